Context: an optimization exercise on an open-source flow, tuned for small area and a short achievable clock period. The choices shown serve that exercise and are no tape-out recipe. At most, simulation tests tie the RTL to the original design; equivalence was not proved. Order is by start time. A run may have started before the one above it ended, and the first run may already hold edits. Some runs may be left out. An edit can pass the tests and still lose a function that they never use. Function not checked in runs 1 to 4, 9, 16, 17, 20, 21, 23 to 25, 30 to 33, 35, 36, 39, 41, 42 and 46: the RTL went through the layout flow alone.

==> design.v <==
module calc(out, decimal, CLK, RST, CE, plus, sub, multi, equal);
output [14:0] out;
input  [9:0]  decimal;
input  CLK, RST, CE, plus, sub, multi, equal;
reg [14:0] B, R;
reg [2:0]  cnt;
reg [1:0]  ope;    
reg        P;      
reg [3:0]  D;      
wire [3:0] d = decimal[9] ? 4'd9 : decimal[8] ? 4'd8 : decimal[7] ? 4'd7 :
               decimal[6] ? 4'd6 : decimal[5] ? 4'd5 : decimal[4] ? 4'd4 :
               decimal[3] ? 4'd3 : decimal[2] ? 4'd2 : decimal[1] ? 4'd1 : 4'd0;
wire digit = (decimal != 10'd0) && (cnt != 3'd7);
wire oper  = plus | sub | multi;
wire o_add = P & (ope == 2'd1), o_sub = P & (ope == 2'd2), o_mul = P & (ope == 2'd3);
wire o_non = P & (ope == 2'd0);
wire o_as  = o_add | o_sub;
wire x4  = (D == 4'd3) | (D == 4'd4) | (D == 4'd5);
wire x8  = (D >= 4'd6);
wire y1  = (D == 4'd1) | (D == 4'd3) | (D == 4'd5) | (D == 4'd7) | (D == 4'd9);
wire y2  = (D == 4'd2) | (D == 4'd6);
wire yn  = (D == 4'd3) | (D == 4'd6) | (D == 4'd7);
wire [14:0] B2 = {B[13:0], 1'b0};
wire [14:0] B4 = {B[12:0], 2'b0};
wire [14:0] B8 = {B[11:0], 3'b0};
wire [14:0] X = o_as  ? ~B8 :
                o_mul ? ((x8 ? B8 : 15'd0) | (x4 ? B4 : 15'd0)) : 15'd0;
wire [14:0] Yp = (y1 ? B : 15'd0) | (y2 ? B2 : 15'd0);
wire [14:0] Y = o_as  ? ~B :
                o_mul ? (yn ? ~Yp : Yp) : 15'd0;
wire [14:0] Z = o_sub ? {11'h7ff, ~D} : (o_add | o_non) ? {11'd0, D} : 15'd0;
wire [2:0]  c = o_add ? 3'd2 : o_sub ? 3'd3 : (o_mul & yn) ? 3'd1 : 3'd0;
wire [14:0] W = P ? {R[11:0], c} : R;
wire [14:0] V = P ? {R[13:0], 1'b0} : 15'd0;
wire [14:0] Reff = W + V + X + Y + Z;
always @(posedge CLK)
    D <= d;
always @(posedge CLK or negedge RST)
    if (!RST) begin
        B <= 0; R <= 0; cnt <= 0; ope <= 0; P <= 0;
    end else begin
        P <= digit;
        if (digit) begin
            R <= Reff;
            cnt <= cnt + 3'd1;
        end else if (oper) begin
            B <= Reff;
            ope <= plus ? 2'd1 : sub ? 2'd2 : 2'd3;
            R <= (plus | sub) ? Reff : 15'd0;
            cnt <= 0;
        end else if (equal) begin
            if (ope != 2'd0) B <= Reff;
            ope <= 0;
            R <= 0;
            cnt <= 0;
        end else if (CE) begin
            R <= (ope == 2'd1 || ope == 2'd2) ? B : 15'd0;
            cnt <= 0;
        end else
            R <= Reff;
    end
assign out = B;
endmodule
==> run.sh <==
#!/bin/bash
# synth_recipe.tcl (not shown) runs the flow's synth.tcl, then flattens the netlist and writes it again
# the make line also repeats each setting of config.mk as NAME=value (left out here)
make -C /OpenROAD-flow-scripts/flow DESIGN_CONFIG=/design/flow/config.mk WORK_HOME=/design/flow/orfs CLKGATE_MAP_FILE= SYNTH_SCRIPT=/design/flow/synth_recipe.tcl finish
==> config.mk <==
export PLATFORM = sky130hd
export DESIGN_NAME = calc
export DESIGN_NICKNAME = calc
export VERILOG_FILES = /design/flow/design.v
export SDC_FILE = /design/flow/constraint.sdc
export NUM_CORES = 4
export LEC_CHECK = 0
export CAP_MARGIN = 20
export CORE_MARGIN = 2
export CORE_UTILIZATION = 40
export SETUP_SLACK_MARGIN = 4
export SLEW_MARGIN = 20
==> constraint.sdc <==
create_clock -name core_clock -period 7.5 [get_ports {CLK}]
set_input_delay 1.5000 -clock core_clock [delete_from_list [all_inputs] [get_ports {CLK}]]
set_output_delay 1.5000 -clock core_clock [all_outputs]
set_load 0.01 [all_outputs]
==> results of run 1 <==
## timing repair
action,in CTS,in global routing
gates cloned,4,0
pin swaps,17,14
setup endpoints to repair,30,30
buffers inserted,23,18
hold buffers,0,0
resized for setup,53,18
## per-layer routing
metal  global-route usage  vias up  wire length [um]
met5                    0        -                 0
met2                0.354      124              5820
met1                0.300     1896              5530
met4               0.0403        0               114
met3               0.0418       13               694
li1                     -     1778                 -
## metrics by stage
stage	worst slack, ns	area, sq um	utilization	cells	hold WS (ns)
after detailed placement	1.96	4770	0.442	616	0.493
after global placement	1.97	4770	0.442	616	0.475
after floorplan	2.90	4480	-	484	0.455
after CTS	2.77	5280	0.489	651	0.505
final	2.76	5550	0.514	669	0.497
after global routing	2.59	5550	0.514	669	0.528
## synth_stat cells, types with 2 or more instances
master | number | share of area
fa_1 | 40 | 0.18
nor2_1 | 40 | 0.034
dfrtp_1 | 36 | 0.20
inv_1 | 35 | 0.030
a22oi_1 | 28 | 0.048
clkbuf_1 | 27 | 0.023
xor2_1 | 27 | 0.054
o22ai_1 | 26 | 0.037
a21oi_1 | 25 | 0.028
nand2_1 | 25 | 0.021
o21ai_0 | 24 | 0.027
ha_1 | 20 | 0.057
and2_1 | 17 | 0.024
mux2_2 | 16 | 0.041
a21o_1 | 14 | 0.024
a22o_1 | 10 | 0.020
xnor2_1 | 9 | 0.018
buf_2 | 6 | 0.0068
nor3_1 | 6 | 0.0068
dfxtp_1 | 4 | 0.018
mux2i_1 | 4 | 0.0091
nor2b_1 | 4 | 0.0057
buf_1 | 3 | 0.0026
buf_4 | 3 | 0.0051
nand2b_1 | 3 | 0.0043
nor4_1 | 3 | 0.0043
a2111oi_0 | 2 | 0.0040
a32o_1 | 2 | 0.0046
o22a_1 | 2 | 0.0040
o31ai_1 | 2 | 0.0034
or2_2 | 2 | 0.0028
or4_1 | 2 | 0.0034
## cells by family after synthesis
kind of cell / count (synthesis) / share of synthesized area
muxes: 20 / 0.0501
DFF: 40 / 0.223
adders and majority gates: 60 / 0.239
AOI/OAI and AO/OA: 143 / 0.217
and+or+nand+nor: 108 / 0.122
buffers and inverters: 75 / 0.0683
xor gates and xnor gates: 38 / 0.0805
## sequential cells by signal, indices dropped and copies added (netlist names)
signal / count
B: 15
D: 4
P: 1
R: 15
cnt: 3
ope: 2
## worst max-delay path, delay by kind of cell, from the launching register on
family / cells / cell delay [ns]
flops: 1 / 0.41
buf+inv: 5 / 0.35
simple gates: 3 / 0.63
fa+ha+maj: 6 / 1.98
xor+xnor: 1 / 0.08
compound gates: 5 / 0.90
mux: 1 / 0.27
## layout by cell type, fill, tap and decap left out, types with 4 or more instances in the layout
cell and n:
a21o_1 14, a21oi_1 18, a21oi_2 7, a22o_1 10, a22oi_1 27, and2_1 16, buf_4 36, clkbuf_8 7
clkdlybuf4s50_1 30, dfrtp_1 30, dfrtp_2 5, dfxtp_4 4, fa_1 37, ha_1 15, inv_1 32, mux2_2 16
mux2i_1 4, nand2_1 25, nor2_1 36, nor3_1 6, o21ai_0 17, o21ai_2 4, o22ai_1 18, o22ai_2 7
xnor2_1 9, xor2_1 25
## cell type report
class | instances | area, sq um | share of cell area
Tap cell | 140 | 175 | 0.0316
Clock inverter | 1 | 30.0 | 0.00542
Timing Repair Buffer | 72 | 646 | 0.116
Sequential cell | 40 | 1010 | 0.181
Multi-Input combinational cell | 373 | 3450 | 0.623
Clock buffer | 7 | 96.3 | 0.0174
Inverter | 36 | 139 | 0.0250
## worst paths after layout
check                                        start            endpoint  slack [ns]  cells after the start
worst max-delay path            ope[1]$_DFFE_PN0P_   B[14]$_DFFE_PN0P_        2.76                     21
worst min-delay path            cnt[0]$_DFFE_PN0P_  cnt[0]$_DFFE_PN0P_        0.50                      1
worst max register to register  ope[1]$_DFFE_PN0P_   B[14]$_DFFE_PN0P_        2.76                     21
worst min register to register  cnt[0]$_DFFE_PN0P_  cnt[0]$_DFFE_PN0P_        0.50                      1
max in group asynchronous                      RST         P$_DFF_PN0_        5.56                      1
min in group asynchronous                      RST      R[1]$_DFF_PN0_        1.30                      1
==> flow_summary.json, run 1 <==
{
  "core_sq_um": 10800,
  "ys_async_sr_fraction": 0.900,
  "worst_slew_pin_slew_ns": 1.11,
  "n_antenna_cell": 0,
  "synth-edff-count": 0,
  "root_buffer": "clkbuf_8",
  "track_usage": 0.216,
  "syn_area_sq_um": 4400,
  "gp_congestion": 0.881,
  "start_kind": "register",
  "rsz0062_at_grt": "true",
  "fill_cells": 940,
  "drc": 0,
  "clock-sinks": 40,
  "max_clock_freq_mhz": 211,
  "dieArea_sq_um": 11800,
  "clk_latency_ns": 0.30,
  "grt_overflow": 0,
  "nets": 605,
  "htree_levels": 2,
  "grt_max_degree": 37,
  "cp_data_required_time_ns": 7.69,
  "drv_slew": 0,
  "synth_flop_cell": "dfrtp_1",
  "ys_warn_count": 1,
  "antenna_found_initial": 0,
  "tns_ns": 0,
  "dpl.hpwl_mm": 8.02,
  "setup_viol": 0,
  "crit_top_cell": "fa_1",
  "syn_nets": 561,
  "io_pins": 32,
  "worstSetupPathType": "register to register",
  "relSlewSlack": 0.253,
  "clkTransAtPathRegs_ns": 0.08,
  "antenna_left": 0,
  "synthCells": 484,
  "routed_via_density": 5.70,
  "max-cap-violations": 0,
  "end_kind": "register",
  "drive_gt1_frac": 0.255,
  "cp.arrival_ns": 4.92,
  "max-clock-path-buffers": 2,
  "critPathMaxStageDelay_ns": 0.50,
  "synth_seq_cells": 40,
  "holdCritPathClass": "register to register",
  "initial_core_util": 0.407,
  "finalCriticalPeriod_ns": 4.74,
  "die_x_um": 109,
  "wire_per_inst_um": 18.2,
  "status": "no timing/DRC/antenna violations",
  "fin_crit_sh": 0.631,
  "syn_to_final_growth_pct": 26.1,
  "firstDrtPassIters": 5,
  "crit_fanout": 4,
  "worstPathCellList": "buf_6, ha_4, o21ai_4, inv_2, a41o_1, fa_1, inv_1, fa_1, fa_1, inv_1, ha_2, inv_2, fa_2, nor2b_1, o21ai_2, a21boi_4, or4_4, a21o_1, nand2_1, xor2_1, mux2_2",
  "num_vias": 3811,
  "num_rows": 38,
  "grt_pass1_wl_mm": 19.7,
  "ys_seq_area_frac": 0.223,
  "clock_skew_ns": 0.0118,
  "first_iter_violations": 289,
  "finalHoldViolCount": 0,
  "crit_slowest_cell": "fa_1",
  "drt-total-wl_mm": 12.2,
  "cts_tree": "done",
  "io_buffer_count": 31,
  "avgSynthCellArea_sq_um": 9.09,
  "cts_made_buffers": 5,
  "die_y_um": 109,
  "grt_pass1_vias": 3734,
  "ys_types": 49
}
Power of run 1 is left out: the tool's default activity adds up to more than one toggle a clock period on the data nets, which glitch-free logic cannot reach.
==> inputs of run 2 (changes only) <==
--- a/config.mk
+++ b/config.mk
@@ -9,4 +9,3 @@
 export CORE_MARGIN = 2
 export CORE_UTILIZATION = 40
-export SETUP_SLACK_MARGIN = 4
 export SLEW_MARGIN = 20
==> run 2 against run 1 <==
Net effect: still clean; area after synthesis stayed put; count of clock-buffer cells in the layout shrank 1; fmax shrank 17%; first-iteration DRC count shrank 23%; critical path type unchanged.
==> flow_summary.json, run 2 <==
{
  "worstPathCellList": "nor2_1, a32o_1, a41o_1, fa_1, inv_1, fa_1, fa_1, inv_1, ha_1, inv_1, fa_1, nor2b_1, o21ai_0, a21boi_1, o21ai_0, a21oi_1, xor2_1, a22oi_1, nor2_1",
  "initial_core_util": 0.407,
  "ys_seq_area_frac": 0.223,
  "io_buffer_count": 31,
  "cp_data_required_time_ns": 7.74,
  "max-clock-path-buffers": 2,
  "rrSetupSlack_ns": 1.82,
  "holdCritPathClass": "register to register",
  "reg_top3": "B (15), R (15), D (4)",
  "holdBufCountCts": 0,
  "dpl.hpwl_mm": 8.04,
  "synthTopCellsByCount": "fa_1, nor2_1, dfrtp_1",
  "worstSetupEndpoint": "R[10]$_DFF_PN0_",
  "syn_to_final_growth_pct": 10.0,
  "synth-edff-count": 0,
  "ys_async_sr_fraction": 0.900,
  "grt_overflow": 0,
  "grt_pass1_vias": 3616,
  "routed_via_density": 5.66,
  "cp-startpoint": "D[2]$_SDFF_PP0_",
  "synth_flop_cell": "dfrtp_1",
  "clock_skew_ns": 0.00890,
  "gp_congestion": 0.839,
  "die_x_um": 109,
  "first_iter_violations": 223,
  "timing.rr.end": "R[10]$_DFF_PN0_",
  "post_cts_buffers": 0,
  "cts_tree": "done",
  "crit_top_cell": "fa_1",
  "htree_levels": 2,
  "synthCells": 484,
  "max_clock_freq_mhz": 176,
  "ys_warn_count": 1,
  "worst_slew_pin_slew_ns": 1.05,
  "nets": 562,
  "firstDrtPassIters": 6,
  "synth_area_leaders": "dfrtp_1, fa_1, ha_1",
  "final_cell_mix": "nor2_1, fa_1, dfrtp_1",
  "reg2regPathDepth": 19,
  "yosys.area.top_type_share": 0.205,
  "num_rows": 38,
  "relSlewSlack": 0.299,
  "antenna_found_initial": 0,
  "drive_gt1_frac": 0.0679,
  "wire_per_inst_um": 17.3,
  "worstSetupPathType": "register to register",
  "worstReg2RegStart": "D[2]$_SDFF_PP0_",
  "cts_made_buffers": 5,
  "core_sq_um": 10800,
  "dieArea_sq_um": 11800,
  "finalHoldViolCount": 0,
  "critPathMaxStageDelay_ns": 1.02,
  "fin_crit_sh": 0.757,
  "ys_types": 49,
  "crit_slowest_cell": "dfxtp_1",
  "syn_area_sq_um": 4400,
  "io_pins": 32,
  "fill_cells": 1072,
  "drc": 0,
  "end_kind": "register",
  "synth_area_leader_cell": "dfrtp_1",
  "syn_nets": 561,
  "root_buffer": "clkbuf_8",
  "grt_pass1_wl_mm": 18.5,
  "min_path_cells": 1,
  "grt_max_degree": 37,
  "cts.repair.resized": 0,
  "track_usage": 0.201,
  "drv_slew": 0,
  "setup_viol": 0,
  "cp.arrival_ns": 5.92,
  "avgSynthCellArea_sq_um": 9.09,
  "clkTransAtPathRegs_ns": 0.09,
  "status": "no timing/DRC/antenna violations",
  "clk_latency_ns": 0.30,
  "antenna_left": 0,
  "clock-sinks": 40,
  "finalCriticalPeriod_ns": 5.68,
  "tns_ns": 0,
  "drt-total-wl_mm": 10.9,
  "synth_seq_cells": 40,
  "max-cap-violations": 0,
  "rsz0062_at_grt": "false",
  "start_kind": "register",
  "die_y_um": 109,
  "crit_fanout": 22,
  "num_vias": 3541,
  "n_antenna_cell": 0
}
run 2: worst max-delay path, delay by kind of cell, from the launching register on:
| kind | cells | cell delay [ns] |
|---|---|---|
| AO/OA/AOI/OAI | 7 | 1.74 |
| adder cells (fa/ha/maj) | 5 | 2.00 |
| XOR/XNOR | 1 | 0.32 |
| buffers and inverters | 3 | 0.17 |
| flip-flops | 1 | 1.02 |
| AND/OR/NAND/NOR | 3 | 0.34 |
run 2: per-layer routing:
metal	share of wire	vias up	global-route usage
met5	0	-	0
met4	0.012	0	0.0440
met3	0.036	14	0.0323
met2	0.48	67	0.333
met1	0.47	1774	0.278
li1	-	1686	-
run 2: logic make-up (layout without fill, tap and decap cells):
kind of cell | count (synthesis) | after routing | synth area share
compound gates | 143 | 143 | 0.217
simple gates | 108 | 108 | 0.122
buf+inv | 75 | 77 | 0.0683
fa+ha+maj | 60 | 60 | 0.239
flops | 40 | 40 | 0.223
xor+xnor | 38 | 38 | 0.0805
mux | 20 | 20 | 0.0501
run 2: stage by stage:
| stage | util | hold slack (ns) | instance area [sq um] | worst slack [ns] | instances |
|---|---|---|---|---|---|
| global route | 0.448 | 0.532 | 4840 | 1.49 | 626 |
| detailed placement | 0.438 | 0.486 | 4730 | 1.92 | 618 |
| CTS | 0.448 | 0.497 | 4840 | 1.90 | 626 |
| global placement | 0.438 | 0.472 | 4730 | 1.99 | 618 |
| floorplan | - | 0.455 | 4400 | 2.42 | 484 |
| finish | 0.448 | 0.507 | 4840 | 1.82 | 626 |
run 2: worst min-delay path by stage:
stage,endpoint,startpoint
6_report,cnt[0]$_DFFE_PN0P_,cnt[0]$_DFFE_PN0P_
2_1_floorplan,cnt[0]$_DFFE_PN0P_,cnt[0]$_DFFE_PN0P_
3_3_place_gp,cnt[0]$_DFFE_PN0P_,cnt[0]$_DFFE_PN0P_
3_5_place_dp,cnt[0]$_DFFE_PN0P_,cnt[0]$_DFFE_PN0P_
5_1_grt,cnt[0]$_DFFE_PN0P_,cnt[0]$_DFFE_PN0P_
4_1_cts,cnt[0]$_DFFE_PN0P_,cnt[0]$_DFFE_PN0P_
run 2: cell type report:
class | count | area [sq um] | share of cell area
multi-input cells | 369 | 3120 | 0.645
repair buffers | 33 | 320 | 0.0662
clock inverters | 2 | 35.0 | 0.00724
well taps | 140 | 175 | 0.0362
clock buffers | 6 | 72.6 | 0.0150
inverters | 36 | 135 | 0.0279
flip-flops and latches | 40 | 981 | 0.203
Power of run 2 is left out for the same reason.
==> inputs of run 3 (changes only) <==
==> design.v (replaced) <==
module calc(out, decimal, CLK, RST, CE, plus, sub, multi, equal);
output [14:0] out;
input  [9:0]  decimal;
input  CLK, RST, CE, plus, sub, multi, equal;
reg [14:0] B, R;
reg [2:0]  cnt;
reg [1:0]  ope;    
reg        P;      
reg [4:0]  E;      
wire [3:0] d = decimal[9] ? 4'd9 : decimal[8] ? 4'd8 : decimal[7] ? 4'd7 :
               decimal[6] ? 4'd6 : decimal[5] ? 4'd5 : decimal[4] ? 4'd4 :
               decimal[3] ? 4'd3 : decimal[2] ? 4'd2 : decimal[1] ? 4'd1 : 4'd0;
wire digit = (decimal != 10'd0) && (cnt != 3'd7);
wire oper  = plus | sub | multi;
wire o_as = (ope == 2'd1) | (ope == 2'd2);
wire o_mul = (ope == 2'd3);
wire x4 = (d == 4'd3) | (d == 4'd4) | (d == 4'd5);
wire x8 = (d >= 4'd6);
wire y1 = (d == 4'd1) | (d == 4'd3) | (d == 4'd5) | (d == 4'd7) | (d == 4'd9);
wire y2 = (d == 4'd2) | (d == 4'd6);
wire yn = (d == 4'd3) | (d == 4'd6) | (d == 4'd7);
wire [4:0] K = (ope == 2'd1) ? 5'd9 + {1'b0, d} :
               (ope == 2'd2) ? 5'd9 - {1'b0, d} : {1'b0, d};
wire [4:0] Enext = o_mul ? {x8, x4, y2, y1, yn} : K;
wire m   = P & o_mul;
wire as  = P & o_as;
wire [14:0] B2 = {B[13:0], 1'b0};
wire [14:0] B4 = {B[12:0], 2'b0};
wire [14:0] B8 = {B[11:0], 3'b0};
wire [14:0] X = as ? {~B[11:0], 3'b000} :
                ((m & E[4]) ? B8 : 15'd0) | ((m & E[3]) ? B4 : 15'd0);
wire [14:0] Yp = ((m & E[1]) ? B : 15'd0) | ((m & E[2]) ? B2 : 15'd0);
wire [14:0] Y = as ? ~B : ((m & E[0]) ? ~Yp : Yp);
wire [4:0]  Z = !P ? 5'd0 : o_mul ? {4'd0, E[0]} : E;
wire [14:0] W = P ? {R[11:0], 3'b000} : R;
wire [14:0] V = P ? {R[13:0], 1'b0} : 15'd0;
wire [14:0] Reff = W + V + X + Y + {10'd0, Z};
always @(posedge CLK)
    E <= Enext;
always @(posedge CLK or negedge RST)
    if (!RST) begin
        B <= 0; R <= 0; cnt <= 0; ope <= 0; P <= 0;
    end else begin
        P <= digit;
        if (digit) begin
            R <= Reff;
            cnt <= cnt + 3'd1;
        end else if (oper) begin
            B <= Reff;
            ope <= plus ? 2'd1 : sub ? 2'd2 : 2'd3;
            R <= (plus | sub) ? Reff : 15'd0;
            cnt <= 0;
        end else if (equal) begin
            if (ope != 2'd0) B <= Reff;
            ope <= 0;
            R <= 0;
            cnt <= 0;
        end else if (CE) begin
            R <= o_as ? B : 15'd0;
            cnt <= 0;
        end else
            R <= Reff;
    end
assign out = B;
endmodule
--- a/config.mk
+++ b/config.mk
@@ -9,3 +9,4 @@
 export CORE_MARGIN = 2
 export CORE_UTILIZATION = 40
+export SETUP_SLACK_MARGIN = 4
 export SLEW_MARGIN = 20
==> run 3 against run 2 <==
Net effect: die area shrank 4.3%; global-route usage grew 1.3 points; via count grew 8.5%.
==> flow_summary.json, run 3 <==
{
  "start_kind": "register",
  "status": "no timing/DRC/antenna violations",
  "synthTopCellsByCount": "nand2_1, o21ai_0, a21oi_1",
  "drv_slew": 0,
  "ys_warn_count": 1,
  "ys_types": 50,
  "synth_flop_cell": "dfrtp_1",
  "clock_skew_ns": 0.0156,
  "final_common_cell": "nand2_1",
  "fill_cells": 1008,
  "worstPathCellList": "ha_4, buf_4, nand3_1, a21oi_2, buf_4, o21ai_0, o21a_1, fa_1, fa_1, inv_2, fa_2, inv_2, ha_4, inv_2, fa_2, nor2b_2, o21ai_2, a21oi_2, o21ai_1, a21boi_1, or3_1, a32o_1",
  "holdCritPathClass": "register to register",
  "synth-edff-count": 0,
  "worst_slew_pin_slew_ns": 0.846,
  "crit_fanout": 5,
  "syn_to_final_growth_pct": 25.2,
  "cts_tree": "done",
  "root_buffer": "clkbuf_8",
  "fin_crit_sh": 0.638,
  "synth_area_leaders": "dfrtp_1, fa_1, ha_1",
  "dpl.hpwl_mm": 7.89,
  "antenna_left": 0,
  "synthCells": 490,
  "avgSynthCellArea_sq_um": 8.57,
  "synth_area_leader_cell": "dfrtp_1",
  "track_usage": 0.214,
  "max-clock-path-buffers": 2,
  "setup_viol": 0,
  "stdcell_area_sq_um": 5260,
  "yosys.cell_count.top_type": "nand2_1",
  "rsz0062_at_grt": "true",
  "reg_top3": "B (15), R (15), E (5)",
  "die_y_um": 106,
  "first_iter_violations": 178,
  "relSlewSlack": 0.436,
  "critPathMaxStageDelay_ns": 0.57,
  "clock-sinks": 41,
  "cts_made_buffers": 5,
  "grt_pass1_vias": 3705,
  "num_rows": 37,
  "worstSetupPathType": "register to register",
  "wire_per_inst_um": 17.6,
  "drive_gt1_frac": 0.221,
  "gp_congestion": 0.858,
  "crit_slowest_cell": "fa_2",
  "finalCriticalPeriod_ns": 4.78,
  "routed_via_density": 5.77,
  "dieArea_sq_um": 11300,
  "grt_max_degree": 37,
  "end_kind": "register",
  "yosys.area.top_type_share": 0.214,
  "clkTransAtPathRegs_ns": 0.09,
  "syn_area_sq_um": 4200,
  "io_buffer_count": 31,
  "holdBufCountCts": 0,
  "num_vias": 3841,
  "htree_levels": 2,
  "finalHoldViolCount": 0,
  "tns_ns": 0,
  "synth_seq_cells": 41,
  "syn_nets": 570,
  "max_clock_freq_mhz": 209,
  "drc": 0,
  "place_area_sq_um": 4600,
  "initial_core_util": 0.409,
  "final_cell_mix": "nand2_1, o21ai_0, dfrtp_1",
  "cp.arrival_ns": 4.99,
  "ys_async_sr_fraction": 0.878,
  "die_x_um": 106,
  "firstDrtPassIters": 6,
  "antenna_found_initial": 0,
  "nets": 609,
  "grt_pass1_wl_mm": 19.1,
  "io_pins": 32,
  "crit_top_cell": "inv_2",
  "drt-total-wl_mm": 11.7,
  "core_sq_um": 10300,
  "grt_overflow": 0,
  "ys_seq_area_frac": 0.238,
  "clk_latency_ns": 0.30,
  "cp_data_required_time_ns": 7.70,
  "rrSetupSlack_ns": 2.72,
  "n_antenna_cell": 0,
  "max-cap-violations": 0
}
run 3: cell families (layout without fill, tap and decap cells):
logic type,count (synthesis),after routing,share of synthesized area
flops,41,41,0.238
xor+xnor,16,16,0.0366
compound gates,178,178,0.273
fa+ha+maj,63,63,0.243
simple gates,115,117,0.126
mux,7,7,0.0182
buf+inv,70,108,0.0655
run 3: metal layers:
| layer | routed length (um) | up-vias | global-route usage |
|---|---|---|---|
| met4 | 326 | 0 | 0.0612 |
| li1 | - | 1813 | - |
| met3 | 523 | 25 | 0.0264 |
| met5 | 0 | - | 0 |
| met2 | 5630 | 111 | 0.352 |
| met1 | 5260 | 1892 | 0.296 |
run 3: what timing repair did:
action                     4_1_cts  5_1_grt
setup buffers                   27        3
setup endpoints to repair       30       27
resized for setup               67       17
pin swaps                       38       24
gates cloned                     2        0
run 3: critical path, delay by kind of cell (launching register included):
family	cells	cell delay [ns]
AO/OA/AOI/OAI	8	1.15
adder cells (fa/ha/maj)	6	2.08
buffers and inverters	5	0.44
flip-flops	1	0.46
AND/OR/NAND/NOR	3	0.54
run 3: path summary, 6_finish.rpt:
path,cells after the start,end,startpoint
min,1,cnt[0]$_DFFE_PN0P_,cnt[0]$_DFFE_PN0P_
max in group asynchronous,1,ope[0]$_DFFE_PN0P_,RST
max reg2reg,22,R[13]$_DFF_PN0_,ope[0]$_DFFE_PN0P_
min reg2reg,1,cnt[0]$_DFFE_PN0P_,cnt[0]$_DFFE_PN0P_
min in group asynchronous,1,R[6]$_DFF_PN0_,RST
max,22,R[13]$_DFF_PN0_,ope[0]$_DFFE_PN0P_
run 3: stage by stage:
stage / util / instances / setup slack, ns / hold slack (ns)
final: 0.512 / 666 / 2.72 / 0.490
after CTS: 0.503 / 663 / 2.73 / 0.498
after detailed placement: 0.447 / 626 / 1.72 / 0.486
after global placement: 0.447 / 626 / 1.81 / 0.479
after global routing: 0.512 / 666 / 2.52 / 0.517
after floorplan: - / 490 / 2.73 / 0.455
run 3: area by class of cell:
class	count	area, sq um	area share
Tap cell	136	170	0.0323
Clock inverter	1	30.0	0.00571
Timing Repair Buffer	67	611	0.116
Sequential cell	41	1000	0.190
Multi-Input combinational cell	381	3220	0.613
Clock buffer	7	86.3	0.0164
Inverter	33	138	0.0262
Power of run 3 is left out for the same reason.
==> inputs of run 4 (changes only) <==
--- a/config.mk
+++ b/config.mk
@@ -9,4 +9,3 @@
 export CORE_MARGIN = 2
 export CORE_UTILIZATION = 40
-export SETUP_SLACK_MARGIN = 4
 export SLEW_MARGIN = 20
==> run 4 against run 3 <==
Net effect: flip-flop and latch count stayed put; via count decreased by 5.1%; die area is the same; largest cell class unchanged; sequential share of layout area up 2.3 points; wire length is 7.0% lower; count of clock-buffer cells in the layout did not move; non-clock buffer count down 27; final cell count is 4.4% lower; fmax decreased by 17%; clock skew fell by 0.0070 ns; synthesized cell count unchanged; critical path type unchanged.
==> flow_summary.json, run 4 <==
{
  "finalHoldViolCount": 0,
  "grt_pass1_wl_mm": 17.9,
  "io_buffer_count": 31,
  "grt_max_degree": 40,
  "avgSynthCellArea_sq_um": 8.57,
  "routed_via_density": 5.72,
  "die_x_um": 106,
  "status": "no timing/DRC/antenna violations",
  "ys_seq_area_frac": 0.238,
  "fin_crit_sh": 0.768,
  "antenna_left": 0,
  "track_usage": 0.202,
  "clkTransAtPathRegs_ns": 0.08,
  "ys_types": 50,
  "dieArea_sq_um": 11300,
  "worst_slew_pin_slew_ns": 0.835,
  "holdBufCountCts": 0,
  "n_antenna_cell": 0,
  "cts.repair.resized": 0,
  "yosys.cell_count.top_type": "nand2_1",
  "rrSetupSlack_ns": 1.74,
  "final_cell_mix": "nand2_1, o21ai_0, a21oi_1",
  "max-cap-violations": 0,
  "drive_gt1_frac": 0.0599,
  "cp.arrival_ns": 5.95,
  "synth_seq_cells": 41,
  "num_vias": 3645,
  "clk_latency_ns": 0.31,
  "max_clock_freq_mhz": 174,
  "rsz0062_at_grt": "false",
  "synthTopCellsByCount": "nand2_1, o21ai_0, a21oi_1",
  "synth-edff-count": 0,
  "die_y_um": 106,
  "dpl.hpwl_mm": 8.06,
  "htree_levels": 2,
  "gp_congestion": 0.868,
  "setup_viol": 0,
  "reg_top3": "B (15), R (15), E (5)",
  "syn_nets": 570,
  "first_iter_violations": 158,
  "firstDrtPassIters": 4,
  "ys_async_sr_fraction": 0.878,
  "start_kind": "register",
  "cts_made_buffers": 5,
  "nets": 580,
  "finalCriticalPeriod_ns": 5.76,
  "grt_pass1_vias": 3558,
  "antenna_found_initial": 0,
  "tns_ns": 0,
  "synth_area_leader_cell": "dfrtp_1",
  "worstSetupPathType": "register to register",
  "clock_skew_ns": 0.00860,
  "synthCells": 490,
  "synth_flop_cell": "dfrtp_1",
  "end_kind": "register",
  "io_pins": 32,
  "max-clock-path-buffers": 2,
  "grt_overflow": 0,
  "yosys.area.top_type_share": 0.214,
  "num_rows": 37,
  "syn_to_final_growth_pct": 11.6,
  "drt-total-wl_mm": 10.9,
  "cp_data_required_time_ns": 7.69,
  "drc": 0,
  "cts_tree": "done",
  "final_common_cell": "nand2_1",
  "holdCritPathClass": "register to register",
  "crit_fanout": 15,
  "relSlewSlack": 0.444,
  "core_sq_um": 10300,
  "initial_core_util": 0.409,
  "syn_area_sq_um": 4200,
  "post_cts_buffers": 0,
  "ys_warn_count": 1,
  "drv_slew": 0,
  "root_buffer": "clkbuf_8",
  "synth_area_leaders": "dfrtp_1, fa_1, ha_1",
  "wire_per_inst_um": 17.1,
  "clock-sinks": 41
}
[run 4: cell counts after synthesis]
Identical to the previous run, type by type.
[run 4: metrics by stage]
step	cell area, sq um	cells	hold WS, ns	worst slack [ns]	utilization
3_5_place_dp	4600	629	0.496	1.74	0.447
4_1_cts	4690	637	0.507	1.73	0.456
2_1_floorplan	4200	490	0.455	2.11	-
3_3_place_gp	4600	629	0.475	1.84	0.447
6_report	4690	637	0.497	1.74	0.456
5_1_grt	4690	637	0.536	1.29	0.456
[run 4: final cells by class]
type / instances / area, sq um
clock buffers: 7 / 86.3
well taps: 136 / 170
fillers: 1012 / 5590
repair buffers: 40 / 373
multi-input cells: 379 / 2930
clock inverters: 1 / 7.51
flip-flops and latches: 41 / 1000
inverters: 33 / 124
[run 4: layer usage]
layer | wire, um | vias up | part of all wire | track usage
met1 | 4840 | 1743 | 0.44 | 0.262
li1 | - | 1747 | - | -
met5 | 0 | - | 0 | 0
met2 | 5110 | 129 | 0.47 | 0.332
met3 | 674 | 26 | 0.062 | 0.0448
met4 | 301 | 0 | 0.028 | 0.0696
[run 4: worst paths after layout]
path / depth (start not counted) / from / to
setup reg to reg: 20 / ope[1]$_DFFE_PN0P_ / B[14]$_DFFE_PN0P_
hold reg to reg: 1 / cnt[0]$_DFFE_PN0P_ / cnt[0]$_DFFE_PN0P_
max in group asynchronous: 1 / RST / P$_DFF_PN0_
min in group asynchronous: 1 / RST / B[9]$_DFFE_PN0P_
setup / recovery: 20 / ope[1]$_DFFE_PN0P_ / B[14]$_DFFE_PN0P_
hold / removal: 1 / cnt[0]$_DFFE_PN0P_ / cnt[0]$_DFFE_PN0P_
[run 4: cells by family (layout without fill, tap and decap cells)]
family / after synthesis / count (layout) / share of synthesized area
buffers and inverters: 70 / 81 / 0.0655
XOR/XNOR: 16 / 16 / 0.0366
adder cells (fa/ha/maj): 63 / 63 / 0.243
AND/OR/NAND/NOR: 115 / 115 / 0.126
multiplexers: 7 / 7 / 0.0182
flip-flops: 41 / 41 / 0.238
AO/OA/AOI/OAI: 178 / 178 / 0.273
[run 4: critical path, cell delays in order, from the launching register on]
cell,delay (ns)
dfrtp_1,0.40
ha_1,0.44
clkinv_1,0.35
nor3_1,0.24
buf_4,0.23
a21oi_1,0.05
o21ai_0,0.15
o21a_1,0.15
fa_1,0.44
fa_1,0.55
inv_1,0.05
fa_1,0.59
inv_1,0.06
ha_1,0.31
a211o_1,0.31
o211ai_2,0.09
a21oi_1,0.15
o21a_1,0.21
o221ai_1,0.17
xnor3_1,0.43
mux2_2,0.27
Power of run 4 is left out for the same reason.
==> inputs of run 5 (changes only) <==
==> design.v (replaced) <==
module calc(out, decimal, CLK, RST, CE, plus, sub, multi, equal);
output [14:0] out;
input  [9:0]  decimal;
input  CLK, RST, CE, plus, sub, multi, equal;
reg [14:0] B, R;
reg [2:0]  cnt;
reg [1:0]  ope;    
reg        P;      
reg fx8, fx4, fxn, fy1, fy2, fyn;   
reg fk;                             
reg fci;                            
reg [3:0] ff;                       
wire [3:0] d = decimal[9] ? 4'd9 : decimal[8] ? 4'd8 : decimal[7] ? 4'd7 :
               decimal[6] ? 4'd6 : decimal[5] ? 4'd5 : decimal[4] ? 4'd4 :
               decimal[3] ? 4'd3 : decimal[2] ? 4'd2 : decimal[1] ? 4'd1 : 4'd0;
wire digit = (decimal != 10'd0) && (cnt != 3'd7);
wire o_non = (ope == 2'd0), o_add = (ope == 2'd1), o_sub = (ope == 2'd2), o_mul = (ope == 2'd3);
wire o_as  = o_add | o_sub;
wire bx4 = (d == 4'd3) | (d == 4'd4) | (d == 4'd5);
wire bx8 = (d >= 4'd6);
wire by1 = (d == 4'd1) | (d == 4'd3) | (d == 4'd5) | (d == 4'd7) | (d == 4'd9);
wire by2 = (d == 4'd2) | (d == 4'd6);
wire byn = (d == 4'd3) | (d == 4'd6) | (d == 4'd7);
wire [3:0] f = o_mul ? 4'd0 : o_sub ? 4'd9 - d : d;
always @(posedge CLK) begin
    fx8 <= o_as | (o_mul & bx8);
    fx4 <= o_mul & bx4;
    fxn <= o_as;
    fy1 <= o_as | (o_mul & by1);
    fy2 <= o_mul & by2;
    fyn <= o_as | (o_mul & byn);
    fk  <= o_add;
    fci <= o_add | (o_mul & byn);
    ff  <= {f[3], f[2] | f[3], f[1] | f[3], f[0]};
end
wire [14:0] W = {R[11:0], fk, fk, fk};
wire [14:0] V = {R[13:0], fk};
wire [11:0] Xh = ((fx8 ? B[11:0] : 12'd0) | (fx4 ? B[12:1] : 12'd0)) ^ {12{fxn}};
wire [14:0] X = {Xh, (fx4 & B[0]) | ff[2], ff[1], ff[0]};
wire [14:0] Y = ((fy1 ? B : 15'd0) | (fy2 ? {B[13:0], 1'b0} : 15'd0)) ^ {15{fyn}};
wire [14:0] s1 = W ^ V ^ X;
wire [14:0] c1 = {(W[13:0] & V[13:0]) | (W[13:0] & X[13:0]) | (V[13:0] & X[13:0]), ff[3]};
wire [14:0] s2 = s1 ^ c1 ^ Y;
wire [14:0] c2 = {(s1[13:0] & c1[13:0]) | (s1[13:0] & Y[13:0]) | (c1[13:0] & Y[13:0]), ff[3]};
wire [14:0] S = s2 + c2 + {14'd0, fci};
wire [14:0] Reff = P ? S : R;
always @(posedge CLK or negedge RST)
    if (!RST) begin
        B <= 0; R <= 0; cnt <= 0; ope <= 0; P <= 0;
    end else begin
        P <= digit;
        if (digit) begin
            R <= Reff;
            cnt <= cnt + 3'd1;
        end else if (plus | sub | multi) begin
            B <= Reff;
            ope <= plus ? 2'd1 : sub ? 2'd2 : 2'd3;
            R <= (plus | sub) ? Reff : 15'd0;
            cnt <= 0;
        end else if (equal) begin
            if (!o_non) B <= Reff;
            ope <= 0;
            R <= 0;
            cnt <= 0;
        end else if (CE) begin
            R <= o_as ? B : 15'd0;
            cnt <= 0;
        end else
            R <= Reff;
    end
assign out = B;
endmodule
==> run 5 against run 4 <==
Net effect: still clean; non-clock buffer count decreased by 8; count of clock-buffer cells in the layout decreased by 1; global-route usage decreased by 0.55 points; area after synthesis decreased by 7.1%; flip-flop and latch count increased by 7; final area decreased by 6.5%; die area decreased by 6.8%; first-iteration DRC count decreased by 2.5%; critical endpoint is now R[10]$_DFF_PN0_; largest cell class unchanged.
==> flow_summary.json, run 5 <==
{
  "synth_area_leaders": "dfrtp_1, fa_1, xnor2_1",
  "gp_congestion": 0.848,
  "drt-total-wl_mm": 9.66,
  "post_cts_buffers": 0,
  "clock_skew_ns": 0.0147,
  "holdBufCountCts": 0,
  "grt_pass1_vias": 3031,
  "start_kind": "register",
  "grt_max_degree": 37,
  "num_vias": 3070,
  "syn_nets": 474,
  "cp.arrival_ns": 4.54,
  "cts_made_buffers": 5,
  "grt_pass1_wl_mm": 16.0,
  "max_clock_freq_mhz": 233,
  "synth_seq_cells": 48,
  "max-clock-path-buffers": 2,
  "htree_levels": 2,
  "dieArea_sq_um": 10600,
  "reg2regPathDepth": 11,
  "worst-path-buf-inv": 0,
  "grt_overflow": 0,
  "grt_use_met3": 0.0258,
  "finalCriticalPeriod_ns": 4.30,
  "clock-sinks": 48,
  "critical-path-top-delay-family": "adder cells",
  "drive_gt1_frac": 0.0442,
  "syn_to_final_growth_pct": 12.3,
  "antenna_found_initial": 0,
  "synth_area_leader_cell": "dfrtp_1",
  "io_buffer_count": 31,
  "drc": 0,
  "rsz0062_at_grt": "false",
  "avgSynthCellArea_sq_um": 9.57,
  "drv_slew": 0,
  "nets": 495,
  "holdCritPathClass": "register to register",
  "synthCells": 408,
  "timing.rr.end": "R[10]$_DFF_PN0_",
  "die_y_um": 103,
  "max-cap-violations": 0,
  "n_antenna_cell": 0,
  "ys_async_sr_fraction": 0.750,
  "tns_ns": 0,
  "ys_types": 54,
  "crit_top_cell": "fa_1",
  "end_kind": "register",
  "core_sq_um": 9640,
  "yosys.area.top_type_share": 0.231,
  "fin_crit_sh": 0.573,
  "rrSetupSlack_ns": 3.20,
  "worstPathCellList": "xor2_1, fa_1, fa_1, fa_1, nand2b_1, a21o_1, a211oi_1, nor3_1, o31ai_1, a221oi_1, nor2_1",
  "track_usage": 0.196,
  "ys_seq_area_frac": 0.292,
  "antenna_left": 0,
  "reg_top3": "B (15), R (15), ff (4)",
  "finalHoldViolCount": 0,
  "cp_data_required_time_ns": 7.74,
  "first_iter_violations": 154,
  "min_from": "cnt[0]$_DFFE_PN0P_",
  "ys_warn_count": 1,
  "root_buffer": "clkbuf_8",
  "met2_usage": 0.322,
  "worstReg2RegStart": "fyn$_DFF_P_",
  "cts.repair.resized": 0,
  "routed_via_density": 5.45,
  "num_rows": 36,
  "relSlewSlack": 0.330,
  "post-route-util": 0.455,
  "grt-busiest-layer": "met2",
  "status": "no timing/DRC/antenna violations",
  "setup_viol": 0,
  "worst_slew_pin_slew_ns": 1.00,
  "hold_end": "cnt[0]$_DFFE_PN0P_",
  "met1_usage": 0.285,
  "clkTransAtPathRegs_ns": 0.10,
  "final_cell_mix": "dfrtp_1, nand2_1, xnor2_1, clkdlybuf4s50_1, fa_1",
  "min_path_cells": 1,
  "crit_fanout": 15,
  "dpl.hpwl_mm": 7.46,
  "io_pins": 32,
  "crit_slowest_cell": "dfxtp_1",
  "worstSetupPathType": "register to register",
  "firstDrtPassIters": 5,
  "wire_per_inst_um": 17.2,
  "synth_flop_cell": "dfrtp_1",
  "clk_latency_ns": 0.31,
  "cts_tree": "done",
  "syn_area_sq_um": 3900,
  "initial_core_util": 0.405,
  "critPathMaxStageDelay_ns": 0.99,
  "die_x_um": 103,
  "synthTopCellsByCount": "dfrtp_1, nand2_1, xnor2_1",
  "synth-edff-count": 0
}
[run 5: metrics by stage]
step / area (sq um) / worst slack [ns] / hold WS (ns) / std cells
after floorplan: 3910 / 3.80 / 0.464 / 408
after global placement: 4300 / 3.28 / 0.490 / 555
after detailed placement: 4300 / 3.28 / 0.499 / 555
after CTS: 4390 / 3.26 / 0.521 / 563
after global routing: 4390 / 2.92 / 0.550 / 563
final: 4390 / 3.20 / 0.516 / 563
[run 5: area by class of cell]
class                      count  area, sq um
multi-input combinational    320         2600
sequential                    48         1140
clock inverter                 2         11.3
inverter                      22         85.1
fill                         963         5250
tap                          133          166
clock buffer                   6         72.6
timing repair buffer          32          313
[run 5: per-layer routing]
| metal | vias to the layer above | part of all wire | wire (um) |
|---|---|---|---|
| met4 | 0 | 0.0070 | 68 |
| li1 | 1479 | - | - |
| met5 | - | 0 | 0 |
| met3 | 7 | 0.052 | 502 |
| met2 | 81 | 0.47 | 4570 |
| met1 | 1503 | 0.47 | 4520 |
[run 5: how the worst max path moves through the flow]
stage          cells after the start                 to   startpoint
6_report                          11    R[10]$_DFF_PN0_  fyn$_DFF_P_
5_1_grt                           11    R[10]$_DFF_PN0_  fyn$_DFF_P_
4_1_cts                           11    R[10]$_DFF_PN0_  fyn$_DFF_P_
3_5_place_dp                      11    R[10]$_DFF_PN0_  fyn$_DFF_P_
3_3_place_gp                      11  B[14]$_DFFE_PN0P_  fyn$_DFF_P_
2_1_floorplan                     11    R[13]$_DFF_PN0_  fxn$_DFF_P_
[run 5: cells by family after synthesis]
family                     after synthesis  synth area share
AOI/OAI and AO/OA                      118             0.207
and+or+nand+nor                         99             0.120
adders and majority gates               49             0.213
DFF                                     48             0.292
xor gates and xnor gates                44            0.0987
buffers and inverters                   40            0.0429
muxes                                   10            0.0269
Power of run 5 is left out for the same reason.
==> inputs of run 6 (changes only) <==
--- a/config.mk
+++ b/config.mk
@@ -9,3 +9,4 @@
 export CORE_MARGIN = 2
 export CORE_UTILIZATION = 40
+export SETUP_SLACK_MARGIN = 5
 export SLEW_MARGIN = 20
==> run 6 against run 5 <==
Net effect: via count rose by 14%; critical path depth did not move; final area rose by 28%; fmax rose by 19%; critical path type unchanged; largest cell class unchanged; highest routed layer unchanged.
==> flow_summary.json, run 6 <==
{
  "die_x_um": 103,
  "holdCritPathClass": "register to register",
  "syn_to_final_growth_pct": 44.1,
  "post-route-util": 0.584,
  "grt_overflow": 0,
  "initial_core_util": 0.405,
  "synth_seq_cells": 48,
  "fill_cells": 852,
  "place_ws_ns": 3.37,
  "grt_pass1_wl_mm": 18.6,
  "clock-sinks": 48,
  "synthMuxAreaShare": 0.0269,
  "end_kind": "register",
  "stdcell_count": 640,
  "max-clock-path-buffers": 2,
  "finalCriticalPeriod_ns": 3.60,
  "first_iter_violations": 160,
  "fin_crit_sh": 0.479,
  "dieArea_sq_um": 10600,
  "synth_flop_cell": "dfrtp_1",
  "routed_via_density": 5.46,
  "nets": 572,
  "track_usage": 0.227,
  "ys_types": 54,
  "core_sq_um": 9640,
  "syn_nets": 474,
  "wire_per_inst_um": 18.2,
  "tns_ns": 0,
  "holdBufCountCts": 0,
  "finalHoldViolCount": 0,
  "htree_levels": 2,
  "ys_warn_count": 1,
  "synth-edff-count": 0,
  "clkTransAtPathRegs_ns": 0.10,
  "start_kind": "register",
  "placedCellCount": 554,
  "cp.arrival_ns": 3.74,
  "clock_skew_ns": 0.00846,
  "drive_gt1_frac": 0.430,
  "drv_slew": 0,
  "max-cap-violations": 0,
  "reg_top3": "B (15), R (15), ff (4)",
  "antenna_found_initial": 0,
  "grt_max_degree": 37,
  "num_rows": 36,
  "final_cell_mix": "buf_4, nand2_1, buf_6",
  "grt_pass1_vias": 3503,
  "synth-xor-area-share": 0.0987,
  "num_vias": 3495,
  "setup_slack_ns": 3.90,
  "synthTopCellsByCount": "dfrtp_1, nand2_1, xnor2_1",
  "dpl.hpwl_mm": 7.81,
  "firstDrtPassIters": 5,
  "synth_top_family_by_area": "adder cells",
  "rsz0062_at_grt": "true",
  "synthCells": 408,
  "drt-total-wl_mm": 11.6,
  "synth_compound_area_frac": 0.207,
  "yosys.area.top_type_share": 0.231,
  "drc": 0,
  "crit_fanout": 4,
  "cp_data_required_time_ns": 7.64,
  "die_y_um": 103,
  "max_clock_freq_mhz": 278,
  "status": "no timing/DRC/antenna violations",
  "worstSetupPathType": "register to register",
  "synthAdderAreaFrac": 0.213,
  "setup_viol": 0,
  "ys_async_sr_fraction": 0.750,
  "ys_seq_area_frac": 0.292,
  "synth_area_leader_cell": "dfrtp_1",
  "clk_latency_ns": 0.30,
  "final_common_cell": "buf_4",
  "relSlewSlack": 0.425,
  "io_buffer_count": 31,
  "cts_made_buffers": 5,
  "worst_slew_pin_slew_ns": 0.863,
  "root_buffer": "clkbuf_8",
  "synth-simple-area-share": 0.120,
  "antenna_left": 0,
  "avgSynthCellArea_sq_um": 9.57,
  "n_antenna_cell": 0,
  "io_pins": 32,
  "synth_area_leaders": "dfrtp_1, fa_1, xnor2_1",
  "cts_tree": "done",
  "syn_area_sq_um": 3900,
  "gp_congestion": 0.852
}
==> run 6: per-stage QoR <==
| step | instance area [sq um] | hold slack, ns |
|---|---|---|
| floorplan | 4210 | 0.465 |
| global placement | 4550 | 0.487 |
| finish | 5630 | 0.510 |
| CTS | 5430 | 0.509 |
| global route | 5630 | 0.532 |
| detailed placement | 4550 | 0.495 |
==> run 6: metal layers <==
metal	track usage	wire, um	up-vias
li1	-	-	1638
met1	0.332	5470	1763
met2	0.373	5650	84
met3	0.0183	422	10
met4	0.0466	103	0
met5	0	0	-
==> run 6: kinds of logic (layout without fill, tap and decap cells) <==
kind of cell    after synthesis  after routing
compound gates              118            119
xor+xnor                     44             44
fa+ha+maj                    49             49
buf+inv                      40            138
flops                        48             48
mux                          10             10
simple gates                 99             99
==> run 6: worst max-delay path, stage by stage (launching register included) <==
cell	delay (ns)
dfrtp_2	0.46
a22oi_2	0.24
xnor2_2	0.15
fa_1	0.45
fa_1	0.51
ha_4	0.20
a2111o_1	0.44
o22ai_4	0.22
o21ai_2	0.11
a311oi_2	0.29
xor2_1	0.23
a32oi_1	0.13
==> run 6: cell type report <==
type,count,area [sq um],share of cell area
multi-input combinational,321,3130,0.557
sequential,48,1180,0.210
timing repair buffer,108,918,0.163
tap,133,166,0.0296
inverter,22,90.1,0.0160
clock buffer,5,68.8,0.0122
clock inverter,3,68.8,0.0122
==> run 6: final timing paths <==
check                      cells past startpoint                 end  slack, ns                from
max                                           11     R[13]$_DFF_PN0_       3.90    B[3]$_DFFE_PN0P_
min                                            1  cnt[0]$_DFFE_PN0P_       0.51  cnt[0]$_DFFE_PN0P_
max reg2reg                                   11     R[13]$_DFF_PN0_       3.90    B[3]$_DFFE_PN0P_
min reg2reg                                    1  cnt[0]$_DFFE_PN0P_       0.51  cnt[0]$_DFFE_PN0P_
max in group asynchronous                      1    B[0]$_DFFE_PN0P_       5.60                 RST
min in group asynchronous                      1  cnt[0]$_DFFE_PN0P_       1.30                 RST
==> run 6: what timing repair did <==
item / CTS / global route
endpoints found under the setup margin: 60 / 50
resized for setup: 198 / 28
gates cloned: 1 / 0
buffers inserted: 64 / 13
pin swaps: 51 / 30
Power of run 6 is left out for the same reason.
==> inputs of run 7 (changes only) <==
--- a/config.mk
+++ b/config.mk
@@ -6,7 +6,8 @@
 export NUM_CORES = 4
 export LEC_CHECK = 0
+export ABC_CLOCK_PERIOD_IN_PS = 2500
 export CAP_MARGIN = 20
 export CORE_MARGIN = 2
 export CORE_UTILIZATION = 40
-export SETUP_SLACK_MARGIN = 5
+export SETUP_SLACK_MARGIN = 4
 export SLEW_MARGIN = 20
==> run 7 against run 6 <==
Net effect: non-clock buffer count decreased by 57; flip-flop and latch count unchanged; register-to-register slack improved by 0.06 ns; first-iteration DRC count up 14%.
==> flow_summary.json, run 7 <==
{
  "status": "no timing/DRC/antenna violations",
  "io_pins": 32,
  "grt_pass1_wl_mm": 16.5,
  "finalCriticalPeriod_ns": 3.53,
  "clock_skew_ns": 0.00908,
  "relSlewSlack": 0.370,
  "cp.arrival_ns": 3.67,
  "end_kind": "register",
  "crit_fanout": 12,
  "yosys.area.top_type_share": 0.231,
  "ys_warn_count": 1,
  "cts_made_buffers": 5,
  "max_clock_freq_mhz": 283,
  "drt-total-wl_mm": 10.2,
  "tns_ns": 0,
  "num_vias": 3249,
  "synth_compound_area_frac": 0.207,
  "synth-xor-area-share": 0.0987,
  "holdCritPathClass": "register to register",
  "synthAdderAreaFrac": 0.213,
  "die_x_um": 103,
  "synthMuxAreaShare": 0.0269,
  "synth_area_leaders": "dfrtp_1, fa_1, xnor2_1",
  "worst_slew_pin_slew_ns": 0.945,
  "synth_top_family_by_area": "adder cells",
  "num_rows": 36,
  "first_iter_violations": 182,
  "n_antenna_cell": 0,
  "routed_via_density": 5.58,
  "synth_area_leader_cell": "dfrtp_1",
  "multi_input_area_sq_um": 2910,
  "ys_seq_area_frac": 0.292,
  "root_buffer": "clkbuf_8",
  "syn_nets": 474,
  "synth-edff-count": 0,
  "max-cap-violations": 0,
  "io_buffer_count": 31,
  "final_cell_mix": "nand2_1, dfrtp_1, clkdlybuf4s50_1",
  "whs_ns": 0.508,
  "reg_top3": "B (15), R (15), ff (4)",
  "ys_types": 54,
  "avgSynthCellArea_sq_um": 9.57,
  "track_usage": 0.204,
  "drive_gt1_frac": 0.212,
  "setup_slack_ns": 3.97,
  "syn_area_sq_um": 3900,
  "wire_per_inst_um": 17.6,
  "regArea_sq_um": 1170,
  "htree_levels": 2,
  "worstSetupPathType": "register to register",
  "synth-simple-area-share": 0.120,
  "clock-sinks": 48,
  "synth_flop_cell": "dfrtp_1",
  "nets": 514,
  "gp_congestion": 0.975,
  "ys_async_sr_fraction": 0.750,
  "final_common_cell": "nand2_1",
  "cp_data_required_time_ns": 7.64,
  "clk_latency_ns": 0.31,
  "rsz0062_at_grt": "true",
  "synthCells": 408,
  "fin_crit_sh": 0.471,
  "place_ws_ns": 3.26,
  "initial_core_util": 0.405,
  "syn_to_final_growth_pct": 25.9,
  "dieArea_sq_um": 10600,
  "drv_slew": 0,
  "finalHoldViolCount": 0,
  "dpl.hpwl_mm": 7.53,
  "fill_cells": 917,
  "grt_max_degree": 37,
  "cts_tree": "done",
  "synthTopCellsByCount": "dfrtp_1, nand2_1, xnor2_1",
  "antenna_found_initial": 0,
  "holdBufCountCts": 0,
  "die_y_um": 103,
  "setup_viol": 0,
  "start_kind": "register",
  "clkTransAtPathRegs_ns": 0.09,
  "grt_pass1_vias": 3291,
  "synth_seq_cells": 48,
  "grt_overflow": 0,
  "firstDrtPassIters": 5,
  "drc": 0,
  "core_sq_um": 9640,
  "max-clock-path-buffers": 2,
  "antenna_left": 0
}
[run 7: cells by family after synthesis]
family                   Yosys count
AO/OA/AOI/OAI                    118
AND/OR/NAND/NOR                   99
adder cells (fa/ha/maj)           49
flip-flops                        48
XOR/XNOR                          44
buffers and inverters             40
multiplexers                      10
[run 7: stage by stage]
step / instance area, sq um / instances / utilization
after floorplan: 3920 / 408 / -
after global placement: 4310 / 555 / 0.447
after detailed placement: 4310 / 555 / 0.447
after CTS: 4770 / 578 / 0.495
after global routing: 4920 / 582 / 0.510
final: 4920 / 582 / 0.510
[run 7: final timing paths]
| check | from | endpoint | slack [ns] | depth (start not counted) |
|---|---|---|---|---|
| max reg2reg | fx8$_DFF_P_ | R[13]$_DFF_PN0_ | 3.97 | 11 |
| min | cnt[0]$_DFFE_PN0P_ | cnt[0]$_DFFE_PN0P_ | 0.51 | 1 |
| min in group asynchronous | RST | B[14]$_DFFE_PN0P_ | 1.27 | 1 |
| max | fx8$_DFF_P_ | R[13]$_DFF_PN0_ | 3.97 | 11 |
| min reg2reg | cnt[0]$_DFFE_PN0P_ | cnt[0]$_DFFE_PN0P_ | 0.51 | 1 |
| max in group asynchronous | RST | B[1]$_DFFE_PN0P_ | 5.65 | 1 |
[run 7: critical path, cell delays in order (launching register included)]
cell and delay (ns):
dfxtp_4 0.41, a22oi_2 0.20, xnor2_2 0.09, fa_1 0.57
fa_1 0.47, ha_4 0.29, a2111o_1 0.39, o22ai_4 0.19
o21ai_2 0.10, a311oi_2 0.30, xor2_1 0.21, a32oi_1 0.12
[run 7: area by class of cell]
| cell class | instances | area share |
|---|---|---|
| Multi-Input combinational cell | 320 | 0.593 |
| Sequential cell | 48 | 0.237 |
| Timing Repair Buffer | 51 | 0.0926 |
| Tap cell | 133 | 0.0339 |
| Clock buffer | 7 | 0.0242 |
| Inverter | 22 | 0.0173 |
| Clock inverter | 1 | 0.00178 |
[run 7: timing repair]
action / in CTS / in global routing
gates resized for setup: 53 / 21
pin swaps: 23 / 17
endpoints found under the setup margin: 29 / 23
setup buffers: 15 / 4
[run 7: metal layers]
layer / share of wire / track usage
met1: 0.43 / 0.271
met2: 0.50 / 0.354
met3: 0.062 / 0.0325
met4: 0.0068 / 0.0466
met5: 0 / 0
Power of run 7 is left out for the same reason.
==> inputs of run 8 (changes only) <==
--- a/config.mk
+++ b/config.mk
@@ -6,5 +6,4 @@
 export NUM_CORES = 4
 export LEC_CHECK = 0
-export ABC_CLOCK_PERIOD_IN_PS = 2500
 export CAP_MARGIN = 20
 export CORE_MARGIN = 2
==> run 8 against run 7 <==
Net effect: sequential share of layout area unchanged; global-route usage unchanged; wire length unchanged; hold slack unchanged; flip-flop and latch count unchanged; core utilization unchanged; non-clock buffer count unchanged; final area unchanged; first-iteration DRC count unchanged; via count unchanged.
==> flow_summary.json, run 8 <==
{
  "num_vias": 3249,
  "yosys.area.top_type_share": 0.231,
  "status": "no timing/DRC/antenna violations",
  "syn_to_final_growth_pct": 25.9,
  "grt_pass1_wl_mm": 16.5,
  "worst_slew_pin_slew_ns": 0.945,
  "finalHoldViolCount": 0,
  "gp_congestion": 0.975,
  "tns_ns": 0,
  "cp.arrival_ns": 3.67,
  "relSlewSlack": 0.370,
  "worst-path-buf-inv": 0,
  "worstSetupPathType": "register to register",
  "grt_overflow": 0,
  "dieArea_sq_um": 10600,
  "cts_tree": "done",
  "max-cap-violations": 0,
  "routed_via_density": 5.58,
  "reg_top3": "B (15), R (15), ff (4)",
  "firstDrtPassIters": 5,
  "ys_warn_count": 1,
  "cp_data_required_time_ns": 7.64,
  "avgSynthCellArea_sq_um": 9.57,
  "wire_per_inst_um": 17.6,
  "rsz0062_at_grt": "true",
  "final_cell_mix": "nand2_1, dfrtp_1, clkdlybuf4s50_1",
  "final_common_cell": "nand2_1",
  "first_iter_violations": 182,
  "synthTopCellsByCount": "dfrtp_1, nand2_1, xnor2_1",
  "worstPathCellList": "a22oi_2, xnor2_2, fa_1, fa_1, ha_4, a2111o_1, o22ai_4, o21ai_2, a311oi_2, xor2_1, a32oi_1",
  "ys_seq_area_frac": 0.292,
  "clk_latency_ns": 0.31,
  "initial_core_util": 0.405,
  "critical-path-top-delay-family": "adder cells",
  "ys_async_sr_fraction": 0.750,
  "io_pins": 32,
  "n_antenna_cell": 0,
  "die_x_um": 103,
  "cp_num_cells": 11,
  "antenna_found_initial": 0,
  "num_rows": 36,
  "finalCriticalPeriod_ns": 3.53,
  "clkTransAtPathRegs_ns": 0.09,
  "synth_flop_cell": "dfrtp_1",
  "clock-sinks": 48,
  "fill_cells": 917,
  "drc": 0,
  "holdBufCountCts": 0,
  "max-clock-path-buffers": 2,
  "ys_types": 54,
  "crit_fanout": 12,
  "drive_gt1_frac": 0.212,
  "nets": 514,
  "crit_top_cell": "fa_1",
  "antenna_left": 0,
  "drv_slew": 0,
  "drt-total-wl_mm": 10.2,
  "fin_crit_sh": 0.471,
  "track_usage": 0.204,
  "multi_input_area_sq_um": 2910,
  "syn_area_sq_um": 3900,
  "cts_made_buffers": 5,
  "start_kind": "register",
  "reg2regPathDepth": 11,
  "grt_pass1_vias": 3291,
  "critPathMaxStageDelay_ns": 0.57,
  "synth_area_leaders": "dfrtp_1, fa_1, xnor2_1",
  "holdCritPathClass": "register to register",
  "syn_nets": 474,
  "die_y_um": 103,
  "grt_max_degree": 37,
  "regArea_sq_um": 1170,
  "clock_skew_ns": 0.00908,
  "crit_slowest_cell": "fa_1",
  "synthCells": 408,
  "synth_seq_cells": 48,
  "max_clock_freq_mhz": 283,
  "io_buffer_count": 31,
  "dpl.hpwl_mm": 7.53,
  "htree_levels": 2,
  "core_sq_um": 9640,
  "root_buffer": "clkbuf_8",
  "synth-edff-count": 0,
  "min_path_cells": 1,
  "synth_area_leader_cell": "dfrtp_1",
  "end_kind": "register",
  "setup_viol": 0
}
==> run 8: layer usage <==
metal  vias to the layer above  share of wire  wire length, um  global-route usage
li1                       1520              -                -                   -
met1                      1618           0.43             4430               0.271
met2                       104           0.50             5110               0.354
met3                         7          0.062              631              0.0325
met4                         0         0.0068               70              0.0466
met5                         -              0                0                   0
==> run 8: per-stage QoR <==
step / instances / setup slack [ns] / hold slack (ns) / instance area (sq um) / util
2_1_floorplan: 408 / 4.04 / 0.464 / 3920 / -
3_3_place_gp: 555 / 3.28 / 0.486 / 4310 / 0.447
3_5_place_dp: 555 / 3.26 / 0.494 / 4310 / 0.447
4_1_cts: 578 / 4.00 / 0.513 / 4770 / 0.495
5_1_grt: 582 / 3.87 / 0.529 / 4920 / 0.510
6_report: 582 / 3.97 / 0.508 / 4920 / 0.510
==> run 8: kinds of logic after synthesis <==
logic type | count (synthesis) | share of synthesized area
fa+ha+maj | 49 | 0.213
flops | 48 | 0.292
buf+inv | 40 | 0.0429
xor+xnor | 44 | 0.0987
compound gates | 118 | 0.207
simple gates | 99 | 0.120
mux | 10 | 0.0269
==> run 8: layout make-up <==
type | instances | area share
Clock inverter | 1 | 0.00178
Inverter | 22 | 0.0173
Tap cell | 133 | 0.0339
Clock buffer | 7 | 0.0242
Sequential cell | 48 | 0.237
Multi-Input combinational cell | 320 | 0.593
Timing Repair Buffer | 51 | 0.0926
==> run 8: path summary, 6_finish.rpt <==
check,from,end,slack [ns]
max in group asynchronous,RST,B[1]$_DFFE_PN0P_,5.65
min in group asynchronous,RST,B[14]$_DFFE_PN0P_,1.27
worst min register to register,cnt[0]$_DFFE_PN0P_,cnt[0]$_DFFE_PN0P_,0.51
worst max register to register,fx8$_DFF_P_,R[13]$_DFF_PN0_,3.97
worst min-delay path,cnt[0]$_DFFE_PN0P_,cnt[0]$_DFFE_PN0P_,0.51
worst max-delay path,fx8$_DFF_P_,R[13]$_DFF_PN0_,3.97
==> run 8: timing repair <==
item	4_1_cts	5_1_grt
setup buffers	15	4
endpoints found under the setup margin	29	23
resized for setup	53	21
pin swaps	23	17
Power of run 8 is left out for the same reason.
==> inputs of run 9 (changes only) <==
--- a/design.v
+++ b/design.v
@@ -7,5 +7,6 @@
 reg [1:0]  ope;    
 reg        P;      
-reg fx8, fx4, fxn, fy1, fy2, fyn;   
+reg [14:2] Xr;                      
+reg fy1, fy2, fyn;                  
 reg fk;                             
 reg fci;                            
@@ -24,7 +25,7 @@
 wire [3:0] f = o_mul ? 4'd0 : o_sub ? 4'd9 - d : d;
 always @(posedge CLK) begin
-    fx8 <= o_as | (o_mul & bx8);
-    fx4 <= o_mul & bx4;
-    fxn <= o_as;
+    Xr  <= {((o_as | (o_mul & bx8)) ? B[11:0] : 12'd0) ^ {12{o_as}} |
+            ((o_mul & bx4) ? B[12:1] : 12'd0),
+            (o_mul & bx4 & B[0]) | f[2] | f[3]};
     fy1 <= o_as | (o_mul & by1);
     fy2 <= o_mul & by2;
@@ -32,10 +33,9 @@
     fk  <= o_add;
     fci <= o_add | (o_mul & byn);
-    ff  <= {f[3], f[2] | f[3], f[1] | f[3], f[0]};
+    ff  <= {f[3], 1'b0, f[1] | f[3], f[0]};
 end
 wire [14:0] W = {R[11:0], fk, fk, fk};
 wire [14:0] V = {R[13:0], fk};
-wire [11:0] Xh = ((fx8 ? B[11:0] : 12'd0) | (fx4 ? B[12:1] : 12'd0)) ^ {12{fxn}};
-wire [14:0] X = {Xh, (fx4 & B[0]) | ff[2], ff[1], ff[0]};
+wire [14:0] X = {Xr, ff[1], ff[0]};
 wire [14:0] Y = ((fy1 ? B : 15'd0) | (fy2 ? {B[13:0], 1'b0} : 15'd0)) ^ {15{fyn}};
 wire [14:0] s1 = W ^ V ^ X;
==> run 9 against run 8 <==
Net effect: die area grew 8.1%; via count is 6.2% higher; clock skew is 0.0038 ns higher; final area rose by 6.7%; synthesized cell count grew 13%; critical path depth up 1; wire length rose by 3.1%; first-iteration DRC count up 26%; count of clock-buffer cells in the layout is 4 higher.
==> flow_summary.json, run 9 <==
{
  "initial_core_util": 0.410,
  "finalCriticalPeriod_ns": 3.43,
  "start_kind": "register",
  "antenna_left": 0,
  "synth_area_leaders": "dfrtp_1, fa_1, dfxtp_1",
  "dpl.hpwl_mm": 7.44,
  "synth_area_leader_cell": "dfrtp_1",
  "max-clock-path-buffers": 2,
  "yosys.cell_count.top_type": "inv_1",
  "io_pins": 32,
  "final_common_cell": "inv_1",
  "worstPathCellList": "fa_1, inv_2, fa_1, inv_2, ha_4, nor2b_4, o31a_1, o211ai_2, nand2_2, a311oi_4, mux2i_1, o311ai_1",
  "io_buffer_count": 31,
  "worstSetupPathType": "register to register",
  "wire_per_inst_um": 16.2,
  "clock_skew_ns": 0.0129,
  "holdCritPathClass": "register to register",
  "worstSetupEndpoint": "B[13]$_DFFE_PN0P_",
  "gp_congestion": 0.845,
  "fill_cells": 945,
  "grt_pass1_vias": 3567,
  "htree_levels": 3,
  "cp_data_required_time_ns": 7.68,
  "track_usage": 0.199,
  "routed_via_density": 5.30,
  "worst_slew_pin_slew_ns": 0.961,
  "antenna_found_initial": 0,
  "die_y_um": 107,
  "fin_crit_sh": 0.457,
  "syn_to_final_growth_pct": 23.9,
  "status": "no timing/DRC/antenna violations",
  "dieArea_sq_um": 11400,
  "timing.rr.end": "B[13]$_DFFE_PN0P_",
  "root_buffer": "clkbuf_8",
  "drv_slew": 0,
  "n_antenna_cell": 0,
  "worstReg2RegStart": "R[0]$_DFF_PN0_",
  "clk_latency_ns": 0.35,
  "max-cap-violations": 0,
  "holdBufCountCts": 0,
  "rrSetupSlack_ns": 4.07,
  "synthTopCellsByCount": "inv_1, nand2_1, dfrtp_1",
  "drt-total-wl_mm": 10.6,
  "crit_slowest_cell": "fa_1",
  "grt_pass1_wl_mm": 17.7,
  "syn_nets": 528,
  "clock-sinks": 57,
  "end_kind": "register",
  "synth-edff-count": 0,
  "yosys.area.top_type_share": 0.213,
  "synth_flop_cell": "dfrtp_1",
  "multi_input_area_sq_um": 2740,
  "synthCells": 462,
  "cp-startpoint": "R[0]$_DFF_PN0_",
  "finalHoldViolCount": 0,
  "critPathMaxStageDelay_ns": 0.54,
  "rsz0062_at_grt": "true",
  "final_cell_mix": "inv_1, nand2_1, dfrtp_1",
  "drive_gt1_frac": 0.157,
  "cts_made_buffers": 9,
  "cts_tree": "done",
  "first_iter_violations": 229,
  "num_rows": 37,
  "ys_warn_count": 1,
  "reg2regPathDepth": 12,
  "synth_seq_cells": 57,
  "num_vias": 3451,
  "regArea_sq_um": 1330,
  "firstDrtPassIters": 5,
  "ys_seq_area_frac": 0.312,
  "cp.arrival_ns": 3.61,
  "min_from": "cnt[1]$_DFFE_PN0P_",
  "tns_ns": 0,
  "setup_viol": 0,
  "ys_types": 57,
  "core_sq_um": 10300,
  "max_clock_freq_mhz": 292,
  "drc": 0,
  "relSlewSlack": 0.359,
  "grt_max_degree": 37,
  "die_x_um": 107,
  "avgSynthCellArea_sq_um": 9.17,
  "grt_overflow": 0,
  "reg_top3": "B (15), R (15), Xr (13)",
  "ys_async_sr_fraction": 0.632,
  "syn_area_sq_um": 4240,
  "nets": 576,
  "clkTransAtPathRegs_ns": 0.07,
  "crit_fanout": 3
}
run 9: metrics by stage:
step	hold slack [ns]	util	area, sq um	setup slack [ns]	std cells
floorplan	0.464	-	4240	4.08	462
global placement	0.496	0.450	4650	3.42	614
detailed placement	0.496	0.453	4670	3.31	616
CTS	0.514	0.488	5030	4.00	636
global route	0.551	0.508	5250	3.88	651
finish	0.510	0.508	5250	4.07	651
run 9: final cells by class:
cell class / instances / share of cell area
multi-input combinational: 325 / 0.523
inverter: 64 / 0.0463
clock inverter: 5 / 0.0238
clock buffer: 11 / 0.0289
timing repair buffer: 53 / 0.0918
sequential: 57 / 0.254
tap: 136 / 0.0324
run 9: kinds of logic (layout without fill, tap and decap cells):
group,count (synthesis),in the layout,share of synthesized area
multiplexers,11,11,0.0263
AND/OR/NAND/NOR,125,125,0.142
AO/OA/AOI/OAI,111,111,0.187
flip-flops,57,57,0.312
adder cells (fa/ha/maj),49,49,0.196
buffers and inverters,80,133,0.0762
XOR/XNOR,29,29,0.0600
run 9: metal layers:
metal / up-vias / track usage / share of wire / wire length, um
li1: 1662 / - / - / -
met2: 106 / 0.328 / 0.48 / 5050
met3: 19 / 0.0304 / 0.051 / 533
met1: 1664 / 0.264 / 0.45 / 4750
met5: - / 0 / 0 / 0
met4: 0 / 0.0770 / 0.021 / 225
run 9: how the worst min path moves through the flow:
stage | end | slack, ns | cells after the start
finish | cnt[1]$_DFFE_PN0P_ | 0.51 | 2
CTS | cnt[1]$_DFFE_PN0P_ | 0.51 | 2
global route | cnt[0]$_DFFE_PN0P_ | 0.55 | 1
detailed placement | cnt[1]$_DFFE_PN0P_ | 0.50 | 2
floorplan | cnt[0]$_DFFE_PN0P_ | 0.46 | 1
global placement | cnt[1]$_DFFE_PN0P_ | 0.50 | 2
run 9: worst max-delay path: cells and delay by family, from the launching register on:
| family | cells | cell delay, ns |
|---|---|---|
| and+or+nand+nor | 2 | 0.22 |
| adders and majority gates | 3 | 1.27 |
| AOI/OAI and AO/OA | 4 | 1.01 |
| muxes | 1 | 0.26 |
| DFF | 1 | 0.40 |
| buffers and inverters | 2 | 0.10 |
run 9: timing repair:
| action | CTS | global route |
|---|---|---|
| pin swaps | 3 | 21 |
| endpoints found under the hold margin | 0 | 0 |
| resized for setup | 13 | 26 |
| endpoints found under the setup margin | 25 | 15 |
| setup buffers | 4 | 15 |
Power of run 9 is left out for the same reason.
==> inputs of run 10 (changes only) <==
--- a/design.v
+++ b/design.v
@@ -7,6 +7,5 @@
 reg [1:0]  ope;    
 reg        P;      
-reg [14:2] Xr;                      
-reg fy1, fy2, fyn;                  
+reg fx8, fx4, fxn, fy1, fy2, fyn;   
 reg fk;                             
 reg fci;                            
@@ -25,7 +24,7 @@
 wire [3:0] f = o_mul ? 4'd0 : o_sub ? 4'd9 - d : d;
 always @(posedge CLK) begin
-    Xr  <= {((o_as | (o_mul & bx8)) ? B[11:0] : 12'd0) ^ {12{o_as}} |
-            ((o_mul & bx4) ? B[12:1] : 12'd0),
-            (o_mul & bx4 & B[0]) | f[2] | f[3]};
+    fx8 <= o_as | (o_mul & bx8);
+    fx4 <= o_mul & bx4;
+    fxn <= o_as;
     fy1 <= o_as | (o_mul & by1);
     fy2 <= o_mul & by2;
@@ -33,9 +32,10 @@
     fk  <= o_add;
     fci <= o_add | (o_mul & byn);
-    ff  <= {f[3], 1'b0, f[1] | f[3], f[0]};
+    ff  <= {f[3], f[2] | f[3], f[1] | f[3], f[0]};
 end
 wire [14:0] W = {R[11:0], fk, fk, fk};
 wire [14:0] V = {R[13:0], fk};
-wire [14:0] X = {Xr, ff[1], ff[0]};
+wire [11:0] Xh = ((fx8 ? B[11:0] : 12'd0) | (fx4 ? B[12:1] : 12'd0)) ^ {12{fxn}};
+wire [14:0] X = {Xh, (fx4 & B[0]) | ff[2], ff[1], ff[0]};
 wire [14:0] Y = ((fy1 ? B : 15'd0) | (fy2 ? {B[13:0], 1'b0} : 15'd0)) ^ {15{fyn}};
 wire [14:0] s1 = W ^ V ^ X;
==> flow/run.sh (new file) <==
#!/bin/bash
# Standard layout, but with plain buf_2 cells as the port buffers.
set -euo pipefail
bash standard.sh "BUFFER_PORTS_ARGS=-buffer_cell sky130_fd_sc_hd__buf_2" finish > orfs_flow.log 2>&1
==> standard.sh (new file) <==
#!/bin/bash
# synth_recipe.tcl (not shown) runs the flow's synth.tcl, then flattens the netlist and writes it again
# the make line also repeats each setting of config.mk as NAME=value (left out here)
make -C /OpenROAD-flow-scripts/flow DESIGN_CONFIG=/design/flow/config.mk WORK_HOME=/design/flow/orfs CLKGATE_MAP_FILE= SYNTH_SCRIPT=/design/flow/synth_recipe.tcl "${@:-finish}"
removed: run.sh
==> run 10 against run 9 <==
Net effect: sequential share of layout area fell by 0.77 points; fmax down 5.5%; clock skew fell by 0.0063 ns; final cell count down 11%; critical path depth shrank 1; still clean; final area is 9.3% lower; largest cell class unchanged; die area is 7.5% lower.
==> flow_summary.json, run 10 <==
{
  "synth_flop_cell": "dfrtp_1",
  "final_common_cell": "nand2_1",
  "first_iter_violations": 176,
  "crit_fanout": 3,
  "worstSetupPathType": "register to register",
  "gp_congestion": 0.982,
  "dpl.hpwl_mm": 7.52,
  "max-cap-violations": 0,
  "synthCells": 408,
  "io_buffer_count": 31,
  "ys_warn_count": 1,
  "tns_ns": 0,
  "firstDrtPassIters": 5,
  "place_area_sq_um": 4160,
  "holdCritPathClass": "register to register",
  "syn_to_final_growth_pct": 21.8,
  "setup_slack_ns": 3.87,
  "rsz0062_at_grt": "true",
  "start_kind": "register",
  "crit_top_cell": "fa_1",
  "antenna_left": 0,
  "grt_pass1_wl_mm": 16.3,
  "synth-edff-count": 0,
  "clk_latency_ns": 0.30,
  "cts_made_buffers": 5,
  "cp.arrival_ns": 3.76,
  "antenna_found_initial": 0,
  "avgSynthCellArea_sq_um": 9.57,
  "syn_nets": 474,
  "ys_async_sr_fraction": 0.750,
  "cp-startpoint": "B[3]$_DFFE_PN0P_",
  "synth_seq_cells": 48,
  "htree_levels": 2,
  "min_from": "cnt[0]$_DFFE_PN0P_",
  "nets": 513,
  "finalCriticalPeriod_ns": 3.63,
  "synthTopCellsByCount": "dfrtp_1, nand2_1, xnor2_1",
  "track_usage": 0.200,
  "max_clock_freq_mhz": 276,
  "root_buffer": "clkbuf_8",
  "setup_viol": 0,
  "drc": 0,
  "clock-sinks": 48,
  "drv_slew": 0,
  "final_cell_mix": "nand2_1, buf_2, dfrtp_1, fa_1, nor2_1",
  "critPathMaxStageDelay_ns": 0.56,
  "num_vias": 3290,
  "drive_gt1_frac": 0.281,
  "clkTransAtPathRegs_ns": 0.09,
  "routed_via_density": 5.66,
  "reg_top3": "B (15), R (15), ff (4)",
  "stdcell_area_sq_um": 4760,
  "drt-total-wl_mm": 10.3,
  "worstPathCellList": "a22oi_2, xnor2_2, fa_1, fa_1, ha_4, a2111o_1, o22ai_4, o21ai_4, a311oi_2, xor2_1, a32oi_1",
  "fin_crit_sh": 0.484,
  "status": "no timing/DRC/antenna violations",
  "wire_per_inst_um": 17.8,
  "synth_area_leader_cell": "dfrtp_1",
  "dieArea_sq_um": 10600,
  "grt_max_degree": 37,
  "place_ws_ns": 3.28,
  "yosys.area.top_type_share": 0.231,
  "relSlewSlack": 0.422,
  "cp_data_required_time_ns": 7.63,
  "grt_overflow": 0,
  "end_kind": "register",
  "ys_seq_area_frac": 0.292,
  "worstReg2RegStart": "B[3]$_DFFE_PN0P_",
  "core_sq_um": 9640,
  "syn_area_sq_um": 3900,
  "n_antenna_cell": 0,
  "io_pins": 32,
  "cts_tree": "done",
  "ys_types": 54,
  "grt_pass1_vias": 3088,
  "max-clock-path-buffers": 2,
  "finalHoldViolCount": 0,
  "initial_core_util": 0.405,
  "crit_slowest_cell": "fa_1",
  "reg2regPathDepth": 11,
  "worst_slew_pin_slew_ns": 0.867,
  "clock_skew_ns": 0.00661,
  "die_y_um": 103,
  "num_rows": 36,
  "synth_area_leaders": "dfrtp_1, fa_1, xnor2_1",
  "min_path_cells": 1,
  "die_x_um": 103
}
run 10: changes by cell type after synthesis, sizes merged, moves of 5 or more:
| cell | previous run | this run |
|---|---|---|
| inv | 64 | 22 |
| xnor2 | 11 | 30 |
| nand2 | 53 | 36 |
| nor2b | 18 | 3 |
| a221o | 12 | 0 |
| o21ai | 32 | 20 |
| a22oi | 15 | 26 |
| dfxtp | 21 | 12 |
| nand2b | 0 | 9 |
| a21oi | 16 | 22 |
| o31ai | 1 | 6 |
run 10: critical path: cells and delay by family, from the launching register on:
| family | cells | cell delay (ns) |
|---|---|---|
| compound gates | 6 | 1.45 |
| xor+xnor | 2 | 0.34 |
| flops | 1 | 0.44 |
| fa+ha+maj | 3 | 1.23 |
run 10: worst paths after layout:
path	to	slack [ns]
worst min-delay path	cnt[0]$_DFFE_PN0P_	0.51
worst max-delay path	R[13]$_DFF_PN0_	3.87
worst max register to register	R[13]$_DFF_PN0_	3.87
worst min register to register	cnt[0]$_DFFE_PN0P_	0.51
min in group asynchronous	B[12]$_DFFE_PN0P_	1.30
max in group asynchronous	B[0]$_DFFE_PN0P_	5.61
run 10: cell families after synthesis:
logic type,share of synthesized area
xor gates and xnor gates,0.0987
DFF,0.292
buffers and inverters,0.0429
and+or+nand+nor,0.120
adders and majority gates,0.213
AOI/OAI and AO/OA,0.207
muxes,0.0269
run 10: timing repair:
| action | 4_1_cts | 5_1_grt |
|---|---|---|
| hold buffers | 0 | 0 |
| gates resized for setup | 36 | 39 |
| pin swaps | 7 | 25 |
| endpoints found under the setup margin | 17 | 18 |
| endpoints found under the hold margin | 0 | 0 |
| setup buffers | 7 | 11 |
run 10: routing by layer:
metal  track usage  wire length, um  up-vias
met1         0.284             4520     1610
met2         0.328             4870      136
met4        0.0486              303        0
met5             0                0        -
met3        0.0237              630       31
li1              -                -     1513
run 10: area by class of cell:
type	instances	area [sq um]
fill	891	4880
sequential	48	1170
multi-input combinational	320	2930
tap	133	166
clock inverter	1	6.26
clock buffer	7	86.3
timing repair buffer	50	310
inverter	22	85.1
run 10: metrics by stage:
step / std cells / hold WS (ns) / util
4_1_cts: 570 / 0.513 / 0.460
6_report: 581 / 0.508 / 0.494
3_5_place_dp: 555 / 0.501 / 0.431
3_3_place_gp: 555 / 0.489 / 0.431
2_1_floorplan: 408 / 0.464 / -
5_1_grt: 581 / 0.535 / 0.494
Power of run 10 is left out for the same reason.
==> inputs of run 11 (changes only) <==
==> flow/run.sh (replaced) <==
#!/bin/bash
# Standard layout, but with plain buf_2 cells as the port buffers and
# without mapping adders to full-adder cells before ABC.
set -euo pipefail
bash standard.sh "BUFFER_PORTS_ARGS=-buffer_cell sky130_fd_sc_hd__buf_2" ADDER_MAP_FILE= finish > orfs_flow.log 2>&1
==> run 11 against run 10 <==
Net effect: register-to-register slack got worse by 0.08 ns; flip-flop and latch count did not move; fmax fell by 2.2%; critical path type unchanged; critical endpoint unchanged.
==> flow_summary.json, run 11 <==
{
  "synth_area_leader_cell": "dfrtp_1",
  "dieArea_sq_um": 12200,
  "drc": 0,
  "avgSynthCellArea_sq_um": 8.49,
  "grt_pass1_vias": 3961,
  "critPathMaxStageDelay_ns": 0.48,
  "setup_viol": 0,
  "n_antenna_cell": 0,
  "syn_nets": 550,
  "drt-total-wl_mm": 11.7,
  "worstPathCellList": "a22oi_2, xnor3_1, xor2_2, xnor2_4, mux2i_1, a32oi_2, o211ai_4, a21oi_4, o311ai_4, a211o_1, o311ai_4, or2_1, a211oi_2, a22oi_1",
  "firstDrtPassIters": 4,
  "rsz0062_at_grt": "true",
  "status": "no timing/DRC/antenna violations",
  "final_cell_mix": "xnor2_1, nor2_1, nand2_1",
  "whs_ns": 0.557,
  "reg_top3": "B (15), R (15), ff (4)",
  "yosys.cell_count.top_type": "xnor2_1",
  "initial_core_util": 0.414,
  "max-clock-path-buffers": 2,
  "rrSetupSlack_ns": 3.79,
  "max_clock_freq_mhz": 270,
  "yosys.area.top_type_share": 0.199,
  "die_y_um": 110,
  "grt_use_met3": 0.0194,
  "first_iter_violations": 245,
  "fill_cells": 1055,
  "grt_overflow": 0,
  "critical-path-top-delay-family": "compound AO/OA/AOI/OAI gates",
  "tns_ns": 0,
  "max-cap-violations": 0,
  "placedCellCount": 677,
  "worst-path-buf-inv": 0,
  "syn_to_final_growth_pct": 18.6,
  "timing.rr.end": "R[13]$_DFF_PN0_",
  "met1_usage": 0.271,
  "clock-sinks": 48,
  "regArea_sq_um": 1170,
  "synth-edff-count": 0,
  "crit_top_cell": "o311ai_4",
  "ys_warn_count": 1,
  "cts_made_buffers": 5,
  "ys_async_sr_fraction": 0.750,
  "hold_end": "cnt[2]$_DFFE_PN0P_",
  "gp_congestion": 0.895,
  "ys_types": 71,
  "root_buffer": "clkbuf_16",
  "min_path_cells": 1,
  "synth_flop_cell": "dfrtp_1",
  "setup_slack_ns": 3.79,
  "drive_gt1_frac": 0.269,
  "met2_usage": 0.354,
  "ys_seq_area_frac": 0.252,
  "end_kind": "register",
  "synth_area_leaders": "dfrtp_1, xnor2_1, a22oi_1",
  "crit_slowest_cell": "dfrtp_1",
  "core_sq_um": 10900,
  "nets": 589,
  "worst_slew_pin_slew_ns": 1.10,
  "io_buffer_count": 31,
  "synthCells": 533,
  "grt_pass1_wl_mm": 19.3,
  "multi_input_area_sq_um": 3430,
  "worstSetupPathType": "register to register",
  "worstReg2RegStart": "B[4]$_DFFE_PN0P_",
  "holdBufCountCts": 0,
  "final_common_cell": "xnor2_1",
  "num_rows": 38,
  "start_kind": "register",
  "grt-busiest-layer": "met2",
  "io_pins": 32,
  "grt_max_degree": 37,
  "synth_seq_cells": 48,
  "holdCritPathClass": "register to register",
  "reg2regPathDepth": 14,
  "antenna_found_initial": 0,
  "dpl.hpwl_mm": 8.44,
  "syn_area_sq_um": 4530,
  "track_usage": 0.202,
  "crit_fanout": 7,
  "cts_tree": "done",
  "place_ws_ns": 3.19,
  "cp_data_required_time_ns": 7.66,
  "min_from": "cnt[2]$_DFFE_PN0P_",
  "synthTopCellsByCount": "xnor2_1, nor2_1, nand2_1",
  "clock_skew_ns": 0.00908,
  "cp.arrival_ns": 3.87,
  "routed_via_density": 5.60,
  "antenna_left": 0,
  "die_x_um": 110,
  "finalCriticalPeriod_ns": 3.71,
  "fin_crit_sh": 0.495,
  "clk_latency_ns": 0.28,
  "num_vias": 3993,
  "relSlewSlack": 0.268,
  "drv_slew": 0,
  "finalHoldViolCount": 0,
  "stdcell_count": 713,
  "clkTransAtPathRegs_ns": 0.07,
  "wire_per_inst_um": 16.4,
  "htree_levels": 2
}
-- run 11: per-stage QoR --
| step | util | instance area, sq um |
|---|---|---|
| 6_report | 0.491 | 5370 |
| 5_1_grt | 0.491 | 5370 |
| 4_1_cts | 0.480 | 5250 |
| 3_5_place_dp | 0.438 | 4790 |
| 3_3_place_gp | 0.438 | 4790 |
| 2_1_floorplan | - | 4600 |
-- run 11: per-layer routing --
metal,vias up,share of wire
met1,1920,0.46
met4,0,0.013
met3,10,0.033
met5,-,0
li1,1983,-
met2,80,0.49
-- run 11: cells by family (layout without fill, tap and decap cells) --
family | Yosys count | in the layout | share of synthesized area
adder cells (fa/ha/maj) | 15 | 15 | 0.0340
buffers and inverters | 36 | 76 | 0.0376
multiplexers | 19 | 19 | 0.0451
AND/OR/NAND/NOR | 160 | 160 | 0.163
AO/OA/AOI/OAI | 154 | 154 | 0.247
flip-flops | 48 | 48 | 0.252
XOR/XNOR | 101 | 101 | 0.222
-- run 11: worst max-delay path by stage --
stage | endpoint | slack, ns | cells past startpoint | from
floorplan | R[13]$_DFF_PN0_ | 3.95 | 10 | decimal[7]
global placement | R[13]$_DFF_PN0_ | 3.33 | 14 | fyn$_DFF_P_
detailed placement | R[13]$_DFF_PN0_ | 3.19 | 14 | fyn$_DFF_P_
CTS | R[13]$_DFF_PN0_ | 3.81 | 14 | B[2]$_DFFE_PN0P_
global route | B[13]$_DFFE_PN0P_ | 3.62 | 14 | B[2]$_DFFE_PN0P_
finish | R[13]$_DFF_PN0_ | 3.79 | 14 | B[4]$_DFFE_PN0P_
-- run 11: area by class of cell --
type	instances	share of cell area
multi-input cells	449	0.639
flip-flops and latches	48	0.219
repair buffers	60	0.0718
well taps	140	0.0326
clock buffers	6	0.0259
clock inverters	2	0.00629
inverters	8	0.00559
-- run 11: worst reg2reg max path, cell delays in order, from the launching register on --
cell and delay [ns]:
dfrtp_1 0.48, a22oi_2 0.26, xnor3_1 0.30, xor2_2 0.25, xnor2_4 0.17, mux2i_1 0.24
a32oi_2 0.17, o211ai_4 0.35, a21oi_4 0.15, o311ai_4 0.33, a211o_1 0.18, o311ai_4 0.11
or2_1 0.26, a211oi_2 0.22, a22oi_1 0.12
-- run 11: what timing repair did --
item / 4_1_cts / 5_1_grt
pin swaps: 22 / 7
setup endpoints to repair: 21 / 30
cloned: 0 / 0
gates resized for setup: 34 / 14
setup buffers: 21 / 7
Power of run 11 is left out for the same reason.
==> inputs of run 12 (changes only) <==
==> flow/run.sh (replaced) <==
#!/bin/bash
# Standard layout, but with plain buf_2 cells as the port buffers.
set -euo pipefail
bash standard.sh "BUFFER_PORTS_ARGS=-buffer_cell sky130_fd_sc_hd__buf_2" finish > orfs_flow.log 2>&1
--- a/config.mk
+++ b/config.mk
@@ -9,4 +9,4 @@
 export CORE_MARGIN = 2
 export CORE_UTILIZATION = 40
-export SETUP_SLACK_MARGIN = 4
+export SETUP_SLACK_MARGIN = 3
 export SLEW_MARGIN = 20
==> run 12 against run 11 <==
Net effect: highest routed layer unchanged; area after synthesis is 14% lower; hold slack worse by 0.043 ns; largest cell class unchanged; sequential share of layout area is 4.8 points higher; critical endpoint is now R[10]$_DFF_PN0_; wire length is 15% lower.
==> flow_summary.json, run 12 <==
{
  "status": "no timing/DRC/antenna violations",
  "num_rows": 36,
  "max-clock-path-buffers": 2,
  "tns_ns": 0,
  "synthCells": 408,
  "synth_area_leaders": "dfrtp_1, fa_1, xnor2_1",
  "clock_skew_ns": 0.0199,
  "worstSetupPathType": "register to register",
  "grt_overflow": 0,
  "die_y_um": 103,
  "setup_viol": 0,
  "firstDrtPassIters": 4,
  "holdBufCountCts": 0,
  "cts_tree": "done",
  "holdCritPathClass": "register to register",
  "clock-sinks": 48,
  "finalHoldViolCount": 0,
  "synth_area_leader_cell": "dfrtp_1",
  "root_buffer": "clkbuf_8",
  "post_cts_buffers": 0,
  "cp.arrival_ns": 4.42,
  "end_kind": "register",
  "yosys.area.top_type_share": 0.231,
  "synth-xor-area-share": 0.0987,
  "crit_slowest_cell": "dfxtp_1",
  "critPathMaxStageDelay_ns": 0.89,
  "track_usage": 0.201,
  "dieArea_sq_um": 10600,
  "wire_per_inst_um": 17.6,
  "io_buffer_count": 31,
  "cts_made_buffers": 5,
  "ys_async_sr_fraction": 0.750,
  "min_path_cells": 2,
  "reg_top3": "B (15), R (15), ff (4)",
  "grt_pass1_vias": 3091,
  "reg2regPathDepth": 11,
  "crit_fanout": 15,
  "nets": 495,
  "htree_levels": 2,
  "synthMuxAreaShare": 0.0269,
  "avgSynthCellArea_sq_um": 9.57,
  "synth_seq_cells": 48,
  "relSlewSlack": 0.384,
  "routed_via_density": 5.55,
  "worst_slew_pin_slew_ns": 0.922,
  "synth_flop_cell": "dfrtp_1",
  "ys_types": 54,
  "hold_end": "cnt[1]$_DFFE_PN0P_",
  "final_cell_mix": "dfrtp_1, nand2_1, buf_2",
  "antenna_left": 0,
  "fin_crit_sh": 0.555,
  "synthTopCellsByCount": "dfrtp_1, nand2_1, xnor2_1",
  "drc": 0,
  "crit_top_cell": "fa_1",
  "worst-path-buf-inv": 0,
  "max_clock_freq_mhz": 240,
  "initial_core_util": 0.405,
  "clkTransAtPathRegs_ns": 0.09,
  "finalCriticalPeriod_ns": 4.16,
  "antenna_found_initial": 0,
  "syn_area_sq_um": 3900,
  "setup_slack_ns": 3.34,
  "synth-edff-count": 0,
  "syn_to_final_growth_pct": 9.45,
  "core_sq_um": 9640,
  "grt_pass1_wl_mm": 16.0,
  "placedCellCount": 555,
  "drive_gt1_frac": 0.114,
  "drv_slew": 0,
  "synth-simple-area-share": 0.120,
  "max-cap-violations": 0,
  "stdcell_count": 563,
  "rrSetupSlack_ns": 3.34,
  "cp_data_required_time_ns": 7.76,
  "fill_cells": 960,
  "dpl.hpwl_mm": 7.54,
  "num_vias": 3123,
  "grt_max_degree": 37,
  "place_ws_ns": 3.37,
  "worstPathCellList": "xor2_1, fa_1, fa_1, fa_1, nand2b_1, a21o_1, a211oi_1, nor3_1, o31ai_1, a221oi_1, nor2_1",
  "synthAdderAreaFrac": 0.213,
  "timing.rr.end": "R[10]$_DFF_PN0_",
  "min_from": "cnt[1]$_DFFE_PN0P_",
  "cts.repair.resized": 0,
  "die_x_um": 103,
  "rsz0062_at_grt": "false",
  "synth_top_family_by_area": "adder cells",
  "syn_nets": 474,
  "io_pins": 32,
  "clk_latency_ns": 0.33,
  "ys_warn_count": 1,
  "worstReg2RegStart": "fyn$_DFF_P_",
  "start_kind": "register",
  "drt-total-wl_mm": 9.89,
  "gp_congestion": 0.946,
  "first_iter_violations": 198,
  "critical-path-top-delay-family": "adder cells",
  "ys_seq_area_frac": 0.292,
  "n_antenna_cell": 0,
  "synth_compound_area_frac": 0.207
}
-- run 12: final cells by class --
type,instances,area (sq um),share of cell area
clock buffers,8,123,0.0287
flip-flops and latches,48,1140,0.267
multi-input cells,320,2600,0.607
well taps,133,166,0.0389
inverters,22,85.1,0.0199
repair buffers,32,163,0.0381
-- run 12: worst reg2reg max path: cells and delay by family (launching register included) --
kind,cells,cell delay [ns]
adder cells (fa/ha/maj),3,1.37
flip-flops,1,0.89
AND/OR/NAND/NOR,3,0.40
XOR/XNOR,1,0.23
AO/OA/AOI/OAI,4,1.22
-- run 12: cell families after synthesis --
group                      after synthesis
adders and majority gates               49
AOI/OAI and AO/OA                      118
muxes                                   10
DFF                                     48
and+or+nand+nor                         99
buffers and inverters                   40
xor gates and xnor gates                44
-- run 12: how the worst max path moves through the flow --
stage | startpoint | end | cells after the start
4_1_cts | fyn$_DFF_P_ | R[10]$_DFF_PN0_ | 11
5_1_grt | fyn$_DFF_P_ | R[10]$_DFF_PN0_ | 11
3_3_place_gp | fyn$_DFF_P_ | R[10]$_DFF_PN0_ | 11
2_1_floorplan | fxn$_DFF_P_ | R[13]$_DFF_PN0_ | 11
6_report | fyn$_DFF_P_ | R[10]$_DFF_PN0_ | 11
3_5_place_dp | fyn$_DFF_P_ | R[10]$_DFF_PN0_ | 11
-- run 12: per-stage QoR --
step	hold slack [ns]	util	cell area [sq um]
6_report	0.514	0.443	4270
5_1_grt	0.554	0.443	4270
4_1_cts	0.520	0.443	4270
3_5_place_dp	0.495	0.431	4150
3_3_place_gp	0.486	0.431	4150
2_1_floorplan	0.464	-	3910
-- run 12: layer usage --
layer | routed length, um | vias up | track usage
li1 | - | 1484 | -
met1 | 4630 | 1525 | 0.275
met2 | 4560 | 98 | 0.326
met3 | 499 | 16 | 0.0366
met4 | 196 | 0 | 0.0607
met5 | 0 | - | 0
Power of run 12 is left out for the same reason.
==> inputs of run 13 (changes only) <==
--- a/config.mk
+++ b/config.mk
@@ -9,4 +9,4 @@
 export CORE_MARGIN = 2
 export CORE_UTILIZATION = 40
-export SETUP_SLACK_MARGIN = 3
+export SETUP_SLACK_MARGIN = 3.5
 export SLEW_MARGIN = 20
==> run 13 against run 12 <==
Net effect: first-iteration DRC count is 4.0% lower; fmax is 8.8% higher; final cell count stayed put; core utilization is 0.35 points higher; wire length is 0.63% lower; non-clock buffer count stayed put; via count is 1.1% lower; clock skew is 0.0028 ns lower; worst setup slack better by 0.34 ns; area after synthesis stayed put; count of clock-buffer cells in the layout stayed put; sequential share of layout area is 0.064 points lower.
==> flow_summary.json, run 13 <==
{
  "ys_async_sr_fraction": 0.750,
  "setup_viol": 0,
  "synth_area_leaders": "dfrtp_1, fa_1, xnor2_1",
  "nets": 495,
  "fin_crit_sh": 0.510,
  "finalCriticalPeriod_ns": 3.82,
  "synth_seq_cells": 48,
  "end_kind": "register",
  "avgSynthCellArea_sq_um": 9.57,
  "grt-busiest-layer": "met2",
  "worstPathCellList": "a22oi_1, xnor2_1, fa_1, fa_1, ha_1, a2111o_1, o22ai_2, o21ai_1, a311oi_2, xor2_1, a32oi_1",
  "track_usage": 0.201,
  "tns_ns": 0,
  "status": "no timing/DRC/antenna violations",
  "syn_nets": 474,
  "syn_area_sq_um": 3900,
  "drc": 0,
  "clk_latency_ns": 0.32,
  "ys_seq_area_frac": 0.292,
  "final_cell_mix": "dfrtp_1, nand2_1, buf_2",
  "die_y_um": 103,
  "io_buffer_count": 31,
  "grt_use_met3": 0.0366,
  "grt_pass1_vias": 3091,
  "crit_slowest_cell": "dfrtp_1",
  "reg2regPathDepth": 11,
  "crit_top_cell": "fa_1",
  "relSlewSlack": 0.384,
  "root_buffer": "clkbuf_8",
  "worstReg2RegStart": "B[4]$_DFFE_PN0P_",
  "critPathMaxStageDelay_ns": 0.48,
  "worst-path-buf-inv": 0,
  "holdBufCountCts": 0,
  "synth_area_leader_cell": "dfrtp_1",
  "synthTopCellsByCount": "dfrtp_1, nand2_1, xnor2_1",
  "io_pins": 32,
  "drive_gt1_frac": 0.137,
  "cp_data_required_time_ns": 7.67,
  "clkTransAtPathRegs_ns": 0.10,
  "critical-path-top-delay-family": "compound AO/OA/AOI/OAI gates",
  "clock_skew_ns": 0.0171,
  "holdCritPathClass": "register to register",
  "drv_slew": 0,
  "dieArea_sq_um": 10600,
  "die_x_um": 103,
  "finalHoldViolCount": 0,
  "grt_pass1_wl_mm": 16.0,
  "met1_usage": 0.275,
  "first_iter_violations": 190,
  "num_vias": 3089,
  "min_from": "cnt[1]$_DFFE_PN0P_",
  "firstDrtPassIters": 5,
  "synth-edff-count": 0,
  "rsz0062_at_grt": "true",
  "htree_levels": 2,
  "post_cts_buffers": 0,
  "max-cap-violations": 0,
  "crit_fanout": 7,
  "num_rows": 36,
  "worstSetupPathType": "register to register",
  "reg_top3": "B (15), R (15), ff (4)",
  "synth_flop_cell": "dfrtp_1",
  "grt_overflow": 0,
  "n_antenna_cell": 0,
  "hold_end": "cnt[1]$_DFFE_PN0P_",
  "antenna_found_initial": 0,
  "start_kind": "register",
  "timing.rr.end": "R[13]$_DFF_PN0_",
  "cts_tree": "done",
  "cts_made_buffers": 5,
  "initial_core_util": 0.405,
  "ys_warn_count": 1,
  "cp.arrival_ns": 3.99,
  "wire_per_inst_um": 17.5,
  "clock-sinks": 48,
  "syn_to_final_growth_pct": 10.3,
  "max_clock_freq_mhz": 262,
  "max-clock-path-buffers": 2,
  "gp_congestion": 0.946,
  "yosys.area.top_type_share": 0.231,
  "antenna_left": 0,
  "drt-total-wl_mm": 9.83,
  "min_path_cells": 2,
  "rrSetupSlack_ns": 3.68,
  "cp_num_cells": 11,
  "ys_types": 54,
  "met2_usage": 0.326,
  "worst_slew_pin_slew_ns": 0.922,
  "dpl.hpwl_mm": 7.54,
  "synthCells": 408,
  "routed_via_density": 5.49,
  "core_sq_um": 9640,
  "grt_max_degree": 37
}
==> run 13: cell counts after synthesis <==
No cell type changed its count.
==> run 13: per-stage QoR <==
step	hold WS, ns	setup WS, ns	util	instances	cell area [sq um]
after global placement	0.486	3.41	0.431	555	4150
after detailed placement	0.495	3.37	0.431	555	4150
after global routing	0.554	3.49	0.447	563	4310
final	0.514	3.68	0.447	563	4310
after floorplan	0.464	3.80	-	408	3910
after CTS	0.520	3.51	0.444	563	4280
==> run 13: worst register-to-register path, delay by kind of cell (launching register included) <==
kind | cells | cell delay (ns)
xor+xnor | 2 | 0.44
fa+ha+maj | 3 | 1.29
compound gates | 6 | 1.46
flops | 1 | 0.48
==> run 13: cell families (layout without fill, tap and decap cells) <==
| kind of cell | count (synthesis) | after routing | synth area share |
|---|---|---|---|
| multiplexers | 10 | 10 | 0.0269 |
| buffers and inverters | 40 | 62 | 0.0429 |
| AO/OA/AOI/OAI | 118 | 118 | 0.207 |
| XOR/XNOR | 44 | 44 | 0.0987 |
| flip-flops | 48 | 48 | 0.292 |
| AND/OR/NAND/NOR | 99 | 99 | 0.120 |
| adder cells (fa/ha/maj) | 49 | 49 | 0.213 |
==> run 13: area by class of cell <==
| type | instances | area [sq um] |
|---|---|---|
| fill | 953 | 5330 |
| multi-input combinational | 320 | 2620 |
| sequential | 48 | 1150 |
| tap | 133 | 166 |
| timing repair buffer | 32 | 163 |
| clock buffer | 8 | 123 |
| inverter | 22 | 85.1 |
==> run 13: per-layer routing <==
metal  vias up  part of all wire
met3        15             0.058
met4         0             0.020
met1      1503              0.46
met2        90              0.46
met5         -                 0
li1       1481                 -
==> run 13: worst max path at each step <==
stage | from | to | slack, ns
6_report | B[4]$_DFFE_PN0P_ | R[13]$_DFF_PN0_ | 3.68
5_1_grt | B[4]$_DFFE_PN0P_ | R[13]$_DFF_PN0_ | 3.49
4_1_cts | fxn$_DFF_P_ | R[13]$_DFF_PN0_ | 3.51
3_5_place_dp | fyn$_DFF_P_ | R[10]$_DFF_PN0_ | 3.37
3_3_place_gp | fyn$_DFF_P_ | R[10]$_DFF_PN0_ | 3.41
2_1_floorplan | fxn$_DFF_P_ | R[13]$_DFF_PN0_ | 3.80
==> run 13: timing repair <==
action,in CTS,in global routing
resized for setup,2,8
endpoints found under the setup margin,4,10
hold endpoints to repair,0,0
Power of run 13 is left out for the same reason.
==> inputs of run 14 (changes only) <==
--- a/config.mk
+++ b/config.mk
@@ -9,4 +9,4 @@
 export CORE_MARGIN = 2
 export CORE_UTILIZATION = 40
-export SETUP_SLACK_MARGIN = 3.5
+export SETUP_SLACK_MARGIN = 3.75
 export SLEW_MARGIN = 20
==> run 14 against run 13 <==
Net effect: area after synthesis is the same; critical path depth is the same; final cell count grew 1.1%; largest cell class unchanged; critical endpoint unchanged; first-iteration DRC count shrank 15%; critical path type unchanged; flip-flop and latch count is the same; die area is the same.
==> flow_summary.json, run 14 <==
{
  "antenna_left": 0,
  "firstDrtPassIters": 6,
  "cts_tree": "done",
  "nets": 501,
  "syn_area_sq_um": 3900,
  "synth_area_leaders": "dfrtp_1, fa_1, xnor2_1",
  "die_y_um": 103,
  "htree_levels": 2,
  "dieArea_sq_um": 10600,
  "placedCellCount": 555,
  "end_kind": "register",
  "relSlewSlack": 0.389,
  "rrSetupSlack_ns": 3.83,
  "max_clock_freq_mhz": 273,
  "fin_crit_sh": 0.489,
  "routed_via_density": 5.53,
  "setup_viol": 0,
  "track_usage": 0.202,
  "finalHoldViolCount": 0,
  "gp_congestion": 0.946,
  "max-clock-path-buffers": 2,
  "fill_cells": 938,
  "worstReg2RegStart": "B[3]$_DFFE_PN0P_",
  "tns_ns": 0,
  "drc": 0,
  "antenna_found_initial": 0,
  "synth_seq_cells": 48,
  "worst_slew_pin_slew_ns": 0.915,
  "ys_warn_count": 1,
  "start_kind": "register",
  "drt-total-wl_mm": 9.97,
  "ys_async_sr_fraction": 0.750,
  "clock-sinks": 48,
  "die_x_um": 103,
  "synthCells": 408,
  "wire_per_inst_um": 17.5,
  "rsz0062_at_grt": "true",
  "drive_gt1_frac": 0.193,
  "cp-startpoint": "B[3]$_DFFE_PN0P_",
  "n_antenna_cell": 0,
  "num_vias": 3145,
  "holdCritPathClass": "register to register",
  "synthTopCellsByCount": "dfrtp_1, nand2_1, xnor2_1",
  "cp.arrival_ns": 3.83,
  "syn_to_final_growth_pct": 14.3,
  "worstSetupPathType": "register to register",
  "initial_core_util": 0.405,
  "ys_seq_area_frac": 0.292,
  "clkTransAtPathRegs_ns": 0.10,
  "stdcell_count": 569,
  "cp_data_required_time_ns": 7.67,
  "final_common_cell": "nand2_1",
  "cts_made_buffers": 5,
  "synth-edff-count": 0,
  "io_buffer_count": 31,
  "synth_area_leader_cell": "dfrtp_1",
  "ys_types": 54,
  "grt_max_degree": 37,
  "io_pins": 32,
  "holdBufCountCts": 0,
  "reg_top3": "B (15), R (15), ff (4)",
  "syn_nets": 474,
  "yosys.area.top_type_share": 0.231,
  "root_buffer": "clkbuf_8",
  "drv_slew": 0,
  "final_cell_mix": "nand2_1, dfrtp_1, buf_2",
  "grt_overflow": 0,
  "first_iter_violations": 161,
  "dpl.hpwl_mm": 7.54,
  "status": "no timing/DRC/antenna violations",
  "max-cap-violations": 0,
  "min_from": "cnt[1]$_DFFE_PN0P_",
  "crit_fanout": 7,
  "avgSynthCellArea_sq_um": 9.57,
  "num_rows": 36,
  "core_sq_um": 9640,
  "clock_skew_ns": 0.0167,
  "grt_pass1_wl_mm": 16.1,
  "finalCriticalPeriod_ns": 3.67,
  "clk_latency_ns": 0.33,
  "synth_flop_cell": "dfrtp_1",
  "grt_pass1_vias": 3093
}
## run 14: cell counts after synthesis
No cell type changed its count.
## run 14: final timing paths
path	end	cells past startpoint
setup / recovery	R[13]$_DFF_PN0_	11
hold / removal	cnt[1]$_DFFE_PN0P_	2
setup reg to reg	R[13]$_DFF_PN0_	11
hold reg to reg	cnt[1]$_DFFE_PN0P_	2
max in group asynchronous	B[0]$_DFFE_PN0P_	1
min in group asynchronous	cnt[1]$_DFFE_PN0P_	1
## run 14: cell families after synthesis
group,synth area share
buffers and inverters,0.0429
DFF,0.292
muxes,0.0269
xor gates and xnor gates,0.0987
adders and majority gates,0.213
and+or+nand+nor,0.120
AOI/OAI and AO/OA,0.207
## run 14: through the flow
| stage | hold slack, ns | setup WS (ns) | util | instance area (sq um) |
|---|---|---|---|---|
| finish | 0.514 | 3.83 | 0.463 | 4460 |
| CTS | 0.520 | 3.77 | 0.448 | 4320 |
| global route | 0.554 | 3.68 | 0.463 | 4460 |
| detailed placement | 0.495 | 3.37 | 0.431 | 4150 |
| floorplan | 0.464 | 3.80 | - | 3910 |
| global placement | 0.486 | 3.41 | 0.431 | 4150 |
## run 14: critical path, cell delays in order, from the launching register on
cell and delay, ns:
dfrtp_2 0.48, a22oi_1 0.26, xnor2_1 0.18, fa_1 0.46, fa_1 0.49, ha_4 0.19
a2111o_1 0.45, o22ai_4 0.21, o21ai_2 0.10, a311oi_2 0.29, xor2_1 0.25, a32oi_1 0.13
## run 14: layer usage
| layer | GRT usage | share of wire | vias up |
|---|---|---|---|
| li1 | - | - | 1498 |
| met5 | 0 | 0 | - |
| met2 | 0.333 | 0.47 | 104 |
| met1 | 0.275 | 0.45 | 1527 |
| met4 | 0.0547 | 0.017 | 0 |
| met3 | 0.0366 | 0.062 | 16 |
## run 14: layout make-up
| cell class | count | area (sq um) | area share |
|---|---|---|---|
| Timing Repair Buffer | 38 | 208 | 0.0466 |
| Multi-Input combinational cell | 320 | 2720 | 0.609 |
| Inverter | 22 | 85.1 | 0.0191 |
| Sequential cell | 48 | 1160 | 0.261 |
| Clock buffer | 8 | 123 | 0.0275 |
| Tap cell | 133 | 166 | 0.0373 |
## run 14: timing repair
action,4_1_cts,5_1_grt
setup endpoints to repair,11,12
pin swaps,3,10
resized for setup,12,23
setup buffers,0,6
hold endpoints to repair,0,0
Power of run 14 is left out for the same reason.
==> inputs of run 15 (changes only) <==
--- a/config.mk
+++ b/config.mk
@@ -9,4 +9,4 @@
 export CORE_MARGIN = 2
 export CORE_UTILIZATION = 40
-export SETUP_SLACK_MARGIN = 3.75
+export SETUP_SLACK_MARGIN = 3.25
 export SLEW_MARGIN = 20
==> run 15 against run 14 <==
Net effect: highest routed layer unchanged; critical path type unchanged; non-clock buffer count shrank 6; critical endpoint unchanged; hold slack hardly changed; wire length down 0.84%; die area did not move.
==> flow_summary.json, run 15 <==
{
  "status": "no timing/DRC/antenna violations",
  "cts_made_buffers": 5,
  "cts.repair.resized": 0,
  "crit_fanout": 12,
  "num_vias": 3123,
  "firstDrtPassIters": 4,
  "yosys.area.top_type_share": 0.231,
  "worst_slew_pin_slew_ns": 0.922,
  "grt_pass1_vias": 3091,
  "ys_types": 54,
  "max_clock_freq_mhz": 246,
  "clock_skew_ns": 0.0199,
  "nets": 495,
  "clock-sinks": 48,
  "dpl.hpwl_mm": 7.54,
  "synth_area_leader_cell": "dfrtp_1",
  "io_pins": 32,
  "grt_overflow": 0,
  "gp_congestion": 0.946,
  "first_iter_violations": 198,
  "rsz0062_at_grt": "false",
  "synth_flop_cell": "dfrtp_1",
  "cp_data_required_time_ns": 7.67,
  "holdBufCountCts": 0,
  "post_cts_buffers": 0,
  "end_kind": "register",
  "initial_core_util": 0.405,
  "clk_latency_ns": 0.33,
  "wire_per_inst_um": 17.6,
  "antenna_left": 0,
  "max-clock-path-buffers": 2,
  "grt_pass1_wl_mm": 16.0,
  "drv_slew": 0,
  "avgSynthCellArea_sq_um": 9.57,
  "hold_end": "cnt[1]$_DFFE_PN0P_",
  "drive_gt1_frac": 0.121,
  "max-cap-violations": 0,
  "min_from": "cnt[1]$_DFFE_PN0P_",
  "final_cell_mix": "dfrtp_1, nand2_1, buf_2",
  "antenna_found_initial": 0,
  "root_buffer": "clkbuf_8",
  "syn_area_sq_um": 3900,
  "fill_cells": 959,
  "dieArea_sq_um": 10600,
  "start_kind": "register",
  "syn_nets": 474,
  "reg_top3": "B (15), R (15), ff (4)",
  "n_antenna_cell": 0,
  "cts_tree": "done",
  "fin_crit_sh": 0.542,
  "die_x_um": 103,
  "synth-edff-count": 0,
  "synthCells": 408,
  "grt_max_degree": 37,
  "drt-total-wl_mm": 9.89,
  "rrSetupSlack_ns": 3.44,
  "finalHoldViolCount": 0,
  "cp.arrival_ns": 4.23,
  "ys_async_sr_fraction": 0.750,
  "reg2regPathDepth": 10,
  "ys_warn_count": 1,
  "drc": 0,
  "min_path_cells": 2,
  "num_rows": 36,
  "clkTransAtPathRegs_ns": 0.11,
  "ys_seq_area_frac": 0.292,
  "io_buffer_count": 31,
  "htree_levels": 2,
  "worstSetupPathType": "register to register",
  "worstReg2RegStart": "fxn$_DFF_P_",
  "setup_viol": 0,
  "tns_ns": 0,
  "die_y_um": 103,
  "synthTopCellsByCount": "dfrtp_1, nand2_1, xnor2_1",
  "track_usage": 0.201,
  "core_sq_um": 9640,
  "synth_seq_cells": 48,
  "routed_via_density": 5.55,
  "timing.rr.end": "R[13]$_DFF_PN0_",
  "synth_area_leaders": "dfrtp_1, fa_1, xnor2_1",
  "finalCriticalPeriod_ns": 4.06,
  "holdCritPathClass": "register to register",
  "syn_to_final_growth_pct": 9.55,
  "relSlewSlack": 0.384
}
==> run 15: changes by cell type in the layout (fill, tap and decap cells not counted), sizes merged <==
cell / previous run / this run
buf: 38 / 32
==> run 15: through the flow <==
stage                     setup slack, ns  utilization  cell area (sq um)  cells  hold WS, ns
after detailed placement             3.37        0.431               4150    555        0.495
after global placement               3.41        0.431               4150    555        0.486
after floorplan                      3.80            -               3910    408        0.464
after CTS                            3.36        0.443               4270    563        0.520
after global routing                 3.27        0.444               4280    563        0.554
final                                3.44        0.444               4280    563        0.514
==> run 15: how the worst max path moves through the flow <==
stage,startpoint,end,cells after the start
5_1_grt,fx8$_DFF_P_,R[13]$_DFF_PN0_,11
2_1_floorplan,fxn$_DFF_P_,R[13]$_DFF_PN0_,11
3_5_place_dp,fyn$_DFF_P_,R[10]$_DFF_PN0_,11
3_3_place_gp,fyn$_DFF_P_,R[10]$_DFF_PN0_,11
6_report,fxn$_DFF_P_,R[13]$_DFF_PN0_,10
4_1_cts,fyn$_DFF_P_,R[10]$_DFF_PN0_,11
==> run 15: kinds of logic (layout without fill, tap and decap cells) <==
| logic type | Yosys count | in the layout | share of synthesized area |
|---|---|---|---|
| buffers and inverters | 40 | 62 | 0.0429 |
| AO/OA/AOI/OAI | 118 | 118 | 0.207 |
| AND/OR/NAND/NOR | 99 | 99 | 0.120 |
| XOR/XNOR | 44 | 44 | 0.0987 |
| multiplexers | 10 | 10 | 0.0269 |
| flip-flops | 48 | 48 | 0.292 |
| adder cells (fa/ha/maj) | 49 | 49 | 0.213 |
==> run 15: critical path, stage by stage, from the launching register on <==
cell,delay [ns]
dfxtp_1,0.74
xnor2_1,0.21
fa_1,0.54
fa_1,0.42
ha_1,0.37
a2111o_1,0.39
o22ai_1,0.34
o21ai_1,0.15
a311oi_1,0.36
xor2_1,0.26
a32oi_1,0.13
==> run 15: layout make-up <==
type                    instances  area [sq um]  area share
multi-input cells             320          2600       0.607
flip-flops and latches         48          1140       0.268
well taps                     133           166      0.0389
repair buffers                 32           163      0.0380
clock buffers                   8           123      0.0287
inverters                      22          85.1      0.0199
==> run 15: routing by layer <==
metal  share of wire  wire (um)  global-route usage  vias up
met2            0.46       4560               0.326       98
met3           0.050        499              0.0366       16
li1                -          -                   -     1484
met4           0.020        196              0.0607        0
met5               0          0                   0        -
met1            0.47       4630               0.275     1525
Power of run 15 is left out for the same reason.
==> inputs of run 16 (changes only) <==
--- a/design.v
+++ b/design.v
@@ -43,5 +43,38 @@
 wire [14:0] s2 = s1 ^ c1 ^ Y;
 wire [14:0] c2 = {(s1[13:0] & c1[13:0]) | (s1[13:0] & Y[13:0]) | (c1[13:0] & Y[13:0]), ff[3]};
-wire [14:0] S = s2 + c2 + {14'd0, fci};
+wire [15:0] g0 = {s2 & c2, fci};
+wire [15:0] p0 = {s2 ^ c2, 1'b0};
+wire [15:0] g1, p1, g2, p2, g3, p3, g4;
+genvar i;
+generate
+    for (i = 0; i < 16; i = i + 1) begin : pfx
+        if (i % 2 == 1) begin
+            assign g1[i] = g0[i] | (p0[i] & g0[i-1]);
+            assign p1[i] = p0[i] & p0[i-1];
+        end else begin
+            assign g1[i] = g0[i];
+            assign p1[i] = p0[i];
+        end
+        if (i % 4 >= 2) begin
+            assign g2[i] = g1[i] | (p1[i] & g1[(i/4)*4+1]);
+            assign p2[i] = p1[i] & p1[(i/4)*4+1];
+        end else begin
+            assign g2[i] = g1[i];
+            assign p2[i] = p1[i];
+        end
+        if (i % 8 >= 4) begin
+            assign g3[i] = g2[i] | (p2[i] & g2[(i/8)*8+3]);
+            assign p3[i] = p2[i] & p2[(i/8)*8+3];
+        end else begin
+            assign g3[i] = g2[i];
+            assign p3[i] = p2[i];
+        end
+        if (i >= 8)
+            assign g4[i] = g3[i] | (p3[i] & g3[7]);
+        else
+            assign g4[i] = g3[i];
+    end
+endgenerate
+wire [14:0] S = p0[15:1] ^ g4[14:0];
 wire [14:0] Reff = P ? S : R;
 always @(posedge CLK or negedge RST)
--- a/config.mk
+++ b/config.mk
@@ -9,4 +9,4 @@
 export CORE_MARGIN = 2
 export CORE_UTILIZATION = 40
-export SETUP_SLACK_MARGIN = 3.25
+export SETUP_SLACK_MARGIN = 3.5
 export SLEW_MARGIN = 20
==> run 16 against run 15 <==
Net effect: still clean on timing, DRC and antenna; via count down 5.9%; fmax rose by 3.7%; worst setup slack better by 0.15 ns; critical endpoint is now B[14]$_DFFE_PN0P_; core utilization grew 2.8 points; critical path type unchanged; clock skew is 0.015 ns lower; synthesized cell count decreased by 0.98%.
==> flow_summary.json, run 16 <==
{
  "finalHoldViolCount": 0,
  "ys_async_sr_fraction": 0.750,
  "tns_ns": 0,
  "ys_seq_area_frac": 0.301,
  "synth-edff-count": 0,
  "synth_area_leaders": "dfrtp_1, fa_1, ha_1",
  "crit_fanout": 7,
  "gp_congestion": 0.786,
  "yosys.cell_count.top_type": "inv_1",
  "setup_viol": 0,
  "dieArea_sq_um": 10300,
  "track_usage": 0.180,
  "place_ws_ns": 3.51,
  "placedCellCount": 548,
  "grt_overflow": 0,
  "clkTransAtPathRegs_ns": 0.10,
  "grt_pass1_vias": 2963,
  "root_buffer": "clkbuf_8",
  "io_pins": 32,
  "syn_nets": 472,
  "initial_core_util": 0.411,
  "nets": 504,
  "stdcell_count": 566,
  "holdCritPathClass": "register to register",
  "worst_slew_pin_slew_ns": 0.922,
  "ys_warn_count": 1,
  "cp.arrival_ns": 4.12,
  "n_antenna_cell": 0,
  "cp-startpoint": "B[1]$_DFFE_PN0P_",
  "cts_made_buffers": 5,
  "cts_tree": "done",
  "core_sq_um": 9240,
  "htree_levels": 2,
  "synth_flop_cell": "dfrtp_1",
  "io_buffer_count": 31,
  "rsz0062_at_grt": "true",
  "yosys.area.top_type_share": 0.237,
  "drive_gt1_frac": 0.190,
  "reg2regPathDepth": 14,
  "syn_to_final_growth_pct": 14.8,
  "synth_area_leader_cell": "dfrtp_1",
  "clock_skew_ns": 0.00445,
  "routed_via_density": 5.19,
  "clk_latency_ns": 0.32,
  "avgSynthCellArea_sq_um": 9.39,
  "holdBufCountCts": 0,
  "dpl.hpwl_mm": 6.21,
  "status": "no timing/DRC/antenna violations",
  "num_vias": 2938,
  "antenna_left": 0,
  "ys_types": 46,
  "rrSetupSlack_ns": 3.58,
  "grt_max_degree": 37,
  "worstSetupEndpoint": "B[14]$_DFFE_PN0P_",
  "grt_pass1_wl_mm": 14.5,
  "final_common_cell": "inv_1",
  "max_clock_freq_mhz": 255,
  "syn_area_sq_um": 3790,
  "die_y_um": 101,
  "fin_crit_sh": 0.522,
  "firstDrtPassIters": 4,
  "first_iter_violations": 114,
  "drt-total-wl_mm": 8.61,
  "finalCriticalPeriod_ns": 3.92,
  "cp_data_required_time_ns": 7.70,
  "relSlewSlack": 0.385,
  "synthCells": 404,
  "reg_top3": "B (15), R (15), ff (4)",
  "end_kind": "register",
  "drc": 0,
  "drv_slew": 0,
  "max-clock-path-buffers": 2,
  "clock-sinks": 48,
  "wire_per_inst_um": 15.2,
  "final_cell_mix": "inv_1, nand2_1, dfrtp_1, fa_1, buf_2",
  "timing.rr.end": "B[14]$_DFFE_PN0P_",
  "setup_slack_ns": 3.58,
  "die_x_um": 101,
  "synth_seq_cells": 48,
  "antenna_found_initial": 0,
  "worstSetupPathType": "register to register",
  "synthTopCellsByCount": "inv_1, nand2_1, dfrtp_1",
  "worstReg2RegStart": "B[1]$_DFFE_PN0P_",
  "start_kind": "register",
  "num_rows": 35,
  "max-cap-violations": 0
}
-- run 16: cell types whose count changed in the layout (fill, tap and decap cells not counted), moves of 5 or more --
cell	previous run	this run
inv_1	21	49
nor2_1	27	12
a21oi_1	21	7
buf_4	1	11
o21ai_0	16	26
o21ai_1	4	14
nand2_1	36	45
xnor2_1	30	21
a22oi_1	26	21
a22oi_2	0	5
dfrtp_1	36	31
dfrtp_2	0	5
-- run 16: worst min path at each step --
stage | start | end | slack (ns) | depth (start not counted)
6_report | cnt[0]$_DFFE_PN0P_ | cnt[0]$_DFFE_PN0P_ | 0.52 | 1
5_1_grt | cnt[0]$_DFFE_PN0P_ | cnt[0]$_DFFE_PN0P_ | 0.55 | 1
4_1_cts | cnt[0]$_DFFE_PN0P_ | cnt[0]$_DFFE_PN0P_ | 0.52 | 1
3_5_place_dp | cnt[0]$_DFFE_PN0P_ | cnt[0]$_DFFE_PN0P_ | 0.50 | 1
3_3_place_gp | cnt[0]$_DFFE_PN0P_ | cnt[0]$_DFFE_PN0P_ | 0.49 | 1
2_1_floorplan | cnt[0]$_DFFE_PN0P_ | cnt[0]$_DFFE_PN0P_ | 0.46 | 1
-- run 16: cells by family after synthesis --
kind of cell,synth area share
xor gates and xnor gates,0.0969
AOI/OAI and AO/OA,0.172
buffers and inverters,0.0696
muxes,0.0297
adders and majority gates,0.229
and+or+nand+nor,0.102
DFF,0.301
-- run 16: repair_timing --
action	CTS	global route
setup buffers	0	10
pin swaps	0	15
endpoints found under the setup margin	2	10
resized for setup	1	26
gates cloned	0	0
hold endpoints to repair	0	0
-- run 16: layer usage --
layer | part of all wire | vias to the layer above | GRT usage | routed length [um]
li1 | - | 1409 | - | -
met1 | 0.47 | 1448 | 0.255 | 4010
met2 | 0.48 | 71 | 0.296 | 4140
met3 | 0.038 | 10 | 0.0235 | 326
met4 | 0.015 | 0 | 0.0374 | 128
met5 | 0 | - | 0 | 0
-- run 16: per-stage QoR --
step / instance area, sq um / hold WS, ns / utilization
final: 4360 / 0.515 / 0.472
after global placement: 4050 / 0.495 / 0.438
after detailed placement: 4050 / 0.504 / 0.438
after floorplan: 3790 / 0.463 / -
after CTS: 4160 / 0.521 / 0.450
after global routing: 4360 / 0.548 / 0.472
-- run 16: layout make-up --
class / count / area (sq um)
fill: 891 / 4880
clock buffer: 6 / 93.8
multi-input combinational: 289 / 2500
clock inverter: 2 / 16.3
tap: 129 / 161
inverter: 50 / 188
timing repair buffer: 42 / 238
sequential: 48 / 1160
-- run 16: critical path, cell delays in order (launching register included) --
cell	delay [ns]
dfrtp_1	0.48
a22oi_1	0.24
xor2_1	0.23
fa_1	0.45
inv_1	0.08
fa_1	0.45
ha_1	0.29
o211ai_1	0.09
a21o_1	0.20
a31oi_2	0.16
a221o_1	0.41
o31a_1	0.30
xnor2_1	0.12
mux2i_1	0.21
o21ai_1	0.08
Power of run 16 is left out for the same reason.
==> inputs of run 17 (changes only) <==
--- a/config.mk
+++ b/config.mk
@@ -9,4 +9,4 @@
 export CORE_MARGIN = 2
 export CORE_UTILIZATION = 40
-export SETUP_SLACK_MARGIN = 3.5
+export SETUP_SLACK_MARGIN = 3.75
 export SLEW_MARGIN = 20
==> run 17 against run 16 <==
Net effect: die area is the same; final cell count up 0.71%; critical path type unchanged; count of clock-buffer cells in the layout is the same; worst setup slack improved by 0.096 ns; wire length shrank 1.1%; flip-flop and latch count is the same; first-iteration DRC count down 5.3%; sequential share of layout area shrank 0.23 points.
==> flow_summary.json, run 17 <==
{
  "status": "no timing/DRC/antenna violations",
  "routed_via_density": 5.06,
  "setup_viol": 0,
  "cp_data_required_time_ns": 7.70,
  "yosys.cell_count.top_type": "inv_1",
  "initial_core_util": 0.411,
  "num_vias": 2884,
  "holdCritPathClass": "register to register",
  "max_clock_freq_mhz": 262,
  "die_y_um": 101,
  "rrSetupSlack_ns": 3.68,
  "syn_area_sq_um": 3790,
  "root_buffer": "clkbuf_8",
  "dpl.hpwl_mm": 6.10,
  "synth-edff-count": 0,
  "finalCriticalPeriod_ns": 3.82,
  "drc": 0,
  "grt_pass1_vias": 2934,
  "worstSetupEndpoint": "R[14]$_DFF_PN0_",
  "n_antenna_cell": 0,
  "nets": 508,
  "clock-sinks": 48,
  "first_iter_violations": 108,
  "reg_top3": "B (15), R (15), ff (4)",
  "final_cell_mix": "inv_1, nand2_1, buf_2",
  "grt_pass1_wl_mm": 14.1,
  "max-cap-violations": 0,
  "relSlewSlack": 0.391,
  "io_buffer_count": 31,
  "rsz0062_at_grt": "true",
  "die_x_um": 101,
  "synthCells": 404,
  "worstSetupPathType": "register to register",
  "track_usage": 0.174,
  "ys_async_sr_fraction": 0.750,
  "clkTransAtPathRegs_ns": 0.11,
  "cts_tree": "done",
  "grt_max_degree": 37,
  "worst_slew_pin_slew_ns": 0.913,
  "drv_slew": 0,
  "synth_seq_cells": 48,
  "drive_gt1_frac": 0.218,
  "end_kind": "register",
  "num_rows": 35,
  "tns_ns": 0,
  "antenna_left": 0,
  "firstDrtPassIters": 4,
  "dieArea_sq_um": 10300,
  "htree_levels": 2,
  "cp-startpoint": "B[3]$_DFFE_PN0P_",
  "synth_flop_cell": "dfrtp_1",
  "start_kind": "register",
  "synth_area_leader_cell": "dfrtp_1",
  "ys_seq_area_frac": 0.301,
  "fin_crit_sh": 0.510,
  "cp.arrival_ns": 4.02,
  "max-clock-path-buffers": 2,
  "crit_fanout": 5,
  "grt_overflow": 0,
  "clock_skew_ns": 0.0162,
  "avgSynthCellArea_sq_um": 9.39,
  "gp_congestion": 0.802,
  "finalHoldViolCount": 0,
  "drt-total-wl_mm": 8.51,
  "synth_area_leaders": "dfrtp_1, fa_1, ha_1",
  "timing.rr.end": "R[14]$_DFF_PN0_",
  "wire_per_inst_um": 14.9,
  "ys_warn_count": 1,
  "antenna_found_initial": 0,
  "io_pins": 32,
  "core_sq_um": 9240,
  "synthTopCellsByCount": "inv_1, nand2_1, dfrtp_1",
  "reg2regPathDepth": 14,
  "syn_to_final_growth_pct": 16.2,
  "yosys.area.top_type_share": 0.237,
  "syn_nets": 472,
  "worstReg2RegStart": "B[3]$_DFFE_PN0P_",
  "ys_types": 46,
  "cts_made_buffers": 5,
  "clk_latency_ns": 0.32
}
==> run 17: worst min-delay path by stage <==
stage,start,endpoint,cells past startpoint
2_1_floorplan,cnt[0]$_DFFE_PN0P_,cnt[0]$_DFFE_PN0P_,1
3_3_place_gp,cnt[0]$_DFFE_PN0P_,cnt[0]$_DFFE_PN0P_,1
3_5_place_dp,cnt[0]$_DFFE_PN0P_,cnt[0]$_DFFE_PN0P_,1
4_1_cts,cnt[0]$_DFFE_PN0P_,cnt[0]$_DFFE_PN0P_,1
5_1_grt,cnt[0]$_DFFE_PN0P_,cnt[0]$_DFFE_PN0P_,1
6_report,cnt[0]$_DFFE_PN0P_,cnt[0]$_DFFE_PN0P_,1
==> run 17: worst max-delay path, stage by stage, from the launching register on <==
cell      delay (ns)
dfrtp_2         0.46
a22oi_2         0.22
xor2_2          0.21
fa_1            0.43
fa_1            0.51
inv_2           0.05
ha_4            0.22
o21a_1          0.20
o211ai_1        0.26
a31oi_4         0.08
a221o_1         0.37
o31a_1          0.26
xnor2_1         0.12
mux2i_1         0.21
o21ai_1         0.09
==> run 17: final cells by class <==
cell class	count	area, sq um
tap	129	161
sequential	48	1160
multi-input combinational	289	2520
fill	872	4830
inverter	50	188
clock buffer	6	93.8
timing repair buffer	46	272
clock inverter	2	17.5
==> run 17: cell families (layout without fill, tap and decap cells) <==
| family | Yosys count | count (layout) | share of synthesized area |
|---|---|---|---|
| AND/OR/NAND/NOR | 84 | 84 | 0.102 |
| flip-flops | 48 | 48 | 0.301 |
| buffers and inverters | 67 | 104 | 0.0696 |
| adder cells (fa/ha/maj) | 51 | 51 | 0.229 |
| AO/OA/AOI/OAI | 101 | 101 | 0.172 |
| XOR/XNOR | 42 | 42 | 0.0969 |
| multiplexers | 11 | 11 | 0.0297 |
==> run 17: per-stage QoR <==
stage	worst slack (ns)	hold WS (ns)	util	instances	instance area [sq um]
after detailed placement	3.47	0.521	0.438	548	4050
after CTS	3.64	0.538	0.467	563	4320
final	3.68	0.522	0.477	570	4410
after global placement	3.57	0.494	0.438	548	4050
after floorplan	3.75	0.463	-	404	3800
after global routing	3.56	0.553	0.477	570	4410
==> run 17: what timing repair did <==
action,4_1_cts,5_1_grt
setup buffers,7,7
endpoints found under the setup margin,10,13
hold buffers,0,0
pin swaps,9,12
resized for setup,24,14
==> run 17: routing by layer <==
metal,share of wire,track usage
met1,0.47,0.235
met2,0.47,0.286
met3,0.043,0.0373
met5,0,0
met4,0.016,0.0426
Power of run 17 is left out for the same reason.
==> inputs of run 18 (changes only) <==
--- a/design.v
+++ b/design.v
@@ -43,38 +43,5 @@
 wire [14:0] s2 = s1 ^ c1 ^ Y;
 wire [14:0] c2 = {(s1[13:0] & c1[13:0]) | (s1[13:0] & Y[13:0]) | (c1[13:0] & Y[13:0]), ff[3]};
-wire [15:0] g0 = {s2 & c2, fci};
-wire [15:0] p0 = {s2 ^ c2, 1'b0};
-wire [15:0] g1, p1, g2, p2, g3, p3, g4;
-genvar i;
-generate
-    for (i = 0; i < 16; i = i + 1) begin : pfx
-        if (i % 2 == 1) begin
-            assign g1[i] = g0[i] | (p0[i] & g0[i-1]);
-            assign p1[i] = p0[i] & p0[i-1];
-        end else begin
-            assign g1[i] = g0[i];
-            assign p1[i] = p0[i];
-        end
-        if (i % 4 >= 2) begin
-            assign g2[i] = g1[i] | (p1[i] & g1[(i/4)*4+1]);
-            assign p2[i] = p1[i] & p1[(i/4)*4+1];
-        end else begin
-            assign g2[i] = g1[i];
-            assign p2[i] = p1[i];
-        end
-        if (i % 8 >= 4) begin
-            assign g3[i] = g2[i] | (p2[i] & g2[(i/8)*8+3]);
-            assign p3[i] = p2[i] & p2[(i/8)*8+3];
-        end else begin
-            assign g3[i] = g2[i];
-            assign p3[i] = p2[i];
-        end
-        if (i >= 8)
-            assign g4[i] = g3[i] | (p3[i] & g3[7]);
-        else
-            assign g4[i] = g3[i];
-    end
-endgenerate
-wire [14:0] S = p0[15:1] ^ g4[14:0];
+wire [14:0] S = s2 + c2 + {14'd0, fci};
 wire [14:0] Reff = P ? S : R;
 always @(posedge CLK or negedge RST)
--- a/config.mk
+++ b/config.mk
@@ -8,5 +8,5 @@
 export CAP_MARGIN = 20
 export CORE_MARGIN = 2
-export CORE_UTILIZATION = 40
+export CORE_UTILIZATION = 70
 export SETUP_SLACK_MARGIN = 3.75
 export SLEW_MARGIN = 20
==> run 18 against run 17 <==
Net effect: worst setup slack better by 0.11 ns; synthesized cell count up 0.99%; register-to-register slack better by 0.11 ns; flip-flop and latch count unchanged; critical path depth down 3; final cell count down 11%; first-iteration DRC count rose to 3.2 times the previous value; critical path type unchanged; critical endpoint is now R[13]$_DFF_PN0_; largest cell class unchanged.
==> flow_summary.json, run 18 <==
{
  "grt_overflow": 0,
  "final_common_cell": "nand2_1",
  "dieArea_sq_um": 6190,
  "dpl.hpwl_mm": 7.19,
  "root_buffer": "clkbuf_8",
  "stdcell_count": 509,
  "core_sq_um": 5440,
  "placedCellCount": 494,
  "nets": 502,
  "reg_top3": "B (15), R (15), ff (4)",
  "cp_data_required_time_ns": 7.64,
  "cts_made_buffers": 5,
  "synth_flop_cell": "dfrtp_1",
  "synth_area_leader_cell": "dfrtp_1",
  "regArea_sq_um": 1160,
  "max-cap-violations": 0,
  "end_kind": "register",
  "die_y_um": 78.7,
  "status": "no timing/DRC/antenna violations",
  "grt_max_degree": 37,
  "max-clock-path-buffers": 2,
  "clkTransAtPathRegs_ns": 0.09,
  "worst_slew_pin_slew_ns": 0.892,
  "first_iter_violations": 342,
  "grt_pass1_vias": 3161,
  "routed_via_density": 6.50,
  "avgSynthCellArea_sq_um": 9.57,
  "htree_levels": 2,
  "yosys.area.top_type_share": 0.231,
  "fill_cells": 338,
  "drive_gt1_frac": 0.199,
  "drc": 0,
  "cts_tree": "done",
  "num_vias": 3311,
  "ys_seq_area_frac": 0.292,
  "track_usage": 0.338,
  "synth-edff-count": 0,
  "clock_skew_ns": 0.00573,
  "antenna_left": 0,
  "ys_warn_count": 1,
  "gp_congestion": 0.922,
  "die_x_um": 78.7,
  "initial_core_util": 0.718,
  "grt_pass1_wl_mm": 16.1,
  "syn_to_final_growth_pct": 13.6,
  "synth_area_leaders": "dfrtp_1, fa_1, xnor2_1",
  "synthTopCellsByCount": "dfrtp_1, nand2_1, xnor2_1",
  "syn_area_sq_um": 3900,
  "relSlewSlack": 0.405,
  "firstDrtPassIters": 5,
  "ys_async_sr_fraction": 0.750,
  "finalCriticalPeriod_ns": 3.71,
  "holdCritPathClass": "register to register",
  "antenna_found_initial": 0,
  "crit_fanout": 4,
  "max_clock_freq_mhz": 269,
  "io_buffer_count": 31,
  "tns_ns": 0,
  "rsz0062_at_grt": "false",
  "io_pins": 32,
  "fin_crit_sh": 0.495,
  "n_antenna_cell": 0,
  "num_rows": 27,
  "finalHoldViolCount": 0,
  "ys_types": 54,
  "clk_latency_ns": 0.30,
  "drt-total-wl_mm": 10.3,
  "drv_slew": 0,
  "setup_viol": 0,
  "multi_input_area_sq_um": 2760,
  "synthCells": 408,
  "cp.arrival_ns": 3.86,
  "start_kind": "register",
  "synth_seq_cells": 48,
  "syn_nets": 474,
  "holdBufCountCts": 0,
  "wire_per_inst_um": 20.2,
  "clock-sinks": 48,
  "final_cell_mix": "nand2_1, dfrtp_1, buf_2",
  "worstSetupPathType": "register to register"
}
-- run 18: cell count changes after synthesis, moves of 4 or more --
cell / previous run / this run
buf_2: 7 / 3
nand2_1: 45 / 36
o22ai_1: 0 / 4
nor2_1: 12 / 27
xnor2_1: 21 / 30
xor2_1: 21 / 14
o31ai_1: 2 / 6
o21ai_0: 26 / 16
o21ai_1: 14 / 4
inv_1: 49 / 21
a21oi_1: 8 / 21
-- run 18: layout make-up --
class | count | share of cell area
clock buffer | 8 | 0.0277
inverter | 22 | 0.0192
multi-input combinational | 320 | 0.622
sequential | 48 | 0.263
tap | 72 | 0.0203
timing repair buffer | 39 | 0.0485
-- run 18: cell families after synthesis --
logic type	Yosys count	share of synthesized area
adders and majority gates	49	0.213
and+or+nand+nor	99	0.120
xor gates and xnor gates	44	0.0987
DFF	48	0.292
AOI/OAI and AO/OA	118	0.207
buffers and inverters	40	0.0429
muxes	10	0.0269
-- run 18: final timing paths --
check                                    from                 end  slack, ns  cells past startpoint
min reg2reg                cnt[0]$_DFFE_PN0P_  cnt[0]$_DFFE_PN0P_       0.51                      1
min                        cnt[0]$_DFFE_PN0P_  cnt[0]$_DFFE_PN0P_       0.51                      1
min in group asynchronous                 RST      R[4]$_DFF_PN0_       1.29                      1
max reg2reg                  B[2]$_DFFE_PN0P_     R[13]$_DFF_PN0_       3.79                     11
max                          B[2]$_DFFE_PN0P_     R[13]$_DFF_PN0_       3.79                     11
max in group asynchronous                 RST    B[0]$_DFFE_PN0P_       5.64                      1
-- run 18: stage by stage --
stage / worst slack (ns) / cell area (sq um) / utilization / hold slack, ns
after floorplan: 3.80 / 3910 / - / 0.464
after global placement: 3.60 / 4080 / 0.749 / 0.486
after detailed placement: 3.46 / 4080 / 0.749 / 0.497
after CTS: 3.74 / 4220 / 0.776 / 0.520
after global routing: 3.66 / 4430 / 0.815 / 0.553
final: 3.79 / 4430 / 0.815 / 0.515
-- run 18: metal layers --
metal,GRT usage,wire [um],share of wire
met1,0.485,4280,0.42
met2,0.527,4810,0.47
met3,0.0602,911,0.089
met4,0.104,256,0.025
met5,0,0,0
-- run 18: timing repair --
action / in CTS / in global routing
cloned: 0 / 0
resized for setup: 9 / 33
pin swaps: 2 / 11
endpoints found under the setup margin: 11 / 12
buffers inserted: 0 / 7
-- run 18: critical path: stages (launching register included) --
cell and delay (ns):
dfrtp_2 0.45, a22oi_2 0.23, xnor2_2 0.11, fa_1 0.46
fa_1 0.50, ha_1 0.26, a2111o_1 0.47, o22ai_4 0.24
o21ai_4 0.09, a311oi_2 0.33, xor2_1 0.27, a32oi_1 0.13
Power of run 18 is left out for the same reason.
==> inputs of run 19 (changes only) <==
--- a/config.mk
+++ b/config.mk
@@ -6,7 +6,8 @@
 export NUM_CORES = 4
 export LEC_CHECK = 0
+export ABC_AREA = 1
 export CAP_MARGIN = 20
 export CORE_MARGIN = 2
-export CORE_UTILIZATION = 70
+export CORE_UTILIZATION = 40
 export SETUP_SLACK_MARGIN = 3.75
 export SLEW_MARGIN = 20
==> run 19 against run 18 <==
Net effect: area after synthesis rose by 12%; wire length rose by 13%; fmax rose by 5.5%; synthesized cell count rose by 47%; via count rose by 19%; register-to-register slack improved by 0.19 ns; core utilization fell by 37 points.
==> flow_summary.json, run 19 <==
{
  "status": "no timing/DRC/antenna violations",
  "max-cap-violations": 0,
  "finalHoldViolCount": 0,
  "clock-sinks": 48,
  "worstReg2RegStart": "B[6]$_DFFE_PN0P_",
  "synthTopCellsByCount": "nand2_1, inv_1, nand3_1",
  "crit_fanout": 5,
  "ys_warn_count": 1,
  "synth_seq_cells": 48,
  "grt_pass1_wl_mm": 19.3,
  "grt_overflow": 0,
  "avgSynthCellArea_sq_um": 7.30,
  "synth-edff-count": 0,
  "rsz0062_at_grt": "false",
  "critPathMaxStageDelay_ns": 0.45,
  "yosys.cell_count.top_type": "nand2_1",
  "htree_levels": 2,
  "finalCriticalPeriod_ns": 3.52,
  "synth_area_leaders": "dfrtp_1, nand2_1, fa_1",
  "dpl.hpwl_mm": 9.41,
  "holdCritPathClass": "register to register",
  "crit_slowest_cell": "fa_1",
  "final_cell_mix": "nand2_1, inv_1, nand3_1",
  "cts_made_buffers": 5,
  "critical-path-top-delay-family": "adder cells",
  "worstSetupPathType": "register to register",
  "clk_latency_ns": 0.30,
  "synth_flop_cell": "dfrtp_1",
  "yosys.area.top_type_share": 0.206,
  "drive_gt1_frac": 0.113,
  "die_x_um": 109,
  "tns_ns": 0,
  "synthCells": 599,
  "syn_area_sq_um": 4380,
  "grt_pass1_vias": 3858,
  "drt-total-wl_mm": 11.6,
  "rrSetupSlack_ns": 3.98,
  "min_from": "cnt[0]$_DFFE_PN0P_",
  "relSlewSlack": 0.423,
  "max_clock_freq_mhz": 284,
  "clock_skew_ns": 0.00842,
  "clkTransAtPathRegs_ns": 0.09,
  "fin_crit_sh": 0.469,
  "gp_congestion": 0.888,
  "antenna_found_initial": 0,
  "grt_max_degree": 37,
  "cts_tree": "done",
  "synth_area_leader_cell": "dfrtp_1",
  "dieArea_sq_um": 11800,
  "wire_per_inst_um": 15.2,
  "root_buffer": "clkbuf_8",
  "io_buffer_count": 31,
  "worst-path-buf-inv": 2,
  "drc": 0,
  "cp_data_required_time_ns": 7.71,
  "cp.arrival_ns": 3.73,
  "crit_top_cell": "nand2_1",
  "syn_to_final_growth_pct": 9.21,
  "drv_slew": 0,
  "core_sq_um": 10700,
  "worst_slew_pin_slew_ns": 0.866,
  "die_y_um": 109,
  "final_common_cell": "nand2_1",
  "max-clock-path-buffers": 2,
  "track_usage": 0.210,
  "ys_types": 39,
  "antenna_left": 0,
  "setup_viol": 0,
  "start_kind": "register",
  "num_vias": 3952,
  "ys_seq_area_frac": 0.261,
  "initial_core_util": 0.407,
  "reg_top3": "B (15), R (15), ff (4)",
  "n_antenna_cell": 0,
  "syn_nets": 665,
  "firstDrtPassIters": 6,
  "worstPathCellList": "inv_1, o22ai_1, xor2_1, fa_1, fa_1, ha_1, nand2_1, nor2_2, nand3_1, nand4_1, nand3_1, nand2_1, nand2_1, nand2_1, inv_1",
  "ys_async_sr_fraction": 0.750,
  "routed_via_density": 5.15,
  "holdBufCountCts": 0,
  "nets": 692,
  "end_kind": "register",
  "num_rows": 38,
  "io_pins": 32,
  "first_iter_violations": 173,
  "cp-startpoint": "B[6]$_DFFE_PN0P_"
}
## run 19: cell types whose count changed after synthesis, sizes merged, moves of 23 or more
| cell | before | now |
|---|---|---|
| inv | 22 | 106 |
| a22oi | 26 | 0 |
| xnor2 | 30 | 1 |
| o21ai | 20 | 43 |
| nand3 | 5 | 53 |
| nand2 | 36 | 162 |
## run 19: logic make-up after synthesis
kind of cell	Yosys count	synth area share
xor+xnor	28	0.0560
flops	48	0.261
compound gates	97	0.129
buf+inv	120	0.107
mux	1	0.00229
fa+ha+maj	49	0.190
simple gates	256	0.255
## run 19: timing repair
| action | 4_1_cts | 5_1_grt |
|---|---|---|
| setup buffers | 0 | 1 |
| resized for setup | 0 | 13 |
| endpoints found under the setup margin | 0 | 11 |
## run 19: cell type report
class / instances / area (sq um)
Clock buffer: 6 / 82.6
Sequential cell: 48 / 1140
Timing Repair inverter: 1 / 7.51
Fill cell: 1147 / 5970
Inverter: 107 / 408
Multi-Input combinational cell: 431 / 2790
Tap cell: 140 / 175
Timing Repair Buffer: 32 / 163
Clock inverter: 2 / 10.0
## run 19: worst paths after layout
path | to | cells past startpoint
worst max-delay path | R[10]$_DFF_PN0_ | 15
worst min-delay path | cnt[0]$_DFFE_PN0P_ | 1
worst max register to register | R[10]$_DFF_PN0_ | 15
worst min register to register | cnt[0]$_DFFE_PN0P_ | 1
max in group asynchronous | B[5]$_DFFE_PN0P_ | 1
min in group asynchronous | B[8]$_DFFE_PN0P_ | 1
## run 19: metal layers
layer  wire length, um  GRT usage  up-vias
li1                  -          -     1960
met1              5290      0.277     1884
met2              5750      0.362       93
met3               382     0.0229       15
met4               211     0.0678        0
met5                 0          0        -
## run 19: stage by stage
| stage | std cells | util | instance area, sq um | hold WS (ns) | setup slack (ns) |
|---|---|---|---|---|---|
| global placement | 757 | 0.432 | 4640 | 0.475 | 3.95 |
| CTS | 765 | 0.441 | 4740 | 0.501 | 3.93 |
| floorplan | 599 | - | 4380 | 0.450 | 4.30 |
| detailed placement | 757 | 0.432 | 4640 | 0.489 | 3.94 |
| finish | 767 | 0.445 | 4780 | 0.489 | 3.98 |
| global route | 767 | 0.445 | 4780 | 0.513 | 3.76 |
Power of run 19 is left out for the same reason.
==> inputs of run 20 (changes only) <==
--- a/design.v
+++ b/design.v
@@ -23,17 +23,21 @@
 wire byn = (d == 4'd3) | (d == 4'd6) | (d == 4'd7);
 wire [3:0] f = o_mul ? 4'd0 : o_sub ? 4'd9 - d : d;
-always @(posedge CLK) begin
-    fx8 <= o_as | (o_mul & bx8);
-    fx4 <= o_mul & bx4;
-    fxn <= o_as;
-    fy1 <= o_as | (o_mul & by1);
-    fy2 <= o_mul & by2;
-    fyn <= o_as | (o_mul & byn);
-    fk  <= o_add;
-    fci <= o_add | (o_mul & byn);
-    ff  <= {f[3], f[2] | f[3], f[1] | f[3], f[0]};
-end
-wire [14:0] W = {R[11:0], fk, fk, fk};
-wire [14:0] V = {R[13:0], fk};
+always @(posedge CLK or negedge RST)
+    if (!RST) begin
+        fx8 <= 0; fx4 <= 0; fxn <= 0; fy1 <= 0; fy2 <= 0; fyn <= 0;
+        fk <= 0; fci <= 0; ff <= 0;
+    end else begin
+        fx8 <= digit & (o_as | (o_mul & bx8));
+        fx4 <= digit & o_mul & bx4;
+        fxn <= digit & o_as;
+        fy1 <= digit & (o_as | (o_mul & by1));
+        fy2 <= digit & o_mul & by2;
+        fyn <= digit & (o_as | (o_mul & byn));
+        fk  <= digit & o_add;
+        fci <= digit & (o_add | (o_mul & byn));
+        ff  <= digit ? {f[3], f[2] | f[3], f[1] | f[3], f[0]} : 4'd0;
+    end
+wire [14:0] W = P ? {R[11:0], fk, fk, fk} : R;
+wire [14:0] V = P ? {R[13:0], fk} : 15'd0;
 wire [11:0] Xh = ((fx8 ? B[11:0] : 12'd0) | (fx4 ? B[12:1] : 12'd0)) ^ {12{fxn}};
 wire [14:0] X = {Xh, (fx4 & B[0]) | ff[2], ff[1], ff[0]};
@@ -44,5 +48,5 @@
 wire [14:0] c2 = {(s1[13:0] & c1[13:0]) | (s1[13:0] & Y[13:0]) | (c1[13:0] & Y[13:0]), ff[3]};
 wire [14:0] S = s2 + c2 + {14'd0, fci};
-wire [14:0] Reff = P ? S : R;
+wire [14:0] Reff = S;    
 always @(posedge CLK or negedge RST)
     if (!RST) begin
--- a/config.mk
+++ b/config.mk
@@ -6,8 +6,7 @@
 export NUM_CORES = 4
 export LEC_CHECK = 0
-export ABC_AREA = 1
 export CAP_MARGIN = 20
 export CORE_MARGIN = 2
-export CORE_UTILIZATION = 40
+export CORE_UTILIZATION = 55
 export SETUP_SLACK_MARGIN = 3.75
 export SLEW_MARGIN = 20
==> run 20 against run 19 <==
Net effect: register-to-register slack worse by 0.29 ns; core utilization up 20 points; sequential share of layout area rose by 2.0 points; critical path depth fell by 3; final cell count down 29%; area after synthesis shrank 6.0%; flip-flop and latch count unchanged; hold slack better by 0.026 ns; first-iteration DRC count up 1.7%; via count shrank 19%; die area fell by 31%; critical path type unchanged.
==> flow_summary.json, run 20 <==
{
  "synth_area_leader_cell": "dfrtp_1",
  "reg_top3": "B (15), R (15), ff (4)",
  "stdcell_area_sq_um": 4670,
  "routed_via_density": 5.88,
  "grt_pass1_vias": 3048,
  "num_vias": 3200,
  "drt-total-wl_mm": 9.77,
  "clock-sinks": 48,
  "max_clock_freq_mhz": 263,
  "ys_warn_count": 1,
  "rrSetupSlack_ns": 3.69,
  "worstSetupPathType": "register to register",
  "die_y_um": 90.5,
  "grt_overflow": 0,
  "clkTransAtPathRegs_ns": 0.10,
  "synthCells": 414,
  "antenna_left": 0,
  "antenna_found_initial": 0,
  "cp_data_required_time_ns": 7.70,
  "multi_input_area_sq_um": 2900,
  "final_cell_mix": "dfrtp_1, xnor2_1, nand2_1",
  "drive_gt1_frac": 0.243,
  "synthTopCellsByCount": "dfrtp_1, xnor2_1, nand2_1",
  "cp.arrival_ns": 4.01,
  "crit_fanout": 7,
  "firstDrtPassIters": 4,
  "fill_cells": 596,
  "worst_slew_pin_slew_ns": 1.06,
  "status": "no timing/DRC/antenna violations",
  "final_common_cell": "dfrtp_1",
  "nets": 510,
  "ys_async_sr_fraction": 1.00,
  "dpl.hpwl_mm": 7.02,
  "relSlewSlack": 0.290,
  "regArea_sq_um": 1210,
  "cts_tree": "done",
  "drc": 0,
  "io_pins": 32,
  "cts_made_buffers": 5,
  "syn_area_sq_um": 4110,
  "drv_slew": 0,
  "initial_core_util": 0.567,
  "max-clock-path-buffers": 2,
  "die_x_um": 90.5,
  "io_buffer_count": 31,
  "placedCellCount": 527,
  "setup_slack_ns": 3.69,
  "n_antenna_cell": 0,
  "yosys.cell_count.top_type": "dfrtp_1",
  "synth_flop_cell": "dfrtp_1",
  "cp-startpoint": "P$_DFF_PN0_",
  "finalCriticalPeriod_ns": 3.81,
  "max-cap-violations": 0,
  "htree_levels": 2,
  "first_iter_violations": 176,
  "synth_seq_cells": 48,
  "tns_ns": 0,
  "stdcell_count": 544,
  "avgSynthCellArea_sq_um": 9.93,
  "synth-edff-count": 0,
  "setup_viol": 0,
  "worstReg2RegStart": "P$_DFF_PN0_",
  "gp_congestion": 0.850,
  "yosys.area.top_type_share": 0.292,
  "place_ws_ns": 3.33,
  "synth_area_leaders": "dfrtp_1, fa_1, xnor2_1",
  "min_from": "cnt[2]$_DFFE_PN0P_",
  "end_kind": "register",
  "ys_types": 61,
  "root_buffer": "clkbuf_8",
  "place_area_sq_um": 4330,
  "wire_per_inst_um": 18.0,
  "clock_skew_ns": 0.0165,
  "syn_nets": 480,
  "ys_seq_area_frac": 0.292,
  "core_sq_um": 7250,
  "syn_to_final_growth_pct": 13.5,
  "holdCritPathClass": "register to register",
  "grt_max_degree": 49,
  "finalHoldViolCount": 0,
  "dieArea_sq_um": 8180,
  "fin_crit_sh": 0.507,
  "start_kind": "register",
  "track_usage": 0.247,
  "rsz0062_at_grt": "true",
  "num_rows": 31,
  "grt_pass1_wl_mm": 16.0,
  "clk_latency_ns": 0.31
}
==> run 20: layout make-up <==
| type | count | area share |
|---|---|---|
| multi-input cells | 326 | 0.620 |
| clock inverters | 3 | 0.00509 |
| well taps | 99 | 0.0265 |
| clock buffers | 5 | 0.0147 |
| repair buffers | 41 | 0.0557 |
| inverters | 22 | 0.0177 |
| flip-flops and latches | 48 | 0.260 |
==> run 20: worst paths after layout <==
kind	to	cells after the start
min in group asynchronous	R[14]$_DFF_PN0_	2
setup reg to reg	R[13]$_DFF_PN0_	12
setup / recovery	R[13]$_DFF_PN0_	12
max in group asynchronous	P$_DFF_PN0_	2
hold / removal	cnt[2]$_DFFE_PN0P_	2
hold reg to reg	cnt[2]$_DFFE_PN0P_	2
==> run 20: routing by layer <==
| layer | GRT usage | vias to the layer above | routed length (um) |
|---|---|---|---|
| li1 | - | 1537 | - |
| met1 | 0.357 | 1599 | 4640 |
| met2 | 0.407 | 56 | 4640 |
| met5 | 0 | - | 0 |
| met4 | 0.0487 | 0 | 93 |
| met3 | 0.0275 | 8 | 396 |
==> run 20: kinds of logic (layout without fill, tap and decap cells) <==
logic type / count (synthesis) / in the layout / synth area share
compound gates: 111 / 111 / 0.191
simple gates: 110 / 110 / 0.146
fa+ha+maj: 49 / 49 / 0.202
flops: 48 / 48 / 0.292
xor+xnor: 41 / 41 / 0.0873
buf+inv: 40 / 71 / 0.0408
mux: 15 / 15 / 0.0408
==> run 20: timing repair <==
item	CTS	global route
endpoints found under the hold margin	0	0
pin swaps	5	15
resized for setup	8	30
cloned	0	1
hold buffers	0	0
setup endpoints to repair	19	15
setup buffers	3	5
==> run 20: metrics by stage <==
| stage | utilization | hold WS [ns] |
|---|---|---|
| floorplan | - | 0.467 |
| global placement | 0.596 | 0.486 |
| detailed placement | 0.596 | 0.493 |
| CTS | 0.617 | 0.515 |
| global route | 0.644 | 0.533 |
| finish | 0.644 | 0.515 |
==> run 20: worst max-delay path: stages (launching register included) <==
cell     delay (ns)
dfrtp_4        0.50
buf_12         0.15
mux2i_4        0.18
fa_1           0.49
inv_2          0.04
fa_1           0.49
ha_1           0.31
nor2b_4        0.13
o31a_1         0.26
o31a_1         0.37
and3_4         0.22
or3_4          0.33
a32o_1         0.23
Power of run 20 is left out for the same reason.
==> inputs of run 21 (changes only) <==
--- a/design.v
+++ b/design.v
@@ -7,5 +7,6 @@
 reg [1:0]  ope;    
 reg        P;      
-reg fx8, fx4, fxn, fy1, fy2, fyn;   
+reg [14:2] Xr;                      
+reg fy1, fy2, fyn;                  
 reg fk;                             
 reg fci;                            
@@ -23,23 +24,18 @@
 wire byn = (d == 4'd3) | (d == 4'd6) | (d == 4'd7);
 wire [3:0] f = o_mul ? 4'd0 : o_sub ? 4'd9 - d : d;
-always @(posedge CLK or negedge RST)
-    if (!RST) begin
-        fx8 <= 0; fx4 <= 0; fxn <= 0; fy1 <= 0; fy2 <= 0; fyn <= 0;
-        fk <= 0; fci <= 0; ff <= 0;
-    end else begin
-        fx8 <= digit & (o_as | (o_mul & bx8));
-        fx4 <= digit & o_mul & bx4;
-        fxn <= digit & o_as;
-        fy1 <= digit & (o_as | (o_mul & by1));
-        fy2 <= digit & o_mul & by2;
-        fyn <= digit & (o_as | (o_mul & byn));
-        fk  <= digit & o_add;
-        fci <= digit & (o_add | (o_mul & byn));
-        ff  <= digit ? {f[3], f[2] | f[3], f[1] | f[3], f[0]} : 4'd0;
-    end
-wire [14:0] W = P ? {R[11:0], fk, fk, fk} : R;
-wire [14:0] V = P ? {R[13:0], fk} : 15'd0;
-wire [11:0] Xh = ((fx8 ? B[11:0] : 12'd0) | (fx4 ? B[12:1] : 12'd0)) ^ {12{fxn}};
-wire [14:0] X = {Xh, (fx4 & B[0]) | ff[2], ff[1], ff[0]};
+always @(posedge CLK) begin
+    Xr  <= {((o_as | (o_mul & bx8)) ? B[11:0] : 12'd0) ^ {12{o_as}} |
+            ((o_mul & bx4) ? B[12:1] : 12'd0),
+            (o_mul & bx4 & B[0]) | f[2] | f[3]};
+    fy1 <= o_as | (o_mul & by1);
+    fy2 <= o_mul & by2;
+    fyn <= o_as | (o_mul & byn);
+    fk  <= o_add;
+    fci <= o_add | (o_mul & byn);
+    ff  <= {f[3], 1'b0, f[1] | f[3], f[0]};
+end
+wire [14:0] W = {R[11:0], fk, fk, fk};
+wire [14:0] V = {R[13:0], fk};
+wire [14:0] X = {Xr, ff[1], ff[0]};
 wire [14:0] Y = ((fy1 ? B : 15'd0) | (fy2 ? {B[13:0], 1'b0} : 15'd0)) ^ {15{fyn}};
 wire [14:0] s1 = W ^ V ^ X;
@@ -48,5 +44,5 @@
 wire [14:0] c2 = {(s1[13:0] & c1[13:0]) | (s1[13:0] & Y[13:0]) | (c1[13:0] & Y[13:0]), ff[3]};
 wire [14:0] S = s2 + c2 + {14'd0, fci};
-wire [14:0] Reff = S;    
+wire [14:0] Reff = P ? S : R;
 always @(posedge CLK or negedge RST)
     if (!RST) begin
==> run 21 against run 20 <==
Net effect: largest cell class unchanged; critical path type unchanged; die area increased by 2.9%; worst setup slack improved by 0.25 ns; synthesized cell count increased by 12%; flip-flop and latch count increased by 9.
==> flow_summary.json, run 21 <==
{
  "status": "no timing/DRC/antenna violations",
  "syn_nets": 528,
  "num_vias": 3372,
  "first_iter_violations": 157,
  "start_kind": "register",
  "drt-total-wl_mm": 9.96,
  "holdCritPathClass": "register to register",
  "rrSetupSlack_ns": 3.95,
  "syn_area_sq_um": 4240,
  "synth-edff-count": 0,
  "synth_flop_cell": "dfrtp_1",
  "htree_levels": 3,
  "synth_area_leader_cell": "dfrtp_1",
  "clock_skew_ns": 0.0113,
  "worstSetupPathType": "register to register",
  "max-clock-path-buffers": 2,
  "worstSetupEndpoint": "R[13]$_DFF_PN0_",
  "holdBufCountCts": 0,
  "drc": 0,
  "fill_cells": 657,
  "timing.rr.end": "R[13]$_DFF_PN0_",
  "ys_seq_area_frac": 0.312,
  "reg2regPathDepth": 12,
  "worst_slew_pin_slew_ns": 1.02,
  "n_antenna_cell": 0,
  "worstPathCellList": "fa_1, inv_1, fa_1, inv_1, ha_1, nor2b_1, o31a_1, o211ai_2, nand2_1, a311oi_4, mux2i_1, o311ai_1",
  "io_pins": 32,
  "clk_latency_ns": 0.35,
  "wire_per_inst_um": 16.8,
  "regArea_sq_um": 1330,
  "syn_to_final_growth_pct": 9.81,
  "clkTransAtPathRegs_ns": 0.07,
  "drv_slew": 0,
  "cts_made_buffers": 9,
  "crit_fanout": 3,
  "yosys.area.top_type_share": 0.213,
  "worst-path-buf-inv": 2,
  "antenna_found_initial": 0,
  "cp_data_required_time_ns": 7.69,
  "multi_input_area_sq_um": 2620,
  "yosys.cell_count.top_type": "inv_1",
  "io_buffer_count": 31,
  "die_y_um": 91.8,
  "track_usage": 0.258,
  "relSlewSlack": 0.320,
  "synthTopCellsByCount": "inv_1, nand2_1, dfrtp_1",
  "cp_num_cells": 12,
  "finalCriticalPeriod_ns": 3.55,
  "core_sq_um": 7370,
  "nets": 556,
  "grt_pass1_wl_mm": 16.8,
  "reg_top3": "B (15), R (15), Xr (13)",
  "end_kind": "register",
  "initial_core_util": 0.575,
  "placedCellCount": 577,
  "worstReg2RegStart": "R[0]$_DFF_PN0_",
  "root_buffer": "clkbuf_8",
  "ys_types": 57,
  "antenna_left": 0,
  "tns_ns": 0,
  "final_common_cell": "inv_1",
  "dpl.hpwl_mm": 7.22,
  "clock-sinks": 57,
  "rsz0062_at_grt": "false",
  "synthCells": 462,
  "cp-startpoint": "R[0]$_DFF_PN0_",
  "grt_overflow": 0,
  "routed_via_density": 5.68,
  "max-cap-violations": 0,
  "dieArea_sq_um": 8420,
  "critical-path-top-delay-family": "adder cells",
  "gp_congestion": 0.881,
  "avgSynthCellArea_sq_um": 9.17,
  "die_x_um": 91.8,
  "place_area_sq_um": 4450,
  "ys_async_sr_fraction": 0.632,
  "synth_area_leaders": "dfrtp_1, fa_1, dfxtp_1",
  "critPathMaxStageDelay_ns": 0.55,
  "grt_pass1_vias": 3342,
  "max_clock_freq_mhz": 281,
  "cp.arrival_ns": 3.74,
  "setup_viol": 0,
  "num_rows": 31,
  "final_cell_mix": "inv_1, nand2_1, dfrtp_1",
  "drive_gt1_frac": 0.133,
  "crit_slowest_cell": "fa_1",
  "stdcell_count": 594,
  "fin_crit_sh": 0.474,
  "synth_seq_cells": 57,
  "grt_max_degree": 37,
  "ys_warn_count": 1,
  "stdcell_area_sq_um": 4650,
  "finalHoldViolCount": 0,
  "cts_tree": "done",
  "firstDrtPassIters": 5
}
## run 21: cell count changes in the layout (fill, tap and decap cells not counted), sizes merged, moves of 12 or more
cell,change
inv,+42
xnor2,-28
dfxtp,+21
and2,-18
nand2,+18
xor2,+16
mux2,-13
dfrtp,-12
nor2b,+12
## run 21: metrics by stage
step / setup WS [ns] / util / hold slack [ns]
4_1_cts: 3.83 / 0.625 / 0.513
3_3_place_gp: 3.67 / 0.604 / 0.487
6_report: 3.95 / 0.631 / 0.514
3_5_place_dp: 3.56 / 0.604 / 0.495
2_1_floorplan: 4.08 / - / 0.464
5_1_grt: 3.71 / 0.631 / 0.538
## run 21: area by class of cell
type | instances | area share
Tap cell | 99 | 0.0266
Clock inverter | 4 | 0.00430
Inverter | 64 | 0.0522
Timing Repair Buffer | 33 | 0.0374
Clock buffer | 12 | 0.0291
Multi-Input combinational cell | 325 | 0.564
Sequential cell | 57 | 0.286
## run 21: worst min path at each step
stage	cells past startpoint	slack [ns]	end	start
after detailed placement	2	0.50	cnt[1]$_DFFE_PN0P_	cnt[1]$_DFFE_PN0P_
final	2	0.51	cnt[1]$_DFFE_PN0P_	cnt[1]$_DFFE_PN0P_
after floorplan	1	0.46	cnt[0]$_DFFE_PN0P_	cnt[0]$_DFFE_PN0P_
after global placement	2	0.49	cnt[1]$_DFFE_PN0P_	cnt[1]$_DFFE_PN0P_
after CTS	2	0.51	cnt[1]$_DFFE_PN0P_	cnt[1]$_DFFE_PN0P_
after global routing	1	0.54	cnt[0]$_DFFE_PN0P_	cnt[0]$_DFFE_PN0P_
## run 21: metal layers
| layer | global-route usage | share of wire | vias to the layer above |
|---|---|---|---|
| met4 | 0.0572 | 0.011 | 0 |
| met5 | 0 | 0 | - |
| met3 | 0.0534 | 0.045 | 11 |
| li1 | - | - | 1623 |
| met2 | 0.399 | 0.46 | 77 |
| met1 | 0.377 | 0.48 | 1661 |
## run 21: repair_timing
action / CTS / global route
setup buffers: 0 / 0
resized for setup: 2 / 7
pin swaps: 0 / 1
hold endpoints to repair: 0 / 0
endpoints found under the setup margin: 6 / 8
## run 21: tightest hold or removal path, delay by kind of cell, from the launching register on
family           cells  cell delay, ns
flip-flops           1            0.35
AND/OR/NAND/NOR      2            0.13
## run 21: logic make-up after synthesis
logic type                 Yosys count  synth area share
muxes                               11            0.0263
adders and majority gates           49             0.196
AOI/OAI and AO/OA                  111             0.187
and+or+nand+nor                    125             0.142
xor gates and xnor gates            29            0.0600
buffers and inverters               80            0.0762
DFF                                 57             0.312
Power of run 21 is left out for the same reason.
==> inputs of run 22 (changes only) <==
--- a/design.v
+++ b/design.v
@@ -7,6 +7,5 @@
 reg [1:0]  ope;    
 reg        P;      
-reg [14:2] Xr;                      
-reg fy1, fy2, fyn;                  
+reg fx8, fx4, fxn, fy1, fy2, fyn;   
 reg fk;                             
 reg fci;                            
@@ -25,7 +24,7 @@
 wire [3:0] f = o_mul ? 4'd0 : o_sub ? 4'd9 - d : d;
 always @(posedge CLK) begin
-    Xr  <= {((o_as | (o_mul & bx8)) ? B[11:0] : 12'd0) ^ {12{o_as}} |
-            ((o_mul & bx4) ? B[12:1] : 12'd0),
-            (o_mul & bx4 & B[0]) | f[2] | f[3]};
+    fx8 <= o_as | (o_mul & bx8);
+    fx4 <= o_mul & bx4;
+    fxn <= o_as;
     fy1 <= o_as | (o_mul & by1);
     fy2 <= o_mul & by2;
@@ -33,9 +32,10 @@
     fk  <= o_add;
     fci <= o_add | (o_mul & byn);
-    ff  <= {f[3], 1'b0, f[1] | f[3], f[0]};
+    ff  <= {f[3], f[2] | f[3], f[1] | f[3], f[0]};
 end
 wire [14:0] W = {R[11:0], fk, fk, fk};
 wire [14:0] V = {R[13:0], fk};
-wire [14:0] X = {Xr, ff[1], ff[0]};
+wire [11:0] Xh = ((fx8 ? B[11:0] : 12'd0) | (fx4 ? B[12:1] : 12'd0)) ^ {12{fxn}};
+wire [14:0] X = {Xh, (fx4 & B[0]) | ff[2], ff[1], ff[0]};
 wire [14:0] Y = ((fy1 ? B : 15'd0) | (fy2 ? {B[13:0], 1'b0} : 15'd0)) ^ {15{fyn}};
 wire [14:0] s1 = W ^ V ^ X;
==> run 22 against run 21 <==
Net effect: critical path depth is 1 lower; first-iteration DRC count rose by 7.0%; non-clock buffer count is 5 higher; sequential share of layout area is 2.2 points lower; global-route usage up 1.6 points; clock skew down 0.0060 ns; fmax shrank 1.5%; via count down 5.3%; count of clock-buffer cells in the layout down 7; die area shrank 7.5%; synthesized cell count fell by 12%; core utilization increased by 1.4 points; critical path type unchanged.
==> flow_summary.json, run 22 <==
{
  "status": "no timing/DRC/antenna violations",
  "synth_flop_cell": "dfrtp_1",
  "finalCriticalPeriod_ns": 3.61,
  "die_x_um": 88.3,
  "crit_fanout": 15,
  "clkTransAtPathRegs_ns": 0.10,
  "start_kind": "register",
  "fill_cells": 580,
  "drt-total-wl_mm": 10.1,
  "fin_crit_sh": 0.481,
  "rrSetupSlack_ns": 3.89,
  "grt_pass1_wl_mm": 16.2,
  "n_antenna_cell": 0,
  "synth_seq_cells": 48,
  "min_from": "cnt[0]$_DFFE_PN0P_",
  "stdcell_area_sq_um": 4410,
  "max_clock_freq_mhz": 277,
  "io_buffer_count": 31,
  "die_y_um": 88.3,
  "place_ws_ns": 3.29,
  "max-cap-violations": 0,
  "synthMuxAreaShare": 0.0269,
  "cp-startpoint": "fyn$_DFF_P_",
  "cp.arrival_ns": 3.81,
  "num_rows": 30,
  "synth_area_leaders": "dfrtp_1, fa_1, xnor2_1",
  "synthTopCellsByCount": "dfrtp_1, nand2_1, xnor2_1",
  "synth_top_family_by_area": "adder cells",
  "ys_async_sr_fraction": 0.750,
  "track_usage": 0.274,
  "reg2regPathDepth": 11,
  "drive_gt1_frac": 0.200,
  "num_vias": 3194,
  "ys_seq_area_frac": 0.292,
  "syn_to_final_growth_pct": 12.9,
  "holdCritPathClass": "register to register",
  "synth-simple-area-share": 0.120,
  "clk_latency_ns": 0.31,
  "tns_ns": 0,
  "htree_levels": 2,
  "worstReg2RegStart": "fyn$_DFF_P_",
  "synth_compound_area_frac": 0.207,
  "synth-edff-count": 0,
  "io_pins": 32,
  "ys_types": 54,
  "setup_slack_ns": 3.89,
  "syn_area_sq_um": 3900,
  "cts_tree": "done",
  "cp_data_required_time_ns": 7.70,
  "wire_per_inst_um": 19.1,
  "yosys.area.top_type_share": 0.231,
  "first_iter_violations": 168,
  "min_path_cells": 1,
  "dpl.hpwl_mm": 7.30,
  "clock_skew_ns": 0.00526,
  "clock-sinks": 48,
  "root_buffer": "clkbuf_8",
  "grt_overflow": 0,
  "relSlewSlack": 0.426,
  "synthCells": 408,
  "cts_made_buffers": 5,
  "avgSynthCellArea_sq_um": 9.57,
  "grt_max_degree": 37,
  "whs_ns": 0.510,
  "grt_pass1_vias": 3097,
  "antenna_found_initial": 0,
  "setup_viol": 0,
  "place_area_sq_um": 4110,
  "dieArea_sq_um": 7790,
  "final_cell_mix": "nand2_1, dfrtp_1, buf_2",
  "antenna_left": 0,
  "worst_slew_pin_slew_ns": 0.861,
  "holdBufCountCts": 0,
  "firstDrtPassIters": 5,
  "initial_core_util": 0.572,
  "syn_nets": 474,
  "worstSetupPathType": "register to register",
  "finalHoldViolCount": 0,
  "drc": 0,
  "core_sq_um": 6830,
  "ys_warn_count": 1,
  "nets": 501,
  "routed_via_density": 6.00,
  "final_common_cell": "nand2_1",
  "synth_area_leader_cell": "dfrtp_1",
  "end_kind": "register",
  "synth-xor-area-share": 0.0987,
  "gp_congestion": 0.933,
  "synthAdderAreaFrac": 0.213,
  "reg_top3": "B (15), R (15), ff (4)",
  "max-clock-path-buffers": 2,
  "drv_slew": 0,
  "rsz0062_at_grt": "true"
}
## run 22: per-layer routing
| metal | track usage | wire, um |
|---|---|---|
| met2 | 0.420 | 4820 |
| met4 | 0.0840 | 236 |
| met1 | 0.396 | 4460 |
| met5 | 0 | 0 |
| met3 | 0.0532 | 631 |
## run 22: path summary, 6_finish.rpt
path / endpoint
max: R[10]$_DFF_PN0_
min reg2reg: cnt[0]$_DFFE_PN0P_
min: cnt[0]$_DFFE_PN0P_
min in group asynchronous: B[9]$_DFFE_PN0P_
max reg2reg: R[10]$_DFF_PN0_
max in group asynchronous: B[3]$_DFFE_PN0P_
## run 22: final cells by class
| class | count | area, sq um | area share |
|---|---|---|---|
| Timing Repair Buffer | 38 | 208 | 0.0471 |
| Sequential cell | 48 | 1160 | 0.264 |
| Multi-Input combinational cell | 320 | 2740 | 0.621 |
| Clock inverter | 3 | 22.5 | 0.00511 |
| Clock buffer | 5 | 68.8 | 0.0156 |
| Tap cell | 96 | 120 | 0.0272 |
| Inverter | 22 | 85.1 | 0.0193 |
## run 22: cell families after synthesis
kind of cell / Yosys count
adders and majority gates: 49
and+or+nand+nor: 99
buffers and inverters: 40
muxes: 10
AOI/OAI and AO/OA: 118
xor gates and xnor gates: 44
DFF: 48
## run 22: worst max-delay path, cell delays in order (launching register included)
cell and delay [ns]:
dfxtp_4 0.55, xor2_1 0.23, fa_1 0.46, fa_1 0.45, fa_1 0.48, nand2b_1 0.20
a21o_1 0.24, a211oi_4 0.30, o21a_1 0.17, o31ai_2 0.09, a221oi_1 0.25, nor2_1 0.08
## run 22: what timing repair did
item,CTS,global route
endpoints found under the setup margin,12,12
gates resized for setup,10,29
pin swaps,0,10
setup buffers,0,5
cloned,0,0
## run 22: through the flow
step,util,instances
detailed placement,0.602,519
global route,0.645,532
floorplan,-,408
finish,0.645,532
CTS,0.620,527
global placement,0.602,519
Power of run 22 is left out for the same reason.
==> inputs of run 23 (changes only) <==
--- a/design.v
+++ b/design.v
@@ -7,7 +7,5 @@
 reg [1:0]  ope;    
 reg        P;      
-reg fx8, fx4, fxn, fy1, fy2, fyn;   
-reg fk;                             
-reg fci;                            
+reg fx8, fx4, fy1, fy2, fyn;        
 reg [3:0] ff;                       
 wire [3:0] d = decimal[9] ? 4'd9 : decimal[8] ? 4'd8 : decimal[7] ? 4'd7 :
@@ -15,6 +13,6 @@
                decimal[3] ? 4'd3 : decimal[2] ? 4'd2 : decimal[1] ? 4'd1 : 4'd0;
 wire digit = (decimal != 10'd0) && (cnt != 3'd7);
-wire o_non = (ope == 2'd0), o_add = (ope == 2'd1), o_sub = (ope == 2'd2), o_mul = (ope == 2'd3);
-wire o_as  = o_add | o_sub;
+wire o_non = (ope == 2'b00), o_add = (ope == 2'b10), o_sub = (ope == 2'b11), o_mul = (ope == 2'b01);
+wire o_as  = ope[1];
 wire bx4 = (d == 4'd3) | (d == 4'd4) | (d == 4'd5);
 wire bx8 = (d >= 4'd6);
@@ -26,12 +24,12 @@
     fx8 <= o_as | (o_mul & bx8);
     fx4 <= o_mul & bx4;
-    fxn <= o_as;
     fy1 <= o_as | (o_mul & by1);
     fy2 <= o_mul & by2;
     fyn <= o_as | (o_mul & byn);
-    fk  <= o_add;
-    fci <= o_add | (o_mul & byn);
     ff  <= {f[3], f[2] | f[3], f[1] | f[3], f[0]};
 end
+wire fxn = o_as;                    
+wire fk  = o_add;                   
+wire fci = o_add | (o_mul & fyn);   
 wire [14:0] W = {R[11:0], fk, fk, fk};
 wire [14:0] V = {R[13:0], fk};
@@ -55,5 +53,5 @@
         end else if (plus | sub | multi) begin
             B <= Reff;
-            ope <= plus ? 2'd1 : sub ? 2'd2 : 2'd3;
+            ope <= plus ? 2'b10 : sub ? 2'b11 : 2'b01;
             R <= (plus | sub) ? Reff : 15'd0;
             cnt <= 0;
==> run 23 against run 22 <==
Net effect: synthesized cell count fell by 0.49%; core utilization down 0.29 points; still clean on timing, DRC and antenna; critical path depth decreased by 1; non-clock buffer count rose by 3; final cell count grew 0.56%; via count rose by 1.4%; first-iteration DRC count up 47%; final area down 0.99%; global-route usage up 0.48 points; critical endpoint is now B[13]$_DFFE_PN0P_; area after synthesis down 1.6%; register-to-register slack lost 0.05 ns.
==> flow_summary.json, run 23 <==
{
  "io_buffer_count": 31,
  "holdBufCountCts": 0,
  "place_area_sq_um": 4060,
  "drv_slew": 0,
  "setup_viol": 0,
  "synth_seq_cells": 45,
  "avgSynthCellArea_sq_um": 9.47,
  "relSlewSlack": 0.340,
  "reg_top3": "B (15), R (15), ff (4)",
  "synth_area_leader_cell": "dfrtp_1",
  "synth_flop_cell": "dfrtp_1",
  "die_y_um": 87.6,
  "end_kind": "register",
  "crit_fanout": 8,
  "clock-sinks": 45,
  "cts_made_buffers": 5,
  "num_rows": 30,
  "holdCritPathClass": "register to register",
  "n_antenna_cell": 0,
  "drive_gt1_frac": 0.226,
  "gp_congestion": 0.897,
  "firstDrtPassIters": 5,
  "wire_per_inst_um": 18.9,
  "synth_area_leaders": "dfrtp_1, fa_1, xnor2_1",
  "max_clock_freq_mhz": 273,
  "ys_types": 53,
  "routed_via_density": 6.05,
  "stdcell_area_sq_um": 4370,
  "tns_ns": 0,
  "post-route-util": 0.643,
  "max-clock-path-buffers": 2,
  "dieArea_sq_um": 7670,
  "clkTransAtPathRegs_ns": 0.09,
  "synth-edff-count": 0,
  "grt_max_degree": 37,
  "io_pins": 32,
  "status": "no timing/DRC/antenna violations",
  "cp.arrival_ns": 3.86,
  "finalCriticalPeriod_ns": 3.66,
  "worst_slew_pin_slew_ns": 0.990,
  "antenna_found_initial": 0,
  "finalHoldViolCount": 0,
  "clock_skew_ns": 0.00625,
  "root_buffer": "clkbuf_8",
  "drt-total-wl_mm": 10.1,
  "ys_async_sr_fraction": 0.800,
  "max-cap-violations": 0,
  "syn_nets": 468,
  "rsz0062_at_grt": "true",
  "drc": 0,
  "grt_pass1_vias": 3165,
  "initial_core_util": 0.566,
  "syn_area_sq_um": 3840,
  "first_iter_violations": 247,
  "track_usage": 0.279,
  "clk_latency_ns": 0.30,
  "htree_levels": 2,
  "num_vias": 3238,
  "final_common_cell": "xnor2_1",
  "grt_pass1_wl_mm": 16.4,
  "die_x_um": 87.6,
  "synthCells": 406,
  "ys_seq_area_frac": 0.281,
  "dpl.hpwl_mm": 7.27,
  "ys_warn_count": 1,
  "core_sq_um": 6790,
  "antenna_left": 0,
  "nets": 500,
  "cp_data_required_time_ns": 7.70,
  "synthTopCellsByCount": "xnor2_1, dfrtp_1, nand2_1",
  "yosys.area.top_type_share": 0.234,
  "yosys.cell_count.top_type": "xnor2_1",
  "worstSetupPathType": "register to register",
  "syn_to_final_growth_pct": 13.6,
  "fin_crit_sh": 0.488,
  "final_cell_mix": "xnor2_1, nand2_1, dfrtp_1",
  "start_kind": "register",
  "cts_tree": "done",
  "grt_overflow": 0
}
==> run 23: cell types whose count changed in the layout (fill, tap and decap cells not counted), sizes merged, moves of 5 or more <==
cell and delta:
xor2 -9, o21ai +6, a21oi +6, nand2b -5
xnor2 +7
==> run 23: critical path, cell delays in order (launching register included) <==
cell and delay (ns):
dfrtp_4 0.51, buf_4 0.20, xnor2_1 0.21, fa_1 0.46, fa_1 0.50, ha_2 0.31
a21o_1 0.18, a31o_2 0.26, a221oi_1 0.23, or3b_4 0.43, mux2_2 0.26
==> run 23: routing by layer <==
metal / up-vias / part of all wire / global-route usage
met1: 1589 / 0.48 / 0.417
met5: - / 0 / 0
met4: 0 / 0.016 / 0.0727
met3: 14 / 0.053 / 0.0443
li1: 1503 / - / -
met2: 132 / 0.45 / 0.423
==> run 23: kinds of logic (layout without fill, tap and decap cells) <==
group,count (synthesis),in the layout,share of synthesized area
AOI/OAI and AO/OA,124,124,0.216
xor gates and xnor gates,42,42,0.0957
adders and majority gates,45,45,0.203
buffers and inverters,39,72,0.0391
DFF,45,45,0.281
muxes,15,15,0.0417
and+or+nand+nor,96,96,0.123
==> run 23: final timing paths <==
kind                                    start                  to  slack (ns)  cells after the start
setup reg to reg           ope[1]$_DFFE_PN0P_   B[13]$_DFFE_PN0P_        3.84                     10
hold / removal             cnt[2]$_DFFE_PN0P_  cnt[2]$_DFFE_PN0P_        0.52                      1
min in group asynchronous                 RST  cnt[0]$_DFFE_PN0P_        1.30                      1
hold reg to reg            cnt[2]$_DFFE_PN0P_  cnt[2]$_DFFE_PN0P_        0.52                      1
setup / recovery           ope[1]$_DFFE_PN0P_   B[13]$_DFFE_PN0P_        3.84                     10
max in group asynchronous                 RST  ope[1]$_DFFE_PN0P_        5.54                      1
==> run 23: layout make-up <==
type	count	area, sq um
clock buffer	5	68.8
clock inverter	3	17.5
inverter	23	91.3
tap	96	120
fill	582	2430
timing repair buffer	41	230
sequential	45	1100
multi-input combinational	322	2730
==> run 23: repair_timing <==
action                                  4_1_cts  5_1_grt
endpoints found under the setup margin       22       12
pin swaps                                     0        6
buffers inserted                              5        5
resized for setup                             9       35
==> run 23: metrics by stage <==
stage	setup slack (ns)	hold slack, ns	instances
6_report	3.84	0.519	535
3_3_place_gp	3.30	0.494	517
3_5_place_dp	3.22	0.491	517
2_1_floorplan	3.78	0.470	406
5_1_grt	3.70	0.547	535
4_1_cts	3.75	0.521	530
Power of run 23 is left out for the same reason.
==> inputs of run 24 (changes only) <==
--- a/config.mk
+++ b/config.mk
@@ -6,4 +6,5 @@
 export NUM_CORES = 4
 export LEC_CHECK = 0
+export ABC_AREA = 1
 export CAP_MARGIN = 20
 export CORE_MARGIN = 2
==> run 24 against run 23 <==
Net effect: highest routed layer unchanged; largest cell class unchanged; flip-flop and latch count is the same; die area grew 12%; hold slack lost 0.0084 ns; still clean on timing, DRC and antenna; critical path type unchanged.
==> flow_summary.json, run 24 <==
{
  "status": "no timing/DRC/antenna violations",
  "cp_data_required_time_ns": 7.70,
  "ys_seq_area_frac": 0.250,
  "die_y_um": 92.6,
  "relSlewSlack": 0.426,
  "cts_made_buffers": 5,
  "drc": 0,
  "die_x_um": 92.6,
  "clkTransAtPathRegs_ns": 0.09,
  "grt_max_degree": 37,
  "max-cap-violations": 0,
  "root_buffer": "clkbuf_8",
  "rrSetupSlack_ns": 3.86,
  "stdcell_count": 707,
  "final_common_cell": "nand2_1",
  "finalHoldViolCount": 0,
  "start_kind": "register",
  "num_vias": 3734,
  "clock-sinks": 45,
  "place_area_sq_um": 4520,
  "holdCritPathClass": "register to register",
  "synthCells": 577,
  "antenna_left": 0,
  "drt-total-wl_mm": 10.9,
  "max_clock_freq_mhz": 274,
  "first_iter_violations": 277,
  "grt_pass1_wl_mm": 18.7,
  "worstSetupPathType": "register to register",
  "fill_cells": 737,
  "grt_pass1_vias": 3717,
  "yosys.cell_count.top_type": "nand2_1",
  "clock_skew_ns": 0.00855,
  "tns_ns": 0,
  "ys_warn_count": 1,
  "worst_slew_pin_slew_ns": 0.861,
  "avgSynthCellArea_sq_um": 7.48,
  "met2_usage": 0.455,
  "cts_tree": "done",
  "synthTopCellsByCount": "nand2_1, inv_1, nand3_1",
  "whs_ns": 0.511,
  "crit_fanout": 5,
  "clk_latency_ns": 0.31,
  "routed_via_density": 5.28,
  "synth_flop_cell": "dfrtp_1",
  "syn_nets": 639,
  "num_rows": 32,
  "syn_to_final_growth_pct": 8.26,
  "grt_use_met3": 0.0309,
  "synth_seq_cells": 45,
  "synth_area_leader_cell": "dfrtp_1",
  "n_antenna_cell": 0,
  "io_buffer_count": 31,
  "ys_types": 42,
  "initial_core_util": 0.565,
  "holdBufCountCts": 0,
  "dpl.hpwl_mm": 8.62,
  "wire_per_inst_um": 15.4,
  "grt_overflow": 0,
  "nets": 666,
  "finalCriticalPeriod_ns": 3.64,
  "placedCellCount": 697,
  "track_usage": 0.282,
  "synth-edff-count": 0,
  "end_kind": "register",
  "synth_area_leaders": "dfrtp_1, fa_1, nand2_1",
  "firstDrtPassIters": 5,
  "drive_gt1_frac": 0.170,
  "stdcell_area_sq_um": 4670,
  "final_cell_mix": "nand2_1, inv_1, nand3_1",
  "syn_area_sq_um": 4320,
  "met1_usage": 0.415,
  "rsz0062_at_grt": "true",
  "core_sq_um": 7650,
  "antenna_found_initial": 0,
  "io_pins": 32,
  "htree_levels": 2,
  "setup_viol": 0,
  "yosys.area.top_type_share": 0.209,
  "drv_slew": 0,
  "reg_top3": "B (15), R (15), ff (4)",
  "grt-busiest-layer": "met2",
  "cp.arrival_ns": 3.85,
  "gp_congestion": 0.930,
  "max-clock-path-buffers": 2,
  "fin_crit_sh": 0.486,
  "dieArea_sq_um": 8580,
  "ys_async_sr_fraction": 0.800
}
==> run 24: worst paths after layout <==
check                                    from            endpoint  cells past startpoint
setup / recovery                  fx4$_DFF_P_   B[14]$_DFFE_PN0P_                     18
hold / removal             cnt[1]$_DFFE_PN0P_  cnt[1]$_DFFE_PN0P_                      1
setup reg to reg                  fx4$_DFF_P_   B[14]$_DFFE_PN0P_                     18
hold reg to reg            cnt[1]$_DFFE_PN0P_  cnt[1]$_DFFE_PN0P_                      1
max in group asynchronous                 RST  ope[1]$_DFFE_PN0P_                      1
min in group asynchronous                 RST      R[1]$_DFF_PN0_                      1
==> run 24: through the flow <==
stage | setup WS (ns) | utilization
after floorplan | 4.35 | -
after global placement | 3.78 | 0.591
after detailed placement | 3.66 | 0.591
after CTS | 3.91 | 0.606
after global routing | 3.75 | 0.611
final | 3.86 | 0.611
==> run 24: cell families after synthesis <==
group,after synthesis,share of synthesized area
buffers and inverters,115,0.109
adders and majority gates,45,0.181
xor gates and xnor gates,32,0.0649
DFF,45,0.250
and+or+nand+nor,255,0.267
muxes,1,0.00232
AOI/OAI and AO/OA,84,0.126
==> run 24: worst max-delay path, cell delays in order (launching register included) <==
cell and delay (ns):
dfxtp_2 0.40, clkinvlp_2 0.23, buf_4 0.21, o22ai_1 0.17
xor2_1 0.23, fa_1 0.46, fa_1 0.50, inv_1 0.05
ha_1 0.34, a21oi_1 0.22, nand2_1 0.08, a21oi_1 0.12
nand2_1 0.13, inv_1 0.09, nand2_1 0.05, nand2_1 0.05
nand2_1 0.07, nand3_1 0.09, nand2_1 0.06
==> run 24: repair_timing <==
action	4_1_cts	5_1_grt
gates resized for setup	1	8
gates cloned	0	1
endpoints found under the setup margin	14	16
setup buffers	0	1
pin swaps	0	0
==> run 24: layout make-up <==
class / count / area [sq um] / share of cell area
Multi-Input combinational cell: 417 / 2790 / 0.596
Sequential cell: 45 / 1090 / 0.232
Inverter: 101 / 388 / 0.0830
Timing Repair Buffer: 33 / 170 / 0.0364
Tap cell: 102 / 128 / 0.0273
Clock buffer: 5 / 68.8 / 0.0147
Clock inverter: 3 / 43.8 / 0.00937
Timing Repair inverter: 1 / 5.00 / 0.00107
==> run 24: per-layer routing <==
layer,up-vias,part of all wire
met2,82,0.46
met5,-,0
li1,1871,-
met1,1772,0.50
met3,9,0.035
met4,0,0.010
Power of run 24 is left out for the same reason.
==> inputs of run 25 (changes only) <==
--- a/config.mk
+++ b/config.mk
@@ -10,4 +10,4 @@
 export CORE_MARGIN = 2
 export CORE_UTILIZATION = 55
-export SETUP_SLACK_MARGIN = 3.75
+export SETUP_SLACK_MARGIN = 3.5
 export SLEW_MARGIN = 20
==> run 25 against run 24 <==
Net effect: core utilization fell by 0.49 points; fmax rose by 1.1%; final area fell by 0.80%; clock skew barely moved; critical path type unchanged; synthesized cell count did not move; first-iteration DRC count fell by 24%; area after synthesis did not move; highest routed layer unchanged; non-clock buffer count fell by 1; wire length fell by 0.97%.
==> flow_summary.json, run 25 <==
{
  "holdBufCountCts": 0,
  "hold_end": "cnt[1]$_DFFE_PN0P_",
  "final_common_cell": "nand2_1",
  "drv_slew": 0,
  "cp.arrival_ns": 3.81,
  "ys_async_sr_fraction": 0.800,
  "first_iter_violations": 210,
  "io_pins": 32,
  "fin_crit_sh": 0.481,
  "start_kind": "register",
  "drt-total-wl_mm": 10.8,
  "stdcell_area_sq_um": 4640,
  "io_buffer_count": 31,
  "status": "no timing/DRC/antenna violations",
  "worst_slew_pin_slew_ns": 0.868,
  "initial_core_util": 0.565,
  "place_area_sq_um": 4520,
  "clock_skew_ns": 0.00895,
  "num_rows": 32,
  "synth_flop_cell": "dfrtp_1",
  "synthCells": 577,
  "grt_pass1_wl_mm": 18.7,
  "max-cap-violations": 0,
  "die_y_um": 92.6,
  "die_x_um": 92.6,
  "grt_max_degree": 37,
  "worstSetupPathType": "register to register",
  "track_usage": 0.281,
  "max-clock-path-buffers": 2,
  "root_buffer": "clkbuf_8",
  "setup_viol": 0,
  "clk_latency_ns": 0.31,
  "cts_tree": "done",
  "antenna_left": 0,
  "synth_seq_cells": 45,
  "placedCellCount": 697,
  "tns_ns": 0,
  "dpl.hpwl_mm": 8.62,
  "routed_via_density": 5.30,
  "relSlewSlack": 0.422,
  "max_clock_freq_mhz": 277,
  "clock-sinks": 45,
  "cts_made_buffers": 5,
  "worstReg2RegStart": "ope[1]$_DFFE_PN0P_",
  "min_path_cells": 1,
  "synth-edff-count": 0,
  "gp_congestion": 0.930,
  "ys_seq_area_frac": 0.250,
  "timing.rr.end": "R[8]$_DFF_PN0_",
  "reg_top3": "B (15), R (15), ff (4)",
  "nets": 664,
  "finalHoldViolCount": 0,
  "cp_data_required_time_ns": 7.71,
  "min_from": "cnt[1]$_DFFE_PN0P_",
  "crit_fanout": 17,
  "core_sq_um": 7650,
  "ys_warn_count": 1,
  "drc": 0,
  "synth_area_leader_cell": "dfrtp_1",
  "final_cell_mix": "nand2_1, inv_1, nand3_1",
  "syn_to_final_growth_pct": 7.39,
  "n_antenna_cell": 0,
  "wire_per_inst_um": 15.3,
  "grt_overflow": 0,
  "finalCriticalPeriod_ns": 3.61,
  "holdCritPathClass": "register to register",
  "avgSynthCellArea_sq_um": 7.48,
  "syn_area_sq_um": 4320,
  "firstDrtPassIters": 6,
  "drive_gt1_frac": 0.158,
  "end_kind": "register",
  "htree_levels": 2,
  "rrSetupSlack_ns": 3.89,
  "whs_ns": 0.511,
  "num_vias": 3733,
  "dieArea_sq_um": 8580,
  "yosys.cell_count.top_type": "nand2_1",
  "clkTransAtPathRegs_ns": 0.09,
  "stdcell_count": 705,
  "synthTopCellsByCount": "nand2_1, inv_1, nand3_1",
  "syn_nets": 639,
  "synth_area_leaders": "dfrtp_1, fa_1, nand2_1",
  "reg2regPathDepth": 16,
  "antenna_found_initial": 0,
  "ys_types": 42,
  "yosys.area.top_type_share": 0.209,
  "rsz0062_at_grt": "false",
  "grt_pass1_vias": 3716
}
run 25: final cells by class:
| class | count | area (sq um) |
|---|---|---|
| clock buffers | 5 | 68.8 |
| clock inverters | 3 | 43.8 |
| fillers | 744 | 3010 |
| inverters | 101 | 384 |
| multi-input cells | 417 | 2770 |
| flip-flops and latches | 45 | 1080 |
| well taps | 102 | 128 |
| repair buffers | 32 | 163 |
run 25: per-layer routing:
layer / share of wire / global-route usage / vias up
met1: 0.47 / 0.417 / 1753
li1: - / - / 1871
met3: 0.056 / 0.0309 / 7
met2: 0.46 / 0.449 / 102
met4: 0.0085 / 0.0535 / 0
met5: 0 / 0 / -
run 25: timing repair:
| item | 4_1_cts | 5_1_grt |
|---|---|---|
| setup buffers | 0 | 0 |
| gates resized for setup | 0 | 1 |
| endpoints found under the setup margin | 0 | 17 |
| hold endpoints to repair | 0 | 0 |
run 25: worst max-delay path, cell delays in order, from the launching register on:
cell     delay, ns
dfrtp_2       0.65
inv_4         0.13
nor2_1        0.31
fa_1          0.48
inv_1         0.08
fa_1          0.45
fa_1          0.45
inv_1         0.11
nand3_1       0.07
nand3_1       0.15
nand2_1       0.10
nand3_1       0.09
nand3_1       0.11
o21ai_1       0.16
nand2_1       0.07
nand2_1       0.07
inv_1         0.03
run 25: logic make-up after synthesis:
logic type / after synthesis / synth area share
adder cells (fa/ha/maj): 45 / 0.181
XOR/XNOR: 32 / 0.0649
flip-flops: 45 / 0.250
multiplexers: 1 / 0.00232
buffers and inverters: 115 / 0.109
AO/OA/AOI/OAI: 84 / 0.126
AND/OR/NAND/NOR: 255 / 0.267
run 25: worst max-delay path by stage:
stage                     endpoint                from  cells past startpoint  slack [ns]
finish              R[8]$_DFF_PN0_  ope[1]$_DFFE_PN0P_                     16        3.89
global route        R[8]$_DFF_PN0_  ope[1]$_DFFE_PN0P_                     16        3.60
CTS                 R[8]$_DFF_PN0_  ope[1]$_DFFE_PN0P_                     16        3.65
detailed placement  R[8]$_DFF_PN0_  ope[1]$_DFFE_PN0P_                     16        3.66
global placement    R[8]$_DFF_PN0_  ope[1]$_DFFE_PN0P_                     16        3.78
floorplan           R[8]$_DFF_PN0_         fx4$_DFF_P_                     17        4.35
run 25: metrics by stage:
stage	worst slack, ns	util
2_1_floorplan	4.35	-
3_3_place_gp	3.78	0.591
3_5_place_dp	3.66	0.591
4_1_cts	3.65	0.606
5_1_grt	3.60	0.606
6_report	3.89	0.606
Power of run 25 is left out for the same reason.
==> inputs of run 26 (changes only) <==
--- a/design.v
+++ b/design.v
@@ -7,5 +7,6 @@
 reg [1:0]  ope;    
 reg        P;      
-reg fx8, fx4, fy1, fy2, fyn;        
+reg [14:2] Xr;                      
+reg fy1, fy2, fyn;                  
 reg [3:0] ff;                       
 wire [3:0] d = decimal[9] ? 4'd9 : decimal[8] ? 4'd8 : decimal[7] ? 4'd7 :
@@ -22,18 +23,17 @@
 wire [3:0] f = o_mul ? 4'd0 : o_sub ? 4'd9 - d : d;
 always @(posedge CLK) begin
-    fx8 <= o_as | (o_mul & bx8);
-    fx4 <= o_mul & bx4;
+    Xr  <= {((o_as | (o_mul & bx8)) ? B[11:0] : 12'd0) ^ {12{o_as}} |
+            ((o_mul & bx4) ? B[12:1] : 12'd0),
+            (o_mul & bx4 & B[0]) | f[2] | f[3]};
     fy1 <= o_as | (o_mul & by1);
     fy2 <= o_mul & by2;
     fyn <= o_as | (o_mul & byn);
-    ff  <= {f[3], f[2] | f[3], f[1] | f[3], f[0]};
+    ff  <= {f[3], 1'b0, f[1] | f[3], f[0]};
 end
-wire fxn = o_as;                    
 wire fk  = o_add;                   
 wire fci = o_add | (o_mul & fyn);   
 wire [14:0] W = {R[11:0], fk, fk, fk};
 wire [14:0] V = {R[13:0], fk};
-wire [11:0] Xh = ((fx8 ? B[11:0] : 12'd0) | (fx4 ? B[12:1] : 12'd0)) ^ {12{fxn}};
-wire [14:0] X = {Xh, (fx4 & B[0]) | ff[2], ff[1], ff[0]};
+wire [14:0] X = {Xr, ff[1], ff[0]};
 wire [14:0] Y = ((fy1 ? B : 15'd0) | (fy2 ? {B[13:0], 1'b0} : 15'd0)) ^ {15{fyn}};
 wire [14:0] s1 = W ^ V ^ X;
--- a/config.mk
+++ b/config.mk
@@ -6,8 +6,7 @@
 export NUM_CORES = 4
 export LEC_CHECK = 0
-export ABC_AREA = 1
 export CAP_MARGIN = 20
 export CORE_MARGIN = 2
 export CORE_UTILIZATION = 55
-export SETUP_SLACK_MARGIN = 3.5
+export SETUP_SLACK_MARGIN = 4.25
 export SLEW_MARGIN = 20
==> run 26 against run 25 <==
Net effect: sequential share of layout area grew 4.1 points; global-route usage fell by 2.7 points; still clean on timing, DRC and antenna; highest routed layer unchanged; fmax up 8.9%; register-to-register slack better by 0.29 ns; via count decreased by 11%; area after synthesis is 5.7% lower; final cell count down 16%; wire length is 5.4% lower; worst setup slack gained 0.29 ns; count of clock-buffer cells in the layout increased by 2; clock skew down 0.0025 ns.
==> flow_summary.json, run 26 <==
{
  "holdBufCountCts": 0,
  "end_kind": "register",
  "root_buffer": "clkbuf_8",
  "gp_congestion": 0.889,
  "firstDrtPassIters": 5,
  "clock_skew_ns": 0.00645,
  "topRoutingLayerUsed": "met4",
  "max_clock_freq_mhz": 302,
  "clkTransAtPathRegs_ns": 0.10,
  "wire_per_inst_um": 17.3,
  "worstPathCellList": "fa_1, inv_1, fa_1, inv_1, ha_4, a21oi_4, o211ai_1, a31oi_1, o21ai_2, a31oi_4, nor4b_1, or3_1",
  "antenna_left": 0,
  "avgSynthCellArea_sq_um": 9.06,
  "clk_latency_ns": 0.30,
  "synth_area_leaders": "dfrtp_1, fa_1, dfxtp_1",
  "finalHoldViolCount": 0,
  "num_vias": 3317,
  "synth_area_leader_cell": "dfrtp_1",
  "core_sq_um": 7210,
  "synthCells": 449,
  "final_common_cell": "nand2_1",
  "final_cell_mix": "nand2_1, inv_1, buf_2",
  "drt-total-wl_mm": 10.2,
  "yosys.area.top_type_share": 0.221,
  "first_iter_violations": 199,
  "n_antenna_cell": 0,
  "syn_to_final_growth_pct": 17.1,
  "met3WireLength_um": 466,
  "fill_cells": 609,
  "setup_slack_ns": 4.19,
  "place_ws_ns": 3.47,
  "drv_slew": 0,
  "rsz0062_at_grt": "true",
  "cp-startpoint": "R[3]$_DFF_PN0_",
  "drive_gt1_frac": 0.238,
  "worstReg2RegStart": "R[3]$_DFF_PN0_",
  "drt-met1-wl_mm": 4.56,
  "setup_viol": 0,
  "fin_crit_sh": 0.442,
  "drc": 0,
  "io_buffer_count": 31,
  "syn_area_sq_um": 4070,
  "tns_ns": 0,
  "reg_top3": "B (15), R (15), Xr (13)",
  "num_rows": 31,
  "grt_pass1_vias": 3153,
  "ys_types": 53,
  "cts_made_buffers": 5,
  "met2_length_mm": 4.96,
  "critical-path-top-delay-family": "adder cells",
  "stdcell_count": 590,
  "grt_pass1_wl_mm": 16.3,
  "critPathMaxStageDelay_ns": 0.54,
  "synthTopCellsByCount": "nand2_1, inv_1, o21ai_0",
  "synth_flop_cell": "dfrtp_1",
  "max-cap-violations": 0,
  "htree_levels": 2,
  "worst_slew_pin_slew_ns": 1.01,
  "ys_warn_count": 1,
  "cp_data_required_time_ns": 7.69,
  "worst-path-buf-inv": 2,
  "relSlewSlack": 0.324,
  "start_kind": "register",
  "max-clock-path-buffers": 2,
  "nets": 550,
  "cts_tree": "done",
  "initial_core_util": 0.564,
  "crit_fanout": 5,
  "cp_num_cells": 12,
  "placedCellCount": 563,
  "finalCriticalPeriod_ns": 3.31,
  "die_x_um": 90.0,
  "routed_via_density": 5.62,
  "antenna_found_initial": 0,
  "worstSetupPathType": "register to register",
  "timing.rr.end": "B[13]$_DFFE_PN0P_",
  "holdCritPathClass": "register to register",
  "status": "no timing/DRC/antenna violations",
  "die_y_um": 90.0,
  "cp.arrival_ns": 3.50,
  "track_usage": 0.254,
  "rrSetupSlack_ns": 4.19,
  "yosys.cell_count.top_type": "nand2_1",
  "syn_nets": 509,
  "worstSetupEndpoint": "B[13]$_DFFE_PN0P_",
  "dpl.hpwl_mm": 6.58,
  "io_pins": 32,
  "reg2regPathDepth": 12,
  "dieArea_sq_um": 8100,
  "synth-edff-count": 0,
  "synth_seq_cells": 55,
  "clock-sinks": 55,
  "grt_max_degree": 37,
  "ys_async_sr_fraction": 0.655,
  "grt_overflow": 0,
  "crit_slowest_cell": "fa_1",
  "ys_seq_area_frac": 0.315
}
==> run 26: layout make-up <==
type | count | area, sq um | share of cell area
flip-flops and latches | 55 | 1310 | 0.274
well taps | 99 | 124 | 0.0260
inverters | 54 | 205 | 0.0430
multi-input cells | 323 | 2740 | 0.575
clock inverters | 1 | 5.00 | 0.00105
repair buffers | 51 | 309 | 0.0648
clock buffers | 7 | 76.3 | 0.0160
==> run 26: through the flow <==
stage | util | hold WS (ns) | area [sq um]
2_1_floorplan | - | 0.464 | 4080
3_3_place_gp | 0.593 | 0.492 | 4280
3_5_place_dp | 0.593 | 0.496 | 4280
4_1_cts | 0.629 | 0.515 | 4540
5_1_grt | 0.661 | 0.551 | 4770
6_report | 0.661 | 0.515 | 4770
==> run 26: logic make-up after synthesis <==
| family | synth area share |
|---|---|
| AO/OA/AOI/OAI | 0.180 |
| XOR/XNOR | 0.0796 |
| adder cells (fa/ha/maj) | 0.187 |
| buffers and inverters | 0.0701 |
| flip-flops | 0.315 |
| multiplexers | 0.0295 |
| AND/OR/NAND/NOR | 0.140 |
==> run 26: worst register-to-register path, stage by stage, from the launching register on <==
cell and delay (ns):
dfrtp_2 0.46, fa_1 0.54, inv_1 0.06, fa_1 0.48, inv_1 0.06, ha_4 0.25
a21oi_4 0.17, o211ai_1 0.14, a31oi_1 0.25, o21ai_2 0.13, a31oi_4 0.23, nor4b_1 0.09
or3_1 0.35
==> run 26: timing repair <==
item,in CTS,in global routing
endpoints found under the setup margin,30,16
buffers inserted,10,9
pin swaps,7,23
resized for setup,29,50
==> run 26: per-layer routing <==
metal	global-route usage	vias to the layer above
li1	-	1601
met1	0.353	1609
met2	0.422	89
met3	0.0419	18
met4	0.0526	0
met5	0	-
==> run 26: worst min-delay path by stage <==
stage                        from            endpoint  slack, ns  depth (start not counted)
5_1_grt        cnt[0]$_DFFE_PN0P_  cnt[0]$_DFFE_PN0P_       0.55                          1
2_1_floorplan  cnt[0]$_DFFE_PN0P_  cnt[0]$_DFFE_PN0P_       0.46                          1
3_5_place_dp   cnt[0]$_DFFE_PN0P_  cnt[0]$_DFFE_PN0P_       0.50                          1
4_1_cts        cnt[0]$_DFFE_PN0P_  cnt[0]$_DFFE_PN0P_       0.52                          1
3_3_place_gp   cnt[2]$_DFFE_PN0P_  cnt[2]$_DFFE_PN0P_       0.49                          2
6_report       cnt[0]$_DFFE_PN0P_  cnt[0]$_DFFE_PN0P_       0.51                          1
Power of run 26 is left out for the same reason.
==> inputs of run 27 (changes only) <==
--- a/config.mk
+++ b/config.mk
@@ -9,4 +9,4 @@
 export CORE_MARGIN = 2
 export CORE_UTILIZATION = 55
-export SETUP_SLACK_MARGIN = 4.25
+export SETUP_SLACK_MARGIN = 4
 export SLEW_MARGIN = 20
==> run 27 against run 26 <==
Net effect: still clean; worst setup slack got worse by 0.066 ns; clock skew rose by 0.0022 ns; wire length fell by 6.6%; count of clock-buffer cells in the layout rose by 1; critical path depth did not move; synthesized cell count did not move; final area fell by 4.5%; largest cell class unchanged.
==> flow_summary.json, run 27 <==
{
  "status": "no timing/DRC/antenna violations",
  "crit_fanout": 5,
  "cp.arrival_ns": 3.55,
  "synthTopCellsByCount": "nand2_1, inv_1, o21ai_0",
  "synth_area_leaders": "dfrtp_1, fa_1, dfxtp_1",
  "drive_gt1_frac": 0.155,
  "crit_slowest_cell": "fa_1",
  "die_y_um": 90.0,
  "nets": 544,
  "initial_core_util": 0.564,
  "fill_cells": 661,
  "worst_slew_pin_slew_ns": 1.03,
  "gp_congestion": 0.874,
  "cts_tree": "done",
  "grt-busiest-layer": "met2",
  "grt_max_degree": 37,
  "grt_overflow": 0,
  "routed_via_density": 5.58,
  "clkTransAtPathRegs_ns": 0.10,
  "num_vias": 3260,
  "ys_warn_count": 1,
  "reg_top3": "B (15), R (15), Xr (13)",
  "syn_to_final_growth_pct": 11.8,
  "setup_viol": 0,
  "track_usage": 0.245,
  "num_rows": 31,
  "n_antenna_cell": 0,
  "syn_area_sq_um": 4070,
  "synth_area_leader_cell": "dfrtp_1",
  "holdBufCountCts": 0,
  "ys_async_sr_fraction": 0.655,
  "clock_skew_ns": 0.00867,
  "finalCriticalPeriod_ns": 3.38,
  "core_sq_um": 7210,
  "stdcell_count": 584,
  "place_ws_ns": 3.51,
  "dieArea_sq_um": 8100,
  "htree_levels": 2,
  "synth_seq_cells": 55,
  "max-clock-path-buffers": 2,
  "max_clock_freq_mhz": 296,
  "holdCritPathClass": "register to register",
  "clk_latency_ns": 0.31,
  "drv_slew": 0,
  "final_common_cell": "nand2_1",
  "antenna_left": 0,
  "ys_types": 53,
  "die_x_um": 90.0,
  "placedCellCount": 563,
  "io_pins": 32,
  "met2_usage": 0.408,
  "first_iter_violations": 134,
  "met1_usage": 0.344,
  "cp_data_required_time_ns": 7.67,
  "ys_seq_area_frac": 0.315,
  "critPathMaxStageDelay_ns": 0.55,
  "yosys.area.top_type_share": 0.221,
  "synthCells": 449,
  "avgSynthCellArea_sq_um": 9.06,
  "clock-sinks": 55,
  "fin_crit_sh": 0.450,
  "firstDrtPassIters": 4,
  "setup_slack_ns": 4.12,
  "grt_use_met3": 0.0293,
  "drt-total-wl_mm": 9.52,
  "wire_per_inst_um": 16.3,
  "rsz0062_at_grt": "true",
  "io_buffer_count": 31,
  "cts_made_buffers": 5,
  "dpl.hpwl_mm": 6.60,
  "worstPathCellList": "fa_1, inv_1, fa_1, inv_1, ha_1, a21oi_1, o211ai_1, a21boi_0, o21ai_0, xor2_1, mux2i_1, o21ai_0",
  "end_kind": "register",
  "yosys.cell_count.top_type": "nand2_1",
  "antenna_found_initial": 0,
  "relSlewSlack": 0.312,
  "synth-edff-count": 0,
  "final_cell_mix": "nand2_1, inv_1, o21ai_0",
  "tns_ns": 0,
  "synth_flop_cell": "dfrtp_1",
  "worstSetupPathType": "register to register",
  "root_buffer": "clkbuf_8",
  "grt_pass1_vias": 3090,
  "grt_pass1_wl_mm": 15.7,
  "max-cap-violations": 0,
  "start_kind": "register",
  "syn_nets": 509,
  "drc": 0,
  "finalHoldViolCount": 0
}
## run 27: cell counts after synthesis
Identical to the previous run, type by type.
## run 27: logic make-up after synthesis
logic type               Yosys count  share of synthesized area
AO/OA/AOI/OAI                    113                      0.180
XOR/XNOR                          37                     0.0796
adder cells (fa/ha/maj)           45                      0.187
buffers and inverters             71                     0.0701
flip-flops                        55                      0.315
multiplexers                      12                     0.0295
AND/OR/NAND/NOR                  116                      0.140
## run 27: per-stage QoR
| step | utilization | instance area [sq um] | hold slack [ns] |
|---|---|---|---|
| floorplan | - | 4070 | 0.464 |
| global placement | 0.593 | 4280 | 0.490 |
| detailed placement | 0.593 | 4280 | 0.495 |
| CTS | 0.611 | 4410 | 0.519 |
| global route | 0.631 | 4550 | 0.546 |
| finish | 0.631 | 4550 | 0.519 |
## run 27: worst max-delay path: cells and delay by family, from the launching register on
family	cells	cell delay (ns)
buffers and inverters	2	0.09
muxes	1	0.17
AOI/OAI and AO/OA	5	0.99
xor gates and xnor gates	1	0.17
DFF	1	0.46
adders and majority gates	3	1.37
## run 27: final timing paths
check / startpoint / endpoint / slack (ns) / cells past startpoint
min in group asynchronous: RST / B[11]$_DFFE_PN0P_ / 1.29 / 1
min: cnt[1]$_DFFE_PN0P_ / cnt[1]$_DFFE_PN0P_ / 0.52 / 2
min reg2reg: cnt[1]$_DFFE_PN0P_ / cnt[1]$_DFFE_PN0P_ / 0.52 / 2
max reg2reg: R[1]$_DFF_PN0_ / R[9]$_DFF_PN0_ / 4.12 / 12
max in group asynchronous: RST / ope[1]$_DFFE_PN0P_ / 5.59 / 1
max: R[1]$_DFF_PN0_ / R[9]$_DFF_PN0_ / 4.12 / 12
## run 27: cell type report
cell class              instances  area (sq um)  share of cell area
clock buffers                   8           100              0.0220
repair buffers                 45           277              0.0608
well taps                      99           124              0.0272
inverters                      54           205              0.0451
multi-input cells             323          2550               0.560
flip-flops and latches         55          1300               0.285
## run 27: metal layers
layer	routed length (um)	part of all wire	vias to the layer above
met1	4410	0.46	1590
met4	124	0.013	0
li1	-	-	1584
met2	4560	0.48	74
met3	416	0.044	12
met5	0	0	-
## run 27: timing repair
item	in CTS	in global routing
resized for setup	9	15
endpoints found under the setup margin	24	18
pin swaps	0	5
buffers inserted	1	12
hold endpoints to repair	0	0
Power of run 27 is left out for the same reason.
==> inputs of run 28 (changes only) <==
--- a/config.mk
+++ b/config.mk
@@ -9,4 +9,6 @@
 export CORE_MARGIN = 2
 export CORE_UTILIZATION = 55
-export SETUP_SLACK_MARGIN = 4
+export CTS_CLUSTER_DIAMETER = 200
+export CTS_CLUSTER_SIZE = 30
+export SETUP_SLACK_MARGIN = 3.9
 export SLEW_MARGIN = 20
==> run 28 against run 27 <==
Net effect: non-clock buffer count shrank 6; die area unchanged; worst setup slack worse by 0.054 ns; count of clock-buffer cells in the layout unchanged; sequential share of layout area rose by 0.54 points; still clean; global-route usage is 0.85 points higher; critical endpoint is now B[13]$_DFFE_PN0P_; fmax is 1.6% lower; synthesized cell count unchanged; first-iteration DRC count up 49%.
==> flow_summary.json, run 28 <==
{
  "status": "no timing/DRC/antenna violations",
  "holdCritPathClass": "register to register",
  "routed_via_density": 5.57,
  "cp_data_required_time_ns": 7.70,
  "worstPathCellList": "fa_1, inv_1, fa_1, inv_1, ha_2, nand3_1, o211ai_1, a31oi_1, o21ai_2, a31oi_4, and4_1, or3_1",
  "clk_latency_ns": 0.31,
  "clkTransAtPathRegs_ns": 0.10,
  "holdBufCountCts": 0,
  "worstSetupPathType": "register to register",
  "ys_types": 53,
  "gp_congestion": 0.843,
  "timing.rr.end": "B[13]$_DFFE_PN0P_",
  "crit_fanout": 5,
  "rsz0062_at_grt": "true",
  "synthCells": 449,
  "grt_pass1_wl_mm": 16.2,
  "drt-total-wl_mm": 9.61,
  "tns_ns": 0,
  "start_kind": "register",
  "root_buffer": "clkbuf_8",
  "fill_cells": 654,
  "syn_to_final_growth_pct": 9.62,
  "synth_seq_cells": 55,
  "ys_seq_area_frac": 0.315,
  "die_x_um": 90.0,
  "hold_end": "cnt[2]$_DFFE_PN0P_",
  "worst_slew_pin_slew_ns": 1.03,
  "ys_warn_count": 1,
  "synth_area_leaders": "dfrtp_1, fa_1, dfxtp_1",
  "setup_viol": 0,
  "grt_max_degree": 37,
  "finalHoldViolCount": 0,
  "antenna_found_initial": 0,
  "wire_per_inst_um": 16.6,
  "reg_top3": "B (15), R (15), Xr (13)",
  "cts_tree": "done",
  "max_clock_freq_mhz": 291,
  "drive_gt1_frac": 0.134,
  "regArea_sq_um": 1300,
  "grt_pass1_vias": 3188,
  "drv_slew": 0,
  "finalCriticalPeriod_ns": 3.43,
  "first_iter_violations": 199,
  "syn_area_sq_um": 4070,
  "crit_slowest_cell": "fa_1",
  "antenna_left": 0,
  "io_pins": 32,
  "ys_async_sr_fraction": 0.655,
  "end_kind": "register",
  "rrSetupSlack_ns": 4.07,
  "synth_flop_cell": "dfrtp_1",
  "clock-sinks": 55,
  "nets": 538,
  "worstReg2RegStart": "R[1]$_DFF_PN0_",
  "synthTopCellsByCount": "nand2_1, inv_1, o21ai_0",
  "num_vias": 3222,
  "synth_area_leader_cell": "dfrtp_1",
  "max-clock-path-buffers": 2,
  "io_buffer_count": 31,
  "num_rows": 31,
  "drc": 0,
  "whs_ns": 0.515,
  "yosys.area.top_type_share": 0.221,
  "min_from": "cnt[2]$_DFFE_PN0P_",
  "firstDrtPassIters": 4,
  "track_usage": 0.253,
  "clock_skew_ns": 0.0128,
  "fin_crit_sh": 0.457,
  "cts_made_buffers": 5,
  "cp.arrival_ns": 3.63,
  "grt_overflow": 0,
  "relSlewSlack": 0.311,
  "dpl.hpwl_mm": 6.74,
  "final_common_cell": "nand2_1",
  "initial_core_util": 0.564,
  "cp-startpoint": "R[1]$_DFF_PN0_",
  "multi_input_area_sq_um": 2540,
  "reg2regPathDepth": 12,
  "min_path_cells": 2,
  "synth-edff-count": 0,
  "critPathMaxStageDelay_ns": 0.55,
  "core_sq_um": 7210,
  "yosys.cell_count.top_type": "nand2_1",
  "avgSynthCellArea_sq_um": 9.06,
  "final_cell_mix": "nand2_1, inv_1, o21ai_0",
  "dieArea_sq_um": 8100,
  "htree_levels": 2,
  "n_antenna_cell": 0,
  "max-cap-violations": 0,
  "syn_nets": 509,
  "die_y_um": 90.0
}
## run 28: cell count changes in the layout (fill, tap and decap cells not counted), sizes merged
cell  change
buf       -6
## run 28: cell families after synthesis
family                     synth area share
AOI/OAI and AO/OA                     0.180
xor gates and xnor gates             0.0796
adders and majority gates             0.187
buffers and inverters                0.0701
DFF                                   0.315
muxes                                0.0295
and+or+nand+nor                       0.140
## run 28: worst max path at each step
stage | endpoint | cells past startpoint
3_3_place_gp | B[10]$_DFFE_PN0P_ | 11
2_1_floorplan | B[12]$_DFFE_PN0P_ | 13
6_report | B[13]$_DFFE_PN0P_ | 12
3_5_place_dp | B[13]$_DFFE_PN0P_ | 13
5_1_grt | B[13]$_DFFE_PN0P_ | 12
4_1_cts | B[13]$_DFFE_PN0P_ | 13
## run 28: layer usage
| layer | routed length [um] | global-route usage |
|---|---|---|
| met1 | 4420 | 0.349 |
| met2 | 4680 | 0.425 |
| met4 | 97 | 0.0615 |
| met3 | 417 | 0.0344 |
| met5 | 0 | 0 |
## run 28: critical path: cells and delay by family, from the launching register on
kind / cells / cell delay, ns
adder cells (fa/ha/maj): 3 / 1.38
flip-flops: 1 / 0.46
AO/OA/AOI/OAI: 4 / 0.74
AND/OR/NAND/NOR: 3 / 0.62
buffers and inverters: 2 / 0.09
## run 28: stage by stage
stage                util  setup slack (ns)  cell area, sq um  cells
floorplan               -              3.99              4070    449
global placement    0.594              3.60              4280    564
finish              0.618              4.07              4460    578
global route        0.618              3.84              4460    578
detailed placement  0.594              3.50              4280    564
CTS                 0.608              3.87              4380    573
## run 28: area by class of cell
cell class,instances,area share
flip-flops and latches,55,0.291
inverters,54,0.0460
well taps,99,0.0278
clock buffers,8,0.0179
multi-input cells,323,0.569
repair buffers,39,0.0482
## run 28: timing repair
action,in CTS,in global routing
gates resized for setup,6,15
setup buffers,1,5
setup endpoints to repair,18,16
pin swaps,0,5
hold endpoints to repair,0,0
Power of run 28 is left out for the same reason.
==> inputs of run 29 (changes only) <==
--- a/config.mk
+++ b/config.mk
@@ -8,7 +8,5 @@
 export CAP_MARGIN = 20
 export CORE_MARGIN = 2
-export CORE_UTILIZATION = 55
-export CTS_CLUSTER_DIAMETER = 200
-export CTS_CLUSTER_SIZE = 30
+export CORE_UTILIZATION = 45
 export SETUP_SLACK_MARGIN = 3.9
 export SLEW_MARGIN = 20
==> run 29 against run 28 <==
Net effect: first-iteration DRC count is 3.5% lower; register-to-register slack worse by 0.03 ns; global-route usage fell by 5.2 points; clock skew is 0.0048 ns lower; non-clock buffer count rose by 5; final area is 1.6% higher; highest routed layer unchanged.
==> flow_summary.json, run 29 <==
{
  "max-cap-violations": 0,
  "io_buffer_count": 31,
  "synth-edff-count": 0,
  "num_rows": 34,
  "synthTopCellsByCount": "nand2_1, inv_1, o21ai_0",
  "final_cell_mix": "nand2_1, inv_1, o21ai_0",
  "rsz0062_at_grt": "true",
  "routed_via_density": 5.43,
  "ys_seq_area_frac": 0.315,
  "synth_area_leader_cell": "dfrtp_1",
  "n_antenna_cell": 0,
  "relSlewSlack": 0.331,
  "htree_levels": 2,
  "setup_viol": 0,
  "drive_gt1_frac": 0.143,
  "holdBufCountCts": 0,
  "clk_latency_ns": 0.31,
  "whs_ns": 0.505,
  "clkTransAtPathRegs_ns": 0.10,
  "avgSynthCellArea_sq_um": 9.06,
  "holdCritPathClass": "register to register",
  "root_buffer": "clkbuf_8",
  "multi_input_area_sq_um": 2530,
  "num_vias": 3215,
  "finalCriticalPeriod_ns": 3.46,
  "die_x_um": 99.1,
  "die_y_um": 99.1,
  "cp.arrival_ns": 3.66,
  "synthCells": 449,
  "synth_seq_cells": 55,
  "io_pins": 32,
  "tns_ns": 0,
  "gp_congestion": 0.808,
  "stdcell_count": 592,
  "final_common_cell": "nand2_1",
  "yosys.cell_count.top_type": "nand2_1",
  "core_sq_um": 8760,
  "max-clock-path-buffers": 2,
  "drv_slew": 0,
  "worstPathCellList": "fa_1, inv_1, fa_1, inv_1, ha_1, a21oi_1, o211ai_1, a31oi_1, o21ai_2, a31oi_2, nor4b_1, or3_1",
  "drc": 0,
  "cts_tree": "done",
  "synth_flop_cell": "dfrtp_1",
  "syn_area_sq_um": 4070,
  "dpl.hpwl_mm": 6.62,
  "yosys.area.top_type_share": 0.221,
  "ys_types": 53,
  "max_clock_freq_mhz": 289,
  "ys_async_sr_fraction": 0.655,
  "firstDrtPassIters": 4,
  "placedCellCount": 572,
  "grt_pass1_vias": 3062,
  "syn_to_final_growth_pct": 11.4,
  "end_kind": "register",
  "initial_core_util": 0.464,
  "fill_cells": 830,
  "syn_nets": 509,
  "clock-sinks": 55,
  "finalHoldViolCount": 0,
  "ys_warn_count": 1,
  "grt_overflow": 0,
  "cts_made_buffers": 5,
  "wire_per_inst_um": 16.3,
  "first_iter_violations": 192,
  "antenna_left": 0,
  "nets": 543,
  "start_kind": "register",
  "status": "no timing/DRC/antenna violations",
  "regArea_sq_um": 1300,
  "track_usage": 0.202,
  "cp_data_required_time_ns": 7.70,
  "critPathMaxStageDelay_ns": 0.55,
  "crit_fanout": 5,
  "synth_area_leaders": "dfrtp_1, fa_1, dfxtp_1",
  "antenna_found_initial": 0,
  "dieArea_sq_um": 9820,
  "fin_crit_sh": 0.461,
  "grt_pass1_wl_mm": 15.8,
  "drt-total-wl_mm": 9.63,
  "grt_max_degree": 37,
  "clock_skew_ns": 0.00808,
  "reg_top3": "B (15), R (15), Xr (13)",
  "worst_slew_pin_slew_ns": 1.00,
  "crit_slowest_cell": "fa_1",
  "worstSetupPathType": "register to register"
}
==> run 29: cell types whose count changed in the layout (fill, tap and decap cells not counted), moves of 2 or more <==
cell	previous run	this run
clkbuf_1	3	1
buf_4	8	11
clkbuf_8	5	7
o21ai_0	41	43
o21ai_1	3	1
==> run 29: cell type report <==
type,instances,area share
Timing Repair Buffer,44,0.0593
Sequential cell,55,0.286
Clock buffer,8,0.0221
Inverter,54,0.0453
Multi-Input combinational cell,323,0.558
Tap cell,108,0.0298
==> run 29: layer usage <==
layer,share of wire,global-route usage,up-vias
li1,-,-,1585
met1,0.47,0.294,1538
met2,0.46,0.315,80
met3,0.055,0.0253,12
met4,0.016,0.0622,0
met5,0,0,-
==> run 29: cell families after synthesis <==
family                   synth area share
AO/OA/AOI/OAI                       0.180
XOR/XNOR                           0.0796
buffers and inverters              0.0701
multiplexers                       0.0295
flip-flops                          0.315
AND/OR/NAND/NOR                     0.140
adder cells (fa/ha/maj)             0.187
==> run 29: through the flow <==
step / area [sq um] / util / setup slack, ns
3_5_place_dp: 4290 / 0.489 / 3.46
4_1_cts: 4420 / 0.504 / 3.93
6_report: 4530 / 0.517 / 4.04
3_3_place_gp: 4290 / 0.489 / 3.52
5_1_grt: 4530 / 0.517 / 3.84
2_1_floorplan: 4070 / - / 3.99
==> run 29: timing repair <==
item	in CTS	in global routing
setup buffers	1	11
gates resized for setup	9	7
pin swaps	0	2
setup endpoints to repair	18	19
==> run 29: worst paths after layout <==
path,startpoint,endpoint,slack (ns),cells past startpoint
min in group asynchronous,RST,B[4]$_DFFE_PN0P_,1.28,1
max reg2reg,R[1]$_DFF_PN0_,B[13]$_DFFE_PN0P_,4.04,12
min reg2reg,cnt[0]$_DFFE_PN0P_,cnt[0]$_DFFE_PN0P_,0.51,1
max,R[1]$_DFF_PN0_,B[13]$_DFFE_PN0P_,4.04,12
min,cnt[0]$_DFFE_PN0P_,cnt[0]$_DFFE_PN0P_,0.51,1
max in group asynchronous,RST,ope[1]$_DFFE_PN0P_,5.58,1
==> run 29: worst max-delay path, delay by kind of cell, from the launching register on <==
| kind | cells | cell delay, ns |
|---|---|---|
| and+or+nand+nor | 2 | 0.47 |
| DFF | 1 | 0.46 |
| buffers and inverters | 2 | 0.09 |
| adders and majority gates | 3 | 1.37 |
| AOI/OAI and AO/OA | 5 | 0.97 |
Power of run 29 is left out for the same reason.
==> inputs of run 30 (changes only) <==
--- a/design.v
+++ b/design.v
@@ -9,4 +9,6 @@
 reg [14:2] Xr;                      
 reg fy1, fy2, fyn;                  
+reg fk;                             
+reg fci;                            
 reg [3:0] ff;                       
 wire [3:0] d = decimal[9] ? 4'd9 : decimal[8] ? 4'd8 : decimal[7] ? 4'd7 :
@@ -30,7 +32,7 @@
     fyn <= o_as | (o_mul & byn);
     ff  <= {f[3], 1'b0, f[1] | f[3], f[0]};
+    fk  <= o_add;
+    fci <= o_add | (o_mul & byn);
 end
-wire fk  = o_add;                   
-wire fci = o_add | (o_mul & fyn);   
 wire [14:0] W = {R[11:0], fk, fk, fk};
 wire [14:0] V = {R[13:0], fk};
--- a/config.mk
+++ b/config.mk
@@ -8,5 +8,5 @@
 export CAP_MARGIN = 20
 export CORE_MARGIN = 2
-export CORE_UTILIZATION = 45
+export CORE_UTILIZATION = 55
 export SETUP_SLACK_MARGIN = 3.9
 export SLEW_MARGIN = 20
==> run 30 against run 29 <==
Net effect: global-route usage increased by 5.3 points; area after synthesis increased by 2.9%; critical path depth unchanged; wire length increased by 4.9%; worst setup slack got worse by 0.0085 ns; synthesized cell count increased by 4.7%; register-to-register slack about the same; sequential share of layout area decreased by 0.61 points; critical path type unchanged.
==> flow_summary.json, run 30 <==
{
  "status": "no timing/DRC/antenna violations",
  "ys_async_sr_fraction": 0.632,
  "synth_flop_cell": "dfrtp_1",
  "met1_usage": 0.375,
  "clock_skew_ns": 0.00864,
  "ys_warn_count": 1,
  "first_iter_violations": 236,
  "cp_data_required_time_ns": 7.68,
  "n_antenna_cell": 0,
  "end_kind": "register",
  "core_sq_um": 7330,
  "final_common_cell": "inv_1",
  "drive_gt1_frac": 0.165,
  "worstSetupPathType": "register to register",
  "clkTransAtPathRegs_ns": 0.06,
  "routed_via_density": 5.47,
  "die_x_um": 91.3,
  "ys_seq_area_frac": 0.315,
  "firstDrtPassIters": 4,
  "yosys.cell_count.top_type": "inv_1",
  "grt_pass1_vias": 3197,
  "synth_area_leaders": "dfrtp_1, fa_1, dfxtp_1",
  "initial_core_util": 0.571,
  "fill_cells": 628,
  "final_cell_mix": "inv_1, nand2_1, o21ai_0",
  "critPathMaxStageDelay_ns": 0.54,
  "crit_fanout": 6,
  "synth-edff-count": 0,
  "grt_use_met3": 0.0398,
  "met2_usage": 0.379,
  "finalHoldViolCount": 0,
  "start_kind": "register",
  "htree_levels": 3,
  "fin_crit_sh": 0.462,
  "io_pins": 32,
  "min_from": "cnt[0]$_DFFE_PN0P_",
  "cts_made_buffers": 9,
  "reg_top3": "B (15), R (15), Xr (13)",
  "clk_latency_ns": 0.33,
  "relSlewSlack": 0.299,
  "crit_slowest_cell": "fa_1",
  "avgSynthCellArea_sq_um": 8.91,
  "cts_tree": "done",
  "nets": 567,
  "synth_area_leader_cell": "dfrtp_1",
  "die_y_um": 91.3,
  "max_clock_freq_mhz": 288,
  "clock-sinks": 57,
  "antenna_found_initial": 0,
  "synthTopCellsByCount": "inv_1, nand2_1, o21ai_0",
  "yosys.area.top_type_share": 0.215,
  "io_buffer_count": 31,
  "num_vias": 3330,
  "rsz0062_at_grt": "true",
  "setup_viol": 0,
  "drt-total-wl_mm": 10.1,
  "max-cap-violations": 0,
  "synth_seq_cells": 57,
  "tns_ns": 0,
  "worstReg2RegStart": "R[3]$_DFF_PN0_",
  "antenna_left": 0,
  "drc": 0,
  "critical-path-top-delay-family": "adder cells",
  "ys_types": 52,
  "dpl.hpwl_mm": 7.28,
  "worst-path-buf-inv": 2,
  "worstPathCellList": "fa_1, inv_1, fa_1, inv_1, ha_1, a21oi_2, o21ai_0, a21oi_2, a21oi_1, or3_1, a31oi_2, o21ai_0",
  "holdCritPathClass": "register to register",
  "grt_overflow": 0,
  "grt_max_degree": 37,
  "drv_slew": 0,
  "gp_congestion": 0.803,
  "worst_slew_pin_slew_ns": 1.05,
  "track_usage": 0.254,
  "syn_nets": 532,
  "root_buffer": "clkbuf_8",
  "max-clock-path-buffers": 2,
  "cp-startpoint": "R[3]$_DFF_PN0_",
  "finalCriticalPeriod_ns": 3.47,
  "dieArea_sq_um": 8330,
  "syn_area_sq_um": 4190,
  "grt-busiest-layer": "met2",
  "syn_to_final_growth_pct": 13.7,
  "wire_per_inst_um": 16.6,
  "num_rows": 31,
  "synthCells": 470,
  "cp.arrival_ns": 3.65,
  "grt_pass1_wl_mm": 16.3
}
[run 30: changes by cell type after synthesis, moves of 6 or more]
cell	delta
nor2_1	+9
a21oi_1	+7
xnor2_1	-7
inv_1	+6
nand2b_1	+6
o21ai_0	-6
[run 30: what timing repair did]
action	4_1_cts	5_1_grt
hold endpoints to repair	0	0
setup buffers	0	10
pin swaps	0	10
hold buffers	0	0
setup endpoints to repair	19	15
resized for setup	8	13
[run 30: cell families (layout without fill, tap and decap cells)]
group / count (synthesis) / after routing / synth area share
xor+xnor: 28 / 28 / 0.0585
simple gates: 132 / 132 / 0.155
mux: 9 / 9 / 0.0230
flops: 57 / 57 / 0.315
compound gates: 122 / 122 / 0.191
buf+inv: 77 / 117 / 0.0705
fa+ha+maj: 45 / 45 / 0.186
[run 30: worst register-to-register path, cell delays in order (launching register included)]
cell     delay (ns)
dfrtp_1        0.43
fa_1           0.54
inv_1          0.04
fa_1           0.47
inv_1          0.04
ha_1           0.38
a21oi_2        0.21
o21ai_0        0.12
a21oi_2        0.18
a21oi_1        0.10
or3_1          0.33
a31oi_2        0.33
o21ai_0        0.15
[run 30: final cells by class]
cell class	instances	area, sq um	area share
well taps	99	124	0.0260
multi-input cells	336	2640	0.554
flip-flops and latches	57	1330	0.280
inverters	59	221	0.0465
clock buffers	14	173	0.0363
repair buffers	42	238	0.0499
clock inverters	2	35.0	0.00736
[run 30: worst paths after layout]
kind	depth (start not counted)	slack, ns	endpoint
worst max-delay path	12	4.03	B[11]$_DFFE_PN0P_
worst min-delay path	1	0.49	cnt[0]$_DFFE_PN0P_
worst max register to register	12	4.03	B[11]$_DFFE_PN0P_
worst min register to register	1	0.49	cnt[0]$_DFFE_PN0P_
max in group asynchronous	1	5.68	B[0]$_DFFE_PN0P_
min in group asynchronous	1	1.26	cnt[2]$_DFFE_PN0P_
[run 30: per-layer routing]
layer	wire (um)	vias to the layer above
li1	-	1650
met1	4880	1592
met2	4520	78
met3	565	10
met4	142	0
met5	0	-
[run 30: stage by stage]
stage	hold WS (ns)	util	cells	instance area, sq um	worst slack (ns)
finish	0.495	0.649	609	4760	4.03
floorplan	0.455	-	470	4190	4.07
global route	0.527	0.649	609	4760	3.89
CTS	0.500	0.632	599	4630	3.93
detailed placement	0.489	0.600	583	4400	3.43
global placement	0.487	0.600	583	4400	3.51
Power of run 30 is left out for the same reason.
==> inputs of run 31 (changes only) <==
==> flow/run.sh (replaced) <==
#!/bin/bash
# Standard layout, but with plain buf_2 cells as the port buffers, and
# without Yosys's generic ABC pass before full adders are extracted.
set -euo pipefail
bash standard.sh "BUFFER_PORTS_ARGS=-buffer_cell sky130_fd_sc_hd__buf_2" "SYNTH_ARGS=-noabc" finish > orfs_flow.log 2>&1
==> run 31 against run 30 <==
Net effect: count of clock-buffer cells in the layout is 2 lower; largest cell class unchanged; hold slack better by 0.039 ns; critical path type unchanged; still clean; via count is 6.0% lower.
==> flow_summary.json, run 31 <==
{
  "final_common_cell": "nand2_1",
  "firstDrtPassIters": 4,
  "cts_made_buffers": 9,
  "initial_core_util": 0.573,
  "finalCriticalPeriod_ns": 3.47,
  "die_x_um": 88.6,
  "die_y_um": 88.6,
  "setup_viol": 0,
  "fill_cells": 576,
  "synth-edff-count": 0,
  "worstReg2RegStart": "R[0]$_DFF_PN0_",
  "dpl.hpwl_mm": 6.71,
  "synth_area_leader_cell": "dfrtp_1",
  "grt_max_degree": 37,
  "drv_slew": 0,
  "routed_via_density": 5.91,
  "num_rows": 30,
  "io_pins": 32,
  "worstSetupPathType": "register to register",
  "reg2regPathDepth": 11,
  "synth_area_leaders": "dfrtp_1, fa_1, dfxtp_1",
  "core_sq_um": 6870,
  "synth_seq_cells": 57,
  "cp.arrival_ns": 3.73,
  "clock-sinks": 57,
  "hold_end": "cnt[0]$_DFFE_PN0P_",
  "grt_pass1_vias": 2927,
  "num_vias": 3130,
  "yosys.area.top_type_share": 0.229,
  "antenna_left": 0,
  "cp-startpoint": "R[0]$_DFF_PN0_",
  "max-cap-violations": 0,
  "rrSetupSlack_ns": 4.03,
  "cp_data_required_time_ns": 7.76,
  "clkTransAtPathRegs_ns": 0.07,
  "avgSynthCellArea_sq_um": 9.95,
  "ys_seq_area_frac": 0.335,
  "ys_async_sr_fraction": 0.632,
  "min_from": "cnt[0]$_DFFE_PN0P_",
  "synthTopCellsByCount": "nand2_1, dfrtp_1, fa_1",
  "clk_latency_ns": 0.34,
  "drive_gt1_frac": 0.214,
  "ys_types": 55,
  "holdCritPathClass": "register to register",
  "syn_nets": 458,
  "multi_input_area_sq_um": 2630,
  "syn_to_final_growth_pct": 15.0,
  "synthCells": 396,
  "ys_warn_count": 1,
  "reg_top3": "B (15), R (15), Xr (13)",
  "drt-total-wl_mm": 9.62,
  "relSlewSlack": 0.246,
  "regArea_sq_um": 1340,
  "clock_skew_ns": 0.00782,
  "grt_overflow": 0,
  "final_cell_mix": "nand2_1, buf_2, dfrtp_1",
  "antenna_found_initial": 0,
  "rsz0062_at_grt": "true",
  "min_path_cells": 1,
  "timing.rr.end": "R[8]$_DFF_PN0_",
  "dieArea_sq_um": 7850,
  "syn_area_sq_um": 3940,
  "wire_per_inst_um": 18.1,
  "first_iter_violations": 211,
  "cts_tree": "done",
  "synth_flop_cell": "dfrtp_1",
  "htree_levels": 3,
  "fin_crit_sh": 0.462,
  "io_buffer_count": 31,
  "gp_congestion": 0.893,
  "crit_fanout": 3,
  "yosys.cell_count.top_type": "nand2_1",
  "track_usage": 0.268,
  "end_kind": "register",
  "n_antenna_cell": 0,
  "max-clock-path-buffers": 2,
  "drc": 0,
  "tns_ns": 0,
  "root_buffer": "clkbuf_8",
  "grt_pass1_wl_mm": 15.5,
  "start_kind": "register",
  "finalHoldViolCount": 0,
  "worst_slew_pin_slew_ns": 1.13,
  "max_clock_freq_mhz": 288,
  "status": "no timing/DRC/antenna violations",
  "nets": 492
}
==> run 31: cell count changes in the layout (fill, tap and decap cells not counted), sizes merged, moves of 11 or more <==
cell,previous run,this run
inv,59,4
xnor2,10,27
xor2,18,3
a21oi,24,13
nand2,58,47
==> run 31: worst max-delay path, stage by stage, from the launching register on <==
cell	delay (ns)
dfrtp_2	0.44
fa_1	0.57
fa_1	0.48
fa_2	0.42
a21o_1	0.20
a311oi_2	0.37
buf_4	0.18
o21bai_1	0.07
a21oi_1	0.19
xnor2_1	0.15
mux2i_1	0.12
o21ai_0	0.19
==> run 31: metal layers <==
layer  wire length (um)  global-route usage
met3                784              0.0625
met2               4280               0.385
met5                  0                   0
met4                 78              0.0758
met1               4470               0.404
==> run 31: stage by stage <==
stage / instances / util / worst slack, ns / cell area, sq um / hold slack (ns)
5_1_grt: 530 / 0.659 / 3.86 / 4530 / 0.566
3_3_place_gp: 507 / 0.605 / 3.63 / 4160 / 0.509
3_5_place_dp: 507 / 0.605 / 3.49 / 4160 / 0.524
2_1_floorplan: 396 / - / 3.91 / 3940 / 0.483
6_report: 530 / 0.659 / 4.03 / 4530 / 0.534
4_1_cts: 522 / 0.640 / 3.90 / 4400 / 0.532
==> run 31: final cells by class <==
cell class / instances / area share
Multi-Input combinational cell: 317 / 0.581
Clock inverter: 3 / 0.00884
Tap cell: 96 / 0.0265
Timing Repair Buffer: 41 / 0.0508
Inverter: 4 / 0.00331
Clock buffer: 12 / 0.0343
Sequential cell: 57 / 0.295
==> run 31: cells by family (layout without fill, tap and decap cells) <==
| kind of cell | Yosys count | in the layout | synth area share |
|---|---|---|---|
| compound gates | 122 | 122 | 0.212 |
| xor+xnor | 30 | 30 | 0.0667 |
| fa+ha+maj | 45 | 45 | 0.198 |
| buf+inv | 22 | 60 | 0.0219 |
| flops | 57 | 57 | 0.335 |
| mux | 13 | 13 | 0.0334 |
| simple gates | 107 | 107 | 0.132 |
==> run 31: timing repair <==
item / in CTS / in global routing
setup endpoints to repair: 14 / 15
pin swaps: 1 / 4
gates resized for setup: 10 / 20
hold buffers: 0 / 0
setup buffers: 0 / 8
==> run 31: how the worst max path moves through the flow <==
stage	slack [ns]	depth (start not counted)	end
after floorplan	3.91	12	B[13]$_DFFE_PN0P_
after global placement	3.63	11	B[12]$_DFFE_PN0P_
after detailed placement	3.49	11	R[12]$_DFF_PN0_
after CTS	3.90	8	R[11]$_DFF_PN0_
after global routing	3.86	12	B[12]$_DFFE_PN0P_
final	4.03	11	R[8]$_DFF_PN0_
Power of run 31 is left out for the same reason.
==> inputs of run 32 (changes only) <==
--- a/design.v
+++ b/design.v
@@ -9,6 +9,4 @@
 reg [14:2] Xr;                      
 reg fy1, fy2, fyn;                  
-reg fk;                             
-reg fci;                            
 reg [3:0] ff;                       
 wire [3:0] d = decimal[9] ? 4'd9 : decimal[8] ? 4'd8 : decimal[7] ? 4'd7 :
@@ -32,7 +30,7 @@
     fyn <= o_as | (o_mul & byn);
     ff  <= {f[3], 1'b0, f[1] | f[3], f[0]};
-    fk  <= o_add;
-    fci <= o_add | (o_mul & byn);
 end
+wire fk  = o_add;                   
+wire fci = o_add | (o_mul & fyn);   
 wire [14:0] W = {R[11:0], fk, fk, fk};
 wire [14:0] V = {R[13:0], fk};
@@ -43,6 +41,33 @@
 wire [14:0] s2 = s1 ^ c1 ^ Y;
 wire [14:0] c2 = {(s1[13:0] & c1[13:0]) | (s1[13:0] & Y[13:0]) | (c1[13:0] & Y[13:0]), ff[3]};
-wire [14:0] S = s2 + c2 + {14'd0, fci};
-wire [14:0] Reff = P ? S : R;
+wire [14:0] p = s2 ^ c2;
+wire [15:0] g0 = {s2 & c2, fci};
+wire [15:0] p0 = {p, 1'b0};
+wire [15:0] g1 = g0 | ({p0[15:1], 1'b0} & {g0[14:0], 1'b0});
+wire [15:0] p1 = {p0[15:1] & p0[14:0], p0[0]};
+wire [15:0] g2 = g1 | ({p1[15:2], 2'b0} & {g1[13:0], 2'b0});
+wire [15:0] p2 = {p1[15:2] & p1[13:0], p1[1:0]};
+wire [15:0] g3 = g2 | ({p2[15:4], 4'b0} & {g2[11:0], 4'b0});
+wire [15:0] p3 = {p2[15:4] & p2[11:0], p2[3:0]};
+wire [15:0] g4 = g3 | ({p3[15:8], 8'b0} & {g3[7:0], 8'b0});
+wire [14:0] C = g4[14:0];
+wire opk    = plus | sub | multi;
+wire useRe  = digit | plus | sub | ~(multi | equal | CE);    
+wire useB   = ~useRe & ~multi & ~equal & CE & o_as;           
+wire ldB    = ~digit & (opk | (equal & ~o_non));              
+wire rS = useRe & P, rR = useRe & ~P;
+wire bS = ldB & P,   bR = ldB & ~P;
+wire [14:0] Rk = ({15{rR}} & R) | ({15{useB}} & B);
+wire [14:0] Bk = ({15{bR}} & R) | ({15{~ldB}} & B);
+wire [14:0] R0 = ({15{rS}} &  p) | Rk;
+wire [14:0] R1 = ({15{rS}} & ~p) | Rk;
+wire [14:0] B0 = ({15{bS}} &  p) | Bk;
+wire [14:0] B1 = ({15{bS}} & ~p) | Bk;
+wire [14:0] Rnext, Bnext;
+genvar k;
+generate for (k = 0; k < 15; k = k + 1) begin : nx
+    assign Rnext[k] = C[k] ? R1[k] : R0[k];
+    assign Bnext[k] = C[k] ? B1[k] : B0[k];
+end endgenerate
 always @(posedge CLK or negedge RST)
     if (!RST) begin
@@ -50,22 +75,16 @@
     end else begin
         P <= digit;
-        if (digit) begin
-            R <= Reff;
+        R <= Rnext;
+        B <= Bnext;
+        if (digit)
             cnt <= cnt + 3'd1;
-        end else if (plus | sub | multi) begin
-            B <= Reff;
-            ope <= plus ? 2'b10 : sub ? 2'b11 : 2'b01;
-            R <= (plus | sub) ? Reff : 15'd0;
+        else if (opk | equal | CE)
             cnt <= 0;
-        end else if (equal) begin
-            if (!o_non) B <= Reff;
-            ope <= 0;
-            R <= 0;
-            cnt <= 0;
-        end else if (CE) begin
-            R <= o_as ? B : 15'd0;
-            cnt <= 0;
-        end else
-            R <= Reff;
+        if (!digit) begin
+            if (opk)
+                ope <= plus ? 2'b10 : sub ? 2'b11 : 2'b01;
+            else if (equal)
+                ope <= 0;
+        end
     end
 assign out = B;
==> flow/run.sh (replaced) <==
#!/bin/bash
# Standard layout, but with plain buf_2 cells as the port buffers.
set -euo pipefail
bash standard.sh "BUFFER_PORTS_ARGS=-buffer_cell sky130_fd_sc_hd__buf_2" finish > orfs_flow.log 2>&1
--- a/config.mk
+++ b/config.mk
@@ -9,4 +9,4 @@
 export CORE_MARGIN = 2
 export CORE_UTILIZATION = 55
-export SETUP_SLACK_MARGIN = 3.9
+export SETUP_SLACK_MARGIN = 4
 export SLEW_MARGIN = 20
==> run 32 against run 31 <==
Net effect: die area is 2.9% higher; register-to-register slack better by 0.07 ns; worst setup slack better by 0.072 ns; highest routed layer unchanged; flip-flop and latch count decreased by 2.
==> flow_summary.json, run 32 <==
{
  "status": "no timing/DRC/antenna violations",
  "regArea_sq_um": 1310,
  "finalCriticalPeriod_ns": 3.40,
  "critPathMaxStageDelay_ns": 0.51,
  "worstPathCellList": "nor2b_4, maj3_1, inv_1, fa_1, inv_1, ha_1, nand2_1, nor2_1, a211o_1, a31o_1, or3_4, a31oi_4, o21ai_1",
  "relSlewSlack": 0.285,
  "yosys.area.top_type_share": 0.222,
  "synth_flop_cell": "dfrtp_1",
  "n_antenna_cell": 0,
  "multi_input_area_sq_um": 2590,
  "cts_made_buffers": 5,
  "clock_skew_ns": 0.0151,
  "fill_cells": 646,
  "crit_top_cell": "inv_1",
  "nets": 536,
  "synthTopCellsByCount": "inv_1, nand2_1, dfrtp_1",
  "final_common_cell": "inv_1",
  "io_pins": 32,
  "antenna_found_initial": 0,
  "num_vias": 3253,
  "ys_warn_count": 1,
  "dieArea_sq_um": 8080,
  "grt_pass1_vias": 3178,
  "syn_to_final_growth_pct": 13.7,
  "end_kind": "register",
  "track_usage": 0.250,
  "clock-sinks": 55,
  "dpl.hpwl_mm": 6.76,
  "cts_tree": "done",
  "grt_overflow": 0,
  "setup_slack_ns": 4.10,
  "place_ws_ns": 3.55,
  "worstReg2RegStart": "ope[1]$_DFFE_PN0P_",
  "holdCritPathClass": "register to register",
  "ys_types": 53,
  "reg_top3": "B (15), R (15), Xr (13)",
  "cp-startpoint": "ope[1]$_DFFE_PN0P_",
  "max_clock_freq_mhz": 294,
  "fin_crit_sh": 0.453,
  "htree_levels": 2,
  "initial_core_util": 0.562,
  "die_y_um": 89.9,
  "worstSetupPathType": "register to register",
  "whs_ns": 0.521,
  "min_from": "cnt[1]$_DFFE_PN0P_",
  "crit_fanout": 4,
  "synthCells": 443,
  "synth_area_leaders": "dfrtp_1, fa_1, dfxtp_1",
  "antenna_left": 0,
  "cp.arrival_ns": 3.59,
  "root_buffer": "clkbuf_8",
  "firstDrtPassIters": 4,
  "tns_ns": 0,
  "clk_latency_ns": 0.32,
  "die_x_um": 89.9,
  "finalHoldViolCount": 0,
  "worst_slew_pin_slew_ns": 1.07,
  "routed_via_density": 5.64,
  "ys_seq_area_frac": 0.316,
  "avgSynthCellArea_sq_um": 9.16,
  "wire_per_inst_um": 17.0,
  "max-clock-path-buffers": 2,
  "grt_pass1_wl_mm": 16.1,
  "yosys.cell_count.top_type": "inv_1",
  "rsz0062_at_grt": "false",
  "grt_max_degree": 37,
  "core_sq_um": 7210,
  "ys_async_sr_fraction": 0.655,
  "holdBufCountCts": 0,
  "max-cap-violations": 0,
  "final_cell_mix": "inv_1, nand2_1, buf_2",
  "drc": 0,
  "drv_slew": 0,
  "synth_seq_cells": 55,
  "drt-total-wl_mm": 9.79,
  "synth_area_leader_cell": "dfrtp_1",
  "num_rows": 31,
  "first_iter_violations": 148,
  "setup_viol": 0,
  "start_kind": "register",
  "gp_congestion": 0.833,
  "clkTransAtPathRegs_ns": 0.12,
  "synth-edff-count": 0,
  "crit_slowest_cell": "dfrtp_4",
  "syn_area_sq_um": 4060,
  "io_buffer_count": 31,
  "cp_data_required_time_ns": 7.70,
  "syn_nets": 502,
  "drive_gt1_frac": 0.192
}
run 32: changes by cell type in the layout (fill, tap and decap cells not counted), moves of 4 or more:
| cell | change |
|---|---|
| xor2_1 | +12 |
| ha_2 | -4 |
| buf_4 | +4 |
| nand2_1 | -7 |
| clkbuf_8 | -6 |
| o21ai_1 | -14 |
| nor2b_1 | -4 |
| a21oi_1 | +6 |
| inv_1 | +55 |
| mux2i_1 | -6 |
| xnor2_1 | -5 |
run 32: metrics by stage:
| step | area [sq um] | util | std cells |
|---|---|---|---|
| finish | 4610 | 0.639 | 577 |
| global route | 4610 | 0.639 | 577 |
| CTS | 4430 | 0.615 | 569 |
| detailed placement | 4280 | 0.593 | 557 |
| global placement | 4280 | 0.593 | 557 |
| floorplan | 4060 | - | 443 |
run 32: cell families (layout without fill, tap and decap cells):
kind of cell             after synthesis  count (layout)  share of synthesized area
AO/OA/AOI/OAI                        115             115                      0.198
AND/OR/NAND/NOR                      104             104                      0.124
buffers and inverters                 79             114                     0.0774
flip-flops                            55              55                      0.316
adder cells (fa/ha/maj)               44              44                      0.181
XOR/XNOR                              36              36                     0.0777
multiplexers                          10              10                     0.0259
run 32: layout make-up:
type | count | share of cell area
clock buffers | 5 | 0.0149
clock inverters | 3 | 0.00733
inverters | 61 | 0.0502
multi-input cells | 309 | 0.561
flip-flops and latches | 55 | 0.283
well taps | 99 | 0.0269
repair buffers | 45 | 0.0564
run 32: what timing repair did:
action	in CTS	in global routing
setup buffers	4	8
setup endpoints to repair	20	23
hold endpoints to repair	0	0
gates resized for setup	10	28
pin swaps	1	10
cloned	0	0
run 32: final timing paths:
kind | endpoint | slack (ns) | cells after the start
max | R[13]$_DFF_PN0_ | 4.10 | 13
min | cnt[1]$_DFFE_PN0P_ | 0.52 | 2
max reg2reg | R[13]$_DFF_PN0_ | 4.10 | 13
min reg2reg | cnt[1]$_DFFE_PN0P_ | 0.52 | 2
max in group asynchronous | ope[1]$_DFFE_PN0P_ | 5.62 | 1
min in group asynchronous | B[11]$_DFF_PN0_ | 1.26 | 1
run 32: metal layers:
layer  global-route usage  share of wire
met1                0.371           0.48
met2                0.393           0.46
met3               0.0327          0.050
met4               0.0577          0.011
met5                    0              0
run 32: worst max-delay path, delay by kind of cell (launching register included):
| kind | cells | cell delay, ns |
|---|---|---|
| flip-flops | 1 | 0.51 |
| buffers and inverters | 2 | 0.16 |
| AND/OR/NAND/NOR | 4 | 0.68 |
| adder cells (fa/ha/maj) | 3 | 1.04 |
| AO/OA/AOI/OAI | 4 | 0.89 |
Power of run 32 is left out for the same reason.
==> inputs of run 33 (changes only) <==
--- a/config.mk
+++ b/config.mk
@@ -9,4 +9,4 @@
 export CORE_MARGIN = 2
 export CORE_UTILIZATION = 55
-export SETUP_SLACK_MARGIN = 4
+export SETUP_SLACK_MARGIN = 3.9
 export SLEW_MARGIN = 20
==> run 33 against run 32 <==
Net effect: core utilization fell by 1.8 points; global-route usage fell by 0.27 points; synthesized cell count unchanged; area after synthesis stayed put; wire length down 3.3%; critical path depth down 1; clock skew is 0.0039 ns higher; final cell count shrank 1.0%; count of clock-buffer cells in the layout unchanged; highest routed layer unchanged; fmax shrank 3.0%; still clean; hold slack about the same.
==> flow_summary.json, run 33 <==
{
  "ys_warn_count": 1,
  "finalHoldViolCount": 0,
  "drc": 0,
  "place_ws_ns": 3.55,
  "synth_area_leaders": "dfrtp_1, fa_1, dfxtp_1",
  "grt_max_degree": 37,
  "holdBufCountCts": 0,
  "drt-total-wl_mm": 9.47,
  "min_from": "cnt[1]$_DFFE_PN0P_",
  "nets": 530,
  "reg2regPathDepth": 12,
  "core_sq_um": 7210,
  "yosys.area.top_type_share": 0.222,
  "clock-sinks": 55,
  "grt_pass1_wl_mm": 16.0,
  "cp_data_required_time_ns": 7.70,
  "place_area_sq_um": 4280,
  "tns_ns": 0,
  "antenna_found_initial": 0,
  "routed_via_density": 5.58,
  "clk_latency_ns": 0.32,
  "dieArea_sq_um": 8080,
  "cp.arrival_ns": 3.70,
  "rrSetupSlack_ns": 4.00,
  "max-cap-violations": 0,
  "die_x_um": 89.9,
  "ys_async_sr_fraction": 0.655,
  "ys_seq_area_frac": 0.316,
  "drive_gt1_frac": 0.161,
  "grt_overflow": 0,
  "setup_viol": 0,
  "holdCritPathClass": "register to register",
  "die_y_um": 89.9,
  "end_kind": "register",
  "synth_flop_cell": "dfrtp_1",
  "htree_levels": 2,
  "post-route-util": 0.622,
  "worst_slew_pin_slew_ns": 1.06,
  "root_buffer": "clkbuf_8",
  "final_common_cell": "inv_1",
  "relSlewSlack": 0.289,
  "track_usage": 0.247,
  "synth-edff-count": 0,
  "syn_to_final_growth_pct": 10.6,
  "initial_core_util": 0.562,
  "io_buffer_count": 31,
  "final_cell_mix": "inv_1, nand2_1, o21ai_0",
  "status": "no timing/DRC/antenna violations",
  "clock_skew_ns": 0.0191,
  "crit_fanout": 3,
  "io_pins": 32,
  "avgSynthCellArea_sq_um": 9.16,
  "num_rows": 31,
  "antenna_left": 0,
  "syn_nets": 502,
  "yosys.cell_count.top_type": "inv_1",
  "clkTransAtPathRegs_ns": 0.12,
  "fin_crit_sh": 0.467,
  "firstDrtPassIters": 5,
  "num_vias": 3187,
  "worstSetupPathType": "register to register",
  "max-clock-path-buffers": 2,
  "synthTopCellsByCount": "inv_1, nand2_1, dfrtp_1",
  "gp_congestion": 0.833,
  "synthCells": 443,
  "worstReg2RegStart": "R[2]$_DFF_PN0_",
  "reg_top3": "B (15), R (15), Xr (13)",
  "start_kind": "register",
  "min_path_cells": 2,
  "synth_seq_cells": 55,
  "grt_pass1_vias": 3153,
  "rsz0062_at_grt": "false",
  "synth_area_leader_cell": "dfrtp_1",
  "setup_slack_ns": 4.00,
  "drv_slew": 0,
  "cts_tree": "done",
  "max_clock_freq_mhz": 286,
  "n_antenna_cell": 0,
  "timing.rr.end": "R[13]$_DFF_PN0_",
  "dpl.hpwl_mm": 6.76,
  "ys_types": 53,
  "wire_per_inst_um": 16.6,
  "cts_made_buffers": 5,
  "hold_end": "cnt[1]$_DFFE_PN0P_",
  "first_iter_violations": 164,
  "stdcell_area_sq_um": 4490,
  "syn_area_sq_um": 4060,
  "finalCriticalPeriod_ns": 3.50
}
[run 33: cell counts after synthesis]
No cell type changed its count.
[run 33: repair_timing]
item                                    in CTS  in global routing
endpoints found under the hold margin        0                  0
resized for setup                            7                 13
buffers inserted                             1                  5
pin swaps                                    0                  4
endpoints found under the setup margin      18                 18
[run 33: per-layer routing]
metal  track usage  vias up  wire length [um]
li1              -     1565                 -
met1         0.371     1517              4700
met5             0        -                 0
met2         0.383       95              4200
met4        0.0641        0               118
met3        0.0302       10               452
[run 33: layout make-up]
| cell class | count | area [sq um] |
|---|---|---|
| inverter | 61 | 231 |
| timing repair buffer | 39 | 215 |
| sequential | 55 | 1300 |
| multi-input combinational | 309 | 2510 |
| clock buffer | 5 | 68.8 |
| tap | 99 | 124 |
| clock inverter | 3 | 33.8 |
| fill | 661 | 2730 |
[run 33: worst max-delay path, cell delays in order, from the launching register on]
cell and delay (ns):
dfrtp_1 0.45, fa_1 0.56, inv_1 0.05, fa_1 0.48, inv_1 0.05, ha_1 0.32
a21oi_1 0.19, o21ai_2 0.10, a211o_1 0.29, a31o_1 0.26, or3_1 0.33, a31oi_2 0.23
o21ai_1 0.08
[run 33: worst max-delay path by stage]
stage | startpoint | to | slack (ns) | cells past startpoint
final | R[2]$_DFF_PN0_ | R[13]$_DFF_PN0_ | 4.00 | 12
after global routing | ope[1]$_DFFE_PN0P_ | B[13]$_DFF_PN0_ | 3.89 | 13
after CTS | ope[1]$_DFFE_PN0P_ | R[13]$_DFF_PN0_ | 3.91 | 13
after detailed placement | ope[1]$_DFFE_PN0P_ | B[13]$_DFF_PN0_ | 3.55 | 13
after global placement | ope[1]$_DFFE_PN0P_ | R[13]$_DFF_PN0_ | 3.68 | 13
after floorplan | fyn$_DFF_P_ | B[13]$_DFF_PN0_ | 4.00 | 13
[run 33: logic make-up (layout without fill, tap and decap cells)]
kind of cell,Yosys count,count (layout),synth area share
compound gates,115,115,0.198
simple gates,104,104,0.124
buf+inv,79,108,0.0774
flops,55,55,0.316
fa+ha+maj,44,44,0.181
xor+xnor,36,36,0.0777
mux,10,10,0.0259
[run 33: stage by stage]
stage          std cells  hold slack [ns]
3_5_place_dp         557            0.492
3_3_place_gp         557            0.487
4_1_cts              566            0.522
2_1_floorplan        443            0.464
5_1_grt              571            0.560
6_report             571            0.521
Power of run 33 is left out for the same reason.
==> inputs of run 34 (changes only) <==
--- a/design.v
+++ b/design.v
@@ -41,33 +41,6 @@
 wire [14:0] s2 = s1 ^ c1 ^ Y;
 wire [14:0] c2 = {(s1[13:0] & c1[13:0]) | (s1[13:0] & Y[13:0]) | (c1[13:0] & Y[13:0]), ff[3]};
-wire [14:0] p = s2 ^ c2;
-wire [15:0] g0 = {s2 & c2, fci};
-wire [15:0] p0 = {p, 1'b0};
-wire [15:0] g1 = g0 | ({p0[15:1], 1'b0} & {g0[14:0], 1'b0});
-wire [15:0] p1 = {p0[15:1] & p0[14:0], p0[0]};
-wire [15:0] g2 = g1 | ({p1[15:2], 2'b0} & {g1[13:0], 2'b0});
-wire [15:0] p2 = {p1[15:2] & p1[13:0], p1[1:0]};
-wire [15:0] g3 = g2 | ({p2[15:4], 4'b0} & {g2[11:0], 4'b0});
-wire [15:0] p3 = {p2[15:4] & p2[11:0], p2[3:0]};
-wire [15:0] g4 = g3 | ({p3[15:8], 8'b0} & {g3[7:0], 8'b0});
-wire [14:0] C = g4[14:0];
-wire opk    = plus | sub | multi;
-wire useRe  = digit | plus | sub | ~(multi | equal | CE);    
-wire useB   = ~useRe & ~multi & ~equal & CE & o_as;           
-wire ldB    = ~digit & (opk | (equal & ~o_non));              
-wire rS = useRe & P, rR = useRe & ~P;
-wire bS = ldB & P,   bR = ldB & ~P;
-wire [14:0] Rk = ({15{rR}} & R) | ({15{useB}} & B);
-wire [14:0] Bk = ({15{bR}} & R) | ({15{~ldB}} & B);
-wire [14:0] R0 = ({15{rS}} &  p) | Rk;
-wire [14:0] R1 = ({15{rS}} & ~p) | Rk;
-wire [14:0] B0 = ({15{bS}} &  p) | Bk;
-wire [14:0] B1 = ({15{bS}} & ~p) | Bk;
-wire [14:0] Rnext, Bnext;
-genvar k;
-generate for (k = 0; k < 15; k = k + 1) begin : nx
-    assign Rnext[k] = C[k] ? R1[k] : R0[k];
-    assign Bnext[k] = C[k] ? B1[k] : B0[k];
-end endgenerate
+wire [14:0] S = s2 + c2 + {14'd0, fci};
+wire [14:0] Reff = P ? S : R;
 always @(posedge CLK or negedge RST)
     if (!RST) begin
@@ -75,16 +48,22 @@
     end else begin
         P <= digit;
-        R <= Rnext;
-        B <= Bnext;
-        if (digit)
+        if (digit) begin
+            R <= Reff;
             cnt <= cnt + 3'd1;
-        else if (opk | equal | CE)
+        end else if (plus | sub | multi) begin
+            B <= Reff;
+            ope <= plus ? 2'b10 : sub ? 2'b11 : 2'b01;
+            R <= (plus | sub) ? Reff : 15'd0;
             cnt <= 0;
-        if (!digit) begin
-            if (opk)
-                ope <= plus ? 2'b10 : sub ? 2'b11 : 2'b01;
-            else if (equal)
-                ope <= 0;
-        end
+        end else if (equal) begin
+            if (!o_non) B <= Reff;
+            ope <= 0;
+            R <= 0;
+            cnt <= 0;
+        end else if (CE) begin
+            R <= o_as ? B : 15'd0;
+            cnt <= 0;
+        end else
+            R <= Reff;
     end
 assign out = B;
==> run 34 against run 33 <==
Net effect: still clean on timing, DRC and antenna; global-route usage grew 0.59 points; die area is 0.32% higher; critical path depth did not move; critical path type unchanged.
==> flow_summary.json, run 34 <==
{
  "synth_flop_cell": "dfrtp_1",
  "clock-sinks": 55,
  "cp_data_required_time_ns": 7.70,
  "cts_made_buffers": 5,
  "die_x_um": 90.0,
  "setup_slack_ns": 4.07,
  "io_pins": 32,
  "antenna_found_initial": 0,
  "nets": 538,
  "topRoutingLayerUsed": "met4",
  "track_usage": 0.253,
  "place_ws_ns": 3.50,
  "max_clock_freq_mhz": 291,
  "clock_skew_ns": 0.0128,
  "synth_area_leaders": "dfrtp_1, fa_1, dfxtp_1",
  "crit_fanout": 5,
  "finalHoldViolCount": 0,
  "yosys.area.top_type_share": 0.221,
  "worst-path-buf-inv": 2,
  "drive_gt1_frac": 0.134,
  "critPathMaxStageDelay_ns": 0.55,
  "met3WireLength_um": 417,
  "htree_levels": 2,
  "firstDrtPassIters": 4,
  "root_buffer": "clkbuf_8",
  "worstSetupPathType": "register to register",
  "cts_tree": "done",
  "holdCritPathClass": "register to register",
  "finalCriticalPeriod_ns": 3.43,
  "routed_via_density": 5.57,
  "tns_ns": 0,
  "ys_warn_count": 1,
  "worst_slew_pin_slew_ns": 1.03,
  "grt_pass1_wl_mm": 16.2,
  "grt_overflow": 0,
  "crit_slowest_cell": "fa_1",
  "grt_pass1_vias": 3188,
  "avgSynthCellArea_sq_um": 9.06,
  "cp.arrival_ns": 3.63,
  "yosys.cell_count.top_type": "nand2_1",
  "relSlewSlack": 0.311,
  "syn_to_final_growth_pct": 9.62,
  "dpl.hpwl_mm": 6.74,
  "io_buffer_count": 31,
  "num_vias": 3222,
  "first_iter_violations": 199,
  "wire_per_inst_um": 16.6,
  "gp_congestion": 0.843,
  "syn_nets": 509,
  "worstPathCellList": "fa_1, inv_1, fa_1, inv_1, ha_2, nand3_1, o211ai_1, a31oi_1, o21ai_2, a31oi_4, and4_1, or3_1",
  "ys_types": 53,
  "initial_core_util": 0.564,
  "final_cell_mix": "nand2_1, inv_1, o21ai_0",
  "grt_max_degree": 37,
  "status": "no timing/DRC/antenna violations",
  "drt-met1-wl_mm": 4.42,
  "n_antenna_cell": 0,
  "synth_area_leader_cell": "dfrtp_1",
  "setup_viol": 0,
  "end_kind": "register",
  "fin_crit_sh": 0.457,
  "reg_top3": "B (15), R (15), Xr (13)",
  "drt-total-wl_mm": 9.61,
  "rsz0062_at_grt": "true",
  "synth-edff-count": 0,
  "ys_async_sr_fraction": 0.655,
  "drv_slew": 0,
  "synth_seq_cells": 55,
  "die_y_um": 90.0,
  "dieArea_sq_um": 8100,
  "synthTopCellsByCount": "nand2_1, inv_1, o21ai_0",
  "core_sq_um": 7210,
  "antenna_left": 0,
  "start_kind": "register",
  "syn_area_sq_um": 4070,
  "ys_seq_area_frac": 0.315,
  "synthCells": 449,
  "final_common_cell": "nand2_1",
  "met2_length_mm": 4.68,
  "num_rows": 31,
  "max-cap-violations": 0,
  "drc": 0,
  "clkTransAtPathRegs_ns": 0.10,
  "max-clock-path-buffers": 2,
  "clk_latency_ns": 0.31,
  "critical-path-top-delay-family": "adder cells"
}
## run 34: cells by family after synthesis
kind of cell    after synthesis  share of synthesized area
xor+xnor                     37                     0.0796
compound gates              113                      0.180
fa+ha+maj                    45                      0.187
flops                        55                      0.315
buf+inv                      71                     0.0701
simple gates                116                      0.140
mux                          12                     0.0295
## run 34: timing repair
action	CTS	global route
endpoints found under the setup margin	18	16
gates resized for setup	6	15
setup buffers	1	5
hold buffers	0	0
pin swaps	0	5
## run 34: worst reg2reg max path, stage by stage, from the launching register on
cell      delay, ns
dfrtp_2        0.46
fa_1           0.55
inv_1          0.05
fa_1           0.47
inv_1          0.04
ha_2           0.36
nand3_1        0.09
o211ai_1       0.33
a31oi_1        0.15
o21ai_2        0.13
a31oi_4        0.13
and4_1         0.20
or3_1          0.33
## run 34: final cells by class
type                       count  area [sq um]
clock buffer                   8          80.1
inverter                      54           205
multi-input combinational    323          2540
tap                           99           124
timing repair buffer          39           215
fill                         654          2750
sequential                    55          1300
## run 34: path summary, 6_finish.rpt
| kind | from | end | slack, ns | cells after the start |
|---|---|---|---|---|
| max in group asynchronous | RST | ope[1]$_DFFE_PN0P_ | 5.58 | 1 |
| min in group asynchronous | RST | R[2]$_DFF_PN0_ | 1.28 | 1 |
| worst max register to register | R[1]$_DFF_PN0_ | B[13]$_DFFE_PN0P_ | 4.07 | 12 |
| worst max-delay path | R[1]$_DFF_PN0_ | B[13]$_DFFE_PN0P_ | 4.07 | 12 |
| worst min-delay path | cnt[2]$_DFFE_PN0P_ | cnt[2]$_DFFE_PN0P_ | 0.52 | 2 |
| worst min register to register | cnt[2]$_DFFE_PN0P_ | cnt[2]$_DFFE_PN0P_ | 0.52 | 2 |
## run 34: per-layer routing
| layer | GRT usage | vias to the layer above |
|---|---|---|
| met4 | 0.0615 | 0 |
| met3 | 0.0344 | 8 |
| met1 | 0.349 | 1568 |
| met2 | 0.425 | 72 |
| li1 | - | 1574 |
| met5 | 0 | - |
## run 34: through the flow
stage	hold WS, ns	utilization	instance area, sq um	std cells
final	0.515	0.618	4460	578
after global routing	0.551	0.618	4460	578
after CTS	0.520	0.608	4380	573
after detailed placement	0.497	0.594	4280	564
after global placement	0.489	0.594	4280	564
after floorplan	0.464	-	4070	449
Power of run 34 is left out for the same reason.
==> inputs of run 35 (changes only) <==
--- a/design.v
+++ b/design.v
@@ -42,5 +42,14 @@
 wire [14:0] c2 = {(s1[13:0] & c1[13:0]) | (s1[13:0] & Y[13:0]) | (c1[13:0] & Y[13:0]), ff[3]};
 wire [14:0] S = s2 + c2 + {14'd0, fci};
-wire [14:0] Reff = P ? S : R;
+wire opk    = plus | sub | multi;
+wire useRe  = digit | plus | sub | ~(multi | equal | CE);    
+wire useB   = ~useRe & ~multi & ~equal & CE & o_as;           
+wire ldB    = ~digit & (opk | (equal & ~o_non));              
+wire rS = useRe & P, rR = useRe & ~P;
+wire bS = ldB & P,   bR = ldB & ~P;
+wire [14:0] Ro = rR ? R : useB ? B : 15'd0;
+wire [14:0] Bo = bR ? R : B;
+wire [14:0] Rnext = rS ? S : Ro;
+wire [14:0] Bnext = bS ? S : Bo;
 always @(posedge CLK or negedge RST)
     if (!RST) begin
@@ -48,22 +57,16 @@
     end else begin
         P <= digit;
-        if (digit) begin
-            R <= Reff;
+        R <= Rnext;
+        B <= Bnext;
+        if (digit)
             cnt <= cnt + 3'd1;
-        end else if (plus | sub | multi) begin
-            B <= Reff;
-            ope <= plus ? 2'b10 : sub ? 2'b11 : 2'b01;
-            R <= (plus | sub) ? Reff : 15'd0;
+        else if (opk | equal | CE)
             cnt <= 0;
-        end else if (equal) begin
-            if (!o_non) B <= Reff;
-            ope <= 0;
-            R <= 0;
-            cnt <= 0;
-        end else if (CE) begin
-            R <= o_as ? B : 15'd0;
-            cnt <= 0;
-        end else
-            R <= Reff;
+        if (!digit) begin
+            if (opk)
+                ope <= plus ? 2'b10 : sub ? 2'b11 : 2'b01;
+            else if (equal)
+                ope <= 0;
+        end
     end
 assign out = B;
==> run 35 against run 34 <==
Net effect: fmax decreased by 1.7%; count of clock-buffer cells in the layout decreased by 3; final cell count increased by 4.7%; highest routed layer unchanged; sequential share of layout area decreased by 0.91 points; still clean on timing, DRC and antenna; core utilization increased by 1.3 points; synthesized cell count increased by 7.1%; non-clock buffer count decreased by 2; via count increased by 9.4%; register-to-register slack got worse by 0.06 ns.
==> flow_summary.json, run 35 <==
{
  "root_buffer": "clkbuf_8",
  "synthCells": 481,
  "initial_core_util": 0.571,
  "fill_cells": 672,
  "yosys.cell_count.top_type": "inv_1",
  "antenna_found_initial": 0,
  "multi_input_area_sq_um": 2670,
  "io_buffer_count": 31,
  "final_cell_mix": "inv_1, nand2_1, nor2_1, o21ai_0, a21oi_1",
  "dpl.hpwl_mm": 7.60,
  "ys_seq_area_frac": 0.308,
  "max-cap-violations": 0,
  "firstDrtPassIters": 5,
  "ys_warn_count": 1,
  "setup_viol": 0,
  "ys_types": 48,
  "syn_nets": 541,
  "clock_skew_ns": 0.0113,
  "crit_fanout": 12,
  "reg_top3": "B (15), R (15), Xr (13)",
  "io_pins": 32,
  "die_y_um": 91.0,
  "synth_area_leaders": "dfrtp_1, fa_1, dfxtp_1",
  "drt-total-wl_mm": 10.5,
  "cp.arrival_ns": 3.70,
  "fin_crit_sh": 0.466,
  "max-clock-path-buffers": 2,
  "grt_max_degree": 37,
  "place_area_sq_um": 4400,
  "routed_via_density": 5.83,
  "avgSynthCellArea_sq_um": 8.66,
  "worstReg2RegStart": "ope[0]$_DFFE_PN0P_",
  "stdcell_area_sq_um": 4610,
  "status": "no timing/DRC/antenna violations",
  "ys_async_sr_fraction": 0.655,
  "worstSetupPathType": "register to register",
  "gp_congestion": 0.892,
  "wire_per_inst_um": 17.4,
  "drv_slew": 0,
  "nets": 565,
  "core_sq_um": 7290,
  "synth_area_leader_cell": "dfrtp_1",
  "grt_overflow": 0,
  "whs_ns": 0.499,
  "finalCriticalPeriod_ns": 3.49,
  "tns_ns": 0,
  "num_vias": 3526,
  "synth-edff-count": 0,
  "min_from": "cnt[0]$_DFFE_PN0P_",
  "grt_pass1_vias": 3485,
  "regArea_sq_um": 1300,
  "placedCellCount": 593,
  "num_rows": 31,
  "cp-startpoint": "ope[0]$_DFFE_PN0P_",
  "holdBufCountCts": 0,
  "max_clock_freq_mhz": 286,
  "end_kind": "register",
  "synth_flop_cell": "dfrtp_1",
  "synth_seq_cells": 55,
  "holdCritPathClass": "register to register",
  "syn_to_final_growth_pct": 10.5,
  "htree_levels": 2,
  "cts_made_buffers": 5,
  "relSlewSlack": 0.313,
  "dieArea_sq_um": 8290,
  "cts_tree": "done",
  "final_common_cell": "inv_1",
  "stdcell_count": 605,
  "cp_data_required_time_ns": 7.70,
  "syn_area_sq_um": 4170,
  "clock-sinks": 55,
  "worst_slew_pin_slew_ns": 1.03,
  "rsz0062_at_grt": "false",
  "die_x_um": 91.0,
  "yosys.area.top_type_share": 0.216,
  "grt_pass1_wl_mm": 17.6,
  "drc": 0,
  "finalHoldViolCount": 0,
  "drive_gt1_frac": 0.130,
  "track_usage": 0.269,
  "n_antenna_cell": 0,
  "antenna_left": 0,
  "clk_latency_ns": 0.31,
  "clkTransAtPathRegs_ns": 0.11,
  "start_kind": "register",
  "first_iter_violations": 243,
  "synthTopCellsByCount": "inv_1, nand2_1, nor2_1"
}
-- run 35: cell count changes after synthesis, sizes merged, moves of 6 or more --
cell	before	now
clkbuf	10	17
nor2	12	42
nor2b	17	5
nand2	59	45
xnor2	17	11
a221o	12	0
a21o	3	16
a21oi	16	35
nor3	2	10
-- run 35: final cells by class --
type,count,area share
inverter,54,0.0440
multi-input combinational,352,0.579
tap,99,0.0269
clock inverter,3,0.0103
sequential,55,0.282
clock buffer,5,0.0149
timing repair buffer,37,0.0435
-- run 35: metal layers --
metal | vias to the layer above | share of wire | GRT usage
li1 | 1701 | - | -
met1 | 1696 | 0.46 | 0.383
met2 | 118 | 0.46 | 0.433
met3 | 11 | 0.071 | 0.0498
met4 | 0 | 0.0096 | 0.0530
met5 | - | 0 | 0
-- run 35: cell families (layout without fill, tap and decap cells) --
group,count (synthesis),in the layout,synth area share
AOI/OAI and AO/OA,141,141,0.217
and+or+nand+nor,126,126,0.138
buffers and inverters,74,99,0.0673
DFF,55,55,0.308
adders and majority gates,43,43,0.178
xor gates and xnor gates,30,30,0.0631
muxes,12,12,0.0294
-- run 35: path summary, 6_finish.rpt --
path	slack, ns	cells after the start	to
max	4.01	11	B[13]$_DFFE_PN0P_
min	0.50	1	cnt[0]$_DFFE_PN0P_
max reg2reg	4.01	11	B[13]$_DFFE_PN0P_
min reg2reg	0.50	1	cnt[0]$_DFFE_PN0P_
max in group asynchronous	5.57	1	ope[1]$_DFFE_PN0P_
min in group asynchronous	1.29	1	R[12]$_DFFE_PN0P_
-- run 35: timing repair --
action                     in CTS  in global routing
setup endpoints to repair      20                 19
resized for setup               9                 11
pin swaps                       0                  1
setup buffers                   2                  2
-- run 35: critical path, cell delays in order (launching register included) --
cell	delay, ns
dfrtp_2	0.51
nor2_4	0.24
xnor2_1	0.13
fa_1	0.62
inv_1	0.06
ha_1	0.26
nor2b_1	0.15
o2111ai_1	0.35
a21oi_2	0.15
o41a_1	0.39
a211o_1	0.32
a22o_1	0.19
-- run 35: per-stage QoR --
stage / utilization / setup WS, ns
after global placement: 0.603 / 3.53
after global routing: 0.632 / 3.89
after detailed placement: 0.603 / 3.43
final: 0.632 / 4.01
after CTS: 0.624 / 3.89
after floorplan: - / 3.95
Power of run 35 is left out for the same reason.
==> inputs of run 36 (changes only) <==
--- a/design.v
+++ b/design.v
@@ -48,8 +48,6 @@
 wire rS = useRe & P, rR = useRe & ~P;
 wire bS = ldB & P,   bR = ldB & ~P;
-wire [14:0] Ro = rR ? R : useB ? B : 15'd0;
-wire [14:0] Bo = bR ? R : B;
-wire [14:0] Rnext = rS ? S : Ro;
-wire [14:0] Bnext = bS ? S : Bo;
+wire [14:0] Rnext = ({15{rS}} & S) | ({15{rR}} & R) | ({15{useB}} & B);
+wire [14:0] Bnext = ({15{bS}} & S) | ({15{bR}} & R) | ({15{~ldB}} & B);
 always @(posedge CLK or negedge RST)
     if (!RST) begin
==> run 36 against run 35 <==
Net effect: area after synthesis rose by 2.5%; flip-flop and latch count unchanged; wire length is 0.41% lower; fmax is 1.3% higher; final area up 1.4%; synthesized cell count shrank 2.5%; first-iteration DRC count shrank 6.6%; worst setup slack improved by 0.046 ns; critical path type unchanged; critical endpoint is now B[8]$_DFF_PN0_; largest cell class unchanged.
==> flow_summary.json, run 36 <==
{
  "synth_flop_cell": "dfrtp_1",
  "critPathMaxStageDelay_ns": 0.48,
  "yosys.cell_count.top_type": "inv_1",
  "track_usage": 0.262,
  "holdBufCountCts": 0,
  "synthCells": 469,
  "worst_slew_pin_slew_ns": 0.976,
  "status": "no timing/DRC/antenna violations",
  "final_cell_mix": "inv_1, nand2_1, dfrtp_1",
  "synth_area_leaders": "dfrtp_1, fa_1, dfxtp_1",
  "end_kind": "register",
  "fin_crit_sh": 0.459,
  "yosys.area.top_type_share": 0.211,
  "gp_congestion": 0.879,
  "drc": 0,
  "grt_max_degree": 37,
  "first_iter_violations": 227,
  "drt-total-wl_mm": 10.5,
  "io_pins": 32,
  "synth-edff-count": 0,
  "dieArea_sq_um": 8480,
  "cts_made_buffers": 5,
  "grt_pass1_vias": 3364,
  "io_buffer_count": 31,
  "crit_top_cell": "fa_1",
  "routed_via_density": 5.76,
  "syn_area_sq_um": 4270,
  "die_x_um": 92.1,
  "multi_input_area_sq_um": 2690,
  "clk_latency_ns": 0.32,
  "final_common_cell": "inv_1",
  "max-cap-violations": 0,
  "grt_pass1_wl_mm": 17.2,
  "num_vias": 3457,
  "dpl.hpwl_mm": 7.70,
  "rsz0062_at_grt": "false",
  "crit_slowest_cell": "fa_1",
  "worstPathCellList": "nand2_1, xnor2_1, fa_1, fa_2, fa_1, a21oi_2, o22ai_2, o32ai_2, buf_4, xor2_1, a211oi_1, a21o_1",
  "ys_types": 56,
  "antenna_left": 0,
  "tns_ns": 0,
  "synth_seq_cells": 55,
  "clkTransAtPathRegs_ns": 0.11,
  "relSlewSlack": 0.347,
  "antenna_found_initial": 0,
  "initial_core_util": 0.561,
  "htree_levels": 2,
  "regArea_sq_um": 1290,
  "worst-path-buf-inv": 1,
  "holdCritPathClass": "register to register",
  "clock_skew_ns": 0.00738,
  "ys_seq_area_frac": 0.300,
  "cp_data_required_time_ns": 7.72,
  "fill_cells": 698,
  "start_kind": "register",
  "reg_top3": "B (15), R (15), Xr (13)",
  "nets": 557,
  "ys_warn_count": 1,
  "die_y_um": 92.1,
  "finalHoldViolCount": 0,
  "stdcell_area_sq_um": 4670,
  "grt_overflow": 0,
  "syn_nets": 529,
  "synthTopCellsByCount": "inv_1, nand2_1, dfrtp_1",
  "max_clock_freq_mhz": 290,
  "drive_gt1_frac": 0.143,
  "wire_per_inst_um": 17.5,
  "cts_tree": "done",
  "drv_slew": 0,
  "post-route-util": 0.614,
  "cp.arrival_ns": 3.66,
  "num_rows": 32,
  "worstSetupPathType": "register to register",
  "avgSynthCellArea_sq_um": 9.10,
  "critical-path-top-delay-family": "adder cells",
  "firstDrtPassIters": 5,
  "ys_async_sr_fraction": 0.655,
  "root_buffer": "clkbuf_8",
  "finalCriticalPeriod_ns": 3.45,
  "syn_to_final_growth_pct": 9.44,
  "core_sq_um": 7610,
  "n_antenna_cell": 0,
  "max-clock-path-buffers": 2,
  "place_area_sq_um": 4460,
  "synth_area_leader_cell": "dfrtp_1",
  "crit_fanout": 5,
  "setup_viol": 0,
  "clock-sinks": 55
}
-- run 36: cells by family after synthesis --
family,synth area share
mux,0.0141
xor+xnor,0.0739
flops,0.300
simple gates,0.126
fa+ha+maj,0.178
compound gates,0.229
buf+inv,0.0785
-- run 36: worst paths after layout --
kind / start / to / slack [ns] / cells past startpoint
hold / removal: cnt[0]$_DFFE_PN0P_ / cnt[0]$_DFFE_PN0P_ / 0.50 / 1
max in group asynchronous: RST / ope[1]$_DFFE_PN0P_ / 5.59 / 1
hold reg to reg: cnt[0]$_DFFE_PN0P_ / cnt[0]$_DFFE_PN0P_ / 0.50 / 1
setup reg to reg: B[0]$_DFF_PN0_ / B[8]$_DFF_PN0_ / 4.05 / 12
min in group asynchronous: RST / B[5]$_DFF_PN0_ / 1.28 / 1
setup / recovery: B[0]$_DFF_PN0_ / B[8]$_DFF_PN0_ / 4.05 / 12
-- run 36: layout make-up --
class / instances / area share
multi-input cells: 332 / 0.576
clock inverters: 3 / 0.00536
flip-flops and latches: 55 / 0.277
repair buffers: 41 / 0.0493
inverters: 62 / 0.0498
well taps: 102 / 0.0273
clock buffers: 5 / 0.0147
-- run 36: layer usage --
layer / track usage / share of wire / vias to the layer above
li1: - / - / 1677
met1: 0.371 / 0.46 / 1655
met2: 0.427 / 0.47 / 112
met3: 0.0279 / 0.055 / 13
met4: 0.0771 / 0.018 / 0
met5: 0 / 0 / -
-- run 36: repair_timing --
item | in CTS | in global routing
pin swaps | 0 | 3
resized for setup | 7 | 11
endpoints found under the setup margin | 14 | 15
setup buffers | 0 | 8
endpoints found under the hold margin | 0 | 0
-- run 36: stage by stage --
stage | setup slack (ns) | hold slack [ns] | cells
final | 4.05 | 0.502 | 600
after CTS | 3.90 | 0.512 | 592
after global routing | 3.89 | 0.523 | 600
after global placement | 3.69 | 0.471 | 584
after detailed placement | 3.52 | 0.496 | 584
after floorplan | 3.91 | 0.455 | 469
-- run 36: worst reg2reg max path, stage by stage, from the launching register on --
cell	delay [ns]
dfrtp_2	0.46
nand2_1	0.09
xnor2_1	0.13
fa_1	0.47
fa_2	0.38
fa_1	0.49
a21oi_2	0.20
o22ai_2	0.13
o32ai_2	0.34
buf_4	0.18
xor2_1	0.18
a211oi_1	0.10
a21o_1	0.19
Power of run 36 is left out for the same reason.
==> inputs of run 37 (changes only) <==
--- a/design.v
+++ b/design.v
@@ -42,12 +42,5 @@
 wire [14:0] c2 = {(s1[13:0] & c1[13:0]) | (s1[13:0] & Y[13:0]) | (c1[13:0] & Y[13:0]), ff[3]};
 wire [14:0] S = s2 + c2 + {14'd0, fci};
-wire opk    = plus | sub | multi;
-wire useRe  = digit | plus | sub | ~(multi | equal | CE);    
-wire useB   = ~useRe & ~multi & ~equal & CE & o_as;           
-wire ldB    = ~digit & (opk | (equal & ~o_non));              
-wire rS = useRe & P, rR = useRe & ~P;
-wire bS = ldB & P,   bR = ldB & ~P;
-wire [14:0] Rnext = ({15{rS}} & S) | ({15{rR}} & R) | ({15{useB}} & B);
-wire [14:0] Bnext = ({15{bS}} & S) | ({15{bR}} & R) | ({15{~ldB}} & B);
+wire [14:0] Reff = P ? S : R;
 always @(posedge CLK or negedge RST)
     if (!RST) begin
@@ -55,16 +48,22 @@
     end else begin
         P <= digit;
-        R <= Rnext;
-        B <= Bnext;
-        if (digit)
+        if (digit) begin
+            R <= Reff;
             cnt <= cnt + 3'd1;
-        else if (opk | equal | CE)
+        end else if (plus | sub | multi) begin
+            B <= Reff;
+            ope <= plus ? 2'b10 : sub ? 2'b11 : 2'b01;
+            R <= (plus | sub) ? Reff : 15'd0;
             cnt <= 0;
-        if (!digit) begin
-            if (opk)
-                ope <= plus ? 2'b10 : sub ? 2'b11 : 2'b01;
-            else if (equal)
-                ope <= 0;
-        end
+        end else if (equal) begin
+            if (!o_non) B <= Reff;
+            ope <= 0;
+            R <= 0;
+            cnt <= 0;
+        end else if (CE) begin
+            R <= o_as ? B : 15'd0;
+            cnt <= 0;
+        end else
+            R <= Reff;
     end
 assign out = B;
--- a/config.mk
+++ b/config.mk
@@ -9,4 +9,4 @@
 export CORE_MARGIN = 2
 export CORE_UTILIZATION = 55
-export SETUP_SLACK_MARGIN = 3.9
+export SETUP_SLACK_MARGIN = 3.6
 export SLEW_MARGIN = 20
==> run 37 against run 36 <==
Net effect: core utilization fell by 0.56 points; fmax down 5.4%; sequential share of layout area up 1.7 points; clock skew is 0.0036 ns higher; area after synthesis decreased by 4.7%; die area fell by 4.5%; non-clock buffer count decreased by 7; first-iteration DRC count down 16%; final cell count down 4.5%; final area is 6.0% lower; flip-flop and latch count stayed put; highest routed layer unchanged.
==> flow_summary.json, run 37 <==
{
  "cts_tree": "done",
  "post-route-util": 0.609,
  "core_sq_um": 7210,
  "rsz0062_at_grt": "true",
  "root_buffer": "clkbuf_8",
  "place_area_sq_um": 4280,
  "ys_types": 53,
  "n_antenna_cell": 0,
  "clock_skew_ns": 0.0110,
  "firstDrtPassIters": 4,
  "dpl.hpwl_mm": 6.74,
  "io_buffer_count": 31,
  "synth-edff-count": 0,
  "cp_data_required_time_ns": 7.71,
  "start_kind": "register",
  "drv_slew": 0,
  "relSlewSlack": 0.313,
  "antenna_left": 0,
  "status": "no timing/DRC/antenna violations",
  "clock-sinks": 55,
  "final_cell_mix": "nand2_1, inv_1, o21ai_0",
  "cts_made_buffers": 5,
  "clk_latency_ns": 0.32,
  "synth_area_leaders": "dfrtp_1, fa_1, dfxtp_1",
  "drc": 0,
  "initial_core_util": 0.564,
  "synthCells": 449,
  "final_common_cell": "nand2_1",
  "max-clock-path-buffers": 2,
  "worst_slew_pin_slew_ns": 1.03,
  "htree_levels": 2,
  "yosys.cell_count.top_type": "nand2_1",
  "num_rows": 31,
  "grt_pass1_wl_mm": 15.9,
  "drt-total-wl_mm": 9.51,
  "max_clock_freq_mhz": 275,
  "synthTopCellsByCount": "nand2_1, inv_1, o21ai_0",
  "drive_gt1_frac": 0.103,
  "ys_warn_count": 1,
  "setup_viol": 0,
  "finalCriticalPeriod_ns": 3.64,
  "ys_seq_area_frac": 0.315,
  "reg_top3": "B (15), R (15), Xr (13)",
  "routed_via_density": 5.54,
  "num_vias": 3177,
  "synth_flop_cell": "dfrtp_1",
  "wire_per_inst_um": 16.6,
  "finalHoldViolCount": 0,
  "grt_overflow": 0,
  "synth_area_leader_cell": "dfrtp_1",
  "syn_to_final_growth_pct": 7.87,
  "avgSynthCellArea_sq_um": 9.06,
  "fill_cells": 664,
  "nets": 533,
  "first_iter_violations": 191,
  "holdCritPathClass": "register to register",
  "syn_area_sq_um": 4070,
  "end_kind": "register",
  "tns_ns": 0,
  "grt_pass1_vias": 3182,
  "clkTransAtPathRegs_ns": 0.09,
  "stdcell_area_sq_um": 4390,
  "syn_nets": 509,
  "die_y_um": 90.0,
  "max-cap-violations": 0,
  "synth_seq_cells": 55,
  "rrSetupSlack_ns": 3.86,
  "grt_max_degree": 37,
  "io_pins": 32,
  "antenna_found_initial": 0,
  "gp_congestion": 0.843,
  "track_usage": 0.248,
  "fin_crit_sh": 0.486,
  "cp.arrival_ns": 3.86,
  "yosys.area.top_type_share": 0.221,
  "worstSetupPathType": "register to register",
  "die_x_um": 90.0,
  "crit_fanout": 16,
  "ys_async_sr_fraction": 0.655,
  "dieArea_sq_um": 8100
}
## run 37: cell types whose count changed in the layout (fill, tap and decap cells not counted), sizes merged, moves of 6 or more
cell	before	now
nor2	25	12
inv	61	54
mux2i	6	12
nand2	41	59
o21ai	33	45
a22oi	25	14
buf	41	34
a21o	9	3
## run 37: final cells by class
class,count,area [sq um],area share
multi-input cells,323,2510,0.572
repair buffers,34,181,0.0413
flip-flops and latches,55,1290,0.294
inverters,54,205,0.0467
well taps,99,124,0.0282
clock buffers,8,80.1,0.0182
## run 37: worst max-delay path, stage by stage, from the launching register on
cell	delay, ns
dfxtp_2	0.64
xnor2_1	0.19
fa_1	0.46
fa_1	0.43
fa_1	0.49
a21oi_1	0.19
o21ai_0	0.15
o22ai_1	0.27
o21ai_0	0.18
xnor2_1	0.21
mux2i_1	0.12
o21ai_0	0.20
## run 37: cells by family (layout without fill, tap and decap cells)
family                     count (synthesis)  in the layout  share of synthesized area
buffers and inverters                     71             96                     0.0701
AOI/OAI and AO/OA                        113            113                      0.180
muxes                                     12             12                     0.0295
DFF                                       55             55                      0.315
xor gates and xnor gates                  37             37                     0.0796
and+or+nand+nor                          116            116                      0.140
adders and majority gates                 45             45                      0.187
## run 37: repair_timing
action	4_1_cts	5_1_grt
endpoints found under the setup margin	4	13
gates resized for setup	2	4
hold buffers	0	0
setup buffers	0	1
pin swaps	0	0
## run 37: per-layer routing
metal	global-route usage	wire length [um]	vias up
met4	0.0603	114	0
met1	0.339	4390	1537
met2	0.417	4600	69
met5	0	0	-
li1	-	-	1560
met3	0.0369	408	11
## run 37: path summary, 6_finish.rpt
path | startpoint | to | depth (start not counted)
max | fyn$_DFF_P_ | B[10]$_DFFE_PN0P_ | 11
min | cnt[2]$_DFFE_PN0P_ | cnt[2]$_DFFE_PN0P_ | 2
max reg2reg | fyn$_DFF_P_ | B[10]$_DFFE_PN0P_ | 11
min reg2reg | cnt[2]$_DFFE_PN0P_ | cnt[2]$_DFFE_PN0P_ | 2
max in group asynchronous | RST | ope[1]$_DFFE_PN0P_ | 1
min in group asynchronous | RST | R[3]$_DFF_PN0_ | 1
## run 37: through the flow
step	hold slack (ns)	std cells	setup slack, ns
floorplan	0.464	449	3.99
global placement	0.489	564	3.60
detailed placement	0.497	564	3.50
CTS	0.520	572	3.64
global route	0.551	573	3.57
finish	0.516	573	3.86
Power of run 37 is left out for the same reason.
==> inputs of run 38 (changes only) <==
--- a/config.mk
+++ b/config.mk
@@ -9,4 +9,4 @@
 export CORE_MARGIN = 2
 export CORE_UTILIZATION = 55
-export SETUP_SLACK_MARGIN = 3.6
+export SETUP_SLACK_MARGIN = 3.75
 export SLEW_MARGIN = 20
==> run 38 against run 37 <==
Net effect: register-to-register slack improved by 0.15 ns; worst setup slack improved by 0.15 ns; core utilization increased by 0.28 points; still clean on timing, DRC and antenna; final area increased by 0.46%; hold slack about the same; flip-flop and latch count unchanged; die area unchanged; fmax increased by 4.4%; first-iteration DRC count decreased by 9.9%; final cell count unchanged; global-route usage unchanged; via count increased by 0.76%.
==> flow_summary.json, run 38 <==
{
  "final_common_cell": "nand2_1",
  "synth_area_leaders": "dfrtp_1, fa_1, dfxtp_1",
  "root_buffer": "clkbuf_8",
  "max-cap-violations": 0,
  "synth_flop_cell": "dfrtp_1",
  "dpl.hpwl_mm": 6.74,
  "timing.rr.end": "B[13]$_DFFE_PN0P_",
  "grt_overflow": 0,
  "yosys.area.top_type_share": 0.221,
  "core_sq_um": 7210,
  "tns_ns": 0,
  "grt_pass1_vias": 3182,
  "yosys.cell_count.top_type": "nand2_1",
  "place_ws_ns": 3.50,
  "ys_types": 53,
  "ys_seq_area_frac": 0.315,
  "synth_seq_cells": 55,
  "antenna_found_initial": 0,
  "finalCriticalPeriod_ns": 3.49,
  "num_rows": 31,
  "min_path_cells": 2,
  "cts_made_buffers": 5,
  "relSlewSlack": 0.309,
  "fin_crit_sh": 0.465,
  "track_usage": 0.248,
  "ys_async_sr_fraction": 0.655,
  "first_iter_violations": 172,
  "status": "no timing/DRC/antenna violations",
  "grt_max_degree": 37,
  "initial_core_util": 0.564,
  "htree_levels": 2,
  "num_vias": 3201,
  "gp_congestion": 0.843,
  "final_cell_mix": "nand2_1, inv_1, o21ai_0",
  "end_kind": "register",
  "routed_via_density": 5.59,
  "crit_fanout": 14,
  "cp_data_required_time_ns": 7.73,
  "worstSetupPathType": "input pin to register",
  "max-clock-path-buffers": 2,
  "holdCritPathClass": "register to register",
  "io_pins": 32,
  "ys_warn_count": 1,
  "cp-startpoint": "decimal[3]",
  "start_kind": "input pin",
  "synth-edff-count": 0,
  "cp.arrival_ns": 3.72,
  "max_clock_freq_mhz": 287,
  "die_y_um": 90.0,
  "setup_slack_ns": 4.01,
  "grt_pass1_wl_mm": 15.9,
  "clock-sinks": 55,
  "drive_gt1_frac": 0.116,
  "clk_latency_ns": 0.32,
  "min_from": "cnt[2]$_DFFE_PN0P_",
  "reg2regPathDepth": 12,
  "synthCells": 449,
  "hold_end": "cnt[2]$_DFFE_PN0P_",
  "drv_slew": 0,
  "syn_area_sq_um": 4070,
  "synthTopCellsByCount": "nand2_1, inv_1, o21ai_0",
  "io_buffer_count": 31,
  "finalHoldViolCount": 0,
  "dieArea_sq_um": 8100,
  "drt-total-wl_mm": 9.58,
  "reg_top3": "B (15), R (15), Xr (13)",
  "nets": 533,
  "die_x_um": 90.0,
  "antenna_left": 0,
  "clock_skew_ns": 0.0141,
  "wire_per_inst_um": 16.7,
  "syn_to_final_growth_pct": 8.36,
  "avgSynthCellArea_sq_um": 9.06,
  "worst_slew_pin_slew_ns": 1.04,
  "setup_viol": 0,
  "clkTransAtPathRegs_ns": 0.09,
  "synth_area_leader_cell": "dfrtp_1",
  "worstReg2RegStart": "R[1]$_DFF_PN0_",
  "firstDrtPassIters": 5,
  "cts_tree": "done",
  "rrSetupSlack_ns": 4.01,
  "rsz0062_at_grt": "false",
  "drc": 0,
  "syn_nets": 509,
  "whs_ns": 0.516,
  "n_antenna_cell": 0
}
-- run 38: cell counts after synthesis --
No cell type changed its count.
-- run 38: metrics by stage --
stage          area (sq um)  std cells   util
2_1_floorplan          4070        449      -
3_3_place_gp           4280        564  0.594
3_5_place_dp           4280        564  0.594
4_1_cts                4370        572  0.605
5_1_grt                4410        573  0.611
6_report               4410        573  0.611
-- run 38: worst max path at each step --
stage	endpoint
3_5_place_dp	B[13]$_DFFE_PN0P_
2_1_floorplan	B[12]$_DFFE_PN0P_
3_3_place_gp	B[10]$_DFFE_PN0P_
6_report	R[13]$_DFF_PN0_
4_1_cts	B[13]$_DFFE_PN0P_
5_1_grt	B[13]$_DFFE_PN0P_
-- run 38: cell families after synthesis --
group                    Yosys count  synth area share
AND/OR/NAND/NOR                  116             0.140
AO/OA/AOI/OAI                    113             0.180
buffers and inverters             71            0.0701
flip-flops                        55             0.315
adder cells (fa/ha/maj)           45             0.187
XOR/XNOR                          37            0.0796
multiplexers                      12            0.0295
-- run 38: metal layers --
layer	GRT usage	up-vias	wire, um	share of wire
met5	0	-	0	0
met1	0.339	1562	4480	0.47
met4	0.0603	0	114	0.012
met3	0.0369	11	375	0.039
met2	0.417	69	4610	0.48
li1	-	1559	-	-
-- run 38: critical path: stages --
cell and delay, ns:
buf_2 0.10, or2_1 0.26, nor4b_2 0.22, a21o_1 0.36
inv_4 0.10, nor3_4 0.71, nand2_1 0.15, o2bb2ai_1 0.16
a31oi_1 0.15
-- run 38: what timing repair did --
action,CTS,global route
resized for setup,3,10
pin swaps,0,1
setup endpoints to repair,14,16
buffers inserted,0,1
hold buffers,0,0
-- run 38: final cells by class --
class / count / area [sq um]
multi-input cells: 323 / 2520
well taps: 99 / 124
flip-flops and latches: 55 / 1290
fillers: 662 / 2800
repair buffers: 34 / 181
inverters: 54 / 205
clock buffers: 8 / 80.1
Power of run 38 is left out for the same reason.
==> inputs of run 39 (changes only) <==
--- a/design.v
+++ b/design.v
@@ -37,9 +37,6 @@
 wire [14:0] X = {Xr, ff[1], ff[0]};
 wire [14:0] Y = ((fy1 ? B : 15'd0) | (fy2 ? {B[13:0], 1'b0} : 15'd0)) ^ {15{fyn}};
-wire [14:0] s1 = W ^ V ^ X;
-wire [14:0] c1 = {(W[13:0] & V[13:0]) | (W[13:0] & X[13:0]) | (V[13:0] & X[13:0]), ff[3]};
-wire [14:0] s2 = s1 ^ c1 ^ Y;
-wire [14:0] c2 = {(s1[13:0] & c1[13:0]) | (s1[13:0] & Y[13:0]) | (c1[13:0] & Y[13:0]), ff[3]};
-wire [14:0] S = s2 + c2 + {14'd0, fci};
+wire [14:0] S;
+sum10 u_sum (.W(W), .V(V), .X(X), .Y(Y), .k3(ff[3]), .ci(fci), .S(S));
 wire [14:0] Reff = P ? S : R;
 always @(posedge CLK or negedge RST)
@@ -69,2 +66,12 @@
 assign out = B;
 endmodule
+module sum10(W, V, X, Y, k3, ci, S);
+input  [14:0] W, V, X, Y;
+input  k3, ci;
+output [14:0] S;
+wire [14:0] s1 = W ^ V ^ X;
+wire [14:0] c1 = {(W[13:0] & V[13:0]) | (W[13:0] & X[13:0]) | (V[13:0] & X[13:0]), k3};
+wire [14:0] s2 = s1 ^ c1 ^ Y;
+wire [14:0] c2 = {(s1[13:0] & c1[13:0]) | (s1[13:0] & Y[13:0]) | (c1[13:0] & Y[13:0]), k3};
+assign S = s2 + c2 + {14'd0, ci};
+endmodule
--- a/config.mk
+++ b/config.mk
@@ -9,4 +9,6 @@
 export CORE_MARGIN = 2
 export CORE_UTILIZATION = 55
-export SETUP_SLACK_MARGIN = 3.75
+export SETUP_SLACK_MARGIN = 3.9
 export SLEW_MARGIN = 20
+export SYNTH_HIERARCHICAL = 1
+export SYNTH_MINIMUM_KEEP_SIZE = 0
==> run 39 against run 38 <==
Net effect: still clean; first-iteration DRC count shrank 12%; sequential share of layout area shrank 2.9 points; hold slack lost 0.019 ns; register-to-register slack lost 0.09 ns; synthesized cell count grew 15%; non-clock buffer count grew 3; flip-flop and latch count is the same; core utilization shrank 0.78 points.
==> flow_summary.json, run 39 <==
{
  "status": "no timing/DRC/antenna violations",
  "end_kind": "register",
  "stdcell_count": 640,
  "initial_core_util": 0.556,
  "whs_ns": 0.497,
  "ys_warn_count": 7,
  "worstSetupPathType": "register to register",
  "start_kind": "register",
  "finalCriticalPeriod_ns": 3.58,
  "place_area_sq_um": 4670,
  "clk_latency_ns": 0.31,
  "min_from": "cnt[0]$_DFFE_PN0P_",
  "timing.rr.end": "R[14]$_DFF_PN0_",
  "worst_slew_pin_slew_ns": 0.960,
  "die_x_um": 94.5,
  "setup_viol": 0,
  "num_rows": 33,
  "drc": 0,
  "nets": 597,
  "final_common_cell": "inv_1",
  "antenna_found_initial": 0,
  "multi_input_area_sq_um": 2820,
  "worst-path-buf-inv": 2,
  "worstPathCellList": "clkinv_4, nor2_4, fa_1, inv_2, fa_1, fa_2, fa_2, nor2b_4, o21bai_4, a211oi_4, nor3_2, a2bb2oi_1, mux2i_1, o21ai_1",
  "root_buffer": "clkbuf_8",
  "track_usage": 0.251,
  "dieArea_sq_um": 8930,
  "rsz0062_at_grt": "true",
  "cts_made_buffers": 5,
  "synth_area_leader_cell": "dfrtp_1",
  "cp.arrival_ns": 3.76,
  "core_sq_um": 8090,
  "dpl.hpwl_mm": 7.81,
  "routed_via_density": 5.50,
  "antenna_left": 0,
  "critical-path-top-delay-family": "adder cells",
  "ys_seq_area_frac": 0.285,
  "drive_gt1_frac": 0.159,
  "syn_nets": 579,
  "htree_levels": 2,
  "grt_overflow": 0,
  "max_clock_freq_mhz": 279,
  "synth-edff-count": 0,
  "grt_pass1_vias": 3416,
  "reg_top3": "B (15), R (15), Xr (13)",
  "drv_slew": 0,
  "holdCritPathClass": "register to register",
  "io_pins": 32,
  "cp_data_required_time_ns": 7.67,
  "ys_async_sr_fraction": 0.655,
  "max-clock-path-buffers": 2,
  "clock_skew_ns": 0.0203,
  "tns_ns": 0,
  "die_y_um": 94.5,
  "io_buffer_count": 31,
  "placedCellCount": 627,
  "synth_seq_cells": 55,
  "firstDrtPassIters": 4,
  "synthTopCellsByCount": "inv_1, nor2_1, nand2_1",
  "worstReg2RegStart": "ope[1]$_DFFE_PN0P_",
  "synth_area_leaders": "dfrtp_1, fa_1, dfxtp_1",
  "relSlewSlack": 0.360,
  "synth_flop_cell": "dfrtp_1",
  "yosys.cell_count.top_type": "inv_1",
  "n_antenna_cell": 0,
  "cp_num_cells": 14,
  "first_iter_violations": 152,
  "hold_end": "cnt[0]$_DFFE_PN0P_",
  "cts_tree": "done",
  "syn_to_final_growth_pct": 8.47,
  "crit_fanout": 5,
  "avgSynthCellArea_sq_um": 8.73,
  "holdBufCountCts": 0,
  "reg2regPathDepth": 14,
  "clock-sinks": 55,
  "grt_max_degree": 37,
  "final_cell_mix": "inv_1, nand2_1, nor2_1",
  "finalHoldViolCount": 0,
  "drt-total-wl_mm": 10.6,
  "clkTransAtPathRegs_ns": 0.10,
  "fin_crit_sh": 0.478,
  "rrSetupSlack_ns": 3.92,
  "max-cap-violations": 0,
  "stdcell_area_sq_um": 4880,
  "crit_slowest_cell": "fa_1",
  "ys_types": 54,
  "syn_area_sq_um": 4500,
  "regArea_sq_um": 1290,
  "wire_per_inst_um": 16.5,
  "num_vias": 3517,
  "synthCells": 516,
  "grt_pass1_wl_mm": 17.4,
  "gp_congestion": 0.839,
  "fill_cells": 773,
  "min_path_cells": 1,
  "critPathMaxStageDelay_ns": 0.51,
  "yosys.area.top_type_share": 0.200
}
run 39: worst max-delay path by stage:
stage	from	to	slack, ns
floorplan	ope[1]$_DFFE_PN0P_	R[14]$_DFF_PN0_	3.94
global placement	ope[1]$_DFFE_PN0P_	R[14]$_DFF_PN0_	3.45
detailed placement	ope[1]$_DFFE_PN0P_	R[14]$_DFF_PN0_	3.36
CTS	ope[1]$_DFFE_PN0P_	R[14]$_DFF_PN0_	3.89
global route	ope[1]$_DFFE_PN0P_	R[14]$_DFF_PN0_	3.79
finish	ope[1]$_DFFE_PN0P_	R[14]$_DFF_PN0_	3.92
run 39: Yosys stat by module, one instance, submodules excluded:
module | cells inside | flops+latches
calc | 292 | 55
sum10 | 224 | 0
run 39: kinds of logic after synthesis:
| logic type | count (synthesis) | share of synthesized area |
|---|---|---|
| buffers and inverters | 120 | 0.109 |
| flip-flops | 55 | 0.285 |
| multiplexers | 23 | 0.0511 |
| AO/OA/AOI/OAI | 117 | 0.193 |
| adder cells (fa/ha/maj) | 46 | 0.178 |
| AND/OR/NAND/NOR | 125 | 0.126 |
| XOR/XNOR | 30 | 0.0583 |
run 39: stage by stage:
stage / worst slack (ns) / util
after global placement: 3.45 / 0.577
after CTS: 3.89 / 0.595
after floorplan: 3.94 / -
final: 3.92 / 0.604
after global routing: 3.79 / 0.604
after detailed placement: 3.36 / 0.578
run 39: area by class of cell:
class | instances | area share
sequential | 55 | 0.265
tap | 105 | 0.0269
clock buffer | 7 | 0.0156
multi-input combinational | 341 | 0.577
timing repair buffer | 37 | 0.0410
inverter | 94 | 0.0733
clock inverter | 1 | 0.00154
run 39: repair_timing:
action / 4_1_cts / 5_1_grt
endpoints found under the setup margin: 24 / 16
gates resized for setup: 12 / 21
pin swaps: 2 / 15
buffers inserted: 3 / 2
run 39: metal layers:
metal	vias to the layer above	share of wire	GRT usage
met5	-	0	0
met4	0	0.011	0.0459
met3	13	0.030	0.0343
met2	51	0.45	0.387
met1	1717	0.51	0.383
li1	1736	-	-
Power of run 39 is left out for the same reason.
==> inputs of run 40 (changes only) <==
--- a/design.v
+++ b/design.v
@@ -37,6 +37,9 @@
 wire [14:0] X = {Xr, ff[1], ff[0]};
 wire [14:0] Y = ((fy1 ? B : 15'd0) | (fy2 ? {B[13:0], 1'b0} : 15'd0)) ^ {15{fyn}};
-wire [14:0] S;
-sum10 u_sum (.W(W), .V(V), .X(X), .Y(Y), .k3(ff[3]), .ci(fci), .S(S));
+wire [14:0] s1 = W ^ V ^ X;
+wire [14:0] c1 = {(W[13:0] & V[13:0]) | (W[13:0] & X[13:0]) | (V[13:0] & X[13:0]), ff[3]};
+wire [14:0] s2 = s1 ^ c1 ^ Y;
+wire [14:0] c2 = {(s1[13:0] & c1[13:0]) | (s1[13:0] & Y[13:0]) | (c1[13:0] & Y[13:0]), ff[3]};
+wire [14:0] S = s2 + c2 + {14'd0, fci};
 wire [14:0] Reff = P ? S : R;
 always @(posedge CLK or negedge RST)
@@ -66,12 +69,2 @@
 assign out = B;
 endmodule
-module sum10(W, V, X, Y, k3, ci, S);
-input  [14:0] W, V, X, Y;
-input  k3, ci;
-output [14:0] S;
-wire [14:0] s1 = W ^ V ^ X;
-wire [14:0] c1 = {(W[13:0] & V[13:0]) | (W[13:0] & X[13:0]) | (V[13:0] & X[13:0]), k3};
-wire [14:0] s2 = s1 ^ c1 ^ Y;
-wire [14:0] c2 = {(s1[13:0] & c1[13:0]) | (s1[13:0] & Y[13:0]) | (c1[13:0] & Y[13:0]), k3};
-assign S = s2 + c2 + {14'd0, ci};
-endmodule
==> flow/run.sh (replaced) <==
#!/bin/bash
# Standard layout, but with plain buf_2 cells as the port buffers and
# resizing not limited to the same cell footprint.
set -euo pipefail
bash standard.sh "BUFFER_PORTS_ARGS=-buffer_cell sky130_fd_sc_hd__buf_2" MATCH_CELL_FOOTPRINT=0 finish > orfs_flow.log 2>&1
--- a/config.mk
+++ b/config.mk
@@ -11,4 +11,2 @@
 export SETUP_SLACK_MARGIN = 3.9
 export SLEW_MARGIN = 20
-export SYNTH_HIERARCHICAL = 1
-export SYNTH_MINIMUM_KEEP_SIZE = 0
==> run 40 against run 39 <==
Net effect: still clean on timing, DRC and antenna; register-to-register slack improved by 0.15 ns; hold slack improved by 0.018 ns; wire length fell by 9.0%; worst setup slack improved by 0.15 ns; final cell count fell by 9.7%; final area fell by 8.5%; via count fell by 8.5%; sequential share of layout area rose by 2.5 points; core utilization rose by 1.6 points; die area fell by 9.2%; largest cell class unchanged; highest routed layer unchanged.
==> flow_summary.json, run 40 <==
{
  "die_y_um": 90.0,
  "max_clock_freq_mhz": 291,
  "antenna_found_initial": 0,
  "setup_viol": 0,
  "final_common_cell": "nand2_1",
  "syn_nets": 509,
  "end_kind": "register",
  "grt_pass1_vias": 3188,
  "antenna_left": 0,
  "io_buffer_count": 31,
  "status": "no timing/DRC/antenna violations",
  "clkTransAtPathRegs_ns": 0.10,
  "tns_ns": 0,
  "place_ws_ns": 3.50,
  "synth_seq_cells": 55,
  "clock-sinks": 55,
  "wire_per_inst_um": 16.6,
  "relSlewSlack": 0.314,
  "n_antenna_cell": 0,
  "rsz0062_at_grt": "true",
  "holdBufCountCts": 0,
  "crit_fanout": 5,
  "finalCriticalPeriod_ns": 3.43,
  "nets": 538,
  "avgSynthCellArea_sq_um": 9.06,
  "clock_skew_ns": 0.0137,
  "drv_slew": 0,
  "drive_gt1_frac": 0.134,
  "yosys.cell_count.top_type": "nand2_1",
  "drt-total-wl_mm": 9.61,
  "die_x_um": 90.0,
  "grt_overflow": 0,
  "fin_crit_sh": 0.458,
  "syn_to_final_growth_pct": 9.78,
  "ys_async_sr_fraction": 0.655,
  "dpl.hpwl_mm": 6.74,
  "cts_made_buffers": 5,
  "ys_warn_count": 1,
  "cp_data_required_time_ns": 7.70,
  "synth_area_leaders": "dfrtp_1, fa_1, dfxtp_1",
  "grt_max_degree": 37,
  "synthCells": 449,
  "io_pins": 32,
  "worstSetupPathType": "register to register",
  "setup_slack_ns": 4.07,
  "num_rows": 31,
  "max-cap-violations": 0,
  "core_sq_um": 7210,
  "synth-edff-count": 0,
  "first_iter_violations": 224,
  "syn_area_sq_um": 4070,
  "reg_top3": "B (15), R (15), Xr (13)",
  "initial_core_util": 0.564,
  "final_cell_mix": "nand2_1, inv_1, o21ai_0",
  "grt_pass1_wl_mm": 16.2,
  "synth_area_leader_cell": "dfrtp_1",
  "holdCritPathClass": "register to register",
  "max-clock-path-buffers": 2,
  "ys_seq_area_frac": 0.315,
  "cp.arrival_ns": 3.63,
  "yosys.area.top_type_share": 0.221,
  "synthTopCellsByCount": "nand2_1, inv_1, o21ai_0",
  "whs_ns": 0.515,
  "critical-path-top-delay-family": "adder cells",
  "drc": 0,
  "htree_levels": 2,
  "firstDrtPassIters": 5,
  "num_vias": 3218,
  "cts_tree": "done",
  "finalHoldViolCount": 0,
  "clk_latency_ns": 0.31,
  "ys_types": 53,
  "routed_via_density": 5.57,
  "worst-path-buf-inv": 2,
  "track_usage": 0.253,
  "worstPathCellList": "fa_1, inv_1, fa_1, inv_1, ha_2, nand3_1, o211ai_1, a31oi_1, o21ai_2, a31oi_4, and4_1, or3_1",
  "crit_slowest_cell": "fa_1",
  "worst_slew_pin_slew_ns": 1.03,
  "place_area_sq_um": 4280,
  "root_buffer": "clkbuf_8",
  "critPathMaxStageDelay_ns": 0.55,
  "dieArea_sq_um": 8100,
  "stdcell_area_sq_um": 4470,
  "gp_congestion": 0.843,
  "start_kind": "register",
  "synth_flop_cell": "dfrtp_1"
}
-- run 40: per-layer routing --
| layer | GRT usage | up-vias | wire [um] |
|---|---|---|---|
| li1 | - | 1571 | - |
| met1 | 0.349 | 1562 | 4420 |
| met2 | 0.425 | 77 | 4630 |
| met3 | 0.0344 | 8 | 457 |
| met4 | 0.0615 | 0 | 97 |
| met5 | 0 | - | 0 |
-- run 40: worst register-to-register path: stages, from the launching register on --
cell and delay [ns]:
dfrtp_2 0.46, fa_1 0.55, inv_1 0.05, fa_1 0.47, inv_1 0.04, ha_2 0.36
nand3_1 0.09, o211ai_1 0.33, a31oi_1 0.15, o21ai_2 0.14, a31oi_4 0.13, and4_1 0.20
or3_1 0.33
-- run 40: final timing paths --
path                       cells after the start  slack [ns]            endpoint                from
hold / removal                                 2        0.52  cnt[2]$_DFFE_PN0P_  cnt[2]$_DFFE_PN0P_
min in group asynchronous                      1        1.28      R[2]$_DFF_PN0_                 RST
setup reg to reg                              12        4.07   B[13]$_DFFE_PN0P_      R[1]$_DFF_PN0_
hold reg to reg                                2        0.52  cnt[2]$_DFFE_PN0P_  cnt[2]$_DFFE_PN0P_
max in group asynchronous                      1        5.59  ope[1]$_DFFE_PN0P_                 RST
setup / recovery                              12        4.07   B[13]$_DFFE_PN0P_      R[1]$_DFF_PN0_
-- run 40: what timing repair did --
action | CTS | global route
setup endpoints to repair | 18 | 16
cloned | 0 | 0
resized for setup | 6 | 15
pin swaps | 0 | 5
buffers inserted | 1 | 5
-- run 40: cell families (layout without fill, tap and decap cells) --
kind of cell / count (synthesis) / after routing / share of synthesized area
compound gates: 113 / 113 / 0.180
xor+xnor: 37 / 37 / 0.0796
fa+ha+maj: 45 / 45 / 0.187
buf+inv: 71 / 101 / 0.0701
flops: 55 / 55 / 0.315
mux: 12 / 12 / 0.0295
simple gates: 116 / 116 / 0.140
-- run 40: final cells by class --
cell class	count	area, sq um
Sequential cell	55	1300
Clock buffer	8	80.1
Timing Repair Buffer	39	221
Multi-Input combinational cell	323	2540
Fill cell	657	2750
Inverter	54	205
Tap cell	99	124
-- run 40: metrics by stage --
| stage | cells | util |
|---|---|---|
| 6_report | 578 | 0.619 |
| 5_1_grt | 578 | 0.619 |
| 4_1_cts | 573 | 0.608 |
| 3_5_place_dp | 564 | 0.594 |
| 3_3_place_gp | 564 | 0.594 |
| 2_1_floorplan | 449 | - |
Power of run 40 is left out for the same reason.
==> inputs of run 41 (changes only) <==
--- a/design.v
+++ b/design.v
@@ -42,5 +42,15 @@
 wire [14:0] c2 = {(s1[13:0] & c1[13:0]) | (s1[13:0] & Y[13:0]) | (c1[13:0] & Y[13:0]), ff[3]};
 wire [14:0] S = s2 + c2 + {14'd0, fci};
-wire [14:0] Reff = P ? S : R;
+wire opk    = plus | sub | multi;
+wire useRe  = digit | plus | sub | ~(multi | equal | CE);    
+wire useB   = ~useRe & ~multi & ~equal & CE & o_as;           
+wire ldB    = ~digit & (opk | (equal & ~o_non));              
+wire rS = useRe & P, rR = useRe & ~P;
+wire bS = ldB & P,   bR = ldB & ~P;
+wire [14:0] Ro = rR ? R : useB ? B : 15'd0;
+wire [14:0] Bo = bR ? R : B;
+wire [14:0] Rnext, Bnext;
+mux15 u_rn (.s(rS), .a(S), .b(Ro), .y(Rnext));
+mux15 u_bn (.s(bS), .a(S), .b(Bo), .y(Bnext));
 always @(posedge CLK or negedge RST)
     if (!RST) begin
@@ -48,23 +58,23 @@
     end else begin
         P <= digit;
-        if (digit) begin
-            R <= Reff;
+        R <= Rnext;
+        B <= Bnext;
+        if (digit)
             cnt <= cnt + 3'd1;
-        end else if (plus | sub | multi) begin
-            B <= Reff;
-            ope <= plus ? 2'b10 : sub ? 2'b11 : 2'b01;
-            R <= (plus | sub) ? Reff : 15'd0;
+        else if (opk | equal | CE)
             cnt <= 0;
-        end else if (equal) begin
-            if (!o_non) B <= Reff;
-            ope <= 0;
-            R <= 0;
-            cnt <= 0;
-        end else if (CE) begin
-            R <= o_as ? B : 15'd0;
-            cnt <= 0;
-        end else
-            R <= Reff;
+        if (!digit) begin
+            if (opk)
+                ope <= plus ? 2'b10 : sub ? 2'b11 : 2'b01;
+            else if (equal)
+                ope <= 0;
+        end
     end
 assign out = B;
 endmodule
+module mux15(s, a, b, y);
+input s;
+input [14:0] a, b;
+output [14:0] y;
+assign y = s ? a : b;
+endmodule
==> flow/run.sh (replaced) <==
#!/bin/bash
# Standard layout, but with plain buf_2 cells as the port buffers.
set -euo pipefail
bash standard.sh "BUFFER_PORTS_ARGS=-buffer_cell sky130_fd_sc_hd__buf_2" finish > orfs_flow.log 2>&1
--- a/config.mk
+++ b/config.mk
@@ -11,2 +11,4 @@
 export SETUP_SLACK_MARGIN = 3.9
 export SLEW_MARGIN = 20
+export SYNTH_HIERARCHICAL = 1
+export SYNTH_MINIMUM_KEEP_SIZE = 0
==> run 41 against run 40 <==
Net effect: worst setup slack worse by 0.0074 ns; non-clock buffer count down 1; wire length up 2.8%; count of clock-buffer cells in the layout down 1; via count about the same; global-route usage down 1.7 points; sequential share of layout area down 2.0 points; hold slack worse by 0.023 ns; final area up 7.1%.
==> flow_summary.json, run 41 <==
{
  "final_common_cell": "inv_1",
  "syn_to_final_growth_pct": 7.27,
  "relSlewSlack": 0.402,
  "stdcell_area_sq_um": 4780,
  "root_buffer": "clkbuf_8",
  "grt_pass1_wl_mm": 16.1,
  "ys_types": 47,
  "firstDrtPassIters": 4,
  "first_iter_violations": 99,
  "place_area_sq_um": 4640,
  "worst_slew_pin_slew_ns": 0.894,
  "ys_seq_area_frac": 0.287,
  "holdBufCountCts": 0,
  "antenna_found_initial": 0,
  "reg_top3": "B (15), R (15), Xr (13)",
  "ys_async_sr_fraction": 0.655,
  "max_clock_freq_mhz": 291,
  "drv_slew": 0,
  "finalHoldViolCount": 0,
  "ys_warn_count": 7,
  "status": "no timing/DRC/antenna violations",
  "io_buffer_count": 31,
  "num_rows": 32,
  "yosys.cell_count.top_type": "inv_1",
  "nets": 525,
  "cp.arrival_ns": 3.64,
  "htree_levels": 2,
  "dpl.hpwl_mm": 7.10,
  "routed_via_density": 5.66,
  "n_antenna_cell": 0,
  "worstSetupPathType": "input pin to register",
  "die_y_um": 94.1,
  "clock-sinks": 55,
  "avgSynthCellArea_sq_um": 10.2,
  "syn_nets": 498,
  "max-clock-path-buffers": 2,
  "stdcell_count": 568,
  "synth_flop_cell": "dfrtp_1",
  "start_kind": "input pin",
  "drive_gt1_frac": 0.232,
  "num_vias": 3217,
  "synth-edff-count": 0,
  "clk_latency_ns": 0.31,
  "cts_tree": "done",
  "final_cell_mix": "inv_1, dfrtp_1, nor2_1",
  "crit_fanout": 15,
  "track_usage": 0.236,
  "antenna_left": 0,
  "clkTransAtPathRegs_ns": 0.10,
  "initial_core_util": 0.571,
  "core_sq_um": 7810,
  "max-cap-violations": 0,
  "holdCritPathClass": "register to register",
  "grt_max_degree": 37,
  "cts_made_buffers": 5,
  "synth_area_leader_cell": "dfrtp_1",
  "yosys.area.top_type_share": 0.202,
  "grt_overflow": 0,
  "synthTopCellsByCount": "inv_1, dfrtp_1, nor2_1",
  "io_pins": 32,
  "drc": 0,
  "syn_area_sq_um": 4460,
  "wire_per_inst_um": 17.4,
  "tns_ns": 0,
  "rsz0062_at_grt": "false",
  "drt-total-wl_mm": 9.88,
  "synth_seq_cells": 55,
  "end_kind": "register",
  "synthCells": 438,
  "placedCellCount": 557,
  "setup_viol": 0,
  "dieArea_sq_um": 8850,
  "fin_crit_sh": 0.459,
  "cp_data_required_time_ns": 7.70,
  "grt_pass1_vias": 3198,
  "finalCriticalPeriod_ns": 3.44,
  "synth_area_leaders": "dfrtp_1, fa_1, mux2_4",
  "die_x_um": 94.1,
  "clock_skew_ns": 0.0102,
  "gp_congestion": 0.866
}
[run 41: cell count changes after synthesis, sizes merged, moves of 3 or more]
cell,delta
mux2i,-10
nor2,+24
nand3,-6
xnor2,-3
nand2b,-4
a22o,+15
nand2,-38
inv,+8
o21ai,-28
o21a,+3
nor2b,-13
mux2,+45
nor3,+3
[run 41: worst paths after layout]
| kind | depth (start not counted) | slack [ns] | to | start |
|---|---|---|---|---|
| worst max-delay path | 8 | 4.06 | B[3]$_DFF_PN0_ | decimal[9] |
| worst min-delay path | 1 | 0.49 | cnt[0]$_DFFE_PN0P_ | cnt[0]$_DFFE_PN0P_ |
| worst max register to register | 12 | 4.10 | B[14]$_DFF_PN0_ | R[1]$_DFF_PN0_ |
| worst min register to register | 1 | 0.49 | cnt[0]$_DFFE_PN0P_ | cnt[0]$_DFFE_PN0P_ |
| max in group asynchronous | 1 | 5.61 | ope[1]$_DFFE_PN0P_ | RST |
| min in group asynchronous | 1 | 1.30 | B[0]$_DFF_PN0_ | RST |
[run 41: worst max-delay path: stages]
cell	delay [ns]
buf_2	0.12
or2_4	0.27
nor3_4	0.18
a41oi_4	0.27
a21o_4	0.29
nor2_8	0.35
mux2_2	0.38
mux2_4	0.26
[run 41: metrics by stage]
step	util	hold slack [ns]	worst slack [ns]
floorplan	-	0.455	3.98
global placement	0.595	0.475	3.54
detailed placement	0.595	0.479	3.39
CTS	0.608	0.495	3.90
finish	0.613	0.492	4.06
global route	0.613	0.522	3.89
[run 41: Yosys stat by module (local to each module, per instance)]
module	cell area, sq um	flops+latches
calc	3990	55
mux15	238	0
[run 41: what timing repair did]
item / in CTS / in global routing
setup buffers: 1 / 2
resized for setup: 8 / 5
endpoints found under the setup margin: 20 / 16
[run 41: area by class of cell]
cell class	instances	area, sq um
inverter	62	236
sequential	55	1290
fill	681	3020
timing repair buffer	38	208
tap	102	128
clock inverter	1	5.00
multi-input combinational	303	2840
clock buffer	7	76.3
[run 41: logic make-up after synthesis]
| logic type | after synthesis | share of synthesized area |
|---|---|---|
| compound gates | 104 | 0.173 |
| xor+xnor | 35 | 0.0687 |
| fa+ha+maj | 43 | 0.166 |
| buf+inv | 80 | 0.0825 |
| flops | 55 | 0.287 |
| mux | 47 | 0.143 |
| simple gates | 74 | 0.0791 |
[run 41: metal layers]
metal  wire length (um)  track usage  vias up
li1                   -            -     1550
met1               4590        0.321     1575
met2               4720        0.399       80
met3                383       0.0265       12
met4                189       0.0664        0
met5                  0            0        -
Power of run 41 is left out for the same reason.
==> inputs of run 42 (changes only) <==
--- a/design.v
+++ b/design.v
@@ -42,15 +42,6 @@
 wire [14:0] c2 = {(s1[13:0] & c1[13:0]) | (s1[13:0] & Y[13:0]) | (c1[13:0] & Y[13:0]), ff[3]};
 wire [14:0] S = s2 + c2 + {14'd0, fci};
-wire opk    = plus | sub | multi;
-wire useRe  = digit | plus | sub | ~(multi | equal | CE);    
-wire useB   = ~useRe & ~multi & ~equal & CE & o_as;           
-wire ldB    = ~digit & (opk | (equal & ~o_non));              
-wire rS = useRe & P, rR = useRe & ~P;
-wire bS = ldB & P,   bR = ldB & ~P;
-wire [14:0] Ro = rR ? R : useB ? B : 15'd0;
-wire [14:0] Bo = bR ? R : B;
-wire [14:0] Rnext, Bnext;
-mux15 u_rn (.s(rS), .a(S), .b(Ro), .y(Rnext));
-mux15 u_bn (.s(bS), .a(S), .b(Bo), .y(Bnext));
+wire [14:0] Reff;
+mux15 u_reff (.s(P), .a(S), .b(R), .y(Reff));
 always @(posedge CLK or negedge RST)
     if (!RST) begin
@@ -58,16 +49,22 @@
     end else begin
         P <= digit;
-        R <= Rnext;
-        B <= Bnext;
-        if (digit)
+        if (digit) begin
+            R <= Reff;
             cnt <= cnt + 3'd1;
-        else if (opk | equal | CE)
+        end else if (plus | sub | multi) begin
+            B <= Reff;
+            ope <= plus ? 2'b10 : sub ? 2'b11 : 2'b01;
+            R <= (plus | sub) ? Reff : 15'd0;
             cnt <= 0;
-        if (!digit) begin
-            if (opk)
-                ope <= plus ? 2'b10 : sub ? 2'b11 : 2'b01;
-            else if (equal)
-                ope <= 0;
-        end
+        end else if (equal) begin
+            if (!o_non) B <= Reff;
+            ope <= 0;
+            R <= 0;
+            cnt <= 0;
+        end else if (CE) begin
+            R <= o_as ? B : 15'd0;
+            cnt <= 0;
+        end else
+            R <= Reff;
     end
 assign out = B;
==> run 42 against run 41 <==
Net effect: synthesized cell count shrank 5.3%; register-to-register slack got worse by 0.09 ns; flip-flop and latch count did not move; final cell count down 2.5%; die area shrank 6.0%; hold slack improved by 0.0097 ns; final area increased by 0.58%.
==> flow_summary.json, run 42 <==
{
  "status": "no timing/DRC/antenna violations",
  "track_usage": 0.250,
  "drv_slew": 0,
  "htree_levels": 2,
  "drt-total-wl_mm": 9.80,
  "cp.arrival_ns": 3.69,
  "drc": 0,
  "clkTransAtPathRegs_ns": 0.10,
  "dieArea_sq_um": 8320,
  "num_rows": 31,
  "gp_congestion": 0.804,
  "antenna_left": 0,
  "first_iter_violations": 111,
  "crit_fanout": 5,
  "routed_via_density": 5.62,
  "core_sq_um": 7290,
  "reg_top3": "B (15), R (15), Xr (13)",
  "ys_types": 47,
  "io_buffer_count": 31,
  "antenna_found_initial": 0,
  "yosys.area.top_type_share": 0.215,
  "clock-sinks": 55,
  "crit_slowest_cell": "fa_1",
  "synth_flop_cell": "dfrtp_1",
  "max-cap-violations": 0,
  "relSlewSlack": 0.361,
  "max-clock-path-buffers": 2,
  "die_y_um": 91.2,
  "grt_overflow": 0,
  "ys_seq_area_frac": 0.306,
  "worst_slew_pin_slew_ns": 0.958,
  "finalHoldViolCount": 0,
  "grt_pass1_vias": 3145,
  "min_path_cells": 1,
  "avgSynthCellArea_sq_um": 10.1,
  "synth-edff-count": 0,
  "holdCritPathClass": "register to register",
  "synth_area_leader_cell": "dfrtp_1",
  "yosys.cell_count.top_type": "inv_1",
  "synth_seq_cells": 55,
  "clk_latency_ns": 0.31,
  "grt_max_degree": 37,
  "syn_nets": 475,
  "worstPathCellList": "fa_1, inv_1, fa_1, inv_1, ha_2, nand3_4, nor4_4, nor3_2, a21oi_1, a211oi_2, xnor2_1, mux2_2, mux2_2",
  "worstSetupPathType": "register to register",
  "die_x_um": 91.2,
  "setup_viol": 0,
  "io_pins": 32,
  "fin_crit_sh": 0.466,
  "root_buffer": "clkbuf_8",
  "clock_skew_ns": 0.00862,
  "final_common_cell": "inv_1",
  "rsz0062_at_grt": "true",
  "n_antenna_cell": 0,
  "syn_area_sq_um": 4180,
  "cp_data_required_time_ns": 7.69,
  "finalCriticalPeriod_ns": 3.49,
  "reg2regPathDepth": 13,
  "cts_tree": "done",
  "grt_pass1_wl_mm": 16.1,
  "tns_ns": 0,
  "cts_made_buffers": 5,
  "critPathMaxStageDelay_ns": 0.55,
  "syn_to_final_growth_pct": 15.1,
  "dpl.hpwl_mm": 6.41,
  "start_kind": "register",
  "initial_core_util": 0.573,
  "firstDrtPassIters": 5,
  "drive_gt1_frac": 0.277,
  "end_kind": "register",
  "num_vias": 3112,
  "synth_area_leaders": "dfrtp_1, fa_1, dfxtp_1",
  "nets": 515,
  "synthTopCellsByCount": "inv_1, dfrtp_1, xnor2_1",
  "final_cell_mix": "inv_1, buf_2, dfrtp_1",
  "max_clock_freq_mhz": 286,
  "ys_warn_count": 7,
  "synthCells": 415,
  "ys_async_sr_fraction": 0.655,
  "wire_per_inst_um": 17.7
}
## run 42: cell count changes after synthesis, moves of 3 or more
cell       before  now
a31oi_1         4    1
xnor2_1        14   28
mux2_2         15   20
o21ai_0        17   20
nor2_1         35   13
o2bb2ai_1       0   12
inv_1          62   58
a221o_1        12    0
mux2_4         30   10
## run 42: cell families (layout without fill, tap and decap cells)
logic type | count (synthesis) | in the layout | share of synthesized area
flip-flops | 55 | 55 | 0.306
adder cells (fa/ha/maj) | 43 | 43 | 0.177
AO/OA/AOI/OAI | 106 | 106 | 0.177
multiplexers | 32 | 32 | 0.0946
XOR/XNOR | 48 | 48 | 0.101
AND/OR/NAND/NOR | 56 | 56 | 0.0655
buffers and inverters | 75 | 115 | 0.0787
## run 42: timing repair
| item | in CTS | in global routing |
|---|---|---|
| setup endpoints to repair | 20 | 21 |
| buffers inserted | 5 | 11 |
| pin swaps | 3 | 10 |
| gates resized for setup | 26 | 26 |
| gates cloned | 1 | 0 |
| hold buffers | 0 | 0 |
## run 42: per-module statistics from Yosys, one instance, submodules excluded
module | area [sq um] | cells | flops+latches | times used
calc | 3940 | 398 | 55 | 1
mux15 | 238 | 17 | 0 | 1
## run 42: layer usage
metal  up-vias  GRT usage  wire, um
met4         0     0.0732        93
met3         8     0.0307       320
met1      1563      0.362      4750
li1       1488          -         -
met2        53      0.395      4640
met5         -          0         0
## run 42: final cells by class
type                       instances  area (sq um)
clock buffer                       7          76.3
timing repair buffer              50           335
multi-input combinational        285          2760
sequential                        55          1300
inverter                          58           218
fill                             623          2480
tap                               99           124
## run 42: worst paths after layout
path	startpoint	to	slack, ns
min reg2reg	cnt[0]$_DFFE_PN0P_	cnt[0]$_DFFE_PN0P_	0.50
max	R[6]$_DFF_PN0_	B[14]$_DFFE_PN0P_	4.01
min in group asynchronous	RST	B[6]$_DFFE_PN0P_	1.29
min	cnt[0]$_DFFE_PN0P_	cnt[0]$_DFFE_PN0P_	0.50
max in group asynchronous	RST	ope[0]$_DFFE_PN0P_	5.62
max reg2reg	R[6]$_DFF_PN0_	B[14]$_DFFE_PN0P_	4.01
## run 42: through the flow
stage | utilization | hold slack (ns) | setup slack, ns | area (sq um) | cells
final | 0.660 | 0.502 | 4.01 | 4810 | 554
after detailed placement | 0.599 | 0.496 | 3.25 | 4370 | 530
after CTS | 0.630 | 0.508 | 3.90 | 4600 | 543
after floorplan | - | 0.455 | 3.94 | 4190 | 415
after global routing | 0.660 | 0.537 | 3.87 | 4810 | 554
after global placement | 0.599 | 0.476 | 3.38 | 4370 | 530
## run 42: critical path: cells and delay by family (launching register included)
family,cells,cell delay (ns)
adders and majority gates,3,1.40
and+or+nand+nor,3,0.53
muxes,2,0.53
DFF,1,0.46
AOI/OAI and AO/OA,2,0.23
xor gates and xnor gates,1,0.12
buffers and inverters,2,0.09
Power of run 42 is left out for the same reason.
==> inputs of run 43 (changes only) <==
--- a/design.v
+++ b/design.v
@@ -42,6 +42,5 @@
 wire [14:0] c2 = {(s1[13:0] & c1[13:0]) | (s1[13:0] & Y[13:0]) | (c1[13:0] & Y[13:0]), ff[3]};
 wire [14:0] S = s2 + c2 + {14'd0, fci};
-wire [14:0] Reff;
-mux15 u_reff (.s(P), .a(S), .b(R), .y(Reff));
+wire [14:0] Reff = P ? S : R;
 always @(posedge CLK or negedge RST)
     if (!RST) begin
@@ -70,8 +69,2 @@
 assign out = B;
 endmodule
-module mux15(s, a, b, y);
-input s;
-input [14:0] a, b;
-output [14:0] y;
-assign y = s ? a : b;
-endmodule
--- a/config.mk
+++ b/config.mk
@@ -9,6 +9,5 @@
 export CORE_MARGIN = 2
 export CORE_UTILIZATION = 55
+export PLACE_DENSITY = 0.75
 export SETUP_SLACK_MARGIN = 3.9
 export SLEW_MARGIN = 20
-export SYNTH_HIERARCHICAL = 1
-export SYNTH_MINIMUM_KEEP_SIZE = 0
==> run 43 against run 42 <==
Net effect: still clean; count of clock-buffer cells in the layout down 1; core utilization fell by 4.0 points; non-clock buffer count shrank 8; sequential share of layout area increased by 2.0 points; flip-flop and latch count is the same; final area fell by 7.1%; largest cell class unchanged.
==> flow_summary.json, run 43 <==
{
  "setup_viol": 0,
  "antenna_left": 0,
  "ys_warn_count": 1,
  "drt-total-wl_mm": 9.19,
  "synth_area_leader_cell": "dfrtp_1",
  "end_kind": "register",
  "critical-path-top-delay-family": "adder cells",
  "n_antenna_cell": 0,
  "rsz0062_at_grt": "true",
  "drc": 0,
  "initial_core_util": 0.564,
  "max-clock-path-buffers": 2,
  "grt_pass1_wl_mm": 15.6,
  "root_buffer": "clkbuf_8",
  "num_vias": 3307,
  "antenna_found_initial": 0,
  "synth_seq_cells": 55,
  "nets": 541,
  "ys_async_sr_fraction": 0.655,
  "fill_cells": 637,
  "synth_flop_cell": "dfrtp_1",
  "track_usage": 0.239,
  "core_sq_um": 7210,
  "post-route-util": 0.620,
  "syn_nets": 509,
  "ys_seq_area_frac": 0.315,
  "placedCellCount": 563,
  "status": "no timing/DRC/antenna violations",
  "relSlewSlack": 0.316,
  "critPathMaxStageDelay_ns": 0.55,
  "cp_data_required_time_ns": 7.69,
  "synthTopCellsByCount": "nand2_1, inv_1, o21ai_0",
  "syn_to_final_growth_pct": 9.87,
  "cp.arrival_ns": 3.67,
  "ys_types": 53,
  "firstDrtPassIters": 5,
  "holdCritPathClass": "register to register",
  "grt_max_degree": 37,
  "syn_area_sq_um": 4070,
  "max-cap-violations": 0,
  "dieArea_sq_um": 8100,
  "reg_top3": "B (15), R (15), Xr (13)",
  "drive_gt1_frac": 0.137,
  "io_pins": 32,
  "finalHoldViolCount": 0,
  "grt_pass1_vias": 3282,
  "drv_slew": 0,
  "finalCriticalPeriod_ns": 3.48,
  "routed_via_density": 5.69,
  "worstPathCellList": "fa_1, inv_1, fa_1, inv_1, ha_1, a21oi_1, o211ai_1, a31oi_1, o21ai_2, a31oi_2, nor4b_1, or3_1",
  "clkTransAtPathRegs_ns": 0.10,
  "grt_overflow": 0,
  "worstSetupPathType": "register to register",
  "start_kind": "register",
  "gp_congestion": 0.858,
  "tns_ns": 0,
  "die_y_um": 90.0,
  "clock-sinks": 55,
  "fin_crit_sh": 0.464,
  "final_cell_mix": "nand2_1, inv_1, o21ai_0",
  "yosys.area.top_type_share": 0.221,
  "crit_fanout": 5,
  "stdcell_count": 581,
  "cts_tree": "done",
  "crit_slowest_cell": "fa_1",
  "whs_ns": 0.535,
  "synth-edff-count": 0,
  "avgSynthCellArea_sq_um": 9.06,
  "worst_slew_pin_slew_ns": 1.03,
  "htree_levels": 2,
  "final_common_cell": "nand2_1",
  "io_buffer_count": 31,
  "num_rows": 31,
  "max_clock_freq_mhz": 287,
  "dpl.hpwl_mm": 6.43,
  "synthCells": 449,
  "clk_latency_ns": 0.31,
  "wire_per_inst_um": 15.8,
  "cts_made_buffers": 5,
  "first_iter_violations": 202,
  "clock_skew_ns": 0.00965,
  "yosys.cell_count.top_type": "nand2_1",
  "synth_area_leaders": "dfrtp_1, fa_1, dfxtp_1",
  "worst-path-buf-inv": 2,
  "die_x_um": 90.0
}
==> run 43: metrics by stage <==
step | instance area (sq um) | worst slack, ns
6_report | 4470 | 4.02
5_1_grt | 4470 | 3.88
4_1_cts | 4380 | 3.88
3_5_place_dp | 4280 | 3.55
3_3_place_gp | 4280 | 3.58
2_1_floorplan | 4070 | 3.99
==> run 43: cell families (layout without fill, tap and decap cells) <==
| logic type | after synthesis | count (layout) | share of synthesized area |
|---|---|---|---|
| AOI/OAI and AO/OA | 113 | 113 | 0.180 |
| xor gates and xnor gates | 37 | 37 | 0.0796 |
| adders and majority gates | 45 | 45 | 0.187 |
| buffers and inverters | 71 | 104 | 0.0701 |
| DFF | 55 | 55 | 0.315 |
| muxes | 12 | 12 | 0.0295 |
| and+or+nand+nor | 116 | 116 | 0.140 |
==> run 43: routing by layer <==
layer | up-vias | routed length, um | track usage | share of wire
met5 | - | 0 | 0 | 0
met4 | 0 | 163 | 0.0821 | 0.018
met3 | 12 | 596 | 0.0335 | 0.065
met2 | 131 | 4510 | 0.400 | 0.49
met1 | 1590 | 3920 | 0.319 | 0.43
li1 | 1574 | - | - | -
==> run 43: what timing repair did <==
| item | CTS | global route |
|---|---|---|
| endpoints found under the setup margin | 17 | 21 |
| gates cloned | 0 | 0 |
| resized for setup | 6 | 9 |
| buffers inserted | 1 | 9 |
| hold buffers | 0 | 0 |
| endpoints found under the hold margin | 0 | 0 |
| pin swaps | 0 | 1 |
==> run 43: layout make-up <==
type	count	area (sq um)	share of cell area
clock buffer	6	72.6	0.0162
clock inverter	2	12.5	0.00280
inverter	54	205	0.0459
multi-input combinational	323	2520	0.564
sequential	55	1300	0.290
tap	99	124	0.0277
timing repair buffer	42	238	0.0532
==> run 43: path summary, 6_finish.rpt <==
| check | startpoint | depth (start not counted) | end | slack, ns |
|---|---|---|---|---|
| setup / recovery | R[1]$_DFF_PN0_ | 12 | B[13]$_DFFE_PN0P_ | 4.02 |
| hold / removal | cnt[2]$_DFFE_PN0P_ | 2 | cnt[2]$_DFFE_PN0P_ | 0.53 |
| setup reg to reg | R[1]$_DFF_PN0_ | 12 | B[13]$_DFFE_PN0P_ | 4.02 |
| hold reg to reg | cnt[2]$_DFFE_PN0P_ | 2 | cnt[2]$_DFFE_PN0P_ | 0.53 |
| max in group asynchronous | RST | 1 | ope[1]$_DFFE_PN0P_ | 5.61 |
| min in group asynchronous | RST | 1 | P$_DFF_PN0_ | 1.28 |
==> run 43: worst reg2reg max path, stage by stage, from the launching register on <==
cell	delay, ns
dfrtp_1	0.46
fa_1	0.55
inv_1	0.05
fa_1	0.49
inv_1	0.05
ha_1	0.35
a21oi_1	0.19
o211ai_1	0.17
a31oi_1	0.24
o21ai_2	0.10
a31oi_2	0.26
nor4b_1	0.08
or3_1	0.38
Power of run 43 is left out for the same reason.
==> inputs of run 44 (changes only) <==
--- a/config.mk
+++ b/config.mk
@@ -9,5 +9,5 @@
 export CORE_MARGIN = 2
 export CORE_UTILIZATION = 55
-export PLACE_DENSITY = 0.75
+export GPL_TIMING_DRIVEN = 0
 export SETUP_SLACK_MARGIN = 3.9
 export SLEW_MARGIN = 20
==> run 44 against run 43 <==
Net effect: worst setup slack improved by 0.0018 ns; fmax hardly changed; clock skew shrank 0.0040 ns; wire length rose by 10%; hold slack got worse by 0.026 ns; final cell count is 1.7% higher; largest cell class unchanged; highest routed layer unchanged.
==> flow_summary.json, run 44 <==
{
  "tns_ns": 0,
  "start_kind": "register",
  "synth_area_leader_cell": "dfrtp_1",
  "relSlewSlack": 0.390,
  "clock_skew_ns": 0.00563,
  "io_buffer_count": 31,
  "synth_area_leaders": "dfrtp_1, fa_1, dfxtp_1",
  "finalHoldViolCount": 0,
  "grt_pass1_wl_mm": 17.2,
  "drv_slew": 0,
  "min_from": "cnt[0]$_DFFE_PN0P_",
  "timing.rr.end": "B[13]$_DFFE_PN0P_",
  "rsz0062_at_grt": "true",
  "drc": 0,
  "io_pins": 32,
  "die_y_um": 90.0,
  "synth_flop_cell": "dfrtp_1",
  "min_path_cells": 1,
  "n_antenna_cell": 0,
  "synthCells": 449,
  "crit_slowest_cell": "fa_1",
  "max_clock_freq_mhz": 287,
  "yosys.cell_count.top_type": "nand2_1",
  "hold_end": "cnt[0]$_DFFE_PN0P_",
  "synthMuxAreaShare": 0.0295,
  "first_iter_violations": 188,
  "end_kind": "register",
  "max-clock-path-buffers": 2,
  "cp.arrival_ns": 3.67,
  "cts_made_buffers": 5,
  "synth_seq_cells": 55,
  "syn_area_sq_um": 4070,
  "clock-sinks": 55,
  "core_sq_um": 7210,
  "grt_overflow": 0,
  "synthTopCellsByCount": "nand2_1, inv_1, o21ai_0",
  "ys_async_sr_fraction": 0.655,
  "grt_pass1_vias": 3438,
  "clk_latency_ns": 0.31,
  "max-cap-violations": 0,
  "avgSynthCellArea_sq_um": 9.06,
  "worst_slew_pin_slew_ns": 0.916,
  "drive_gt1_frac": 0.150,
  "holdBufCountCts": 0,
  "initial_core_util": 0.564,
  "routed_via_density": 5.58,
  "fin_crit_sh": 0.464,
  "final_common_cell": "nand2_1",
  "crit_fanout": 5,
  "worstReg2RegStart": "R[1]$_DFF_PN0_",
  "syn_nets": 509,
  "htree_levels": 2,
  "nets": 551,
  "wire_per_inst_um": 17.1,
  "fill_cells": 666,
  "worstSetupPathType": "register to register",
  "gp_congestion": 0.828,
  "holdCritPathClass": "register to register",
  "finalCriticalPeriod_ns": 3.48,
  "die_x_um": 90.0,
  "rrSetupSlack_ns": 4.02,
  "grt_max_degree": 37,
  "synth_compound_area_frac": 0.180,
  "num_vias": 3300,
  "worstPathCellList": "fa_1, inv_1, fa_1, inv_1, ha_2, a21oi_2, o211ai_1, buf_4, a31oi_1, o21ai_2, a31oi_4, nor4b_1, or3_1",
  "drt-total-wl_mm": 10.1,
  "setup_viol": 0,
  "reg_top3": "B (15), R (15), Xr (13)",
  "track_usage": 0.268,
  "firstDrtPassIters": 4,
  "ys_warn_count": 1,
  "antenna_found_initial": 0,
  "yosys.area.top_type_share": 0.221,
  "ys_seq_area_frac": 0.315,
  "syn_to_final_growth_pct": 12.6,
  "cp_data_required_time_ns": 7.69,
  "synthAdderAreaFrac": 0.187,
  "antenna_left": 0,
  "synth-edff-count": 0,
  "root_buffer": "clkbuf_8",
  "ys_types": 53,
  "synth-simple-area-share": 0.140,
  "dpl.hpwl_mm": 7.57,
  "status": "no timing/DRC/antenna violations",
  "critPathMaxStageDelay_ns": 0.54,
  "reg2regPathDepth": 13,
  "dieArea_sq_um": 8100,
  "cts_tree": "done",
  "clkTransAtPathRegs_ns": 0.10,
  "synth-xor-area-share": 0.0796,
  "final_cell_mix": "nand2_1, inv_1, o21ai_0",
  "num_rows": 31,
  "synth_top_family_by_area": "adder cells"
}
-- run 44: cell counts after synthesis --
Identical to the previous run, type by type.
-- run 44: timing repair --
item / in CTS / in global routing
gates resized for setup: 21 / 11
pin swaps: 4 / 6
buffers inserted: 3 / 1
endpoints found under the setup margin: 18 / 14
-- run 44: cell families (layout without fill, tap and decap cells) --
kind of cell | Yosys count | after routing
simple gates | 116 | 116
fa+ha+maj | 45 | 45
flops | 55 | 55
mux | 12 | 12
compound gates | 113 | 113
xor+xnor | 37 | 37
buf+inv | 71 | 114
-- run 44: worst max path at each step --
stage | slack, ns | to | from
floorplan | 3.99 | B[12]$_DFFE_PN0P_ | fyn$_DFF_P_
global placement | 3.24 | B[10]$_DFFE_PN0P_ | fyn$_DFF_P_
detailed placement | 3.24 | B[10]$_DFFE_PN0P_ | fyn$_DFF_P_
CTS | 3.91 | B[10]$_DFFE_PN0P_ | fyn$_DFF_P_
global route | 3.80 | B[13]$_DFFE_PN0P_ | R[1]$_DFF_PN0_
finish | 4.02 | B[13]$_DFFE_PN0P_ | R[1]$_DFF_PN0_
-- run 44: layout make-up --
class / count / area [sq um] / share of cell area
buffer: 17 / 104 / 0.0227
clock buffer: 5 / 68.8 / 0.0150
clock inverter: 3 / 43.8 / 0.00955
inverter: 54 / 205 / 0.0448
multi-input combinational: 323 / 2560 / 0.559
sequential: 55 / 1290 / 0.281
tap: 99 / 124 / 0.0270
timing repair buffer: 35 / 185 / 0.0404
-- run 44: worst max-delay path: cells and delay by family (launching register included) --
family | cells | cell delay (ns)
fa+ha+maj | 3 | 1.34
compound gates | 5 | 0.85
flops | 1 | 0.45
simple gates | 2 | 0.45
buf+inv | 3 | 0.27
-- run 44: per-layer routing --
metal  routed length [um]  vias up  GRT usage
met2                 5060       82      0.467
met5                    0        -          0
met3                  531        9     0.0386
met1                 4400     1613      0.355
li1                     -     1596          -
met4                  141        0     0.0615
-- run 44: per-stage QoR --
step	setup WS [ns]	hold WS (ns)	utilization	cells	instance area, sq um
floorplan	3.99	0.464	-	449	4070
global placement	3.24	0.488	0.603	579	4350
detailed placement	3.24	0.496	0.603	579	4350
CTS	3.91	0.517	0.630	590	4550
global route	3.80	0.560	0.635	591	4580
finish	4.02	0.508	0.635	591	4580
Power of run 44 is left out for the same reason.
==> inputs of run 45 (changes only) <==
==> flow/run.sh (replaced) <==
#!/bin/bash
# Standard layout, but with plain buf_2 cells as the port buffers, and
# without Yosys's generic ABC pass before full adders are extracted.
set -euo pipefail
bash standard.sh "BUFFER_PORTS_ARGS=-buffer_cell sky130_fd_sc_hd__buf_2" "SYNTH_ARGS=-noabc" finish > orfs_flow.log 2>&1
--- a/config.mk
+++ b/config.mk
@@ -9,5 +9,4 @@
 export CORE_MARGIN = 2
 export CORE_UTILIZATION = 55
-export GPL_TIMING_DRIVEN = 0
 export SETUP_SLACK_MARGIN = 3.9
 export SLEW_MARGIN = 20
==> run 45 against run 44 <==
Net effect: critical path depth decreased by 1; fmax decreased by 2.9%; register-to-register slack got worse by 0.11 ns; final area decreased by 0.57%; core utilization about the same; worst setup slack got worse by 0.11 ns; largest cell class unchanged; critical endpoint is now R[11]$_DFF_PN0_; sequential share of layout area increased by 0.30 points; critical path type unchanged; synthesized cell count decreased by 6.9%.
==> flow_summary.json, run 45 <==
{
  "status": "no timing/DRC/antenna violations",
  "syn_to_final_growth_pct": 13.6,
  "fin_crit_sh": 0.478,
  "timing.rr.end": "R[11]$_DFF_PN0_",
  "drt-total-wl_mm": 9.97,
  "n_antenna_cell": 0,
  "core_sq_um": 7180,
  "reg_top3": "B (15), R (15), Xr (13)",
  "synth_area_leaders": "dfrtp_1, fa_1, dfxtp_1",
  "drv_slew": 0,
  "ys_async_sr_fraction": 0.655,
  "die_y_um": 89.4,
  "holdCritPathClass": "register to register",
  "ys_seq_area_frac": 0.319,
  "finalHoldViolCount": 0,
  "worstReg2RegStart": "ope[0]$_DFFE_PN0P_",
  "initial_core_util": 0.559,
  "die_x_um": 89.4,
  "io_buffer_count": 31,
  "clk_latency_ns": 0.31,
  "nets": 516,
  "grt_max_degree": 37,
  "htree_levels": 2,
  "synthTopCellsByCount": "nand2_1, dfrtp_1, o21ai_0",
  "setup_viol": 0,
  "synth_flop_cell": "dfrtp_1",
  "met1_usage": 0.377,
  "wire_per_inst_um": 18.0,
  "grt-busiest-layer": "met2",
  "reg2regPathDepth": 12,
  "met2_usage": 0.420,
  "synth_seq_cells": 55,
  "hold_end": "cnt[0]$_DFFE_PN0P_",
  "gp_congestion": 0.915,
  "tns_ns": 0,
  "end_kind": "register",
  "final_common_cell": "nand2_1",
  "syn_area_sq_um": 4010,
  "antenna_found_initial": 0,
  "num_vias": 3250,
  "drive_gt1_frac": 0.185,
  "start_kind": "register",
  "yosys.cell_count.top_type": "nand2_1",
  "holdBufCountCts": 0,
  "drc": 0,
  "rrSetupSlack_ns": 3.92,
  "min_from": "cnt[0]$_DFFE_PN0P_",
  "dpl.hpwl_mm": 6.99,
  "root_buffer": "clkbuf_8",
  "setup_slack_ns": 3.92,
  "worst_slew_pin_slew_ns": 1.07,
  "clock-sinks": 55,
  "relSlewSlack": 0.278,
  "synthCells": 418,
  "dieArea_sq_um": 7990,
  "min_path_cells": 1,
  "cp.arrival_ns": 3.76,
  "ys_warn_count": 1,
  "avgSynthCellArea_sq_um": 9.60,
  "grt_overflow": 0,
  "max-cap-violations": 0,
  "clock_skew_ns": 0.0100,
  "track_usage": 0.262,
  "syn_nets": 480,
  "antenna_left": 0,
  "whs_ns": 0.537,
  "grt_use_met3": 0.0379,
  "worstSetupPathType": "register to register",
  "synth-edff-count": 0,
  "cp_data_required_time_ns": 7.67,
  "grt_pass1_wl_mm": 15.7,
  "cts_tree": "done",
  "cts_made_buffers": 5,
  "first_iter_violations": 144,
  "place_ws_ns": 3.39,
  "clkTransAtPathRegs_ns": 0.10,
  "yosys.area.top_type_share": 0.225,
  "final_cell_mix": "nand2_1, o21ai_0, dfrtp_1",
  "grt_pass1_vias": 3122,
  "num_rows": 31,
  "finalCriticalPeriod_ns": 3.58,
  "ys_types": 50,
  "synth_area_leader_cell": "dfrtp_1",
  "routed_via_density": 5.87,
  "max_clock_freq_mhz": 279,
  "rsz0062_at_grt": "true",
  "io_pins": 32,
  "crit_fanout": 4,
  "max-clock-path-buffers": 2,
  "firstDrtPassIters": 5
}
run 45: changes by cell type after synthesis, moves of 5 or more:
cell,before,now
a21o_1,3,9
clkbuf_1,9,14
inv_1,53,16
nand2_1,59,51
nor2_1,12,19
nor3_1,1,10
o21ai_0,44,36
o21ai_1,0,9
xnor2_1,17,26
xor2_1,20,3
run 45: critical path, stage by stage (launching register included):
cell and delay [ns]:
dfrtp_2 0.43, nand2b_4 0.17, fa_1 0.50, inv_2 0.04
fa_2 0.58, ha_4 0.22, a211oi_4 0.23, o21ai_2 0.07
a211o_1 0.27, a2111o_1 0.44, a21o_1 0.20, a31oi_2 0.21
o21ai_1 0.09
run 45: cell type report:
class                      instances  area (sq um)
clock buffer                       6          82.6
fill                             631          2620
timing repair buffer              47           275
sequential                        55          1300
multi-input combinational        329          2690
clock inverter                     2          35.0
inverter                          16          60.1
tap                               99           124
run 45: timing repair:
action	in CTS	in global routing
resized for setup	13	7
pin swaps	2	17
endpoints found under the hold margin	0	0
endpoints found under the setup margin	19	12
buffers inserted	5	8
run 45: stage by stage:
step / cells / utilization / instance area [sq um]
after floorplan: 418 / - / 4040
after global placement: 533 / 0.594 / 4270
after detailed placement: 533 / 0.594 / 4270
after CTS: 546 / 0.621 / 4460
after global routing: 554 / 0.635 / 4560
final: 554 / 0.635 / 4560
run 45: worst max path at each step:
stage                        endpoint  cells past startpoint               start  slack, ns
floorplan             R[14]$_DFF_PN0_                     13  ope[0]$_DFFE_PN0P_       3.90
global placement    B[11]$_DFFE_PN0P_                     12  ope[1]$_DFFE_PN0P_       3.48
detailed placement  B[11]$_DFFE_PN0P_                     12  ope[1]$_DFFE_PN0P_       3.39
CTS                 B[11]$_DFFE_PN0P_                     12  ope[0]$_DFFE_PN0P_       3.90
global route          R[11]$_DFF_PN0_                     12  ope[0]$_DFFE_PN0P_       3.79
finish                R[11]$_DFF_PN0_                     12  ope[0]$_DFFE_PN0P_       3.92
run 45: cell families after synthesis:
family,share of synthesized area
and+or+nand+nor,0.148
buffers and inverters,0.0324
xor gates and xnor gates,0.0633
muxes,0.0324
AOI/OAI and AO/OA,0.210
DFF,0.319
adders and majority gates,0.195
run 45: layer usage:
| layer | share of wire | wire [um] |
|---|---|---|
| met3 | 0.047 | 473 |
| met5 | 0 | 0 |
| met2 | 0.47 | 4660 |
| met4 | 0.016 | 157 |
| met1 | 0.47 | 4680 |
Power of run 45 is left out for the same reason.
==> inputs of run 46 (changes only) <==
--- a/design.v
+++ b/design.v
@@ -37,8 +37,11 @@
 wire [14:0] X = {Xr, ff[1], ff[0]};
 wire [14:0] Y = ((fy1 ? B : 15'd0) | (fy2 ? {B[13:0], 1'b0} : 15'd0)) ^ {15{fyn}};
-wire [14:0] s1 = W ^ V ^ X;
-wire [14:0] c1 = {(W[13:0] & V[13:0]) | (W[13:0] & X[13:0]) | (V[13:0] & X[13:0]), ff[3]};
-wire [14:0] s2 = s1 ^ c1 ^ Y;
-wire [14:0] c2 = {(s1[13:0] & c1[13:0]) | (s1[13:0] & Y[13:0]) | (c1[13:0] & Y[13:0]), ff[3]};
+wire [14:0] t = W ^ V;
+wire [14:0] u = X ^ Y;
+wire [14:0] q = t ^ u;                                              
+wire [14:0] co = (W & V) | (X & t);                                 
+wire [14:0] ci = {co[13:0], ff[3]};                                 
+wire [14:0] s2 = q ^ ci;
+wire [14:0] c2 = {(q[13:0] & ci[13:0]) | (~q[13:0] & Y[13:0]), ff[3]};  
 wire [14:0] S = s2 + c2 + {14'd0, fci};
 wire [14:0] Reff = P ? S : R;
==> flow/run.sh (replaced) <==
#!/bin/bash
# Standard layout, but with plain buf_2 cells as the port buffers.
set -euo pipefail
bash standard.sh "BUFFER_PORTS_ARGS=-buffer_cell sky130_fd_sc_hd__buf_2" finish > orfs_flow.log 2>&1
==> run 46 against run 45 <==
Net effect: via count up 14%; critical path depth is the same; highest routed layer unchanged; critical path type unchanged; critical endpoint is now R[13]$_DFF_PN0_; synthesized cell count rose by 19%.
==> flow_summary.json, run 46 <==
{
  "status": "no timing/DRC/antenna violations",
  "start_kind": "register",
  "place_ws_ns": 3.01,
  "post-route-util": 0.618,
  "synthTopCellsByCount": "nand2_1, o21ai_0, xnor2_1",
  "synth-xor-area-share": 0.152,
  "initial_core_util": 0.563,
  "ys_async_sr_fraction": 0.655,
  "grt_pass1_vias": 3455,
  "dieArea_sq_um": 8600,
  "ys_seq_area_frac": 0.296,
  "setup_slack_ns": 4.10,
  "n_antenna_cell": 0,
  "synth_area_leader_cell": "dfrtp_1",
  "holdCritPathClass": "register to register",
  "clkTransAtPathRegs_ns": 0.10,
  "worstPathCellList": "nor2b_4, ha_1, a21o_1, maj3_1, ha_1, nor3_1, nand2_1, a311oi_2, nor2_2, a21oi_2, mux2i_1, o311ai_0",
  "core_sq_um": 7690,
  "first_iter_violations": 197,
  "whs_ns": 0.512,
  "ys_types": 50,
  "io_buffer_count": 31,
  "crit_top_cell": "ha_1",
  "gp_congestion": 0.845,
  "syn_area_sq_um": 4330,
  "root_buffer": "clkbuf_8",
  "synth_compound_area_frac": 0.235,
  "die_y_um": 92.7,
  "worst-path-buf-inv": 0,
  "reg_top3": "B (15), R (15), Xr (13)",
  "max-clock-path-buffers": 2,
  "io_pins": 32,
  "final_common_cell": "nand2_1",
  "routed_via_density": 5.96,
  "grt_overflow": 0,
  "syn_to_final_growth_pct": 9.71,
  "cp.arrival_ns": 3.56,
  "clk_latency_ns": 0.31,
  "synthMuxAreaShare": 0.0231,
  "htree_levels": 2,
  "wire_per_inst_um": 17.8,
  "final_cell_mix": "nand2_1, o21ai_0, xnor2_1",
  "synth-edff-count": 0,
  "grt_pass1_wl_mm": 18.0,
  "synth_area_leaders": "dfrtp_1, dfxtp_1, ha_1",
  "fin_crit_sh": 0.453,
  "max_clock_freq_mhz": 294,
  "avgSynthCellArea_sq_um": 8.71,
  "drive_gt1_frac": 0.135,
  "synth_seq_cells": 55,
  "syn_nets": 544,
  "antenna_found_initial": 0,
  "nets": 566,
  "max-cap-violations": 0,
  "antenna_left": 0,
  "crit_slowest_cell": "dfrtp_4",
  "cp_data_required_time_ns": 7.66,
  "num_rows": 32,
  "finalCriticalPeriod_ns": 3.40,
  "cts_made_buffers": 5,
  "clock-sinks": 55,
  "rrSetupSlack_ns": 4.10,
  "grt_max_degree": 37,
  "die_x_um": 92.7,
  "num_vias": 3705,
  "worst_slew_pin_slew_ns": 0.973,
  "synthCells": 497,
  "end_kind": "register",
  "cts_tree": "done",
  "drc": 0,
  "synth_flop_cell": "dfrtp_1",
  "ys_warn_count": 1,
  "setup_viol": 0,
  "rsz0062_at_grt": "true",
  "critPathMaxStageDelay_ns": 0.55,
  "track_usage": 0.269,
  "yosys.cell_count.top_type": "nand2_1",
  "yosys.area.top_type_share": 0.208,
  "drv_slew": 0,
  "tns_ns": 0,
  "synth_top_family_by_area": "compound AO/OA/AOI/OAI gates",
  "drt-total-wl_mm": 11.1,
  "critical-path-top-delay-family": "adder cells",
  "synth-simple-area-share": 0.160,
  "dpl.hpwl_mm": 7.81,
  "clock_skew_ns": 0.00416,
  "crit_fanout": 9,
  "finalHoldViolCount": 0,
  "holdBufCountCts": 0,
  "relSlewSlack": 0.351,
  "synthAdderAreaFrac": 0.107,
  "worstSetupPathType": "register to register",
  "firstDrtPassIters": 5
}
## run 46: what timing repair did
| item | in CTS | in global routing |
|---|---|---|
| setup endpoints to repair | 27 | 20 |
| pin swaps | 0 | 2 |
| resized for setup | 11 | 14 |
| setup buffers | 1 | 3 |
## run 46: cell type report
type	instances	area, sq um
tap	102	128
clock inverter	1	5.00
timing repair buffer	38	211
clock buffer	7	76.3
sequential	55	1290
multi-input combinational	413	3020
inverter	6	22.5
fill	704	2940
## run 46: worst reg2reg max path, cell delays in order, from the launching register on
cell      delay, ns
dfrtp_4        0.55
nor2b_4        0.17
ha_1           0.33
a21o_1         0.21
maj3_1         0.34
ha_1           0.28
nor3_1         0.31
nand2_1        0.10
a311oi_2       0.27
nor2_2         0.11
a21oi_2        0.23
mux2i_1        0.20
o311ai_0       0.15
## run 46: stage by stage
| step | area, sq um | cells |
|---|---|---|
| after floorplan | 4330 | 497 |
| after global placement | 4540 | 610 |
| after detailed placement | 4540 | 610 |
| after CTS | 4660 | 619 |
| after global routing | 4750 | 622 |
| final | 4750 | 622 |
## run 46: path summary, 6_finish.rpt
check                                     end          startpoint  cells after the start
setup / recovery              R[13]$_DFF_PN0_  ope[1]$_DFFE_PN0P_                     12
hold / removal             cnt[0]$_DFFE_PN0P_  cnt[0]$_DFFE_PN0P_                      1
setup reg to reg              R[13]$_DFF_PN0_  ope[1]$_DFFE_PN0P_                     12
hold reg to reg            cnt[0]$_DFFE_PN0P_  cnt[0]$_DFFE_PN0P_                      1
max in group asynchronous  ope[1]$_DFFE_PN0P_                 RST                      1
min in group asynchronous      R[8]$_DFF_PN0_                 RST                      1
## run 46: metal layers
metal | vias to the layer above | wire (um) | GRT usage | part of all wire
met3 | 6 | 386 | 0.0277 | 0.035
met1 | 1778 | 5270 | 0.376 | 0.48
met4 | 0 | 75 | 0.0478 | 0.0068
li1 | 1842 | - | - | -
met5 | - | 0 | 0 | 0
met2 | 79 | 5350 | 0.458 | 0.48
## run 46: logic make-up after synthesis
family,count (synthesis)
AND/OR/NAND/NOR,150
AO/OA/AOI/OAI,152
multiplexers,10
flip-flops,55
adder cells (fa/ha/maj),38
buffers and inverters,29
XOR/XNOR,63
Power of run 46 is left out for the same reason.

-- re-timing with driven ports --
Ports are ideal in the flow. The routed layouts listed here were re-timed in OpenROAD. Step 1: set_driving_cell puts a clkbuf_16 on CLK and a buf_2 on each other input, an assumption about the parent block. Step 2 times the ports against the registers' clock, not the clock port: input delays grow and output delays shrink by t, the midpoint of the rising clock arrivals with the driver on. Three values: ideal, step 1, step 2; two values: the first two.
| run | t, ns | slack for setup (ns) | clock arrival spread, ns | slew at the worst register clock pin (ns) |
|---|---|---|---|---|
| run 1 | 0.328 | 2.765 / 2.765 / 2.765 | 0.012 / 0.012 | 0.09 / 0.09 |
| run 2 | 0.333 | 1.823 / 1.823 / 1.823 | 0.009 / 0.009 | 0.09 / 0.09 |
| run 3 | 0.330 | 2.717 / 2.717 / 2.717 | 0.015 / 0.015 | 0.09 / 0.09 |
| run 4 | 0.333 | 1.742 / 1.742 / 1.742 | 0.009 / 0.009 | 0.08 / 0.08 |
| run 5 | 0.329 | 3.205 / 3.205 / 3.205 | 0.015 / 0.015 | 0.10 / 0.10 |
| run 6 | 0.327 | 3.904 / 3.904 / 3.904 | 0.009 / 0.008 | 0.10 / 0.10 |
| run 7 | 0.335 | 3.969 / 3.969 / 3.711 | 0.009 / 0.009 | 0.10 / 0.10 |
| run 8 | 0.335 | 3.969 / 3.969 / 3.711 | 0.009 / 0.009 | 0.10 / 0.10 |
| run 9 | 0.371 | 4.072 / 4.072 / 3.818 | 0.013 / 0.013 | 0.07 / 0.07 |
| run 10 | 0.331 | 3.872 / 3.872 / 3.869 | 0.006 / 0.006 | 0.09 / 0.09 |
| run 11 | 0.316 | 3.790 / 3.790 / 3.694 | 0.009 / 0.009 | 0.07 / 0.07 |
| run 12 | 0.349 | 3.341 / 3.341 / 3.341 | 0.020 / 0.020 | 0.11 / 0.11 |
| run 13 | 0.347 | 3.677 / 3.677 / 3.677 | 0.017 / 0.017 | 0.10 / 0.10 |
| run 14 | 0.349 | 3.833 / 3.833 / 3.782 | 0.017 / 0.017 | 0.10 / 0.10 |
| run 15 | 0.349 | 3.436 / 3.436 / 3.436 | 0.020 / 0.020 | 0.11 / 0.11 |
| run 16 | 0.342 | 3.583 / 3.583 / 3.583 | 0.004 / 0.004 | 0.10 / 0.10 |
| run 17 | 0.335 | 3.678 / 3.678 / 3.678 | 0.016 / 0.016 | 0.11 / 0.11 |
| run 18 | 0.329 | 3.787 / 3.787 / 3.776 | 0.006 / 0.006 | 0.09 / 0.09 |
| run 19 | 0.330 | 3.981 / 3.981 / 3.981 | 0.008 / 0.009 | 0.09 / 0.09 |
| run 20 | 0.332 | 3.694 / 3.694 / 3.694 | 0.017 / 0.016 | 0.10 / 0.10 |
| run 21 | 0.370 | 3.946 / 3.946 / 3.716 | 0.011 / 0.012 | 0.07 / 0.07 |
| run 22 | 0.338 | 3.891 / 3.891 / 3.761 | 0.005 / 0.005 | 0.10 / 0.10 |
| run 23 | 0.330 | 3.837 / 3.837 / 3.667 | 0.006 / 0.006 | 0.10 / 0.10 |
| run 24 | 0.336 | 3.855 / 3.855 / 3.855 | 0.008 / 0.009 | 0.10 / 0.10 |
| run 25 | 0.338 | 3.894 / 3.894 / 3.894 | 0.009 / 0.009 | 0.10 / 0.10 |
| run 26 | 0.333 | 4.189 / 4.189 / 4.078 | 0.006 / 0.007 | 0.10 / 0.10 |
| run 27 | 0.341 | 4.123 / 4.123 / 3.890 | 0.009 / 0.008 | 0.10 / 0.10 |
| run 28 | 0.340 | 4.069 / 4.069 / 3.768 | 0.013 / 0.013 | 0.10 / 0.10 |
| run 29 | 0.336 | 4.040 / 4.040 / 3.796 | 0.008 / 0.008 | 0.10 / 0.10 |
| run 30 | 0.355 | 4.032 / 4.032 / 3.755 | 0.009 / 0.008 | 0.06 / 0.06 |
| run 31 | 0.367 | 4.032 / 4.032 / 3.811 | 0.007 / 0.008 | 0.07 / 0.07 |
| run 32 | 0.343 | 4.104 / 4.104 / 3.987 | 0.015 / 0.015 | 0.12 / 0.12 |
| run 33 | 0.341 | 3.999 / 3.999 / 3.955 | 0.019 / 0.019 | 0.12 / 0.12 |
| run 34 | 0.340 | 4.069 / 4.069 / 3.768 | 0.013 / 0.013 | 0.10 / 0.10 |
| run 35 | 0.342 | 4.009 / 4.009 / 3.831 | 0.011 / 0.011 | 0.11 / 0.11 |
| run 36 | 0.347 | 4.055 / 4.055 / 3.850 | 0.008 / 0.008 | 0.11 / 0.11 |
| run 37 | 0.345 | 3.857 / 3.857 / 3.670 | 0.011 / 0.011 | 0.10 / 0.10 |
| run 38 | 0.346 | 4.011 / 4.014 / 3.680 | 0.014 / 0.014 | 0.10 / 0.10 |
| run 39 | 0.333 | 3.916 / 3.916 / 3.916 | 0.021 / 0.021 | 0.11 / 0.11 |
| run 40 | 0.341 | 4.068 / 4.068 / 3.767 | 0.013 / 0.014 | 0.10 / 0.10 |
| run 41 | 0.339 | 4.060 / 4.071 / 3.732 | 0.010 / 0.011 | 0.10 / 0.10 |
| run 42 | 0.334 | 4.007 / 4.007 / 3.853 | 0.009 / 0.009 | 0.10 / 0.10 |
| run 43 | 0.334 | 4.019 / 4.019 / 3.821 | 0.010 / 0.010 | 0.10 / 0.10 |
| run 44 | 0.340 | 4.021 / 4.021 / 4.021 | 0.006 / 0.006 | 0.10 / 0.10 |
| run 45 | 0.338 | 3.915 / 3.915 / 3.870 | 0.010 / 0.010 | 0.10 / 0.10 |
| run 46 | 0.343 | 4.100 / 4.100 / 3.874 | 0.005 / 0.004 | 0.10 / 0.10 |
After both steps every run listed still meets setup and hold. For run 38, which loses most, drivers alone change the setup slack by +0.003 ns; drivers and shift together by -0.331 ns.
